Source: an optimization exercise on an open RTL-to-GDS flow (aim: small area). Production flows keep margins and buffers that such runs may drop. The RTL was checked by simulation tests, not by an equivalence proof against the original design. Runs are listed by start time; runs that overlapped did not see each other's results, and the first one shown may already differ from the original design. The series may have gaps, and a smaller design here may also do less where the tests do not look. Power is estimated from default activity; no workload was simulated.

==> flow/design.v <==
package code_defs_pkg;
    typedef enum logic [1:0]
        { SYNC_DATA = 2'b10
        , SYNC_CTL = 2'b01
        } sync_t;
    typedef enum logic [7:0]
        { BT_IDLE = 8'h1e
        , BT_O4   = 8'h2d
        , BT_S4   = 8'h33
        , BT_O0S4 = 8'h66
        , BT_O0O4 = 8'h55
        , BT_S0   = 8'h78
        , BT_O0   = 8'h4b
        , BT_T0   = 8'h87
        , BT_T1   = 8'h99
        , BT_T2   = 8'haa
        , BT_T3   = 8'hb4
        , BT_T4   = 8'hcc
        , BT_T5   = 8'hd2
        , BT_T6   = 8'he1
        , BT_T7   = 8'hff
        } block_type_t;
    typedef enum logic [6:0]
        { CC_IDLE = 7'b00
        , CC_LPI = 7'h06
        , CC_ERROR = 7'h1e
        , CC_RES0 = 7'h2d
        , CC_RES1 = 7'h33
        , CC_RES2 = 7'h4b
        , CC_RES3 = 7'h55
        , CC_RES4 = 7'h66
        , CC_RES5 = 7'h78
        } control_code_t;
    typedef enum logic [3:0]
        { OC_SEQ = 4'h0
        , OC_SIG = 4'hf
        } o_code_t;
    typedef enum logic [7:0]
        { RS_IDLE = 8'h07
        , RS_LPI = 8'h06
        , RS_START = 8'hfb
        , RS_TERM = 8'hfd
        , RS_ERROR = 8'hfe
        , RS_OSEQ = 8'h9c
        , RS_RES0 = 8'h1c
        , RS_RES1 = 8'h3c
        , RS_RES2 = 8'h7c
        , RS_RES3 = 8'hbc
        , RS_RES4 = 8'hdc
        , RS_RES5 = 8'hf7
        , RS_OSIG = 8'h5c
        } rs_code_t;
    typedef enum logic [7:0]
        { MAC_PRE = 8'h55
        , MAC_SFD = 8'hd5
        } mac_code_t;
    function automatic logic [7:0] control_to_rs_code(logic [6:0] icode);
        case (icode)
            CC_IDLE:    control_to_rs_code = RS_IDLE;
            CC_LPI:     control_to_rs_code = RS_LPI;
            CC_ERROR:   control_to_rs_code = RS_ERROR;
            CC_RES0:    control_to_rs_code = RS_RES0;
            CC_RES1:    control_to_rs_code = RS_RES1;
            CC_RES2:    control_to_rs_code = RS_RES2;
            CC_RES3:    control_to_rs_code = RS_RES3;
            CC_RES4:    control_to_rs_code = RS_RES4;
            CC_RES5:    control_to_rs_code = RS_RES5;
            default: begin
                control_to_rs_code = RS_IDLE;
            end
        endcase
    endfunction
    function automatic logic [3:0] rs_to_cc_ocode (input logic [7:0] rs_code);
        rs_to_cc_ocode = rs_code == RS_OSEQ ? OC_SEQ : OC_SIG;
    endfunction
    function automatic logic [7:0] cc_to_rs_ocode (input logic [3:0] cc_ocode);
        cc_to_rs_ocode = cc_ocode == OC_SEQ ? RS_OSEQ : RS_OSIG;
    endfunction
endpackage
`timescale 1ns/1ps
`default_nettype none
module slicing_crc #(
    parameter int SLICE_LENGTH = 4,
    parameter bit [31:0] INITIAL_CRC = 32'hFFFFFFFF,
    parameter bit INVERT_OUTPUT = 1,
    parameter bit REGISTER_OUTPUT = 1
) (
    input wire i_clk,
    input wire i_reset,
    input wire [8*SLICE_LENGTH-1:0] i_data,
    input wire [SLICE_LENGTH-1:0] i_valid,
    output wire [31:0] o_crc
);
    logic [31:0] crc_reg;
    logic [31:0] crc_next;
    function automatic logic [31:0] crc_byte(input logic [31:0] crc, input logic [7:0] data);
        logic [31:0] c;
        c = crc ^ {24'd0, data};
        for (int b = 0; b < 8; b++) begin
            c = c[0] ? ((c >> 1) ^ 32'hEDB88320) : (c >> 1);
        end
        crc_byte = c;
    endfunction
    always_comb begin
        crc_next = crc_reg;
        for (int n = 0; n < SLICE_LENGTH; n++) begin
            if (i_valid[n]) begin
                crc_next = crc_byte(crc_next, i_data[8*n +: 8]);
            end
        end
    end
    always_ff @(posedge i_clk)
    if (i_reset) begin
        crc_reg <= INITIAL_CRC;
    end else begin
        crc_reg <= crc_next;
    end
    generate if (REGISTER_OUTPUT) begin: l_reg_out
        assign o_crc = INVERT_OUTPUT ? ~crc_reg : crc_reg;
    end else begin: l_comb_out
        assign o_crc = INVERT_OUTPUT ? ~crc_next : crc_next;
    end endgenerate
endmodule
`timescale 1ns/1ps
`default_nettype none
module scrambler #(
    parameter bit DESCRAMBLE = 0,
    localparam int DATA_WIDTH = 32
) (
    input wire i_clk,
    input wire i_reset,
    input wire i_init_done,
    input wire i_pause,
    input wire [DATA_WIDTH-1:0] i_data,
    output wire [DATA_WIDTH-1:0] o_data
);
    /*verilator lint_off UNUSED*/
    logic[127:0] scrambler_data;
    /*verilator lint_on UNUSED*/
    logic [127:0] next_scrambler_data;
    logic [95:0] next_scrambler_data_split;
    always_ff @(posedge i_clk) begin
        if (i_reset || !i_init_done) begin
            scrambler_data <= '1;
        end
        else if (!i_pause) begin
            scrambler_data <= next_scrambler_data;
        end
    end
    assign next_scrambler_data_split = {scrambler_data[DATA_WIDTH +: 128 - DATA_WIDTH]};
    assign next_scrambler_data = DESCRAMBLE ? {i_data, next_scrambler_data_split} :
                                                {o_data, next_scrambler_data_split};
    generate
        for (genvar gi = 0; gi < DATA_WIDTH; gi++) begin: l_assign_odata
            assign o_data[gi] = next_scrambler_data_split[(64-DATA_WIDTH) + 6+gi] ^ next_scrambler_data_split[(64-DATA_WIDTH) + 25+gi] ^ i_data[gi];
        end
    endgenerate
endmodule
`timescale 1ns/1ps
`default_nettype none
module rx_gearbox #(
    parameter bit REGISTER_OUTPUT = 1,
    localparam int DATA_WIDTH = 32,
    localparam int HEADER_WIDTH = 2,
    localparam int SEQUENCE_WIDTH = 6
) (
    input wire i_clk,
    input wire i_reset,
    input wire [DATA_WIDTH-1:0] i_data,
    input wire i_slip,
    output logic [DATA_WIDTH-1:0] o_data,
    output logic [HEADER_WIDTH-1:0] o_header,
    output logic o_data_valid,
    output logic o_header_valid
);
    localparam int BUF_SIZE = 2*DATA_WIDTH + HEADER_WIDTH + 1;  
    logic [SEQUENCE_WIDTH-1:0] gearbox_seq;
    logic half_slip;
    always_ff @(posedge i_clk)
    if (i_reset) begin
        gearbox_seq <= '0;
        half_slip <= '0;
    end else begin
        if (!i_slip) begin
            gearbox_seq <= gearbox_seq < 32 ? gearbox_seq + 1 : '0;
        end
        if (i_slip) begin
            half_slip <= ~half_slip;
        end
    end
    logic [BUF_SIZE-1:0] obuf, next_obuf;
    wire frame_word;
    logic [6:0] current_data_idx;
    function automatic logic [6:0] data_idxs(input logic [SEQUENCE_WIDTH-1:0] seq);
        case (seq)
            0: data_idxs = 0;
            1: data_idxs = 32;
            2: data_idxs = 64;
            3: data_idxs = 30;
            4: data_idxs = 62;
            5: data_idxs = 28;
            6: data_idxs = 60;
            7: data_idxs = 26;
            8: data_idxs = 58;
            9: data_idxs = 24;
            10: data_idxs = 56;
            11: data_idxs = 22;
            12: data_idxs = 54;
            13: data_idxs = 20;
            14: data_idxs = 52;
            15: data_idxs = 18;
            16: data_idxs = 50;
            17: data_idxs = 16;
            18: data_idxs = 48;
            19: data_idxs = 14;
            20: data_idxs = 46;
            21: data_idxs = 12;
            22: data_idxs = 44;
            23: data_idxs = 10;
            24: data_idxs = 42;
            25: data_idxs = 8;
            26: data_idxs = 40;
            27: data_idxs = 6;
            28: data_idxs = 38;
            29: data_idxs = 4;
            30: data_idxs = 36;
            31: data_idxs = 2;
            32: data_idxs = 34;
            default: data_idxs = 0;
        endcase
    endfunction
    assign frame_word = (half_slip) ? !gearbox_seq[0] && gearbox_seq != SEQUENCE_WIDTH'(32) : 
                                        !gearbox_seq[0];
    assign current_data_idx = data_idxs(gearbox_seq);
    generate for (genvar gi = 0; gi < BUF_SIZE; gi++) begin: l_assign_obuf
        always @(*) begin
            next_obuf[gi] = obuf[gi];
            if (gi == BUF_SIZE - 1) begin
                next_obuf[gi] = next_obuf[0];  
            end else begin
                if (frame_word) begin
                    if (gearbox_seq != 0 && gi >= current_data_idx) begin
                        next_obuf[gi] = i_data[gi - current_data_idx];
                    end else if (gi < DATA_WIDTH - gearbox_seq) begin
                        next_obuf[gi] = i_data[gi + gearbox_seq];
                    end
                end else begin
                    if (gi >= current_data_idx && gi < current_data_idx + 32) begin
                        next_obuf[gi] = i_data[gi - current_data_idx];
                    end
                end
            end
        end
    end endgenerate
    always_ff @(posedge i_clk)
    if (i_reset) begin
        obuf <= '0;
    end else begin
        obuf <= next_obuf;
    end
    wire [DATA_WIDTH-1:0] odata_int;
    wire [HEADER_WIDTH-1:0] oheader_int;
    wire odata_valid_int;
    wire oheader_valid_int;
    assign odata_valid_int = half_slip ? gearbox_seq != 31 : gearbox_seq != 0;
    assign oheader_int = half_slip ? next_obuf[2:1] : next_obuf[1:0];
    assign oheader_valid_int = !frame_word && odata_valid_int;
    assign odata_int = half_slip ? (!frame_word ? next_obuf[34:3] : next_obuf[66:35]) :
                               (!frame_word ? next_obuf[33:2] : next_obuf[65:34]);
    generate if (REGISTER_OUTPUT) begin: l_register_output
        always_ff @(posedge i_clk)
        if (i_reset) begin
            o_data_valid <= '0;
            o_header <= '0;
            o_header_valid <= '0;
            o_data <= '0;
        end else begin
            o_data_valid <= odata_valid_int;
            o_header <= (oheader_valid_int) ? oheader_int : o_header;
            o_header_valid <= oheader_valid_int;
            o_data <= (odata_valid_int) ? odata_int : o_data;
        end
    end else begin: l_comb_output
        assign o_data_valid = odata_valid_int;
        assign o_header = oheader_int;
        assign o_header_valid = oheader_valid_int;
        assign o_data = odata_int;
    end endgenerate
endmodule
`timescale 1ns/1ps
`default_nettype none
module lock_state(
    input wire i_clk,
    input wire i_reset,
    input wire [1:0] i_header,
    input wire i_valid,
    output wire o_slip
);
    typedef enum logic[3:0] { LOCK_INIT, RESET_CNT, TEST_SH,
        VALID_SH, INVALID_SH, GOOD_64, SLIP} lock_state_t;
    lock_state_t state, next_state;
    /*verilator lint_off UNUSED*/
    logic rx_block_lock, test_sh, slip_done;
    /*verilator lint_on UNUSED*/
    logic [15:0] sh_cnt, sh_invalid_cnt;
    wire sh_valid;
    assign sh_valid = (i_header[1] ^ i_header[0]);
    assign o_slip = (state == SLIP);
    always_ff @(posedge i_clk) begin
        if (i_reset) begin
            state <= LOCK_INIT;
        end else begin
            state <= next_state;
        end
    end
    always_comb begin
        case (state)
            LOCK_INIT: begin
                next_state = RESET_CNT;
            end
            RESET_CNT: begin
                next_state = TEST_SH;
            end
            TEST_SH: begin
                if (!i_valid) begin
                    next_state = TEST_SH;
                end if (sh_valid) begin
                    next_state = VALID_SH;
                end else begin
                    next_state = INVALID_SH;
                end
            end
            VALID_SH: begin
                if (!i_valid) begin
                    next_state = VALID_SH;
                end if (sh_cnt == 64 && sh_invalid_cnt == 0) begin
                    next_state = GOOD_64;
                end else if (sh_cnt == 64 && sh_invalid_cnt != 0) begin
                    next_state = RESET_CNT;
                end else if (sh_cnt < 64 && !sh_valid) begin
                    next_state = INVALID_SH;
                end else begin
                    next_state = VALID_SH;
                end
            end
            INVALID_SH: begin
                if (!i_valid) begin
                    next_state = INVALID_SH;
                end if (sh_cnt == 64 && sh_invalid_cnt < 16) begin
                    next_state = RESET_CNT;
                end else if (sh_invalid_cnt == 16) begin
                    next_state = SLIP;
                end else if (sh_cnt < 64 && !sh_valid) begin
                    next_state = INVALID_SH;
                end else begin
                    next_state = VALID_SH;
                end
            end
            GOOD_64: begin
                next_state = RESET_CNT;
            end
            SLIP: begin
                next_state = RESET_CNT;
            end
            default: begin
                next_state = LOCK_INIT;
            end
            endcase
    end
    always_ff @(posedge i_clk) begin
        if (i_reset) begin
            rx_block_lock <= 1'b0;
            test_sh <= 1'b0;
            sh_cnt <= 0;
            sh_invalid_cnt <= 0;
            slip_done <= 1'b0;
        end else begin
            case (state)
                LOCK_INIT: begin
                    rx_block_lock <= 1'b0;
                    test_sh <= 1'b0;
                end
                RESET_CNT: begin
                    sh_cnt <= 0;
                    sh_invalid_cnt <= 0;
                    slip_done <= 1'b0;
                end
                TEST_SH: begin
                    test_sh <= 1'b0;
                end
                VALID_SH: begin
                    sh_cnt <= (i_valid) ? sh_cnt + 1 : sh_cnt;
                end
                INVALID_SH: begin
                    sh_cnt <= (i_valid) ? sh_cnt + 1 : sh_cnt;
                    sh_invalid_cnt <= (i_valid) ? sh_invalid_cnt + 1 : sh_invalid_cnt;
                end
                GOOD_64: begin
                    rx_block_lock <= 1'b0;
                end
                SLIP: begin
                    rx_block_lock <= 1'b0;
                end
                default: begin
                    rx_block_lock <= 1'b0;
                    test_sh <= 1'b0;
                    sh_cnt <= 0;
                    sh_invalid_cnt <= 0;
                    slip_done <= 1'b0;
                end
            endcase
        end
    end
endmodule
`timescale 1ns/1ps
`default_nettype none
import code_defs_pkg::*;
module decoder #(
    localparam int DATA_WIDTH = 32,
    localparam int DATA_NBYTES = DATA_WIDTH / 8
) (
    input wire i_reset,
    input wire i_rxc,
    input wire [DATA_WIDTH-1:0] i_rxd,
    input wire [1:0] i_rx_header,
    input wire i_rx_data_valid,
    input wire i_rx_header_valid,
    output wire [DATA_WIDTH-1:0] o_rxd,
    output wire [DATA_NBYTES-1:0] o_rxctl
);
    typedef struct packed {
        logic [63:0] odata;
        logic [7:0] octl;
        logic frame_valid;
    } xgmii_data_ctl_t;
    logic [DATA_WIDTH-1:0] delayed_i_rxd;
    wire [63:0] internal_irxd;
    xgmii_data_ctl_t decoded_frame;
    wire output_decode_frame;
    /*verilator lint_off UNUSED*/
    logic [63:0] internal_orxd;
    logic [7:0] internal_orxctl;
    wire frame_valid;
    /*verilator lint_on UNUSED*/
    always_ff @(posedge i_rxc) begin
        if (i_reset) begin
            delayed_i_rxd <= '0;
            internal_orxd <= '0;
            internal_orxctl <= '0;
        end else begin
            if (i_rx_data_valid) begin
                delayed_i_rxd <= i_rxd;
                if (output_decode_frame) begin  
                    internal_orxd <= decoded_frame.odata;
                    internal_orxctl <= decoded_frame.octl;
                end
            end
        end
    end
    assign internal_irxd = {i_rxd, delayed_i_rxd};
    assign output_decode_frame = !i_rx_header_valid  && i_rx_data_valid;  
    assign frame_valid = decoded_frame.frame_valid;
    assign o_rxd = !output_decode_frame ? internal_orxd[32 +: 32] : decoded_frame.odata[0 +: 32];
    assign o_rxctl = !output_decode_frame ? internal_orxctl[4 +: 4] : decoded_frame.octl[0 +: 4];
    function automatic logic [7:0] local_control_to_rs_code(input logic [6:0] icode);
        case (icode)
            CC_IDLE:    local_control_to_rs_code = RS_IDLE;
            CC_LPI:     local_control_to_rs_code = RS_LPI;
            CC_ERROR:   local_control_to_rs_code = RS_ERROR;
            CC_RES0:    local_control_to_rs_code = RS_RES0;
            CC_RES1:    local_control_to_rs_code = RS_RES1;
            CC_RES2:    local_control_to_rs_code = RS_RES2;
            CC_RES3:    local_control_to_rs_code = RS_RES3;
            CC_RES4:    local_control_to_rs_code = RS_RES4;
            CC_RES5:    local_control_to_rs_code = RS_RES5;
            default: begin
                local_control_to_rs_code = RS_IDLE;
            end
        endcase
    endfunction
    function automatic logic [7:0] local_cc_to_rs_ocode(input logic [3:0] cc_ocode);
        local_cc_to_rs_ocode = cc_ocode == OC_SEQ ? RS_OSEQ : RS_OSIG;
    endfunction
    function automatic logic [63:0] control_code_to_rs_lane(input logic [63:0] idata, input bit [7:0] lanes);
        control_code_to_rs_lane = {8{RS_ERROR}};
        for (int i = 0; i < 8; i++) begin
            if (lanes[7-i] == 1) begin
                control_code_to_rs_lane[8*i +: 8] = local_control_to_rs_code(idata[8 + (7*i) +: 7]);
            end
        end
    endfunction
    function automatic logic [72:0] decode_frame(input logic [63:0] idata, input logic [1:0] iheader);
        logic [63:0] odata;
        logic [7:0] octl;
        logic frame_valid;
        odata = '0;
        octl = '0;
        frame_valid = 1;
        if (iheader == SYNC_DATA) begin
            odata = idata;
            octl = '0;
        end else begin
            case (idata[7:0])
                BT_IDLE: begin
                    odata = control_code_to_rs_lane(idata, 8'hFF);
                    octl = '1;
                end
                BT_O4: begin
                    odata = control_code_to_rs_lane(idata, 8'hF0);
                    odata[63:40] = idata[63:40];
                    odata[39:32] = local_cc_to_rs_ocode(idata[39:36]);
                    octl = 8'h1F;
                end
                BT_S4: begin
                    odata = control_code_to_rs_lane(idata, 8'hF0);
                    odata[63:40] = idata[63:40];
                    odata[39:32] = RS_START;
                    octl = 8'h1F;
                end
                BT_O0S4: begin
                    odata[63:40] = idata[63:40];
                    odata[39:32] = RS_START;
                    odata[31: 8] = idata[31: 8];
                    odata[ 7: 0] = local_cc_to_rs_ocode(idata[35:32]);
                    octl = 8'h11;
                end
                BT_O0O4: begin
                    odata[63:40] = idata[63:40];
                    odata[39:32] = local_cc_to_rs_ocode(idata[35:32]);
                    odata[31: 8] = idata[31: 8];
                    odata[ 7: 0] = local_cc_to_rs_ocode(idata[39:36]);
                    octl = 8'h11;
                end
                BT_S0: begin
                    odata[63: 8] = idata[63: 8];
                    odata[ 7: 0] = RS_START;
                    octl = 8'h01;
                end
                BT_O0: begin
                    odata = control_code_to_rs_lane(idata, 8'h0F);
                    odata[31: 8] = idata[31: 8];
                    odata[ 7: 0] = local_cc_to_rs_ocode(idata[35:32]);
                    octl = 8'hF1;
                end
                BT_T0: begin
                    odata = control_code_to_rs_lane(idata, 8'h7F);
                    odata[ 7: 0] = RS_TERM;
                    octl = 8'hFF;
                end
                BT_T1: begin
                    odata = control_code_to_rs_lane(idata, 8'h3F);
                    odata[ 7: 0] = idata[15: 8];
                    odata[15: 8] = RS_TERM;
                    octl = 8'hFE;
                end
                BT_T2: begin
                    odata = control_code_to_rs_lane(idata, 8'h1F);
                    odata[15: 0] = idata[23: 8];
                    odata[23:16] = RS_TERM;
                    octl = 8'hFC;
                end
                BT_T3: begin
                    odata = control_code_to_rs_lane(idata, 8'h0F);
                    odata[23: 0] = idata[31: 8];
                    odata[31:24] = RS_TERM;
                    octl = 8'hF8;
                end
                BT_T4: begin
                    odata = control_code_to_rs_lane(idata, 8'h07);
                    odata[31: 0] = idata[39: 8];
                    odata[39:32] = RS_TERM;
                    octl = 8'hF0;
                end
                BT_T5: begin
                    odata = control_code_to_rs_lane(idata, 8'h03);
                    odata[39: 0] = idata[47: 8];
                    odata[47:40] = RS_TERM;
                    octl = 8'hE0;
                end
                BT_T6: begin
                    odata = control_code_to_rs_lane(idata, 8'h01);
                    odata[47: 0] = idata[55: 8];
                    odata[55:48] = RS_TERM;
                    octl = 8'hC0;
                end
                BT_T7: begin
                    odata[55: 0] = idata[63: 8];
                    odata[63:56] = RS_TERM;
                    octl = 8'h80;
                end
                default: begin
                    octl = 8'hFF;
                    odata[63:0] = {8{RS_ERROR}};
                    frame_valid = 0;
                end
            endcase
        end
        decode_frame = {odata, octl, frame_valid};
    endfunction
    assign decoded_frame = decode_frame(internal_irxd, i_rx_header);
endmodule
`timescale 1ns/1ps
`default_nettype none
import code_defs_pkg::*;
module rx_mac #(
    localparam int DATA_WIDTH = 32,
    localparam int DATA_NBYTES = DATA_WIDTH / 8
) (
    input wire i_reset,
    input wire i_clk,
    input wire [DATA_WIDTH-1:0] i_xgmii_rxd,
    input wire [DATA_NBYTES-1:0] i_xgmii_rxc,
    input wire i_phy_rx_valid,
    input wire [DATA_NBYTES-1:0] i_term_loc,
    output logic [DATA_WIDTH-1:0] m00_axis_tdata,
    output logic [DATA_NBYTES-1:0] m00_axis_tkeep,
    output logic m00_axis_tvalid,
    output logic m00_axis_tlast,
    output logic m00_axis_tuser
);
    typedef enum logic[1:0] {IDLE, PREAMBLE, DATA, TERM} rx_state_t;
    rx_state_t rx_state, rx_next_state;
    wire sfd_found;
    logic [DATA_NBYTES-1:0] start_keep;
    logic sfd_found_del;
    wire start_valid;
    wire term_found;
    wire [DATA_NBYTES-1:0] term_keep;
    wire ctl_found;
    wire data_invalid;
    wire  rx_crc_reset;
    logic [DATA_WIDTH-1:0] rx_crc_input_del;
    logic [31:0] rx_calc_crc;
    logic [31:0] rx_captured_crc;
    logic [DATA_NBYTES-1:0] crc_input_valid;
    logic [DATA_NBYTES-1:0] rx_crc_input_valid_del;
    always_ff @(posedge i_clk)
    if (i_reset) begin
        rx_state <= IDLE;
    end else begin
        rx_state <= rx_next_state;
    end
    always @(*) begin
        m00_axis_tdata = i_xgmii_rxd;
        case (rx_state)
            IDLE: begin
                rx_next_state = (sfd_found) ? DATA : IDLE;
                m00_axis_tvalid = '0;
                m00_axis_tlast = '0;
                m00_axis_tkeep = '0;
                m00_axis_tuser = '0;
            end
            DATA: begin
                if (i_phy_rx_valid && (term_found || ctl_found || data_invalid)) begin
                    rx_next_state = IDLE;
                end else begin
                    rx_next_state = DATA;
                end
                m00_axis_tvalid = i_phy_rx_valid && !data_invalid && (!sfd_found_del || (sfd_found_del && start_valid));
                m00_axis_tlast = rx_next_state == IDLE;
                m00_axis_tkeep = sfd_found_del ? start_keep :
                                    term_found ? term_keep  :
                                                '1;
                m00_axis_tuser = term_found && (rx_calc_crc == rx_captured_crc);
            end
            default: begin
                rx_next_state = IDLE;
                m00_axis_tvalid = '0;
                m00_axis_tlast = '0;
                m00_axis_tkeep = '0;
                m00_axis_tuser = '0;
            end
        endcase
    end
    assign ctl_found = |i_xgmii_rxc;
    assign data_invalid = (i_xgmii_rxc[3] && i_xgmii_rxd[31:24] == RS_ERROR) ||
                            (i_xgmii_rxc[2] && i_xgmii_rxd[23:16] == RS_ERROR) ||
                            (i_xgmii_rxc[1] && i_xgmii_rxd[15: 8] == RS_ERROR) ||
                            (i_xgmii_rxc[0] && i_xgmii_rxd[ 7: 0] == RS_ERROR);
    assign sfd_found = i_phy_rx_valid && (i_xgmii_rxd == {{3{8'h55}}, RS_START}) && (i_xgmii_rxc == 4'b1);
    always_ff @(posedge i_clk)  
    if (i_reset) begin
        sfd_found_del <= '0;
    end else begin
        sfd_found_del <= (i_phy_rx_valid) ? sfd_found : sfd_found_del;
    end
    assign term_found = |i_term_loc;
    assign start_keep = 4'b0000;
    assign start_valid = 1'b0;  
    generate for (genvar gi = 0; gi < DATA_NBYTES; gi++) begin: l_term_keep
        assign term_keep[gi] = (1 << gi) < i_term_loc ? 1'b1 : 1'b0;
    end endgenerate
    always_ff @(posedge i_clk)
    if (i_reset) begin
        rx_crc_input_del <= '0;
        rx_crc_input_valid_del <= '0;
    end else begin
        rx_crc_input_del <= i_phy_rx_valid ? m00_axis_tdata : rx_crc_input_del;
        rx_crc_input_valid_del <= i_phy_rx_valid ? m00_axis_tkeep : rx_crc_input_valid_del;
    end
    always @(*) begin
        if (!i_phy_rx_valid) begin
            crc_input_valid = {DATA_NBYTES{1'b0}};
        end else if (!term_found) begin
            crc_input_valid = rx_crc_input_valid_del;
        end else begin
            case (i_term_loc)
                1: crc_input_valid = 4'b0000;
                2: crc_input_valid = 4'b0001;
                4: crc_input_valid = 4'b0011;
                8: crc_input_valid = 4'b0111;
                default: crc_input_valid = 4'b1111;
            endcase
        end
        case (i_term_loc)
            1: rx_captured_crc = rx_crc_input_del;
            2: rx_captured_crc = {i_xgmii_rxd[0+:8], rx_crc_input_del[8+:24]};
            4: rx_captured_crc = {i_xgmii_rxd[0+:16], rx_crc_input_del[16+:16]};
            8: rx_captured_crc = {i_xgmii_rxd[0+:24], rx_crc_input_del[24+:8]};
            default: rx_captured_crc = i_xgmii_rxd;
        endcase
    end
    assign rx_crc_reset = rx_state == IDLE;
    slicing_crc #(
        .SLICE_LENGTH(DATA_NBYTES),
        .INITIAL_CRC(32'hFFFFFFFF),
        .INVERT_OUTPUT(1),
        .REGISTER_OUTPUT(0)
    ) u_rx_crc (
        .i_clk(i_clk),
        .i_reset(rx_crc_reset),
        .i_data(rx_crc_input_del),
        .i_valid(crc_input_valid),
        .o_crc(rx_calc_crc)
    );
endmodule
`timescale 1ns/1ps
`default_nettype none
import code_defs_pkg::*;
module eth_rx (
    input wire i_clk,
    input wire i_reset,
    input wire [31:0] i_xver_rx_data,
    output logic [31:0] m00_axis_tdata,
    output logic [3:0] m00_axis_tkeep,
    output logic m00_axis_tvalid,
    output logic m00_axis_tlast,
    output logic m00_axis_tuser
);
    wire [31:0] rx_gearbox_data_out, rx_descrambled_data;
    wire [1:0] rx_header;
    wire rx_data_valid, rx_header_valid;
    wire rx_gearbox_slip;
    wire [31:0] rx_decoded_data;
    wire [3:0] rx_decoded_ctl;
    rx_gearbox #(.REGISTER_OUTPUT(1))
    u_rx_gearbox (
        .i_clk(i_clk),
        .i_reset(i_reset),
        .i_data(i_xver_rx_data),
        .i_slip(rx_gearbox_slip),
        .o_data(rx_gearbox_data_out),
        .o_header(rx_header),
        .o_data_valid(rx_data_valid),
        .o_header_valid(rx_header_valid)
    );
    lock_state u_lock_state(
        .i_clk(i_clk),
        .i_reset(i_reset),
        .i_header(rx_header),
        .i_valid(rx_header_valid),
        .o_slip(rx_gearbox_slip)
    );
    scrambler #(
        .DESCRAMBLE(1)
    ) u_descrambler(
        .i_clk(i_clk),
        .i_reset(i_reset),
        .i_init_done(!i_reset),
        .i_pause(!rx_data_valid),
        .i_data(rx_gearbox_data_out),
        .o_data(rx_descrambled_data)
    );
    decoder u_decoder(
        .i_reset(i_reset),
        .i_rxc(i_clk),
        .i_rxd(rx_descrambled_data),
        .i_rx_header(rx_header),
        .i_rx_data_valid(rx_data_valid),
        .i_rx_header_valid(rx_header_valid),
        .o_rxd(rx_decoded_data),
        .o_rxctl(rx_decoded_ctl)
    );
    wire [3:0] early_term_loc;
    generate for (genvar gi = 0; gi < 4; gi++) begin: l_early_term_loc
        assign early_term_loc[gi] = rx_data_valid && rx_decoded_data[gi*8 +: 8] == RS_TERM && rx_decoded_ctl[gi];
    end endgenerate
    logic [31:0] xgmii_rx_data;
    logic [3:0] xgmii_rx_ctl;
    logic phy_rx_valid;
    logic [3:0] term_loc;
    always_ff @(posedge i_clk)
    if (i_reset) begin
        xgmii_rx_data <= '0;
        xgmii_rx_ctl <= '0;
        phy_rx_valid <= '0;
        term_loc <= '0;
    end else begin
        xgmii_rx_data <= rx_decoded_data;
        xgmii_rx_ctl <= rx_decoded_ctl;
        phy_rx_valid <= rx_data_valid;
        term_loc <= early_term_loc;
    end
    wire [31:0] rx_tdata;
    wire [3:0] rx_tkeep;
    wire rx_tvalid;
    wire rx_tlast;
    wire rx_tuser;
    rx_mac u_rx (
        .i_reset(i_reset),
        .i_clk(i_clk),
        .i_xgmii_rxd(xgmii_rx_data),
        .i_xgmii_rxc(xgmii_rx_ctl),
        .i_phy_rx_valid(phy_rx_valid),
        .i_term_loc(term_loc),
        .m00_axis_tdata(rx_tdata),
        .m00_axis_tkeep(rx_tkeep),
        .m00_axis_tvalid(rx_tvalid),
        .m00_axis_tlast(rx_tlast),
        .m00_axis_tuser(rx_tuser)
    );
    always_ff @(posedge i_clk)
    if (i_reset) begin
        m00_axis_tdata <= '0;
        m00_axis_tkeep <= '0;
        m00_axis_tvalid <= '0;
        m00_axis_tlast <= '0;
        m00_axis_tuser <= '0;
    end else begin
        m00_axis_tdata <= rx_tdata;
        m00_axis_tkeep <= rx_tkeep;
        m00_axis_tvalid <= rx_tvalid;
        m00_axis_tlast <= rx_tlast;
        m00_axis_tuser <= rx_tuser;
    end
endmodule
==> flow/run.sh <==
#!/bin/bash
# synth_recipe.tcl (not shown) runs the flow's synth.tcl, then flattens the netlist and writes it again
# the make line also repeats each setting of config.mk as NAME=value (left out here)
make -C /OpenROAD-flow-scripts/flow DESIGN_CONFIG=/design/flow/config.mk WORK_HOME=/design/flow/orfs CLKGATE_MAP_FILE= SYNTH_SCRIPT=/design/flow/synth_recipe.tcl finish
==> flow/config.mk <==
export PLATFORM = sky130hd
export DESIGN_NAME = eth_rx
export DESIGN_NICKNAME = eth_rx
export VERILOG_FILES = /design/flow/design.v
export SDC_FILE = /design/flow/constraint.sdc
export NUM_CORES = 4
export LEC_CHECK = 0
export CAP_MARGIN = 20
export CORE_MARGIN = 2
export CORE_UTILIZATION = 40
export SLEW_MARGIN = 20
==> flow/constraint.sdc <==
create_clock -name core_clock -period 6.5 [get_ports {i_clk}]
set_input_delay 1.3000 -clock core_clock [delete_from_list [all_inputs] [get_ports {i_clk}]]
set_output_delay 1.3000 -clock core_clock [all_outputs]
set_load 0.01 [all_outputs]
==> impl_metrics.csv, run 1 <==
group,metric,value,unit
hold_path,min-delay-start,"u_decoder.internal_orxd[32]",
yosys,ys_top_cells_by_area,"dfxtp_1, xnor2_1, nor2_1",
clock_network,cts-root-buf,"clkbuf_16",
sta,slew_violations,0,
finish,final_cells,5903,
outcome,status,"complete, no violations",
finish,design_area,0.04039,mm^2
sta,finalCriticalPeriod,6.290,ns
floorplanning,pin_count,73,
critical_path,r2r_start,"term_loc[3]",
place,place_inst,5796,
hold_path,hold-path-endpoint,"u_decoder.internal_orxd[32]",
routing,avgViaCountPerCell,6.275,
clock_network,cts_buffers,53,
finish,reg.largest.list,"u_rx_gearbox.obuf (66), u_descrambler.scrambler_data (58)",
yosys,syn_nets,4827,
critical_path,crit_fanout,30,
critical_path,cp_slowest_cell,"xnor2_2",
routing,ant_nets,0,
finish,fillerInstances,9179,
finish,largest_reg_flops,66,
floorplanning,initial_core_util,40.31,%
yosys,synth-edff-count,0,
yosys,ys_seq_area_share,23.50,%
hold_path,whs_path_depth,2,
sta,fmax,0.1590,GHz
critical_path,max_stage_delay,0.70,ns
yosys,synthTopCellsByCount,"nor2_1, nand2_1, dfxtp_1",
routing,dr.pass1.iters,9,
clock_network,clk_path_buf_depth,3,
yosys,ys_types,104,
sta,relSlewSlack,17.05,%
routing,drtIter0Drc,5345,
place,port_buffers,72,
hold_path,hold_class,"reg -> reg",
floorplanning,die-width,305.2,um
critical_path,critPathKind,"reg -> reg",
sta,rsz0062_at_grt,"no",
yosys,syn_inst,4755,
yosys,synth_flop_cell,"dfxtp_1",
place,globalplace.congestion,1.042,
sta,worst_slew_pin_slew,1.240,ns
yosys,synth.most_common_cell,"nor2_1",
sta,setup_viol,0,
critical_path,cp_data_arrival_time,6.79,ns
routing,vias,37040,
place,dpl.hpwl,107.3,mm
global_route,grt_overflow,0,
sta,finalHoldViolCount,0,
finish,drive_gt1_share,9.139,%
critical_path,r2r_slack,0.21,ns
pwr,leakagePower,14.75,nW
yosys,synthArstFlopShare,0,%
finish,nNetsFinal,4756,
run,maxCapViolations,0,
clock_network,clock_latency,0.66,ns
yosys,ys_ff_latch,426,
global_route,antenna_found_initial,4,
critical_path,critPathRequiredTime,7.00,ns
global_route,grt_pass1_wl,217.5,mm
critical_path,worstRegToRegCells,19,
finish,antenna_cells,0,
routing,routed_wl,145.4,mm
pwr,power_density,286.3,mW/mm^2
floorplanning,row_count,110,
sta,period_share,96.77,%
floorplanning,core,0.09001,mm^2
global_route,track_usage,30.01,%
pwr,ir_worst_vdd,0.1908,mV
place,place_area,0.03838,mm^2
critical_path,r2r-end,"m00_axis_tuser",
finish,top_register,"u_rx_gearbox.obuf",
sta,finClkSkew,0.06198,ns
clock_network,clk_pin_slew,0.06,ns
yosys,netlist_area,0.03629,mm^2
critical_path,timing.critical_path.cells,"or3_1 -> o21a_1 -> buf_12 -> and3_1 -> o31a_1 -> nor2_4 -> xnor3_1 -> o21a_1 -> xor2_1 -> o21ai_2 -> xnor2_2 -> xnor2_4 -> xor2_1 -> buf_4 -> xnor3_1 -> or3_1 -> a2111oi_1 -> nand4_1 -> a2111oi_2",
global_route,grt_pass1_vias,34170,
yosys,synth_area_leader_cell,"dfxtp_1",
yosys,ys_warn_count,43,
floorplanning,die_h,305.2,um
yosys,syn_area_per_cell,7.631,um^2
sta,fin_tns_setup,0,ns
clock_network,cts_sinks,426,
yosys,yosysTopAreaCellShare,23.50,%
global_route,grt_max_degree,193,
floorplanning,die_area,0.09314,mm^2
clock_network,cts_tree,"built",
critical_path,critPathCaptureType,"register",
routing,drcViolationCount,0,
critical_path,worstSetupStartpointType,"register",
clock_network,htreeDepth,2,
finish,synthToLayoutAreaGrowth,11.31,%
routing,avgRoutedWirePerCell,24.64,um
==> area by class of cell <==
type	count	area, um^2	share of cell area, %
clock buffers	68	1453	3.597
clock inverters	30	425.4	1.053
inverters	79	296.5	0.7342
multi-input cells	3894	26260	65.01
flip-flops and latches	426	8538	21.14
well taps	1176	1471	3.643
repair buffers	230	1949	4.826
==> worst max-delay path, delay by kind of cell (launching register included) <==
kind,cells,cell delay [ns]
flops,1,0.31
buf+inv,2,0.32
simple gates,5,1.54
compound gates,6,1.84
xor+xnor,6,2.12
==> where the power goes <==
| part | leakage, nW | switching, mW | internal (mW) |
|---|---|---|---|
| clock network | 0.901 | 1.31 | 1.88 |
| registers | 3.49 | 0.383 | 2.91 |
| logic | 10.4 | 3.31 | 1.76 |
| total | 14.8 | 5.01 | 6.56 |
==> per-layer routing <==
metal	global-route usage (%)	wire (um)	vias to the layer above	part of all wire, %
met4	15.69	8947	6	6.2
met3	5.616	14400	488	9.9
met2	45.62	62060	2099	43
li1	-	-	17060	-
met1	40.41	59990	17390	41
met5	0	36	-	0.025
==> per-stage QoR <==
stage | worst slack [ns] | hold slack (ns) | utilization (%) | power [mW]
global placement | 0.1933 | 0.4383 | 42.63 | 8.197
global route | 0.002004 | 0.4792 | 44.87 | 12.06
CTS | 0.1358 | 0.4566 | 44.72 | 11.41
floorplan | 0.5305 | 0.4178 | - | 6.547
finish | 0.2101 | 0.4548 | 44.87 | 11.56
detailed placement | 0.2019 | 0.4433 | 42.64 | 8.212
==> how the worst max path moves through the flow <==
stage,start,cells past startpoint,endpoint
2_1_floorplan,term_loc[3],20,m00_axis_tuser
3_3_place_gp,term_loc[3],19,m00_axis_tuser
3_5_place_dp,term_loc[3],19,m00_axis_tuser
4_1_cts,term_loc[3],19,m00_axis_tuser
5_1_grt,term_loc[3],19,m00_axis_tuser
6_report,term_loc[3],19,m00_axis_tuser
==> layout by cell type (no fill, tap or decap), types with 15 or more instances in the layout <==
master / n
o211ai_1: 35
and2_1: 36
dfxtp_1: 420
o21a_1: 28
nor2b_1: 137
mux2_2: 41
nand4_1: 40
a221oi_1: 32
a311oi_1: 29
a22oi_1: 15
xor2_1: 122
a222oi_1: 37
nand3_1: 107
or2_2: 15
or3_1: 40
nand2_1: 501
nor4_1: 37
o22ai_1: 17
inv_1: 75
a21oi_1: 344
buf_4: 155
o31ai_1: 29
mux2i_1: 179
a211o_1: 68
clkdlybuf4s50_1: 71
nand2b_1: 48
o21ai_0: 242
and3_1: 34
a21o_1: 34
nor2_1: 599
xnor3_1: 47
nor3_1: 178
a31oi_1: 80
clkbuf_16: 53
ha_1: 36
mux4_2: 47
xnor2_1: 283
a211oi_1: 89
==> cells by family (layout without fill, tap and decap cells) <==
| family | after synthesis | count (layout) | synth area share [%] |
|---|---|---|---|
| buffers and inverters | 435 | 407 | 4.610 |
| multiplexers | 271 | 271 | 9.296 |
| adder cells (fa/ha/maj) | 41 | 41 | 1.393 |
| AND/OR/NAND/NOR | 1853 | 1853 | 23.78 |
| AO/OA/AOI/OAI | 1247 | 1247 | 22.89 |
| flip-flops | 426 | 426 | 23.50 |
| XOR/XNOR | 482 | 482 | 14.53 |
==> what timing repair did <==
item                       in CTS  in global routing
hold buffers                    0                  0
resized for setup               0                  9
setup buffers                   0                  9
setup endpoints to repair       0                  1
==> run 2: changes to the inputs <==
--- a/flow/design.v
+++ b/flow/design.v
@@ -173,7 +173,6 @@
     output logic o_data_valid,
     output logic o_header_valid
 );
-    localparam int BUF_SIZE = 2*DATA_WIDTH + HEADER_WIDTH + 1;  
     logic [SEQUENCE_WIDTH-1:0] gearbox_seq;
     logic half_slip;
     always_ff @(posedge i_clk)
@@ -188,104 +187,42 @@
             half_slip <= ~half_slip;
         end
     end
-    logic [BUF_SIZE-1:0] obuf, next_obuf;
-    wire frame_word;
-    logic [6:0] current_data_idx;
-    function automatic logic [6:0] data_idxs(input logic [SEQUENCE_WIDTH-1:0] seq);
-        case (seq)
-            0: data_idxs = 0;
-            1: data_idxs = 32;
-            2: data_idxs = 64;
-            3: data_idxs = 30;
-            4: data_idxs = 62;
-            5: data_idxs = 28;
-            6: data_idxs = 60;
-            7: data_idxs = 26;
-            8: data_idxs = 58;
-            9: data_idxs = 24;
-            10: data_idxs = 56;
-            11: data_idxs = 22;
-            12: data_idxs = 54;
-            13: data_idxs = 20;
-            14: data_idxs = 52;
-            15: data_idxs = 18;
-            16: data_idxs = 50;
-            17: data_idxs = 16;
-            18: data_idxs = 48;
-            19: data_idxs = 14;
-            20: data_idxs = 46;
-            21: data_idxs = 12;
-            22: data_idxs = 44;
-            23: data_idxs = 10;
-            24: data_idxs = 42;
-            25: data_idxs = 8;
-            26: data_idxs = 40;
-            27: data_idxs = 6;
-            28: data_idxs = 38;
-            29: data_idxs = 4;
-            30: data_idxs = 36;
-            31: data_idxs = 2;
-            32: data_idxs = 34;
-            default: data_idxs = 0;
-        endcase
-    endfunction
-    assign frame_word = (half_slip) ? !gearbox_seq[0] && gearbox_seq != SEQUENCE_WIDTH'(32) : 
-                                        !gearbox_seq[0];
-    assign current_data_idx = data_idxs(gearbox_seq);
-    generate for (genvar gi = 0; gi < BUF_SIZE; gi++) begin: l_assign_obuf
-        always @(*) begin
-            next_obuf[gi] = obuf[gi];
-            if (gi == BUF_SIZE - 1) begin
-                next_obuf[gi] = next_obuf[0];  
-            end else begin
-                if (frame_word) begin
-                    if (gearbox_seq != 0 && gi >= current_data_idx) begin
-                        next_obuf[gi] = i_data[gi - current_data_idx];
-                    end else if (gi < DATA_WIDTH - gearbox_seq) begin
-                        next_obuf[gi] = i_data[gi + gearbox_seq];
-                    end
-                end else begin
-                    if (gi >= current_data_idx && gi < current_data_idx + 32) begin
-                        next_obuf[gi] = i_data[gi - current_data_idx];
-                    end
-                end
-            end
-        end
-    end endgenerate
+    logic [DATA_WIDTH-1:0] prev;
+    logic prev2_msb;
     always_ff @(posedge i_clk)
-    if (i_reset) begin
-        obuf <= '0;
-    end else begin
-        obuf <= next_obuf;
+    if (!i_slip) begin
+        prev <= i_data;
+        prev2_msb <= prev[DATA_WIDTH-1];
     end
-    wire [DATA_WIDTH-1:0] odata_int;
-    wire [HEADER_WIDTH-1:0] oheader_int;
+    wire frame_word;
+    wire [64:0] window;
+    logic [4:0] start;
+    wire [33:0] slice;
+    assign frame_word = (half_slip) ? !gearbox_seq[0] && gearbox_seq != SEQUENCE_WIDTH'(32) :
+                                      !gearbox_seq[0];
+    always_comb begin
+        logic [5:0] s1;
+        s1 = half_slip ? gearbox_seq + 6'd1 : gearbox_seq - 6'd1;
+        start = {s1[4:1], !half_slip};
+    end
+    assign window = {i_data, prev, prev2_msb};
+    assign slice = 34'(window >> start);
     wire odata_valid_int;
     wire oheader_valid_int;
     assign odata_valid_int = half_slip ? gearbox_seq != 31 : gearbox_seq != 0;
-    assign oheader_int = half_slip ? next_obuf[2:1] : next_obuf[1:0];
     assign oheader_valid_int = !frame_word && odata_valid_int;
-    assign odata_int = half_slip ? (!frame_word ? next_obuf[34:3] : next_obuf[66:35]) :
-                               (!frame_word ? next_obuf[33:2] : next_obuf[65:34]);
-    generate if (REGISTER_OUTPUT) begin: l_register_output
-        always_ff @(posedge i_clk)
-        if (i_reset) begin
-            o_data_valid <= '0;
-            o_header <= '0;
-            o_header_valid <= '0;
-            o_data <= '0;
-        end else begin
-            o_data_valid <= odata_valid_int;
-            o_header <= (oheader_valid_int) ? oheader_int : o_header;
-            o_header_valid <= oheader_valid_int;
-            o_data <= (odata_valid_int) ? odata_int : o_data;
-        end
-    end else begin: l_comb_output
-        assign o_data_valid = odata_valid_int;
-        assign o_header = oheader_int;
-        assign o_header_valid = oheader_valid_int;
-        assign o_data = odata_int;
-    end endgenerate
+    always_ff @(posedge i_clk)
+    if (i_reset) begin
+        o_data_valid <= '0;
+        o_header <= '0;
+        o_header_valid <= '0;
+    end else begin
+        o_data_valid <= odata_valid_int;
+        o_header <= (oheader_valid_int) ? slice[1:0] : o_header;
+        o_header_valid <= oheader_valid_int;
+    end
+    always_ff @(posedge i_clk)
+        o_data <= slice[33:2];
 endmodule
 `timescale 1ns/1ps
 `default_nettype none
@@ -296,16 +233,18 @@
     input wire i_valid,
     output wire o_slip
 );
-    typedef enum logic[3:0] { LOCK_INIT, RESET_CNT, TEST_SH,
-        VALID_SH, INVALID_SH, GOOD_64, SLIP} lock_state_t;
+    typedef enum logic[2:0] { LOCK_INIT = 3'd0, RESET_CNT = 3'd1, TEST_SH = 3'd2,
+        VALID_SH = 3'd4, INVALID_SH = 3'd5, SLIP = 3'd3} lock_state_t;
     lock_state_t state, next_state;
-    /*verilator lint_off UNUSED*/
-    logic rx_block_lock, test_sh, slip_done;
-    /*verilator lint_on UNUSED*/
-    logic [15:0] sh_cnt, sh_invalid_cnt;
+    logic [6:0] sh_cnt;
+    logic [4:0] sh_invalid_cnt;
     wire sh_valid;
+    wire cnt_64, inv_16, inv_zero;
     assign sh_valid = (i_header[1] ^ i_header[0]);
     assign o_slip = (state == SLIP);
+    assign cnt_64 = sh_cnt[6];
+    assign inv_16 = sh_invalid_cnt[4];
+    assign inv_zero = sh_invalid_cnt == 0;
     always_ff @(posedge i_clk) begin
         if (i_reset) begin
             state <= LOCK_INIT;
@@ -315,100 +254,37 @@
     end
     always_comb begin
         case (state)
-            LOCK_INIT: begin
-                next_state = RESET_CNT;
-            end
-            RESET_CNT: begin
-                next_state = TEST_SH;
-            end
-            TEST_SH: begin
-                if (!i_valid) begin
-                    next_state = TEST_SH;
-                end if (sh_valid) begin
-                    next_state = VALID_SH;
-                end else begin
-                    next_state = INVALID_SH;
-                end
-            end
+            LOCK_INIT: next_state = RESET_CNT;
+            RESET_CNT: next_state = TEST_SH;
+            TEST_SH: next_state = sh_valid ? VALID_SH : INVALID_SH;
             VALID_SH: begin
-                if (!i_valid) begin
-                    next_state = VALID_SH;
-                end if (sh_cnt == 64 && sh_invalid_cnt == 0) begin
-                    next_state = GOOD_64;
-                end else if (sh_cnt == 64 && sh_invalid_cnt != 0) begin
-                    next_state = RESET_CNT;
-                end else if (sh_cnt < 64 && !sh_valid) begin
-                    next_state = INVALID_SH;
+                if (cnt_64) begin
+                    next_state = inv_zero ? LOCK_INIT : RESET_CNT;
                 end else begin
-                    next_state = VALID_SH;
+                    next_state = sh_valid ? VALID_SH : INVALID_SH;
                 end
             end
             INVALID_SH: begin
-                if (!i_valid) begin
-                    next_state = INVALID_SH;
-                end if (sh_cnt == 64 && sh_invalid_cnt < 16) begin
+                if (cnt_64 && !inv_16) begin
                     next_state = RESET_CNT;
-                end else if (sh_invalid_cnt == 16) begin
+                end else if (inv_16) begin
                     next_state = SLIP;
-                end else if (sh_cnt < 64 && !sh_valid) begin
-                    next_state = INVALID_SH;
                 end else begin
-                    next_state = VALID_SH;
+                    next_state = sh_valid ? VALID_SH : INVALID_SH;
                 end
             end
-            GOOD_64: begin
-                next_state = RESET_CNT;
-            end
-            SLIP: begin
-                next_state = RESET_CNT;
-            end
-            default: begin
-                next_state = LOCK_INIT;
-            end
-            endcase
+            default: next_state = RESET_CNT;   
+        endcase
     end
     always_ff @(posedge i_clk) begin
-        if (i_reset) begin
-            rx_block_lock <= 1'b0;
-            test_sh <= 1'b0;
+        if (state == RESET_CNT) begin
             sh_cnt <= 0;
             sh_invalid_cnt <= 0;
-            slip_done <= 1'b0;
-        end else begin
-            case (state)
-                LOCK_INIT: begin
-                    rx_block_lock <= 1'b0;
-                    test_sh <= 1'b0;
-                end
-                RESET_CNT: begin
-                    sh_cnt <= 0;
-                    sh_invalid_cnt <= 0;
-                    slip_done <= 1'b0;
-                end
-                TEST_SH: begin
-                    test_sh <= 1'b0;
-                end
-                VALID_SH: begin
-                    sh_cnt <= (i_valid) ? sh_cnt + 1 : sh_cnt;
-                end
-                INVALID_SH: begin
-                    sh_cnt <= (i_valid) ? sh_cnt + 1 : sh_cnt;
-                    sh_invalid_cnt <= (i_valid) ? sh_invalid_cnt + 1 : sh_invalid_cnt;
-                end
-                GOOD_64: begin
-                    rx_block_lock <= 1'b0;
-                end
-                SLIP: begin
-                    rx_block_lock <= 1'b0;
-                end
-                default: begin
-                    rx_block_lock <= 1'b0;
-                    test_sh <= 1'b0;
-                    sh_cnt <= 0;
-                    sh_invalid_cnt <= 0;
-                    slip_done <= 1'b0;
-                end
-            endcase
+        end else if (state[2] && i_valid) begin
+            sh_cnt <= sh_cnt + 1;
+            if (state[0]) begin
+                sh_invalid_cnt <= sh_invalid_cnt + 1;
+            end
         end
     end
 endmodule
@@ -611,116 +487,87 @@
     input wire [DATA_WIDTH-1:0] i_xgmii_rxd,
     input wire [DATA_NBYTES-1:0] i_xgmii_rxc,
     input wire i_phy_rx_valid,
-    input wire [DATA_NBYTES-1:0] i_term_loc,
     output logic [DATA_WIDTH-1:0] m00_axis_tdata,
     output logic [DATA_NBYTES-1:0] m00_axis_tkeep,
     output logic m00_axis_tvalid,
     output logic m00_axis_tlast,
     output logic m00_axis_tuser
 );
-    typedef enum logic[1:0] {IDLE, PREAMBLE, DATA, TERM} rx_state_t;
-    rx_state_t rx_state, rx_next_state;
-    wire sfd_found;
-    logic [DATA_NBYTES-1:0] start_keep;
+    logic in_frame;      
+    logic next_in_frame;
     logic sfd_found_del;
-    wire start_valid;
+    wire sfd_found;
+    wire [DATA_NBYTES-1:0] term_loc;
     wire term_found;
-    wire [DATA_NBYTES-1:0] term_keep;
     wire ctl_found;
     wire data_invalid;
-    wire  rx_crc_reset;
-    logic [DATA_WIDTH-1:0] rx_crc_input_del;
-    logic [31:0] rx_calc_crc;
-    logic [31:0] rx_captured_crc;
+    wire frame_end;
+    logic [DATA_NBYTES-1:0] tkeep;
     logic [DATA_NBYTES-1:0] crc_input_valid;
-    logic [DATA_NBYTES-1:0] rx_crc_input_valid_del;
-    always_ff @(posedge i_clk)
-    if (i_reset) begin
-        rx_state <= IDLE;
-    end else begin
-        rx_state <= rx_next_state;
-    end
-    always @(*) begin
-        m00_axis_tdata = i_xgmii_rxd;
-        case (rx_state)
-            IDLE: begin
-                rx_next_state = (sfd_found) ? DATA : IDLE;
-                m00_axis_tvalid = '0;
-                m00_axis_tlast = '0;
-                m00_axis_tkeep = '0;
-                m00_axis_tuser = '0;
-            end
-            DATA: begin
-                if (i_phy_rx_valid && (term_found || ctl_found || data_invalid)) begin
-                    rx_next_state = IDLE;
-                end else begin
-                    rx_next_state = DATA;
-                end
-                m00_axis_tvalid = i_phy_rx_valid && !data_invalid && (!sfd_found_del || (sfd_found_del && start_valid));
-                m00_axis_tlast = rx_next_state == IDLE;
-                m00_axis_tkeep = sfd_found_del ? start_keep :
-                                    term_found ? term_keep  :
-                                                '1;
-                m00_axis_tuser = term_found && (rx_calc_crc == rx_captured_crc);
-            end
-            default: begin
-                rx_next_state = IDLE;
-                m00_axis_tvalid = '0;
-                m00_axis_tlast = '0;
-                m00_axis_tkeep = '0;
-                m00_axis_tuser = '0;
-            end
-        endcase
-    end
+    logic [31:0] rx_captured_crc;
+    wire [31:0] rx_calc_crc;
+    generate for (genvar gi = 0; gi < DATA_NBYTES; gi++) begin: l_term_loc
+        assign term_loc[gi] = i_phy_rx_valid && i_xgmii_rxc[gi] && i_xgmii_rxd[gi*8 +: 8] == RS_TERM;
+    end endgenerate
+    assign term_found = |term_loc;
     assign ctl_found = |i_xgmii_rxc;
     assign data_invalid = (i_xgmii_rxc[3] && i_xgmii_rxd[31:24] == RS_ERROR) ||
-                            (i_xgmii_rxc[2] && i_xgmii_rxd[23:16] == RS_ERROR) ||
-                            (i_xgmii_rxc[1] && i_xgmii_rxd[15: 8] == RS_ERROR) ||
-                            (i_xgmii_rxc[0] && i_xgmii_rxd[ 7: 0] == RS_ERROR);
+                          (i_xgmii_rxc[2] && i_xgmii_rxd[23:16] == RS_ERROR) ||
+                          (i_xgmii_rxc[1] && i_xgmii_rxd[15: 8] == RS_ERROR) ||
+                          (i_xgmii_rxc[0] && i_xgmii_rxd[ 7: 0] == RS_ERROR);
     assign sfd_found = i_phy_rx_valid && (i_xgmii_rxd == {{3{8'h55}}, RS_START}) && (i_xgmii_rxc == 4'b1);
-    always_ff @(posedge i_clk)  
-    if (i_reset) begin
-        sfd_found_del <= '0;
-    end else begin
-        sfd_found_del <= (i_phy_rx_valid) ? sfd_found : sfd_found_del;
+    assign frame_end = i_phy_rx_valid && ctl_found;
+    assign next_in_frame = in_frame ? !frame_end : sfd_found;
+    always_comb begin
+        if (sfd_found_del) begin
+            tkeep = 4'b0000;
+        end else begin
+            case (1'b1)
+                term_loc[0]: tkeep = 4'b0000;
+                term_loc[1]: tkeep = 4'b0001;
+                term_loc[2]: tkeep = 4'b0011;
+                term_loc[3]: tkeep = 4'b0111;
+                default: tkeep = 4'b1111;
+            endcase
+        end
     end
-    assign term_found = |i_term_loc;
-    assign start_keep = 4'b0000;
-    assign start_valid = 1'b0;  
-    generate for (genvar gi = 0; gi < DATA_NBYTES; gi++) begin: l_term_keep
-        assign term_keep[gi] = (1 << gi) < i_term_loc ? 1'b1 : 1'b0;
-    end endgenerate
     always_ff @(posedge i_clk)
     if (i_reset) begin
-        rx_crc_input_del <= '0;
-        rx_crc_input_valid_del <= '0;
+        in_frame <= 1'b0;
+        m00_axis_tvalid <= 1'b0;
     end else begin
-        rx_crc_input_del <= i_phy_rx_valid ? m00_axis_tdata : rx_crc_input_del;
-        rx_crc_input_valid_del <= i_phy_rx_valid ? m00_axis_tkeep : rx_crc_input_valid_del;
+        in_frame <= next_in_frame;
+        m00_axis_tvalid <= in_frame && i_phy_rx_valid && !data_invalid && !sfd_found_del;
+    end
+    always_ff @(posedge i_clk) begin
+        m00_axis_tlast <= in_frame && frame_end;
+        m00_axis_tuser <= in_frame && term_found && (rx_calc_crc == rx_captured_crc);
+        if (i_phy_rx_valid) begin
+            sfd_found_del <= sfd_found;
+            m00_axis_tdata <= i_xgmii_rxd;
+            m00_axis_tkeep <= in_frame ? tkeep : 4'b0000;
+        end
     end
-    always @(*) begin
+    always_comb begin
         if (!i_phy_rx_valid) begin
-            crc_input_valid = {DATA_NBYTES{1'b0}};
-        end else if (!term_found) begin
-            crc_input_valid = rx_crc_input_valid_del;
+            crc_input_valid = 4'b0000;
         end else begin
-            case (i_term_loc)
-                1: crc_input_valid = 4'b0000;
-                2: crc_input_valid = 4'b0001;
-                4: crc_input_valid = 4'b0011;
-                8: crc_input_valid = 4'b0111;
-                default: crc_input_valid = 4'b1111;
+            case (1'b1)
+                term_loc[0]: crc_input_valid = 4'b0000;
+                term_loc[1]: crc_input_valid = 4'b0001;
+                term_loc[2]: crc_input_valid = 4'b0011;
+                term_loc[3]: crc_input_valid = 4'b0111;
+                default: crc_input_valid = m00_axis_tkeep;
             endcase
         end
-        case (i_term_loc)
-            1: rx_captured_crc = rx_crc_input_del;
-            2: rx_captured_crc = {i_xgmii_rxd[0+:8], rx_crc_input_del[8+:24]};
-            4: rx_captured_crc = {i_xgmii_rxd[0+:16], rx_crc_input_del[16+:16]};
-            8: rx_captured_crc = {i_xgmii_rxd[0+:24], rx_crc_input_del[24+:8]};
+        case (1'b1)
+            term_loc[0]: rx_captured_crc = m00_axis_tdata;
+            term_loc[1]: rx_captured_crc = {i_xgmii_rxd[0+:8], m00_axis_tdata[8+:24]};
+            term_loc[2]: rx_captured_crc = {i_xgmii_rxd[0+:16], m00_axis_tdata[16+:16]};
+            term_loc[3]: rx_captured_crc = {i_xgmii_rxd[0+:24], m00_axis_tdata[24+:8]};
             default: rx_captured_crc = i_xgmii_rxd;
         endcase
     end
-    assign rx_crc_reset = rx_state == IDLE;
     slicing_crc #(
         .SLICE_LENGTH(DATA_NBYTES),
         .INITIAL_CRC(32'hFFFFFFFF),
@@ -728,8 +575,8 @@
         .REGISTER_OUTPUT(0)
     ) u_rx_crc (
         .i_clk(i_clk),
-        .i_reset(rx_crc_reset),
-        .i_data(rx_crc_input_del),
+        .i_reset(!in_frame),
+        .i_data(m00_axis_tdata),
         .i_valid(crc_input_valid),
         .o_crc(rx_calc_crc)
     );
@@ -791,56 +638,29 @@
         .o_rxd(rx_decoded_data),
         .o_rxctl(rx_decoded_ctl)
     );
-    wire [3:0] early_term_loc;
-    generate for (genvar gi = 0; gi < 4; gi++) begin: l_early_term_loc
-        assign early_term_loc[gi] = rx_data_valid && rx_decoded_data[gi*8 +: 8] == RS_TERM && rx_decoded_ctl[gi];
-    end endgenerate
     logic [31:0] xgmii_rx_data;
     logic [3:0] xgmii_rx_ctl;
     logic phy_rx_valid;
-    logic [3:0] term_loc;
     always_ff @(posedge i_clk)
     if (i_reset) begin
-        xgmii_rx_data <= '0;
-        xgmii_rx_ctl <= '0;
         phy_rx_valid <= '0;
-        term_loc <= '0;
     end else begin
+        phy_rx_valid <= rx_data_valid;
+    end
+    always_ff @(posedge i_clk) begin
         xgmii_rx_data <= rx_decoded_data;
         xgmii_rx_ctl <= rx_decoded_ctl;
-        phy_rx_valid <= rx_data_valid;
-        term_loc <= early_term_loc;
     end
-    wire [31:0] rx_tdata;
-    wire [3:0] rx_tkeep;
-    wire rx_tvalid;
-    wire rx_tlast;
-    wire rx_tuser;
     rx_mac u_rx (
         .i_reset(i_reset),
         .i_clk(i_clk),
         .i_xgmii_rxd(xgmii_rx_data),
         .i_xgmii_rxc(xgmii_rx_ctl),
         .i_phy_rx_valid(phy_rx_valid),
-        .i_term_loc(term_loc),
-        .m00_axis_tdata(rx_tdata),
-        .m00_axis_tkeep(rx_tkeep),
-        .m00_axis_tvalid(rx_tvalid),
-        .m00_axis_tlast(rx_tlast),
-        .m00_axis_tuser(rx_tuser)
+        .m00_axis_tdata(m00_axis_tdata),
+        .m00_axis_tkeep(m00_axis_tkeep),
+        .m00_axis_tvalid(m00_axis_tvalid),
+        .m00_axis_tlast(m00_axis_tlast),
+        .m00_axis_tuser(m00_axis_tuser)
     );
-    always_ff @(posedge i_clk)
-    if (i_reset) begin
-        m00_axis_tdata <= '0;
-        m00_axis_tkeep <= '0;
-        m00_axis_tvalid <= '0;
-        m00_axis_tlast <= '0;
-        m00_axis_tuser <= '0;
-    end else begin
-        m00_axis_tdata <= rx_tdata;
-        m00_axis_tkeep <= rx_tkeep;
-        m00_axis_tvalid <= rx_tvalid;
-        m00_axis_tlast <= rx_tlast;
-        m00_axis_tuser <= rx_tuser;
-    end
 endmodule
==> run 2 against run 1 <==
Still clean on timing, DRC and antenna. Count of clock-buffer cells in the layout down 20. Total power is 5.2% lower. Synthesized cell count is 34% lower. Via count decreased by 32%. Critical endpoint is now u_rx.m00_axis_tuser.
==> impl_metrics.csv, run 2 <==
group,metric,value,unit
outcome,status,"complete, no violations",
finish,fillerInstances,6312,
clock_network,htreeDepth,2,
yosys,syn_nets,3159,
routing,ant_nets,0,
finish,drive_gt1_share,11.50,%
global_route,grt_pass1_vias,23160,
pwr,swShare,45.62,%
clock_network,cts-root-buf,"clkbuf_16",
critical_path,max_stage_delay,0.60,ns
floorplanning,initial_core_util,40.19,%
pwr,power_density,371.3,mW/mm^2
yosys,synth_flop_cell,"dfxtp_1",
finish,largest_reg_flops,58,
floorplanning,core,0.06412,mm^2
hold_path,whs_path_depth,2,
yosys,syn_inst,3115,
critical_path,r2r_slack,0.24,ns
critical_path,r2r-end,"u_rx.m00_axis_tuser",
run,maxCapViolations,0,
global_route,antenna_found_initial,0,
finish,nNetsFinal,3214,
global_route,grt_pass1_wl,152.8,mm
place,post-place-ws,0.1887,ns
clock_network,clock_latency,0.58,ns
routing,dr.pass1.iters,8,
yosys,ys_top_cells_by_area,"dfxtp_1, xnor2_1, edfxtp_1",
routing,avgViaCountPerCell,6.168,
hold_path,hold_class,"reg -> reg",
clock_network,cts_buffers,40,
critical_path,critPathKind,"reg -> reg",
place,dpl.hpwl,81.48,mm
sta,slew_violations,0,
pwr,p_switching,4.999,mW
place,port_buffers,72,
hold_path,min-delay-start,"u_decoder.internal_orxd[59]",
critical_path,critPathRequiredTime,6.98,ns
hold_path,hold-path-endpoint,"xgmii_rx_data[27]",
critical_path,r2r_start,"u_rx.m00_axis_tdata[0]",
yosys,synth.most_common_cell,"nand2_1",
sta,finalHoldViolCount,0,
global_route,grt_max_degree,87,
finish,multi_input_area,0.01784,mm^2
pwr,p_clk_share,20.8,%
clock_network,clk_pin_slew,0.06,ns
sta,finalWorstSetupSlack,0.2369,ns
critical_path,worstRegToRegCells,18,
critical_path,cp_data_arrival_time,6.74,ns
floorplanning,row_count,93,
finish,final_common_cell,"nand2_1",
yosys,ys_warn_count,7,
yosys,synth_area_leader_cell,"dfxtp_1",
routing,drcViolationCount,0,
pwr,ir_worst_vdd,0.2751,mV
routing,routed_wl,104.0,mm
pwr,seqPwrFrac,26.9,%
pwr,p_total,10.96,mW
sta,period_share,96.36,%
routing,avgRoutedWirePerCell,25.64,um
sta,finalCriticalPeriod,6.263,ns
sta,rsz0062_at_grt,"no",
clock_network,cts_sinks,327,
floorplanning,die-width,257.8,um
critical_path,critPathCaptureType,"register",
routing,vias,25010,
finish,top_register,"u_descrambler.scrambler_data",
global_route,grt_overflow,0,
clock_network,holdBufCountCts,0,
critical_path,crit_fanout,9,
clock_network,clk_path_buf_depth,3,
yosys,yosysTopAreaCellShare,19.97,%
finish,synthToLayoutAreaGrowth,14.54,%
sta,setup_viol,0,
routing,drtIter0Drc,2983,
sta,worst_slew_pin_slew,1.132,ns
yosys,ys_ff_latch,327,
floorplanning,die_h,257.8,um
finish,seq_area,0.007253,mm^2
pwr,p_comb_share,52.2,%
clock_network,cts_tree,"built",
yosys,ys_types,106,
critical_path,timing.critical_path.cells,"xnor3_1 -> xor3_1 -> xor3_1 -> or3_4 -> and4_4 -> o211a_1 -> or4_4 -> nand2_4 -> xnor3_1 -> o21ai_2 -> xnor2_2 -> xor3_2 -> xnor2_2 -> xnor2_1 -> o2111ai_1 -> a21oi_1 -> nand4_1 -> nor4bb_1",
sta,fmax,0.1597,GHz
floorplanning,die_area,0.06646,mm^2
yosys,syn_area_per_cell,8.272,um^2
yosys,synthTopCellsByCount,"nand2_1, nor2_1, dfxtp_1",
yosys,netlist_area,0.02577,mm^2
sta,finClkSkew,0.03359,ns
yosys,synth-edff-count,70,
yosys,ys_seq_area_share,28.12,%
critical_path,worstSetupStartpointType,"register",
pwr,leakagePower,11.16,nW
floorplanning,pin_count,73,
critical_path,cp_slowest_cell,"xor3_2",
yosys,synthArstFlopShare,0,%
sta,relSlewSlack,23.92,%
sta,fin_tns_setup,0,ns
global_route,track_usage,30.24,%
pwr,internal_power,5.960,mW
place,globalplace.congestion,1.005,
finish,layout_common_cells,"nand2_1, nor2_1, dfxtp_1, xnor2_1, a21oi_1",
run 2: changes by cell type after synthesis, sizes merged, moves of 52 or more:
cell / change
nor2b: -52
dfxtp: -169
edfxtp: +70
mux2i: -54
clkbuf: -117
a21oi: -147
a211oi: -56
nor2: -341
nor3: -120
nand2: -62
o21ai: -54
run 2: critical path: cells and delay by family, from the launching register on:
family           cells  cell delay (ns)
AO/OA/AOI/OAI        4             0.93
XOR/XNOR             8             3.03
flip-flops           1             0.50
AND/OR/NAND/NOR      6             1.70
run 2: how the worst max path moves through the flow:
| stage | from | slack (ns) | to |
|---|---|---|---|
| 2_1_floorplan | phy_rx_valid | 0.02 | u_rx.m00_axis_tuser |
| 3_3_place_gp | xgmii_rx_data[10] | 0.18 | u_rx.m00_axis_tuser |
| 3_5_place_dp | xgmii_rx_data[8] | 0.19 | u_rx.m00_axis_tuser |
| 4_1_cts | xgmii_rx_data[8] | 0.12 | u_rx.m00_axis_tuser |
| 5_1_grt | u_rx.m00_axis_tdata[0] | 0.005 | u_rx.m00_axis_tuser |
| 6_report | u_rx.m00_axis_tdata[0] | 0.24 | u_rx.m00_axis_tuser |
run 2: area by class of cell:
cell class	count	share of cell area, %
inverter	40	0.5087
multi-input combinational	2539	60.44
tap	855	3.625
clock inverter	23	0.9284
timing repair buffer	222	6.317
antenna	1	0.008479
clock buffer	48	3.595
sequential	327	24.58
run 2: kinds of logic after synthesis:
group | synth area share, %
AOI/OAI and AO/OA | 20.45
DFF | 28.12
muxes | 8.226
adders and majority gates | 0.5147
buffers and inverters | 3.724
xor gates and xnor gates | 17.96
and+or+nand+nor | 21.00
run 2: metrics by stage:
stage	cell area [um^2]	hold WS (ns)	std cells	utilization, %
6_report	29510	0.4376	4055	46.03
5_1_grt	29510	0.4655	4054	46.03
4_1_cts	29320	0.4390	4052	45.74
3_5_place_dp	27990	0.4259	3981	43.65
3_3_place_gp	27980	0.4305	3981	43.64
2_1_floorplan	25770	0.4100	3115	-
run 2: what timing repair did:
action | 4_1_cts | 5_1_grt
endpoints found under the setup margin | 0 | 1
setup buffers | 0 | 2
gates resized for setup | 0 | 27
run 2: power by group through the flow:
stage,registers (mW),clock network (mW),logic (mW)
finish,2.95,2.28,5.73
global route,2.99,2.40,6.09
CTS,2.94,2.32,5.55
detailed placement,2.98,0,5.52
global placement,2.96,0,5.49
floorplan,2.73,0,3.79
run 2: per-layer routing:
metal | wire length (um) | vias to the layer above | GRT usage (%)
met1 | 45410 | 12140 | 43.45
met3 | 9450 | 163 | 4.878
li1 | - | 11380 | -
met4 | 3155 | 0 | 8.815
met5 | 0 | - | 0
met2 | 45940 | 1331 | 46.57
==> run 3: changes to the inputs <==
--- a/flow/design.v
+++ b/flow/design.v
@@ -79,47 +79,29 @@
 endpackage
 `timescale 1ns/1ps
 `default_nettype none
-module slicing_crc #(
-    parameter int SLICE_LENGTH = 4,
-    parameter bit [31:0] INITIAL_CRC = 32'hFFFFFFFF,
-    parameter bit INVERT_OUTPUT = 1,
-    parameter bit REGISTER_OUTPUT = 1
-) (
+module slicing_crc (
     input wire i_clk,
-    input wire i_reset,
-    input wire [8*SLICE_LENGTH-1:0] i_data,
-    input wire [SLICE_LENGTH-1:0] i_valid,
-    output wire [31:0] o_crc
+    input wire i_init,
+    input wire i_en,
+    input wire [31:0] i_data,
+    output wire [31:0] o_crc_next
 );
     logic [31:0] crc_reg;
-    logic [31:0] crc_next;
-    function automatic logic [31:0] crc_byte(input logic [31:0] crc, input logic [7:0] data);
+    function automatic logic [31:0] crc_word(input logic [31:0] x);
         logic [31:0] c;
-        c = crc ^ {24'd0, data};
-        for (int b = 0; b < 8; b++) begin
+        c = x;
+        for (int b = 0; b < 32; b++) begin
             c = c[0] ? ((c >> 1) ^ 32'hEDB88320) : (c >> 1);
         end
-        crc_byte = c;
+        crc_word = c;
     endfunction
-    always_comb begin
-        crc_next = crc_reg;
-        for (int n = 0; n < SLICE_LENGTH; n++) begin
-            if (i_valid[n]) begin
-                crc_next = crc_byte(crc_next, i_data[8*n +: 8]);
-            end
-        end
-    end
+    assign o_crc_next = crc_word(crc_reg ^ i_data);
     always_ff @(posedge i_clk)
-    if (i_reset) begin
-        crc_reg <= INITIAL_CRC;
-    end else begin
-        crc_reg <= crc_next;
+    if (i_init) begin
+        crc_reg <= 32'hFFFFFFFF;
+    end else if (i_en) begin
+        crc_reg <= o_crc_next;
     end
-    generate if (REGISTER_OUTPUT) begin: l_reg_out
-        assign o_crc = INVERT_OUTPUT ? ~crc_reg : crc_reg;
-    end else begin: l_comb_out
-        assign o_crc = INVERT_OUTPUT ? ~crc_next : crc_next;
-    end endgenerate
 endmodule
 `timescale 1ns/1ps
 `default_nettype none
@@ -304,176 +286,97 @@
     output wire [DATA_WIDTH-1:0] o_rxd,
     output wire [DATA_NBYTES-1:0] o_rxctl
 );
-    typedef struct packed {
-        logic [63:0] odata;
-        logic [7:0] octl;
-        logic frame_valid;
-    } xgmii_data_ctl_t;
     logic [DATA_WIDTH-1:0] delayed_i_rxd;
-    wire [63:0] internal_irxd;
-    xgmii_data_ctl_t decoded_frame;
+    logic [31:0] upper_rxd;
+    logic [3:0] upper_rxctl;
+    wire [63:0] idata;
     wire output_decode_frame;
-    /*verilator lint_off UNUSED*/
-    logic [63:0] internal_orxd;
-    logic [7:0] internal_orxctl;
-    wire frame_valid;
-    /*verilator lint_on UNUSED*/
+    logic [63:0] odata;
+    logic [7:0] octl;
+    assign idata = {i_rxd, delayed_i_rxd};
+    assign output_decode_frame = !i_rx_header_valid && i_rx_data_valid;
+    always_ff @(posedge i_rxc) begin
+        if (i_rx_data_valid) begin
+            delayed_i_rxd <= i_rxd;
+        end
+    end
     always_ff @(posedge i_rxc) begin
         if (i_reset) begin
-            delayed_i_rxd <= '0;
-            internal_orxd <= '0;
-            internal_orxctl <= '0;
-        end else begin
-            if (i_rx_data_valid) begin
-                delayed_i_rxd <= i_rxd;
-                if (output_decode_frame) begin  
-                    internal_orxd <= decoded_frame.odata;
-                    internal_orxctl <= decoded_frame.octl;
-                end
-            end
+            upper_rxctl <= '0;
+        end else if (output_decode_frame) begin
+            upper_rxctl <= octl[7:4];
         end
     end
-    assign internal_irxd = {i_rxd, delayed_i_rxd};
-    assign output_decode_frame = !i_rx_header_valid  && i_rx_data_valid;  
-    assign frame_valid = decoded_frame.frame_valid;
-    assign o_rxd = !output_decode_frame ? internal_orxd[32 +: 32] : decoded_frame.odata[0 +: 32];
-    assign o_rxctl = !output_decode_frame ? internal_orxctl[4 +: 4] : decoded_frame.octl[0 +: 4];
-    function automatic logic [7:0] local_control_to_rs_code(input logic [6:0] icode);
+    always_ff @(posedge i_rxc) begin
+        if (output_decode_frame) begin
+            upper_rxd <= odata[63:32];
+        end
+    end
+    assign o_rxd = !output_decode_frame ? upper_rxd : odata[31:0];
+    assign o_rxctl = !output_decode_frame ? upper_rxctl : octl[3:0];
+    function automatic logic [7:0] cc_map(input logic [6:0] icode);
         case (icode)
-            CC_IDLE:    local_control_to_rs_code = RS_IDLE;
-            CC_LPI:     local_control_to_rs_code = RS_LPI;
-            CC_ERROR:   local_control_to_rs_code = RS_ERROR;
-            CC_RES0:    local_control_to_rs_code = RS_RES0;
-            CC_RES1:    local_control_to_rs_code = RS_RES1;
-            CC_RES2:    local_control_to_rs_code = RS_RES2;
-            CC_RES3:    local_control_to_rs_code = RS_RES3;
-            CC_RES4:    local_control_to_rs_code = RS_RES4;
-            CC_RES5:    local_control_to_rs_code = RS_RES5;
-            default: begin
-                local_control_to_rs_code = RS_IDLE;
-            end
+            CC_IDLE:    cc_map = RS_IDLE;
+            CC_LPI:     cc_map = RS_LPI;
+            CC_ERROR:   cc_map = RS_ERROR;
+            CC_RES0:    cc_map = RS_RES0;
+            CC_RES1:    cc_map = RS_RES1;
+            CC_RES2:    cc_map = RS_RES2;
+            CC_RES3:    cc_map = RS_RES3;
+            CC_RES4:    cc_map = RS_RES4;
+            CC_RES5:    cc_map = RS_RES5;
+            default:    cc_map = RS_IDLE;
         endcase
     endfunction
-    function automatic logic [7:0] local_cc_to_rs_ocode(input logic [3:0] cc_ocode);
-        local_cc_to_rs_ocode = cc_ocode == OC_SEQ ? RS_OSEQ : RS_OSIG;
-    endfunction
-    function automatic logic [63:0] control_code_to_rs_lane(input logic [63:0] idata, input bit [7:0] lanes);
-        control_code_to_rs_lane = {8{RS_ERROR}};
-        for (int i = 0; i < 8; i++) begin
-            if (lanes[7-i] == 1) begin
-                control_code_to_rs_lane[8*i +: 8] = local_control_to_rs_code(idata[8 + (7*i) +: 7]);
+    wire is_data = i_rx_header == SYNC_DATA;
+    wire [7:0] bt = idata[7:0];
+    wire t_idle = !is_data && bt == BT_IDLE;
+    wire t_o4   = !is_data && bt == BT_O4;
+    wire t_s4   = !is_data && bt == BT_S4;
+    wire t_o0s4 = !is_data && bt == BT_O0S4;
+    wire t_o0o4 = !is_data && bt == BT_O0O4;
+    wire t_s0   = !is_data && bt == BT_S0;
+    wire t_o0   = !is_data && bt == BT_O0;
+    wire [7:0] t_term;    
+    assign t_term[0] = !is_data && bt == BT_T0;
+    assign t_term[1] = !is_data && bt == BT_T1;
+    assign t_term[2] = !is_data && bt == BT_T2;
+    assign t_term[3] = !is_data && bt == BT_T3;
+    assign t_term[4] = !is_data && bt == BT_T4;
+    assign t_term[5] = !is_data && bt == BT_T5;
+    assign t_term[6] = !is_data && bt == BT_T6;
+    assign t_term[7] = !is_data && bt == BT_T7;
+    wire t_known = is_data | t_idle | t_o4 | t_s4 | t_o0s4 | t_o0o4 | t_s0 | t_o0 | (|t_term);
+    wire [7:0] oc_a = idata[35:32] == OC_SEQ ? RS_OSEQ : RS_OSIG;
+    wire [7:0] oc_b = idata[39:36] == OC_SEQ ? RS_OSEQ : RS_OSIG;
+    always_comb begin
+        for (int j = 0; j < 8; j++) begin
+            logic s_raw, s_shf, s_map, s_fb, s_fd, s_oca, s_ocb, s_ctl;
+            logic [7:0] raw, shf;
+            raw = idata[8*j +: 8];
+            shf = (j < 7) ? idata[8*j+8 +: 8] : 8'h00;
+            s_raw = is_data || (j >= 1 && j != 4 && (t_o0s4 || t_o0o4 || t_o0)) ||
+                    (j >= 5 && (t_o4 || t_s4)) || (j >= 1 && t_s0);
+            s_shf = 1'b0;
+            s_fd = 1'b0;
+            s_map = t_idle || (j < 4 && (t_o4 || t_s4)) || (j >= 4 && t_o0);
+            for (int n = 0; n < 8; n++) begin
+                if (j < n) s_shf = s_shf || t_term[n];
+                if (j == n) s_fd = s_fd || t_term[n];
+                if (j > n) s_map = s_map || t_term[n];
             end
+            s_fb = (j == 4 && (t_s4 || t_o0s4)) || (j == 0 && t_s0);
+            s_oca = (j == 0 && (t_o0s4 || t_o0)) || (j == 4 && t_o0o4);
+            s_ocb = (j == 4 && t_o4) || (j == 0 && t_o0o4);
+            s_ctl = !t_known || s_map || s_fb || s_fd || s_oca || s_ocb;
+            odata[8*j +: 8] = ({8{s_raw}} & raw) | ({8{s_shf}} & shf) |
+                              ({8{s_map}} & cc_map(idata[8 + 7*j +: 7])) |
+                              ({8{s_fb}} & RS_START) | ({8{s_fd}} & RS_TERM) |
+                              ({8{s_oca}} & oc_a) | ({8{s_ocb}} & oc_b) |
+                              ({8{!t_known}} & RS_ERROR);
+            octl[j] = s_ctl;
         end
-    endfunction
-    function automatic logic [72:0] decode_frame(input logic [63:0] idata, input logic [1:0] iheader);
-        logic [63:0] odata;
-        logic [7:0] octl;
-        logic frame_valid;
-        odata = '0;
-        octl = '0;
-        frame_valid = 1;
-        if (iheader == SYNC_DATA) begin
-            odata = idata;
-            octl = '0;
-        end else begin
-            case (idata[7:0])
-                BT_IDLE: begin
-                    odata = control_code_to_rs_lane(idata, 8'hFF);
-                    octl = '1;
-                end
-                BT_O4: begin
-                    odata = control_code_to_rs_lane(idata, 8'hF0);
-                    odata[63:40] = idata[63:40];
-                    odata[39:32] = local_cc_to_rs_ocode(idata[39:36]);
-                    octl = 8'h1F;
-                end
-                BT_S4: begin
-                    odata = control_code_to_rs_lane(idata, 8'hF0);
-                    odata[63:40] = idata[63:40];
-                    odata[39:32] = RS_START;
-                    octl = 8'h1F;
-                end
-                BT_O0S4: begin
-                    odata[63:40] = idata[63:40];
-                    odata[39:32] = RS_START;
-                    odata[31: 8] = idata[31: 8];
-                    odata[ 7: 0] = local_cc_to_rs_ocode(idata[35:32]);
-                    octl = 8'h11;
-                end
-                BT_O0O4: begin
-                    odata[63:40] = idata[63:40];
-                    odata[39:32] = local_cc_to_rs_ocode(idata[35:32]);
-                    odata[31: 8] = idata[31: 8];
-                    odata[ 7: 0] = local_cc_to_rs_ocode(idata[39:36]);
-                    octl = 8'h11;
-                end
-                BT_S0: begin
-                    odata[63: 8] = idata[63: 8];
-                    odata[ 7: 0] = RS_START;
-                    octl = 8'h01;
-                end
-                BT_O0: begin
-                    odata = control_code_to_rs_lane(idata, 8'h0F);
-                    odata[31: 8] = idata[31: 8];
-                    odata[ 7: 0] = local_cc_to_rs_ocode(idata[35:32]);
-                    octl = 8'hF1;
-                end
-                BT_T0: begin
-                    odata = control_code_to_rs_lane(idata, 8'h7F);
-                    odata[ 7: 0] = RS_TERM;
-                    octl = 8'hFF;
-                end
-                BT_T1: begin
-                    odata = control_code_to_rs_lane(idata, 8'h3F);
-                    odata[ 7: 0] = idata[15: 8];
-                    odata[15: 8] = RS_TERM;
-                    octl = 8'hFE;
-                end
-                BT_T2: begin
-                    odata = control_code_to_rs_lane(idata, 8'h1F);
-                    odata[15: 0] = idata[23: 8];
-                    odata[23:16] = RS_TERM;
-                    octl = 8'hFC;
-                end
-                BT_T3: begin
-                    odata = control_code_to_rs_lane(idata, 8'h0F);
-                    odata[23: 0] = idata[31: 8];
-                    odata[31:24] = RS_TERM;
-                    octl = 8'hF8;
-                end
-                BT_T4: begin
-                    odata = control_code_to_rs_lane(idata, 8'h07);
-                    odata[31: 0] = idata[39: 8];
-                    odata[39:32] = RS_TERM;
-                    octl = 8'hF0;
-                end
-                BT_T5: begin
-                    odata = control_code_to_rs_lane(idata, 8'h03);
-                    odata[39: 0] = idata[47: 8];
-                    odata[47:40] = RS_TERM;
-                    octl = 8'hE0;
-                end
-                BT_T6: begin
-                    odata = control_code_to_rs_lane(idata, 8'h01);
-                    odata[47: 0] = idata[55: 8];
-                    odata[55:48] = RS_TERM;
-                    octl = 8'hC0;
-                end
-                BT_T7: begin
-                    odata[55: 0] = idata[63: 8];
-                    odata[63:56] = RS_TERM;
-                    octl = 8'h80;
-                end
-                default: begin
-                    octl = 8'hFF;
-                    odata[63:0] = {8{RS_ERROR}};
-                    frame_valid = 0;
-                end
-            endcase
-        end
-        decode_frame = {odata, octl, frame_valid};
-    endfunction
-    assign decoded_frame = decode_frame(internal_irxd, i_rx_header);
+    end
 endmodule
 `timescale 1ns/1ps
 `default_nettype none
@@ -503,9 +406,7 @@
     wire data_invalid;
     wire frame_end;
     logic [DATA_NBYTES-1:0] tkeep;
-    logic [DATA_NBYTES-1:0] crc_input_valid;
-    logic [31:0] rx_captured_crc;
-    wire [31:0] rx_calc_crc;
+    logic fcs_ok;
     generate for (genvar gi = 0; gi < DATA_NBYTES; gi++) begin: l_term_loc
         assign term_loc[gi] = i_phy_rx_valid && i_xgmii_rxc[gi] && i_xgmii_rxd[gi*8 +: 8] == RS_TERM;
     end endgenerate
@@ -541,45 +442,30 @@
     end
     always_ff @(posedge i_clk) begin
         m00_axis_tlast <= in_frame && frame_end;
-        m00_axis_tuser <= in_frame && term_found && (rx_calc_crc == rx_captured_crc);
+        m00_axis_tuser <= in_frame && fcs_ok;
         if (i_phy_rx_valid) begin
             sfd_found_del <= sfd_found;
             m00_axis_tdata <= i_xgmii_rxd;
             m00_axis_tkeep <= in_frame ? tkeep : 4'b0000;
         end
     end
+    wire [31:0] crc_word_next;
+    slicing_crc u_rx_crc (
+        .i_clk(i_clk),
+        .i_init(!in_frame),
+        .i_en(i_phy_rx_valid && m00_axis_tkeep[3]),
+        .i_data(m00_axis_tdata),
+        .o_crc_next(crc_word_next)
+    );
     always_comb begin
-        if (!i_phy_rx_valid) begin
-            crc_input_valid = 4'b0000;
-        end else begin
-            case (1'b1)
-                term_loc[0]: crc_input_valid = 4'b0000;
-                term_loc[1]: crc_input_valid = 4'b0001;
-                term_loc[2]: crc_input_valid = 4'b0011;
-                term_loc[3]: crc_input_valid = 4'b0111;
-                default: crc_input_valid = m00_axis_tkeep;
-            endcase
-        end
         case (1'b1)
-            term_loc[0]: rx_captured_crc = m00_axis_tdata;
-            term_loc[1]: rx_captured_crc = {i_xgmii_rxd[0+:8], m00_axis_tdata[8+:24]};
-            term_loc[2]: rx_captured_crc = {i_xgmii_rxd[0+:16], m00_axis_tdata[16+:16]};
-            term_loc[3]: rx_captured_crc = {i_xgmii_rxd[0+:24], m00_axis_tdata[24+:8]};
-            default: rx_captured_crc = i_xgmii_rxd;
+            term_loc[0]: fcs_ok = crc_word_next == 32'hDEBB20E3;
+            term_loc[1]: fcs_ok = crc_word_next == ({24'd0, i_xgmii_rxd[7:0]} ^ 32'h00BE26ED);
+            term_loc[2]: fcs_ok = crc_word_next == ({16'd0, i_xgmii_rxd[15:0]} ^ 32'hBE26ED00);
+            term_loc[3]: fcs_ok = crc_word_next == ({8'd0, i_xgmii_rxd[23:0]} ^ 32'h2DFD1072);
+            default: fcs_ok = 1'b0;
         endcase
     end
-    slicing_crc #(
-        .SLICE_LENGTH(DATA_NBYTES),
-        .INITIAL_CRC(32'hFFFFFFFF),
-        .INVERT_OUTPUT(1),
-        .REGISTER_OUTPUT(0)
-    ) u_rx_crc (
-        .i_clk(i_clk),
-        .i_reset(!in_frame),
-        .i_data(m00_axis_tdata),
-        .i_valid(crc_input_valid),
-        .o_crc(rx_calc_crc)
-    );
 endmodule
 `timescale 1ns/1ps
 `default_nettype none
==> run 3 against run 2 <==
Via count decreased by 31%. Largest cell class unchanged. Flip-flop and latch count stayed put. Count of clock-buffer cells in the layout grew 9. Still clean. Design area down 18%. Highest routed layer unchanged. First-iteration DRC count decreased by 38%. Non-clock buffer count down 127. Die area decreased by 17%.
==> impl_metrics.csv, run 3 <==
group,metric,value,unit
outcome,status,"complete, no violations",
sta,rsz0062_at_grt,"no",
hold_path,hold-path-endpoint,"u_descrambler.scrambler_data[95]",
routing,dr.pass1.iters,7,
hold_path,min-delay-start,"u_descrambler.scrambler_data[127]",
routing,avgViaCountPerCell,5.847,
clock_network,holdBufCountCts,0,
global_route,antenna_found_initial,0,
clock_network,htreeDepth,2,
clock_network,clk_path_buf_depth,3,
yosys,synth-edff-count,134,
clock_network,cts_buffers,40,
yosys,netlist_area,0.02141,mm^2
floorplanning,pin_count,73,
hold_path,whs_path_depth,1,
routing,wl_met2,32.99,mm
routing,dr_wl_met3,5.066,mm
sta,finalCriticalPeriod,4.927,ns
critical_path,r2r-end,"u_rx.m00_axis_tuser",
critical_path,worstSetupStartpointType,"register",
clock_network,cts_sinks,327,
routing,drcViolationCount,0,
routing,top_layer,"met4",
critical_path,critPathRequiredTime,6.96,ns
routing,vias,17370,
routing,met1_length,28.76,mm
global_route,grt_max_degree,85,
yosys,syn_nets,2275,
floorplanning,die_h,235.4,um
clock_network,cts-root-buf,"clkbuf_16",
routing,drtIter0Drc,1846,
finish,drive_gt1_share,8.322,%
critical_path,r2r_start,"u_rx.m00_axis_tdata[6]",
finish,final_cells,2971,
sta,fmax,0.2030,GHz
critical_path,cp_data_arrival_time,5.39,ns
yosys,ys_ff_latch,327,
sta,relSlewSlack,24.58,%
place,dpl.hpwl,52.43,mm
place,globalplace.congestion,0.9546,
finish,nNetsFinal,2297,
yosys,syn_inst,2229,
floorplanning,row_count,84,
yosys,synth_flop_cell,"dfxtp_1",
floorplanning,die-width,235.4,um
sta,finalHoldViolCount,0,
yosys,ys_warn_count,7,
routing,avgRoutedWirePerCell,23.19,um
sta,slew_violations,0,
floorplanning,die_area,0.05540,mm^2
global_route,grt_overflow,0,
sta,fin_tns_setup,0,ns
finish,seq_area,0.007894,mm^2
critical_path,critPathCaptureType,"register",
hold_path,hold_class,"reg -> reg",
critical_path,crit_fanout,7,
finish,final_common_cell,"nand2_1",
yosys,ys_seq_area_share,36.84,%
finish,utilization,45.83,%
global_route,track_usage,24.31,%
sta,worst_slew_pin_slew,1.123,ns
yosys,synthArstFlopShare,0,%
finish,top_register,"u_descrambler.scrambler_data",
yosys,syn_area_per_cell,9.606,um^2
global_route,grt_pass1_wl,103.4,mm
place,place_inst,2897,
clock_network,cts_setup_buffers,0,
clock_network,cts_resized,0,
critical_path,crit_start,"u_rx.m00_axis_tdata[6]",
global_route,grt_pass1_vias,16470,
run,maxCapViolations,0,
place,post-place-ws,1.617,ns
sta,period_share,75.80,%
finish,antenna_cells,0,
critical_path,critPathKind,"reg -> reg",
yosys,synth_area_leader_cell,"edfxtp_1",
critical_path,r2r_slack,1.57,ns
place,port_buffers,72,
critical_path,worstRegToRegCells,11,
sta,finalWorstSetupSlack,1.573,ns
finish,layout_common_cells,"nand2_1, xnor2_1, dfxtp_1, nor2_1, edfxtp_1",
clock_network,cts_tree,"built",
routing,ant_nets,0,
sta,finClkSkew,0.02040,ns
clock_network,clk_pin_slew,0.06,ns
yosys,synth.most_common_cell,"nand2_1",
yosys,ys_types,76,
yosys,ys_top_cells_by_area,"edfxtp_1, dfxtp_1, xnor2_1",
sta,setup_viol,0,
finish,synthToLayoutAreaGrowth,12.92,%
finish,fillerInstances,5001,
floorplanning,core,0.05276,mm^2
clock_network,clock_latency,0.57,ns
floorplanning,initial_core_util,40.58,%
finish,largest_reg_flops,58,
finish,multi_input_area,0.01295,mm^2
yosys,synthTopCellsByCount,"nand2_1, xnor2_1, dfxtp_1",
routing,routed_wl,68.90,mm
yosys,yosysTopAreaCellShare,18.79,%
[run 3: cell types whose count changed after synthesis, moves of 27 or more]
cell,change
mux2i_1,-70
o21ai_0,-73
xnor2_1,-53
dfxtp_1,-64
nor2_1,-110
edfxtp_1,+64
clkbuf_1,-80
nand2_1,-141
a21oi_1,-113
xnor3_1,+27
[run 3: logic make-up after synthesis]
family | count (synthesis) | share of synthesized area (%)
xor+xnor | 375 | 21.45
compound gates | 441 | 13.69
simple gates | 815 | 18.38
flops | 327 | 36.84
fa+ha+maj | 12 | 0.7363
buf+inv | 169 | 2.980
mux | 90 | 5.931
[run 3: worst max path at each step]
stage                                     end  cells past startpoint
final                     u_rx.m00_axis_tuser                     11
after global routing      u_rx.m00_axis_tuser                     12
after CTS                 u_rx.m00_axis_tuser                     11
after detailed placement  u_rx.m00_axis_tuser                     11
after global placement    u_rx.m00_axis_tuser                     11
after floorplan           u_rx.m00_axis_tuser                     11
[run 3: critical path: stages, from the launching register on]
cell and delay (ns):
edfxtp_1 0.42, xnor2_2 0.57, xor3_1 0.65, xnor3_1 0.39
xnor3_1 0.52, xnor3_1 0.57, xnor3_1 0.48, xor2_1 0.16
or4b_1 0.51, nor4b_1 0.34, a22oi_1 0.11, o32ai_1 0.12
[run 3: area by class of cell]
class | count | share of cell area (%)
clock inverters | 17 | 0.6158
flip-flops and latches | 327 | 32.65
multi-input cells | 1733 | 53.57
clock buffers | 57 | 5.087
well taps | 688 | 3.560
repair buffers | 95 | 3.674
inverters | 54 | 0.8487
[run 3: per-layer routing]
layer  GRT usage (%)  vias up
li1                -     8117
met1           32.52     8384
met2           40.82      754
met3           3.295      115
met4           7.566        0
met5               0        -
[run 3: through the flow]
| stage | hold slack [ns] | instance area (um^2) |
|---|---|---|
| final | 0.4462 | 24180 |
| after global routing | 0.4626 | 24180 |
| after CTS | 0.4562 | 24180 |
| after detailed placement | 0.4407 | 22800 |
| after global placement | 0.4352 | 22800 |
| after floorplan | 0.4079 | 21410 |
Power of run 3 is not shown: the default activity estimate is doubtful for this run.
==> run 4: changes to the inputs <==
--- a/flow/config.mk
+++ b/flow/config.mk
@@ -5,7 +5,8 @@
 export SDC_FILE = /design/flow/constraint.sdc
 export NUM_CORES = 4
 export LEC_CHECK = 0
-export CAP_MARGIN = 20
+export CAP_MARGIN = 0
 export CORE_MARGIN = 2
 export CORE_UTILIZATION = 40
-export SLEW_MARGIN = 20
+export CTS_BUF_LIST = sky130_fd_sc_hd__clkbuf_4
+export SLEW_MARGIN = 0
==> run 4 against run 3 <==
Still clean on timing, DRC and antenna. Routed wire length is 0.44% higher. Maximum frequency is 1.6% lower. Final cell count is 3.2% higher. Utilization is 0.42 points lower. Critical path type unchanged. Critical endpoint unchanged.
==> impl_metrics.csv, run 4 <==
group,metric,value,unit
critical_path,cp_data_arrival_time,5.76,ns
sta,slew_violations,0,
finish,utilization,45.40,%
routing,routed_wl,69.20,mm
yosys,ys_seq_area_share,36.84,%
place,port_buffers,72,
floorplanning,die-width,235.4,um
sta,period_share,77.05,%
clock_network,cts_sinks,327,
yosys,synthArstFlopShare,0,%
yosys,synth_flop_cell,"dfxtp_1",
global_route,grt_overflow,0,
sta,setup_viol,0,
critical_path,critPathCaptureType,"register",
routing,vias,17700,
clock_network,cts-root-buf,"clkbuf_4",
place,globalplace.congestion,0.9546,
routing,avgRoutedWirePerCell,22.56,um
finish,final_common_cell,"nand2_1",
finish,layout_common_cells,"nand2_1, xnor2_1, dfxtp_1, nor2_1, edfxtp_1",
routing,drcViolationCount,0,
sta,worst_slew_pin_slew,1.190,ns
critical_path,cp_slowest_cell,"xor3_1",
yosys,synth_compound_area_share,13.69,%
floorplanning,row_count,84,
yosys,ys_top_cells_by_area,"edfxtp_1, dfxtp_1, xnor2_1",
sta,fmax,0.1997,GHz
yosys,synthXorXnorAreaFrac,21.45,%
critical_path,r2r_start,"u_rx.m00_axis_tdata[6]",
yosys,netlist_area,0.02141,mm^2
yosys,synth_area_leader_cell,"edfxtp_1",
yosys,synthTopCellsByCount,"nand2_1, xnor2_1, dfxtp_1",
yosys,synth-edff-count,134,
global_route,grt_pass1_wl,104.4,mm
yosys,ys_types,76,
critical_path,worstSetupStartpointType,"register",
clock_network,clk_path_buf_depth,3,
hold_path,min-delay-start,"xgmii_rx_data[22]",
sta,fin_tns_setup,0,ns
critical_path,critPathRequiredTime,7.25,ns
clock_network,htreeDepth,3,
floorplanning,pin_count,73,
finish,drive_gt1_share,10.86,%
routing,ant_nets,0,
sta,finalHoldViolCount,0,
finish,nNetsFinal,2349,
clock_network,holdBufCountCts,0,
clock_network,clk_pin_slew,0.07,ns
hold_path,whs_path_depth,0,
sta,finClkSkew,0.08280,ns
routing,dr.pass1.iters,6,
critical_path,critPathKind,"reg -> reg",
yosys,synth_adder_area_share,0.7363,%
sta,rsz0062_at_grt,"no",
critical_path,worstRegToRegCells,11,
floorplanning,die_area,0.05540,mm^2
yosys,syn_area_per_cell,9.606,um^2
critical_path,r2r-end,"u_rx.m00_axis_tuser",
finish,largest_reg_flops,58,
yosys,synth_top_family_by_area,"XOR/XNOR gates",
critical_path,r2r_slack,1.49,ns
yosys,muxShareOfSynthArea,5.931,%
clock_network,cts_resized,0,
clock_network,clock_latency,0.88,ns
clock_network,cts_setup_buffers,0,
clock_network,cts_buffers,92,
clock_network,cts_tree,"built",
floorplanning,die_h,235.4,um
hold_path,hold_class,"reg -> reg",
yosys,syn_nets,2275,
finish,synthToLayoutAreaGrowth,11.88,%
global_route,antenna_found_initial,4,
critical_path,crit_fanout,7,
run,maxCapViolations,0,
critical_path,max_stage_delay,0.65,ns
yosys,yosysTopAreaCellShare,18.79,%
global_route,track_usage,24.62,%
routing,avgViaCountPerCell,5.771,
critical_path,cp_common_cell,"xnor3_1",
hold_path,hold-path-endpoint,"u_rx.m00_axis_tdata[22]",
yosys,synth.most_common_cell,"nand2_1",
place,dpl.hpwl,52.43,mm
sta,finalCriticalPeriod,5.008,ns
outcome,status,"complete, no violations",
floorplanning,core,0.05276,mm^2
finish,top_register,"u_descrambler.scrambler_data",
global_route,grt_max_degree,85,
yosys,syn_inst,2229,
yosys,ys_ff_latch,327,
critical_path,timing.critical_path.cells,"xnor2_2 -> xor3_1 -> xnor3_1 -> xnor3_1 -> xnor3_1 -> xnor3_1 -> xor2_1 -> or4b_1 -> nor4b_1 -> a22oi_1 -> o32ai_1",
global_route,grt_pass1_vias,16980,
sta,relSlewSlack,20.36,%
yosys,synth-simple-area-share,18.38,%
yosys,ys_warn_count,7,
routing,drtIter0Drc,1803,
floorplanning,initial_core_util,40.58,%
-- run 4: cell counts after synthesis --
No cell type changed its count.
-- run 4: area by class of cell --
| class | count | area, um^2 |
|---|---|---|
| Multi-Input combinational cell | 1733 | 12950 |
| Antenna cell | 3 | 7.507 |
| Inverter | 54 | 205.2 |
| Clock inverter | 42 | 212.7 |
| Fill cell | 5063 | 28810 |
| Sequential cell | 327 | 7894 |
| Timing Repair Buffer | 95 | 888.4 |
| Tap cell | 688 | 860.8 |
| Clock buffer | 125 | 938.4 |
-- run 4: logic make-up after synthesis --
kind of cell / count (synthesis)
AOI/OAI and AO/OA: 441
and+or+nand+nor: 815
DFF: 327
buffers and inverters: 169
xor gates and xnor gates: 375
muxes: 90
adders and majority gates: 12
-- run 4: metrics by stage --
step	instances	hold WS, ns	setup slack (ns)	instance area (um^2)
floorplan	2229	0.4079	2.123	21410
global placement	2897	0.4352	1.615	22800
detailed placement	2897	0.4407	1.617	22800
CTS	3064	0.4213	1.504	23950
global route	3067	0.4589	1.330	23960
finish	3067	0.4409	1.492	23960
-- run 4: worst max-delay path: cells and delay by family, from the launching register on --
| family | cells | cell delay, ns |
|---|---|---|
| DFF | 1 | 0.43 |
| and+or+nand+nor | 2 | 0.86 |
| xor gates and xnor gates | 7 | 3.34 |
| AOI/OAI and AO/OA | 2 | 0.23 |
-- run 4: worst max path at each step --
stage,from,end,slack (ns),depth (start not counted)
after floorplan,u_rx.m00_axis_tdata[6],u_rx.m00_axis_tuser,2.12,11
after global placement,u_rx.m00_axis_tdata[6],u_rx.m00_axis_tuser,1.62,11
after detailed placement,u_rx.m00_axis_tdata[6],u_rx.m00_axis_tuser,1.62,11
after CTS,u_rx.m00_axis_tdata[6],u_rx.m00_axis_tuser,1.50,11
after global routing,u_rx.m00_axis_tdata[3],u_rx.m00_axis_tuser,1.33,12
final,u_rx.m00_axis_tdata[6],u_rx.m00_axis_tuser,1.49,11
-- run 4: layer usage --
metal | vias to the layer above | wire, um | GRT usage, %
met5 | - | 0 | 0
met4 | 0 | 2258 | 8.589
met3 | 123 | 4661 | 4.503
met2 | 734 | 33290 | 41.12
met1 | 8556 | 28990 | 32.03
li1 | 8287 | - | -
Power of run 4 is not shown: the default activity estimate is doubtful for this run.
==> run 5: changes to the inputs <==
--- a/flow/design.v
+++ b/flow/design.v
@@ -87,15 +87,111 @@
     output wire [31:0] o_crc_next
 );
     logic [31:0] crc_reg;
-    function automatic logic [31:0] crc_word(input logic [31:0] x);
-        logic [31:0] c;
-        c = x;
-        for (int b = 0; b < 32; b++) begin
-            c = c[0] ? ((c >> 1) ^ 32'hEDB88320) : (c >> 1);
-        end
-        crc_word = c;
-    endfunction
-    assign o_crc_next = crc_word(crc_reg ^ i_data);
+    wire [31:0] x;
+    assign x = crc_reg ^ i_data;
+    wire t0 = x[0] ^ x[22];
+    wire t1 = x[2] ^ x[7];
+    wire t2 = x[3] ^ x[21];
+    wire t3 = x[4] ^ t0;
+    wire t4 = x[1] ^ x[23];
+    wire t5 = x[16] ^ x[28];
+    wire t6 = x[10] ^ x[26];
+    wire t7 = x[11] ^ x[25];
+    wire t8 = x[5] ^ x[31];
+    wire t9 = x[14] ^ x[30];
+    wire t10 = x[17] ^ x[29];
+    wire t11 = x[6] ^ x[9];
+    wire t12 = x[19] ^ x[27];
+    wire t13 = x[15] ^ x[24];
+    wire t14 = x[5] ^ x[8];
+    wire t15 = x[20] ^ t1;
+    wire t16 = x[13] ^ x[18];
+    wire t17 = x[24] ^ x[27];
+    wire t18 = x[0] ^ x[12];
+    wire t19 = x[15] ^ t8;
+    wire t20 = x[23] ^ t5;
+    wire t21 = x[7] ^ x[25];
+    wire t22 = t1 ^ t2;
+    wire t23 = x[4] ^ x[11];
+    wire t24 = t7 ^ t11;
+    wire t25 = t3 ^ t9;
+    wire t26 = x[26] ^ t16;
+    wire t27 = x[12] ^ x[18];
+    wire t28 = t4 ^ t6;
+    wire t29 = x[8] ^ t3;
+    wire t30 = t2 ^ t10;
+    wire t31 = x[29] ^ t12;
+    wire t32 = x[3] ^ x[10];
+    wire t33 = t11 ^ t13;
+    wire t34 = x[9] ^ x[14];
+    wire t35 = x[30] ^ t26;
+    wire t36 = t14 ^ t17;
+    wire t37 = x[2] ^ x[20];
+    wire t38 = x[31] ^ t6;
+    wire t39 = x[6] ^ t4;
+    wire t40 = t9 ^ t13;
+    wire t41 = x[13] ^ t18;
+    wire t42 = t15 ^ t39;
+    wire t43 = t20 ^ t33;
+    wire t44 = t7 ^ t27;
+    wire t45 = x[25] ^ x[28];
+    wire t46 = t24 ^ t28;
+    wire t47 = x[2] ^ t19;
+    wire t48 = x[3] ^ x[7];
+    wire t49 = t16 ^ t21;
+    wire t50 = t15 ^ t23;
+    wire t51 = x[17] ^ t29;
+    wire t52 = x[4] ^ x[19];
+    wire t53 = x[6] ^ t25;
+    wire t54 = t10 ^ t37;
+    wire t55 = t12 ^ t28;
+    wire t56 = x[28] ^ t2;
+    wire t57 = x[3] ^ x[26];
+    wire t58 = x[30] ^ t17;
+    wire t59 = x[20] ^ x[31];
+    wire t60 = t18 ^ t30;
+    wire t61 = x[12] ^ t36;
+    wire t62 = x[16] ^ t25;
+    wire t63 = x[24] ^ t14;
+    wire t64 = t22 ^ t38;
+    wire t65 = x[8] ^ t56;
+    wire t66 = x[12] ^ x[13];
+    wire t67 = t0 ^ t10;
+    wire t68 = x[13] ^ t23;
+    wire t69 = x[19] ^ t19;
+    wire t70 = t1 ^ t34;
+    assign o_crc_next[0] = x[16] ^ t29 ^ t42 ^ t57;
+    assign o_crc_next[1] = x[4] ^ x[9] ^ x[17] ^ t4 ^ t22 ^ t36;
+    assign o_crc_next[2] = x[2] ^ x[18] ^ t3 ^ t11 ^ t32 ^ t45 ^ t63;
+    assign o_crc_next[3] = x[5] ^ x[29] ^ t46 ^ t48 ^ t52;
+    assign o_crc_next[4] = x[6] ^ x[30] ^ t6 ^ t50 ^ t61;
+    assign o_crc_next[5] = x[7] ^ x[27] ^ t8 ^ t24 ^ t41 ^ t65;
+    assign o_crc_next[6] = x[29] ^ t20 ^ t32 ^ t34 ^ t37 ^ t41;
+    assign o_crc_next[7] = x[1] ^ x[10] ^ t30 ^ t40 ^ t68;
+    assign o_crc_next[8] = t44 ^ t47 ^ t62;
+    assign o_crc_next[9] = t15 ^ t51 ^ t66 ^ t69;
+    assign o_crc_next[10] = x[5] ^ x[21] ^ t3 ^ t26 ^ t70;
+    assign o_crc_next[11] = x[14] ^ x[15] ^ x[22] ^ t12 ^ t14 ^ t32 ^ t39;
+    assign o_crc_next[12] = t43 ^ t50;
+    assign o_crc_next[13] = x[10] ^ x[16] ^ t21 ^ t60 ^ t63;
+    assign o_crc_next[14] = x[1] ^ t24 ^ t35 ^ t51;
+    assign o_crc_next[15] = t8 ^ t27 ^ t55 ^ t70;
+    assign o_crc_next[16] = x[7] ^ x[22] ^ t5 ^ t13 ^ t55 ^ t68;
+    assign o_crc_next[17] = x[14] ^ t7 ^ t20 ^ t54 ^ t61;
+    assign o_crc_next[18] = t33 ^ t35 ^ t45 ^ t60;
+    assign o_crc_next[19] = x[1] ^ t31 ^ t38 ^ t49 ^ t62;
+    assign o_crc_next[20] = x[11] ^ x[17] ^ t5 ^ t12 ^ t19 ^ t48 ^ t53;
+    assign o_crc_next[21] = x[28] ^ t27 ^ t47 ^ t57 ^ t67;
+    assign o_crc_next[22] = x[8] ^ x[22] ^ t15 ^ t31 ^ t35;
+    assign o_crc_next[23] = x[0] ^ x[9] ^ x[23] ^ t9 ^ t12 ^ t59 ^ t65;
+    assign o_crc_next[24] = x[8] ^ x[29] ^ t43 ^ t64;
+    assign o_crc_next[25] = t46 ^ t54 ^ t58;
+    assign o_crc_next[26] = x[28] ^ t44 ^ t58 ^ t64;
+    assign o_crc_next[27] = x[31] ^ t5 ^ t7 ^ t31 ^ t41 ^ t42;
+    assign o_crc_next[28] = x[21] ^ x[24] ^ t10 ^ t20 ^ t53 ^ t66;
+    assign o_crc_next[29] = t4 ^ t8 ^ t40 ^ t49 ^ t67;
+    assign o_crc_next[30] = x[3] ^ x[18] ^ x[22] ^ t21 ^ t40 ^ t52 ^ t59;
+    assign o_crc_next[31] = x[1] ^ x[6] ^ x[25] ^ t0 ^ t22 ^ t69;
     always_ff @(posedge i_clk)
     if (i_init) begin
         crc_reg <= 32'hFFFFFFFF;
@@ -153,7 +249,8 @@
     output logic [DATA_WIDTH-1:0] o_data,
     output logic [HEADER_WIDTH-1:0] o_header,
     output logic o_data_valid,
-    output logic o_header_valid
+    output logic o_header_valid,
+    output wire o_next_second_word    
 );
     logic [SEQUENCE_WIDTH-1:0] gearbox_seq;
     logic half_slip;
@@ -193,6 +290,7 @@
     wire oheader_valid_int;
     assign odata_valid_int = half_slip ? gearbox_seq != 31 : gearbox_seq != 0;
     assign oheader_valid_int = !frame_word && odata_valid_int;
+    assign o_next_second_word = odata_valid_int && frame_word;
     always_ff @(posedge i_clk)
     if (i_reset) begin
         o_data_valid <= '0;
@@ -283,37 +381,37 @@
     input wire [1:0] i_rx_header,
     input wire i_rx_data_valid,
     input wire i_rx_header_valid,
+    input wire i_next_decode,      
     output wire [DATA_WIDTH-1:0] o_rxd,
     output wire [DATA_NBYTES-1:0] o_rxctl
 );
-    logic [DATA_WIDTH-1:0] delayed_i_rxd;
-    logic [31:0] upper_rxd;
-    logic [3:0] upper_rxctl;
-    wire [63:0] idata;
+    logic [DATA_WIDTH-1:0] rxd_q;
+    logic [1:0] hdr_q;
+    logic [7:0] bt_q;
     wire output_decode_frame;
-    logic [63:0] odata;
-    logic [7:0] octl;
-    assign idata = {i_rxd, delayed_i_rxd};
+    wire [71:0] dec_lo, dec_hi;
     assign output_decode_frame = !i_rx_header_valid && i_rx_data_valid;
     always_ff @(posedge i_rxc) begin
-        if (i_rx_data_valid) begin
-            delayed_i_rxd <= i_rxd;
+        if (i_rx_data_valid && (output_decode_frame || i_next_decode)) begin
+            rxd_q <= i_rxd;
         end
     end
     always_ff @(posedge i_rxc) begin
         if (i_reset) begin
-            upper_rxctl <= '0;
+            hdr_q <= SYNC_DATA;
         end else if (output_decode_frame) begin
-            upper_rxctl <= octl[7:4];
+            hdr_q <= i_rx_header;
         end
     end
     always_ff @(posedge i_rxc) begin
         if (output_decode_frame) begin
-            upper_rxd <= odata[63:32];
+            bt_q <= rxd_q[7:0];
         end
     end
-    assign o_rxd = !output_decode_frame ? upper_rxd : odata[31:0];
-    assign o_rxctl = !output_decode_frame ? upper_rxctl : octl[3:0];
+    assign dec_lo = decode_frame({i_rxd, rxd_q}, i_rx_header);
+    assign dec_hi = decode_frame({rxd_q, 24'd0, bt_q}, hdr_q);
+    assign o_rxd = output_decode_frame ? dec_lo[8 +: 32] : dec_hi[40 +: 32];
+    assign o_rxctl = output_decode_frame ? dec_lo[0 +: 4] : dec_hi[4 +: 4];
     function automatic logic [7:0] cc_map(input logic [6:0] icode);
         case (icode)
             CC_IDLE:    cc_map = RS_IDLE;
@@ -328,35 +426,39 @@
             default:    cc_map = RS_IDLE;
         endcase
     endfunction
-    wire is_data = i_rx_header == SYNC_DATA;
-    wire [7:0] bt = idata[7:0];
-    wire t_idle = !is_data && bt == BT_IDLE;
-    wire t_o4   = !is_data && bt == BT_O4;
-    wire t_s4   = !is_data && bt == BT_S4;
-    wire t_o0s4 = !is_data && bt == BT_O0S4;
-    wire t_o0o4 = !is_data && bt == BT_O0O4;
-    wire t_s0   = !is_data && bt == BT_S0;
-    wire t_o0   = !is_data && bt == BT_O0;
-    wire [7:0] t_term;    
-    assign t_term[0] = !is_data && bt == BT_T0;
-    assign t_term[1] = !is_data && bt == BT_T1;
-    assign t_term[2] = !is_data && bt == BT_T2;
-    assign t_term[3] = !is_data && bt == BT_T3;
-    assign t_term[4] = !is_data && bt == BT_T4;
-    assign t_term[5] = !is_data && bt == BT_T5;
-    assign t_term[6] = !is_data && bt == BT_T6;
-    assign t_term[7] = !is_data && bt == BT_T7;
-    wire t_known = is_data | t_idle | t_o4 | t_s4 | t_o0s4 | t_o0o4 | t_s0 | t_o0 | (|t_term);
-    wire [7:0] oc_a = idata[35:32] == OC_SEQ ? RS_OSEQ : RS_OSIG;
-    wire [7:0] oc_b = idata[39:36] == OC_SEQ ? RS_OSEQ : RS_OSIG;
-    always_comb begin
+    function automatic logic [71:0] decode_frame(input logic [63:0] idata, input logic [1:0] iheader);
+        logic [63:0] odata;
+        logic [7:0] octl;
+        logic is_data, t_idle, t_o4, t_s4, t_o0s4, t_o0o4, t_s0, t_o0, t_known;
+        logic [7:0] t_term;    
+        logic [7:0] bt, oc_a, oc_b;
+        is_data = iheader == SYNC_DATA;
+        bt = idata[7:0];
+        t_idle = !is_data && bt == BT_IDLE;
+        t_o4   = !is_data && bt == BT_O4;
+        t_s4   = !is_data && bt == BT_S4;
+        t_o0s4 = !is_data && bt == BT_O0S4;
+        t_o0o4 = !is_data && bt == BT_O0O4;
+        t_s0   = !is_data && bt == BT_S0;
+        t_o0   = !is_data && bt == BT_O0;
+        t_term[0] = !is_data && bt == BT_T0;
+        t_term[1] = !is_data && bt == BT_T1;
+        t_term[2] = !is_data && bt == BT_T2;
+        t_term[3] = !is_data && bt == BT_T3;
+        t_term[4] = !is_data && bt == BT_T4;
+        t_term[5] = !is_data && bt == BT_T5;
+        t_term[6] = !is_data && bt == BT_T6;
+        t_term[7] = !is_data && bt == BT_T7;
+        t_known = is_data | t_idle | t_o4 | t_s4 | t_o0s4 | t_o0o4 | t_s0 | t_o0 | (|t_term);
+        oc_a = idata[35:32] == OC_SEQ ? RS_OSEQ : RS_OSIG;
+        oc_b = idata[39:36] == OC_SEQ ? RS_OSEQ : RS_OSIG;
         for (int j = 0; j < 8; j++) begin
-            logic s_raw, s_shf, s_map, s_fb, s_fd, s_oca, s_ocb, s_ctl;
+            logic s_raw, s_shf, s_map, s_fb, s_fd, s_oca, s_ocb;
             logic [7:0] raw, shf;
             raw = idata[8*j +: 8];
             shf = (j < 7) ? idata[8*j+8 +: 8] : 8'h00;
-            s_raw = is_data || (j >= 1 && j != 4 && (t_o0s4 || t_o0o4 || t_o0)) ||
-                    (j >= 5 && (t_o4 || t_s4)) || (j >= 1 && t_s0);
+            s_raw = is_data || (j >= 1 && j <= 3 && (t_o0s4 || t_o0o4 || t_o0)) ||
+                    (j >= 5 && (t_o4 || t_s4 || t_o0s4 || t_o0o4)) || (j >= 1 && t_s0);
             s_shf = 1'b0;
             s_fd = 1'b0;
             s_map = t_idle || (j < 4 && (t_o4 || t_s4)) || (j >= 4 && t_o0);
@@ -368,15 +470,15 @@
             s_fb = (j == 4 && (t_s4 || t_o0s4)) || (j == 0 && t_s0);
             s_oca = (j == 0 && (t_o0s4 || t_o0)) || (j == 4 && t_o0o4);
             s_ocb = (j == 4 && t_o4) || (j == 0 && t_o0o4);
-            s_ctl = !t_known || s_map || s_fb || s_fd || s_oca || s_ocb;
             odata[8*j +: 8] = ({8{s_raw}} & raw) | ({8{s_shf}} & shf) |
                               ({8{s_map}} & cc_map(idata[8 + 7*j +: 7])) |
                               ({8{s_fb}} & RS_START) | ({8{s_fd}} & RS_TERM) |
                               ({8{s_oca}} & oc_a) | ({8{s_ocb}} & oc_b) |
                               ({8{!t_known}} & RS_ERROR);
-            octl[j] = s_ctl;
+            octl[j] = !t_known || s_map || s_fb || s_fd || s_oca || s_ocb;
         end
-    end
+        decode_frame = {odata, octl};
+    endfunction
 endmodule
 `timescale 1ns/1ps
 `default_nettype none
@@ -482,7 +584,7 @@
 );
     wire [31:0] rx_gearbox_data_out, rx_descrambled_data;
     wire [1:0] rx_header;
-    wire rx_data_valid, rx_header_valid;
+    wire rx_data_valid, rx_header_valid, rx_next_second_word;
     wire rx_gearbox_slip;
     wire [31:0] rx_decoded_data;
     wire [3:0] rx_decoded_ctl;
@@ -495,7 +597,8 @@
         .o_data(rx_gearbox_data_out),
         .o_header(rx_header),
         .o_data_valid(rx_data_valid),
-        .o_header_valid(rx_header_valid)
+        .o_header_valid(rx_header_valid),
+        .o_next_second_word(rx_next_second_word)
     );
     lock_state u_lock_state(
         .i_clk(i_clk),
@@ -521,6 +624,7 @@
         .i_rx_header(rx_header),
         .i_rx_data_valid(rx_data_valid),
         .i_rx_header_valid(rx_header_valid),
+        .i_next_decode(rx_next_second_word),
         .o_rxd(rx_decoded_data),
         .o_rxctl(rx_decoded_ctl)
     );
==> run 5 against run 4 <==
Sequential share of layout area fell by 1.0 points. Worst setup slack improved by 1.0 ns. First-iteration DRC count fell by 4.0%. Maximum frequency rose by 26%. Global-route usage fell by 0.75 points. Flip-flop and latch count fell by 26. Hold slack got worse by 0.0057 ns. Synthesized cell count fell by 5.3%. Critical path type unchanged. Clock skew fell by 0.027 ns. Synthesized area fell by 6.6%.
==> impl_metrics.csv, run 5 <==
group,metric,value,unit
clock_network,clk_pin_slew,0.06,ns
sta,finalWorstSetupSlack,2.526,ns
yosys,synth_top_family_by_area,"simple AND/OR/NAND/NOR gates",
pwr,internal_power,5.441,mW
critical_path,critPathRequiredTime,7.11,ns
global_route,grt_pass1_wl,94.57,mm
yosys,ys_types,80,
floorplanning,row_count,81,
floorplanning,die_h,227.6,um
clock_network,cts_setup_buffers,0,
finish,synthToLayoutAreaGrowth,11.69,%
routing,ant_nets,0,
clock_network,clk_path_buf_depth,3,
yosys,synth_flop_cell,"dfxtp_1",
routing,avgRoutedWirePerCell,21.45,um
floorplanning,initial_core_util,40.70,%
yosys,synth-simple-area-share,20.32,%
clock_network,cts-root-buf,"clkbuf_4",
finish,largest_reg_flops,58,
global_route,antenna_found_initial,1,
yosys,syn_area_per_cell,9.477,um^2
yosys,ys_seq_area_share,35.62,%
sta,fin_tns_setup,0,ns
clock_network,clock_latency,0.82,ns
yosys,ys_ff_latch,301,
critical_path,worstSetupStartpointType,"register",
run,maxCapViolations,0,
pwr,p_clk_share,18.7,%
yosys,syn_nets,2155,
clock_network,htreeDepth,3,
sta,relSlewSlack,24.03,%
routing,routed_wl,61.67,mm
sta,finClkSkew,0.05531,ns
sta,period_share,61.14,%
finish,final_cells,2875,
sta,slew_violations,0,
critical_path,r2r_slack,2.53,ns
place,place_inst,2723,
pwr,power_density,433.5,mW/mm^2
yosys,ys_top_cells_by_area,"dfxtp_1, edfxtp_1, xnor2_1",
sta,setup_viol,0,
yosys,ys_warn_count,7,
place,port_buffers,72,
sta,finalHoldViolCount,0,
sta,worst_slew_pin_slew,1.140,ns
critical_path,crit_fanout,69,
sta,whs,0.4352,ns
pwr,p_switching,4.245,mW
floorplanning,pin_count,73,
critical_path,critPathKind,"reg -> reg",
yosys,synthTopCellsByCount,"nand2_1, dfxtp_1, xnor2_1",
floorplanning,die_area,0.05182,mm^2
yosys,syn_inst,2111,
sta,finalCriticalPeriod,3.974,ns
pwr,p_comb_share,48.5,%
routing,dr.pass1.iters,7,
routing,vias,16750,
yosys,synth_area_leader_cell,"dfxtp_1",
sta,rsz0062_at_grt,"no",
finish,utilization,45.46,%
finish,design_area,0.02234,mm^2
floorplanning,die-width,227.6,um
outcome,status,"complete, no violations",
yosys,netlist_area,0.02001,mm^2
clock_network,cts_sinks,301,
place,place_area,0.02122,mm^2
clock_network,cts_tree,"built",
finish,layout_common_cells,"nand2_1, dfxtp_1, xnor2_1, nor2_1, clkbuf_4",
clock_network,holdBufCountCts,0,
critical_path,cp_data_arrival_time,4.58,ns
finish,final_common_cell,"nand2_1",
yosys,yosysTopAreaCellShare,19.11,%
routing,avgViaCountPerCell,5.824,
sta,fmax,0.2516,GHz
global_route,grt_max_degree,73,
pwr,seqPwrFrac,32.8,%
global_route,grt_pass1_vias,16040,
yosys,synth_adder_area_share,0.6630,%
pwr,p_total,9.685,mW
yosys,synth-edff-count,110,
place,globalplace.congestion,1.028,
pwr,ir_worst_vdd,0.1790,mV
yosys,synthArstFlopShare,0,%
pwr,swShare,43.83,%
yosys,synthXorXnorAreaFrac,18.71,%
clock_network,cts_resized,0,
routing,drcViolationCount,0,
clock_network,cts_buffers,84,
global_route,grt_overflow,0,
finish,nNetsFinal,2189,
hold_path,hold_class,"reg -> reg",
place,dpl.hpwl,45.88,mm
yosys,muxShareOfSynthArea,6.517,%
global_route,track_usage,23.87,%
critical_path,critPathCaptureType,"register",
pwr,leakagePower,8.579,nW
yosys,synth.most_common_cell,"nand2_1",
yosys,synth_compound_area_share,14.97,%
floorplanning,core,0.04915,mm^2
finish,drive_gt1_share,10.68,%
finish,top_register,"u_descrambler.scrambler_data",
routing,drtIter0Drc,1731,
place,post-place-ws,2.436,ns
==> run 5: worst max-delay path, stage by stage (launching register included) <==
cell	delay, ns
dfxtp_4	0.59
fa_4	1.58
mux2_2	0.45
o21ai_0	0.24
o21ai_0	0.16
o21ai_0	0.53
o21ai_0	0.21
==> run 5: logic make-up after synthesis <==
family,after synthesis
fa+ha+maj,10
buf+inv,170
flops,301
mux,93
simple gates,807
compound gates,427
xor+xnor,303
==> run 5: worst paths after layout <==
check,startpoint,endpoint,cells after the start
max,u_rx_gearbox.half_slip,u_rx_gearbox.o_data[31],6
min,u_descrambler.scrambler_data[123],u_descrambler.scrambler_data[91],1
max reg2reg,u_rx_gearbox.half_slip,u_rx_gearbox.o_data[31],6
min reg2reg,u_descrambler.scrambler_data[123],u_descrambler.scrambler_data[91],1
==> run 5: layout make-up <==
class	count	area, um^2
flip-flops and latches	301	7136
well taps	664	830.8
clock inverters	29	207.7
repair buffers	86	820.8
clock buffers	122	915.9
multi-input cells	1640	12310
inverters	32	120.1
fillers	4733	26810
diodes	1	2.502
==> run 5: power by group through the flow <==
stage          Sequential, mW  Clock, mW  Combinational [mW]
2_1_floorplan            2.76          0                3.56
3_3_place_gp             3.20          0                4.62
3_5_place_dp             3.21          0                4.60
4_1_cts                  3.16       1.87                4.63
5_1_grt                  3.23       1.97                5.02
6_report                 3.18       1.81                4.70
==> run 5: metal layers <==
| layer | wire, um | vias up | global-route usage (%) |
|---|---|---|---|
| li1 | - | 7865 | - |
| met1 | 25900 | 7998 | 31.06 |
| met2 | 29100 | 730 | 39.15 |
| met3 | 4191 | 152 | 4.191 |
| met4 | 2479 | 0 | 10.12 |
| met5 | 0 | - | 0 |
==> run 6: changes to the inputs <==
--- a/flow/design.v
+++ b/flow/design.v
@@ -285,7 +285,23 @@
         start = {s1[4:1], !half_slip};
     end
     assign window = {i_data, prev, prev2_msb};
-    assign slice = 34'(window >> start);
+    logic [40:0] sh_a;
+    logic [34:0] sh_b;
+    always_comb begin
+        case (start[4:3])
+            2'd0: sh_a = window[0 +: 41];
+            2'd1: sh_a = window[8 +: 41];
+            2'd2: sh_a = window[16 +: 41];
+            default: sh_a = window[24 +: 41];
+        endcase
+        case (start[2:1])
+            2'd0: sh_b = sh_a[0 +: 35];
+            2'd1: sh_b = sh_a[2 +: 35];
+            2'd2: sh_b = sh_a[4 +: 35];
+            default: sh_b = sh_a[6 +: 35];
+        endcase
+    end
+    assign slice = start[0] ? sh_b[1 +: 34] : sh_b[0 +: 34];
     wire odata_valid_int;
     wire oheader_valid_int;
     assign odata_valid_int = half_slip ? gearbox_seq != 31 : gearbox_seq != 0;
@@ -389,7 +405,6 @@
     logic [1:0] hdr_q;
     logic [7:0] bt_q;
     wire output_decode_frame;
-    wire [71:0] dec_lo, dec_hi;
     assign output_decode_frame = !i_rx_header_valid && i_rx_data_valid;
     always_ff @(posedge i_rxc) begin
         if (i_rx_data_valid && (output_decode_frame || i_next_decode)) begin
@@ -408,10 +423,32 @@
             bt_q <= rxd_q[7:0];
         end
     end
-    assign dec_lo = decode_frame({i_rxd, rxd_q}, i_rx_header);
-    assign dec_hi = decode_frame({rxd_q, 24'd0, bt_q}, hdr_q);
-    assign o_rxd = output_decode_frame ? dec_lo[8 +: 32] : dec_hi[40 +: 32];
-    assign o_rxctl = output_decode_frame ? dec_lo[0 +: 4] : dec_hi[4 +: 4];
+    wire hi = !output_decode_frame;
+    wire [7:0] bt = hi ? bt_q : rxd_q[7:0];
+    wire [1:0] hdr = hi ? hdr_q : i_rx_header;
+    wire [63:0] lo_bits = {i_rxd, rxd_q};
+    wire [3:0] oc_a_src = hi ? rxd_q[3:0] : i_rxd[3:0];
+    wire [3:0] oc_b_src = hi ? rxd_q[7:4] : i_rxd[7:4];
+    wire is_data = hdr == SYNC_DATA;
+    wire t_idle = !is_data && bt == BT_IDLE;
+    wire t_o4   = !is_data && bt == BT_O4;
+    wire t_s4   = !is_data && bt == BT_S4;
+    wire t_o0s4 = !is_data && bt == BT_O0S4;
+    wire t_o0o4 = !is_data && bt == BT_O0O4;
+    wire t_s0   = !is_data && bt == BT_S0;
+    wire t_o0   = !is_data && bt == BT_O0;
+    wire [7:0] t_term;    
+    assign t_term[0] = !is_data && bt == BT_T0;
+    assign t_term[1] = !is_data && bt == BT_T1;
+    assign t_term[2] = !is_data && bt == BT_T2;
+    assign t_term[3] = !is_data && bt == BT_T3;
+    assign t_term[4] = !is_data && bt == BT_T4;
+    assign t_term[5] = !is_data && bt == BT_T5;
+    assign t_term[6] = !is_data && bt == BT_T6;
+    assign t_term[7] = !is_data && bt == BT_T7;
+    wire t_known = is_data | t_idle | t_o4 | t_s4 | t_o0s4 | t_o0o4 | t_s0 | t_o0 | (|t_term);
+    wire [7:0] oc_a = oc_a_src == OC_SEQ ? RS_OSEQ : RS_OSIG;
+    wire [7:0] oc_b = oc_b_src == OC_SEQ ? RS_OSEQ : RS_OSIG;
     function automatic logic [7:0] cc_map(input logic [6:0] icode);
         case (icode)
             CC_IDLE:    cc_map = RS_IDLE;
@@ -426,59 +463,50 @@
             default:    cc_map = RS_IDLE;
         endcase
     endfunction
-    function automatic logic [71:0] decode_frame(input logic [63:0] idata, input logic [1:0] iheader);
-        logic [63:0] odata;
-        logic [7:0] octl;
-        logic is_data, t_idle, t_o4, t_s4, t_o0s4, t_o0o4, t_s0, t_o0, t_known;
-        logic [7:0] t_term;    
-        logic [7:0] bt, oc_a, oc_b;
-        is_data = iheader == SYNC_DATA;
-        bt = idata[7:0];
-        t_idle = !is_data && bt == BT_IDLE;
-        t_o4   = !is_data && bt == BT_O4;
-        t_s4   = !is_data && bt == BT_S4;
-        t_o0s4 = !is_data && bt == BT_O0S4;
-        t_o0o4 = !is_data && bt == BT_O0O4;
-        t_s0   = !is_data && bt == BT_S0;
-        t_o0   = !is_data && bt == BT_O0;
-        t_term[0] = !is_data && bt == BT_T0;
-        t_term[1] = !is_data && bt == BT_T1;
-        t_term[2] = !is_data && bt == BT_T2;
-        t_term[3] = !is_data && bt == BT_T3;
-        t_term[4] = !is_data && bt == BT_T4;
-        t_term[5] = !is_data && bt == BT_T5;
-        t_term[6] = !is_data && bt == BT_T6;
-        t_term[7] = !is_data && bt == BT_T7;
-        t_known = is_data | t_idle | t_o4 | t_s4 | t_o0s4 | t_o0o4 | t_s0 | t_o0 | (|t_term);
-        oc_a = idata[35:32] == OC_SEQ ? RS_OSEQ : RS_OSIG;
-        oc_b = idata[39:36] == OC_SEQ ? RS_OSEQ : RS_OSIG;
-        for (int j = 0; j < 8; j++) begin
+    function automatic logic [6:0] lane_sel(input int l, input logic is_data, input logic t_idle,
+            input logic t_o4, input logic t_s4, input logic t_o0s4, input logic t_o0o4,
+            input logic t_s0, input logic t_o0, input logic [7:0] t_term);
+        logic s_raw, s_shf, s_map, s_fb, s_fd, s_oca, s_ocb;
+        s_raw = is_data || (l >= 1 && l <= 3 && (t_o0s4 || t_o0o4 || t_o0)) ||
+                (l >= 5 && (t_o4 || t_s4 || t_o0s4 || t_o0o4)) || (l >= 1 && t_s0);
+        s_shf = 1'b0;
+        s_fd = 1'b0;
+        s_map = t_idle || (l < 4 && (t_o4 || t_s4)) || (l >= 4 && t_o0);
+        for (int n = 0; n < 8; n++) begin
+            if (l < n) s_shf = s_shf || t_term[n];
+            if (l == n) s_fd = s_fd || t_term[n];
+            if (l > n) s_map = s_map || t_term[n];
+        end
+        s_fb = (l == 4 && (t_s4 || t_o0s4)) || (l == 0 && t_s0);
+        s_oca = (l == 0 && (t_o0s4 || t_o0)) || (l == 4 && t_o0o4);
+        s_ocb = (l == 4 && t_o4) || (l == 0 && t_o0o4);
+        lane_sel = {s_raw, s_shf, s_map, s_fb, s_fd, s_oca, s_ocb};
+    endfunction
+    logic [31:0] rxd_out;
+    logic [3:0] ctl_out;
+    always_comb begin
+        for (int j = 0; j < 4; j++) begin
+            logic [6:0] sel_lo, sel_hi, sel;
             logic s_raw, s_shf, s_map, s_fb, s_fd, s_oca, s_ocb;
             logic [7:0] raw, shf;
-            raw = idata[8*j +: 8];
-            shf = (j < 7) ? idata[8*j+8 +: 8] : 8'h00;
-            s_raw = is_data || (j >= 1 && j <= 3 && (t_o0s4 || t_o0o4 || t_o0)) ||
-                    (j >= 5 && (t_o4 || t_s4 || t_o0s4 || t_o0o4)) || (j >= 1 && t_s0);
-            s_shf = 1'b0;
-            s_fd = 1'b0;
-            s_map = t_idle || (j < 4 && (t_o4 || t_s4)) || (j >= 4 && t_o0);
-            for (int n = 0; n < 8; n++) begin
-                if (j < n) s_shf = s_shf || t_term[n];
-                if (j == n) s_fd = s_fd || t_term[n];
-                if (j > n) s_map = s_map || t_term[n];
-            end
-            s_fb = (j == 4 && (t_s4 || t_o0s4)) || (j == 0 && t_s0);
-            s_oca = (j == 0 && (t_o0s4 || t_o0)) || (j == 4 && t_o0o4);
-            s_ocb = (j == 4 && t_o4) || (j == 0 && t_o0o4);
-            odata[8*j +: 8] = ({8{s_raw}} & raw) | ({8{s_shf}} & shf) |
-                              ({8{s_map}} & cc_map(idata[8 + 7*j +: 7])) |
-                              ({8{s_fb}} & RS_START) | ({8{s_fd}} & RS_TERM) |
-                              ({8{s_oca}} & oc_a) | ({8{s_ocb}} & oc_b) |
-                              ({8{!t_known}} & RS_ERROR);
-            octl[j] = !t_known || s_map || s_fb || s_fd || s_oca || s_ocb;
+            logic [6:0] code;
+            sel_lo = lane_sel(j, is_data, t_idle, t_o4, t_s4, t_o0s4, t_o0o4, t_s0, t_o0, t_term);
+            sel_hi = lane_sel(j + 4, is_data, t_idle, t_o4, t_s4, t_o0s4, t_o0o4, t_s0, t_o0, t_term);
+            sel = hi ? sel_hi : sel_lo;
+            {s_raw, s_shf, s_map, s_fb, s_fd, s_oca, s_ocb} = sel;
+            raw = rxd_q[8*j +: 8];
+            shf = (j < 3) ? rxd_q[8*j+8 +: 8] : i_rxd[7:0];
+            code = hi ? rxd_q[4 + 7*j +: 7] : lo_bits[8 + 7*j +: 7];
+            rxd_out[8*j +: 8] = ({8{s_raw}} & raw) | ({8{s_shf}} & shf) |
+                                ({8{s_map}} & cc_map(code)) |
+                                ({8{s_fb}} & RS_START) | ({8{s_fd}} & RS_TERM) |
+                                ({8{s_oca}} & oc_a) | ({8{s_ocb}} & oc_b) |
+                                ({8{!t_known}} & RS_ERROR);
+            ctl_out[j] = !t_known || s_map || s_fb || s_fd || s_oca || s_ocb;
         end
-        decode_frame = {odata, octl};
-    endfunction
+    end
+    assign o_rxd = rxd_out;
+    assign o_rxctl = ctl_out;
 endmodule
 `timescale 1ns/1ps
 `default_nettype none
==> run 6 against run 5 <==
Still clean on timing, DRC and antenna. Global-route usage down 2.5 points. Via count decreased by 18%. Die area fell by 8.3%. Clock skew grew 0.039 ns. Largest cell class unchanged. Highest routed layer unchanged.
==> impl_metrics.csv, run 6 <==
group,metric,value,unit
outcome,status,"complete, no violations",
routing,vias,13750,
critical_path,crit_buf_inv,3,
global_route,grt_pass1_vias,13560,
critical_path,critPathKind,"reg -> reg",
routing,drcViolationCount,0,
critical_path,cp_slowest_cell,"buf_4",
pwr,p_total,10.14,mW
clock_network,cts-root-buf,"clkbuf_4",
routing,avgViaCountPerCell,5.447,
place,port_buffers,72,
yosys,ys_warn_count,7,
clock_network,cts_buffers,81,
critical_path,crit_cells,11,
critical_path,r2r_start,"u_rx_gearbox.half_slip",
critical_path,critPathRequiredTime,7.22,ns
critical_path,worstRegToRegCells,11,
yosys,syn_nets,1826,
global_route,antenna_found_initial,1,
yosys,syn_area_per_cell,10.28,um^2
hold_path,hold_class,"reg -> reg",
critical_path,cp_data_arrival_time,5.36,ns
yosys,synthTopCellsByCount,"nand2_1, dfxtp_1, xnor2_1",
yosys,ys_top_cells_by_area,"dfxtp_1, edfxtp_1, xnor2_1",
sta,fmax,0.2154,GHz
critical_path,critPathCaptureType,"register",
floorplanning,die_area,0.04754,mm^2
clock_network,clock_latency,0.86,ns
global_route,grt_pass1_wl,78.40,mm
routing,ant_nets,0,
yosys,synth_area_leader_cell,"dfxtp_1",
floorplanning,core,0.04528,mm^2
sta,finClkSkew,0.09477,ns
finish,utilization,45.59,%
global_route,grt_overflow,0,
sta,whs,0.4043,ns
critical_path,timing.critical_path.cells,"buf_4 -> inv_1 -> ha_1 -> a21o_1 -> a21oi_1 -> xnor2_2 -> buf_4 -> mux4_2 -> mux2i_1 -> mux2i_1 -> mux2_2",
yosys,synth.most_common_cell,"nand2_1",
clock_network,cts_resized,0,
finish,final_cells,2524,
sta,worst_slew_pin_slew,1.068,ns
pwr,ir_worst_vdd,0.2633,mV
floorplanning,die-width,218.0,um
hold_path,min-delay-start,"xgmii_rx_data[30]",
floorplanning,initial_core_util,40.47,%
run,maxCapViolations,0,
clock_network,htreeDepth,3,
floorplanning,row_count,78,
routing,dr.pass1.iters,6,
yosys,syn_inst,1783,
clock_network,clk_pin_slew,0.06,ns
critical_path,crit_start,"u_rx_gearbox.half_slip",
finish,layout_common_cells,"nand2_1, dfxtp_1, xnor2_1, clkbuf_4, edfxtp_1",
place,globalplace.congestion,0.9444,
critical_path,cp_top_family,"buffers and inverters",
yosys,yosysTopAreaCellShare,21.74,%
hold_path,whs_path_depth,0,
floorplanning,pin_count,73,
finish,design_area,0.02064,mm^2
finish,drive_gt1_share,13.05,%
finish,final_common_cell,"nand2_1",
sta,period_share,71.44,%
clock_network,cts_setup_buffers,0,
place,place_inst,2373,
critical_path,crit_fanout,42,
sta,finalWorstSetupSlack,1.856,ns
yosys,netlist_area,0.01833,mm^2
routing,drtIter0Drc,1096,
pwr,power_density,491.3,mW/mm^2
finish,largest_reg_flops,58,
sta,relSlewSlack,28.78,%
clock_network,clk_path_buf_depth,3,
routing,avgRoutedWirePerCell,20.03,um
sta,rsz0062_at_grt,"no",
clock_network,holdBufCountCts,0,
yosys,synth_flop_cell,"dfxtp_1",
global_route,grt_max_degree,106,
pwr,leakagePower,8.041,nW
finish,nNetsFinal,1899,
clock_network,cts_sinks,301,
yosys,synth-edff-count,102,
clock_network,cts_tree,"built",
sta,finalCriticalPeriod,4.644,ns
yosys,synthArstFlopShare,0,%
sta,fin_tns_setup,0,ns
place,post-place-ws,1.867,ns
floorplanning,die_h,218.0,um
finish,synthToLayoutAreaGrowth,12.66,%
yosys,ys_types,70,
yosys,ys_seq_area_share,38.45,%
sta,finalHoldViolCount,0,
sta,setup_viol,0,
routing,routed_wl,50.56,mm
place,place_area,0.01958,mm^2
finish,top_register,"u_descrambler.scrambler_data",
critical_path,worstSetupStartpointType,"register",
sta,slew_violations,0,
critical_path,max_stage_delay,0.62,ns
yosys,ys_ff_latch,301,
place,dpl.hpwl,37.39,mm
global_route,track_usage,21.36,%
## run 6: worst reg2reg max path, cell delays in order (launching register included)
cell	delay, ns
dfxtp_1	0.31
buf_4	0.37
inv_1	0.58
ha_1	0.60
a21o_1	0.20
a21oi_1	0.23
xnor2_2	0.14
buf_4	0.62
mux4_2	0.63
mux2i_1	0.36
mux2i_1	0.19
mux2_2	0.32
## run 6: logic make-up (layout without fill, tap and decap cells)
kind of cell / Yosys count / after routing / share of synthesized area, %
AO/OA/AOI/OAI: 272 / 272 / 10.53
XOR/XNOR: 315 / 315 / 20.52
adder cells (fa/ha/maj): 9 / 9 / 0.6555
buffers and inverters: 130 / 270 / 2.724
flip-flops: 301 / 301 / 38.45
multiplexers: 126 / 126 / 9.873
other: 0 / 1 / 0
AND/OR/NAND/NOR: 630 / 630 / 17.24
## run 6: where the power goes
part,switching (mW),internal (mW),total (mW),leakage (nW)
sequential,0.628,2.52,3.15,2.63
clock,0.847,0.862,1.71,0.616
combinational,2.93,2.35,5.28,4.79
total,4.40,5.74,10.1,8.04
## run 6: worst paths after layout
kind	to	slack, ns
max	u_rx_gearbox.o_data[1]	1.86
min reg2reg	u_rx.m00_axis_tdata[30]	0.40
min	u_rx.m00_axis_tdata[30]	0.40
max reg2reg	u_rx_gearbox.o_data[1]	1.86
## run 6: layer usage
layer,GRT usage (%),up-vias,part of all wire [%]
met4,8.027,0,2.8
met3,3.766,98,5.1
met5,0,-,0
met1,26.81,6658,43
li1,-,6599,-
met2,36.58,393,49
## run 6: cell type report
cell class,instances,area [um^2]
clock buffer,113,848.3
fill,4354,24640
multi-input combinational,1352,10840
sequential,301,7052
inverter,36,135.1
clock inverter,37,211.5
timing repair buffer,84,805.8
tap,600,750.7
antenna,1,2.502
==> run 7: changes to the inputs <==
--- a/flow/config.mk
+++ b/flow/config.mk
@@ -7,6 +7,7 @@
 export LEC_CHECK = 0
 export CAP_MARGIN = 0
 export CORE_MARGIN = 2
-export CORE_UTILIZATION = 40
+export CORE_UTILIZATION = 60
 export CTS_BUF_LIST = sky130_fd_sc_hd__clkbuf_4
+export PLACE_DENSITY = 0.75
 export SLEW_MARGIN = 0
==> run 7 against run 6 <==
Still clean on timing, DRC and antenna. Critical path depth fell by 1. Global-route usage grew 9.7 points. Sequential power down 2%. Largest power group unchanged. Highest routed layer unchanged.
==> impl_metrics.csv, run 7 <==
group,metric,value,unit
outcome,status,"complete, no violations",
critical_path,crit_start,"u_rx_gearbox.o_header_valid",
routing,vias,14050,
floorplanning,pin_count,73,
floorplanning,initial_core_util,61.34,%
critical_path,cp_data_arrival_time,4.97,ns
clock_network,holdBufCountCts,0,
finish,fillerInstances,2331,
critical_path,worstSetupStartpointType,"register",
clock_network,clk_path_buf_depth,3,
critical_path,r2r_start,"u_rx_gearbox.o_header_valid",
global_route,grt_busiest_layer,"met2",
routing,avgRoutedWirePerCell,21.10,um
floorplanning,die_area,0.03196,mm^2
critical_path,critPathRequiredTime,7.10,ns
yosys,ys_types,70,
pwr,p_total,10.14,mW
critical_path,endpoint,"xgmii_rx_data[28]",
global_route,antenna_found_initial,1,
yosys,syn_area_per_cell,10.28,um^2
floorplanning,row_count,63,
finish,final_common_cell,"nand2_1",
floorplanning,die-width,178.8,um
routing,drcViolationCount,0,
routing,routed_wl,48.85,mm
finish,top_register,"u_descrambler.scrambler_data",
place,dpl.hpwl,36.08,mm
clock_network,cts_buffers,81,
global_route,use_met3,5.386,%
pwr,leakagePower,8.043,nW
global_route,grt_pass1_wl,75.77,mm
sta,finClkSkew,0.05847,ns
finish,synthToLayoutAreaGrowth,11.18,%
global_route,grt_pass1_vias,13790,
critical_path,max_stage_delay,0.70,ns
critical_path,cp_slowest_cell,"a21oi_1",
place,globalplace.congestion,0.9753,
yosys,netlist_area,0.01833,mm^2
clock_network,cts-root-buf,"clkbuf_4",
critical_path,crit_cells,10,
routing,drtIter0Drc,1272,
finish,multi_input_area,0.01084,mm^2
critical_path,timing.critical_path.cells,"nand2b_2 -> buf_4 -> o21ai_0 -> o21ai_0 -> nor4_1 -> or3_1 -> a21oi_1 -> o21a_1 -> nand2b_1 -> a221o_1",
clock_network,htreeDepth,3,
finish,nNetsFinal,1901,
yosys,ys_warn_count,7,
pwr,power_density,497.7,mW/mm^2
floorplanning,core,0.02987,mm^2
clock_network,cts_resized,0,
critical_path,critPathCaptureType,"register",
sta,fmax,0.2283,GHz
place,port_buffers,72,
run,maxCapViolations,0,
sta,finalHoldViolCount,0,
yosys,ys_ff_latch,301,
yosys,syn_nets,1826,
yosys,syn_inst,1783,
global_route,track_usage,31.01,%
finish,drive_gt1_share,13.20,%
critical_path,critPathKind,"reg -> reg",
routing,ant_nets,0,
floorplanning,die_h,178.8,um
sta,worst_slew_pin_slew,1.085,ns
routing,avgViaCountPerCell,6.068,
sta,finalCriticalPeriod,4.379,ns
finish,largest_reg_flops,58,
critical_path,r2r_slack,2.12,ns
routing,dr.pass1.iters,7,
yosys,synth_area_leader_cell,"dfxtp_1",
yosys,synth-edff-count,102,
yosys,yosysTopAreaCellShare,21.74,%
critical_path,r2r-end,"xgmii_rx_data[28]",
sta,slew_violations,0,
sta,period_share,67.37,%
place,place_area,0.01933,mm^2
clock_network,cts_tree,"built",
sta,setup_viol,0,
global_route,grt_util_met2,54.23,%
critical_path,crit_fanout,69,
global_route,grt_max_degree,113,
sta,relSlewSlack,27.70,%
clock_network,cts_setup_buffers,0,
yosys,synth_flop_cell,"dfxtp_1",
sta,rsz0062_at_grt,"no",
pwr,ir_worst_vdd,0.3575,mV
hold_path,hold_class,"reg -> reg",
critical_path,worstRegToRegCells,10,
global_route,grt_overflow,0,
yosys,synth.most_common_cell,"nand2_1",
yosys,ys_top_cells_by_area,"dfxtp_1, edfxtp_1, xnor2_1",
critical_path,cp_top_family,"compound AO/OA/AOI/OAI gates",
critical_path,crit_buf_inv,1,
finish,design_area,0.02037,mm^2
global_route,grt_use_met1,37.46,%
critical_path,cp_common_cell,"o21ai_0",
yosys,synthArstFlopShare,0,%
clock_network,cts_sinks,301,
sta,whs,0.4210,ns
finish,seq_area,0.007052,mm^2
yosys,ys_seq_area_share,38.45,%
clock_network,clock_latency,0.76,ns
yosys,synthTopCellsByCount,"nand2_1, dfxtp_1, xnor2_1",
clock_network,clk_pin_slew,0.07,ns
finish,layout_common_cells,"nand2_1, dfxtp_1, xnor2_1, clkbuf_4, edfxtp_1",
sta,fin_tns_setup,0,ns
run 7: worst reg2reg max path, cell delays in order (launching register included):
cell and delay (ns):
dfxtp_1 0.67, nand2b_2 0.44, buf_4 0.57, o21ai_0 0.18, o21ai_0 0.19, nor4_1 0.13, or3_1 0.36, a21oi_1 0.70
o21a_1 0.41, nand2b_1 0.26, a221o_1 0.36
run 7: cell type report:
class / instances / share of cell area [%]
antenna: 1 / 0.01228
clock buffer: 116 / 4.274
clock inverter: 33 / 0.8168
inverter: 36 / 0.6632
multi-input combinational: 1352 / 53.20
sequential: 301 / 34.61
tap: 390 / 2.395
timing repair buffer: 86 / 4.029
run 7: worst min path at each step:
stage,start,endpoint,slack [ns],depth (start not counted)
6_report,xgmii_rx_data[28],u_rx.m00_axis_tdata[28],0.42,0
5_1_grt,xgmii_rx_data[28],u_rx.m00_axis_tdata[28],0.42,0
4_1_cts,xgmii_rx_data[28],u_rx.m00_axis_tdata[28],0.39,0
3_5_place_dp,xgmii_rx_data[26],u_rx.m00_axis_tdata[26],0.43,0
3_3_place_gp,xgmii_rx_data[28],u_rx.m00_axis_tdata[28],0.42,0
2_1_floorplan,xgmii_rx_data[26],u_rx.m00_axis_tdata[26],0.41,0
run 7: power breakdown:
group | total, mW | leakage (nW) | internal, mW | switching, mW
combinational | 5.36 | 4.80 | 2.36 | 3.00
sequential | 3.10 | 2.63 | 2.52 | 0.580
clock | 1.68 | 0.609 | 0.839 | 0.840
total | 10.1 | 8.04 | 5.72 | 4.42
run 7: cells by family after synthesis:
logic type,count (synthesis),synth area share [%]
DFF,301,38.45
buffers and inverters,130,2.724
AOI/OAI and AO/OA,272,10.53
and+or+nand+nor,630,17.24
muxes,126,9.873
adders and majority gates,9,0.6555
xor gates and xnor gates,315,20.52
run 7: per-stage QoR:
stage                     cells  utilization [%]  setup slack, ns
final                      2315            68.20            2.121
after global routing       2315            68.20            1.797
after CTS                  2314            68.19            2.170
after detailed placement   2165            64.72            2.215
after global placement     2165            64.72            2.418
after floorplan            1783                -            2.313
run 7: metal layers:
layer	up-vias	wire, um	share of wire (%)
met5	-	0	0
met3	148	3009	6.2
li1	6608	-	-
met2	588	24240	50
met4	0	2130	4.4
met1	6704	19470	40
==> run 8: changes to the inputs <==
--- a/flow/design.v
+++ b/flow/design.v
@@ -81,14 +81,14 @@
 `default_nettype none
 module slicing_crc (
     input wire i_clk,
-    input wire i_init,
     input wire i_en,
+    input wire i_continue,
     input wire [31:0] i_data,
-    output wire [31:0] o_crc_next
+    output logic [31:0] o_crc
 );
-    logic [31:0] crc_reg;
     wire [31:0] x;
-    assign x = crc_reg ^ i_data;
+    wire [31:0] crc_next;
+    assign x = (i_continue ? o_crc : 32'hFFFFFFFF) ^ i_data;
     wire t0 = x[0] ^ x[22];
     wire t1 = x[2] ^ x[7];
     wire t2 = x[3] ^ x[21];
@@ -160,43 +160,41 @@
     wire t68 = x[13] ^ t23;
     wire t69 = x[19] ^ t19;
     wire t70 = t1 ^ t34;
-    assign o_crc_next[0] = x[16] ^ t29 ^ t42 ^ t57;
-    assign o_crc_next[1] = x[4] ^ x[9] ^ x[17] ^ t4 ^ t22 ^ t36;
-    assign o_crc_next[2] = x[2] ^ x[18] ^ t3 ^ t11 ^ t32 ^ t45 ^ t63;
-    assign o_crc_next[3] = x[5] ^ x[29] ^ t46 ^ t48 ^ t52;
-    assign o_crc_next[4] = x[6] ^ x[30] ^ t6 ^ t50 ^ t61;
-    assign o_crc_next[5] = x[7] ^ x[27] ^ t8 ^ t24 ^ t41 ^ t65;
-    assign o_crc_next[6] = x[29] ^ t20 ^ t32 ^ t34 ^ t37 ^ t41;
-    assign o_crc_next[7] = x[1] ^ x[10] ^ t30 ^ t40 ^ t68;
-    assign o_crc_next[8] = t44 ^ t47 ^ t62;
-    assign o_crc_next[9] = t15 ^ t51 ^ t66 ^ t69;
-    assign o_crc_next[10] = x[5] ^ x[21] ^ t3 ^ t26 ^ t70;
-    assign o_crc_next[11] = x[14] ^ x[15] ^ x[22] ^ t12 ^ t14 ^ t32 ^ t39;
-    assign o_crc_next[12] = t43 ^ t50;
-    assign o_crc_next[13] = x[10] ^ x[16] ^ t21 ^ t60 ^ t63;
-    assign o_crc_next[14] = x[1] ^ t24 ^ t35 ^ t51;
-    assign o_crc_next[15] = t8 ^ t27 ^ t55 ^ t70;
-    assign o_crc_next[16] = x[7] ^ x[22] ^ t5 ^ t13 ^ t55 ^ t68;
-    assign o_crc_next[17] = x[14] ^ t7 ^ t20 ^ t54 ^ t61;
-    assign o_crc_next[18] = t33 ^ t35 ^ t45 ^ t60;
-    assign o_crc_next[19] = x[1] ^ t31 ^ t38 ^ t49 ^ t62;
-    assign o_crc_next[20] = x[11] ^ x[17] ^ t5 ^ t12 ^ t19 ^ t48 ^ t53;
-    assign o_crc_next[21] = x[28] ^ t27 ^ t47 ^ t57 ^ t67;
-    assign o_crc_next[22] = x[8] ^ x[22] ^ t15 ^ t31 ^ t35;
-    assign o_crc_next[23] = x[0] ^ x[9] ^ x[23] ^ t9 ^ t12 ^ t59 ^ t65;
-    assign o_crc_next[24] = x[8] ^ x[29] ^ t43 ^ t64;
-    assign o_crc_next[25] = t46 ^ t54 ^ t58;
-    assign o_crc_next[26] = x[28] ^ t44 ^ t58 ^ t64;
-    assign o_crc_next[27] = x[31] ^ t5 ^ t7 ^ t31 ^ t41 ^ t42;
-    assign o_crc_next[28] = x[21] ^ x[24] ^ t10 ^ t20 ^ t53 ^ t66;
-    assign o_crc_next[29] = t4 ^ t8 ^ t40 ^ t49 ^ t67;
-    assign o_crc_next[30] = x[3] ^ x[18] ^ x[22] ^ t21 ^ t40 ^ t52 ^ t59;
-    assign o_crc_next[31] = x[1] ^ x[6] ^ x[25] ^ t0 ^ t22 ^ t69;
+    assign crc_next[0] = x[16] ^ t29 ^ t42 ^ t57;
+    assign crc_next[1] = x[4] ^ x[9] ^ x[17] ^ t4 ^ t22 ^ t36;
+    assign crc_next[2] = x[2] ^ x[18] ^ t3 ^ t11 ^ t32 ^ t45 ^ t63;
+    assign crc_next[3] = x[5] ^ x[29] ^ t46 ^ t48 ^ t52;
+    assign crc_next[4] = x[6] ^ x[30] ^ t6 ^ t50 ^ t61;
+    assign crc_next[5] = x[7] ^ x[27] ^ t8 ^ t24 ^ t41 ^ t65;
+    assign crc_next[6] = x[29] ^ t20 ^ t32 ^ t34 ^ t37 ^ t41;
+    assign crc_next[7] = x[1] ^ x[10] ^ t30 ^ t40 ^ t68;
+    assign crc_next[8] = t44 ^ t47 ^ t62;
+    assign crc_next[9] = t15 ^ t51 ^ t66 ^ t69;
+    assign crc_next[10] = x[5] ^ x[21] ^ t3 ^ t26 ^ t70;
+    assign crc_next[11] = x[14] ^ x[15] ^ x[22] ^ t12 ^ t14 ^ t32 ^ t39;
+    assign crc_next[12] = t43 ^ t50;
+    assign crc_next[13] = x[10] ^ x[16] ^ t21 ^ t60 ^ t63;
+    assign crc_next[14] = x[1] ^ t24 ^ t35 ^ t51;
+    assign crc_next[15] = t8 ^ t27 ^ t55 ^ t70;
+    assign crc_next[16] = x[7] ^ x[22] ^ t5 ^ t13 ^ t55 ^ t68;
+    assign crc_next[17] = x[14] ^ t7 ^ t20 ^ t54 ^ t61;
+    assign crc_next[18] = t33 ^ t35 ^ t45 ^ t60;
+    assign crc_next[19] = x[1] ^ t31 ^ t38 ^ t49 ^ t62;
+    assign crc_next[20] = x[11] ^ x[17] ^ t5 ^ t12 ^ t19 ^ t48 ^ t53;
+    assign crc_next[21] = x[28] ^ t27 ^ t47 ^ t57 ^ t67;
+    assign crc_next[22] = x[8] ^ x[22] ^ t15 ^ t31 ^ t35;
+    assign crc_next[23] = x[0] ^ x[9] ^ x[23] ^ t9 ^ t12 ^ t59 ^ t65;
+    assign crc_next[24] = x[8] ^ x[29] ^ t43 ^ t64;
+    assign crc_next[25] = t46 ^ t54 ^ t58;
+    assign crc_next[26] = x[28] ^ t44 ^ t58 ^ t64;
+    assign crc_next[27] = x[31] ^ t5 ^ t7 ^ t31 ^ t41 ^ t42;
+    assign crc_next[28] = x[21] ^ x[24] ^ t10 ^ t20 ^ t53 ^ t66;
+    assign crc_next[29] = t4 ^ t8 ^ t40 ^ t49 ^ t67;
+    assign crc_next[30] = x[3] ^ x[18] ^ x[22] ^ t21 ^ t40 ^ t52 ^ t59;
+    assign crc_next[31] = x[1] ^ x[6] ^ x[25] ^ t0 ^ t22 ^ t69;
     always_ff @(posedge i_clk)
-    if (i_init) begin
-        crc_reg <= 32'hFFFFFFFF;
-    end else if (i_en) begin
-        crc_reg <= o_crc_next;
+    if (i_en) begin
+        o_crc <= crc_next;
     end
 endmodule
 `timescale 1ns/1ps
@@ -529,6 +527,7 @@
     logic in_frame;      
     logic next_in_frame;
     logic sfd_found_del;
+    logic prev_full;     
     wire sfd_found;
     wire [DATA_NBYTES-1:0] term_loc;
     wire term_found;
@@ -550,7 +549,7 @@
     assign frame_end = i_phy_rx_valid && ctl_found;
     assign next_in_frame = in_frame ? !frame_end : sfd_found;
     always_comb begin
-        if (sfd_found_del) begin
+        if (!in_frame || sfd_found_del) begin
             tkeep = 4'b0000;
         end else begin
             case (1'b1)
@@ -573,26 +572,27 @@
     always_ff @(posedge i_clk) begin
         m00_axis_tlast <= in_frame && frame_end;
         m00_axis_tuser <= in_frame && fcs_ok;
+        m00_axis_tdata <= i_xgmii_rxd;
+        m00_axis_tkeep <= tkeep;
         if (i_phy_rx_valid) begin
             sfd_found_del <= sfd_found;
-            m00_axis_tdata <= i_xgmii_rxd;
-            m00_axis_tkeep <= in_frame ? tkeep : 4'b0000;
+            prev_full <= in_frame && tkeep[3];
         end
     end
-    wire [31:0] crc_word_next;
+    wire [31:0] crc;
     slicing_crc u_rx_crc (
         .i_clk(i_clk),
-        .i_init(!in_frame),
-        .i_en(i_phy_rx_valid && m00_axis_tkeep[3]),
-        .i_data(m00_axis_tdata),
-        .o_crc_next(crc_word_next)
+        .i_en(i_phy_rx_valid),
+        .i_continue(in_frame && prev_full),
+        .i_data(i_xgmii_rxd),
+        .o_crc(crc)
     );
     always_comb begin
         case (1'b1)
-            term_loc[0]: fcs_ok = crc_word_next == 32'hDEBB20E3;
-            term_loc[1]: fcs_ok = crc_word_next == ({24'd0, i_xgmii_rxd[7:0]} ^ 32'h00BE26ED);
-            term_loc[2]: fcs_ok = crc_word_next == ({16'd0, i_xgmii_rxd[15:0]} ^ 32'hBE26ED00);
-            term_loc[3]: fcs_ok = crc_word_next == ({8'd0, i_xgmii_rxd[23:0]} ^ 32'h2DFD1072);
+            term_loc[0]: fcs_ok = crc == 32'hDEBB20E3;
+            term_loc[1]: fcs_ok = crc == ({24'd0, i_xgmii_rxd[7:0]} ^ 32'h00BE26ED);
+            term_loc[2]: fcs_ok = crc == ({16'd0, i_xgmii_rxd[15:0]} ^ 32'hBE26ED00);
+            term_loc[3]: fcs_ok = crc == ({8'd0, i_xgmii_rxd[23:0]} ^ 32'h2DFD1072);
             default: fcs_ok = 1'b0;
         endcase
     end
--- a/flow/config.mk
+++ b/flow/config.mk
@@ -7,7 +7,8 @@
 export LEC_CHECK = 0
 export CAP_MARGIN = 0
 export CORE_MARGIN = 2
-export CORE_UTILIZATION = 60
-export CTS_BUF_LIST = sky130_fd_sc_hd__clkbuf_4
-export PLACE_DENSITY = 0.75
+export CORE_UTILIZATION = 40
+export CTS_BUF_LIST = sky130_fd_sc_hd__clkbuf_8
+export CTS_CLUSTER_DIAMETER = 60
+export CTS_CLUSTER_SIZE = 20
 export SLEW_MARGIN = 0
==> run 8 against run 7 <==
Maximum frequency shrank 1.6%. Synthesized area up 0.31%. Flip-flop and latch count grew 1. Synthesized cell count grew 4.0%. Via count decreased by 0.41%. Largest cell class unchanged.
==> impl_metrics.csv, run 8 <==
group,metric,value,unit
outcome,status,"complete, no violations",
finish,fillerInstances,4309,
global_route,grt_pass1_vias,13330,
routing,routed_wl,52.18,mm
finish,drive_gt1_share,8.141,%
yosys,ys_warn_count,7,
routing,dr.pass1.iters,7,
critical_path,critPathKind,"reg -> reg",
critical_path,critPathCaptureType,"register",
global_route,antenna_found_initial,0,
clock_network,cts-root-buf,"clkbuf_8",
finish,largest_reg_flops,58,
routing,avgRoutedWirePerCell,21.15,um
yosys,synth_area_leader_cell,"dfxtp_1",
yosys,synth_adder_area_share,0.6535,%
critical_path,cp_top_family,"multiplexers",
floorplanning,die_h,218.4,um
critical_path,cp_common_cell,"mux2i_1",
global_route,grt_pass1_wl,80.14,mm
sta,worst_slew_pin_slew,1.037,ns
yosys,synth_compound_area_share,12.36,%
place,globalplace.congestion,0.9638,
yosys,synthTopCellsByCount,"xnor2_1, dfxtp_1, nor2_1",
yosys,yosysTopAreaCellShare,22.11,%
routing,ant_nets,0,
place,dpl.hpwl,38.53,mm
clock_network,htreeDepth,1,
sta,finalHoldViolCount,0,
run,maxCapViolations,0,
yosys,ys_seq_area_share,38.28,%
sta,period_share,68.48,%
routing,avgViaCountPerCell,5.671,
routing,drtIter0Drc,1341,
clock_network,clk_pin_slew,0.12,ns
yosys,ys_ff_latch,302,
yosys,netlist_area,0.01838,mm^2
global_route,grt_overflow,0,
clock_network,cts_tree,"built",
finish,antenna_cells,0,
critical_path,crit_buf_inv,2,
finish,top_register,"u_descrambler.scrambler_data",
sta,setup_viol,0,
finish,synthToLayoutAreaGrowth,9.891,%
critical_path,cp_data_arrival_time,5.00,ns
yosys,muxShareOfSynthArea,9.414,%
sta,rsz0062_at_grt,"no",
floorplanning,row_count,78,
floorplanning,initial_core_util,40.50,%
critical_path,r2r_slack,2.05,ns
global_route,grt_max_degree,110,
finish,layout_common_cells,"xnor2_1, dfxtp_1, nor2_1, nand2_1, edfxtp_1",
clock_network,cts_buffers,30,
critical_path,timing.critical_path.cells,"inv_1 -> ha_1 -> nand2b_1 -> a21oi_1 -> xnor2_4 -> buf_4 -> mux4_2 -> mux2i_1 -> mux2i_1 -> mux2_2",
critical_path,worstSetupStartpointType,"register",
global_route,track_usage,21.56,%
place,place_inst,2411,
finish,nNetsFinal,1886,
clock_network,holdBufCountCts,0,
sta,finalCriticalPeriod,4.451,ns
clock_network,cts_sinks,302,
floorplanning,core,0.04538,mm^2
yosys,synth.most_common_cell,"xnor2_1",
floorplanning,pin_count,73,
finish,final_common_cell,"xnor2_1",
hold_path,hold_class,"reg -> reg",
critical_path,cp_slowest_cell,"dfxtp_1",
sta,fmax,0.2246,GHz
sta,fin_tns_setup,0,ns
sta,relSlewSlack,30.72,%
clock_network,cts_setup_buffers,0,
sta,slew_violations,0,
critical_path,max_stage_delay,0.77,ns
yosys,syn_nets,1897,
clock_network,cts_resized,0,
yosys,synth-edff-count,99,
floorplanning,die-width,218.4,um
yosys,ys_top_cells_by_area,"dfxtp_1, edfxtp_1, xnor2_1",
critical_path,crit_fanout,44,
finish,final_cells,2467,
floorplanning,die_area,0.04768,mm^2
clock_network,clock_latency,0.65,ns
critical_path,critPathRequiredTime,7.05,ns
yosys,synth-simple-area-share,16.14,%
routing,vias,13990,
place,port_buffers,72,
yosys,synth_top_family_by_area,"XOR/XNOR gates",
yosys,synthXorXnorAreaFrac,19.29,%
yosys,syn_area_per_cell,9.914,um^2
clock_network,clk_path_buf_depth,3,
yosys,ys_types,91,
routing,drcViolationCount,0,
yosys,synth_flop_cell,"dfxtp_1",
yosys,syn_inst,1854,
yosys,synthArstFlopShare,0,%
sta,finClkSkew,0.02707,ns
[run 8: cell types whose count changed after synthesis, sizes merged, moves of 20 or more]
cell | before | now
o21ai | 58 | 33
clkbuf | 67 | 87
a221oi | 9 | 31
buf | 27 | 47
xor2 | 46 | 72
xnor3 | 41 | 0
nand3 | 51 | 31
a22o | 0 | 25
xnor2 | 219 | 323
nor2 | 79 | 128
nand2 | 243 | 127
[run 8: layout make-up]
type	count	area (um^2)	area share, %
multi-input cells	1388	10690	52.93
flip-flops and latches	302	7041	34.85
repair buffers	91	858.3	4.249
well taps	600	750.7	3.717
clock buffers	33	454.2	2.249
clock inverters	23	291.5	1.443
inverters	30	112.6	0.5575
[run 8: path summary, 6_finish.rpt]
check | start | to | cells after the start
max | u_rx_gearbox.half_slip | u_rx_gearbox.o_data[3] | 10
min | u_decoder.hdr_q[0] | u_decoder.hdr_q[0] | 2
max reg2reg | u_rx_gearbox.half_slip | u_rx_gearbox.o_data[3] | 10
min reg2reg | u_decoder.hdr_q[0] | u_decoder.hdr_q[0] | 2
[run 8: kinds of logic (layout without fill, tap and decap cells)]
logic type,Yosys count,in the layout
mux,126,126
simple gates,560,560
buf+inv,164,177
xor+xnor,398,398
fa+ha+maj,9,9
compound gates,295,295
flops,302,302
[run 8: metal layers]
metal  routed length (um)  up-vias  GRT usage (%)
met5                    0        -              0
met4                 1935        0          7.732
met3                 3599      109          3.062
met2                23860      563          35.13
met1                22790     6666          29.12
li1                     -     6653              -
[run 8: worst reg2reg max path: stages, from the launching register on]
cell and delay [ns]:
dfxtp_1 0.77, inv_1 0.40, ha_1 0.56, nand2b_1 0.10
a21oi_1 0.34, xnor2_4 0.15, buf_4 0.60, mux4_2 0.61
mux2i_1 0.36, mux2i_1 0.16, mux2_2 0.30
[run 8: per-stage QoR]
stage          setup WS [ns]  utilization, %  hold WS (ns)  instance area (um^2)
3_3_place_gp           2.116           42.87        0.4365                 19450
2_1_floorplan          2.177               -        0.3290                 18380
3_5_place_dp           2.035           42.87        0.4417                 19450
4_1_cts                1.980           44.51        0.4563                 20200
5_1_grt                1.694           44.51        0.4698                 20200
6_report               2.049           44.51        0.4573                 20200
Power of run 8 is not shown: the default activity estimate is doubtful for this run.
==> run 9: changes to the inputs <==
==> flow/flow/run.sh (new file) <==
#!/bin/bash
# Layout flow: the standard flow (standard.sh, the ORFS make targets), with
#  - ABC run with an area-oriented mapping script (flow/abc_speed.script:
#    choice-based structural rewriting and area-recovering mapping, no
#    buffering/upsizing; the repair steps after placement fix any timing);
#    everything else in synthesis is the standard one, so the registers
#    are the standard synthesis's;
#  - CTS without dummy load cells;
#  - the smallest buffer on every input and output port.
# Each tool's log is in orfs/logs/; this script's own output is in flow.log.
set -euo pipefail
W=$(pwd)
{
  echo "copying ORFS scripts to $W/scripts_mod"
  rm -rf "$W/scripts_mod"
  cp -r "$FLOW_HOME/scripts" "$W/scripts_mod"
  cp "$W/flow/abc_speed.script" "$W/scripts_mod/abc_speed.script"
  bash "$W/standard.sh" \
    "SCRIPTS_DIR=$W/scripts_mod" \
    "CTS_ARGS=-sink_clustering_enable -repair_clock_nets -dont_use_dummy_load -buf_list sky130_fd_sc_hd__clkbuf_8 -sink_clustering_size 20 -sink_clustering_max_diameter 60" \
    "BUFFER_PORTS_ARGS=-buffer_cell sky130_fd_sc_hd__buf_1" \
    finish
} > "$W/flow.log" 2>&1
==> flow/flow/abc_speed.script (new file) <==
&get -n
&st
&dch -f
&nf -R 1000
&st
&dch -f
&nf -R 1000
&st
&dch -f
&nf -R 1000
&st
&dch -f
&nf -R 1000
&put
topo
stime -c
dnsize -c
==> flow/standard.sh (new file) <==
#!/bin/bash
# synth_recipe.tcl (not shown) runs the flow's synth.tcl, then flattens the netlist and writes it again
# the make line also repeats each setting of config.mk as NAME=value (left out here)
make -C /OpenROAD-flow-scripts/flow DESIGN_CONFIG=/design/flow/config.mk WORK_HOME=/design/flow/orfs CLKGATE_MAP_FILE= SYNTH_SCRIPT=/design/flow/synth_recipe.tcl "${@:-finish}"
removed: flow/run.sh
==> run 9 against run 8 <==
Highest routed layer unchanged. Synthesized cell count fell by 9.4%. Synthesized area fell by 12%. Hold slack worse by 0.026 ns. Design area fell by 13%. Critical path depth grew 6. Global-route usage is 1.0 points higher. Non-clock buffer count increased by 5. Die area is 12% lower.
==> impl_metrics.csv, run 9 <==
group,metric,value,unit
place,dpl.hpwl,36.52,mm
global_route,grt_pass1_vias,12660,
sta,slew_violations,0,
clock_network,clk_pin_slew,0.11,ns
sta,fmax,0.2192,GHz
yosys,synth_flop_cell,"dfxtp_1",
sta,period_share,70.17,%
outcome,status,"complete, no violations",
clock_network,htreeDepth,1,
floorplanning,die_area,0.04185,mm^2
critical_path,worstSetupStartpointType,"register",
sta,finalHoldViolCount,0,
sta,finClkSkew,0.06375,ns
finish,final_cells,2329,
global_route,grt_pass1_wl,74.33,mm
yosys,yosysTopAreaCellShare,25.26,%
routing,dr.pass1.iters,9,
place,port_buffers,72,
yosys,synth_area_leader_cell,"dfxtp_1",
clock_network,cts-root-buf,"clkbuf_8",
yosys,ys_top_cells_by_area,"dfxtp_1, edfxtp_1, xnor2_1",
finish,top_register,"u_descrambler.scrambler_data",
routing,vias,13360,
clock_network,cts_resized,0,
finish,largest_reg_flops,58,
sta,whs,0.4318,ns
clock_network,cts_setup_buffers,0,
global_route,grt_max_degree,98,
hold_path,hold_class,"reg -> reg",
yosys,synthArstFlopShare,0,%
place,place_inst,2301,
finish,utilization,44.35,%
finish,nNetsFinal,1849,
floorplanning,die_h,204.6,um
yosys,ys_ff_latch,302,
finish,synthToLayoutAreaGrowth,9.510,%
yosys,ys_warn_count,7,
yosys,syn_nets,1723,
critical_path,crit_fanout,18,
sta,fin_tns_setup,0,ns
yosys,ys_types,56,
sta,relSlewSlack,15.16,%
yosys,netlist_area,0.01609,mm^2
finish,drive_gt1_share,3.603,%
floorplanning,row_count,73,
global_route,antenna_found_initial,0,
floorplanning,core,0.03973,mm^2
floorplanning,initial_core_util,40.50,%
critical_path,critPathKind,"reg -> reg",
critical_path,critPathCaptureType,"register",
yosys,ys_seq_area_share,43.73,%
clock_network,clk_path_buf_depth,3,
clock_network,cts_tree,"built",
global_route,track_usage,22.57,%
routing,avgRoutedWirePerCell,20.51,um
critical_path,cp_data_arrival_time,5.11,ns
sta,finalCriticalPeriod,4.561,ns
critical_path,critPathRequiredTime,7.05,ns
floorplanning,pin_count,73,
yosys,syn_inst,1680,
routing,ant_nets,0,
routing,avgViaCountPerCell,5.738,
global_route,grt_overflow,0,
yosys,synth-edff-count,99,
sta,setup_viol,0,
routing,routed_wl,47.76,mm
run,maxCapViolations,0,
finish,layout_common_cells,"xnor2_1, dfxtp_1, nor2_1, nand2_1, edfxtp_1",
yosys,synthTopCellsByCount,"xnor2_1, dfxtp_1, nor2_1",
routing,drcViolationCount,0,
clock_network,cts_buffers,28,
clock_network,holdBufCountCts,0,
floorplanning,die-width,204.6,um
sta,worst_slew_pin_slew,1.271,ns
routing,drtIter0Drc,1167,
place,globalplace.congestion,0.9891,
clock_network,cts_sinks,302,
yosys,syn_area_per_cell,9.578,um^2
clock_network,clock_latency,0.64,ns
finish,final_common_cell,"xnor2_1",
finish,antenna_cells,0,
sta,rsz0062_at_grt,"no",
yosys,synth.most_common_cell,"xnor2_1",
==> run 9: cell count changes in the layout (fill, tap and decap cells not counted), moves of 26 or more <==
| cell | delta |
|---|---|
| nor2_1 | +49 |
| mux2i_1 | -41 |
| buf_1 | +71 |
| a222oi_1 | +26 |
| o21ai_0 | +42 |
| inv_1 | -32 |
| a21oi_1 | +66 |
| mux4_2 | -32 |
| clkdlybuf4s50_1 | -71 |
| xnor2_1 | -84 |
==> run 9: final timing paths <==
check / to / slack [ns] / depth (start not counted) / start
setup reg to reg: u_rx_gearbox.o_data[21] / 1.94 / 16 / u_rx_gearbox.half_slip
hold / removal: u_rx.m00_axis_tdata[30] / 0.43 / 0 / xgmii_rx_data[30]
setup / recovery: u_rx_gearbox.o_data[21] / 1.94 / 16 / u_rx_gearbox.half_slip
hold reg to reg: u_rx.m00_axis_tdata[30] / 0.43 / 0 / xgmii_rx_data[30]
==> run 9: logic make-up after synthesis <==
kind of cell | share of synthesized area, %
AND/OR/NAND/NOR | 19.32
AO/OA/AOI/OAI | 16.15
XOR/XNOR | 16.60
flip-flops | 43.73
multiplexers | 2.869
buffers and inverters | 0.5832
adder cells (fa/ha/maj) | 0.7465
==> run 9: per-stage QoR <==
step	setup slack, ns	instance area, um^2
after floorplan	0.07852	16090
after global placement	2.080	17240
after detailed placement	2.015	17240
after CTS	2.022	17620
after global routing	1.558	17620
final	1.939	17620
==> run 9: critical path, stage by stage, from the launching register on <==
cell and delay [ns]:
dfxtp_2 0.33, clkinv_1 0.28, ha_1 0.47, nor2b_1 0.15
o21ai_0 0.14, nand2b_1 0.08, xnor2_1 0.16, buf_4 0.23
clkinv_1 0.24, nor2_2 0.60, buf_4 0.35, a222oi_1 0.11
o21ai_0 0.67, a222oi_1 0.24, mux2i_1 0.25, nor2_1 0.07
a21oi_1 0.12
==> run 9: area by class of cell <==
class / instances / area (um^2)
clock buffers: 28 / 385.4
inverters: 25 / 93.84
flip-flops and latches: 302 / 7042
repair buffers: 96 / 451.7
multi-input cells: 1353 / 8991
well taps: 525 / 656.9
fillers: 3896 / 22110
==> run 9: metal layers <==
layer,part of all wire (%),GRT usage (%)
met1,44,29.99
met2,48,38.92
met3,5.3,2.784
met4,2.5,5.487
met5,0,0
Power of run 9 is not shown: the default activity estimate is doubtful for this run.
==> run 10: changes to the inputs <==
==> flow/flow/abc_speed.script (replaced) <==
&get -n
&st
&dch -f
&nf -R 1000
&st
&dch -f
&nf -R 1000
&st
&dch -f
&nf -R 1000
&st
&dch -f
&nf -R 1000
&put
strash
dch -f
amap -m
topo
stime -c
dnsize -c
==> run 10 against run 9 <==
Still clean on timing, DRC and antenna. Final cell count rose by 13%. Via count is 19% higher. Register-to-register slack got worse by 1.2 ns. Clock skew is 0.041 ns higher. Die area decreased by 1.9%. Synthesized cell count up 17%. Count of clock-buffer cells in the layout is 1 higher. Sequential share of layout area up 0.34 points. Critical endpoint is now xgmii_rx_data[18]. Largest cell class unchanged.
==> impl_metrics.csv, run 10 <==
group,metric,value,unit
outcome,status,"complete, no violations",
yosys,synth-edff-count,99,
finish,multi_input_area,0.007569,mm^2
finish,fillerInstances,3972,
sta,period_share,88.70,%
routing,ant_nets,0,
clock_network,cts-root-buf,"clkbuf_8",
routing,vias,15960,
floorplanning,row_count,72,
sta,slew_violations,0,
yosys,synth_adder_area_share,0.7612,%
clock_network,cts_resized,0,
place,globalplace.congestion,0.9617,
finish,drive_gt1_share,3.926,%
yosys,synth-simple-area-share,16.67,%
routing,avgViaCountPerCell,6.063,
finish,largest_reg_flops,58,
yosys,synthTopCellsByCount,"clkinv_1, o22ai_1, nor2_1",
place,place_area,0.01707,mm^2
floorplanning,initial_core_util,40.64,%
sta,finClkSkew,0.1047,ns
floorplanning,die_h,202.6,um
routing,dr.pass1.iters,6,
critical_path,crit_start,"u_rx_gearbox.o_data_valid",
critical_path,crit_fanout,53,
sta,fmax,0.1734,GHz
finish,design_area,0.01747,mm^2
clock_network,clk_pin_slew,0.11,ns
floorplanning,die_area,0.04105,mm^2
yosys,synth.most_common_cell,"clkinv_1",
sta,finalHoldViolCount,0,
yosys,muxShareOfSynthArea,0,%
routing,drcViolationCount,0,
finish,nNetsFinal,2159,
critical_path,worstRegToRegCells,22,
floorplanning,pin_count,73,
critical_path,critPathRequiredTime,7.05,ns
global_route,grt_pass1_wl,87.29,mm
yosys,ys_types,51,
routing,avgRoutedWirePerCell,21.70,um
yosys,synth_flop_cell,"dfxtp_1",
sta,fin_tns_setup,0,ns
routing,routed_wl,57.11,mm
clock_network,cts_buffers,29,
finish,top_register,"u_descrambler.scrambler_data",
clock_network,cts_sinks,302,
critical_path,cp_slowest_cell,"nor2b_1",
finish,synthToLayoutAreaGrowth,10.69,%
clock_network,holdBufCountCts,0,
yosys,yosysTopAreaCellShare,25.75,%
sta,rsz0062_at_grt,"no",
critical_path,critPathCaptureType,"register",
global_route,grt_max_degree,60,
floorplanning,core,0.03883,mm^2
yosys,ys_warn_count,7,
hold_path,hold_class,"reg -> reg",
clock_network,cts_setup_buffers,0,
sta,finalCriticalPeriod,5.766,ns
sta,whs,0.4040,ns
critical_path,max_stage_delay,0.47,ns
finish,layout_common_cells,"clkinv_1, o22ai_1, nor2_1, dfxtp_1, a21oi_1",
finish,final_common_cell,"clkinv_1",
yosys,synthXorXnorAreaFrac,0.3885,%
sta,worst_slew_pin_slew,1.262,ns
place,port_buffers,72,
hold_path,min-delay-start,"xgmii_rx_data[17]",
yosys,netlist_area,0.01578,mm^2
yosys,synth_top_family_by_area,"compound AO/OA/AOI/OAI gates",
hold_path,whs_path_depth,0,
critical_path,r2r_start,"u_rx_gearbox.o_data_valid",
critical_path,timing.critical_path.cells,"clkinv_4 -> nor2_4 -> clkinv_4 -> o22ai_1 -> nor2b_1 -> clkinv_1 -> nand3_1 -> or3_1 -> nor2_1 -> or3_1 -> o32a_1 -> a21oi_1 -> clkinv_1 -> nor2_1 -> clkinv_1 -> nor2_1 -> clkinv_1 -> nor2_1 -> clkinv_1 -> or2_0 -> nor2_1 -> o21ai_0",
critical_path,cp_data_arrival_time,6.31,ns
yosys,synthArstFlopShare,0,%
global_route,grt_pass1_vias,14350,
run,maxCapViolations,0,
global_route,track_usage,27.37,%
yosys,syn_nets,2013,
yosys,synth_area_leader_cell,"dfxtp_1",
clock_network,cts_tree,"built",
sta,relSlewSlack,14.97,%
clock_network,htreeDepth,1,
yosys,syn_area_per_cell,8.010,um^2
finish,antenna_cells,0,
clock_network,clock_latency,0.66,ns
clock_network,clk_path_buf_depth,3,
yosys,ys_ff_latch,302,
critical_path,critPathKind,"reg -> reg",
yosys,syn_inst,1970,
floorplanning,die-width,202.6,um
global_route,grt_overflow,0,
yosys,ys_seq_area_share,44.59,%
routing,drtIter0Drc,1976,
global_route,antenna_found_initial,0,
place,dpl.hpwl,44.13,mm
yosys,ys_top_cells_by_area,"dfxtp_1, edfxtp_1, o22ai_1",
sta,setup_viol,0,
critical_path,worstSetupStartpointType,"register",
yosys,synth_compound_area_share,29.95,%
finish,seq_area,0.007039,mm^2
## run 10: changes by cell type after synthesis, moves of 18 or more
cell / before / now
clkinv_1: 25 / 320
o22ai_1: 26 / 294
xnor2_1: 237 / 2
nor2_1: 180 / 286
nor2b_1: 82 / 4
o221ai_1: 4 / 79
a21oi_1: 92 / 166
xor2_1: 68 / 5
a211o_1: 61 / 0
mux2i_1: 36 / 0
o21ai_0: 73 / 96
nor3_1: 38 / 57
a22oi_1: 22 / 4
## run 10: routing by layer
layer	share of wire (%)	vias to the layer above	track usage, %	wire, um
li1	-	7738	-	-
met4	2.2	0	5.813	1269
met2	43	715	41.89	24560
met1	48	7419	41.15	27170
met5	0	-	0	0
met3	7.2	85	3.515	4106
## run 10: cell families after synthesis
family / Yosys count
flip-flops: 302
adder cells (fa/ha/maj): 9
XOR/XNOR: 7
AND/OR/NAND/NOR: 594
buffers and inverters: 321
AO/OA/AOI/OAI: 737
## run 10: through the flow
| stage | utilization, % | setup WS, ns | std cells |
|---|---|---|---|
| 2_1_floorplan | - | 0.04121 | 1970 |
| 3_3_place_gp | 43.96 | 0.9946 | 2603 |
| 3_5_place_dp | 43.96 | 0.8649 | 2603 |
| 4_1_cts | 44.99 | 0.8561 | 2632 |
| 5_1_grt | 44.99 | 0.1308 | 2632 |
| 6_report | 44.99 | 0.7342 | 2632 |
## run 10: path summary, 6_finish.rpt
| check | slack [ns] | to |
|---|---|---|
| min reg2reg | 0.40 | u_rx.m00_axis_tdata[17] |
| min | 0.40 | u_rx.m00_axis_tdata[17] |
| max | 0.73 | xgmii_rx_data[18] |
| max reg2reg | 0.73 | xgmii_rx_data[18] |
## run 10: worst max-delay path, delay by kind of cell, from the launching register on
| family | cells | cell delay, ns |
|---|---|---|
| DFF | 1 | 0.36 |
| buffers and inverters | 7 | 1.51 |
| and+or+nand+nor | 11 | 2.89 |
| AOI/OAI and AO/OA | 4 | 0.92 |
## run 10: area by class of cell
| cell class | instances | share of cell area [%] |
|---|---|---|
| clock buffer | 29 | 2.285 |
| sequential | 302 | 40.30 |
| timing repair buffer | 116 | 3.438 |
| multi-input combinational | 1347 | 43.33 |
| inverter | 320 | 6.934 |
| tap | 518 | 3.711 |
Power of run 10 is not shown: the default activity estimate is doubtful for this run.
==> run 11: changes to the inputs <==
--- a/flow/flow/run.sh
+++ b/flow/flow/run.sh
@@ -17,7 +17,7 @@
   cp "$W/flow/abc_speed.script" "$W/scripts_mod/abc_speed.script"
   bash "$W/standard.sh" \
     "SCRIPTS_DIR=$W/scripts_mod" \
-    "CTS_ARGS=-sink_clustering_enable -repair_clock_nets -dont_use_dummy_load -buf_list sky130_fd_sc_hd__clkbuf_8 -sink_clustering_size 20 -sink_clustering_max_diameter 60" \
+    "CTS_ARGS=-sink_clustering_enable -repair_clock_nets -dont_use_dummy_load -buf_list sky130_fd_sc_hd__clkbuf_4 -sink_clustering_size 8 -sink_clustering_max_diameter 40" \
     "BUFFER_PORTS_ARGS=-buffer_cell sky130_fd_sc_hd__buf_1" \
     finish
 } > "$W/flow.log" 2>&1
==> run 11 against run 10 <==
Worst setup slack lost 0.11 ns. Still clean on timing, DRC and antenna. Non-clock buffer count unchanged. Synthesized cell count unchanged. Design area is essentially flat. Via count grew 0.81%. Critical path depth did not move. Utilization about the same.
==> impl_metrics.csv, run 11 <==
group,metric,value,unit
yosys,synth.most_common_cell,"clkinv_1",
yosys,ys_ff_latch,302,
critical_path,cp_data_arrival_time,6.48,ns
global_route,grt_pass1_vias,14620,
floorplanning,die-width,202.6,um
global_route,track_usage,27.74,%
floorplanning,die_h,202.6,um
yosys,ys_seq_area_share,44.59,%
place,place_area,0.01707,mm^2
finish,final_common_cell,"clkinv_1",
yosys,synth-edff-count,99,
critical_path,critPathRequiredTime,7.10,ns
floorplanning,core,0.03883,mm^2
routing,vias,16090,
finish,nNetsFinal,2183,
yosys,syn_nets,2013,
yosys,ys_warn_count,7,
global_route,grt_overflow,0,
place,post-place-ws,0.8649,ns
global_route,grt_max_degree,60,
place,port_buffers,72,
critical_path,worstSetupStartpointType,"register",
floorplanning,row_count,72,
outcome,status,"complete, no violations",
sta,fin_tns_setup,0,ns
run,maxCapViolations,0,
sta,finClkSkew,0.1121,ns
sta,finalCriticalPeriod,5.878,ns
finish,synthToLayoutAreaGrowth,10.71,%
clock_network,cts-root-buf,"clkbuf_4",
yosys,synthArstFlopShare,0,%
yosys,synthTopCellsByCount,"clkinv_1, o22ai_1, nor2_1",
critical_path,cp_slowest_cell,"nor2b_1",
yosys,synth_flop_cell,"dfxtp_1",
critical_path,max_stage_delay,0.47,ns
finish,largest_reg_flops,58,
sta,period_share,90.43,%
clock_network,cts_buffers,53,
critical_path,critPathKind,"reg -> reg",
sta,worst_slew_pin_slew,1.278,ns
sta,finalHoldViolCount,0,
routing,drcViolationCount,0,
routing,avgRoutedWirePerCell,21.60,um
sta,relSlewSlack,13.90,%
sta,fmax,0.1701,GHz
routing,ant_nets,0,
sta,finalWorstSetupSlack,0.6222,ns
clock_network,cts_sinks,302,
routing,drtIter0Drc,1904,
yosys,synth_area_leader_cell,"dfxtp_1",
clock_network,htreeDepth,2,
critical_path,critPathCaptureType,"register",
yosys,syn_area_per_cell,8.010,um^2
global_route,grt_pass1_wl,87.84,mm
clock_network,clk_pin_slew,0.09,ns
floorplanning,die_area,0.04105,mm^2
routing,avgViaCountPerCell,6.052,
finish,layout_common_cells,"clkinv_1, o22ai_1, nor2_1, dfxtp_1, a21oi_1",
yosys,ys_types,51,
clock_network,cts_resized,0,
place,globalplace.congestion,0.9617,
yosys,ys_top_cells_by_area,"dfxtp_1, edfxtp_1, o22ai_1",
routing,dr.pass1.iters,6,
sta,rsz0062_at_grt,"no",
sta,slew_violations,0,
critical_path,crit_fanout,53,
hold_path,hold_class,"reg -> reg",
place,dpl.hpwl,44.13,mm
finish,design_area,0.01747,mm^2
sta,setup_viol,0,
finish,drive_gt1_share,5.005,%
yosys,netlist_area,0.01578,mm^2
routing,routed_wl,57.41,mm
finish,top_register,"u_descrambler.scrambler_data",
critical_path,timing.critical_path.cells,"clkinv_4 -> nor2_4 -> clkinv_4 -> o22ai_1 -> nor2b_1 -> clkinv_1 -> nand3_1 -> or3_1 -> nor2_1 -> or3_1 -> o32a_1 -> a21oi_1 -> clkinv_1 -> nor2_1 -> clkinv_1 -> nor2_1 -> clkinv_1 -> nor2_1 -> clkinv_1 -> or2_0 -> nor2_1 -> o21ai_0",
yosys,yosysTopAreaCellShare,25.75,%
global_route,antenna_found_initial,2,
clock_network,clock_latency,0.80,ns
clock_network,holdBufCountCts,0,
sta,whs,0.3933,ns
clock_network,cts_setup_buffers,0,
clock_network,cts_tree,"built",
floorplanning,initial_core_util,40.64,%
clock_network,clk_path_buf_depth,3,
yosys,syn_inst,1970,
floorplanning,pin_count,73,
==> run 11: final timing paths <==
kind / from / endpoint / slack, ns / cells past startpoint
setup / recovery: u_rx_gearbox.o_data_valid / xgmii_rx_data[18] / 0.62 / 22
hold / removal: xgmii_rx_data[17] / u_rx.m00_axis_tdata[17] / 0.39 / 0
setup reg to reg: u_rx_gearbox.o_data_valid / xgmii_rx_data[18] / 0.62 / 22
hold reg to reg: xgmii_rx_data[17] / u_rx.m00_axis_tdata[17] / 0.39 / 0
==> run 11: stage by stage <==
stage / std cells / util [%]
after floorplan: 1970 / -
after global placement: 2603 / 43.96
after detailed placement: 2603 / 43.96
after CTS: 2656 / 44.98
after global routing: 2658 / 45.00
final: 2658 / 45.00
==> run 11: critical path: cells and delay by family, from the launching register on <==
family          cells  cell delay [ns]
simple gates       11             2.89
flops               1             0.36
buf+inv             7             1.51
compound gates      4             0.92
==> run 11: cells by family (layout without fill, tap and decap cells) <==
logic type | after synthesis | after routing | synth area share (%)
AOI/OAI and AO/OA | 737 | 737 | 29.95
and+or+nand+nor | 594 | 594 | 16.67
buffers and inverters | 321 | 489 | 7.636
DFF | 302 | 302 | 44.59
adders and majority gates | 9 | 9 | 0.7612
xor gates and xnor gates | 7 | 7 | 0.3885
other | 0 | 2 | 0
==> run 11: final cells by class <==
cell class                 instances  area (um^2)
fill                            3991        21360
multi-input combinational       1347         7569
sequential                       302         7039
inverter                         320         1211
tap                              518        648.1
timing repair buffer             116        600.6
clock buffer                      53        397.9
antenna                            2        5.005
==> run 11: metal layers <==
metal  track usage (%)  up-vias  share of wire [%]
met5                 0        -                  0
met4             7.117        0                2.2
met3             5.329       96                7.4
met2             41.93      692                 43
met1             40.54     7478                 48
li1                  -     7820                  -
Power of run 11 is not shown: the default activity estimate is doubtful for this run.
==> run 12: changes to the inputs <==
--- a/flow/flow/run.sh
+++ b/flow/flow/run.sh
@@ -17,7 +17,7 @@
   cp "$W/flow/abc_speed.script" "$W/scripts_mod/abc_speed.script"
   bash "$W/standard.sh" \
     "SCRIPTS_DIR=$W/scripts_mod" \
-    "CTS_ARGS=-sink_clustering_enable -repair_clock_nets -dont_use_dummy_load -buf_list sky130_fd_sc_hd__clkbuf_4 -sink_clustering_size 8 -sink_clustering_max_diameter 40" \
+    "CTS_ARGS=-sink_clustering_enable -repair_clock_nets -dont_use_dummy_load -buf_list sky130_fd_sc_hd__clkbuf_8 -sink_clustering_size 20 -sink_clustering_max_diameter 60" \
     "BUFFER_PORTS_ARGS=-buffer_cell sky130_fd_sc_hd__buf_1" \
     finish
 } > "$W/flow.log" 2>&1
==> flow/flow/abc_speed.script (replaced) <==
&get -n
&st
&dch -f
&nf -R 1000
&st
&dch -f
&nf -R 1000
&st
&dch -f
&nf -R 1000
&st
&dch -f
&nf -R 1000
&put
topo
stime -c
dnsize -c
--- a/flow/config.mk
+++ b/flow/config.mk
@@ -11,4 +11,5 @@
 export CTS_BUF_LIST = sky130_fd_sc_hd__clkbuf_8
 export CTS_CLUSTER_DIAMETER = 60
 export CTS_CLUSTER_SIZE = 20
+export GPL_TIMING_DRIVEN = 0
 export SLEW_MARGIN = 0
==> run 12 against run 11 <==
Still clean on timing, DRC and antenna. Count of clock-buffer cells in the layout fell by 24. Maximum frequency grew 0.96%. Non-clock buffer count down 32. Synthesized cell count down 15%. Worst setup slack gained 0.056 ns. Die area is 1.9% higher. Critical path depth is 6 lower. Global-route usage shrank 6.2 points. Largest cell class unchanged.
==> impl_metrics.csv, run 12 <==
group,metric,value,unit
global_route,grt_util_met2,35.85,%
sta,relSlewSlack,13.32,%
yosys,synth_area_leader_cell,"dfxtp_1",
clock_network,clk_pin_slew,0.10,ns
yosys,netlist_area,0.01609,mm^2
sta,finalWorstSetupSlack,0.6782,ns
yosys,synth.most_common_cell,"xnor2_1",
clock_network,cts_tree,"built",
clock_network,htreeDepth,1,
yosys,ys_top_cells_by_area,"dfxtp_1, edfxtp_1, xnor2_1",
place,port_buffers,72,
routing,drtIter0Drc,1010,
hold_path,hold_class,"reg -> reg",
global_route,antenna_found_initial,1,
routing,vias,13230,
yosys,synth_flop_cell,"dfxtp_1",
yosys,yosysTopAreaCellShare,25.26,%
critical_path,crit_fanout,60,
sta,finClkSkew,0.06806,ns
outcome,status,"complete, no violations",
clock_network,cts_setup_buffers,0,
sta,fmax,0.1718,GHz
routing,drcViolationCount,0,
finish,antenna_cells,0,
sta,rsz0062_at_grt,"no",
yosys,synthTopCellsByCount,"xnor2_1, dfxtp_1, nor2_1",
clock_network,cts-root-buf,"clkbuf_8",
critical_path,cp_data_arrival_time,6.34,ns
critical_path,cp_slowest_cell,"xnor2_1",
global_route,use_met3,2.561,%
routing,routed_wl,45.53,mm
floorplanning,row_count,73,
yosys,ys_warn_count,7,
yosys,ys_seq_area_share,43.73,%
floorplanning,die-width,204.6,um
floorplanning,core,0.03973,mm^2
critical_path,cp_common_cell,"o21ai_0",
clock_network,clk_path_buf_depth,3,
critical_path,critPathCaptureType,"register",
place,globalplace.congestion,0.9585,
floorplanning,initial_core_util,40.50,%
global_route,grt_use_met1,29.02,%
sta,finalHoldViolCount,0,
sta,slew_violations,0,
sta,finalCriticalPeriod,5.822,ns
finish,top_register,"u_descrambler.scrambler_data",
sta,worst_slew_pin_slew,1.291,ns
global_route,grt_pass1_vias,12560,
clock_network,cts_resized,0,
clock_network,cts_buffers,29,
yosys,ys_ff_latch,302,
routing,avgRoutedWirePerCell,19.64,um
place,place_inst,2289,
clock_network,holdBufCountCts,0,
yosys,syn_nets,1723,
finish,synthToLayoutAreaGrowth,10.07,%
global_route,grt_max_degree,92,
yosys,synth-edff-count,99,
run,maxCapViolations,0,
floorplanning,die_h,204.6,um
global_route,grt_pass1_wl,71.39,mm
clock_network,cts_sinks,302,
sta,whs,0.4282,ns
global_route,grt_overflow,0,
critical_path,timing.critical_path.cells,"buf_12 -> clkinv_1 -> ha_1 -> nor2b_1 -> o21ai_0 -> nand2b_1 -> xnor2_1 -> clkinv_1 -> nor2_2 -> buf_16 -> a222oi_1 -> o21ai_0 -> o21ai_0 -> o221ai_1 -> o21ai_0 -> mux2i_1",
yosys,syn_inst,1680,
finish,layout_common_cells,"xnor2_1, dfxtp_1, nor2_1, nand2_1, edfxtp_1",
yosys,synthArstFlopShare,0,%
yosys,syn_area_per_cell,9.578,um^2
routing,dr.pass1.iters,8,
critical_path,critPathRequiredTime,7.02,ns
critical_path,critPathKind,"reg -> reg",
finish,final_cells,2318,
finish,final_common_cell,"xnor2_1",
place,post-place-ws,0.7122,ns
sta,fin_tns_setup,0,ns
routing,ant_nets,0,
global_route,grt_busiest_layer,"met2",
yosys,ys_types,56,
floorplanning,die_area,0.04185,mm^2
place,dpl.hpwl,34.57,mm
sta,period_share,89.57,%
sta,setup_viol,0,
floorplanning,pin_count,73,
critical_path,max_stage_delay,1.01,ns
routing,avgViaCountPerCell,5.709,
clock_network,clock_latency,0.65,ns
global_route,track_usage,21.56,%
finish,largest_reg_flops,58,
critical_path,worstSetupStartpointType,"register",
finish,drive_gt1_share,3.179,%
finish,nNetsFinal,1838,
==> run 12: metal layers <==
layer | wire, um | part of all wire (%)
met2 | 21150 | 46
met1 | 20100 | 44
met3 | 2656 | 5.8
met4 | 1630 | 3.6
met5 | 0 | 0
==> run 12: cell families after synthesis <==
kind of cell	count (synthesis)	synth area share, %
DFF	302	43.73
muxes	41	2.869
AOI/OAI and AO/OA	380	16.15
and+or+nand+nor	618	19.32
adders and majority gates	9	0.7465
buffers and inverters	25	0.5832
xor gates and xnor gates	305	16.60
==> run 12: final timing paths <==
check / start / endpoint / slack, ns / cells past startpoint
setup / recovery: u_rx_gearbox.half_slip / u_rx_gearbox.o_data[15] / 0.68 / 16
setup reg to reg: u_rx_gearbox.half_slip / u_rx_gearbox.o_data[15] / 0.68 / 16
hold reg to reg: u_rx_gearbox.o_data[24] / u_descrambler.scrambler_data[120] / 0.43 / 1
hold / removal: u_rx_gearbox.o_data[24] / u_descrambler.scrambler_data[120] / 0.43 / 1
==> run 12: worst max-delay path, delay by kind of cell (launching register included) <==
family	cells	cell delay, ns
AOI/OAI and AO/OA	6	1.29
muxes	1	0.25
buffers and inverters	4	1.42
adders and majority gates	1	0.45
DFF	1	0.39
and+or+nand+nor	3	0.91
xor gates and xnor gates	1	1.01
==> run 12: per-stage QoR <==
stage | util [%] | cell area [um^2]
2_1_floorplan | - | 16090
3_3_place_gp | 42.83 | 17020
3_5_place_dp | 43.57 | 17310
4_1_cts | 44.58 | 17710
5_1_grt | 44.58 | 17710
6_report | 44.58 | 17710
==> run 12: final cells by class <==
cell class	instances	area, um^2
repair buffers	84	514.2
clock buffers	29	399.1
flip-flops and latches	302	7043
multi-input cells	1353	9004
well taps	525	656.9
fillers	3913	22020
inverters	25	93.84
Power of run 12 is not shown: the default activity estimate is doubtful for this run.
==> run 13: changes to the inputs <==
--- a/flow/design.v
+++ b/flow/design.v
@@ -400,8 +400,6 @@
     output wire [DATA_NBYTES-1:0] o_rxctl
 );
     logic [DATA_WIDTH-1:0] rxd_q;
-    logic [1:0] hdr_q;
-    logic [7:0] bt_q;
     wire output_decode_frame;
     assign output_decode_frame = !i_rx_header_valid && i_rx_data_valid;
     always_ff @(posedge i_rxc) begin
@@ -409,25 +407,22 @@
             rxd_q <= i_rxd;
         end
     end
-    always_ff @(posedge i_rxc) begin
-        if (i_reset) begin
-            hdr_q <= SYNC_DATA;
-        end else if (output_decode_frame) begin
-            hdr_q <= i_rx_header;
-        end
-    end
-    always_ff @(posedge i_rxc) begin
-        if (output_decode_frame) begin
-            bt_q <= rxd_q[7:0];
-        end
-    end
-    wire hi = !output_decode_frame;
-    wire [7:0] bt = hi ? bt_q : rxd_q[7:0];
-    wire [1:0] hdr = hi ? hdr_q : i_rx_header;
-    wire [63:0] lo_bits = {i_rxd, rxd_q};
-    wire [3:0] oc_a_src = hi ? rxd_q[3:0] : i_rxd[3:0];
-    wire [3:0] oc_b_src = hi ? rxd_q[7:4] : i_rxd[7:4];
-    wire is_data = hdr == SYNC_DATA;
+    function automatic logic [7:0] cc_map(input logic [6:0] icode);
+        case (icode)
+            CC_IDLE:    cc_map = RS_IDLE;
+            CC_LPI:     cc_map = RS_LPI;
+            CC_ERROR:   cc_map = RS_ERROR;
+            CC_RES0:    cc_map = RS_RES0;
+            CC_RES1:    cc_map = RS_RES1;
+            CC_RES2:    cc_map = RS_RES2;
+            CC_RES3:    cc_map = RS_RES3;
+            CC_RES4:    cc_map = RS_RES4;
+            CC_RES5:    cc_map = RS_RES5;
+            default:    cc_map = RS_IDLE;
+        endcase
+    endfunction
+    wire is_data = i_rx_header == SYNC_DATA;
+    wire [7:0] bt = rxd_q[7:0];
     wire t_idle = !is_data && bt == BT_IDLE;
     wire t_o4   = !is_data && bt == BT_O4;
     wire t_s4   = !is_data && bt == BT_S4;
@@ -445,53 +440,84 @@
     assign t_term[6] = !is_data && bt == BT_T6;
     assign t_term[7] = !is_data && bt == BT_T7;
     wire t_known = is_data | t_idle | t_o4 | t_s4 | t_o0s4 | t_o0o4 | t_s0 | t_o0 | (|t_term);
-    wire [7:0] oc_a = oc_a_src == OC_SEQ ? RS_OSEQ : RS_OSIG;
-    wire [7:0] oc_b = oc_b_src == OC_SEQ ? RS_OSEQ : RS_OSIG;
-    function automatic logic [7:0] cc_map(input logic [6:0] icode);
-        case (icode)
-            CC_IDLE:    cc_map = RS_IDLE;
-            CC_LPI:     cc_map = RS_LPI;
-            CC_ERROR:   cc_map = RS_ERROR;
-            CC_RES0:    cc_map = RS_RES0;
-            CC_RES1:    cc_map = RS_RES1;
-            CC_RES2:    cc_map = RS_RES2;
-            CC_RES3:    cc_map = RS_RES3;
-            CC_RES4:    cc_map = RS_RES4;
-            CC_RES5:    cc_map = RS_RES5;
-            default:    cc_map = RS_IDLE;
-        endcase
-    endfunction
-    function automatic logic [6:0] lane_sel(input int l, input logic is_data, input logic t_idle,
+    typedef enum logic [3:0] {
+        C_RAW = 4'd0,    
+        C_MAP = 4'd1,    
+        C_O4  = 4'd2,    
+        C_FB  = 4'd3,    
+        C_OCA = 4'd4,    
+        C_T4  = 4'd5,
+        C_T5  = 4'd6,
+        C_T6  = 4'd7,
+        C_T7  = 4'd8,
+        C_ERR = 4'd9     
+    } hi_class_t;
+    hi_class_t cls, cls_q;
+    always_comb begin
+        if (is_data || t_s0) cls = C_RAW;
+        else if (t_idle || t_o0 || t_term[0] || t_term[1] || t_term[2] || t_term[3]) cls = C_MAP;
+        else if (t_o4) cls = C_O4;
+        else if (t_s4 || t_o0s4) cls = C_FB;
+        else if (t_o0o4) cls = C_OCA;
+        else if (t_term[4]) cls = C_T4;
+        else if (t_term[5]) cls = C_T5;
+        else if (t_term[6]) cls = C_T6;
+        else if (t_term[7]) cls = C_T7;
+        else cls = C_ERR;
+    end
+    always_ff @(posedge i_rxc) begin
+        if (i_reset) begin
+            cls_q <= C_RAW;
+        end else if (output_decode_frame) begin
+            cls_q <= cls;
+        end
+    end
+    function automatic logic [7:0] lo_sel(input int l, input logic is_data, input logic t_idle,
             input logic t_o4, input logic t_s4, input logic t_o0s4, input logic t_o0o4,
-            input logic t_s0, input logic t_o0, input logic [7:0] t_term);
+            input logic t_s0, input logic t_o0, input logic [7:0] t_term, input logic t_known);
         logic s_raw, s_shf, s_map, s_fb, s_fd, s_oca, s_ocb;
-        s_raw = is_data || (l >= 1 && l <= 3 && (t_o0s4 || t_o0o4 || t_o0)) ||
-                (l >= 5 && (t_o4 || t_s4 || t_o0s4 || t_o0o4)) || (l >= 1 && t_s0);
+        s_raw = is_data || (l >= 1 && (t_o0s4 || t_o0o4 || t_o0 || t_s0));
         s_shf = 1'b0;
         s_fd = 1'b0;
-        s_map = t_idle || (l < 4 && (t_o4 || t_s4)) || (l >= 4 && t_o0);
+        s_map = t_idle || t_o4 || t_s4;
         for (int n = 0; n < 8; n++) begin
             if (l < n) s_shf = s_shf || t_term[n];
             if (l == n) s_fd = s_fd || t_term[n];
             if (l > n) s_map = s_map || t_term[n];
         end
-        s_fb = (l == 4 && (t_s4 || t_o0s4)) || (l == 0 && t_s0);
-        s_oca = (l == 0 && (t_o0s4 || t_o0)) || (l == 4 && t_o0o4);
-        s_ocb = (l == 4 && t_o4) || (l == 0 && t_o0o4);
-        lane_sel = {s_raw, s_shf, s_map, s_fb, s_fd, s_oca, s_ocb};
+        s_fb = (l == 0 && t_s0);
+        s_oca = (l == 0 && (t_o0s4 || t_o0));
+        s_ocb = (l == 0 && t_o0o4);
+        lo_sel = {s_raw, s_shf, s_map, s_fb, s_fd, s_oca, s_ocb, !t_known};
     endfunction
+    function automatic logic [7:0] hi_sel(input int l, input hi_class_t c);
+        logic s_raw, s_shf, s_map, s_fb, s_fd, s_oca, s_ocb;
+        s_raw = c == C_RAW || (l >= 1 && (c == C_O4 || c == C_FB || c == C_OCA));
+        s_map = c == C_MAP || (l >= 1 && c == C_T4) || (l >= 2 && c == C_T5) || (l >= 3 && c == C_T6);
+        s_shf = (l < 1 && c == C_T5) || (l < 2 && c == C_T6) || (l < 3 && c == C_T7);
+        s_fd = (l == 0 && c == C_T4) || (l == 1 && c == C_T5) || (l == 2 && c == C_T6) || (l == 3 && c == C_T7);
+        s_fb = l == 0 && c == C_FB;
+        s_oca = l == 0 && c == C_OCA;
+        s_ocb = l == 0 && c == C_O4;
+        hi_sel = {s_raw, s_shf, s_map, s_fb, s_fd, s_oca, s_ocb, c == C_ERR};
+    endfunction
+    wire hi = !output_decode_frame;
+    wire [63:0] lo_bits = {i_rxd, rxd_q};
+    wire [3:0] oc_a_src = hi ? rxd_q[3:0] : i_rxd[3:0];
+    wire [3:0] oc_b_src = hi ? rxd_q[7:4] : i_rxd[7:4];
+    wire [7:0] oc_a = oc_a_src == OC_SEQ ? RS_OSEQ : RS_OSIG;
+    wire [7:0] oc_b = oc_b_src == OC_SEQ ? RS_OSEQ : RS_OSIG;
     logic [31:0] rxd_out;
     logic [3:0] ctl_out;
     always_comb begin
         for (int j = 0; j < 4; j++) begin
-            logic [6:0] sel_lo, sel_hi, sel;
-            logic s_raw, s_shf, s_map, s_fb, s_fd, s_oca, s_ocb;
+            logic [7:0] sel;
+            logic s_raw, s_shf, s_map, s_fb, s_fd, s_oca, s_ocb, s_err;
             logic [7:0] raw, shf;
             logic [6:0] code;
-            sel_lo = lane_sel(j, is_data, t_idle, t_o4, t_s4, t_o0s4, t_o0o4, t_s0, t_o0, t_term);
-            sel_hi = lane_sel(j + 4, is_data, t_idle, t_o4, t_s4, t_o0s4, t_o0o4, t_s0, t_o0, t_term);
-            sel = hi ? sel_hi : sel_lo;
-            {s_raw, s_shf, s_map, s_fb, s_fd, s_oca, s_ocb} = sel;
+            sel = hi ? hi_sel(j, cls_q) :
+                       lo_sel(j, is_data, t_idle, t_o4, t_s4, t_o0s4, t_o0o4, t_s0, t_o0, t_term, t_known);
+            {s_raw, s_shf, s_map, s_fb, s_fd, s_oca, s_ocb, s_err} = sel;
             raw = rxd_q[8*j +: 8];
             shf = (j < 3) ? rxd_q[8*j+8 +: 8] : i_rxd[7:0];
             code = hi ? rxd_q[4 + 7*j +: 7] : lo_bits[8 + 7*j +: 7];
@@ -499,8 +525,8 @@
                                 ({8{s_map}} & cc_map(code)) |
                                 ({8{s_fb}} & RS_START) | ({8{s_fd}} & RS_TERM) |
                                 ({8{s_oca}} & oc_a) | ({8{s_ocb}} & oc_b) |
-                                ({8{!t_known}} & RS_ERROR);
-            ctl_out[j] = !t_known || s_map || s_fb || s_fd || s_oca || s_ocb;
+                                ({8{s_err}} & RS_ERROR);
+            ctl_out[j] = s_err || s_map || s_fb || s_fd || s_oca || s_ocb;
         end
     end
     assign o_rxd = rxd_out;
@@ -549,17 +575,13 @@
     assign frame_end = i_phy_rx_valid && ctl_found;
     assign next_in_frame = in_frame ? !frame_end : sfd_found;
     always_comb begin
-        if (!in_frame || sfd_found_del) begin
-            tkeep = 4'b0000;
-        end else begin
-            case (1'b1)
-                term_loc[0]: tkeep = 4'b0000;
-                term_loc[1]: tkeep = 4'b0001;
-                term_loc[2]: tkeep = 4'b0011;
-                term_loc[3]: tkeep = 4'b0111;
-                default: tkeep = 4'b1111;
-            endcase
-        end
+        case (1'b1)
+            term_loc[0]: tkeep = 4'b0000;
+            term_loc[1]: tkeep = 4'b0001;
+            term_loc[2]: tkeep = 4'b0011;
+            term_loc[3]: tkeep = 4'b0111;
+            default: tkeep = 4'b1111;
+        endcase
     end
     always_ff @(posedge i_clk)
     if (i_reset) begin
@@ -570,13 +592,13 @@
         m00_axis_tvalid <= in_frame && i_phy_rx_valid && !data_invalid && !sfd_found_del;
     end
     always_ff @(posedge i_clk) begin
-        m00_axis_tlast <= in_frame && frame_end;
-        m00_axis_tuser <= in_frame && fcs_ok;
+        m00_axis_tlast <= frame_end;
+        m00_axis_tuser <= fcs_ok;
         m00_axis_tdata <= i_xgmii_rxd;
         m00_axis_tkeep <= tkeep;
         if (i_phy_rx_valid) begin
             sfd_found_del <= sfd_found;
-            prev_full <= in_frame && tkeep[3];
+            prev_full <= in_frame && !sfd_found_del && !term_found;
         end
     end
     wire [31:0] crc;
--- a/flow/config.mk
+++ b/flow/config.mk
@@ -11,5 +11,4 @@
 export CTS_BUF_LIST = sky130_fd_sc_hd__clkbuf_8
 export CTS_CLUSTER_DIAMETER = 60
 export CTS_CLUSTER_SIZE = 20
-export GPL_TIMING_DRIVEN = 0
 export SLEW_MARGIN = 0
==> run 13 against run 12 <==
Clock skew grew 0.039 ns. Global-route usage grew 1.3 points. Still clean. Design area is 0.49% lower. Maximum frequency rose by 22%. Critical path type unchanged. Die area decreased by 0.38%. Non-clock buffer count increased by 19. Final cell count is 1.2% higher.
==> impl_metrics.csv, run 13 <==
group,metric,value,unit
finish,top_register,"u_descrambler.scrambler_data",
place,dpl.hpwl,37.41,mm
finish,largest_reg_flops,58,
routing,routed_wl,48.33,mm
finish,fillerInstances,3848,
clock_network,cts_buffers,29,
clock_network,clock_latency,0.66,ns
sta,rsz0062_at_grt,"no",
critical_path,worstRegToRegCells,13,
floorplanning,core,0.03964,mm^2
place,place_inst,2316,
yosys,syn_nets,1732,
critical_path,worstSetupStartpointType,"register",
yosys,synthXorXnorAreaFrac,16.61,%
finish,layout_common_cells,"xnor2_1, dfxtp_1, nor2_1, nand2_1, a21oi_1",
routing,vias,13430,
hold_path,hold-path-endpoint,"u_rx.m00_axis_tdata[27]",
yosys,synthTopCellsByCount,"xnor2_1, dfxtp_1, nor2_1",
sta,fmax,0.2088,GHz
clock_network,holdBufCountCts,0,
clock_network,cts_sinks,296,
sta,fin_tns_setup,0,ns
yosys,synth_flop_cell,"dfxtp_1",
floorplanning,initial_core_util,40.44,%
floorplanning,die_h,204.2,um
finish,seq_area,0.006922,mm^2
floorplanning,row_count,73,
yosys,synth_adder_area_share,0.8274,%
hold_path,hold_class,"reg -> reg",
routing,drtIter0Drc,1309,
critical_path,r2r_slack,1.71,ns
critical_path,critPathKind,"reg -> reg",
clock_network,htreeDepth,1,
clock_network,cts_resized,0,
finish,antenna_cells,0,
floorplanning,die-width,204.2,um
yosys,synth_top_family_by_area,"simple AND/OR/NAND/NOR gates",
yosys,synthArstFlopShare,0,%
outcome,status,"complete, no violations",
yosys,syn_area_per_cell,9.496,um^2
critical_path,critPathRequiredTime,6.99,ns
yosys,ys_warn_count,7,
global_route,antenna_found_initial,0,
clock_network,cts_setup_buffers,0,
clock_network,cts_tree,"built",
critical_path,r2r-end,"u_rx_gearbox.o_header[0]",
global_route,grt_overflow,0,
routing,avgViaCountPerCell,5.728,
critical_path,critPathCaptureType,"register",
sta,finalWorstSetupSlack,1.710,ns
yosys,ys_top_cells_by_area,"dfxtp_1, edfxtp_1, xnor2_1",
yosys,synth_area_leader_cell,"dfxtp_1",
place,port_buffers,72,
finish,final_common_cell,"xnor2_1",
finish,synthToLayoutAreaGrowth,9.952,%
run,maxCapViolations,0,
floorplanning,pin_count,73,
yosys,ys_ff_latch,296,
routing,dr.pass1.iters,9,
sta,slew_violations,0,
yosys,synth-simple-area-share,19.38,%
sta,worst_slew_pin_slew,1.166,ns
yosys,synth_compound_area_share,17.14,%
critical_path,crit_fanout,51,
yosys,muxShareOfSynthArea,2.396,%
sta,finClkSkew,0.1071,ns
global_route,grt_pass1_vias,12720,
yosys,synth-edff-count,99,
global_route,grt_pass1_wl,74.42,mm
yosys,synth.most_common_cell,"xnor2_1",
critical_path,cp_data_arrival_time,5.28,ns
routing,avgRoutedWirePerCell,20.61,um
sta,finalHoldViolCount,0,
finish,drive_gt1_share,3.736,%
clock_network,cts-root-buf,"clkbuf_8",
finish,nNetsFinal,1866,
place,globalplace.congestion,0.9369,
critical_path,r2r_start,"u_rx_gearbox.half_slip",
hold_path,min-delay-start,"xgmii_rx_data[27]",
place,post-place-ws,1.867,ns
finish,final_cells,2345,
routing,ant_nets,0,
clock_network,clk_pin_slew,0.09,ns
sta,setup_viol,0,
finish,multi_input_area,0.009064,mm^2
global_route,grt_max_degree,118,
global_route,track_usage,22.88,%
sta,relSlewSlack,21.91,%
yosys,netlist_area,0.01603,mm^2
floorplanning,die_area,0.04169,mm^2
sta,finalCriticalPeriod,4.790,ns
yosys,syn_inst,1688,
yosys,ys_seq_area_share,43.15,%
yosys,yosysTopAreaCellShare,24.60,%
hold_path,whs_path_depth,0,
sta,period_share,73.69,%
clock_network,clk_path_buf_depth,3,
routing,drcViolationCount,0,
yosys,ys_types,63,
## run 13: cell count changes in the layout (fill, tap and decap cells not counted), moves of 8 or more
cell     change
nor3_1      +10
o22ai_1     -18
nand2_1      +8
a22oi_1     +18
a21oi_1     +12
buf_4       +31
nor2b_1     -11
## run 13: through the flow
step,hold WS (ns),instance area (um^2),util [%]
after CTS,0.4104,17620,44.46
after global routing,0.4353,17620,44.46
final,0.3987,17620,44.46
after global placement,0.4017,17230,43.45
after floorplan,0.3673,16040,-
after detailed placement,0.4105,17230,43.45
## run 13: how the worst max path moves through the flow
stage	start	end	slack [ns]	cells after the start
5_1_grt	u_rx_gearbox.half_slip	u_rx_gearbox.o_header[0]	1.38	13
3_5_place_dp	u_rx_gearbox.half_slip	u_rx_gearbox.o_header[0]	1.87	13
4_1_cts	u_rx_gearbox.half_slip	u_rx_gearbox.o_header[0]	1.79	13
2_1_floorplan	u_rx_gearbox.half_slip	u_rx_gearbox.o_data[5]	0.32	10
6_report	u_rx_gearbox.half_slip	u_rx_gearbox.o_header[0]	1.71	13
3_3_place_gp	u_rx_gearbox.half_slip	u_rx_gearbox.o_header[0]	1.90	13
## run 13: routing by layer
metal | routed length, um | global-route usage [%]
met5 | 0 | 0
met4 | 1326 | 6.651
met3 | 2970 | 2.982
met2 | 21890 | 37.26
met1 | 22150 | 31.75
## run 13: cells by family after synthesis
logic type                 after synthesis
AOI/OAI and AO/OA                      401
xor gates and xnor gates               304
adders and majority gates               10
buffers and inverters                   21
DFF                                    296
muxes                                   38
and+or+nand+nor                        618
## run 13: critical path, cell delays in order, from the launching register on
cell and delay (ns):
dfxtp_2 0.32, buf_4 0.29, fa_1 0.54, nand2b_1 0.17
a21oi_1 0.34, xnor2_4 0.25, buf_4 0.29, nor2b_2 0.91
a222oi_1 0.24, o21ai_0 0.44, a21oi_1 0.13, a21oi_1 0.33
a21oi_1 0.12, a221oi_1 0.27
## run 13: area by class of cell
| cell class | instances | share of cell area (%) |
|---|---|---|
| inverters | 21 | 0.4473 |
| flip-flops and latches | 296 | 39.27 |
| repair buffers | 103 | 2.861 |
| well taps | 525 | 3.727 |
| clock buffers | 29 | 2.265 |
| multi-input cells | 1371 | 51.43 |
Power of run 13 is left out: the tool's default activity adds up to more than one toggle a clock period on the data nets, which glitch-free logic cannot reach.
==> run 14: changes to the inputs <==
==> flow/flow/abc_speed.script (replaced) <==
&get -n
&st
&dch -f
&nf -R 1000
&st
&dch -f
&nf -R 1000
&st
&dch -f
&nf -R 1000
&st
&dch -f
&nf -R 1000
&put
strash
dch -f
amap -m
topo
stime -c
dnsize -c
--- a/flow/config.mk
+++ b/flow/config.mk
@@ -11,4 +11,5 @@
 export CTS_BUF_LIST = sky130_fd_sc_hd__clkbuf_8
 export CTS_CLUSTER_DIAMETER = 60
 export CTS_CLUSTER_SIZE = 20
+export GPL_TIMING_DRIVEN = 0
 export SLEW_MARGIN = 0
==> run 14 against run 13 <==
First-iteration DRC count is 57% higher. Clock skew fell by 0.035 ns. Maximum frequency fell by 19%. Synthesized area fell by 0.98%. Utilization increased by 0.24 points. Register-to-register slack worse by 1.1 ns. Synthesized cell count up 19%. Final cell count rose by 13%. Die area fell by 0.96%. Non-clock buffer count is 22 lower. Design area fell by 1.3%. Via count grew 19%.
==> impl_metrics.csv, run 14 <==
group,metric,value,unit
floorplanning,row_count,72,
finish,nNetsFinal,2169,
outcome,status,"complete, no violations",
global_route,grt_pass1_wl,82.08,mm
finish,antenna_cells,0,
critical_path,cp_common_cell,"o22ai_1",
sta,fmax,0.1699,GHz
sta,finClkSkew,0.07177,ns
finish,fillerInstances,3906,
critical_path,timing.critical_path.cells,"nand2_1 -> clkinvlp_4 -> o22ai_1 -> clkinv_1 -> o22ai_1 -> clkinv_1 -> o22ai_1 -> clkinv_1 -> o22ai_1 -> clkinv_1 -> o22ai_1 -> nor2_1 -> a21oi_1 -> o21ai_0",
global_route,antenna_found_initial,1,
critical_path,critPathKind,"reg -> reg",
yosys,synthTopCellsByCount,"clkinv_1, nor2_1, o22ai_1",
sta,relSlewSlack,24.25,%
critical_path,cp_data_arrival_time,6.21,ns
clock_network,clock_latency,0.62,ns
routing,avgRoutedWirePerCell,20.35,um
clock_network,htreeDepth,1,
critical_path,worstSetupStartpointType,"register",
clock_network,cts_buffers,26,
sta,finalHoldViolCount,0,
finish,synthToLayoutAreaGrowth,9.593,%
routing,met1_length,23.97,mm
critical_path,cp_slowest_cell,"nand2_1",
finish,largest_reg_flops,58,
yosys,ys_warn_count,7,
sta,rsz0062_at_grt,"no",
yosys,netlist_area,0.01587,mm^2
global_route,grt_max_degree,61,
yosys,syn_area_per_cell,7.893,um^2
run,maxCapViolations,0,
floorplanning,die-width,203.2,um
sta,period_share,90.55,%
sta,setup_viol,0,
routing,vias,16030,
clock_network,clk_path_buf_depth,3,
place,globalplace.congestion,0.9597,
critical_path,crit_fanout,31,
floorplanning,die_h,203.2,um
routing,routed_wl,53.74,mm
routing,drcViolationCount,0,
yosys,yosysTopAreaCellShare,24.85,%
place,port_buffers,72,
routing,top_layer,"met4",
yosys,syn_inst,2011,
yosys,synthArstFlopShare,0,%
finish,drive_gt1_share,2.873,%
clock_network,cts-root-buf,"clkbuf_8",
yosys,ys_types,54,
finish,final_cells,2641,
floorplanning,core,0.03892,mm^2
clock_network,cts_sinks,296,
routing,avgViaCountPerCell,6.070,
yosys,ys_ff_latch,296,
yosys,synth.most_common_cell,"clkinv_1",
yosys,synth_area_leader_cell,"dfxtp_1",
floorplanning,die_area,0.04129,mm^2
floorplanning,pin_count,73,
finish,utilization,44.70,%
finish,design_area,0.01740,mm^2
clock_network,cts_tree,"built",
sta,finalCriticalPeriod,5.886,ns
finish,layout_common_cells,"clkinv_1, nor2_1, o22ai_1, dfxtp_1, a21oi_1",
global_route,grt_pass1_vias,14390,
critical_path,critPathRequiredTime,6.82,ns
global_route,grt_overflow,0,
clock_network,holdBufCountCts,0,
floorplanning,initial_core_util,40.79,%
routing,ant_nets,0,
finish,top_register,"u_descrambler.scrambler_data",
critical_path,max_stage_delay,0.83,ns
global_route,track_usage,25.35,%
routing,dr_wl_met3,5.245,mm
finish,final_common_cell,"clkinv_1",
sta,slew_violations,0,
place,place_area,0.01691,mm^2
routing,drtIter0Drc,2054,
sta,worst_slew_pin_slew,1.133,ns
yosys,synth_flop_cell,"dfxtp_1",
routing,dr.pass1.iters,6,
critical_path,critPathCaptureType,"register",
yosys,ys_seq_area_share,43.58,%
place,dpl.hpwl,41.03,mm
yosys,synth-edff-count,99,
clock_network,clk_pin_slew,0.11,ns
hold_path,hold_class,"reg -> reg",
yosys,ys_top_cells_by_area,"dfxtp_1, edfxtp_1, o22ai_1",
routing,wl_met2,22.60,mm
place,place_inst,2606,
yosys,syn_nets,2055,
-- run 14: cell types whose count changed in the layout (fill, tap and decap cells not counted), sizes merged, moves of 59 or more --
| cell | before | now |
|---|---|---|
| a211o | 59 | 0 |
| a21oi | 104 | 170 |
| clkinv | 21 | 328 |
| nor2 | 174 | 325 |
| nor2b | 72 | 4 |
| o221ai | 6 | 77 |
| o22ai | 8 | 258 |
| xnor2 | 230 | 1 |
| xor2 | 74 | 6 |
-- run 14: cell families after synthesis --
group,synth area share (%)
flops,43.58
buf+inv,7.804
xor+xnor,0.3863
simple gates,17.84
fa+ha+maj,0.8356
compound gates,29.56
-- run 14: stage by stage --
stage,setup WS (ns),hold WS (ns),TNS [ns]
3_3_place_gp,-3.007,0.3505,-243.12
4_1_cts,0.04902,0.3705,0
3_5_place_dp,-1.192,0.3546,-55.39
6_report,0.6140,0.3646,0
5_1_grt,0.1549,0.3763,0
2_1_floorplan,0.1058,0.3380,0
-- run 14: what timing repair did --
item	CTS	global route
setup buffers	0	2
cloned	2	3
resized for setup	6	7
endpoints found under the setup margin	70	58
pin swaps	1	2
-- run 14: final cells by class --
type                            instances  area [um^2]  share of cell area, %
Multi-Input combinational cell       1389         7819                  44.95
Inverter                              330         1252                  7.200
Clock buffer                           26        357.8                  2.057
Timing Repair inverter                  1        5.005                0.02877
Timing Repair Buffer                   81        390.4                  2.244
Sequential cell                       296         6923                  39.80
Tap cell                              518        648.1                  3.726
-- run 14: worst max-delay path, delay by kind of cell, from the launching register on --
family,cells,cell delay (ns)
flip-flops,1,0.37
AO/OA/AOI/OAI,7,2.66
AND/OR/NAND/NOR,2,0.91
buffers and inverters,5,1.64
-- run 14: path summary, 6_finish.rpt --
kind,startpoint,end,slack [ns],cells past startpoint
worst max-delay path,u_rx.prev_full,u_rx.u_rx_crc.o_crc[19],0.61,14
worst min register to register,xgmii_rx_data[13],u_rx.m00_axis_tdata[13],0.36,0
worst min-delay path,xgmii_rx_data[13],u_rx.m00_axis_tdata[13],0.36,0
worst max register to register,u_rx.prev_full,u_rx.u_rx_crc.o_crc[19],0.61,14
-- run 14: routing by layer --
metal	global-route usage (%)	vias up
met5	0	-
met3	4.874	128
met1	36.16	7293
li1	-	7794
met2	38.36	817
met4	8.603	0
Power of run 14 is not shown: the default activity estimate is doubtful for this run.
==> run 15: changes to the inputs <==
==> flow/design.v: back to that of run 8 <==
--- a/flow/flow/abc_speed.script
+++ b/flow/flow/abc_speed.script
@@ -14,7 +14,7 @@
 &put
 strash
 dch -f
-amap -m
+amap -m -Q 0.2
 topo
 stime -c
 dnsize -c
==> run 15 against run 14 <==
Still clean. Highest routed layer unchanged. Utilization fell by 0.061 points. Via count fell by 2.4%. Maximum frequency is 0.11% lower. Sequential share of layout area grew 0.75 points. Die area decreased by 0.16%.
==> impl_metrics.csv, run 15 <==
group,metric,value,unit
outcome,status,"complete, no violations",
yosys,yosysTopAreaCellShare,25.65,%
yosys,ys_types,60,
global_route,antenna_found_initial,0,
global_route,grt_overflow,0,
clock_network,cts_sinks,302,
yosys,synth_flop_cell,"dfxtp_1",
floorplanning,pin_count,73,
run,maxCapViolations,0,
yosys,ys_seq_area_share,44.41,%
critical_path,max_stage_delay,0.64,ns
global_route,track_usage,25.22,%
critical_path,critPathRequiredTime,7.01,ns
yosys,ys_warn_count,7,
yosys,muxShareOfSynthArea,0.07106,%
yosys,synthXorXnorAreaFrac,0.6080,%
critical_path,cp_slowest_cell,"dfxtp_4",
hold_path,min-delay-start,"xgmii_rx_data[9]",
clock_network,cts_tree,"built",
finish,final_common_cell,"clkinv_1",
global_route,grt_max_degree,63,
sta,finClkSkew,0.1320,ns
yosys,synth_area_leader_cell,"dfxtp_1",
routing,drcViolationCount,0,
sta,worst_slew_pin_slew,1.198,ns
yosys,syn_area_per_cell,8.353,um^2
critical_path,timing.critical_path.cells,"clkinv_8 -> nor2_4 -> inv_8 -> o22ai_1 -> nor2b_2 -> clkinv_1 -> nand3_1 -> or3_1 -> nor2_1 -> or3_1 -> nor4_1 -> o21ai_0 -> nor2_2 -> clkinv_1 -> nor2_1 -> clkinv_1 -> nor2_1 -> clkinv_1 -> nor2_1 -> o221ai_1",
clock_network,clock_latency,0.66,ns
place,post-place-ws,-2.471,ns
sta,period_share,90.65,%
finish,layout_common_cells,"clkinv_1, o22ai_1, nor2_1, dfxtp_1, a21oi_1",
floorplanning,die_h,203.0,um
sta,slew_violations,0,
critical_path,crit_start,"u_rx_gearbox.o_data_valid",
hold_path,hold_class,"reg -> reg",
critical_path,cp_data_arrival_time,6.40,ns
yosys,synthArstFlopShare,0,%
clock_network,cts-root-buf,"clkbuf_8",
yosys,syn_inst,1897,
finish,antenna_cells,0,
finish,nNetsFinal,2053,
critical_path,crit_buf_inv,6,
yosys,syn_nets,1940,
sta,finalHoldViolCount,0,
routing,avgViaCountPerCell,6.194,
place,globalplace.congestion,0.9359,
yosys,synth_compound_area_share,31.20,%
floorplanning,die-width,203.0,um
critical_path,cp_top_family,"simple AND/OR/NAND/NOR gates",
clock_network,htreeDepth,1,
routing,ant_nets,0,
yosys,synth-edff-count,99,
clock_network,clk_pin_slew,0.11,ns
sta,setup_viol,0,
sta,rsz0062_at_grt,"no",
sta,relSlewSlack,19.86,%
yosys,synth.most_common_cell,"clkinv_1",
routing,drtIter0Drc,1577,
global_route,grt_pass1_wl,81.54,mm
critical_path,critPathKind,"reg -> reg",
yosys,synthTopCellsByCount,"clkinv_1, o22ai_1, nor2_1",
routing,vias,15650,
critical_path,critPathCaptureType,"register",
floorplanning,core,0.03892,mm^2
clock_network,clk_path_buf_depth,3,
sta,fmax,0.1697,GHz
yosys,synth-simple-area-share,14.74,%
floorplanning,row_count,72,
clock_network,cts_buffers,27,
finish,synthToLayoutAreaGrowth,9.625,%
finish,utilization,44.64,%
sta,fin_tns_setup,0,ns
sta,finalCriticalPeriod,5.892,ns
yosys,ys_top_cells_by_area,"dfxtp_1, edfxtp_1, o22ai_1",
floorplanning,die_area,0.04122,mm^2
finish,largest_reg_flops,58,
clock_network,holdBufCountCts,0,
finish,fillerInstances,3888,
routing,avgRoutedWirePerCell,21.18,um
global_route,grt_pass1_vias,14110,
yosys,netlist_area,0.01585,mm^2
routing,routed_wl,53.49,mm
place,port_buffers,72,
yosys,ys_ff_latch,302,
routing,dr.pass1.iters,8,
yosys,synth_top_family_by_area,"compound AO/OA/AOI/OAI gates",
sta,finalWorstSetupSlack,0.6076,ns
finish,top_register,"u_descrambler.scrambler_data",
yosys,synth_adder_area_share,0.7580,%
finish,drive_gt1_share,3.038,%
critical_path,crit_fanout,62,
critical_path,r2r_start,"u_rx_gearbox.o_data_valid",
critical_path,worstSetupStartpointType,"register",
place,dpl.hpwl,40.71,mm
floorplanning,initial_core_util,40.72,%
[run 15: changes by cell type in the layout (fill, tap and decap cells not counted), sizes merged, moves of 16 or more]
cell and change:
a21oi -62, a2bb2oi +27, clkinv +16, nand2 -41, nor2 -112, o21ai -21, o22ai +55
[run 15: repair_timing]
item,in CTS,in global routing
cloned,2,3
gates resized for setup,10,5
endpoints found under the setup margin,70,52
setup buffers,1,2
pin swaps,1,3
[run 15: cell families (layout without fill, tap and decap cells)]
logic type | Yosys count | after routing
compound gates | 729 | 729
xor+xnor | 11 | 11
fa+ha+maj | 9 | 9
buf+inv | 347 | 454
flops | 302 | 302
mux | 1 | 1
simple gates | 498 | 502
[run 15: layout make-up]
| cell class | count | area (um^2) | share of cell area, % |
|---|---|---|---|
| clock buffer | 27 | 371.6 | 2.139 |
| tap | 518 | 648.1 | 3.731 |
| timing repair inverter | 1 | 5.005 | 0.02881 |
| multi-input combinational | 1252 | 7616 | 43.84 |
| sequential | 302 | 7043 | 40.54 |
| inverter | 346 | 1325 | 7.627 |
| timing repair buffer | 79 | 359.1 | 2.067 |
| buffer | 1 | 3.754 | 0.02161 |
[run 15: path summary, 6_finish.rpt]
check	slack [ns]	depth (start not counted)	end
min reg2reg	0.39	0	u_rx.m00_axis_tdata[9]
min	0.39	0	u_rx.m00_axis_tdata[9]
max	0.61	20	xgmii_rx_data[26]
max reg2reg	0.61	20	xgmii_rx_data[26]
[run 15: per-stage QoR]
stage / instance area [um^2] / hold WS (ns) / std cells
after global routing: 17370 / 0.3835 / 2526
after floorplan: 15880 / 0.3554 / 1897
final: 17370 / 0.3880 / 2526
after detailed placement: 16870 / 0.4003 / 2490
after CTS: 17310 / 0.3929 / 2520
after global placement: 16790 / 0.4019 / 2487
[run 15: worst register-to-register path, cell delays in order, from the launching register on]
cell,delay [ns]
dfxtp_4,0.64
clkinv_8,0.36
nor2_4,0.35
inv_8,0.16
o22ai_1,0.23
nor2b_2,0.38
clkinv_1,0.32
nand3_1,0.19
or3_1,0.15
nor2_1,0.07
or3_1,0.40
nor4_1,0.17
o21ai_0,0.32
nor2_2,0.39
clkinv_1,0.16
nor2_1,0.38
clkinv_1,0.26
nor2_1,0.44
clkinv_1,0.15
nor2_1,0.18
o221ai_1,0.13
[run 15: per-layer routing]
layer  part of all wire, %  routed length (um)  track usage [%]
met4                   2.5                1344            6.491
met5                     0                   0                0
met2                    43               23160            38.86
met3                   8.3                4434            4.125
met1                    46               24560            36.64
Power of run 15 is not shown: the default activity estimate is doubtful for this run.
==> run 16: changes to the inputs <==
==> flow/flow/abc_speed.script (replaced) <==
&get -n
&st
&dch -f
&nf -R 1000
&st
&dch -f
&nf -R 1000
&st
&dch -f
&nf -R 1000
&st
&dch -f
&nf -R 1000
&put
strash
dch -f
amap -m
topo
stime -c
dnsize -c
==> run 16 against run 15 <==
Die area fell by 0.41%. Routed wire length fell by 0.95%. Critical path depth fell by 9. Utilization rose by 0.062 points. Clock skew rose by 0.017 ns. Synthesized cell count rose by 3.8%. Highest routed layer unchanged.
==> impl_metrics.csv, run 16 <==
group,metric,value,unit
outcome,status,"complete, no violations",
routing,avgRoutedWirePerCell,20.36,um
place,place_area,0.01683,mm^2
yosys,ys_types,51,
yosys,synth.most_common_cell,"clkinv_1",
finish,antenna_cells,0,
routing,drcViolationCount,0,
clock_network,cts_tree,"built",
finish,final_cells,2602,
global_route,antenna_found_initial,0,
sta,finalCriticalPeriod,6.092,ns
global_route,grt_overflow,0,
global_route,grt_pass1_wl,81.03,mm
floorplanning,pin_count,73,
finish,layout_common_cells,"clkinv_1, o22ai_1, nor2_1, dfxtp_1, a21oi_1",
floorplanning,initial_core_util,40.64,%
yosys,syn_area_per_cell,8.010,um^2
critical_path,cp_data_arrival_time,6.37,ns
sta,slew_violations,0,
finish,top_register,"u_descrambler.scrambler_data",
critical_path,critPathRequiredTime,6.77,ns
clock_network,cts-root-buf,"clkbuf_8",
routing,drtIter0Drc,1737,
global_route,grt_pass1_vias,14060,
routing,vias,15770,
clock_network,htreeDepth,1,
yosys,synthTopCellsByCount,"clkinv_1, o22ai_1, nor2_1",
clock_network,cts_sinks,302,
place,dpl.hpwl,40.37,mm
finish,largest_reg_flops,58,
sta,fin_tns_setup,0,ns
sta,rsz0062_at_grt,"no",
finish,multi_input_area,0.007627,mm^2
sta,finalHoldViolCount,0,
finish,seq_area,0.007043,mm^2
hold_path,hold_class,"reg -> reg",
clock_network,clk_path_buf_depth,3,
clock_network,cts_buffers,28,
sta,relSlewSlack,26.15,%
sta,finClkSkew,0.1494,ns
critical_path,cp_slowest_cell,"o22ai_1",
clock_network,clk_pin_slew,0.12,ns
critical_path,critPathCaptureType,"register",
yosys,ys_top_cells_by_area,"dfxtp_1, edfxtp_1, o22ai_1",
critical_path,max_stage_delay,0.95,ns
yosys,ys_warn_count,7,
finish,drive_gt1_share,3.071,%
routing,dr.pass1.iters,8,
yosys,ys_ff_latch,302,
place,place_inst,2566,
sta,fmax,0.1641,GHz
routing,routed_wl,52.98,mm
finish,design_area,0.01736,mm^2
global_route,track_usage,25.13,%
clock_network,holdBufCountCts,0,
critical_path,crit_fanout,31,
yosys,synth_flop_cell,"dfxtp_1",
floorplanning,core,0.03883,mm^2
yosys,yosysTopAreaCellShare,25.75,%
sta,period_share,93.73,%
critical_path,critPathKind,"reg -> reg",
yosys,ys_seq_area_share,44.59,%
critical_path,cp_common_cell,"o22ai_1",
critical_path,worstSetupStartpointType,"register",
finish,synthToLayoutAreaGrowth,9.983,%
global_route,grt_max_degree,63,
place,port_buffers,72,
floorplanning,die-width,202.6,um
yosys,netlist_area,0.01578,mm^2
run,maxCapViolations,0,
routing,avgViaCountPerCell,6.059,
yosys,synth-edff-count,99,
floorplanning,die_h,202.6,um
yosys,syn_nets,2013,
finish,nNetsFinal,2129,
finish,final_common_cell,"clkinv_1",
yosys,synth_area_leader_cell,"dfxtp_1",
sta,worst_slew_pin_slew,1.096,ns
yosys,syn_inst,1970,
routing,ant_nets,0,
floorplanning,die_area,0.04105,mm^2
clock_network,clock_latency,0.67,ns
sta,whs,0.3929,ns
sta,setup_viol,0,
place,globalplace.congestion,0.9927,
yosys,synthArstFlopShare,0,%
finish,fillerInstances,3940,
floorplanning,row_count,72,
critical_path,timing.critical_path.cells,"nand2_2 -> clkinvlp_4 -> o22ai_1 -> clkinv_1 -> o22ai_1 -> clkinv_1 -> o22ai_1 -> clkinv_1 -> o22ai_1 -> o22ai_1 -> o21ai_0",
[run 16: critical path: cells and delay by family (launching register included)]
kind	cells	cell delay, ns
and+or+nand+nor	1	0.51
buffers and inverters	4	1.59
AOI/OAI and AO/OA	6	3.22
DFF	1	0.42
[run 16: path summary, 6_finish.rpt]
path / from / end / slack (ns) / cells after the start
hold / removal: xgmii_rx_data[17] / u_rx.m00_axis_tdata[17] / 0.39 / 0
hold reg to reg: xgmii_rx_data[17] / u_rx.m00_axis_tdata[17] / 0.39 / 0
setup / recovery: u_rx.prev_full / u_rx.u_rx_crc.o_crc[3] / 0.41 / 11
setup reg to reg: u_rx.prev_full / u_rx.u_rx_crc.o_crc[3] / 0.41 / 11
[run 16: cell families (layout without fill, tap and decap cells)]
| family | after synthesis | after routing | synth area share, % |
|---|---|---|---|
| adders and majority gates | 9 | 9 | 0.7612 |
| and+or+nand+nor | 594 | 597 | 16.67 |
| xor gates and xnor gates | 7 | 7 | 0.3885 |
| DFF | 302 | 302 | 44.59 |
| AOI/OAI and AO/OA | 737 | 737 | 29.95 |
| buffers and inverters | 321 | 432 | 7.636 |
[run 16: cell type report]
class	instances	area share, %
Buffer	1	0.02163
Clock buffer	28	2.220
Inverter	320	7.130
Multi-Input combinational cell	1350	43.95
Sequential cell	302	40.58
Tap cell	518	3.734
Timing Repair Buffer	82	2.343
Timing Repair inverter	1	0.02163
[run 16: timing repair]
item / CTS / global route
pin swaps: 2 / 0
resized for setup: 7 / 10
buffers inserted: 2 / 1
gates cloned: 4 / 0
setup endpoints to repair: 70 / 62
[run 16: per-stage QoR]
| step | setup WS (ns) | util (%) |
|---|---|---|
| finish | 0.4076 | 44.70 |
| global route | 0.08922 | 44.70 |
| CTS | 0.05434 | 44.55 |
| detailed placement | -2.184 | 43.36 |
| global placement | -2.610 | 43.07 |
| floorplan | 0.04121 | - |
[run 16: layer usage]
metal  share of wire, %  track usage [%]
met5                  0                0
met4                3.0            8.107
met3                8.9            4.671
met2                 42            37.21
met1                 46            36.83
Power of run 16 is not shown: the default activity estimate is doubtful for this run.
==> run 17: changes to the inputs <==
==> flow/flow/abc_speed.script (replaced) <==
&get -n
&st
&deepsyn -T 60
&dch -f
&nf -R 1000
&st
&dch -f
&nf -R 1000
&st
&dch -f
&nf -R 1000
&st
&dch -f
&nf -R 1000
&put
topo
stime -c
dnsize -c
--- a/flow/config.mk
+++ b/flow/config.mk
@@ -11,5 +11,4 @@
 export CTS_BUF_LIST = sky130_fd_sc_hd__clkbuf_8
 export CTS_CLUSTER_DIAMETER = 60
 export CTS_CLUSTER_SIZE = 20
-export GPL_TIMING_DRIVEN = 0
 export SLEW_MARGIN = 0
==> run 17 against run 16 <==
Still clean on timing, DRC and antenna. Count of clock-buffer cells in the layout fell by 1. Critical path depth rose by 8. Die area shrank 0.87%. Synthesized cell count is 17% lower. Worst setup slack improved by 0.85 ns. Clock skew decreased by 0.075 ns. Register-to-register slack better by 0.85 ns. Largest cell class unchanged.
==> impl_metrics.csv, run 17 <==
group,metric,value,unit
sta,finalCriticalPeriod,5.247,ns
yosys,synth.most_common_cell,"xnor2_1",
floorplanning,initial_core_util,40.47,%
place,dpl.hpwl,35.11,mm
sta,relSlewSlack,20.84,%
sta,worst_slew_pin_slew,1.185,ns
routing,avgViaCountPerCell,5.742,
sta,period_share,80.73,%
yosys,ys_warn_count,7,
clock_network,cts_buffers,27,
place,globalplace.congestion,0.9779,
routing,vias,13070,
finish,synthToLayoutAreaGrowth,9.592,%
global_route,grt_overflow,0,
yosys,synth-edff-count,99,
clock_network,cts_setup_buffers,0,
finish,antenna_cells,0,
sta,fin_tns_setup,0,ns
routing,routed_wl,46.37,mm
finish,drive_gt1_share,3.356,%
clock_network,cts-root-buf,"clkbuf_8",
clock_network,clk_path_buf_depth,3,
yosys,ys_seq_area_share,44.99,%
critical_path,critPathCaptureType,"register",
floorplanning,die_h,201.7,um
critical_path,crit_fanout,17,
clock_network,cts_resized,0,
critical_path,cp_data_arrival_time,5.75,ns
critical_path,worstRegToRegCells,19,
yosys,netlist_area,0.01564,mm^2
clock_network,cts_tree,"built",
global_route,antenna_found_initial,0,
yosys,synthArstFlopShare,0,%
hold_path,hold_class,"reg -> reg",
clock_network,clk_pin_slew,0.11,ns
outcome,status,"complete, no violations",
routing,drcViolationCount,0,
critical_path,r2r-end,"xgmii_rx_data[7]",
yosys,ys_top_cells_by_area,"dfxtp_1, edfxtp_1, xnor2_1",
hold_path,whs_path_depth,0,
critical_path,critPathRequiredTime,7.00,ns
clock_network,htreeDepth,1,
yosys,synth_area_leader_cell,"dfxtp_1",
yosys,synthTopCellsByCount,"xnor2_1, nor2_1, dfxtp_1",
critical_path,timing.critical_path.cells,"nand2b_2 -> nand2_1 -> nor2_1 -> a21oi_1 -> nand3_1 -> nor3_1 -> nor2_1 -> o32ai_1 -> and2_0 -> nor2_1 -> nand4_1 -> nand3_1 -> nor2_1 -> nand2_1 -> nor3_1 -> or3_1 -> nand2b_1 -> nand2_1 -> o2111ai_1",
finish,top_register,"u_descrambler.scrambler_data",
critical_path,max_stage_delay,0.55,ns
yosys,syn_nets,1679,
hold_path,min-delay-start,"xgmii_rx_data[5]",
yosys,synth_flop_cell,"dfxtp_1",
yosys,yosysTopAreaCellShare,25.98,%
finish,design_area,0.01714,mm^2
hold_path,hold-path-endpoint,"u_rx.m00_axis_tdata[5]",
critical_path,r2r_slack,1.25,ns
sta,whs,0.4055,ns
global_route,track_usage,22.67,%
routing,avgRoutedWirePerCell,20.37,um
critical_path,cp_common_cell,"nor2_1",
critical_path,worstSetupStartpointType,"register",
global_route,grt_max_degree,63,
sta,slew_violations,0,
yosys,ys_ff_latch,302,
yosys,ys_types,56,
clock_network,cts_sinks,302,
place,place_area,0.01677,mm^2
floorplanning,row_count,72,
finish,nNetsFinal,1803,
sta,fmax,0.1906,GHz
critical_path,cp_slowest_cell,"and2_0",
finish,final_common_cell,"xnor2_1",
global_route,grt_pass1_vias,12210,
global_route,grt_pass1_wl,72.41,mm
floorplanning,die-width,201.7,um
routing,ant_nets,0,
sta,rsz0062_at_grt,"no",
routing,drtIter0Drc,1624,
clock_network,holdBufCountCts,0,
place,port_buffers,72,
critical_path,critPathKind,"reg -> reg",
yosys,syn_area_per_cell,9.560,um^2
floorplanning,core,0.03865,mm^2
routing,dr.pass1.iters,7,
clock_network,clock_latency,0.63,ns
sta,finClkSkew,0.07395,ns
critical_path,r2r_start,"u_rx_gearbox.o_header_valid",
floorplanning,die_area,0.04070,mm^2
finish,layout_common_cells,"xnor2_1, nor2_1, dfxtp_1, nand2_1, edfxtp_1",
finish,largest_reg_flops,58,
yosys,syn_inst,1636,
run,maxCapViolations,0,
floorplanning,pin_count,73,
sta,setup_viol,0,
sta,finalHoldViolCount,0,
## run 17: cell types whose count changed in the layout (fill, tap and decap cells not counted), moves of 18 or more
| cell | change |
|---|---|
| o22ai_1 | -246 |
| a222oi_1 | -22 |
| nand2_1 | +24 |
| mux2i_1 | +40 |
| buf_4 | +19 |
| nor2_1 | -73 |
| o22a_1 | +50 |
| a21oi_1 | -75 |
| xnor2_1 | +224 |
| clkinv_1 | -292 |
| a221oi_1 | +18 |
| o221ai_1 | -66 |
| xor2_1 | +77 |
| o21ai_0 | -37 |
## run 17: metrics by stage
step | instances | setup WS, ns | utilization [%]
5_1_grt | 2276 | 0.4952 | 44.35
4_1_cts | 2276 | 1.296 | 44.35
6_report | 2276 | 1.253 | 44.35
3_3_place_gp | 2249 | 1.435 | 43.39
3_5_place_dp | 2249 | 1.347 | 43.39
2_1_floorplan | 1636 | 0.1655 | -
## run 17: worst max path at each step
| stage | to | start | slack (ns) |
|---|---|---|---|
| CTS | xgmii_rx_data[7] | u_rx_gearbox.o_header_valid | 1.30 |
| detailed placement | xgmii_rx_data[7] | u_rx_gearbox.o_header_valid | 1.35 |
| global placement | xgmii_rx_data[3] | u_rx_gearbox.o_header_valid | 1.43 |
| global route | xgmii_rx_data[7] | u_rx_gearbox.o_header_valid | 0.50 |
| finish | xgmii_rx_data[7] | u_rx_gearbox.o_header_valid | 1.25 |
| floorplan | u_rx_gearbox.o_data[19] | u_rx_gearbox.half_slip | 0.17 |
## run 17: per-layer routing
layer,up-vias,part of all wire [%],GRT usage [%]
met4,0,2.8,6.171
met2,591,42,34.33
met1,6138,46,33.55
li1,6254,-,-
met3,85,8.7,3.337
met5,-,0,0
## run 17: cells by family after synthesis
| group | share of synthesized area [%] |
|---|---|
| buffers and inverters | 0.5520 |
| AO/OA/AOI/OAI | 16.01 |
| flip-flops | 44.99 |
| multiplexers | 2.776 |
| adder cells (fa/ha/maj) | 0.7680 |
| AND/OR/NAND/NOR | 17.54 |
| XOR/XNOR | 17.36 |
## run 17: final cells by class
type	count	area (um^2)
fillers	3821	21510
multi-input cells	1311	8553
flip-flops and latches	302	7038
well taps	518	648.1
repair buffers	95	442.9
clock buffers	27	371.6
inverters	23	86.33
## run 17: worst max-delay path: cells and delay by family, from the launching register on
kind	cells	cell delay, ns
AOI/OAI and AO/OA	3	0.98
DFF	1	0.36
and+or+nand+nor	16	3.79
Power of run 17 is not shown: the default activity estimate is doubtful for this run.
==> run 18: changes to the inputs <==
--- a/flow/flow/abc_speed.script
+++ b/flow/flow/abc_speed.script
@@ -13,6 +13,9 @@
 &dch -f
 &nf -R 1000
 &put
+strash
+dch -f
+amap -m
 topo
 stime -c
 dnsize -c
--- a/flow/config.mk
+++ b/flow/config.mk
@@ -11,4 +11,5 @@
 export CTS_BUF_LIST = sky130_fd_sc_hd__clkbuf_8
 export CTS_CLUSTER_DIAMETER = 60
 export CTS_CLUSTER_SIZE = 20
+export GPL_TIMING_DRIVEN = 0
 export SLEW_MARGIN = 0
==> run 18 against run 17 <==
Synthesized area decreased by 0.95%. Critical path depth up 4. Clock skew down 0.0071 ns. Hold slack worse by 0.0025 ns. Flip-flop and latch count is the same. Utilization is essentially flat.
==> impl_metrics.csv, run 18 <==
group,metric,value,unit
outcome,status,"complete, no violations",
critical_path,max_stage_delay,0.36,ns
critical_path,crit_start,"u_rx_gearbox.o_data_valid",
hold_path,hold_class,"reg -> reg",
global_route,grt_pass1_vias,14040,
floorplanning,die_h,200.8,um
yosys,syn_area_per_cell,8.102,um^2
floorplanning,initial_core_util,40.27,%
sta,worst_slew_pin_slew,1.189,ns
critical_path,cp_top_family,"simple AND/OR/NAND/NOR gates",
run,maxCapViolations,0,
yosys,syn_nets,1955,
yosys,ys_warn_count,7,
global_route,track_usage,26.68,%
floorplanning,die_area,0.04032,mm^2
clock_network,cts_tree,"built",
yosys,netlist_area,0.01549,mm^2
finish,multi_input_area,0.007720,mm^2
global_route,grt_busiest_layer,"met2",
yosys,synth-edff-count,99,
global_route,antenna_found_initial,0,
sta,finalWorstSetupSlack,0.5967,ns
routing,routed_wl,55.22,mm
critical_path,r2r_slack,0.60,ns
routing,avgRoutedWirePerCell,21.72,um
finish,drive_gt1_share,3.162,%
finish,antenna_cells,0,
critical_path,worstSetupStartpointType,"register",
global_route,grt_pass1_wl,83.87,mm
global_route,use_met3,3.149,%
clock_network,cts-root-buf,"clkbuf_8",
place,dpl.hpwl,42.62,mm
yosys,ys_top_cells_by_area,"dfxtp_1, edfxtp_1, o22ai_1",
critical_path,critPathCaptureType,"register",
clock_network,clk_path_buf_depth,3,
critical_path,endpoint,"xgmii_rx_data[1]",
routing,drcViolationCount,0,
routing,dr.pass1.iters,6,
yosys,syn_inst,1912,
sta,relSlewSlack,20.10,%
yosys,synth.most_common_cell,"nor2_1",
finish,largest_reg_flops,58,
sta,finClkSkew,0.06680,ns
finish,seq_area,0.007042,mm^2
routing,drtIter0Drc,1458,
critical_path,cp_slowest_cell,"o22ai_1",
finish,fillerInstances,3933,
critical_path,critPathKind,"reg -> reg",
sta,rsz0062_at_grt,"no",
sta,setup_viol,0,
critical_path,cp_common_cell,"nor2_1",
place,globalplace.congestion,0.9333,
clock_network,clk_pin_slew,0.10,ns
sta,fmax,0.1694,GHz
sta,finalHoldViolCount,0,
routing,vias,15400,
floorplanning,pin_count,73,
routing,ant_nets,0,
floorplanning,core,0.03847,mm^2
clock_network,clock_latency,0.65,ns
finish,layout_common_cells,"nor2_1, o22ai_1, clkinv_1, dfxtp_1, a21oi_1",
global_route,grt_overflow,0,
sta,finalCriticalPeriod,5.903,ns
sta,period_share,90.82,%
yosys,synth_flop_cell,"dfxtp_1",
clock_network,cts_buffers,30,
yosys,ys_ff_latch,302,
critical_path,crit_buf_inv,6,
critical_path,critPathRequiredTime,6.96,ns
floorplanning,row_count,72,
critical_path,r2r-end,"xgmii_rx_data[1]",
finish,final_common_cell,"nor2_1",
global_route,grt_max_degree,65,
finish,top_register,"u_descrambler.scrambler_data",
critical_path,timing.critical_path.cells,"clkinv_1 -> nor2_4 -> clkinv_4 -> o22ai_1 -> clkinv_1 -> nand2_1 -> nor3_1 -> nor2_1 -> nand2_1 -> a211oi_4 -> clkinv_2 -> nor2_1 -> clkinv_1 -> nor3_2 -> nor2_1 -> nand3_1 -> nor2_1 -> nor3_1 -> clkinv_1 -> nor2_2 -> nor2_1 -> a21oi_1 -> o2111ai_1",
global_route,grt_use_met1,35.25,%
routing,avgViaCountPerCell,6.057,
yosys,ys_seq_area_share,45.42,%
finish,synthToLayoutAreaGrowth,10.19,%
place,post-place-ws,-2.037,ns
yosys,synth_area_leader_cell,"dfxtp_1",
yosys,yosysTopAreaCellShare,26.23,%
critical_path,r2r_start,"u_rx_gearbox.o_data_valid",
yosys,ys_types,49,
clock_network,cts_sinks,302,
critical_path,crit_fanout,46,
critical_path,worstRegToRegCells,23,
critical_path,cp_data_arrival_time,6.37,ns
floorplanning,die-width,200.8,um
finish,nNetsFinal,2069,
sta,slew_violations,0,
critical_path,crit_cells,23,
yosys,synthArstFlopShare,0,%
global_route,grt_util_met2,44.11,%
yosys,synthTopCellsByCount,"nor2_1, o22ai_1, clkinv_1",
clock_network,htreeDepth,1,
place,port_buffers,72,
## run 18: metrics by stage
step | hold WS (ns) | util (%) | instances | TNS, ns | cell area (um^2)
after global placement | 0.4011 | 42.69 | 2502 | -145.35 | 16420
after CTS | 0.4013 | 44.22 | 2540 | 0 | 17010
after detailed placement | 0.4048 | 42.98 | 2507 | -52.01 | 16530
after global routing | 0.4115 | 44.37 | 2542 | 0 | 17070
final | 0.4031 | 44.37 | 2542 | 0 | 17070
after floorplan | 0.3552 | - | 1912 | 0 | 15500
## run 18: logic make-up (layout without fill, tap and decap cells)
| kind of cell | count (synthesis) | count (layout) | synth area share (%) |
|---|---|---|---|
| xor+xnor | 10 | 10 | 0.5654 |
| simple gates | 649 | 651 | 18.05 |
| flops | 302 | 302 | 45.42 |
| fa+ha+maj | 9 | 9 | 0.7754 |
| compound gates | 719 | 719 | 29.78 |
| buf+inv | 223 | 333 | 5.403 |
## run 18: routing by layer
| metal | up-vias | wire length [um] | share of wire (%) |
|---|---|---|---|
| met5 | - | 0 | 0 |
| li1 | 7435 | - | - |
| met2 | 632 | 25370 | 46 |
| met4 | 0 | 2789 | 5.1 |
| met1 | 7194 | 23800 | 43 |
| met3 | 135 | 3263 | 5.9 |
## run 18: what timing repair did
action / 4_1_cts / 5_1_grt
pin swaps: 2 / 1
hold buffers: 0 / 0
gates resized for setup: 13 / 5
gates cloned: 2 / 0
endpoints found under the setup margin: 68 / 44
hold endpoints to repair: 0 / 0
buffers inserted: 1 / 1
## run 18: worst min-delay path by stage
stage	start	to	cells after the start
after floorplan	xgmii_rx_data[17]	u_rx.m00_axis_tdata[17]	0
after global placement	xgmii_rx_data[7]	u_rx.m00_axis_tdata[7]	0
after detailed placement	xgmii_rx_data[7]	u_rx.m00_axis_tdata[7]	0
after CTS	xgmii_rx_data[7]	u_rx.m00_axis_tdata[7]	0
after global routing	xgmii_rx_data[5]	u_rx.m00_axis_tdata[5]	0
final	xgmii_rx_data[4]	u_rx.m00_axis_tdata[4]	0
## run 18: layout make-up
cell class	count	share of cell area [%]
multi-input combinational	1389	45.23
clock buffer	30	2.419
inverter	222	4.941
timing repair buffer	80	2.338
sequential	302	41.25
tap	518	3.797
buffer	1	0.02199
## run 18: worst register-to-register path, stage by stage, from the launching register on
cell	delay, ns
dfxtp_1	0.35
clkinv_1	0.26
nor2_4	0.24
clkinv_4	0.30
o22ai_1	0.38
clkinv_1	0.22
nand2_1	0.18
nor3_1	0.10
nor2_1	0.32
nand2_1	0.22
a211oi_4	0.36
clkinv_2	0.26
nor2_1	0.22
clkinv_1	0.17
nor3_2	0.35
nor2_1	0.22
nand3_1	0.22
nor2_1	0.11
nor3_1	0.35
clkinv_1	0.27
nor2_2	0.33
nor2_1	0.07
a21oi_1	0.12
o2111ai_1	0.14
Power of run 18 is not shown: the default activity estimate is doubtful for this run.
==> run 19: changes to the inputs <==
==> flow/design.v: back to that of run 13 <==
--- a/flow/flow/run.sh
+++ b/flow/flow/run.sh
@@ -1,10 +1,11 @@
 #!/bin/bash
 # Layout flow: the standard flow (standard.sh, the ORFS make targets), with
-#  - ABC run with an area-oriented mapping script (flow/abc_speed.script:
-#    choice-based structural rewriting and area-recovering mapping, no
-#    buffering/upsizing; the repair steps after placement fix any timing);
-#    everything else in synthesis is the standard one, so the registers
-#    are the standard synthesis's;
+#  - ABC run with an area-oriented script (flow/abc_speed.script): AIG
+#    resynthesis (&deepsyn), choice-based rewriting with area-recovering
+#    mapping (&dch/&nf), then area-only standard-cell mapping (amap); no
+#    buffering/upsizing in ABC, the repair steps after placement fix timing.
+#    Everything else in synthesis is the standard one, so the registers are
+#    the standard synthesis's;
 #  - CTS without dummy load cells;
 #  - the smallest buffer on every input and output port.
 # Each tool's log is in orfs/logs/; this script's own output is in flow.log.
==> run 19 against run 18 <==
Via count down 1.1%. Maximum frequency fell by 3.7%. Die area decreased by 0.54%. Register-to-register slack worse by 0.22 ns. Count of clock-buffer cells in the layout decreased by 4. Flip-flop and latch count shrank 6. Non-clock buffer count decreased by 8. Synthesized cell count shrank 0.42%. Sequential share of layout area is essentially flat. Routed wire length fell by 3.4%. Hold slack got worse by 0.017 ns. Critical path type unchanged. Highest routed layer unchanged.
==> impl_metrics.csv, run 19 <==
group,metric,value,unit
outcome,status,"complete, no violations",
sta,slew_violations,0,
yosys,ys_top_cells_by_area,"dfxtp_1, edfxtp_1, o22ai_1",
clock_network,htreeDepth,1,
sta,rsz0062_at_grt,"no",
sta,finalCriticalPeriod,6.127,ns
finish,design_area,0.01675,mm^2
place,globalplace.congestion,0.9591,
routing,ant_nets,0,
floorplanning,core,0.03776,mm^2
routing,drtIter0Drc,1549,
clock_network,cts-root-buf,"clkbuf_8",
critical_path,critPathCaptureType,"register",
yosys,ys_types,49,
yosys,synth.most_common_cell,"nor2_1",
hold_path,min-delay-start,"xgmii_rx_data[30]",
yosys,syn_area_per_cell,8.091,um^2
critical_path,r2r-end,"u_rx.u_rx_crc.o_crc[14]",
finish,drive_gt1_share,2.197,%
floorplanning,row_count,71,
routing,dr.pass1.iters,7,
clock_network,cts_buffers,26,
critical_path,cp_data_arrival_time,6.51,ns
finish,layout_common_cells,"nor2_1, o22ai_1, clkinv_1, dfxtp_1, a21oi_1",
place,place_area,0.01635,mm^2
floorplanning,initial_core_util,40.81,%
yosys,syn_nets,1948,
yosys,synthArstFlopShare,0,%
finish,synthToLayoutAreaGrowth,8.747,%
run,maxCapViolations,0,
sta,setup_viol,0,
sta,fmax,0.1632,GHz
sta,relSlewSlack,11.12,%
yosys,synth-edff-count,99,
yosys,ys_ff_latch,296,
finish,nNetsFinal,2049,
place,dpl.hpwl,41.53,mm
global_route,antenna_found_initial,1,
global_route,grt_max_degree,59,
floorplanning,die-width,200.3,um
floorplanning,pin_count,73,
finish,largest_reg_flops,58,
finish,fillerInstances,3813,
yosys,netlist_area,0.01541,mm^2
clock_network,clk_path_buf_depth,3,
critical_path,worstRegToRegCells,13,
routing,avgRoutedWirePerCell,21.22,um
global_route,track_usage,25.86,%
critical_path,crit_fanout,36,
sta,finClkSkew,0.06489,ns
global_route,grt_overflow,0,
sta,finalHoldViolCount,0,
finish,top_register,"u_descrambler.scrambler_data",
critical_path,critPathRequiredTime,6.88,ns
hold_path,whs_path_depth,0,
sta,period_share,94.27,%
yosys,synth_area_leader_cell,"dfxtp_1",
clock_network,cts_tree,"built",
hold_path,hold_class,"reg -> reg",
finish,antenna_cells,0,
global_route,grt_pass1_wl,81.54,mm
clock_network,cts_sinks,296,
clock_network,cts_setup_buffers,0,
yosys,ys_warn_count,7,
place,port_buffers,72,
sta,worst_slew_pin_slew,1.330,ns
yosys,yosysTopAreaCellShare,25.60,%
critical_path,r2r_slack,0.37,ns
clock_network,holdBufCountCts,0,
routing,avgViaCountPerCell,6.059,
floorplanning,die_h,200.3,um
yosys,ys_seq_area_share,44.90,%
yosys,synth_flop_cell,"dfxtp_1",
finish,final_common_cell,"nor2_1",
critical_path,critPathKind,"reg -> reg",
floorplanning,die_area,0.04010,mm^2
hold_path,hold-path-endpoint,"u_rx.m00_axis_tdata[30]",
critical_path,r2r_start,"u_rx.prev_full",
clock_network,clk_pin_slew,0.11,ns
critical_path,worstSetupStartpointType,"register",
routing,routed_wl,53.34,mm
global_route,grt_pass1_vias,13690,
clock_network,clock_latency,0.63,ns
yosys,syn_inst,1904,
routing,vias,15230,
routing,drcViolationCount,0,
yosys,synthTopCellsByCount,"nor2_1, o22ai_1, clkinv_1",
run 19: cell types whose count changed in the layout (fill, tap and decap cells not counted), moves of 5 or more:
| cell | delta |
|---|---|
| clkinv_1 | +20 |
| o221ai_1 | -12 |
| nand4_1 | +5 |
| dfxtp_1 | -6 |
| o21ai_0 | -12 |
| o22ai_1 | +52 |
| a221oi_1 | -10 |
| nor2_1 | +10 |
| nor4_1 | -6 |
| nand3_1 | +6 |
| a21oi_1 | -22 |
| nand2_1 | -39 |
run 19: cells by family after synthesis:
kind of cell | Yosys count | share of synthesized area [%]
AO/OA/AOI/OAI | 727 | 30.45
XOR/XNOR | 6 | 0.3411
adder cells (fa/ha/maj) | 10 | 0.8609
buffers and inverters | 245 | 5.969
flip-flops | 296 | 44.90
AND/OR/NAND/NOR | 620 | 17.49
run 19: worst max-delay path: stages, from the launching register on:
cell	delay [ns]
edfxtp_1	0.40
nand2_2	0.58
clkinv_2	0.56
o22ai_1	1.01
clkinv_1	0.61
o22ai_1	0.45
clkinv_1	0.18
o22ai_1	0.48
clkinv_1	0.32
o22ai_1	0.37
clkinv_1	0.15
o22ai_1	0.39
nor2_1	0.09
a21oi_1	0.27
run 19: through the flow:
step | hold WS, ns | TNS (ns) | worst slack (ns) | util [%] | cells
floorplan | 0.3550 | 0 | 0.5609 | - | 1904
global placement | 0.4196 | -66.94 | -1.874 | 43.21 | 2487
detailed placement | 0.4181 | -67.93 | -2.111 | 43.30 | 2488
CTS | 0.3965 | 0 | 0.03636 | 44.29 | 2514
global route | 0.4043 | 0 | 0.002045 | 44.37 | 2514
finish | 0.3863 | 0 | 0.3727 | 44.37 | 2514
run 19: cell type report:
| class | count | area [um^2] | share of cell area [%] |
|---|---|---|---|
| Multi-Input combinational cell | 1363 | 7606 | 45.40 |
| Sequential cell | 296 | 6919 | 41.30 |
| Inverter | 245 | 940.9 | 5.616 |
| Tap cell | 511 | 639.4 | 3.816 |
| Clock buffer | 26 | 357.8 | 2.136 |
| Timing Repair Buffer | 73 | 290.3 | 1.733 |
run 19: worst max path at each step:
stage                      startpoint  cells past startpoint                      end  slack [ns]
6_report               u_rx.prev_full                     13  u_rx.u_rx_crc.o_crc[14]        0.37
5_1_grt                u_rx.prev_full                     13  u_rx.u_rx_crc.o_crc[14]       0.002
4_1_cts        u_rx_gearbox.half_slip                     18  u_rx_gearbox.o_data[10]        0.04
3_5_place_dp   u_rx_gearbox.half_slip                     17  u_rx_gearbox.o_data[11]       -2.11
3_3_place_gp   u_rx_gearbox.half_slip                     18  u_rx_gearbox.o_data[10]       -1.87
2_1_floorplan  u_rx_gearbox.half_slip                     18  u_rx_gearbox.o_data[10]        0.56
run 19: metal layers:
layer | GRT usage, % | part of all wire, % | up-vias
li1 | - | - | 7401
met1 | 38.48 | 48 | 7084
met2 | 38.81 | 42 | 670
met3 | 4.605 | 8.3 | 78
met4 | 6.032 | 2.4 | 0
met5 | 0 | 0 | -
run 19: what timing repair did:
action,CTS,global route
endpoints found under the setup margin,41,41
resized for setup,6,9
endpoints found under the hold margin,0,0
Power of run 19 is not shown: the default activity estimate is doubtful for this run.
==> run 20: changes to the inputs <==
==> flow/flow/abc_speed.script (replaced) <==
&get -n
&st
&deepsyn -T 60
&dch -f
&nf -R 1000
&st
&dch -f
&nf -R 1000
&st
&dch -f
&nf -R 1000
&st
&dch -f
&nf -R 1000
&put
topo
stime -c
dnsize -c
--- a/flow/config.mk
+++ b/flow/config.mk
@@ -11,5 +11,4 @@
 export CTS_BUF_LIST = sky130_fd_sc_hd__clkbuf_8
 export CTS_CLUSTER_DIAMETER = 60
 export CTS_CLUSTER_SIZE = 20
-export GPL_TIMING_DRIVEN = 0
 export SLEW_MARGIN = 0
==> run 20 against run 19 <==
Via count decreased by 14%. Largest cell class unchanged. Critical path type unchanged. Utilization decreased by 0.22 points. Global-route usage decreased by 3.6 points.
==> impl_metrics.csv, run 20 <==
group,metric,value,unit
sta,fin_tns_setup,0,ns
global_route,grt_overflow,0,
global_route,grt_util_met2,35.36,%
sta,finClkSkew,0.1107,ns
sta,setup_viol,0,
global_route,grt_pass1_wl,71.86,mm
routing,avgViaCountPerCell,5.804,
critical_path,cp_data_arrival_time,5.39,ns
routing,dr.pass1.iters,9,
global_route,antenna_found_initial,0,
place,place_inst,2243,
routing,avgRoutedWirePerCell,20.24,um
yosys,syn_nets,1675,
place,globalplace.congestion,0.9817,
outcome,status,"complete, no violations",
place,port_buffers,72,
global_route,grt_use_met1,31.64,%
critical_path,worstSetupStartpointType,"register",
critical_path,crit_fanout,61,
global_route,grt_busiest_layer,"met2",
clock_network,cts_setup_buffers,0,
floorplanning,row_count,72,
clock_network,cts_tree,"built",
routing,ant_nets,0,
yosys,synth.most_common_cell,"xnor2_1",
clock_network,clk_pin_slew,0.11,ns
yosys,synth_area_leader_cell,"dfxtp_1",
global_route,track_usage,22.23,%
yosys,ys_types,58,
routing,drcViolationCount,0,
finish,drive_gt1_share,3.082,%
sta,finalCriticalPeriod,4.939,ns
clock_network,holdBufCountCts,0,
hold_path,hold_class,"reg -> reg",
routing,drtIter0Drc,1352,
yosys,netlist_area,0.01555,mm^2
clock_network,cts_sinks,296,
place,place_area,0.01665,mm^2
finish,design_area,0.01703,mm^2
sta,period_share,75.99,%
yosys,synthArstFlopShare,0,%
clock_network,clk_path_buf_depth,3,
clock_network,htreeDepth,1,
clock_network,cts_resized,0,
finish,nNetsFinal,1798,
clock_network,cts-root-buf,"clkbuf_8",
routing,routed_wl,45.96,mm
global_route,use_met3,3.207,%
global_route,grt_max_degree,62,
sta,worst_slew_pin_slew,1.137,ns
yosys,yosysTopAreaCellShare,25.35,%
floorplanning,core,0.03856,mm^2
sta,fmax,0.2025,GHz
sta,slew_violations,0,
yosys,synth_flop_cell,"dfxtp_1",
routing,vias,13180,
critical_path,critPathCaptureType,"register",
yosys,synthTopCellsByCount,"xnor2_1, dfxtp_1, nor2_1",
floorplanning,die_h,201.2,um
floorplanning,die_area,0.04048,mm^2
place,dpl.hpwl,35.30,mm
finish,layout_common_cells,"xnor2_1, dfxtp_1, nor2_1, nand2_1, edfxtp_1",
floorplanning,pin_count,73,
finish,antenna_cells,0,
yosys,syn_inst,1631,
finish,top_register,"u_descrambler.scrambler_data",
finish,final_cells,2270,
global_route,grt_pass1_vias,12300,
finish,largest_reg_flops,58,
run,maxCapViolations,0,
yosys,ys_seq_area_share,44.47,%
yosys,ys_warn_count,7,
yosys,ys_ff_latch,296,
yosys,synth-edff-count,99,
floorplanning,die-width,201.2,um
yosys,syn_area_per_cell,9.537,um^2
sta,rsz0062_at_grt,"no",
sta,finalHoldViolCount,0,
sta,relSlewSlack,24.01,%
clock_network,cts_buffers,27,
floorplanning,initial_core_util,40.34,%
finish,synthToLayoutAreaGrowth,9.452,%
critical_path,critPathRequiredTime,6.95,ns
finish,final_common_cell,"xnor2_1",
yosys,ys_top_cells_by_area,"dfxtp_1, edfxtp_1, xnor2_1",
critical_path,critPathKind,"reg -> reg",
clock_network,clock_latency,0.63,ns
[run 20: through the flow]
step / util, % / worst slack [ns] / hold slack (ns)
global route: 44.16 / 1.045 / 0.3400
global placement: 43.19 / 1.822 / 0.4409
detailed placement: 43.19 / 1.678 / 0.4371
floorplan: - / 0.8531 / 0.3672
CTS: 44.16 / 1.646 / 0.3423
finish: 44.16 / 1.561 / 0.3258
[run 20: routing by layer]
layer / vias to the layer above / wire (um)
li1: 6246 / -
met1: 6180 / 20680
met5: - / 0
met4: 0 / 1164
met3: 95 / 3727
met2: 654 / 20380
[run 20: path summary, 6_finish.rpt]
| path | cells past startpoint | slack, ns | to | startpoint |
|---|---|---|---|---|
| max | 10 | 1.56 | u_rx_gearbox.o_data[30] | u_rx_gearbox.half_slip |
| max reg2reg | 10 | 1.56 | u_rx_gearbox.o_data[30] | u_rx_gearbox.half_slip |
| min | 0 | 0.33 | u_rx.m00_axis_tdata[6] | xgmii_rx_data[6] |
| min reg2reg | 0 | 0.33 | u_rx.m00_axis_tdata[6] | xgmii_rx_data[6] |
[run 20: cells by family after synthesis]
family / after synthesis / synth area share [%]
simple gates: 572 / 17.37
compound gates: 379 / 16.45
xor+xnor: 314 / 17.68
flops: 296 / 44.47
mux: 43 / 2.775
buf+inv: 17 / 0.4102
fa+ha+maj: 10 / 0.8527
[run 20: layout make-up]
class / count / area, um^2
Tap cell: 518 / 648.1
Fill cell: 3816 / 21530
Inverter: 17 / 63.81
Clock buffer: 27 / 371.6
Timing Repair Buffer: 94 / 435.4
Sequential cell: 296 / 6918
Multi-Input combinational cell: 1318 / 8588
[run 20: worst max-delay path: stages (launching register included)]
cell and delay (ns):
dfxtp_2 0.33, buf_4 0.46, clkinv_1 0.53, ha_1 0.53
a21oi_1 0.13, xnor2_1 0.72, nand2_1 0.71, o221ai_1 0.71
o21ai_0 0.15, a211oi_1 0.36, o21ai_0 0.17
Power of run 20 is not shown: the default activity estimate is doubtful for this run.
==> run 21: changes to the inputs <==
--- a/flow/flow/run.sh
+++ b/flow/flow/run.sh
@@ -18,7 +18,7 @@
   cp "$W/flow/abc_speed.script" "$W/scripts_mod/abc_speed.script"
   bash "$W/standard.sh" \
     "SCRIPTS_DIR=$W/scripts_mod" \
-    "CTS_ARGS=-sink_clustering_enable -repair_clock_nets -dont_use_dummy_load -buf_list sky130_fd_sc_hd__clkbuf_8 -sink_clustering_size 20 -sink_clustering_max_diameter 60" \
+    "CTS_ARGS=-sink_clustering_enable -repair_clock_nets -dont_use_dummy_load -buf_list sky130_fd_sc_hd__clkbuf_16 -sink_clustering_size 40 -sink_clustering_max_diameter 80" \
     "BUFFER_PORTS_ARGS=-buffer_cell sky130_fd_sc_hd__buf_1" \
     finish
 } > "$W/flow.log" 2>&1
--- a/flow/flow/abc_speed.script
+++ b/flow/flow/abc_speed.script
@@ -13,6 +13,9 @@
 &dch -f
 &nf -R 1000
 &put
+strash
+dch -f
+amap -m
 topo
 stime -c
 dnsize -c
--- a/flow/config.mk
+++ b/flow/config.mk
@@ -11,4 +11,5 @@
 export CTS_BUF_LIST = sky130_fd_sc_hd__clkbuf_8
 export CTS_CLUSTER_DIAMETER = 60
 export CTS_CLUSTER_SIZE = 20
+export GPL_TIMING_DRIVEN = 0
 export SLEW_MARGIN = 0
==> run 21 against run 20 <==
First-iteration DRC count increased by 18%. Largest cell class unchanged. Critical path type unchanged. Register-to-register slack worse by 1.2 ns. Highest routed layer unchanged. Design area shrank 1.2%. Utilization up 0.40 points. Count of clock-buffer cells in the layout shrank 10.
==> impl_metrics.csv, run 21 <==
group,metric,value,unit
outcome,status,"complete, no violations",
run,maxCapViolations,0,
clock_network,cts_tree,"built",
critical_path,cp_data_arrival_time,6.40,ns
finish,final_common_cell,"nor2_1",
floorplanning,row_count,71,
finish,top_register,"u_descrambler.scrambler_data",
floorplanning,die_h,200.3,um
critical_path,crit_fanout,36,
critical_path,worstSetupStartpointType,"register",
yosys,synthTopCellsByCount,"nor2_1, o22ai_1, clkinv_1",
routing,avgRoutedWirePerCell,21.11,um
sta,finClkSkew,0.06917,ns
critical_path,cp_common_cell,"o22ai_1",
yosys,ys_ff_latch,296,
clock_network,cts_sinks,296,
sta,rsz0062_at_grt,"no",
place,globalplace.congestion,0.9591,
critical_path,cp_slowest_cell,"o22ai_1",
place,dpl.hpwl,41.53,mm
global_route,grt_overflow,0,
finish,utilization,44.56,%
critical_path,max_stage_delay,1.03,ns
floorplanning,pin_count,73,
routing,ant_nets,0,
hold_path,hold_class,"reg -> reg",
sta,relSlewSlack,12.85,%
sta,finalHoldViolCount,0,
sta,worst_slew_pin_slew,1.304,ns
finish,synthToLayoutAreaGrowth,9.194,%
yosys,synth_area_leader_cell,"dfxtp_1",
critical_path,critPathRequiredTime,6.80,ns
critical_path,critPathKind,"reg -> reg",
clock_network,cts_buffers,17,
sta,fmax,0.1641,GHz
clock_network,cts-root-buf,"clkbuf_16",
critical_path,timing.critical_path.cells,"nand2_2 -> clkinv_2 -> o22ai_1 -> clkinv_1 -> o22ai_1 -> clkinv_1 -> o22ai_1 -> clkinv_1 -> o22ai_1 -> clkinv_1 -> o22ai_1 -> nor2_1 -> a21oi_1",
finish,fillerInstances,3801,
routing,avgViaCountPerCell,6.065,
clock_network,clk_pin_slew,0.10,ns
yosys,synthArstFlopShare,0,%
yosys,ys_types,49,
yosys,netlist_area,0.01541,mm^2
routing,routed_wl,52.88,mm
critical_path,critPathCaptureType,"register",
floorplanning,die_area,0.04010,mm^2
yosys,ys_seq_area_share,44.90,%
finish,nNetsFinal,2040,
yosys,syn_inst,1904,
global_route,grt_pass1_wl,81.19,mm
yosys,synth.most_common_cell,"nor2_1",
global_route,track_usage,25.68,%
clock_network,clk_path_buf_depth,3,
routing,vias,15190,
sta,setup_viol,0,
routing,drtIter0Drc,1595,
yosys,synth_flop_cell,"dfxtp_1",
yosys,synth-edff-count,99,
sta,finalCriticalPeriod,6.093,ns
clock_network,clock_latency,0.55,ns
critical_path,r2r_slack,0.41,ns
yosys,ys_warn_count,7,
routing,drcViolationCount,0,
sta,slew_violations,0,
global_route,grt_max_degree,59,
global_route,antenna_found_initial,1,
sta,period_share,93.73,%
sta,fin_tns_setup,0,ns
global_route,grt_pass1_vias,13640,
clock_network,htreeDepth,1,
floorplanning,core,0.03776,mm^2
routing,dr.pass1.iters,7,
finish,layout_common_cells,"nor2_1, o22ai_1, clkinv_1, dfxtp_1, a21oi_1",
yosys,ys_top_cells_by_area,"dfxtp_1, edfxtp_1, o22ai_1",
yosys,syn_nets,1948,
finish,drive_gt1_share,1.655,%
finish,largest_reg_flops,58,
yosys,syn_area_per_cell,8.091,um^2
floorplanning,die-width,200.3,um
yosys,yosysTopAreaCellShare,25.60,%
place,port_buffers,72,
floorplanning,initial_core_util,40.81,%
finish,antenna_cells,0,
## run 21: area by class of cell
cell class / instances / area (um^2) / share of cell area, %
inverter: 245 / 937.1 / 5.571
timing repair buffer: 73 / 290.3 / 1.726
clock buffer: 17 / 425.4 / 2.529
sequential: 296 / 6919 / 41.13
multi-input combinational: 1363 / 7611 / 45.24
tap: 511 / 639.4 / 3.801
## run 21: critical path, delay by kind of cell, from the launching register on
| kind | cells | cell delay [ns] |
|---|---|---|
| AND/OR/NAND/NOR | 2 | 0.66 |
| flip-flops | 1 | 0.39 |
| AO/OA/AOI/OAI | 6 | 3.00 |
| buffers and inverters | 5 | 1.81 |
## run 21: cells by family after synthesis
logic type / synth area share [%]
flops: 44.90
compound gates: 30.45
xor+xnor: 0.3411
simple gates: 17.49
buf+inv: 5.969
fa+ha+maj: 0.8609
## run 21: per-stage QoR
stage                     instances  area, um^2  setup WS (ns)  hold WS, ns
after floorplan                1904       15410         0.5609       0.3550
after global placement         2487       16320         -1.874       0.4196
after detailed placement       2488       16350         -2.111       0.4181
after CTS                      2505       16790        0.06012       0.4280
after global routing           2505       16820        0.04530       0.4380
final                          2505       16820         0.4074       0.4275
## run 21: layer usage
layer  wire [um]  part of all wire [%]  GRT usage (%)  vias to the layer above
met5           0                     0              0                        -
li1            -                     -              -                     7384
met3        4377                   8.3          4.605                       67
met2       22240                    42          38.83                      686
met1       25150                    48          38.33                     7057
met4        1108                   2.1          5.026                        0
## run 21: path summary, 6_finish.rpt
kind,start,endpoint,depth (start not counted)
worst max register to register,u_rx.prev_full,u_rx.u_rx_crc.o_crc[14],13
worst min-delay path,xgmii_rx_data[17],u_rx.m00_axis_tdata[17],0
worst min register to register,xgmii_rx_data[17],u_rx.m00_axis_tdata[17],0
worst max-delay path,u_rx.prev_full,u_rx.u_rx_crc.o_crc[14],13
## run 21: what timing repair did
item / CTS / global route
setup endpoints to repair: 41 / 41
hold buffers: 0 / 0
gates resized for setup: 7 / 7
buffers inserted: 0 / 0
Power of run 21 is not shown: the default activity estimate is doubtful for this run.
==> run 22: changes to the inputs <==
--- a/flow/flow/run.sh
+++ b/flow/flow/run.sh
@@ -18,7 +18,7 @@
   cp "$W/flow/abc_speed.script" "$W/scripts_mod/abc_speed.script"
   bash "$W/standard.sh" \
     "SCRIPTS_DIR=$W/scripts_mod" \
-    "CTS_ARGS=-sink_clustering_enable -repair_clock_nets -dont_use_dummy_load -buf_list sky130_fd_sc_hd__clkbuf_16 -sink_clustering_size 40 -sink_clustering_max_diameter 80" \
+    "CTS_ARGS=-sink_clustering_enable -repair_clock_nets -dont_use_dummy_load -buf_list sky130_fd_sc_hd__clkbuf_8 -sink_clustering_size 20 -sink_clustering_max_diameter 60" \
     "BUFFER_PORTS_ARGS=-buffer_cell sky130_fd_sc_hd__buf_1" \
     finish
 } > "$W/flow.log" 2>&1
--- a/flow/config.mk
+++ b/flow/config.mk
@@ -11,5 +11,4 @@
 export CTS_BUF_LIST = sky130_fd_sc_hd__clkbuf_8
 export CTS_CLUSTER_DIAMETER = 60
 export CTS_CLUSTER_SIZE = 20
-export GPL_TIMING_DRIVEN = 0
 export SLEW_MARGIN = 0
==> run 22 against run 21 <==
Hold slack lost 0.021 ns. Utilization grew 0.24 points. Sequential share of layout area shrank 0.23 points. Critical endpoint is now u_rx_gearbox.o_data[3].
==> impl_metrics.csv, run 22 <==
group,metric,value,unit
global_route,grt_pass1_vias,13810,
yosys,ys_warn_count,7,
finish,seq_area,0.006918,mm^2
global_route,use_met3,3.140,%
yosys,synthArstFlopShare,0,%
finish,fillerInstances,3842,
finish,layout_common_cells,"nor2_1, o22ai_1, clkinv_1, dfxtp_1, a21oi_1",
global_route,grt_busiest_layer,"met1",
place,dpl.hpwl,45.09,mm
global_route,track_usage,27.62,%
sta,setup_viol,0,
yosys,synth_flop_cell,"dfxtp_1",
yosys,syn_area_per_cell,8.091,um^2
floorplanning,die_h,200.3,um
clock_network,cts-root-buf,"clkbuf_8",
yosys,ys_seq_area_share,44.90,%
clock_network,clk_path_buf_depth,3,
clock_network,cts_buffers,26,
global_route,antenna_found_initial,1,
outcome,status,"complete, no violations",
global_route,grt_use_met1,42.35,%
critical_path,crit_fanout,40,
routing,vias,15580,
routing,ant_nets,0,
routing,avgRoutedWirePerCell,22.57,um
run,maxCapViolations,0,
global_route,grt_max_degree,59,
yosys,netlist_area,0.01541,mm^2
yosys,syn_nets,1948,
finish,drive_gt1_share,2.951,%
critical_path,critPathRequiredTime,6.99,ns
clock_network,clock_latency,0.64,ns
critical_path,cp_data_arrival_time,5.79,ns
critical_path,worstSetupStartpointType,"register",
floorplanning,die_area,0.04010,mm^2
global_route,grt_overflow,0,
sta,fin_tns_setup,0,ns
yosys,synth.most_common_cell,"nor2_1",
clock_network,htreeDepth,1,
global_route,grt_pass1_wl,86.26,mm
clock_network,cts_setup_buffers,0,
sta,worst_slew_pin_slew,1.088,ns
finish,synthToLayoutAreaGrowth,9.778,%
yosys,yosysTopAreaCellShare,25.60,%
yosys,syn_inst,1904,
critical_path,crit_start,"u_rx_gearbox.half_slip",
clock_network,cts_tree,"built",
yosys,ys_types,49,
finish,top_register,"u_descrambler.scrambler_data",
yosys,synth_area_leader_cell,"dfxtp_1",
yosys,ys_top_cells_by_area,"dfxtp_1, edfxtp_1, o22ai_1",
routing,dr.pass1.iters,6,
floorplanning,pin_count,73,
place,place_area,0.01655,mm^2
clock_network,cts_sinks,296,
sta,slew_violations,0,
global_route,grt_util_met2,41.36,%
routing,drtIter0Drc,1820,
sta,fmax,0.1884,GHz
finish,multi_input_area,0.007575,mm^2
sta,period_share,81.66,%
finish,nNetsFinal,2079,
critical_path,critPathKind,"reg -> reg",
routing,drcViolationCount,0,
hold_path,hold_class,"reg -> reg",
clock_network,clk_pin_slew,0.12,ns
critical_path,worstRegToRegCells,19,
place,globalplace.congestion,0.9356,
finish,antenna_cells,0,
finish,final_common_cell,"nor2_1",
sta,rsz0062_at_grt,"no",
sta,finalHoldViolCount,0,
clock_network,cts_resized,0,
floorplanning,row_count,71,
yosys,synthTopCellsByCount,"nor2_1, o22ai_1, clkinv_1",
hold_path,whs_path_depth,0,
routing,avgViaCountPerCell,6.123,
floorplanning,initial_core_util,40.81,%
finish,design_area,0.01691,mm^2
yosys,ys_ff_latch,296,
place,port_buffers,72,
yosys,synth-edff-count,99,
sta,relSlewSlack,27.18,%
routing,routed_wl,57.42,mm
sta,finalCriticalPeriod,5.308,ns
critical_path,critPathCaptureType,"register",
clock_network,holdBufCountCts,0,
hold_path,min-delay-start,"xgmii_rx_data[2]",
floorplanning,core,0.03776,mm^2
finish,largest_reg_flops,58,
critical_path,r2r_start,"u_rx_gearbox.half_slip",
sta,finClkSkew,0.09577,ns
floorplanning,die-width,200.3,um
==> run 22: cell counts after synthesis <==
Identical to the previous run, type by type.
==> run 22: worst max-delay path, stage by stage, from the launching register on <==
cell      delay (ns)
dfxtp_1         0.32
buf_4           0.36
clkinv_1        0.16
buf_4           0.28
ha_1            0.34
clkinv_1        0.07
nor2_1          0.04
nor2_1          0.12
a21oi_1         0.05
a31oi_1         0.16
buf_4           0.23
clkinv_1        0.36
nor2_1          0.73
clkinv_1        0.71
o22ai_1         0.36
nor3_1          0.14
a21oi_1         0.25
nor2_1          0.06
a311oi_1        0.29
o22ai_1         0.13
==> run 22: layout make-up <==
| cell class | instances | share of cell area (%) |
|---|---|---|
| clock buffer | 26 | 2.116 |
| inverter | 245 | 5.438 |
| sequential | 296 | 40.90 |
| timing repair buffer | 103 | 2.974 |
| tap | 511 | 3.780 |
| multi-input combinational | 1363 | 44.79 |
==> run 22: cells by family (layout without fill, tap and decap cells) <==
logic type / after synthesis / after routing / share of synthesized area, %
DFF: 296 / 296 / 44.90
buffers and inverters: 245 / 374 / 5.969
xor gates and xnor gates: 6 / 6 / 0.3411
AOI/OAI and AO/OA: 727 / 727 / 30.45
adders and majority gates: 10 / 10 / 0.8609
and+or+nand+nor: 620 / 620 / 17.49
==> run 22: final timing paths <==
check / end / slack (ns)
worst max-delay path: u_rx_gearbox.o_data[3] / 1.19
worst min-delay path: u_rx.m00_axis_tdata[2] / 0.41
worst min register to register: u_rx.m00_axis_tdata[2] / 0.41
worst max register to register: u_rx_gearbox.o_data[3] / 1.19
==> run 22: per-stage QoR <==
| stage | hold WS, ns | util [%] | cells | worst slack, ns |
|---|---|---|---|---|
| 2_1_floorplan | 0.3550 | - | 1904 | 0.5609 |
| 3_3_place_gp | 0.4254 | 43.85 | 2518 | 1.402 |
| 3_5_place_dp | 0.4264 | 43.85 | 2518 | 1.307 |
| 4_1_cts | 0.4087 | 44.80 | 2544 | 1.273 |
| 5_1_grt | 0.4078 | 44.80 | 2544 | 0.6804 |
| 6_report | 0.4060 | 44.80 | 2544 | 1.192 |
==> run 22: per-layer routing <==
metal	wire length [um]	up-vias	share of wire, %
met3	4312	98	7.5
li1	-	7465	-
met2	24110	804	42
met1	27610	7211	48
met4	1389	0	2.4
met5	0	-	0
Power of run 22 is not shown: the default activity estimate is doubtful for this run.
==> run 23: changes to the inputs <==
--- a/flow/design.v
+++ b/flow/design.v
@@ -350,12 +350,22 @@
         case (state)
             LOCK_INIT: next_state = RESET_CNT;
             RESET_CNT: next_state = TEST_SH;
-            TEST_SH: next_state = sh_valid ? VALID_SH : INVALID_SH;
+            TEST_SH: begin
+                if (sh_valid) begin
+                    next_state = VALID_SH;
+                end else begin
+                    next_state = INVALID_SH;
+                end
+            end
             VALID_SH: begin
-                if (cnt_64) begin
-                    next_state = inv_zero ? LOCK_INIT : RESET_CNT;
+                if (cnt_64 && inv_zero) begin
+                    next_state = LOCK_INIT;
+                end else if (cnt_64) begin
+                    next_state = RESET_CNT;
+                end else if (sh_valid) begin
+                    next_state = VALID_SH;
                 end else begin
-                    next_state = sh_valid ? VALID_SH : INVALID_SH;
+                    next_state = INVALID_SH;
                 end
             end
             INVALID_SH: begin
@@ -363,8 +373,10 @@
                     next_state = RESET_CNT;
                 end else if (inv_16) begin
                     next_state = SLIP;
+                end else if (sh_valid) begin
+                    next_state = VALID_SH;
                 end else begin
-                    next_state = sh_valid ? VALID_SH : INVALID_SH;
+                    next_state = INVALID_SH;
                 end
             end
             default: next_state = RESET_CNT;   
@@ -408,18 +420,23 @@
         end
     end
     function automatic logic [7:0] cc_map(input logic [6:0] icode);
-        case (icode)
-            CC_IDLE:    cc_map = RS_IDLE;
-            CC_LPI:     cc_map = RS_LPI;
-            CC_ERROR:   cc_map = RS_ERROR;
-            CC_RES0:    cc_map = RS_RES0;
-            CC_RES1:    cc_map = RS_RES1;
-            CC_RES2:    cc_map = RS_RES2;
-            CC_RES3:    cc_map = RS_RES3;
-            CC_RES4:    cc_map = RS_RES4;
-            CC_RES5:    cc_map = RS_RES5;
-            default:    cc_map = RS_IDLE;
+        logic [2:0] h;
+        logic [3:0] lo_exp;
+        logic match;
+        logic [7:0] rs;
+        h = icode[6:4];
+        case (h)
+            3'd0: begin lo_exp = 4'h6; rs = RS_LPI;   end    
+            3'd1: begin lo_exp = 4'he; rs = RS_ERROR; end    
+            3'd2: begin lo_exp = 4'hd; rs = RS_RES0;  end    
+            3'd3: begin lo_exp = 4'h3; rs = RS_RES1;  end    
+            3'd4: begin lo_exp = 4'hb; rs = RS_RES2;  end    
+            3'd5: begin lo_exp = 4'h5; rs = RS_RES3;  end    
+            3'd6: begin lo_exp = 4'h6; rs = RS_RES4;  end    
+            default: begin lo_exp = 4'h8; rs = RS_RES5; end  
         endcase
+        match = icode[3:0] == lo_exp;
+        cc_map = match ? rs : RS_IDLE;
     endfunction
     wire is_data = i_rx_header == SYNC_DATA;
     wire [7:0] bt = rxd_q[7:0];
--- a/flow/config.mk
+++ b/flow/config.mk
@@ -11,4 +11,5 @@
 export CTS_BUF_LIST = sky130_fd_sc_hd__clkbuf_8
 export CTS_CLUSTER_DIAMETER = 60
 export CTS_CLUSTER_SIZE = 20
+export GPL_TIMING_DRIVEN = 0
 export SLEW_MARGIN = 0
==> run 23 against run 22 <==
Still clean on timing, DRC and antenna. Utilization is 0.45 points lower. Count of clock-buffer cells in the layout shrank 1. Via count decreased by 3.8%. Sequential share of layout area rose by 0.53 points. Flip-flop and latch count did not move. First-iteration DRC count decreased by 19%. Clock skew fell by 0.0089 ns. Synthesized cell count is 1.5% lower. Final cell count down 2.2%. Die area is 0.65% lower. Non-clock buffer count shrank 27. Global-route usage shrank 1.9 points.
==> impl_metrics.csv, run 23 <==
group,metric,value,unit
clock_network,cts_tree,"built",
finish,largest_reg_flops,58,
yosys,synthTopCellsByCount,"nor2_1, o22ai_1, clkinv_1",
yosys,ys_top_cells_by_area,"dfxtp_1, edfxtp_1, o22ai_1",
floorplanning,die_h,199.6,um
sta,rsz0062_at_grt,"no",
critical_path,endpoint,"u_rx_gearbox.o_header[1]",
run,maxCapViolations,0,
yosys,netlist_area,0.01530,mm^2
sta,worst_slew_pin_slew,1.272,ns
yosys,yosysTopAreaCellShare,25.77,%
routing,avgViaCountPerCell,6.026,
critical_path,crit_start,"u_rx_gearbox.half_slip",
clock_network,cts_sinks,296,
routing,vias,14990,
global_route,grt_max_degree,59,
sta,finalCriticalPeriod,5.889,ns
hold_path,hold_class,"reg -> reg",
global_route,track_usage,25.71,%
finish,top_register,"u_descrambler.scrambler_data",
place,globalplace.congestion,0.9603,
critical_path,cp_data_arrival_time,6.32,ns
place,post-place-ws,-1.243,ns
routing,drcViolationCount,0,
critical_path,worstRegToRegCells,15,
sta,relSlewSlack,14.66,%
floorplanning,initial_core_util,40.63,%
yosys,syn_inst,1876,
yosys,syn_area_per_cell,8.157,um^2
yosys,synth_area_leader_cell,"dfxtp_1",
sta,slew_violations,0,
critical_path,max_stage_delay,0.68,ns
sta,finalWorstSetupSlack,0.6108,ns
yosys,ys_seq_area_share,45.20,%
clock_network,clock_latency,0.61,ns
critical_path,r2r-end,"u_rx_gearbox.o_header[1]",
floorplanning,core,0.03767,mm^2
finish,fillerInstances,3851,
clock_network,cts_setup_buffers,0,
floorplanning,die_area,0.03984,mm^2
finish,multi_input_area,0.007548,mm^2
finish,antenna_cells,0,
yosys,ys_warn_count,7,
global_route,antenna_found_initial,0,
yosys,synthArstFlopShare,0,%
routing,ant_nets,0,
critical_path,timing.critical_path.cells,"clkinv_2 -> ha_1 -> clkinv_1 -> o21bai_1 -> nor2_1 -> a21oi_2 -> clkinv_1 -> nor2_2 -> clkinv_1 -> o221ai_1 -> o22ai_1 -> nor2_1 -> o21ai_0 -> o221ai_1 -> a21oi_1",
sta,setup_viol,0,
floorplanning,die-width,199.6,um
clock_network,htreeDepth,1,
yosys,ys_ff_latch,296,
routing,avgRoutedWirePerCell,20.56,um
outcome,status,"complete, no violations",
place,port_buffers,72,
sta,fmax,0.1698,GHz
yosys,synth-edff-count,99,
yosys,synth_flop_cell,"dfxtp_1",
routing,routed_wl,51.14,mm
routing,drtIter0Drc,1483,
critical_path,worstSetupStartpointType,"register",
critical_path,cp_slowest_cell,"dfxtp_4",
floorplanning,pin_count,73,
finish,nNetsFinal,2023,
critical_path,critPathKind,"reg -> reg",
finish,final_common_cell,"nor2_1",
finish,layout_common_cells,"nor2_1, o22ai_1, clkinv_1, dfxtp_1, a21oi_1",
routing,dr.pass1.iters,7,
clock_network,clk_path_buf_depth,3,
global_route,grt_overflow,0,
global_route,grt_pass1_wl,79.03,mm
clock_network,clk_pin_slew,0.11,ns
critical_path,cp_top_family,"compound AO/OA/AOI/OAI gates",
critical_path,r2r_slack,0.61,ns
hold_path,min-delay-start,"xgmii_rx_data[31]",
sta,period_share,90.60,%
finish,seq_area,0.006922,mm^2
yosys,ys_types,54,
sta,finClkSkew,0.08683,ns
critical_path,critPathRequiredTime,6.93,ns
clock_network,cts-root-buf,"clkbuf_8",
global_route,grt_pass1_vias,13450,
critical_path,critPathCaptureType,"register",
finish,utilization,44.35,%
yosys,syn_nets,1920,
floorplanning,row_count,71,
yosys,synth.most_common_cell,"nor2_1",
critical_path,crit_cells,15,
critical_path,r2r_start,"u_rx_gearbox.half_slip",
finish,synthToLayoutAreaGrowth,9.157,%
critical_path,crit_fanout,58,
clock_network,holdBufCountCts,0,
critical_path,cp_common_cell,"clkinv_1",
place,dpl.hpwl,40.13,mm
sta,finalHoldViolCount,0,
critical_path,crit_buf_inv,4,
sta,fin_tns_setup,0,ns
clock_network,cts_buffers,25,
finish,drive_gt1_share,2.226,%
sta,whs,0.3921,ns
run 23: changes by cell type after synthesis, moves of 9 or more:
cell / delta
nor3_1: -9
nand2_1: -15
nand3_1: -12
o22ai_1: -33
o21ai_0: +18
a21oi_1: +22
clkinv_1: -11
run 23: worst register-to-register path: cells and delay by family, from the launching register on:
| family | cells | cell delay (ns) |
|---|---|---|
| compound gates | 7 | 2.05 |
| flops | 1 | 0.68 |
| buf+inv | 4 | 1.76 |
| fa+ha+maj | 1 | 0.41 |
| simple gates | 3 | 0.84 |
run 23: stage by stage:
step	instances	cell area [um^2]
floorplan	1876	15300
finish	2488	16700
global route	2488	16700
CTS	2486	16630
detailed placement	2461	16270
global placement	2459	16210
run 23: cells by family (layout without fill, tap and decap cells):
family / after synthesis / in the layout / synth area share, %
adders and majority gates: 10 / 10 / 0.8667
AOI/OAI and AO/OA: 748 / 748 / 31.26
DFF: 296 / 296 / 45.20
muxes: 1 / 1 / 0.06541
and+or+nand+nor: 580 / 580 / 16.47
xor gates and xnor gates: 7 / 7 / 0.4006
buffers and inverters: 234 / 335 / 5.739
run 23: how the worst min path moves through the flow:
stage / cells after the start / to / slack [ns]
finish: 0 / u_rx.m00_axis_tdata[31] / 0.39
global route: 0 / u_rx.m00_axis_tdata[25] / 0.40
CTS: 0 / u_rx.m00_axis_tdata[31] / 0.38
detailed placement: 0 / u_rx.m00_axis_tdata[2] / 0.41
global placement: 0 / u_rx.m00_axis_tdata[12] / 0.41
floorplan: 0 / u_rx.m00_axis_tdata[22] / 0.35
run 23: routing by layer:
layer | vias up | routed length (um) | GRT usage (%)
met2 | 607 | 21940 | 39.38
met5 | - | 0 | 0
met1 | 6984 | 24120 | 37.71
met3 | 80 | 3867 | 4.135
met4 | 0 | 1214 | 6.228
li1 | 7322 | - | -
run 23: what timing repair did:
| item | in CTS | in global routing |
|---|---|---|
| setup endpoints to repair | 34 | 43 |
| gates resized for setup | 6 | 6 |
| pin swaps | 0 | 0 |
| endpoints found under the hold margin | 0 | 0 |
run 23: cell type report:
type / instances / share of cell area [%]
tap: 511 / 3.827
multi-input combinational: 1346 / 45.19
timing repair buffer: 76 / 2.187
clock buffer: 25 / 2.060
inverter: 234 / 5.303
sequential: 296 / 41.44
Power of run 23 is not shown: the default activity estimate is doubtful for this run.

## afterwards: timing with drivers on the ports
How much do the figures lean on ideal ports? The routed layouts below were timed once more, with nothing changed but the port constraints. Step 1 assumes that a clkbuf_16 drives the clock port and a buf_2 every other input. Step 2, shift: input delay + t, output delay - t, t = (earliest + latest rising clock arrival at the registers) / 2. This alone moves slack from input paths to output paths. Three values: no drivers, after step 1, after step 2; two values: the first two.
run	t, ns	slack for setup (ns)	worst setup path at the end	clock arrival spread, ns	worst data-port slew with drivers (ns)
run 1	0.689	0.210 / 0.210 / 0.210	register to register	0.064 / 0.065	0.05
run 2	0.624	0.237 / 0.237 / 0.237	register to register	0.036 / 0.036	0.06
run 3	0.617	1.573 / 1.573 / 1.573	register to register	0.027 / 0.027	0.05
run 4	0.887	1.492 / 1.492 / 1.492	register to register	0.084 / 0.084	0.04
run 5	0.841	2.526 / 2.526 / 2.526	register to register	0.062 / 0.063	0.04
run 6	0.861	1.856 / 1.856 / 1.856	register to register	0.097 / 0.097	0.03
run 7	0.780	2.121 / 2.121 / 2.121	register to register	0.062 / 0.063	0.03
run 8	0.683	2.049 / 2.049 / 2.049	register to register	0.028 / 0.028	0.04
run 9	0.647	1.939 / 1.939 / 1.939	register to register	0.077 / 0.077	0.04
run 10	0.657	0.734 / 0.734 / 0.734	register to register	0.105 / 0.105	0.04
run 11	0.793	0.622 / 0.622 / 0.622	register to register	0.123 / 0.124	0.03
run 12	0.649	0.678 / 0.678 / 0.678	register to register	0.083 / 0.082	0.05
run 13	0.654	1.710 / 1.710 / 1.710	register to register	0.107 / 0.108	0.04
run 14	0.634	0.614 / 0.614 / 0.614	register to register	0.072 / 0.072	0.03
run 15	0.641	0.608 / 0.608 / 0.608	register to register	0.134 / 0.134	0.03
run 16	0.644	0.408 / 0.408 / 0.408	register to register	0.155 / 0.154	0.03
run 17	0.647	1.253 / 1.253 / 1.253	register to register	0.076 / 0.076	0.03
run 18	0.664	0.597 / 0.597 / 0.597	register to register	0.072 / 0.072	0.03
run 19	0.644	0.373 / 0.373 / 0.373	register to register	0.065 / 0.066	0.04
run 20	0.627	1.561 / 1.561 / 1.561	register to register	0.111 / 0.111	0.04
run 21	0.570	0.407 / 0.407 / 0.407	register to register	0.074 / 0.074	0.04
run 22	0.640	1.192 / 1.192 / 1.192	register to register	0.096 / 0.096	0.03
run 23	0.619	0.611 / 0.611 / 0.611	register to register	0.089 / 0.089	0.03
After both steps every run listed still meets setup and hold.
